This design comes from an exercise in tuning for small area, a short achievable clock period and few clock cycles per item on the open sky130 flow, not from production work. RTL that was checked went through simulation tests only; none was proved equivalent to the original. Order is by start time. A run may have started before the one above it ended, and the first run may already hold edits. Not every run is shown, and edits may drop behaviour that the tests do not exercise. For runs 1, 2, 10, 12, 13, 18, 33, 35 to 43, 46 and 47, only the layout was checked, not whether the RTL still works. Power and IR drop assume default switching activity.

**flow/constraint.sdc**
```tcl
create_clock -name core_clock -period 15.0 [get_ports {i_clk}]
set_input_delay 3.0000 -clock core_clock [delete_from_list [all_inputs] [get_ports {i_clk}]]
set_output_delay 3.0000 -clock core_clock [all_outputs]
set_load 0.01 [all_outputs]
```
**flow/design.v**
```verilog
module bubbleSort #(
    parameter SIZE_DATA = 16,
    parameter NUM_VALS  = 8
)(
    input  logic                         i_clk,
    input  logic                         i_rst_n,
    input  logic                         i_start,
    input  logic [NUM_VALS-1:0][SIZE_DATA-1:0]    i_data,
    output logic [NUM_VALS-1:0][SIZE_DATA-1:0]    o_data,
    output logic                         o_done
);
    logic [8*SIZE_DATA-1:0] stage[0:7];
    logic [7:0] valid;
    always_ff @(posedge i_clk or negedge i_rst_n) begin
        if (!i_rst_n)
            stage[0] <= '0;
        else if (i_start)
            stage[0] <= i_data;
    end
    always_ff @(posedge i_clk or negedge i_rst_n) begin
        if (!i_rst_n)
            valid[0] <= 1'b0;
        else
            valid[0] <= i_start;
    end
    generate
        genvar i;
        for (i = 0; i < 7; i++) begin : stage_gen
            logic [8*SIZE_DATA-1:0] temp;
            always_comb begin : bubble_logic
                logic [SIZE_DATA-1:0] t;
                t = '0;
                temp = stage[i];
                for (int j = 0; j < 7 - i; j++) begin
                    if (temp[j*SIZE_DATA +: SIZE_DATA] > temp[(j+1)*SIZE_DATA +: SIZE_DATA]) begin
                        t                                = temp[j*SIZE_DATA +: SIZE_DATA];
                        temp[j*SIZE_DATA +: SIZE_DATA]     = temp[(j+1)*SIZE_DATA +: SIZE_DATA];
                        temp[(j+1)*SIZE_DATA +: SIZE_DATA] = t;
                    end
                end
            end
            always_ff @(posedge i_clk or negedge i_rst_n) begin
                if (!i_rst_n)
                    stage[i+1] <= '0;
                else
                    stage[i+1] <= temp;
            end
            always_ff @(posedge i_clk or negedge i_rst_n) begin
                if (!i_rst_n)
                    valid[i+1] <= 1'b0;
                else
                    valid[i+1] <= valid[i];
            end
        end
    endgenerate
    always_ff @(posedge i_clk or negedge i_rst_n) begin
        if (!i_rst_n) begin
            o_data <= '0;
            o_done <= 1'b0;
        end else begin
            o_data <= stage[7];
            o_done <= valid[7];
        end
    end
endmodule
```
**flow/config.mk**
```make
export PLATFORM = sky130hd
export DESIGN_NAME = bubbleSort
export DESIGN_NICKNAME = bubbleSort
export VERILOG_FILES = /design/flow/design.v
export SDC_FILE = /design/flow/constraint.sdc
export NUM_CORES = 8
export LEC_CHECK = 0
export CAP_MARGIN = 20
export CORE_MARGIN = 2
export CORE_UTILIZATION = 40
export SETUP_SLACK_MARGIN = 1.0
export SLEW_MARGIN = 20
```
**flow/run.sh**
```bash
#!/bin/bash
# synth_recipe.tcl (not shown) runs the flow's synth.tcl, then flattens the netlist and writes it again
# the make line also repeats each setting of config.mk as NAME=value (left out here)
make -C /OpenROAD-flow-scripts/flow DESIGN_CONFIG=/design/flow/config.mk WORK_HOME=/design/flow/orfs CLKGATE_MAP_FILE= SYNTH_SCRIPT=/design/flow/synth_recipe.tcl finish
```
==> results of run 1 <==
## cells in the final DEF (no fill, tap or decap), types with 81 or more instances in the layout
master and n:
inv_1 569, buf_4 162, o21ai_0 339, nor2_1 220
ha_1 443, dfrtp_1 1161, mux2i_1 81, mux2_2 312
a21oi_1 296, clkbuf_16 130, nand2_1 426, clkdlybuf4s50_1 257
## registers in the layout (all words and copies together) (netlist names)
name,cells
valid,8
stage,1024
o_done,1
o_data,128
## layout make-up
| class | count | area (sq um) | share of cell area [%] |
|---|---|---|---|
| clock inverters | 73 | 948 | 1.44 |
| repair buffers | 461 | 4660 | 7.09 |
| well taps | 1794 | 2240 | 3.42 |
| multi-input cells | 3049 | 23400 | 35.6 |
| inverters | 582 | 2180 | 3.33 |
| clock buffers | 146 | 3220 | 4.90 |
| flip-flops and latches | 1161 | 29100 | 44.2 |
## routing by layer
layer	track usage (%)	up-vias
met1	28.0	18600
met3	2.60	294
met5	0	-
met4	8.38	0
met2	35.7	990
li1	-	18200
## Yosys cell counts (26+ instances only)
cell type / number
a31oi_1: 69
mux2i_1: 93
a21oi_1: 304
o21ai_1: 32
ha_1: 448
a21o_1: 59
o21a_1: 26
o21ai_0: 341
nor2_1: 224
clkbuf_1: 129
nand2_1: 429
buf_2: 59
inv_1: 570
nor3_1: 49
nand3_1: 66
mux2_2: 312
o31ai_1: 29
nand4_1: 76
o32ai_1: 30
dfrtp_1: 1161
## critical path, delay by kind of cell (launching register included)
family / cells / cell delay [ps]
muxes: 3 / 760
DFF: 1 / 420
AOI/OAI and AO/OA: 23 / 5400
adders and majority gates: 7 / 2100
buffers and inverters: 17 / 2490
and+or+nand+nor: 13 / 2240
## per-stage QoR
step	utilization, %	std cells	worst slack, ps	instance area (sq um)	hold slack (ps)
floorplan	-	5008	1840	55100	331
global placement	43.9	6978	727	60200	331
detailed placement	43.9	6978	618	60200	335
CTS	47.1	7201	1090	64500	282
global route	47.9	7266	950	65700	284
finish	47.9	7266	1470	65700	296
## worst paths after layout
kind / from / endpoint
worst max-delay path: stage[0][15]$_DFFE_PN0P_ / stage[1][102]$_DFF_PN0_
worst min-delay path: stage[4][107]$_DFF_PN0_ / stage[5][107]$_DFF_PN0_
worst max register to register: stage[0][15]$_DFFE_PN0P_ / stage[1][102]$_DFF_PN0_
worst min register to register: stage[4][107]$_DFF_PN0_ / stage[5][107]$_DFF_PN0_
max in group asynchronous: i_rst_n / stage[5][95]$_DFF_PN0_
min in group asynchronous: i_rst_n / stage[7][70]$_DFF_PN0_
## cells by family (layout without fill, tap and decap cells)
group | count (synthesis) | in the layout | share of synthesized area (%)
simple gates | 995 | 996 | 8.42
buf+inv | 799 | 1262 | 5.77
compound gates | 1185 | 1185 | 14.4
flops | 1161 | 1161 | 52.8
fa+ha+maj | 448 | 448 | 10.2
mux | 420 | 420 | 8.46
## timing repair
action	CTS	global route
gates resized for setup	8	68
gates cloned	1	16
pin swaps	2	24
endpoints found under the setup margin	32	32
setup buffers	3	48
==> impl_results.md, run 1 <==
- Post-synth EDFFs: 0
- Die ar.: around 140000 sq um
- First-pass GRT wire length: approximately 230 mm
- Most used DFF post-synth: dfrtp_1
- Hold Crit Class: reg2reg
- Syn Inst Count: 5008
- Vias in the first global route: roughly 38000
- Status: complete, no violations
- Layout cell share with drive strength beyond 1: 17.6%
- Worst slew margin: 26.7%
- Global route overflow: 0
- Mean Syn Cell Area: between 10 and 15 sq um
- Cells on Worst Hold Path: 0
- Netlist cell types: 94
- Final setup violation count: 0
- Final nets: between 5000 and 6000
- Met2 wire len: 73.0 mm
- Worst setup SP type: register
- Final max-slew violation count: 0
- Post-synthesis net count: 5587
- RSZ-0062 raised after global routing: no
- RD Place Congestion: around 0.93
- Type of the worst setup path: reg2reg
- Worst-margin pin slew: 1100 ps
- Longest Clk Path Bufs: 3
- Root Driver: clkbuf_16
- CTS tree: done
- Global-route total usage across every layer: 21.3%
- Worst-path clk slew: 60 ps
- Vias: approximately 38000
- Largest cells by area after synthesis: dfrtp_1 53%, ha_1 10%, mux2_2 6.4%, inv_1 3.9%, o21ai_0 3.1%
- Min cycle time layout: 13530 ps
- First-pass iteration count of the detailed router: 6
- Vias/cell: ~5.2
- Residual DRC: 0
- Cell row count: 136
- Initial Utilization: 40.2%
- Clock latency (worst-skew pair): just under 800 ps
- Final wirelength: 152 mm
- Hold_buf cts: 0
- Mapped Area: around 55000 sq um
- Critical Path AT: 14190 ps
- Largest net degree at the start of global routing: between 150 and 200
- Cell mode on critical path: ha_1
- WL/cell: 20.9 um
- Initial antenna violation count: 0
- Crit-path max cell delay: 570 ps
- Final antenna-violating net count: 0
- Critical path peak fanout: 17
- Largest area contributor in the netlist: dfrtp_1
- H-Tree Level Count: 3
- Max_cap viols: 0
- Yosys top cell area share: between 50% and 60%
- Setup TNS: 0 ps
- Area delta synth->final: 19.3%
- Die H: between 300 and 400 um
- TritonCTS buffer count: roughly 120
- Metal-1 WL: ~67 mm
- Antenna cell count: 0
- Num ports: 260
- Sink Count: 1161
- CP max-delay cell: or4_4
- CP required: 15660 ps
- Synthesis Warnings: 2
- Post-synthesis sequential area ratio: a little over half
- Final period util: 90.2%
- Hold Vio Cnt, Final: 0
- Worst-case reg-to-reg path depth: 63
- DR iter-0 viols: 2933
- FF+latch count, synth: around 1200
- Crit. End Element: register
- Share of flip-flops with an asynchronous set or reset: 100%
- Fmax: roughly 74 MHz
- Die width: 375 um
- Core area: approximately 140000 sq um
- Fillcell total: 12400
- R2r setup slk: 1470 ps
- Top Metal Used: met4
- Clock Skews: 87.4 ps
- Routed wl met3: 6.13 mm
- Dpl hpwl: around 120 mm
- Port Buf Inserts: 259
Power of run 1 is not shown: default switching activity piles up to over one toggle a cycle in this logic, so the estimate is an artifact.
==> run 2: changes to the inputs <==
==> flow/design.v (replaced) <==
module bubbleSort #(
    parameter SIZE_DATA = 16,
    parameter NUM_VALS  = 8
)(
    input  logic                         i_clk,
    input  logic                         i_rst_n,
    input  logic                         i_start,
    input  logic [NUM_VALS-1:0][SIZE_DATA-1:0]    i_data,
    output logic [NUM_VALS-1:0][SIZE_DATA-1:0]    o_data,
    output logic                         o_done
);
    function automatic logic gt(input logic [SIZE_DATA-1:0] a, input logic [SIZE_DATA-1:0] b);
        logic c;
        c = 1'b0;
        for (int i = 0; i < SIZE_DATA; i++)
            c = (a[i] & ~b[i]) | (a[i] & c) | (~b[i] & c);
        gt = c;
    endfunction
    logic [2:0] valid;
    always_ff @(posedge i_clk or negedge i_rst_n) begin
        if (!i_rst_n)
            valid <= '0;
        else
            valid <= {valid[1:0], i_start};
    end
    assign o_done = valid[2];
    logic [SIZE_DATA-1:0] r0_0;
    logic [SIZE_DATA-1:0] r0_1;
    logic [SIZE_DATA-1:0] r0_2;
    logic [SIZE_DATA-1:0] r0_3;
    logic [SIZE_DATA-1:0] r0_4;
    logic [SIZE_DATA-1:0] r0_5;
    logic [SIZE_DATA-1:0] r0_6;
    logic [SIZE_DATA-1:0] r0_7;
    always_ff @(posedge i_clk) begin
        r0_0 <= i_data[0];
        r0_1 <= i_data[1];
        r0_2 <= i_data[2];
        r0_3 <= i_data[3];
        r0_4 <= i_data[4];
        r0_5 <= i_data[5];
        r0_6 <= i_data[6];
        r0_7 <= i_data[7];
    end
    logic s1_02;
    assign s1_02 = gt(r0_0, r0_2);
    logic s1_13;
    assign s1_13 = gt(r0_1, r0_3);
    logic s1_46;
    assign s1_46 = gt(r0_4, r0_6);
    logic s1_57;
    assign s1_57 = gt(r0_5, r0_7);
    logic [SIZE_DATA-1:0] k1_0;
    logic [SIZE_DATA-1:0] k1_2;
    assign k1_0 = s1_02 ? r0_2 : r0_0;
    assign k1_2 = s1_02 ? r0_0 : r0_2;
    logic [SIZE_DATA-1:0] k1_1;
    logic [SIZE_DATA-1:0] k1_3;
    assign k1_1 = s1_13 ? r0_3 : r0_1;
    assign k1_3 = s1_13 ? r0_1 : r0_3;
    logic [SIZE_DATA-1:0] k1_4;
    logic [SIZE_DATA-1:0] k1_6;
    assign k1_4 = s1_46 ? r0_6 : r0_4;
    assign k1_6 = s1_46 ? r0_4 : r0_6;
    logic [SIZE_DATA-1:0] k1_5;
    logic [SIZE_DATA-1:0] k1_7;
    assign k1_5 = s1_57 ? r0_7 : r0_5;
    assign k1_7 = s1_57 ? r0_5 : r0_7;
    logic s2_04;
    assign s2_04 = gt(k1_0, k1_4);
    logic s2_15;
    assign s2_15 = gt(k1_1, k1_5);
    logic s2_26;
    assign s2_26 = gt(k1_2, k1_6);
    logic s2_37;
    assign s2_37 = gt(k1_3, k1_7);
    logic [SIZE_DATA-1:0] k2_0;
    logic [SIZE_DATA-1:0] k2_4;
    assign k2_0 = s2_04 ? k1_4 : k1_0;
    assign k2_4 = s2_04 ? k1_0 : k1_4;
    logic [SIZE_DATA-1:0] k2_1;
    logic [SIZE_DATA-1:0] k2_5;
    assign k2_1 = s2_15 ? k1_5 : k1_1;
    assign k2_5 = s2_15 ? k1_1 : k1_5;
    logic [SIZE_DATA-1:0] k2_2;
    logic [SIZE_DATA-1:0] k2_6;
    assign k2_2 = s2_26 ? k1_6 : k1_2;
    assign k2_6 = s2_26 ? k1_2 : k1_6;
    logic [SIZE_DATA-1:0] k2_3;
    logic [SIZE_DATA-1:0] k2_7;
    assign k2_3 = s2_37 ? k1_7 : k1_3;
    assign k2_7 = s2_37 ? k1_3 : k1_7;
    logic s3_01;
    assign s3_01 = gt(k2_0, k2_1);
    logic s3_23;
    assign s3_23 = gt(k2_2, k2_3);
    logic s3_45;
    assign s3_45 = gt(k2_4, k2_5);
    logic s3_67;
    assign s3_67 = gt(k2_6, k2_7);
    logic [SIZE_DATA-1:0] k3_0;
    logic [SIZE_DATA-1:0] k3_1;
    assign k3_0 = s3_01 ? k2_1 : k2_0;
    assign k3_1 = s3_01 ? k2_0 : k2_1;
    logic [SIZE_DATA-1:0] k3_2;
    logic [SIZE_DATA-1:0] k3_3;
    assign k3_2 = s3_23 ? k2_3 : k2_2;
    assign k3_3 = s3_23 ? k2_2 : k2_3;
    logic [SIZE_DATA-1:0] k3_4;
    logic [SIZE_DATA-1:0] k3_5;
    assign k3_4 = s3_45 ? k2_5 : k2_4;
    assign k3_5 = s3_45 ? k2_4 : k2_5;
    logic [SIZE_DATA-1:0] k3_6;
    logic [SIZE_DATA-1:0] k3_7;
    assign k3_6 = s3_67 ? k2_7 : k2_6;
    assign k3_7 = s3_67 ? k2_6 : k2_7;
    logic [SIZE_DATA-1:0] r1_0;
    logic [SIZE_DATA-1:0] r1_1;
    logic [SIZE_DATA-1:0] r1_2;
    logic [SIZE_DATA-1:0] r1_3;
    logic [SIZE_DATA-1:0] r1_4;
    logic [SIZE_DATA-1:0] r1_5;
    logic [SIZE_DATA-1:0] r1_6;
    logic [SIZE_DATA-1:0] r1_7;
    always_ff @(posedge i_clk) begin
        r1_0 <= k3_0;
        r1_1 <= k3_1;
        r1_2 <= k3_2;
        r1_3 <= k3_3;
        r1_4 <= k3_4;
        r1_5 <= k3_5;
        r1_6 <= k3_6;
        r1_7 <= k3_7;
    end
    logic s4_24;
    assign s4_24 = gt(r1_2, r1_4);
    logic s4_35;
    assign s4_35 = gt(r1_3, r1_5);
    logic [SIZE_DATA-1:0] k4_2;
    logic [SIZE_DATA-1:0] k4_4;
    assign k4_2 = s4_24 ? r1_4 : r1_2;
    assign k4_4 = s4_24 ? r1_2 : r1_4;
    logic [SIZE_DATA-1:0] k4_3;
    logic [SIZE_DATA-1:0] k4_5;
    assign k4_3 = s4_35 ? r1_5 : r1_3;
    assign k4_5 = s4_35 ? r1_3 : r1_5;
    logic s5_14;
    assign s5_14 = gt(r1_1, k4_4);
    logic s5_36;
    assign s5_36 = gt(k4_3, r1_6);
    logic [SIZE_DATA-1:0] k5_1;
    logic [SIZE_DATA-1:0] k5_4;
    assign k5_1 = s5_14 ? k4_4 : r1_1;
    assign k5_4 = s5_14 ? r1_1 : k4_4;
    logic [SIZE_DATA-1:0] k5_3;
    logic [SIZE_DATA-1:0] k5_6;
    assign k5_3 = s5_36 ? r1_6 : k4_3;
    assign k5_6 = s5_36 ? k4_3 : r1_6;
    logic s6_12;
    assign s6_12 = gt(k5_1, k4_2);
    logic s6_34;
    assign s6_34 = gt(k5_3, k5_4);
    logic s6_56;
    assign s6_56 = gt(k4_5, k5_6);
    logic [SIZE_DATA-1:0] k6_1;
    logic [SIZE_DATA-1:0] k6_2;
    assign k6_1 = s6_12 ? k4_2 : k5_1;
    assign k6_2 = s6_12 ? k5_1 : k4_2;
    logic [SIZE_DATA-1:0] k6_3;
    logic [SIZE_DATA-1:0] k6_4;
    assign k6_3 = s6_34 ? k5_4 : k5_3;
    assign k6_4 = s6_34 ? k5_3 : k5_4;
    logic [SIZE_DATA-1:0] k6_5;
    logic [SIZE_DATA-1:0] k6_6;
    assign k6_5 = s6_56 ? k5_6 : k4_5;
    assign k6_6 = s6_56 ? k4_5 : k5_6;
    logic [SIZE_DATA-1:0] r2_0;
    logic [SIZE_DATA-1:0] r2_1;
    logic [SIZE_DATA-1:0] r2_2;
    logic [SIZE_DATA-1:0] r2_3;
    logic [SIZE_DATA-1:0] r2_4;
    logic [SIZE_DATA-1:0] r2_5;
    logic [SIZE_DATA-1:0] r2_6;
    logic [SIZE_DATA-1:0] r2_7;
    always_ff @(posedge i_clk) begin
        r2_0 <= r1_0;
        r2_1 <= k6_1;
        r2_2 <= k6_2;
        r2_3 <= k6_3;
        r2_4 <= k6_4;
        r2_5 <= k6_5;
        r2_6 <= k6_6;
        r2_7 <= r1_7;
    end
    assign o_data[0] = r2_0;
    assign o_data[1] = r2_1;
    assign o_data[2] = r2_2;
    assign o_data[3] = r2_3;
    assign o_data[4] = r2_4;
    assign o_data[5] = r2_5;
    assign o_data[6] = r2_6;
    assign o_data[7] = r2_7;
endmodule
--- a/flow/config.mk
+++ b/flow/config.mk
@@ -5,6 +5,7 @@
 export SDC_FILE = /design/flow/constraint.sdc
 export NUM_CORES = 8
 export LEC_CHECK = 0
+export ABC_AREA = 1
 export CAP_MARGIN = 20
 export CORE_MARGIN = 2
 export CORE_UTILIZATION = 40
==> run 2 against run 1 <==
Compared with the run above: still clean; clock skew down 63 ps; critical path depth up 4; die area down 61%; global-route usage up 2.1 points; highest routed layer unchanged.
==> impl_results.md, run 2 <==
- Status: complete, no violations (unchanged)
- Final instance area: 25100 sq um (was 65700 sq um)
- RD Place Congestion: 0.959 (was 0.928)
- Worst slew margin: 33.3% (was 26.7%)
- Placed Cells: 4286 (was 6978)
- Vias/cell: 4.70 (was 5.24)
- Initial Utilization: 40.7% (was 40.2%)
- Post-synthesis sequential area ratio: 37.1% (was 52.8%)
- Die H: 233 um (was 375 um)
- Clock latency (worst-skew pair): 590 ps (was 780 ps)
- Finished Layout Cells: 4360 (was 7266)
- Cell row count: 83 (was 136)
- Vias: 20500 (was 38100)
- Die ar.: 54200 sq um (was 141000 sq um)
- CTS tree: done (unchanged)
- Final wirelength: 63.9 mm (was 152 mm)
- Hold Crit Class: reg2reg (unchanged)
- TritonCTS buffer count: 42 (was 116)
- Crit. End Element: register (unchanged)
- Min cycle time layout: 7780 ps (was 13530 ps)
- Largest area contributor in the netlist: dfxtp_1 (was dfrtp_1)
- Num ports: 260 (unchanged)
- Commonest cells after routing, fill and taps aside: 1455 x nand2_1, 635 x inv_1, 384 x dfxtp_1, 260 x nand3_1, 259 x clkdlybuf4s50_1 (was 1161 x dfrtp_1, 569 x inv_1, 443 x ha_1, 426 x nand2_1, 339 x o21ai_0)
- Crit-path max cell delay: 890 ps (was 570 ps)
- Share of flip-flops with an asynchronous set or reset: 0.775% (was 100%)
- Port Buf Inserts: 259 (unchanged)
- Setup WS pre-CTS: 7300 ps (was 618 ps)
- Clock Skews: 24.1 ps (was 87.4 ps)
- RSZ-0062 raised after global routing: no (unchanged)
- Syn Inst Count: 3467 (was 5008)
- FF+latch count, synth: 387 (was 1161)
- Fmax: 129 MHz (was 73.9 MHz)
- CP required: 15430 ps (was 15660 ps)
- Initial antenna violation count: 0 (unchanged)
- Synth cell count leaders: 1455 x nand2_1, 635 x inv_1, 384 x dfxtp_1 (was 1161 x dfrtp_1, 570 x inv_1, 448 x ha_1)
- Final setup violation count: 0 (unchanged)
- Worst setup SP type: register (unchanged)
- Most common cell after layout, fill and taps aside: nand2_1 (was dfrtp_1)
- Critical Path AT: 8210 ps (was 14190 ps)
- Final nets: 3781 (was 5950)
- Mean Syn Cell Area: 6.04 sq um (was 11.0 sq um)
- Layout cell share with drive strength beyond 1: 4.35% (was 17.6%)
- Global-route total usage across every layer: 23.4% (was 21.3%)
- H-Tree Level Count: 2 (was 3)
- Setup fix buffers added after clock tree synthesis: 0 (was 3)
- Netlist cell types: 31 (was 94)
- Yosys top cell area share: 36.7% (was 52.8%)
- Core area: 51500 sq um (was 137000 sq um)
- DP Area: 23700 sq um (was 60200 sq um)
- Count leader, synth: nand2_1 (was dfrtp_1)
- Final max-slew violation count: 0 (unchanged)
- Final setup margin: 7220 ps (was 1470 ps)
- CP max-delay cell: o21ai_0 (was or4_4)
- Area delta synth->final: 19.6% (was 19.3%)
- Final period util: 51.9% (was 90.2%)
- WL/cell: 14.7 um (was 20.9 um)
- First-pass iteration count of the detailed router: 6 (unchanged)
- Longest Clk Path Bufs: 3 (unchanged)
- Worst-path clk slew: 60 ps (about the same)
- Post-synth EDFFs: 0 (unchanged)
- Cell mode on critical path: nand2_1 (was ha_1)
- Critical path peak fanout: 58 (was 17)
- Root Driver: clkbuf_16 (unchanged)
- Post-CTS sizing: 0 (was 8)
- Most used DFF post-synth: dfxtp_1 (was dfrtp_1)
- Worst-margin pin slew: 990 ps (was 1100 ps)
- Hold_buf cts: 0 (unchanged)
- Antenna cell count: 0 (unchanged)
- Dpl hpwl: 51.6 mm (was 115 mm)
- Synthesis Warnings: 1 (was 2)
- Mapped Area: 20900 sq um (was 55100 sq um)
- Max_cap viols: 0 (unchanged)
- DR iter-0 viols: 1674 (was 2933)
- Final antenna-violating net count: 0 (unchanged)
- Type of the worst setup path: reg2reg (unchanged)
- Residual DRC: 0 (unchanged)
- Vias in the first global route: 17700 (was 38000)
- Sink Count: 387 (was 1161)
- Post-synthesis net count: 3598 (was 5587)
- First-pass GRT wire length: 97.3 mm (was 228 mm)
- Setup TNS: 0 ps (unchanged)
- Largest cells by area after synthesis: dfxtp_1 37%, nand2_1 26%, inv_1 11%, nand3_1 6.2%, o21ai_0 5.4% (was dfrtp_1 53%, ha_1 10%, mux2_2 6.4%, inv_1 3.9%, o21ai_0 3.1%)
- Global route overflow: 0 (unchanged)
- Hold Vio Cnt, Final: 0 (unchanged)
- Largest net degree at the start of global routing: 60 (was 168)
- Die width: 233 um (was 375 um)
[run 2: cell type report]
type	instances	area, sq um
Inverter	677	2540
Timing Repair Buffer	270	2680
Multi-Input combinational cell	2272	9840
Clock inverter	19	196
Fill cell	5372	26500
Tap cell	680	851
Clock buffer	55	1180
Sequential cell	387	7760
[run 2: worst max-delay path: cells and delay by family (launching register included)]
kind,cells,cell delay [ps]
and+or+nand+nor,59,5100
AOI/OAI and AO/OA,4,1480
buffers and inverters,4,670
DFF,1,370
[run 2: final timing paths]
path                                      start                  to  slack (ps)  cells after the start
worst max register to register  r0_4[1]$_DFF_P_     r1_2[1]$_DFF_P_        7220                     67
min in group asynchronous               i_rst_n  valid[1]$_DFF_PN0_        2610                      1
max in group asynchronous               i_rst_n  valid[0]$_DFF_PN0_       12260                      1
worst max-delay path            r0_4[1]$_DFF_P_     r1_2[1]$_DFF_P_        7220                     67
worst min register to register  r1_7[5]$_DFF_P_     r2_7[5]$_DFF_P_         320                      0
worst min-delay path            r1_7[5]$_DFF_P_     r2_7[5]$_DFF_P_         320                      0
[run 2: kinds of logic after synthesis]
| group | count (synthesis) | share of synthesized area (%) |
|---|---|---|
| buffers and inverters | 808 | 16.0 |
| flip-flops | 387 | 37.1 |
| AO/OA/AOI/OAI | 493 | 12.9 |
| AND/OR/NAND/NOR | 1779 | 34.1 |
[run 2: routing by layer]
layer / vias up / wire (um) / global-route usage (%)
li1: 11000 / - / -
met1: 8785 / 29200 / 31.5
met3: 133 / 4080 / 3.82
met5: - / 0 / 0
met2: 639 / 27100 / 35.7
met4: 0 / 3530 / 12.3
[run 2: per-stage QoR]
step | hold WS (ps) | utilization (%)
finish | 325 | 48.6
global route | 331 | 48.6
CTS | 327 | 48.6
detailed placement | 313 | 46.0
global placement | 311 | 46.0
floorplan | 310 | -
Power of run 2 is not shown: the default activity estimate is doubtful for this run.
==> run 3: changes to the inputs <==
--- a/flow/design.v
+++ b/flow/design.v
@@ -24,6 +24,14 @@
             valid <= {valid[1:0], i_start};
     end
     assign o_done = valid[2];
+    logic s1_02;
+    assign s1_02 = gt(i_data[0], i_data[2]);
+    logic s1_13;
+    assign s1_13 = gt(i_data[1], i_data[3]);
+    logic s1_46;
+    assign s1_46 = gt(i_data[4], i_data[6]);
+    logic s1_57;
+    assign s1_57 = gt(i_data[5], i_data[7]);
     logic [SIZE_DATA-1:0] r0_0;
     logic [SIZE_DATA-1:0] r0_1;
     logic [SIZE_DATA-1:0] r0_2;
@@ -32,6 +40,7 @@
     logic [SIZE_DATA-1:0] r0_5;
     logic [SIZE_DATA-1:0] r0_6;
     logic [SIZE_DATA-1:0] r0_7;
+    logic [3:0] r0_sel;
     always_ff @(posedge i_clk) begin
         r0_0 <= i_data[0];
         r0_1 <= i_data[1];
@@ -41,31 +50,24 @@
         r0_5 <= i_data[5];
         r0_6 <= i_data[6];
         r0_7 <= i_data[7];
-    end
-    logic s1_02;
-    assign s1_02 = gt(r0_0, r0_2);
-    logic s1_13;
-    assign s1_13 = gt(r0_1, r0_3);
-    logic s1_46;
-    assign s1_46 = gt(r0_4, r0_6);
-    logic s1_57;
-    assign s1_57 = gt(r0_5, r0_7);
+        r0_sel <= {s1_57, s1_46, s1_13, s1_02};
+    end
     logic [SIZE_DATA-1:0] k1_0;
     logic [SIZE_DATA-1:0] k1_2;
-    assign k1_0 = s1_02 ? r0_2 : r0_0;
-    assign k1_2 = s1_02 ? r0_0 : r0_2;
+    assign k1_0 = r0_sel[0] ? r0_2 : r0_0;
+    assign k1_2 = r0_sel[0] ? r0_0 : r0_2;
     logic [SIZE_DATA-1:0] k1_1;
     logic [SIZE_DATA-1:0] k1_3;
-    assign k1_1 = s1_13 ? r0_3 : r0_1;
-    assign k1_3 = s1_13 ? r0_1 : r0_3;
+    assign k1_1 = r0_sel[1] ? r0_3 : r0_1;
+    assign k1_3 = r0_sel[1] ? r0_1 : r0_3;
     logic [SIZE_DATA-1:0] k1_4;
     logic [SIZE_DATA-1:0] k1_6;
-    assign k1_4 = s1_46 ? r0_6 : r0_4;
-    assign k1_6 = s1_46 ? r0_4 : r0_6;
+    assign k1_4 = r0_sel[2] ? r0_6 : r0_4;
+    assign k1_6 = r0_sel[2] ? r0_4 : r0_6;
     logic [SIZE_DATA-1:0] k1_5;
     logic [SIZE_DATA-1:0] k1_7;
-    assign k1_5 = s1_57 ? r0_7 : r0_5;
-    assign k1_7 = s1_57 ? r0_5 : r0_7;
+    assign k1_5 = r0_sel[3] ? r0_7 : r0_5;
+    assign k1_7 = r0_sel[3] ? r0_5 : r0_7;
     logic s2_04;
     assign s2_04 = gt(k1_0, k1_4);
     logic s2_15;
@@ -162,18 +164,6 @@
     assign s6_34 = gt(k5_3, k5_4);
     logic s6_56;
     assign s6_56 = gt(k4_5, k5_6);
-    logic [SIZE_DATA-1:0] k6_1;
-    logic [SIZE_DATA-1:0] k6_2;
-    assign k6_1 = s6_12 ? k4_2 : k5_1;
-    assign k6_2 = s6_12 ? k5_1 : k4_2;
-    logic [SIZE_DATA-1:0] k6_3;
-    logic [SIZE_DATA-1:0] k6_4;
-    assign k6_3 = s6_34 ? k5_4 : k5_3;
-    assign k6_4 = s6_34 ? k5_3 : k5_4;
-    logic [SIZE_DATA-1:0] k6_5;
-    logic [SIZE_DATA-1:0] k6_6;
-    assign k6_5 = s6_56 ? k5_6 : k4_5;
-    assign k6_6 = s6_56 ? k4_5 : k5_6;
     logic [SIZE_DATA-1:0] r2_0;
     logic [SIZE_DATA-1:0] r2_1;
     logic [SIZE_DATA-1:0] r2_2;
@@ -182,22 +172,36 @@
     logic [SIZE_DATA-1:0] r2_5;
     logic [SIZE_DATA-1:0] r2_6;
     logic [SIZE_DATA-1:0] r2_7;
+    logic [2:0] r2_sel;
     always_ff @(posedge i_clk) begin
         r2_0 <= r1_0;
-        r2_1 <= k6_1;
-        r2_2 <= k6_2;
-        r2_3 <= k6_3;
-        r2_4 <= k6_4;
-        r2_5 <= k6_5;
-        r2_6 <= k6_6;
+        r2_1 <= k5_1;
+        r2_2 <= k4_2;
+        r2_3 <= k5_3;
+        r2_4 <= k5_4;
+        r2_5 <= k4_5;
+        r2_6 <= k5_6;
         r2_7 <= r1_7;
-    end
+        r2_sel <= {s6_56, s6_34, s6_12};
+    end
+    logic [SIZE_DATA-1:0] k6_1;
+    logic [SIZE_DATA-1:0] k6_2;
+    assign k6_1 = r2_sel[0] ? r2_2 : r2_1;
+    assign k6_2 = r2_sel[0] ? r2_1 : r2_2;
+    logic [SIZE_DATA-1:0] k6_3;
+    logic [SIZE_DATA-1:0] k6_4;
+    assign k6_3 = r2_sel[1] ? r2_4 : r2_3;
+    assign k6_4 = r2_sel[1] ? r2_3 : r2_4;
+    logic [SIZE_DATA-1:0] k6_5;
+    logic [SIZE_DATA-1:0] k6_6;
+    assign k6_5 = r2_sel[2] ? r2_6 : r2_5;
+    assign k6_6 = r2_sel[2] ? r2_5 : r2_6;
     assign o_data[0] = r2_0;
-    assign o_data[1] = r2_1;
-    assign o_data[2] = r2_2;
-    assign o_data[3] = r2_3;
-    assign o_data[4] = r2_4;
-    assign o_data[5] = r2_5;
-    assign o_data[6] = r2_6;
+    assign o_data[1] = k6_1;
+    assign o_data[2] = k6_2;
+    assign o_data[3] = k6_3;
+    assign o_data[4] = k6_4;
+    assign o_data[5] = k6_5;
+    assign o_data[6] = k6_6;
     assign o_data[7] = r2_7;
 endmodule
==> run 3 against run 2 <==
Compared with the run above: still clean on timing, DRC and antenna; sequential share of layout area increased by 0.52 points; wire length rose by 1.9%; non-clock buffer count decreased by 7; clock-buffer cell count did not move; area after synthesis increased by 0.16%; fmax rose by 8.3%; register-to-register slack better by 600 ps; critical path type unchanged; largest cell class unchanged.
==> impl_results.md, run 3 <==
- Crit. End Element: register (unchanged)
- Cell mode on critical path: nand2_1 (unchanged)
- Worst-path clk slew: 60 ps (about the same)
- Leak: 13.6 nW
- Status: complete, no violations (unchanged)
- Most common cell after layout, fill and taps aside: nand2_1 (unchanged)
- Yosys top cell area share: 37.3% (was 36.7%)
- FF+latch count, synth: 394 (was 387)
- Mapped Area: 21000 sq um (was 20900 sq um)
- Initial Utilization: 40.6% (was 40.7%)
- Post-CTS sizing: 0 (unchanged)
- Vias: 20100 (was 20500)
- Syn Inst Count: 3432 (was 3467)
- Critical path peak fanout: 64 (was 58)
- Placed Cells: 4244 (was 4286)
- Fmax: 139 MHz (was 129 MHz)
- Min cycle time layout: 7180 ps (was 7780 ps)
- Final setup violation count: 0 (unchanged)
- CP required: 15450 ps (was 15430 ps)
- P per Cell Area: approximately 250 nW/um^2
- Layout cell share with drive strength beyond 1: 3.49% (was 4.35%)
- Netlist cell types: 31 (unchanged)
- RD Place Congestion: 0.957 (was 0.959)
- Max_cap viols: 0 (unchanged)
- Crit-path max cell delay: 1000 ps (was 890 ps)
- Commonest cells after routing, fill and taps aside: 1196 x nand2_1, 760 x inv_1, 384 x dfxtp_1, 295 x o21ai_0, 259 x clkdlybuf4s50_1 (was 1455 x nand2_1, 635 x inv_1, 384 x dfxtp_1, 260 x nand3_1, 259 x clkdlybuf4s50_1)
- Cell row count: 83 (unchanged)
- Num ports: 260 (unchanged)
- Critical Path AT: 7640 ps (was 8210 ps)
- Final wirelength: 65.1 mm (was 63.9 mm)
- Die width: 233 um (about the same)
- Worst slew margin: 24.2% (was 33.3%)
- Dpl hpwl: 53.6 mm (was 51.6 mm)
- Vias in the first global route: 17900 (was 17700)
- CP max-delay cell: dfxtp_2 (was o21ai_0)
- Die H: 233 um (about the same)
- Largest net degree at the start of global routing: 65 (was 60)
- Post-synthesis sequential area ratio: 37.7% (was 37.1%)
- Global-route total usage across every layer: 24.0% (was 23.4%)
- Hold Crit Class: reg2reg (unchanged)
- Fillcell total: 5359 (was 5372)
- Final max-slew violation count: 0 (unchanged)
- Synth cell count leaders: 1196 x nand2_1, 760 x inv_1, 391 x dfxtp_1 (was 1455 x nand2_1, 635 x inv_1, 384 x dfxtp_1)
- Peak supply drop: 0.0000802 V
- First-pass GRT wire length: 99.9 mm (was 97.3 mm)
- Initial antenna violation count: 0 (unchanged)
- Post-synthesis net count: 3563 (was 3598)
- Vias/cell: 4.65 (was 4.70)
- Post-synth EDFFs: 0 (unchanged)
- WL/cell: 15.1 um (was 14.7 um)
- Core area: 51600 sq um (was 51500 sq um)
- CTS tree: done (unchanged)
- Worst setup SP type: register (unchanged)
- Share of flip-flops with an asynchronous set or reset: 0.761% (was 0.775%)
- Die ar.: 54300 sq um (was 54200 sq um)
- Clock Skews: 21.9 ps (was 24.1 ps)
- DR iter-0 viols: 1819 (was 1674)
- Synthesis Warnings: 1 (unchanged)
- Final nets: 3739 (was 3781)
- Residual DRC: 0 (unchanged)
- Port Buf Inserts: 259 (unchanged)
- Final period util: 47.9% (was 51.9%)
- Mean Syn Cell Area: 6.11 sq um (was 6.04 sq um)
- Antenna cell count: 0 (unchanged)
- Root Driver: clkbuf_16 (unchanged)
- Setup TNS: 0 ps (unchanged)
- Largest cells by area after synthesis: dfxtp_1 37%, nand2_1 21%, inv_1 14%, o21ai_0 7.0%, nand3_1 4.2% (was dfxtp_1 37%, nand2_1 26%, inv_1 11%, nand3_1 6.2%, o21ai_0 5.4%)
- TritonCTS buffer count: 42 (unchanged)
- Clock latency (worst-skew pair): 580 ps (was 590 ps)
- Final antenna-violating net count: 0 (unchanged)
- Type of the worst setup path: reg2reg (unchanged)
- H-Tree Level Count: 2 (unchanged)
- Setup fix buffers added after clock tree synthesis: 0 (unchanged)
- Count leader, synth: nand2_1 (unchanged)
- Longest Clk Path Bufs: 3 (unchanged)
- RSZ-0062 raised after global routing: no (unchanged)
- Hold_buf cts: 0 (unchanged)
- Most used DFF post-synth: dfxtp_1 (unchanged)
- Sink Count: 394 (was 387)
- Finished Layout Cells: 4321 (was 4360)
- Area delta synth->final: 19.7% (was 19.6%)
- First-pass iteration count of the detailed router: 6 (unchanged)
- Global route overflow: 0 (unchanged)
- Worst-margin pin slew: 1130 ps (was 990 ps)
- Hold Vio Cnt, Final: 0 (unchanged)
- Largest area contributor in the netlist: dfxtp_1 (unchanged)
==> run 3: worst max-delay path: cells and delay by family (launching register included) <==
family / cells / cell delay (ps)
compound gates: 2 / 760
buf+inv: 2 / 150
flops: 1 / 1000
simple gates: 53 / 5090
==> run 3: kinds of logic after synthesis <==
family	count (synthesis)	synth area share, %
DFF	394	37.7
buffers and inverters	917	17.6
AOI/OAI and AO/OA	647	17.0
and+or+nand+nor	1474	27.7
==> run 3: final cells by class <==
| type | instances | area [sq um] | share of cell area, % |
|---|---|---|---|
| Clock buffer | 55 | 1130 | 4.51 |
| Sequential cell | 394 | 7910 | 31.5 |
| Multi-Input combinational cell | 2121 | 9380 | 37.4 |
| Inverter | 786 | 2950 | 11.8 |
| Tap cell | 680 | 851 | 3.39 |
| Timing Repair Buffer | 263 | 2620 | 10.4 |
| Clock inverter | 22 | 256 | 1.02 |
==> run 3: path summary, 6_finish.rpt <==
kind	from	endpoint	slack [ps]	cells past startpoint
min reg2reg	r1_0[1]$_DFF_P_	r2_0[1]$_DFF_P_	320	0
max reg2reg	r0_sel[1]$_DFF_P_	r1_2[4]$_DFF_P_	7820	57
max in group asynchronous	i_rst_n	valid[1]$_DFF_PN0_	12250	1
max	r0_sel[1]$_DFF_P_	r1_2[4]$_DFF_P_	7820	57
min in group asynchronous	i_rst_n	valid[0]$_DFF_PN0_	2610	1
min	r1_0[1]$_DFF_P_	r2_0[1]$_DFF_P_	320	0
==> run 3: layer usage <==
metal / up-vias / global-route usage [%] / part of all wire, %
met2: 504 / 38.5 / 44
li1: 10800 / - / -
met4: 0 / 10.7 / 4.5
met1: 8667 / 31.8 / 46
met3: 96 / 3.80 / 5.4
met5: - / 0 / 0
==> run 3: metrics by stage <==
step	power, W	hold slack, ps	instance area, sq um	setup slack [ps]	utilization (%)
after CTS	0.00627	323	25100	7950	48.6
after floorplan	0.00399	310	21000	10450	-
after global routing	0.00684	330	25100	6770	48.6
final	0.00624	324	25100	7820	48.6
after global placement	0.00519	312	23700	8040	46.0
after detailed placement	0.00521	312	23700	7990	46.0
==> run 3: power breakdown <==
part | total [W] | switching, W | internal [W]
registers | 0.00175 | 0.000301 | 0.00145
logic | 0.00344 | 0.00217 | 0.00127
clock network | 0.00105 | 0.000426 | 0.000621
total | 0.00624 | 0.00290 | 0.00335
Testbench counts for the RTL of run 3, summed over its fixed seeds: cycles 2,072, sets 2,048.
==> run 4: changes to the inputs <==
--- a/flow/config.mk
+++ b/flow/config.mk
@@ -6,8 +6,8 @@
 export NUM_CORES = 8
 export LEC_CHECK = 0
 export ABC_AREA = 1
-export CAP_MARGIN = 20
+export CAP_MARGIN = 80
 export CORE_MARGIN = 2
 export CORE_UTILIZATION = 40
 export SETUP_SLACK_MARGIN = 1.0
-export SLEW_MARGIN = 20
+export SLEW_MARGIN = 80
==> run 4 against run 3 <==
Compared with the run above: largest cell class unchanged; still clean on timing, DRC and antenna; final cell count rose by 1.1%; clock skew fell by 5.1 ps; non-clock buffer count rose by 50; utilization rose by 5.6 points; global-route usage rose by 0.52 points; worst hold slack got worse by 5.5 ps; fmax rose by 25%; die area did not move; worst setup slack improved by 1500 ps; wire length rose by 2.0%; sequential share of layout area fell by 3.2 points.
==> impl_results.md, run 4 <==
- Layout cell share with drive strength beyond 1: 12.7% (was 3.49%)
- Yosys top cell area share: 37.3% (unchanged)
- Final period util: 38.2% (was 47.9%)
- Vias in the first global route: 18700 (was 17900)
- Die H: 233 um (unchanged)
- Commonest cells after routing, fill and taps aside: 1159 x nand2_1, 760 x inv_1, 384 x dfxtp_1, 259 x clkdlybuf4s50_1, 176 x nand3_1 (was 1196 x nand2_1, 760 x inv_1, 384 x dfxtp_1, 295 x o21ai_0, 259 x clkdlybuf4s50_1)
- Clk pwr share: 16.5% (was 16.8%)
- First-pass GRT wire length: 103 mm (was 99.9 mm)
- Global-route total usage across every layer: 24.6% (was 24.0%)
- Mean Syn Cell Area: 6.11 sq um (unchanged)
- Final setup margin: 9280 ps (was 7820 ps)
- Final setup violation count: 0 (unchanged)
- WL/cell: 15.2 um (was 15.1 um)
- Largest area contributor in the netlist: dfxtp_1 (unchanged)
- Die width: 233 um (unchanged)
- Cell mode on critical path: nand2_1 (unchanged)
- Area delta synth->final: 33.6% (was 19.7%)
- Hold_buf cts: 0 (unchanged)
- Synth cell count leaders: 1196 x nand2_1, 760 x inv_1, 391 x dfxtp_1 (unchanged)
- Synthesis Warnings: 1 (unchanged)
- Critical path peak fanout: 17 (was 64)
- RSZ-0062 raised after global routing: no (unchanged)
- Dpl hpwl: 55.8 mm (was 53.6 mm)
- Hold Crit Class: reg2reg (unchanged)
- Power, Total: 0.00688 W (was 0.00624 W)
- GRT Max-Usage Layer: met2 (unchanged)
- Syn Inst Count: 3432 (unchanged)
- Residual DRC: 0 (unchanged)
- CTS tree: done (unchanged)
- Post-synth EDFFs: 0 (unchanged)
- Fillcell total: 5016 (was 5359)
- Final antenna-violating net count: 0 (unchanged)
- Vias: 20600 (was 20100)
- Leak: 14.7 nW (was 13.6 nW)
- Hold Vio Cnt, Final: 0 (unchanged)
- Worst slew margin: 79.5% (was 24.2%)
- Crit. End Element: register (unchanged)
- Count leader, synth: nand2_1 (unchanged)
- Met3 usage: 3.39% (was 3.80%)
- Worst hold margin: 318 ps (was 324 ps)
- Met1 Usage GRT: 32.2% (was 31.8%)
- Share of flip-flops with an asynchronous set or reset: 0.761% (unchanged)
- Global route overflow: 0 (unchanged)
- Netlist cell types: 31 (unchanged)
- CP required: 15450 ps (about the same)
- First-pass iteration count of the detailed router: 5 (was 6)
- Switching share of power: 46.0% (was 46.4%)
- Post-synthesis sequential area ratio: 37.7% (unchanged)
- DR iter-0 viols: 1546 (was 1819)
- Critical Path AT: 6180 ps (was 7640 ps)
- FF+latch count, synth: 394 (unchanged)
- CP max-delay cell: dfxtp_4 (was dfxtp_2)
- Cell family with most CP delay: simple AND/OR/NAND/NOR gates (unchanged)
- Final max-slew violation count: 0 (unchanged)
- Sink Count: 394 (unchanged)
- Mapped Area: 21000 sq um (unchanged)
- Initial antenna violation count: 0 (unchanged)
- Root Driver: clkbuf_16 (unchanged)
- Switching power: 0.00316 W (was 0.00290 W)
- Core area: 51600 sq um (unchanged)
- Fmax: 175 MHz (was 139 MHz)
- P per Cell Area: 246 nW/um^2 (was 249 nW/um^2)
- TritonCTS buffer count: 41 (was 42)
- Longest Clk Path Bufs: 3 (unchanged)
- Max_cap viols: 0 (unchanged)
- Final nets: 3788 (was 3739)
- Worst-path clk slew: 60 ps (about the same)
- Post-synthesis net count: 3563 (unchanged)
- Status: complete, no violations (unchanged)
- Min cycle time layout: 5720 ps (was 7180 ps)
- Type of the worst setup path: reg2reg (unchanged)
- Cell row count: 83 (unchanged)
- Worst-margin pin slew: 306 ps (was 1130 ps)
- Clock latency (worst-skew pair): 580 ps (about the same)
- Setup WS pre-CTS: 9400 ps (was 7990 ps)
- Internal Pwr Total: 0.00372 W (was 0.00335 W)
- Num ports: 260 (unchanged)
- Final wirelength: 66.4 mm (was 65.1 mm)
- Port Buf Inserts: 259 (unchanged)
- Peak supply drop: 0.000109 V (was 0.0000802 V)
- Largest cells by area after synthesis: dfxtp_1 37%, nand2_1 21%, inv_1 14%, o21ai_0 7.0%, nand3_1 4.2% (unchanged)
- RD Place Congestion: 0.957 (unchanged)
- Vias/cell: 4.71 (was 4.65)
- Setup fix buffers added after clock tree synthesis: 0 (unchanged)
- Crit-path max cell delay: 440 ps (was 1000 ps)
- Worst setup SP type: register (unchanged)
- H-Tree Level Count: 2 (unchanged)
- Most common cell after layout, fill and taps aside: nand2_1 (unchanged)
- Die ar.: 54300 sq um (unchanged)
- Most used DFF post-synth: dfxtp_1 (unchanged)
- Buf/Inv on CP: 11 (was 2)
- Post-CTS sizing: 0 (unchanged)
- Setup TNS: 0 ps (unchanged)
- Combinational power share: 58.5% (was 55.2%)
- Largest net degree at the start of global routing: 58 (was 65)
- Antenna cell count: 0 (unchanged)
- Seq pwr share: 25.0% (was 28.1%)
- Clock Skews: 16.8 ps (was 21.9 ps)
- Initial Utilization: 40.6% (unchanged)
- Grt met2 use: 41.2% (was 38.5%)
[run 4: cell count changes in the layout (fill, tap and decap cells not counted), sizes merged]
cell and delta:
bufinv +2, buf +49, inv +1, clkdlybuf4s25 +1, clkinv -5, clkbuf +1
[run 4: worst paths after layout]
path	slack, ps	depth (start not counted)	startpoint	endpoint
max	9280	61	r0_sel[2]$_DFF_P_	r1_3[2]$_DFF_P_
min	320	0	r1_0[14]$_DFF_P_	r2_0[14]$_DFF_P_
max reg2reg	9280	61	r0_sel[2]$_DFF_P_	r1_3[2]$_DFF_P_
min reg2reg	320	0	r1_0[14]$_DFF_P_	r2_0[14]$_DFF_P_
max in group asynchronous	12250	1	i_rst_n	valid[0]$_DFF_PN0_
min in group asynchronous	2610	1	i_rst_n	valid[2]$_DFF_PN0_
[run 4: area by class of cell]
class                      count  area (sq um)  area share [%]
clock inverter                20           304            1.09
inverter                     786          2950            10.5
sequential                   394          7930            28.3
clock buffer                  56          1240            4.41
timing repair buffer         313          3380            12.1
tap                          680           851            3.04
multi-input combinational   2121         11400            40.6
[run 4: worst register-to-register path: cells and delay by family, from the launching register on]
family	cells	cell delay, ps
AOI/OAI and AO/OA	3	450
buffers and inverters	11	1760
DFF	1	440
and+or+nand+nor	47	2950
[run 4: per-layer routing]
layer / vias up / wire, um
li1: 11000 / -
met1: 9044 / 30200
met2: 510 / 30400
met3: 93 / 3450
met4: 0 / 2330
met5: - / 0
[run 4: cells by family (layout without fill, tap and decap cells)]
logic type | after synthesis | count (layout) | synth area share [%]
DFF | 394 | 394 | 37.7
AOI/OAI and AO/OA | 647 | 647 | 17.0
buffers and inverters | 917 | 1175 | 17.6
and+or+nand+nor | 1474 | 1474 | 27.7
[run 4: power groups by stage]
stage               logic [W]  registers (W)  clock network [W]
floorplan             0.00237        0.00162                  0
detailed placement    0.00399        0.00175                  0
global placement      0.00341        0.00177                  0
global route          0.00452        0.00177            0.00120
finish                0.00403        0.00172            0.00114
CTS                   0.00400        0.00172            0.00116
[run 4: per-stage QoR]
stage	cells	cell area, sq um	utilization, %
global route	4370	28000	54.3
global placement	4244	23700	46.0
detailed placement	4292	26400	51.1
floorplan	3432	21000	-
finish	4370	28000	54.3
CTS	4368	27900	54.1
==> run 5: changes to the inputs <==
--- a/flow/config.mk
+++ b/flow/config.mk
@@ -6,8 +6,8 @@
 export NUM_CORES = 8
 export LEC_CHECK = 0
 export ABC_AREA = 1
-export CAP_MARGIN = 80
+export CAP_MARGIN = 50
 export CORE_MARGIN = 2
 export CORE_UTILIZATION = 40
 export SETUP_SLACK_MARGIN = 1.0
-export SLEW_MARGIN = 80
+export SLEW_MARGIN = 50
==> run 5 against run 4 <==
Compared with the run above: critical path depth down 12; fmax down 7.5%; synthesized cell count unchanged; non-clock buffer count down 50; area after synthesis unchanged; die area unchanged; sequential share of layout area up 3.2 points; first-iteration DRC count up 11%; total power down 9.0%; worst setup slack worse by 460 ps; clock power down 6%; cell area down 10%; largest power group unchanged.
==> impl_results.md, run 5 <==
- R2r setup slk: 8820 ps (was 9280 ps)
- H-Tree Level Count: 2 (unchanged)
- P per Cell Area: 248 nW/um^2 (was 246 nW/um^2)
- RD Place Congestion: 0.957 (unchanged)
- Dpl hpwl: 53.7 mm (was 55.8 mm)
- Post-CTS sizing: 0 (unchanged)
- Mapped Area: 21000 sq um (unchanged)
- Area delta synth->final: 20.2% (was 33.6%)
- Final antenna-violating net count: 0 (unchanged)
- RSZ-0062 raised after global routing: no (unchanged)
- Initial antenna violation count: 0 (unchanged)
- Synth cell count leaders: 1196 x nand2_1, 760 x inv_1, 391 x dfxtp_1 (unchanged)
- Worst hold margin: 314 ps (was 318 ps)
- Leak: 13.7 nW (was 14.7 nW)
- Netlist cell types: 31 (unchanged)
- Worst slew margin: 50.2% (was 79.5%)
- Longest Clk Path Bufs: 3 (unchanged)
- Min cycle time layout: 6180 ps (was 5720 ps)
- Clock latency (worst-skew pair): 590 ps (was 580 ps)
- Crit. End Element: register (unchanged)
- Core area: 51600 sq um (unchanged)
- First-pass GRT wire length: 100 mm (was 103 mm)
- Die H: 233 um (unchanged)
- Power, Total: 0.00626 W (was 0.00688 W)
- Syn Inst Count: 3432 (unchanged)
- Antenna cell count: 0 (unchanged)
- Num ports: 260 (unchanged)
- Mean Syn Cell Area: 6.11 sq um (unchanged)
- Die ar.: 54300 sq um (unchanged)
- Most common cell after layout, fill and taps aside: nand2_1 (unchanged)
- Worst-path clk slew: 60 ps (about the same)
- Residual DRC: 0 (unchanged)
- Final period util: 41.2% (was 38.2%)
- FF+latch count, synth: 394 (unchanged)
- CP required: 15430 ps (was 15450 ps)
- Peak supply drop: 0.000107 V (was 0.000109 V)
- Largest area contributor in the netlist: dfxtp_1 (unchanged)
- Cell row count: 83 (unchanged)
- CP max-delay cell: dfxtp_4 (unchanged)
- Hold_sp: r1_0[14]$_DFF_P_ (unchanged)
- Post-synthesis net count: 3563 (unchanged)
- Post-synthesis sequential area ratio: 37.7% (unchanged)
- Cell mode on critical path: nand2_1 (unchanged)
- Vias/cell: 4.65 (was 4.71)
- Worst Hold End: r2_0[14]$_DFF_P_ (unchanged)
- First-pass iteration count of the detailed router: 5 (unchanged)
- Share of flip-flops with an asynchronous set or reset: 0.761% (unchanged)
- Root Driver: clkbuf_16 (unchanged)
- Setup TNS: 0 ps (unchanged)
- Sink Count: 394 (unchanged)
- Port Buf Inserts: 259 (unchanged)
- Setup fix buffers added after clock tree synthesis: 0 (unchanged)
- Final wirelength: 65.1 mm (was 66.4 mm)
- Final setup violation count: 0 (unchanged)
- Global-route total usage across every layer: 24.1% (was 24.6%)
- Initial Utilization: 40.6% (unchanged)
- Commonest cells after routing, fill and taps aside: 1191 x nand2_1, 760 x inv_1, 384 x dfxtp_1, 271 x o21ai_0, 259 x clkdlybuf4s50_1 (was 1159 x nand2_1, 760 x inv_1, 384 x dfxtp_1, 259 x clkdlybuf4s50_1, 176 x nand3_1)
- Hold Vio Cnt, Final: 0 (unchanged)
- Global route overflow: 0 (unchanged)
- Final nets: 3738 (was 3788)
- Worst flop-to-flop path startpoint: r0_sel[3]$_DFF_P_ (was r0_sel[2]$_DFF_P_)
- Most used DFF post-synth: dfxtp_1 (unchanged)
- Worst-case reg-to-reg path depth: 49 (was 61)
- CTS tree: done (unchanged)
- Vias: 20100 (was 20600)
- Yosys top cell area share: 37.3% (unchanged)
- Critical Path AT: 6610 ps (was 6180 ps)
- Crit Reg-Reg Endpoint: r1_1[14]$_DFF_P_ (was r1_3[2]$_DFF_P_)
- Placed Cells: 4244 (was 4292)
- Largest cells by area after synthesis: dfxtp_1 37%, nand2_1 21%, inv_1 14%, o21ai_0 7.0%, nand3_1 4.2% (unchanged)
- Hold Crit Class: reg2reg (unchanged)
- Final max-slew violation count: 0 (unchanged)
- Critical path peak fanout: 64 (was 17)
- Max_cap viols: 0 (unchanged)
- Layout cell share with drive strength beyond 1: 3.65% (was 12.7%)
- Finished Layout Cells: 4320 (was 4370)
- Count leader, synth: nand2_1 (unchanged)
- Crit-path max cell delay: 680 ps (was 440 ps)
- Post-synth EDFFs: 0 (unchanged)
- Status: complete, no violations (unchanged)
- DR iter-0 viols: 1722 (was 1546)
- Synthesis Warnings: 1 (unchanged)
- Clock Skews: 36.3 ps (was 16.8 ps)
- WL/cell: 15.1 um (was 15.2 um)
- Worst setup SP type: register (unchanged)
- Cells on Worst Hold Path: 0 (unchanged)
- Worst-margin pin slew: 740 ps (was 306 ps)
- Die width: 233 um (unchanged)
- Fmax: 162 MHz (was 175 MHz)
- TritonCTS buffer count: 41 (unchanged)
- Hold_buf cts: 0 (unchanged)
- Largest net degree at the start of global routing: 65 (was 58)
- Vias in the first global route: 17900 (was 18700)
- Type of the worst setup path: reg2reg (unchanged)
-- run 5: worst max-delay path, delay by kind of cell, from the launching register on --
family	cells	cell delay, ps
simple gates	43	3950
flops	1	680
compound gates	4	780
buf+inv	2	560
-- run 5: cell families after synthesis --
group / share of synthesized area (%)
buf+inv: 17.6
flops: 37.7
simple gates: 27.7
compound gates: 17.0
-- run 5: layout make-up --
cell class / instances / area (sq um)
clock inverter: 17 / 231
multi-input combinational: 2121 / 9420
tap: 680 / 851
inverter: 786 / 2950
clock buffer: 59 / 1210
sequential: 394 / 7930
fill: 5310 / 26400
timing repair buffer: 263 / 2620
-- run 5: routing by layer --
metal / global-route usage, % / part of all wire (%) / vias to the layer above
met5: 0 / 0 / -
met4: 11.1 / 4.8 / 0
met3: 3.91 / 6.0 / 107
met2: 38.5 / 44 / 518
met1: 31.7 / 46 / 8659
li1: - / - / 10800
-- run 5: report_power, final --
part / leakage (nW) / switching (W) / internal (W) / total [W]
clock network: 0.707 / 0.000421 / 0.000649 / 0.00107
logic: 9.66 / 0.00217 / 0.00127 / 0.00344
registers: 3.33 / 0.000301 / 0.00145 / 0.00175
total: 13.7 / 0.00289 / 0.00337 / 0.00626
-- run 5: worst max-delay path by stage --
stage                       from           endpoint  slack [ps]  cells after the start
2_1_floorplan         i_data[33]  r0_sel[0]$_DFF_P_       10450                     17
3_3_place_gp   r0_sel[1]$_DFF_P_    r1_2[0]$_DFF_P_        8040                     57
3_5_place_dp   r0_sel[3]$_DFF_P_   r1_1[14]$_DFF_P_        8930                     49
4_1_cts        r0_sel[3]$_DFF_P_   r1_1[14]$_DFF_P_        8910                     49
5_1_grt        r0_sel[1]$_DFF_P_   r1_1[14]$_DFF_P_        8230                     50
6_report       r0_sel[3]$_DFF_P_   r1_1[14]$_DFF_P_        8820                     49
-- run 5: through the flow --
step | util, % | instance area, sq um | setup slack [ps]
finish | 48.8 | 25200 | 8820
global route | 48.8 | 25200 | 8230
CTS | 48.8 | 25200 | 8910
detailed placement | 46.1 | 23800 | 8930
global placement | 46.0 | 23700 | 8040
floorplan | - | 21000 | 10450
==> run 6: changes to the inputs <==
==> flow/flow/run.sh (new file) <==
#!/bin/bash
# Standard ORFS layout, with repair_timing aiming at a larger setup margin.
set -euo pipefail
sed -e 's/SETUP_SLACK_MARGIN=[^ ]*/SETUP_SLACK_MARGIN=8/' standard.sh > standard_margin.sh
bash standard_margin.sh > standard_margin.log 2>&1
==> flow/standard.sh (new file) <==
#!/bin/bash
# synth_recipe.tcl (not shown) runs the flow's synth.tcl, then flattens the netlist and writes it again
# the make line also repeats each setting of config.mk as NAME=value (left out here)
make -C /OpenROAD-flow-scripts/flow DESIGN_CONFIG=/design/flow/config.mk WORK_HOME=/design/flow/orfs CLKGATE_MAP_FILE= SYNTH_SCRIPT=/design/flow/synth_recipe.tcl "${@:-finish}"
removed: flow/run.sh
==> run 6 against run 5 <==
Compared with the run above: area after synthesis unchanged; critical path depth unchanged; critical endpoint unchanged; register-to-register slack about the same; global-route usage unchanged; cell area unchanged; total power unchanged; worst setup slack unchanged; clock power about the same; final cell count unchanged; wire length unchanged.
==> impl_results.md, run 6 <==
- Critical path peak fanout: 64 (unchanged)
- Core area: 51600 sq um (unchanged)
- Min cycle time layout: 6180 ps (unchanged)
- Worst hold margin: 314 ps (unchanged)
- Post-synth EDFFs: 0 (unchanged)
- Die H: 233 um (unchanged)
- Hold_buf cts: 0 (unchanged)
- Clk pwr share: 17.1% (about the same)
- Max_cap viols: 0 (unchanged)
- CP required: 15430 ps (about the same)
- Share of flip-flops with an asynchronous set or reset: 0.761% (unchanged)
- Worst-path clk slew: 60 ps (about the same)
- Hold Crit Class: reg2reg (unchanged)
- CTS tree: done (unchanged)
- Setup TNS: 0 ps (unchanged)
- RSZ-0062 raised after global routing: no (unchanged)
- Die width: 233 um (unchanged)
- First-pass iteration count of the detailed router: 5 (unchanged)
- Worst Hold End: r2_0[14]$_DFF_P_ (unchanged)
- Num ports: 260 (unchanged)
- Combinational power share: 54.9% (about the same)
- Hold_sp: r1_0[14]$_DFF_P_ (unchanged)
- Largest net degree at the start of global routing: 65 (unchanged)
- Antenna cell count: 0 (unchanged)
- Final antenna-violating net count: 0 (unchanged)
- Power, Total: 0.00626 W (unchanged)
- DR iter-0 viols: 1722 (unchanged)
- Setup fix buffers added after clock tree synthesis: 0 (unchanged)
- Seq pwr share: 28.0% (about the same)
- Synth cell count leaders: 1196 x nand2_1, 760 x inv_1, 391 x dfxtp_1 (unchanged)
- Final period util: 41.2% (unchanged)
- Hold Vio Cnt, Final: 0 (unchanged)
- Final wirelength: 65.1 mm (unchanged)
- RD Place Congestion: 0.957 (unchanged)
- Setup WS pre-CTS: 8930 ps (unchanged)
- Yosys top cell area share: 37.3% (unchanged)
- Type of the worst setup path: reg2reg (unchanged)
- Internal Pwr Total: 0.00337 W (unchanged)
- Crit-path max cell delay: 680 ps (about the same)
- P per Cell Area: 248 nW/um^2 (unchanged)
- Worst-case reg-to-reg path depth: 49 (unchanged)
- Worst setup SP type: register (unchanged)
- Root Driver: clkbuf_16 (unchanged)
- Switching share of power: 46.1% (unchanged)
- TritonCTS buffer count: 41 (unchanged)
- Synthesis Warnings: 1 (unchanged)
- Worst flop-to-flop path startpoint: r0_sel[3]$_DFF_P_ (unchanged)
- Commonest cells after routing, fill and taps aside: 1191 x nand2_1, 760 x inv_1, 384 x dfxtp_1, 271 x o21ai_0, 259 x clkdlybuf4s50_1 (unchanged)
- Mapped Area: 21000 sq um (unchanged)
- CP max-delay cell: dfxtp_4 (unchanged)
- FF+latch count, synth: 394 (unchanged)
- Placed Cells: 4244 (unchanged)
- Leak: 13.7 nW (unchanged)
- Layout cell share with drive strength beyond 1: 3.65% (unchanged)
- Crit Reg-Reg Endpoint: r1_1[14]$_DFF_P_ (unchanged)
- Status: complete, no violations (unchanged)
- Final max-slew violation count: 0 (unchanged)
- H-Tree Level Count: 2 (unchanged)
- Final setup margin: 8820 ps (unchanged)
- Global-route total usage across every layer: 24.1% (unchanged)
- Residual DRC: 0 (unchanged)
- R2r setup slk: 8820 ps (about the same)
- Global route overflow: 0 (unchanged)
- Switching power: 0.00289 W (unchanged)
- Cell row count: 83 (unchanged)
- Vias/cell: 4.65 (unchanged)
- Most used DFF post-synth: dfxtp_1 (unchanged)
- Mean Syn Cell Area: 6.11 sq um (unchanged)
- Post-synthesis net count: 3563 (unchanged)
- Longest Clk Path Bufs: 3 (unchanged)
- Finished Layout Cells: 4320 (unchanged)
- Largest cells by area after synthesis: dfxtp_1 37%, nand2_1 21%, inv_1 14%, o21ai_0 7.0%, nand3_1 4.2% (unchanged)
- Crit. End Element: register (unchanged)
- Die ar.: 54300 sq um (unchanged)
- Clock Skews: 36.3 ps (unchanged)
- Post-CTS sizing: 0 (unchanged)
- Count leader, synth: nand2_1 (unchanged)
- Vias in the first global route: 17900 (unchanged)
- Peak supply drop: 0.000107 V (unchanged)
- Area delta synth->final: 20.2% (unchanged)
- Initial Utilization: 40.6% (unchanged)
- Critical Path AT: 6610 ps (about the same)
- Netlist cell types: 31 (unchanged)
- Final setup violation count: 0 (unchanged)
- Sink Count: 394 (unchanged)
- Most common cell after layout, fill and taps aside: nand2_1 (unchanged)
- Port Buf Inserts: 259 (unchanged)
- Cell mode on critical path: nand2_1 (unchanged)
- Post-synthesis sequential area ratio: 37.7% (unchanged)
- Vias: 20100 (unchanged)
- Cells on Worst Hold Path: 0 (unchanged)
- Largest area contributor in the netlist: dfxtp_1 (unchanged)
- Clock latency (worst-skew pair): 590 ps (about the same)
- Initial antenna violation count: 0 (unchanged)
- Worst slew margin: 50.2% (unchanged)
- Worst-margin pin slew: 740 ps (unchanged)
- Dpl hpwl: 53.7 mm (unchanged)
- WL/cell: 15.1 um (unchanged)
- Syn Inst Count: 3432 (unchanged)
- First-pass GRT wire length: 100 mm (unchanged)
- Final nets: 3738 (unchanged)
- Fmax: 162 MHz (unchanged)
==> run 6: cell families (layout without fill, tap and decap cells) <==
family          count (synthesis)  count (layout)  synth area share (%)
simple gates                 1474            1474                  27.7
buf+inv                       917            1125                  17.6
compound gates                647             647                  17.0
flops                         394             394                  37.7
==> run 6: how the worst max path moves through the flow <==
stage | startpoint | to | slack, ps | cells past startpoint
after floorplan | i_data[33] | r0_sel[0]$_DFF_P_ | 10450 | 17
after global placement | r0_sel[1]$_DFF_P_ | r1_2[0]$_DFF_P_ | 8040 | 57
after detailed placement | r0_sel[3]$_DFF_P_ | r1_1[14]$_DFF_P_ | 8930 | 49
after CTS | r0_sel[3]$_DFF_P_ | r1_1[14]$_DFF_P_ | 8910 | 49
after global routing | r0_sel[1]$_DFF_P_ | r1_1[14]$_DFF_P_ | 8230 | 50
final | r0_sel[3]$_DFF_P_ | r1_1[14]$_DFF_P_ | 8820 | 49
==> run 6: routing by layer <==
| layer | share of wire, % | vias to the layer above | track usage [%] |
|---|---|---|---|
| met2 | 44 | 518 | 38.5 |
| met4 | 4.8 | 0 | 11.1 |
| met5 | 0 | - | 0 |
| met1 | 46 | 8659 | 31.7 |
| li1 | - | 10800 | - |
| met3 | 6.0 | 107 | 3.91 |
==> run 6: per-stage QoR <==
stage | util, % | area (sq um)
2_1_floorplan | - | 21000
6_report | 48.8 | 25200
4_1_cts | 48.8 | 25200
3_5_place_dp | 46.1 | 23800
3_3_place_gp | 46.0 | 23700
5_1_grt | 48.8 | 25200
==> run 6: worst max-delay path: cells and delay by family (launching register included) <==
family                 cells  cell delay [ps]
AND/OR/NAND/NOR           43             3950
AO/OA/AOI/OAI              4              780
buffers and inverters      2              560
flip-flops                 1              680
==> run 6: power by group through the flow <==
stage	logic, W	registers (W)	clock network [W]
floorplan	0.00237	0.00162	0
global placement	0.00341	0.00177	0
detailed placement	0.00344	0.00178	0
CTS	0.00345	0.00176	0.00109
global route	0.00392	0.00181	0.00114
finish	0.00344	0.00175	0.00107
==> run 6: cell type report <==
type | count | area (sq um)
Fill cell | 5310 | 26400
Clock inverter | 17 | 231
Sequential cell | 394 | 7930
Inverter | 786 | 2950
Tap cell | 680 | 851
Clock buffer | 59 | 1210
Multi-Input combinational cell | 2121 | 9420
Timing Repair Buffer | 263 | 2620
==> run 7: changes to the inputs <==
==> flow/flow/run.sh (replaced) <==
#!/bin/bash
# Standard ORFS layout, with repair_timing aiming at a larger setup margin.
set -euo pipefail
sed -e 's/SETUP_SLACK_MARGIN=[^ ]*/SETUP_SLACK_MARGIN=10.5/' standard.sh > standard_margin.sh
bash standard_margin.sh > standard_margin.log 2>&1
==> run 7 against run 6 <==
Compared with the run above: worst setup slack improved by 1500 ps; die area is the same; sequential cell count stayed put.
==> impl_results.md, run 7 <==
- DP Area: 23800 sq um (about the same)
- Fmax: 212 MHz (was 162 MHz)
- Largest net degree at the start of global routing: 45 (was 65)
- Share of flip-flops with an asynchronous set or reset: 0.761% (unchanged)
- Root Driver: clkbuf_16 (unchanged)
- Hold_buf cts: 0 (unchanged)
- Worst slew margin: 46.2% (was 50.2%)
- Layout cell share with drive strength beyond 1: 22.9% (was 3.65%)
- Syn Inst Count: 3432 (unchanged)
- Synthesis Warnings: 1 (unchanged)
- Hold_sp: r1_7[13]$_DFF_P_ (was r1_0[14]$_DFF_P_)
- Residual DRC: 0 (unchanged)
- DR iter-0 viols: 1824 (was 1722)
- Commonest cells after routing, fill and taps aside: 1023 x nand2_1, 740 x inv_1, 373 x dfxtp_1, 188 x o21ai_0, 134 x nand2_2 (was 1191 x nand2_1, 760 x inv_1, 384 x dfxtp_1, 271 x o21ai_0, 259 x clkdlybuf4s50_1)
- Vias in the first global route: 19000 (was 17900)
- Most common cell after layout, fill and taps aside: nand2_1 (unchanged)
- Die width: 233 um (unchanged)
- Clock latency (worst-skew pair): 580 ps (was 590 ps)
- Core area: 51600 sq um (unchanged)
- Worst-margin pin slew: 798 ps (was 740 ps)
- Global route overflow: 0 (unchanged)
- Worst-path clk slew: 60 ps (about the same)
- Initial Utilization: 40.6% (unchanged)
- CP required: 15460 ps (was 15430 ps)
- Critical Path Source: r0_sel[3]$_DFF_P_ (unchanged)
- Num ports: 260 (unchanged)
- Netlist cell types: 31 (unchanged)
- RD Place Congestion: 0.975 (was 0.957)
- Die H: 233 um (unchanged)
- Cell mode on critical path: nand2_1 (unchanged)
- Dpl hpwl: 53.5 mm (was 53.7 mm)
- Largest cells by area after synthesis: dfxtp_1 37%, nand2_1 21%, inv_1 14%, o21ai_0 7.0%, nand3_1 4.2% (unchanged)
- Final wirelength: 76.3 mm (was 65.1 mm)
- H-Tree Level Count: 2 (unchanged)
- CTS tree: done (unchanged)
- Worst setup SP type: register (unchanged)
- Die ar.: 54300 sq um (unchanged)
- Setup TNS: 0 ps (unchanged)
- TritonCTS buffer count: 42 (was 41)
- Vias: 22200 (was 20100)
- Final antenna-violating net count: 0 (unchanged)
- Final instance area: 29600 sq um (was 25200 sq um)
- Initial antenna violation count: 0 (unchanged)
- Buf/Inv on CP: 6 (was 2)
- Most used DFF post-synth: dfxtp_1 (unchanged)
- Sink Count: 394 (unchanged)
- Port Buf Inserts: 259 (unchanged)
- FF+latch count, synth: 394 (unchanged)
- Max_cap viols: 0 (unchanged)
- Hold Vio Cnt, Final: 0 (unchanged)
- Final max-slew violation count: 0 (unchanged)
- Area delta synth->final: 41.3% (was 20.2%)
- Crit. End Element: register (unchanged)
- Critical Path AT: 5180 ps (was 6610 ps)
- Final period util: 31.5% (was 41.2%)
- Worst flop-to-flop path startpoint: r0_sel[3]$_DFF_P_ (unchanged)
- First-pass GRT wire length: 108 mm (was 100 mm)
- Antenna cell count: 0 (unchanged)
- WL/cell: 16.9 um (was 15.1 um)
- Status: complete, no violations (unchanged)
- Synth cell count leaders: 1196 x nand2_1, 760 x inv_1, 391 x dfxtp_1 (unchanged)
- Critical path peak fanout: 34 (was 64)
- Count leader, synth: nand2_1 (unchanged)
- Crit-path max cell delay: 570 ps (was 680 ps)
- Largest area contributor in the netlist: dfxtp_1 (unchanged)
- Longest Clk Path Bufs: 3 (unchanged)
- Post-synthesis net count: 3563 (unchanged)
- Vias/cell: 4.91 (was 4.65)
- Min cycle time layout: 4720 ps (was 6180 ps)
- First-pass iteration count of the detailed router: 6 (was 5)
- RSZ-0062 raised after global routing: yes (was no)
- Post-synthesis sequential area ratio: 37.7% (unchanged)
- Final setup violation count: 0 (unchanged)
- Yosys top cell area share: 37.3% (unchanged)
- Type of the worst setup path: reg2reg (unchanged)
- Mean Syn Cell Area: 6.11 sq um (unchanged)
- Global-route total usage across every layer: 25.9% (was 24.1%)
- Hold Crit Class: reg2reg (unchanged)
- Final nets: 3939 (was 3738)
- CP max-delay cell: o21ai_1 (was dfxtp_4)
- Cell row count: 83 (unchanged)
- Cell family with most CP delay: simple AND/OR/NAND/NOR gates (unchanged)
- Mapped Area: 21000 sq um (unchanged)
- Fillcell total: 4927 (was 5310)
- Clock Skews: 17.0 ps (was 36.3 ps)
- Post-synth EDFFs: 0 (unchanged)
-- run 7: cell counts after synthesis --
Identical to the previous run, type by type.
-- run 7: cell families (layout without fill, tap and decap cells) --
family / Yosys count / count (layout) / synth area share (%)
flops: 394 / 394 / 37.7
compound gates: 647 / 647 / 17.0
buf+inv: 917 / 1287 / 17.6
simple gates: 1474 / 1511 / 27.7
-- run 7: metrics by stage --
stage	std cells	util (%)	hold slack [ps]	setup WS, ps
final	4519	57.4	319	10280
after global routing	4519	57.4	320	9980
after CTS	4417	51.8	318	10430
after detailed placement	4246	46.1	312	9000
after global placement	4246	46.0	311	8120
after floorplan	3432	-	310	10450
-- run 7: cell type report --
class	instances	area, sq um	share of cell area [%]
flip-flops and latches	394	7950	26.8
clock buffers	61	1290	4.34
inverters	786	2970	10.0
multi-input cells	2158	12300	41.4
well taps	680	851	2.87
clock inverters	14	148	0.498
repair buffers	426	4170	14.1
-- run 7: layer usage --
layer | GRT usage, % | vias to the layer above | part of all wire [%]
met2 | 42.5 | 751 | 46
met3 | 3.90 | 183 | 6.1
met5 | 0 | - | 0
li1 | - | 11300 | -
met4 | 10.4 | 0 | 5.1
met1 | 34.0 | 9965 | 43
-- run 7: repair_timing --
action	4_1_cts	5_1_grt
setup buffers	68	75
pin swaps	98	183
gates resized for setup	724	546
cloned	28	27
setup endpoints to repair	224	178
-- run 7: worst paths after layout --
| kind | cells after the start | to | slack, ps |
|---|---|---|---|
| setup / recovery | 41 | r1_1[5]$_DFF_P_ | 10280 |
| hold / removal | 0 | r2_7[13]$_DFF_P_ | 320 |
| setup reg to reg | 41 | r1_1[5]$_DFF_P_ | 10280 |
| hold reg to reg | 0 | r2_7[13]$_DFF_P_ | 320 |
| max in group asynchronous | 1 | valid[0]$_DFF_PN0_ | 12250 |
| min in group asynchronous | 1 | valid[2]$_DFF_PN0_ | 2610 |
Power of run 7 is not shown: the default activity estimate is doubtful for this run.
==> run 8: changes to the inputs <==
==> flow/flow/run.sh (replaced) <==
#!/bin/bash
# Standard ORFS layout, with repair_timing aiming at a larger setup margin.
set -euo pipefail
sed -e 's/SETUP_SLACK_MARGIN=[^ ]*/SETUP_SLACK_MARGIN=11/' standard.sh > standard_margin.sh
bash standard_margin.sh > standard_margin.log 2>&1
==> run 8 against run 7 <==
Compared with the run above: still clean on timing, DRC and antenna; first-iteration DRC count is 3.9% lower; clock-buffer cell count is 5 lower; utilization is 3.4 points higher; clock skew hardly changed; final cell count is 1.7% higher; area after synthesis stayed put; synthesized cell count stayed put; global-route usage is 1.6 points higher; worst setup slack better by 86 ps; fmax is 1.9% higher; critical path depth is 36 lower.
==> impl_results.md, run 8 <==
- Commonest cells after routing, fill and taps aside: 955 x nand2_1, 733 x inv_1, 356 x dfxtp_1, 174 x nand2_2, 150 x o21ai_0 (was 1023 x nand2_1, 740 x inv_1, 373 x dfxtp_1, 188 x o21ai_0, 134 x nand2_2)
- WL/cell: 17.0 um (was 16.9 um)
- Status: complete, no violations (unchanged)
- Netlist cell types: 31 (unchanged)
- Hold Vio Cnt, Final: 0 (unchanged)
- Final antenna-violating net count: 0 (unchanged)
- Clock Skews: 16.9 ps (was 17.0 ps)
- Clock latency (worst-skew pair): 580 ps (about the same)
- Core area: 51600 sq um (unchanged)
- Vias in the first global route: 20800 (was 19000)
- Post-synthesis sequential area ratio: 37.7% (unchanged)
- Worst setup SP type: register (unchanged)
- Final period util: 30.9% (was 31.5%)
- Sink Count: 394 (unchanged)
- Port Buf Inserts: 259 (unchanged)
- Fmax: 216 MHz (was 212 MHz)
- Mean Syn Cell Area: 6.11 sq um (unchanged)
- TritonCTS buffer count: 42 (unchanged)
- Cell row count: 83 (unchanged)
- Share of flip-flops with an asynchronous set or reset: 0.761% (unchanged)
- Synthesis Warnings: 1 (unchanged)
- FF+latch count, synth: 394 (unchanged)
- First-pass iteration count of the detailed router: 5 (was 6)
- Die H: 233 um (unchanged)
- Yosys top cell area share: 37.3% (unchanged)
- Worst slew margin: 44.6% (was 46.2%)
- Initial antenna violation count: 0 (unchanged)
- Mapped Area: 21000 sq um (unchanged)
- H-Tree Level Count: 2 (unchanged)
- Initial Utilization: 40.6% (unchanged)
- Dpl hpwl: 53.3 mm (was 53.5 mm)
- RD Place Congestion: 0.947 (was 0.975)
- Vias/cell: 4.92 (was 4.91)
- Critical path peak fanout: 8 (was 34)
- Setup TNS: 0 ps (unchanged)
- Final max-slew violation count: 0 (unchanged)
- Most used DFF post-synth: dfxtp_1 (unchanged)
- Die ar.: 54300 sq um (unchanged)
- Largest net degree at the start of global routing: 35 (was 45)
- Min cycle time layout: 4640 ps (was 4720 ps)
- Critical Path AT: 1640 ps (was 5180 ps)
- RSZ-0062 raised after global routing: yes (unchanged)
- R2r setup slk: 10430 ps (was 10280 ps)
- Area delta synth->final: 49.6% (was 41.3%)
- Crit. End Element: output pin (was register)
- Largest cells by area after synthesis: dfxtp_1 37%, nand2_1 21%, inv_1 14%, o21ai_0 7.0%, nand3_1 4.2% (unchanged)
- Final nets: 4012 (was 3939)
- Root Driver: clkbuf_16 (unchanged)
- First-pass GRT wire length: 116 mm (was 108 mm)
- Residual DRC: 0 (unchanged)
- Longest Clk Path Bufs: 3 (unchanged)
- Type of the worst setup path: reg2out (was reg2reg)
- CP required: 12000 ps (was 15460 ps)
- Die width: 233 um (unchanged)
- Synth cell count leaders: 1196 x nand2_1, 760 x inv_1, 391 x dfxtp_1 (unchanged)
- Final wirelength: 78.0 mm (was 76.3 mm)
- Syn Inst Count: 3432 (unchanged)
- CTS tree: done (unchanged)
- Worst-path clk slew: 60 ps (about the same)
- Worst-margin pin slew: 829 ps (was 798 ps)
- DR iter-0 viols: 1753 (was 1824)
- Final setup violation count: 0 (unchanged)
- Post-synthesis net count: 3563 (unchanged)
- Count leader, synth: nand2_1 (unchanged)
- Max_cap viols: 0 (unchanged)
- Global-route total usage across every layer: 27.5% (was 25.9%)
- Post-synth EDFFs: 0 (unchanged)
- Hold Crit Class: reg2reg (unchanged)
- Num ports: 260 (unchanged)
- Antenna cell count: 0 (unchanged)
- Global route overflow: 0 (unchanged)
- Largest area contributor in the netlist: dfxtp_1 (unchanged)
- Layout cell share with drive strength beyond 1: 30.0% (was 22.9%)
- Most common cell after layout, fill and taps aside: nand2_1 (unchanged)
- Vias: 22600 (was 22200)
-- run 8: cell type report --
| type | instances | area (sq um) |
|---|---|---|
| Fill cell | 4733 | 20200 |
| Multi-Input combinational cell | 2162 | 13200 |
| Sequential cell | 394 | 7980 |
| Timing Repair Buffer | 495 | 4870 |
| Inverter | 786 | 2970 |
| Clock buffer | 56 | 1240 |
| Tap cell | 680 | 851 |
| Clock inverter | 21 | 260 |
-- run 8: cells by family after synthesis --
family          share of synthesized area [%]
buf+inv                                  17.6
simple gates                             27.7
flops                                    37.7
compound gates                           17.0
-- run 8: through the flow --
stage / hold WS (ps) / std cells / cell area [sq um] / util [%] / setup WS [ps]
finish: 323 / 4594 / 31400 / 60.8 / 10360
global route: 323 / 4594 / 31400 / 60.8 / 10010
detailed placement: 312 / 4244 / 23800 / 46.1 / 9150
floorplan: 310 / 3432 / 21000 / - / 10450
CTS: 320 / 4532 / 29300 / 56.7 / 10410
global placement: 311 / 4244 / 23700 / 46.0 / 8010
-- run 8: per-layer routing --
layer	vias up	wire, um	GRT usage, %	share of wire [%]
li1	11500	-	-	-
met1	10300	33200	34.6	43
met2	703	36400	45.7	47
met3	170	4310	3.98	5.5
met4	0	4140	14.0	5.3
met5	-	0	0	0
-- run 8: final timing paths --
path	cells after the start	start	endpoint
max in group asynchronous	1	i_rst_n	valid[1]$_DFF_PN0_
max reg2reg	48	r0_sel[0]$_DFF_P_	r1_2[2]$_DFF_P_
min reg2reg	0	r1_7[13]$_DFF_P_	r2_7[13]$_DFF_P_
min	0	r1_7[13]$_DFF_P_	r2_7[13]$_DFF_P_
min in group asynchronous	1	i_rst_n	valid[0]$_DFF_PN0_
max	5	r2_sel[0]$_DFF_P_	o_data[19]
-- run 8: what timing repair did --
item / 4_1_cts / 5_1_grt
setup buffers: 163 / 44
pin swaps: 191 / 208
hold buffers: 0 / 0
setup endpoints to repair: 316 / 276
gates cloned: 48 / 16
resized for setup: 1287 / 437
-- run 8: critical path, stage by stage (launching register included) --
cell and delay, ps:
dfxtp_4 510, buf_12 180, buf_4 110, nand2_2 40, o21ai_2 60, buf_2 150
Power of run 8 is not shown: the default activity estimate is doubtful for this run.
==> run 9: changes to the inputs <==
==> flow/flow/run.sh (replaced) <==
#!/bin/bash
# Standard ORFS layout, with repair_timing aiming at a larger setup margin.
set -euo pipefail
sed -e 's/SETUP_SLACK_MARGIN=[^ ]*/SETUP_SLACK_MARGIN=10/' standard.sh > standard_margin.sh
bash standard_margin.sh > standard_margin.log 2>&1
==> run 9 against run 8 <==
Compared with the run above: worst hold slack got worse by 2.4 ps; global-route usage decreased by 2.8 points; sequential share of layout area increased by 3.7 points; clock skew increased by 13 ps; via count decreased by 5.6%; largest cell class unchanged; wire length decreased by 8.6%.
==> impl_results.md, run 9 <==
- Vias/cell: 4.83 (was 4.92)
- Cell family with most CP delay: buffers and inverters (was flip-flops)
- Critical Path AT: 1970 ps (was 1640 ps)
- Largest area contributor in the netlist: dfxtp_1 (unchanged)
- Post-synth EDFFs: 0 (unchanged)
- Post-synthesis sequential area ratio: 37.7% (unchanged)
- Fmax: 201 MHz (was 216 MHz)
- Seq pwr share: 25.1%
- Worst-path clk slew: 60 ps (about the same)
- Global route overflow: 0 (unchanged)
- Sink Count: 394 (unchanged)
- Min cycle time layout: 4970 ps (was 4640 ps)
- Grt met2 use: 39.6% (was 45.7%)
- GRT Max-Usage Layer: met2 (unchanged)
- Switching power: 0.00317 W
- RSZ-0062 raised after global routing: yes (unchanged)
- Final max-slew violation count: 0 (unchanged)
- Mean Syn Cell Area: 6.11 sq um (unchanged)
- Most common cell after layout, fill and taps aside: nand2_1 (unchanged)
- Finished Layout Cells: 4418 (was 4594)
- Worst-margin pin slew: 794 ps (was 829 ps)
- Yosys top cell area share: 37.3% (unchanged)
- Cell row count: 83 (unchanged)
- Longest Clk Path Bufs: 3 (unchanged)
- Hold_sp: r1_0[14]$_DFF_P_ (was r1_7[13]$_DFF_P_)
- CTS tree: done (unchanged)
- Final wirelength: 71.2 mm (was 78.0 mm)
- Met1 Usage GRT: 32.4% (was 34.6%)
- Critical Path Source: r2_sel[0]$_DFF_P_ (unchanged)
- FF+latch count, synth: 394 (unchanged)
- Core area: 51600 sq um (unchanged)
- Hold Crit Class: reg2reg (unchanged)
- Clock Skews: 29.9 ps (was 16.9 ps)
- Hold Vio Cnt, Final: 0 (unchanged)
- Crit-path max cell delay: 600 ps (was 510 ps)
- Most used DFF post-synth: dfxtp_1 (unchanged)
- Critical path peak fanout: 14 (was 8)
- First-pass iteration count of the detailed router: 6 (was 5)
- Final nets: 3836 (was 4012)
- Worst slew margin: 46.8% (was 44.6%)
- Share of flip-flops with an asynchronous set or reset: 0.761% (unchanged)
- Mapped Area: 21000 sq um (unchanged)
- Root Driver: clkbuf_16 (unchanged)
- Final antenna-violating net count: 0 (unchanged)
- Layout Utilization: 52.8% (was 60.8%)
- Die width: 233 um (unchanged)
- Vias: 21300 (was 22600)
- Port Buf Inserts: 259 (unchanged)
- Placed Cells: 4244 (unchanged)
- CP required: 12000 ps (about the same)
- Vias in the first global route: 18300 (was 20800)
- Count leader, synth: nand2_1 (unchanged)
- Worst setup SP type: register (unchanged)
- Residual DRC: 0 (unchanged)
- Critical path cell sequence: buf_12 > o21ai_0 > clkdlybuf4s50_1 (was buf_12 > buf_4 > nand2_2 > o21ai_2 > buf_2)
- Power, Total: 0.00679 W
- Commonest cells after routing, fill and taps aside: 1152 x nand2_1, 757 x inv_1, 377 x dfxtp_1, 243 x clkdlybuf4s50_1, 240 x o21ai_0 (was 955 x nand2_1, 733 x inv_1, 356 x dfxtp_1, 174 x nand2_2, 150 x o21ai_0)
- Final setup violation count: 0 (unchanged)
- Antenna cell count: 0 (unchanged)
- Global-route total usage across every layer: 24.7% (was 27.5%)
- Type of the worst setup path: reg2out (unchanged)
- Synthesis Warnings: 1 (unchanged)
- CP max-delay cell: clkdlybuf4s50_1 (was dfxtp_4)
- Setup WS pre-CTS: 8930 ps (was 9150 ps)
- Dpl hpwl: 53.7 mm (was 53.3 mm)
- DR iter-0 viols: 2002 (was 1753)
- WL/cell: 16.1 um (was 17.0 um)
- Post-synthesis net count: 3563 (unchanged)
- Internal Pwr Total: 0.00362 W
- H-Tree Level Count: 2 (unchanged)
- Setup TNS: 0 ps (unchanged)
- Combinational power share: 59.1%
- Final setup margin: 10030 ps (was 10360 ps)
- Clk pwr share: 15.8%
- Peak supply drop: 0.000112 V
- Num ports: 260 (unchanged)
- TritonCTS buffer count: 41 (was 42)
- Crit. End Element: output pin (unchanged)
- R2r setup slk: 10180 ps (was 10430 ps)
- Buf/Inv on CP: 2 (was 3)
- Clock latency (worst-skew pair): 590 ps (was 580 ps)
- RD Place Congestion: 0.957 (was 0.947)
- Netlist cell types: 31 (unchanged)
- Switching share of power: 46.7%
- Area delta synth->final: 29.9% (was 49.6%)
- Worst flop-to-flop path startpoint: r0_sel[3]$_DFF_P_ (was r0_sel[0]$_DFF_P_)
- Largest cells by area after synthesis: dfxtp_1 37%, nand2_1 21%, inv_1 14%, o21ai_0 7.0%, nand3_1 4.2% (unchanged)
- FF/Latch Area: 7940 sq um (was 7980 sq um)
- Initial Utilization: 40.6% (unchanged)
- Met3 usage: 4.01% (was 3.98%)
- Layout cell share with drive strength beyond 1: 9.18% (was 30.0%)
- Die ar.: 54300 sq um (unchanged)
- First-pass GRT wire length: 103 mm (was 116 mm)
- Leak: 14.6 nW
- Die H: 233 um (unchanged)
- Max_cap viols: 0 (unchanged)
- Final period util: 33.1% (was 30.9%)
- Fillcell total: 5136 (was 4733)
- Syn Inst Count: 3432 (unchanged)
- Synth cell count leaders: 1196 x nand2_1, 760 x inv_1, 391 x dfxtp_1 (unchanged)
- Status: complete, no violations (unchanged)
- Initial antenna violation count: 0 (unchanged)
- P per Cell Area: 249 nW/um^2
- Largest net degree at the start of global routing: 62 (was 35)
- Multi-input gate area in the final layout: 10600 sq um (was 13200 sq um)
==> run 9: cell counts after synthesis <==
No cell type changed its count.
==> run 9: stage by stage <==
| stage | hold WS [ps] | instance area [sq um] |
|---|---|---|
| floorplan | 310 | 21000 |
| global placement | 312 | 23700 |
| detailed placement | 312 | 23800 |
| CTS | 319 | 25600 |
| global route | 330 | 27200 |
| finish | 320 | 27200 |
==> run 9: area by class of cell <==
cell class,instances,share of cell area (%)
Sequential cell,394,29.1
Multi-Input combinational cell,2147,38.7
Timing Repair Buffer,335,12.9
Clock buffer,59,4.43
Inverter,786,10.8
Tap cell,680,3.12
Clock inverter,17,0.849
==> run 9: kinds of logic (layout without fill, tap and decap cells) <==
family,count (synthesis),count (layout),synth area share [%]
simple gates,1474,1500,27.7
buf+inv,917,1197,17.6
compound gates,647,647,17.0
flops,394,394,37.7
==> run 9: power by group through the flow <==
stage	registers, W	logic, W	clock network [W]
5_1_grt	0.00174	0.00449	0.00114
4_1_cts	0.00171	0.00359	0.00109
2_1_floorplan	0.00162	0.00237	0
3_3_place_gp	0.00177	0.00341	0
3_5_place_dp	0.00178	0.00344	0
6_report	0.00170	0.00401	0.00107
==> run 9: final timing paths <==
path	to	cells past startpoint
min in group asynchronous	valid[0]$_DFF_PN0_	1
worst min register to register	r2_0[14]$_DFF_P_	0
worst min-delay path	r2_0[14]$_DFF_P_	0
worst max-delay path	o_data[21]	3
max in group asynchronous	valid[1]$_DFF_PN0_	1
worst max register to register	r1_1[4]$_DFF_P_	42
==> run 9: worst reg2reg max path, delay by kind of cell (launching register included) <==
family                 cells  cell delay (ps)
AO/OA/AOI/OAI              5             1120
buffers and inverters      4              720
AND/OR/NAND/NOR           33             2490
flip-flops                 1              390
==> run 9: timing repair <==
action	CTS	global route
setup buffers	16	52
endpoints found under the setup margin	217	167
hold buffers	0	0
gates resized for setup	49	214
pin swaps	1	68
gates cloned	1	29
==> run 9: routing by layer <==
| layer | share of wire, % | wire length (um) |
|---|---|---|
| met5 | 0 | 0 |
| met4 | 4.7 | 3330 |
| met1 | 44 | 31400 |
| met2 | 45 | 31800 |
| met3 | 6.6 | 4690 |
==> run 10: changes to the inputs <==
--- a/flow/design.v
+++ b/flow/design.v
@@ -10,11 +10,26 @@
     output logic                         o_done
 );
     function automatic logic gt(input logic [SIZE_DATA-1:0] a, input logic [SIZE_DATA-1:0] b);
-        logic c;
-        c = 1'b0;
-        for (int i = 0; i < SIZE_DATA; i++)
-            c = (a[i] & ~b[i]) | (a[i] & c) | (~b[i] & c);
-        gt = c;
+        logic [SIZE_DATA-1:0] g, e;
+        g = a & ~b;
+        e = ~(a ^ b);
+        for (int i = 0; i < 8; i++) begin
+            g[i] = g[2*i+1] | (e[2*i+1] & g[2*i]);
+            e[i] = e[2*i+1] & e[2*i];
+        end
+        for (int i = 0; i < 4; i++) begin
+            g[i] = g[2*i+1] | (e[2*i+1] & g[2*i]);
+            e[i] = e[2*i+1] & e[2*i];
+        end
+        for (int i = 0; i < 2; i++) begin
+            g[i] = g[2*i+1] | (e[2*i+1] & g[2*i]);
+            e[i] = e[2*i+1] & e[2*i];
+        end
+        for (int i = 0; i < 1; i++) begin
+            g[i] = g[2*i+1] | (e[2*i+1] & g[2*i]);
+            e[i] = e[2*i+1] & e[2*i];
+        end
+        gt = g[0];
     endfunction
     logic [2:0] valid;
     always_ff @(posedge i_clk or negedge i_rst_n) begin
==> flow/flow/run.sh (replaced) <==
#!/bin/bash
# Layout flow: the standard ORFS flow (standard.sh) with two changes:
#  - synthesis maps the logic with flow/abc.script (area-oriented mapping)
#    instead of ORFS's abc_area.script; everything else in synth_recipe.tcl,
#    including the register mapping, is unchanged;
#  - repair_timing aims at a larger setup margin (flow/margin.txt), so the
#    placer and CTS steps size and buffer the critical paths.
# Each tool's log stays in orfs/logs/; the make output goes to standard_custom.log.
set -euo pipefail
HERE=$(pwd)
MARGIN=$(cat flow/margin.txt)
cp "$FLOW_HOME/scripts/synth.tcl" synth_abc.tcl
sed -i "s|^source \$::env(SCRIPTS_DIR)/synth_preamble.tcl|&\nset abc_args [lreplace \$abc_args 1 1 $HERE/flow/abc.script]|" synth_abc.tcl
sed "s|\$::env(SCRIPTS_DIR)/synth.tcl|$HERE/synth_abc.tcl|" synth_recipe.tcl > synth_recipe_abc.tcl
sed -e "s/SETUP_SLACK_MARGIN=[^ ]*/SETUP_SLACK_MARGIN=$MARGIN/" \
    -e "s|SYNTH_SCRIPT=[^ ]*|SYNTH_SCRIPT=$HERE/synth_recipe_abc.tcl|" standard.sh > standard_custom.sh
bash standard_custom.sh > standard_custom.log 2>&1
==> flow/flow/abc.script (new file) <==
&get -n
&st
&dch
&nf -R 1000
&put
topo
stime -c
==> flow/flow/margin.txt (new file) <==
10
--- a/flow/config.mk
+++ b/flow/config.mk
@@ -9,5 +9,4 @@
 export CAP_MARGIN = 50
 export CORE_MARGIN = 2
 export CORE_UTILIZATION = 40
-export SETUP_SLACK_MARGIN = 1.0
 export SLEW_MARGIN = 50
==> run 10 against run 9 <==
Compared with the run above: final cell count decreased by 27%; sequential cell count unchanged; non-clock buffer count decreased by 50; critical path depth increased by 24; sequential share of layout area increased by 1.8 points; highest routed layer unchanged.
==> impl_results.md, run 10 <==
- Max_cap viols: 0 (unchanged)
- Initial antenna violation count: 0 (unchanged)
- Longest Clk Path Bufs: 3 (unchanged)
- FF+latch count, synth: 394 (unchanged)
- Met2 wire len: 26.6 mm (was 31.8 mm)
- Global route overflow: 0 (unchanged)
- Largest cells by area after synthesis: dfxtp_1 38%, ha_1 17%, mux2_1 8.9%, mux2i_1 7.1%, a21oi_1 6.0% (was dfxtp_1 37%, nand2_1 21%, inv_1 14%, o21ai_0 7.0%, nand3_1 4.2%)
- Mean Syn Cell Area: 9.27 sq um (was 6.11 sq um)
- Largest area contributor in the netlist: dfxtp_1 (unchanged)
- Post-synth EDFFs: 0 (unchanged)
- Initial Utilization: 40.6% (about the same)
- Post-synthesis sequential area ratio: 38.7% (was 37.7%)
- Most used DFF post-synth: dfxtp_1 (unchanged)
- Routed wl met3: 2.67 mm (was 4.69 mm)
- First-pass GRT wire length: 89.2 mm (was 103 mm)
- Final antenna-violating net count: 0 (unchanged)
- TritonCTS buffer count: 41 (unchanged)
- Top Metal Used: met4 (unchanged)
- Final wirelength: 57.9 mm (was 71.2 mm)
- Dpl hpwl: 48.3 mm (was 53.7 mm)
- Yosys top cell area share: 38.4% (was 37.3%)
- Final max-slew violation count: 0 (unchanged)
- Vias: 16500 (was 21300)
- H-Tree Level Count: 2 (unchanged)
- Setup TNS: 0 ps (unchanged)
- Hold Crit Class: reg2reg (unchanged)
- Fillcell total: 4739 (was 5136)
- DR iter-0 viols: 931 (was 2002)
- Hold Vio Cnt, Final: 0 (unchanged)
- Mapped Area: 20400 sq um (was 21000 sq um)
- Crit. End Element: register (was output pin)
- Min cycle time layout: 6570 ps (was 4970 ps)
- Largest net degree at the start of global routing: 65 (was 62)
- Most common cell after layout, fill and taps aside: dfxtp_1 (was nand2_1)
- Setup fix buffers added after clock tree synthesis: 0 (was 16)
- Fmax: 152 MHz (was 201 MHz)
- Layout cell share with drive strength beyond 1: 4.22% (was 9.18%)
- Type of the worst setup path: reg2reg (was reg2out)
- Share of flip-flops with an asynchronous set or reset: 0.761% (unchanged)
- Worst-path clk slew: 60 ps (about the same)
- Synthesis Warnings: 1 (unchanged)
- Buf/Inv on CP: 6 (was 2)
- CTS tree: done (unchanged)
- Post-synthesis net count: 2617 (was 3563)
- CP max-delay cell: a2111oi_0 (was clkdlybuf4s50_1)
- Root Driver: clkbuf_16 (unchanged)
- Synth cell count leaders: 391 x dfxtp_1, 284 x ha_1, 244 x a21oi_1 (was 1196 x nand2_1, 760 x inv_1, 391 x dfxtp_1)
- Final setup violation count: 0 (unchanged)
- Residual DRC: 0 (unchanged)
- Setup WS pre-CTS: 8280 ps (was 8930 ps)
- Port Buf Inserts: 259 (unchanged)
- CP required: 15450 ps (was 12000 ps)
- RSZ-0062 raised after global routing: no (was yes)
- Commonest cells after routing, fill and taps aside: 389 x dfxtp_1, 284 x ha_1, 259 x clkdlybuf4s50_1, 244 x a21oi_1, 225 x nand2_1 (was 1152 x nand2_1, 757 x inv_1, 377 x dfxtp_1, 243 x clkdlybuf4s50_1, 240 x o21ai_0)
- Critical path peak fanout: 40 (was 14)
- Die ar.: 52800 sq um (was 54300 sq um)
- Cell row count: 82 (was 83)
- Worst hold margin: 324 ps (was 320 ps)
- Critical Path AT: 7020 ps (was 1970 ps)
- Worst slew margin: 49.7% (was 46.8%)
- First-pass iteration count of the detailed router: 5 (was 6)
- Worst setup SP type: register (unchanged)
- Global-route total usage across every layer: 21.7% (was 24.7%)
- Netlist cell types: 29 (was 31)
- Final nets: 2945 (was 3836)
- RD Place Congestion: 0.918 (was 0.957)
- Antenna cell count: 0 (unchanged)
- Clock Skews: 27.0 ps (was 29.9 ps)
- Final period util: 43.8% (was 33.1%)
- Core area: 50300 sq um (was 51600 sq um)
- Metal-1 WL: 27.8 mm (was 31.4 mm)
- Vias/cell: 5.10 (was 4.83)
- Cell family with most CP delay: compound AO/OA/AOI/OAI gates (was buffers and inverters)
- Status: complete, no violations (unchanged)
- Post-CTS sizing: 0 (was 49)
- Worst-margin pin slew: 747 ps (was 794 ps)
- Final setup margin: 8430 ps (was 10030 ps)
- Crit-path max cell delay: 580 ps (was 600 ps)
- Hold_buf cts: 0 (unchanged)
- Die width: 230 um (was 233 um)
- Syn Inst Count: 2202 (was 3432)
- Clock latency (worst-skew pair): 580 ps (was 590 ps)
- Sink Count: 394 (unchanged)
- Num ports: 260 (unchanged)
- Die H: 230 um (was 233 um)
- Count leader, synth: dfxtp_1 (was nand2_1)
- Vias in the first global route: 15800 (was 18300)
- R2r setup slk: 8430 ps (was 10180 ps)
- WL/cell: 17.9 um (was 16.1 um)
- Area delta synth->final: 25.1% (was 29.9%)
[run 10: cell type report]
cell class | instances | area, sq um | share of cell area (%)
Multi-Input combinational cell | 1593 | 11800 | 46.3
Tap cell | 672 | 841 | 3.29
Inverter | 215 | 807 | 3.16
Timing Repair Buffer | 285 | 2790 | 10.9
Clock inverter | 14 | 155 | 0.608
Clock buffer | 59 | 1200 | 4.71
Sequential cell | 394 | 7910 | 31.0
[run 10: metrics by stage]
step,instance area (sq um),std cells,util (%)
2_1_floorplan,20400,2202,-
3_3_place_gp,24100,3157,48.0
3_5_place_dp,24200,3159,48.1
4_1_cts,25500,3232,50.8
5_1_grt,25500,3232,50.8
6_report,25500,3232,50.8
[run 10: routing by layer]
metal  GRT usage (%)  vias up
li1                -     8460
met1            30.0     7629
met2            36.0      346
met3            2.99       62
met4            4.38        0
met5               0        -
[run 10: cell families (layout without fill, tap and decap cells)]
family                   Yosys count  count (layout)  share of synthesized area (%)
AO/OA/AOI/OAI                    528             528                           14.4
adder cells (fa/ha/maj)          284             284                           17.4
buffers and inverters            215             573                           3.95
flip-flops                       394             394                           38.7
multiplexers                     306             306                           16.0
AND/OR/NAND/NOR                  475             475                           9.47
[run 10: final timing paths]
path | from | end | cells after the start
max in group asynchronous | i_rst_n | valid[1]$_DFF_PN0_ | 1
min | r1_0[0]$_DFF_P_ | r2_0[0]$_DFF_P_ | 0
max reg2reg | r1_5[9]$_DFF_P_ | r2_sel[2]$_DFF_P_ | 27
min reg2reg | r1_0[0]$_DFF_P_ | r2_0[0]$_DFF_P_ | 0
min in group asynchronous | i_rst_n | valid[0]$_DFF_PN0_ | 1
max | r1_5[9]$_DFF_P_ | r2_sel[2]$_DFF_P_ | 27
[run 10: worst reg2reg max path: cells and delay by family (launching register included)]
kind                       cells  cell delay, ps
adders and majority gates      3             890
AOI/OAI and AO/OA             14            3430
buffers and inverters          6            1290
and+or+nand+nor                4             510
DFF                            1             320
Power of run 10 is not shown: the default activity estimate is doubtful for this run.
==> run 11: changes to the inputs <==
--- a/flow/design.v
+++ b/flow/design.v
@@ -10,26 +10,11 @@
     output logic                         o_done
 );
     function automatic logic gt(input logic [SIZE_DATA-1:0] a, input logic [SIZE_DATA-1:0] b);
-        logic [SIZE_DATA-1:0] g, e;
-        g = a & ~b;
-        e = ~(a ^ b);
-        for (int i = 0; i < 8; i++) begin
-            g[i] = g[2*i+1] | (e[2*i+1] & g[2*i]);
-            e[i] = e[2*i+1] & e[2*i];
-        end
-        for (int i = 0; i < 4; i++) begin
-            g[i] = g[2*i+1] | (e[2*i+1] & g[2*i]);
-            e[i] = e[2*i+1] & e[2*i];
-        end
-        for (int i = 0; i < 2; i++) begin
-            g[i] = g[2*i+1] | (e[2*i+1] & g[2*i]);
-            e[i] = e[2*i+1] & e[2*i];
-        end
-        for (int i = 0; i < 1; i++) begin
-            g[i] = g[2*i+1] | (e[2*i+1] & g[2*i]);
-            e[i] = e[2*i+1] & e[2*i];
-        end
-        gt = g[0];
+        logic c;
+        c = 1'b0;
+        for (int i = 0; i < SIZE_DATA; i++)
+            c = (a[i] & ~b[i]) | (a[i] & c) | (~b[i] & c);
+        gt = c;
     endfunction
     logic [2:0] valid;
     always_ff @(posedge i_clk or negedge i_rst_n) begin
==> run 11 against run 10 <==
Compared with the run above: final cell count decreased by 14%; via count decreased by 17%; first-iteration DRC count decreased by 1.7%; global-route usage decreased by 1.0 points; wire length decreased by 19%; largest cell class unchanged.
==> impl_results.md, run 11 <==
- Status: complete, no violations (unchanged)
- Area delta synth->final: 28.8% (was 25.1%)
- Hold Vio Cnt, Final: 0 (unchanged)
- Mapped Area: 17400 sq um (was 20400 sq um)
- Antenna cell count: 0 (unchanged)
- Root Driver: clkbuf_16 (unchanged)
- Commonest cells after routing, fill and taps aside: 390 x dfxtp_1, 259 x clkdlybuf4s50_1, 200 x nor2_1, 198 x maj3_1, 191 x a21oi_1 (was 389 x dfxtp_1, 284 x ha_1, 259 x clkdlybuf4s50_1, 244 x a21oi_1, 225 x nand2_1)
- Worst setup SP type: register (unchanged)
- RSZ-0062 raised after global routing: no (unchanged)
- Vias/cell: 4.91 (was 5.10)
- Initial Utilization: 40.4% (was 40.6%)
- Fmax: 69.5 MHz (was 152 MHz)
- Final wirelength: 46.8 mm (was 57.9 mm)
- Clock Skews: 18.6 ps (was 27.0 ps)
- Largest area contributor in the netlist: dfxtp_1 (unchanged)
- First-pass iteration count of the detailed router: 5 (unchanged)
- Multi-input gate area in the final layout: 8910 sq um (was 11800 sq um)
- Post-synthesis net count: 1970 (was 2617)
- Port Buf Inserts: 259 (unchanged)
- CP max-delay cell: maj3_4 (was a2111oi_0)
- Finished Layout Cells: 2788 (was 3232)
- Largest net degree at the start of global routing: 61 (was 65)
- Die H: 212 um (was 230 um)
- FF/Latch Area: 7900 sq um (was 7910 sq um)
- Cell mode on critical path: maj3_1
- Crit. End Element: register (unchanged)
- Count leader, synth: dfxtp_1 (unchanged)
- Layout cell share with drive strength beyond 1: 5.49% (was 4.22%)
- Fillcell total: 4086 (was 4739)
- Core area: 43000 sq um (was 50300 sq um)
- Final instance area: 22400 sq um (was 25500 sq um)
- Die ar.: 45100 sq um (was 52800 sq um)
- Sink Count: 394 (unchanged)
- RD Place Congestion: 0.860 (was 0.918)
- Die width: 212 um (was 230 um)
- Final antenna-violating net count: 0 (unchanged)
- Critical path peak fanout: 8 (was 40)
- Max_cap viols: 0 (unchanged)
- Clock latency (worst-skew pair): 560 ps (was 580 ps)
- Peak supply drop: 0.0000943 V
- Synth cell count leaders: 391 x dfxtp_1, 214 x maj3_1, 201 x nor2_1 (was 391 x dfxtp_1, 284 x ha_1, 244 x a21oi_1)
- Global route overflow: 0 (unchanged)
- FF+latch count, synth: 394 (unchanged)
- Most used DFF post-synth: dfxtp_1 (unchanged)
- First-pass GRT wire length: 71.2 mm (was 89.2 mm)
- Most common cell after layout, fill and taps aside: dfxtp_1 (unchanged)
- Leak: 8.68 nW
- Power, Total: 0.00519 W
- Cell row count: 76 (was 82)
- Worst-margin pin slew: 701 ps (was 747 ps)
- Mean Syn Cell Area: 9.45 sq um (was 9.27 sq um)
- Worst slew margin: 52.7% (was 49.7%)
- Worst-path clk slew: 60 ps (about the same)
- Post-synth EDFFs: 0 (unchanged)
- Syn Inst Count: 1839 (was 2202)
- Global-route total usage across every layer: 20.6% (was 21.7%)
- Synthesis Warnings: 1 (unchanged)
- DR iter-0 viols: 915 (was 931)
- Longest Clk Path Bufs: 3 (unchanged)
- Dpl hpwl: 37.9 mm (was 48.3 mm)
- Cells on Worst Hold Path: 0 (unchanged)
- Final max-slew violation count: 0 (unchanged)
- Netlist cell types: 28 (was 29)
- Initial antenna violation count: 2 (was 0)
- Final period util: 95.9% (was 43.8%)
- Type of the worst setup path: reg2reg (unchanged)
- Yosys top cell area share: 45.0% (was 38.4%)
- H-Tree Level Count: 2 (unchanged)
- Setup TNS: 0 ps (unchanged)
- Placed Cells: 2709 (was 3159)
- DP Area: 21000 sq um (was 24200 sq um)
- CTS tree: done (unchanged)
- WL/cell: 16.8 um (was 17.9 um)
- Vias: 13700 (was 16500)
- Vias in the first global route: 13000 (was 15800)
- Largest cells by area after synthesis: dfxtp_1 45%, maj3_1 12%, mux2_1 11%, mux2i_1 7.3%, a21oi_1 5.6% (was dfxtp_1 38%, ha_1 17%, mux2_1 8.9%, mux2i_1 7.1%, a21oi_1 6.0%)
- Final nets: 2301 (was 2945)
- Residual DRC: 0 (unchanged)
- Hold Crit Class: reg2reg (unchanged)
- Final setup margin: 612 ps (was 8430 ps)
- CP required: 15440 ps (was 15450 ps)
- Crit-path max cell delay: 400 ps (was 580 ps)
- Critical Path AT: 14830 ps (was 7020 ps)
- Setup WS pre-CTS: -46.1 ps (was 8280 ps)
- Share of flip-flops with an asynchronous set or reset: 0.761% (unchanged)
- Min cycle time layout: 14390 ps (was 6570 ps)
- Final setup violation count: 0 (unchanged)
- Num ports: 260 (unchanged)
- TritonCTS buffer count: 41 (unchanged)
- P per Cell Area: 232 nW/um^2
- Post-synthesis sequential area ratio: 45.5% (was 38.7%)
- Worst-case reg-to-reg path depth: 46 (was 27)
-- run 11: cell types whose count changed after synthesis, moves of 18 or more --
| cell | change |
|---|---|
| a2111oi_0 | -18 |
| a21o_1 | -30 |
| a21oi_1 | -51 |
| clkinv_1 | -43 |
| ha_1 | -284 |
| maj3_1 | +214 |
| nand2_1 | -70 |
| nand3_1 | -26 |
| nand4_1 | -32 |
| nor2_1 | +24 |
| o21ai_0 | -33 |
-- run 11: critical path, delay by kind of cell, from the launching register on --
kind            cells  cell delay [ps]
simple gates        2              220
fa+ha+maj          34            12130
buf+inv             1              150
compound gates      9             1420
flops               1              300
-- run 11: what timing repair did --
| action | CTS | global route |
|---|---|---|
| setup buffers | 0 | 3 |
| resized for setup | 1 | 15 |
| setup endpoints to repair | 1 | 1 |
| pin swaps | 0 | 8 |
| hold buffers | 0 | 0 |
-- run 11: power by group --
| part | leakage [nW] | switching [W] | internal (W) |
|---|---|---|---|
| Combinational | 4.66 | 0.00133 | 0.00119 |
| Sequential | 3.33 | 0.000215 | 0.00142 |
| Clock | 0.686 | 0.000416 | 0.000621 |
| Total | 8.68 | 0.00196 | 0.00323 |
-- run 11: area by class of cell --
class                           instances  share of cell area, %
Multi-Input combinational cell       1273                   39.8
Clock buffer                           55                   5.23
Tap cell                              585                   3.27
Sequential cell                       394                   35.3
Clock inverter                         21                  0.983
Inverter                              172                   2.88
Timing Repair Buffer                  288                   12.6
-- run 11: routing by layer --
| metal | GRT usage, % | wire length [um] |
|---|---|---|
| met5 | 0 | 0 |
| met4 | 5.50 | 922 |
| met3 | 3.31 | 2120 |
| met2 | 33.1 | 20900 |
| met1 | 28.8 | 22800 |
-- run 11: per-stage QoR --
stage | util [%] | hold WS [ps]
2_1_floorplan | - | 310
3_3_place_gp | 48.7 | 312
3_5_place_dp | 48.7 | 313
4_1_cts | 52.0 | 324
5_1_grt | 52.1 | 326
6_report | 52.1 | 322
-- run 11: cell families after synthesis --
group | synth area share (%)
mux | 17.9
flops | 45.5
compound gates | 12.0
buf+inv | 3.71
fa+ha+maj | 12.3
simple gates | 8.62
-- run 11: final timing paths --
check | startpoint | to | slack, ps
worst max-delay path | r1_4[0]$_DFF_P_ | r2_sel[1]$_DFF_P_ | 610
worst min-delay path | r1_7[14]$_DFF_P_ | r2_7[14]$_DFF_P_ | 320
worst max register to register | r1_4[0]$_DFF_P_ | r2_sel[1]$_DFF_P_ | 610
worst min register to register | r1_7[14]$_DFF_P_ | r2_7[14]$_DFF_P_ | 320
max in group asynchronous | i_rst_n | valid[2]$_DFF_PN0_ | 12240
min in group asynchronous | i_rst_n | valid[0]$_DFF_PN0_ | 2620
Testbench counts for the RTL of run 11, summed over its fixed seeds: cycles 2,072, sets 2,048.
==> run 12: changes to the inputs <==
--- a/flow/design.v
+++ b/flow/design.v
@@ -10,11 +10,26 @@
     output logic                         o_done
 );
     function automatic logic gt(input logic [SIZE_DATA-1:0] a, input logic [SIZE_DATA-1:0] b);
-        logic c;
-        c = 1'b0;
-        for (int i = 0; i < SIZE_DATA; i++)
-            c = (a[i] & ~b[i]) | (a[i] & c) | (~b[i] & c);
-        gt = c;
+        logic [SIZE_DATA-1:0] g, e;
+        g = a & ~b;
+        e = ~(a ^ b);
+        for (int i = 0; i < 8; i++) begin
+            g[i] = g[2*i+1] | (e[2*i+1] & g[2*i]);
+            e[i] = e[2*i+1] & e[2*i];
+        end
+        for (int i = 0; i < 4; i++) begin
+            g[i] = g[2*i+1] | (e[2*i+1] & g[2*i]);
+            e[i] = e[2*i+1] & e[2*i];
+        end
+        for (int i = 0; i < 2; i++) begin
+            g[i] = g[2*i+1] | (e[2*i+1] & g[2*i]);
+            e[i] = e[2*i+1] & e[2*i];
+        end
+        for (int i = 0; i < 1; i++) begin
+            g[i] = g[2*i+1] | (e[2*i+1] & g[2*i]);
+            e[i] = e[2*i+1] & e[2*i];
+        end
+        gt = g[0];
     endfunction
     logic [2:0] valid;
     always_ff @(posedge i_clk or negedge i_rst_n) begin
==> flow/flow/abc.script (replaced) <==
strash
dch
map -B 0.9
topo
stime -c
buffer -c
upsize -c
dnsize -c
==> run 12 against run 11 <==
Compared with the run above: still clean; register-to-register slack improved by 8500 ps; area after synthesis rose by 26%; first-iteration DRC count rose by 60%; critical path type unchanged.
==> impl_results.md, run 12 <==
- Longest Clk Path Bufs: 3 (unchanged)
- Most used DFF post-synth: dfxtp_1 (unchanged)
- Global-route total usage across every layer: 23.4% (was 20.6%)
- Mapped Area: 21900 sq um (was 17400 sq um)
- GRT Max-Usage Layer: met2 (unchanged)
- Min cycle time layout: 5870 ps (was 14390 ps)
- Xor/xnor cell area share of the yosys netlist: 0% (unchanged)
- Clock latency (worst-skew pair): 590 ps (was 560 ps)
- DR iter-0 viols: 1465 (was 915)
- Final setup violation count: 0 (unchanged)
- Buf/Inv on CP: 2 (was 1)
- Largest net degree at the start of global routing: 65 (was 61)
- Netlist cell types: 37 (was 28)
- Cell family with most CP delay: simple AND/OR/NAND/NOR gates (was adder cells)
- Routed wl met3: 4.17 mm (was 2.12 mm)
- Fillcell total: 5322 (was 4086)
- Share of flip-flops with an asynchronous set or reset: 0.761% (unchanged)
- Final nets: 3668 (was 2301)
- Critical path peak fanout: 35 (was 8)
- CTS tree: done (unchanged)
- Crit-path max cell delay: 650 ps (was 400 ps)
- RD Place Congestion: 0.961 (was 0.860)
- Synth cell count leaders: 813 x nand2_1, 414 x inv_1, 391 x dfxtp_1 (was 391 x dfxtp_1, 214 x maj3_1, 201 x nor2_1)
- FF+latch count, synth: 394 (unchanged)
- TritonCTS buffer count: 43 (was 41)
- Worst setup SP type: register (unchanged)
- Clock Skews: 31.6 ps (was 18.6 ps)
- Cell row count: 85 (was 76)
- Post-CTS sizing: 0 (was 1)
- CP max-delay cell: dfxtp_2 (was maj3_4)
- Synth Area in Compound Gates: 15.9% (was 12.0%)
- Grt met2 use: 39.7% (was 33.1%)
- Global route overflow: 0 (unchanged)
- Root Driver: clkbuf_16 (unchanged)
- Cell mode on critical path: nand2_1 (was maj3_1)
- Worst slew margin: 39.0% (was 52.7%)
- Syn Inst Count: 3074 (was 1839)
- Port Buf Inserts: 259 (unchanged)
- First-pass iteration count of the detailed router: 6 (was 5)
- Largest cells by area after synthesis: dfxtp_1 36%, ha_1 16%, nand2_1 14%, o21ai_0 8.0%, inv_1 7.1% (was dfxtp_1 45%, maj3_1 12%, mux2_1 11%, mux2i_1 7.3%, a21oi_1 5.6%)
- Crit. End Element: register (unchanged)
- Hold_buf cts: 0 (unchanged)
- Fmax: 170 MHz (was 69.5 MHz)
- CP required: 15450 ps (was 15440 ps)
- Vias: 19900 (was 13700)
- Hold Vio Cnt, Final: 0 (unchanged)
- Largest area contributor in the netlist: dfxtp_1 (unchanged)
- Most common cell after layout, fill and taps aside: nand2_1 (was dfxtp_1)
- Num ports: 260 (unchanged)
- Commonest cells after routing, fill and taps aside: 812 x nand2_1, 413 x inv_1, 386 x dfxtp_1, 295 x o21ai_0, 284 x ha_1 (was 390 x dfxtp_1, 259 x clkdlybuf4s50_1, 200 x nor2_1, 198 x maj3_1, 191 x a21oi_1)
- Final wirelength: 67.5 mm (was 46.8 mm)
- Vias in the first global route: 18400 (was 13000)
- Dpl hpwl: 55.6 mm (was 37.9 mm)
- Initial antenna violation count: 0 (was 2)
- Setup fix buffers added after clock tree synthesis: 0 (unchanged)
- Residual DRC: 0 (unchanged)
- Synthesis Warnings: 1 (unchanged)
- RSZ-0062 raised after global routing: no (unchanged)
- Top Metal Used: met4 (unchanged)
- Antenna cell count: 0 (unchanged)
- Status: complete, no violations (unchanged)
- Met3 usage: 4.07% (was 3.31%)
- Mean Syn Cell Area: 7.14 sq um (was 9.45 sq um)
- WL/cell: 16.9 um (was 16.8 um)
- Metal-1 WL: 29.7 mm (was 22.8 mm)
- Post-synthesis sequential area ratio: 36.0% (was 45.5%)
- Core area: 54000 sq um (was 43000 sq um)
- Worst-path clk slew: 60 ps (about the same)
- Largest family of logic cells by synthesized area: simple AND/OR/NAND/NOR gates (was multiplexers)
- Mux share of post-synthesis cell area: 0% (was 17.9%)
- Post-synthesis simple-gate area fraction: 21.9% (was 8.62%)
- Post-synth EDFFs: 0 (unchanged)
- Type of the worst setup path: reg2reg (unchanged)
- Final period util: 39.1% (was 95.9%)
- Critical Path AT: 6320 ps (was 14830 ps)
- Adder and majority gate portion of the synthesized area: 16.2% (was 12.3%)
- First-pass GRT wire length: 102 mm (was 71.2 mm)
- Final antenna-violating net count: 0 (unchanged)
- Layout cell share with drive strength beyond 1: 4.38% (was 5.49%)
- Area delta synth->final: 20.6% (was 28.8%)
- H-Tree Level Count: 2 (unchanged)
- Initial Utilization: 40.6% (was 40.4%)
- Setup TNS: 0 ps (unchanged)
- Final max-slew violation count: 0 (unchanged)
- Hold Crit Class: reg2reg (unchanged)
- Critical path cell sequence: inv_2 > o21ai_0 > ha_1 > nand4_1 > a31oi_1 > a2111oi_1 > nand2_2 > inv_2 > o21ai_0 > ha_1 > nand2_1 > nor2_1 > a211oi_1 > nand2_1 > nand2_2 > nand2_2 > nand2_1 > nand2_1
- Count leader, synth: nand2_1 (was dfxtp_1)
- Die ar.: 56700 sq um (was 45100 sq um)
- Max_cap viols: 0 (unchanged)
- Met1 Usage GRT: 29.5% (was 28.8%)
- Post-synthesis net count: 3489 (was 1970)
- Die H: 238 um (was 212 um)
- Sink Count: 394 (unchanged)
- Met2 wire len: 30.9 mm (was 20.9 mm)
- Vias/cell: 5.01 (was 4.91)
- Yosys top cell area share: 35.7% (was 45.0%)
- Worst-margin pin slew: 906 ps (was 701 ps)
- Die width: 238 um (was 212 um)
## run 12: cell count changes in the layout (fill, tap and decap cells not counted), sizes merged, moves of 21 or more
cell | before | now
maj3 | 214 | 0
nand2 | 155 | 825
nand4 | 0 | 23
o21ai | 136 | 372
nor2 | 201 | 167
mux2 | 163 | 0
mux2i | 127 | 0
a21oi | 193 | 223
inv | 2 | 425
nand3 | 0 | 156
buf | 29 | 8
ha | 0 | 284
clkinv | 184 | 14
## run 12: path summary, 6_finish.rpt
| kind | startpoint | to | slack, ps | cells after the start |
|---|---|---|---|---|
| max | r0_sel[0]$_DFF_P_ | r1_3[15]$_DFF_P_ | 9130 | 18 |
| min | r1_0[6]$_DFF_P_ | r2_0[6]$_DFF_P_ | 320 | 0 |
| max reg2reg | r0_sel[0]$_DFF_P_ | r1_3[15]$_DFF_P_ | 9130 | 18 |
| min reg2reg | r1_0[6]$_DFF_P_ | r2_0[6]$_DFF_P_ | 320 | 0 |
| max in group asynchronous | i_rst_n | valid[0]$_DFF_PN0_ | 12260 | 1 |
| min in group asynchronous | i_rst_n | valid[2]$_DFF_PN0_ | 2600 | 1 |
## run 12: worst register-to-register path, cell delays in order (launching register included)
cell and delay, ps:
dfxtp_2 650, inv_2 310, o21ai_0 580, ha_1 370, nand4_1 120, a31oi_1 60
a2111oi_1 470, nand2_2 460, inv_2 470, o21ai_0 310, ha_1 380, nand2_1 100
nor2_1 50, a211oi_1 150, nand2_1 90, nand2_2 430, nand2_2 500, nand2_1 180
nand2_1 60
## run 12: kinds of logic (layout without fill, tap and decap cells)
| group | count (synthesis) | count (layout) |
|---|---|---|
| AO/OA/AOI/OAI | 654 | 654 |
| adder cells (fa/ha/maj) | 284 | 284 |
| buffers and inverters | 555 | 767 |
| flip-flops | 394 | 394 |
| AND/OR/NAND/NOR | 1187 | 1187 |
## run 12: area by class of cell
class / count / area [sq um] / area share (%)
clock buffers: 53 / 1200 / 4.52
inverters: 422 / 1590 / 5.99
flip-flops and latches: 394 / 7920 / 29.9
repair buffers: 267 / 2650 / 10.0
clock inverters: 25 / 302 / 1.14
multi-input cells: 2125 / 11900 / 45.1
well taps: 696 / 871 / 3.29
## run 12: metrics by stage
step | instances | utilization [%] | setup WS, ps | instance area (sq um) | hold WS (ps)
2_1_floorplan | 3074 | - | 10360 | 21900 | 310
3_3_place_gp | 3904 | 46.1 | 8280 | 24900 | 312
3_5_place_dp | 3904 | 46.1 | 8960 | 24900 | 312
4_1_cts | 3982 | 48.9 | 8960 | 26400 | 325
5_1_grt | 3982 | 49.0 | 8510 | 26500 | 332
6_report | 3982 | 49.0 | 9130 | 26500 | 324
Power of run 12 is not shown: the default activity estimate is doubtful for this run.
==> run 13: changes to the inputs <==
==> flow/flow/run.sh (replaced) <==
#!/bin/bash
# Layout flow: the standard ORFS flow (standard.sh) with these changes:
#  - synthesis maps the logic with flow/abc.script instead of ORFS's
#    abc_area.script; everything else in synth_recipe.tcl, including the
#    register mapping, is unchanged;
#  - the make variables in flow/make_vars.txt (one VAR=value per line) are
#    added to the make command line, e.g. a larger SETUP_SLACK_MARGIN so
#    repair_timing sizes and buffers the critical paths.
# Each tool's log stays in orfs/logs/; the make output goes to standard_custom.log.
set -euo pipefail
HERE=$(pwd)
cp "$FLOW_HOME/scripts/synth.tcl" synth_abc.tcl
sed -i "s|^source \$::env(SCRIPTS_DIR)/synth_preamble.tcl|&\nset abc_args [lreplace \$abc_args 1 1 $HERE/flow/abc.script]|" synth_abc.tcl
sed "s|\$::env(SCRIPTS_DIR)/synth.tcl|$HERE/synth_abc.tcl|" synth_recipe.tcl > synth_recipe_abc.tcl
EXTRA=""
while IFS= read -r line; do
  [[ -z "$line" || "$line" == \#* ]] && continue
  EXTRA="$EXTRA '$line'"
done < flow/make_vars.txt
sed -e "s|SYNTH_SCRIPT=[^ ]*|SYNTH_SCRIPT=$HERE/synth_recipe_abc.tcl|" \
    -e "s|\"\${@:-finish}\"|$EXTRA &|" standard.sh > standard_custom.sh
bash standard_custom.sh > standard_custom.log 2>&1
==> flow/flow/make_vars.txt (new file) <==
SETUP_SLACK_MARGIN=11
BUFFER_PORTS_ARGS=-buffer_cell sky130_fd_sc_hd__buf_2
removed: flow/flow/margin.txt
==> run 13 against run 12 <==
Compared with the run above: first-iteration DRC count rose by 47%; synthesized cell count did not move; fmax rose by 30%; clock-buffer cell count fell by 2; still clean on timing, DRC and antenna; register-to-register slack improved by 1400 ps; area after synthesis did not move; global-route usage rose by 1.2 points; worst setup slack improved by 1400 ps; utilization rose by 13 points.
==> impl_results.md, run 13 <==
- Status: complete, no violations (unchanged)
- Longest Clk Path Bufs: 3 (unchanged)
- R2r setup slk: 10490 ps (was 9130 ps)
- Post-synthesis net count: 3489 (unchanged)
- Hold_sp: r1_0[7]$_DFF_P_ (was r1_0[6]$_DFF_P_)
- Final setup violation count: 0 (unchanged)
- H-Tree Level Count: 2 (unchanged)
- Sink Count: 394 (unchanged)
- Final wirelength: 82.6 mm (was 67.5 mm)
- Global-route total usage across every layer: 24.7% (was 23.4%)
- Area delta synth->final: 52.9% (was 20.6%)
- Worst-path clk slew: 60 ps (about the same)
- Critical path cell sequence: buf_4 > clkbuf_16 > o21ai_1 > nor2_1 > a21oi_2 > o21ai_1 > nor3b_2 > o21ai_2 > buf_6 > buf_6 > nand2_8 > o21ai_1 > ha_4 > buf_4 > a2111oi_4 > buf_4 > buf_12 > buf_12 > nand2_8 > nand2_2 > nand2_1 (was inv_2 > o21ai_0 > ha_1 > nand4_1 > a31oi_1 > a2111oi_1 > nand2_2 > inv_2 > o21ai_0 > ha_1 > nand2_1 > nor2_1 > a211oi_1 > nand2_1 > nand2_2 > nand2_2 > nand2_1 > nand2_1)
- Worst slew margin: 45.0% (was 39.0%)
- Mean Syn Cell Area: 7.14 sq um (unchanged)
- Largest cells by area after synthesis: dfxtp_1 36%, ha_1 16%, nand2_1 14%, o21ai_0 8.0%, inv_1 7.1% (unchanged)
- Cells on Worst Hold Path: 0 (unchanged)
- Worst-case reg-to-reg path depth: 21 (was 18)
- Vias in the first global route: 19800 (was 18400)
- First-pass GRT wire length: 110 mm (was 102 mm)
- Syn Inst Count: 3074 (unchanged)
- Final max-slew violation count: 0 (unchanged)
- Max_cap viols: 0 (unchanged)
- RSZ-0062 raised after global routing: yes (was no)
- Yosys top cell area share: 35.7% (unchanged)
- Residual DRC: 0 (unchanged)
- Final antenna-violating net count: 0 (unchanged)
- Fmax: 222 MHz (was 170 MHz)
- Largest net degree at the start of global routing: 34 (was 65)
- Port Buf Inserts: 259 (unchanged)
- Largest area contributor in the netlist: dfxtp_1 (unchanged)
- Mapped Area: 21900 sq um (unchanged)
- Global route overflow: 0 (unchanged)
- Critical path peak fanout: 16 (was 35)
- Placed Cells: 3903 (was 3904)
- Synthesis Warnings: 1 (unchanged)
- Dpl hpwl: 51.7 mm (was 55.6 mm)
- Post-synth EDFFs: 0 (unchanged)
- Synth cell count leaders: 813 x nand2_1, 414 x inv_1, 391 x dfxtp_1 (unchanged)
- CP required: 15470 ps (was 15450 ps)
- Final period util: 30.1% (was 39.1%)
- Count leader, synth: nand2_1 (unchanged)
- Core area: 54000 sq um (unchanged)
- Commonest cells after routing, fill and taps aside: 689 x nand2_1, 376 x inv_1, 334 x dfxtp_1, 239 x buf_2, 212 x ha_1 (was 812 x nand2_1, 413 x inv_1, 386 x dfxtp_1, 295 x o21ai_0, 284 x ha_1)
- Crit Reg-Reg Endpoint: r1_2[3]$_DFF_P_ (was r1_3[15]$_DFF_P_)
- DR iter-0 viols: 2156 (was 1465)
- CTS tree: done (unchanged)
- Vias: 23300 (was 19900)
- Die ar.: 56700 sq um (unchanged)
- Post-synthesis sequential area ratio: 36.0% (unchanged)
- Finished Layout Cells: 4330 (was 3982)
- Hold Vio Cnt, Final: 0 (unchanged)
- Worst-margin pin slew: 820 ps (was 906 ps)
- Setup TNS: 0 ps (unchanged)
- Initial Utilization: 40.6% (unchanged)
- Critical Path AT: 4980 ps (was 6320 ps)
- Die H: 238 um (unchanged)
- Worst flop-to-flop path startpoint: r0_sel[3]$_DFF_P_ (was r0_sel[0]$_DFF_P_)
- Vias/cell: 5.37 (was 5.01)
- Most common cell after layout, fill and taps aside: nand2_1 (unchanged)
- Share of flip-flops with an asynchronous set or reset: 0.761% (unchanged)
- CP max-delay cell: o21ai_1 (was dfxtp_2)
- Setup crit end: r1_2[3]$_DFF_P_ (was r1_3[15]$_DFF_P_)
- Worst setup SP type: register (unchanged)
- Cell row count: 85 (unchanged)
- FF+latch count, synth: 394 (unchanged)
- Hold Crit Class: reg2reg (unchanged)
- Root Driver: clkbuf_16 (unchanged)
- Crit. End Element: register (unchanged)
- Antenna cell count: 0 (unchanged)
- Most used DFF post-synth: dfxtp_1 (unchanged)
- First-pass iteration count of the detailed router: 6 (unchanged)
- Die width: 238 um (unchanged)
- Final nets: 4015 (was 3668)
- Crit-path max cell delay: 640 ps (was 650 ps)
- Layout cell share with drive strength beyond 1: 39.6% (was 4.38%)
- Num ports: 260 (unchanged)
- Type of the worst setup path: reg2reg (unchanged)
- RD Place Congestion: 0.936 (was 0.961)
- Initial antenna violation count: 0 (unchanged)
- Min cycle time layout: 4510 ps (was 5870 ps)
- TritonCTS buffer count: 43 (unchanged)
- Critical Path Source: r0_sel[3]$_DFF_P_ (was r0_sel[0]$_DFF_P_)
- Clock latency (worst-skew pair): 600 ps (was 590 ps)
- WL/cell: 19.1 um (was 16.9 um)
- Netlist cell types: 37 (unchanged)
- Clock Skews: 28.5 ps (was 31.6 ps)
[run 13: changes by cell type in the layout (fill, tap and decap cells not counted), sizes merged]
cell,previous run,this run
o221a,10,11
clkinvlp,3,7
clkdlybuf4s50,259,0
buf,8,560
bufbuf,0,1
nand2,825,859
bufinv,5,6
inv,425,428
clkbuf,53,60
clkinv,14,18
[run 13: layout make-up]
class | instances | area [sq um]
Timing Repair Buffer | 570 | 4810
Clock inverter | 28 | 324
Multi-Input combinational cell | 2160 | 16600
Fill cell | 4351 | 20500
Inverter | 422 | 1700
Sequential cell | 394 | 8000
Timing Repair inverter | 9 | 104
Tap cell | 696 | 871
Clock buffer | 51 | 1180
[run 13: critical path, delay by kind of cell, from the launching register on]
family          cells  cell delay [ps]
flops               1              370
fa+ha+maj           1              310
buf+inv             8             1250
simple gates        6              590
compound gates      6             1870
[run 13: kinds of logic (layout without fill, tap and decap cells)]
family / count (synthesis) / count (layout) / share of synthesized area, %
buf+inv: 555 / 1080 / 9.97
simple gates: 1187 / 1221 / 21.9
flops: 394 / 394 / 36.0
fa+ha+maj: 284 / 284 / 16.2
compound gates: 654 / 655 / 15.9
[run 13: through the flow]
| stage | setup WS (ps) | instance area [sq um] | hold slack, ps | util [%] |
|---|---|---|---|---|
| floorplan | 10710 | 22000 | 310 | - |
| global placement | 8630 | 23600 | 312 | 43.8 |
| detailed placement | 8920 | 23700 | 312 | 43.8 |
| CTS | 10520 | 28500 | 320 | 52.8 |
| global route | 10430 | 33500 | 321 | 62.1 |
| finish | 10490 | 33500 | 319 | 62.1 |
[run 13: per-layer routing]
layer | vias to the layer above | track usage [%] | wire length [um]
met2 | 1134 | 40.9 | 38100
li1 | 11100 | - | -
met5 | - | 0 | 0
met1 | 10700 | 32.3 | 32900
met4 | 0 | 10.6 | 5530
met3 | 352 | 3.17 | 6110
[run 13: worst min path at each step]
stage	end	slack, ps
4_1_cts	r2_0[7]$_DFF_P_	320
3_3_place_gp	r2_0[14]$_DFF_P_	310
5_1_grt	r2_0[7]$_DFF_P_	320
2_1_floorplan	r2_0[0]$_DFF_P_	310
3_5_place_dp	r2_7[4]$_DFF_P_	310
6_report	r2_0[7]$_DFF_P_	320
[run 13: repair_timing]
action                                 in CTS  in global routing
endpoints found under the hold margin       0                  0
gates resized for setup                   629                697
gates cloned                               26                 33
setup endpoints to repair                 296                262
hold buffers                                0                  0
setup buffers                             128                161
pin swaps                                  60                231
Power of run 13 is left out: the tool's default activity adds up to more than one toggle a clock period on the data nets, which glitch-free logic cannot reach.
==> run 14: changes to the inputs <==
--- a/flow/design.v
+++ b/flow/design.v
@@ -10,26 +10,11 @@
     output logic                         o_done
 );
     function automatic logic gt(input logic [SIZE_DATA-1:0] a, input logic [SIZE_DATA-1:0] b);
-        logic [SIZE_DATA-1:0] g, e;
-        g = a & ~b;
-        e = ~(a ^ b);
-        for (int i = 0; i < 8; i++) begin
-            g[i] = g[2*i+1] | (e[2*i+1] & g[2*i]);
-            e[i] = e[2*i+1] & e[2*i];
-        end
-        for (int i = 0; i < 4; i++) begin
-            g[i] = g[2*i+1] | (e[2*i+1] & g[2*i]);
-            e[i] = e[2*i+1] & e[2*i];
-        end
-        for (int i = 0; i < 2; i++) begin
-            g[i] = g[2*i+1] | (e[2*i+1] & g[2*i]);
-            e[i] = e[2*i+1] & e[2*i];
-        end
-        for (int i = 0; i < 1; i++) begin
-            g[i] = g[2*i+1] | (e[2*i+1] & g[2*i]);
-            e[i] = e[2*i+1] & e[2*i];
-        end
-        gt = g[0];
+        logic c;
+        c = 1'b0;
+        for (int i = 0; i < SIZE_DATA; i++)
+            c = (a[i] & ~b[i]) | (a[i] & c) | (~b[i] & c);
+        gt = c;
     endfunction
     logic [2:0] valid;
     always_ff @(posedge i_clk or negedge i_rst_n) begin
==> flow/flow/make_vars.txt (replaced) <==
SETUP_SLACK_MARGIN=10
BUFFER_PORTS_ARGS=-buffer_cell sky130_fd_sc_hd__buf_2
==> run 14 against run 13 <==
Compared with the run above: wire length shrank 17%; non-clock buffer count shrank 253; via count shrank 9.4%; worst hold slack gained 4.3 ps; cell area shrank 23%; sequential share of layout area grew 6.8 points; utilization shrank 12 points; area after synthesis shrank 4.4%; fmax shrank 5.0%; critical path type unchanged; highest routed layer unchanged.
==> impl_results.md, run 14 <==
- First-pass GRT wire length: 98.4 mm (was 110 mm)
- First-pass iteration count of the detailed router: 6 (unchanged)
- Root Driver: clkbuf_16 (unchanged)
- Largest cells by area after synthesis: dfxtp_1 37%, nand2_1 21%, inv_1 14%, o21ai_0 7.0%, nand3_1 4.2% (was dfxtp_1 36%, ha_1 16%, nand2_1 14%, o21ai_0 8.0%, inv_1 7.1%)
- Type of the worst setup path: reg2reg (unchanged)
- Crit-path max cell delay: 380 ps (was 640 ps)
- Synth cell count leaders: 1196 x nand2_1, 760 x inv_1, 391 x dfxtp_1 (was 813 x nand2_1, 414 x inv_1, 391 x dfxtp_1)
- Fmax: 211 MHz (was 222 MHz)
- Syn Inst Count: 3432 (was 3074)
- Met3 usage: 3.55% (was 3.17%)
- R2r setup slk: 10250 ps (was 10490 ps)
- Worst-margin pin slew: 938 ps (was 820 ps)
- Core area: 51600 sq um (was 54000 sq um)
- Die ar.: 54300 sq um (was 56700 sq um)
- Post-synthesis net count: 3563 (was 3489)
- Longest Clk Path Bufs: 3 (unchanged)
- Vias/cell: 4.79 (was 5.37)
- Finished Layout Cells: 4398 (was 4330)
- Placed Cells: 4245 (was 3903)
- Grt met2 use: 38.9% (was 40.9%)
- Share of flip-flops with an asynchronous set or reset: 0.761% (unchanged)
- Critical path peak fanout: 8 (was 16)
- CP max-delay cell: dfxtp_4 (was o21ai_1)
- Vias in the first global route: 17600 (was 19800)
- Netlist cell types: 31 (was 37)
- Commonest cells after routing, fill and taps aside: 1143 x nand2_1, 758 x inv_1, 377 x dfxtp_1, 259 x buf_2, 244 x o21ai_0 (was 689 x nand2_1, 376 x inv_1, 334 x dfxtp_1, 239 x buf_2, 212 x ha_1)
- Most used DFF post-synth: dfxtp_1 (unchanged)
- Initial antenna violation count: 0 (unchanged)
- Synthesis Warnings: 1 (unchanged)
- Global route overflow: 0 (unchanged)
- Min cycle time layout: 4750 ps (was 4510 ps)
- Largest area contributor in the netlist: dfxtp_1 (unchanged)
- Setup TNS: 0 ps (unchanged)
- Final max-slew violation count: 0 (unchanged)
- Final period util: 31.7% (was 30.1%)
- Final antenna-violating net count: 0 (unchanged)
- Num ports: 260 (unchanged)
- Hold Vio Cnt, Final: 0 (unchanged)
- Cell mode on critical path: nand2_1
- Dpl hpwl: 53.2 mm (was 51.7 mm)
- RSZ-0062 raised after global routing: yes (unchanged)
- Post-synth EDFFs: 0 (unchanged)
- Yosys top cell area share: 37.3% (was 35.7%)
- WL/cell: 15.7 um (was 19.1 um)
- Worst hold margin: 324 ps (was 319 ps)
- Worst-path clk slew: 60 ps (about the same)
- CP required: 15460 ps (was 15470 ps)
- GRT Max-Usage Layer: met2 (unchanged)
- Mean Syn Cell Area: 6.11 sq um (was 7.14 sq um)
- Status: complete, no violations (unchanged)
- Final nets: 3817 (was 4015)
- Sink Count: 394 (unchanged)
- Max_cap viols: 0 (unchanged)
- Die width: 233 um (was 238 um)
- Hold Crit Class: reg2reg (unchanged)
- Most common cell after layout, fill and taps aside: nand2_1 (unchanged)
- Die H: 233 um (was 238 um)
- Global-route total usage across every layer: 23.6% (was 24.7%)
- DR iter-0 viols: 1798 (was 2156)
- Clock latency (worst-skew pair): 570 ps (was 600 ps)
- Port Buf Inserts: 259 (unchanged)
- RD Place Congestion: 0.968 (was 0.936)
- Largest net degree at the start of global routing: 65 (was 34)
- Residual DRC: 0 (unchanged)
- Area delta synth->final: 23.3% (was 52.9%)
- Layout cell share with drive strength beyond 1: 16.5% (was 39.6%)
- Count leader, synth: nand2_1 (unchanged)
- Critical Path AT: 5210 ps (was 4980 ps)
- Antenna cell count: 0 (unchanged)
- Worst setup SP type: register (unchanged)
- Final wirelength: 68.9 mm (was 82.6 mm)
- Cell row count: 83 (was 85)
- Met1 Usage GRT: 31.5% (was 32.3%)
- Clock Skews: 23.9 ps (was 28.5 ps)
- Vias: 21100 (was 23300)
- Final setup violation count: 0 (unchanged)
- TritonCTS buffer count: 44 (was 43)
- Initial Utilization: 40.6% (about the same)
- CTS tree: done (unchanged)
- Crit. End Element: register (unchanged)
- Layout Utilization: 50.1% (was 62.1%)
- Post-synthesis sequential area ratio: 37.7% (was 36.0%)
- FF+latch count, synth: 394 (unchanged)
- Mapped Area: 21000 sq um (was 21900 sq um)
- Worst slew margin: 37.3% (was 45.0%)
- H-Tree Level Count: 2 (unchanged)
==> run 14: cells by family (layout without fill, tap and decap cells) <==
logic type      count (synthesis)  in the layout  synth area share, %
buf+inv                       917           1181                 17.6
flops                         394            394                 37.7
simple gates                 1474           1496                 27.7
compound gates                647            647                 17.0
==> run 14: metrics by stage <==
stage | area [sq um] | worst slack [ps]
5_1_grt | 25900 | 9850
6_report | 25900 | 10250
3_3_place_gp | 22400 | 8150
2_1_floorplan | 21000 | 10450
4_1_cts | 24200 | 9990
3_5_place_dp | 22500 | 8970
==> run 14: path summary, 6_finish.rpt <==
check                                        from            endpoint  depth (start not counted)
worst max-delay path            r0_sel[1]$_DFF_P_    r1_1[14]$_DFF_P_                         46
worst min-delay path              r1_7[7]$_DFF_P_     r2_7[7]$_DFF_P_                          0
worst max register to register  r0_sel[1]$_DFF_P_    r1_1[14]$_DFF_P_                         46
worst min register to register    r1_7[7]$_DFF_P_     r2_7[7]$_DFF_P_                          0
max in group asynchronous                 i_rst_n  valid[1]$_DFF_PN0_                          1
min in group asynchronous                 i_rst_n  valid[2]$_DFF_PN0_                          1
==> run 14: metal layers <==
metal	part of all wire (%)	wire [um]
met1	45	30800
met2	45	31200
met3	6.1	4200
met4	3.9	2710
met5	0	0
==> run 14: area by class of cell <==
| class | instances | area (sq um) |
|---|---|---|
| clock buffer | 60 | 1270 |
| timing repair buffer | 317 | 2000 |
| sequential | 394 | 7940 |
| multi-input combinational | 2143 | 10600 |
| fill | 5364 | 25700 |
| clock inverter | 18 | 224 |
| inverter | 786 | 2950 |
| tap | 680 | 851 |
==> run 14: worst max-delay path: cells and delay by family, from the launching register on <==
| kind | cells | cell delay, ps |
|---|---|---|
| simple gates | 39 | 3120 |
| flops | 1 | 380 |
| buf+inv | 3 | 380 |
| compound gates | 4 | 730 |
==> run 14: timing repair <==
action,4_1_cts,5_1_grt
gates resized for setup,51,217
setup endpoints to repair,123,123
pin swaps,0,35
gates cloned,0,30
hold buffers,0,0
buffers inserted,3,42
Testbench counts for the RTL of run 14, summed over its fixed seeds: cycles 2,072, sets 2,048.
Power of run 14 is not shown: the default activity estimate is doubtful for this run.
==> run 15: changes to the inputs <==
==> flow/flow/make_vars.txt (replaced) <==
SETUP_SLACK_MARGIN=11
BUFFER_PORTS_ARGS=-buffer_cell sky130_fd_sc_hd__buf_2
==> run 15 against run 14 <==
Compared with the run above: critical path depth is 3 lower; clock skew is essentially flat; worst hold slack lost 4.9 ps; highest routed layer unchanged; still clean on timing, DRC and antenna; area after synthesis did not move; final cell count increased by 4.3%; global-route usage increased by 3.9 points; wire length increased by 14%; worst setup slack worse by 110 ps; critical endpoint is now r1_1[1]$_DFF_P_; critical path type unchanged.
==> impl_results.md, run 15 <==
- Worst setup SP type: register (unchanged)
- Post-synthesis net count: 3563 (unchanged)
- Die width: 233 um (unchanged)
- Largest area contributor in the netlist: dfxtp_1 (unchanged)
- Vias in the first global route: 20300 (was 17600)
- Global-route total usage across every layer: 27.5% (was 23.6%)
- Hold Crit Class: reg2reg (unchanged)
- Clock Skews: 24.2 ps (was 23.9 ps)
- Mapped Area: 21000 sq um (unchanged)
- CTS tree: done (unchanged)
- Num ports: 260 (unchanged)
- Core area: 51600 sq um (unchanged)
- Worst Hold End: r2_7[11]$_DFF_P_ (was r2_7[7]$_DFF_P_)
- Antenna cell count: 0 (unchanged)
- Final max-slew violation count: 0 (unchanged)
- Type of the worst setup path: reg2reg (unchanged)
- Yosys top cell area share: 37.3% (unchanged)
- Cells on Worst Hold Path: 0 (unchanged)
- Longest Clk Path Bufs: 3 (unchanged)
- Count leader, synth: nand2_1 (unchanged)
- Min cycle time layout: 4860 ps (was 4750 ps)
- Synthesis Warnings: 1 (unchanged)
- Placed Cells: 4247 (was 4245)
- Post-synthesis sequential area ratio: 37.7% (unchanged)
- Post-synth EDFFs: 0 (unchanged)
- Initial Utilization: 40.6% (unchanged)
- Vias/cell: 4.91 (was 4.79)
- Setup TNS: 0 ps (unchanged)
- Largest cells by area after synthesis: dfxtp_1 37%, nand2_1 21%, inv_1 14%, o21ai_0 7.0%, nand3_1 4.2% (unchanged)
- Worst-path clk slew: 60 ps (about the same)
- Worst slew margin: 43.5% (was 37.3%)
- Area delta synth->final: 43.3% (was 23.3%)
- R2r setup slk: 10140 ps (was 10250 ps)
- Critical Path AT: 5320 ps (was 5210 ps)
- Mean Syn Cell Area: 6.11 sq um (unchanged)
- Hold_sp: r1_7[11]$_DFF_P_ (was r1_7[7]$_DFF_P_)
- Initial antenna violation count: 0 (unchanged)
- Finished Layout Cells: 4586 (was 4398)
- Port Buf Inserts: 259 (unchanged)
- Hold Vio Cnt, Final: 0 (unchanged)
- Cell row count: 83 (unchanged)
- Layout Utilization: 58.2% (was 50.1%)
- Max_cap viols: 0 (unchanged)
- Final antenna-violating net count: 0 (unchanged)
- Worst flop-to-flop path startpoint: r0_sel[1]$_DFF_P_ (unchanged)
- Commonest cells after routing, fill and taps aside: 981 x nand2_1, 747 x inv_1, 360 x dfxtp_1, 238 x buf_2, 173 x nand2_2 (was 1143 x nand2_1, 758 x inv_1, 377 x dfxtp_1, 259 x buf_2, 244 x o21ai_0)
- RD Place Congestion: 0.966 (was 0.968)
- Root Driver: clkbuf_16 (unchanged)
- Share of flip-flops with an asynchronous set or reset: 0.761% (unchanged)
- Final nets: 4003 (was 3817)
- Layout cell share with drive strength beyond 1: 30.0% (was 16.5%)
- H-Tree Level Count: 2 (unchanged)
- Final wirelength: 78.2 mm (was 68.9 mm)
- Crit. End Element: register (unchanged)
- Largest net degree at the start of global routing: 35 (was 65)
- First-pass GRT wire length: 115 mm (was 98.4 mm)
- Die H: 233 um (unchanged)
- Synth cell count leaders: 1196 x nand2_1, 760 x inv_1, 391 x dfxtp_1 (unchanged)
- Crit Reg-Reg Endpoint: r1_1[1]$_DFF_P_ (was r1_1[14]$_DFF_P_)
- Final setup violation count: 0 (unchanged)
- Most used DFF post-synth: dfxtp_1 (unchanged)
- TritonCTS buffer count: 43 (was 44)
- Fmax: 206 MHz (was 211 MHz)
- First-pass iteration count of the detailed router: 6 (unchanged)
- FF+latch count, synth: 394 (unchanged)
- Vias: 22500 (was 21100)
- Dpl hpwl: 53.7 mm (was 53.2 mm)
- WL/cell: 17.1 um (was 15.7 um)
- Final period util: 32.4% (was 31.7%)
- Die ar.: 54300 sq um (unchanged)
- Sink Count: 394 (unchanged)
- Residual DRC: 0 (unchanged)
- Critical path peak fanout: 6 (was 8)
- CP required: 15460 ps (about the same)
- Netlist cell types: 31 (unchanged)
- Worst-margin pin slew: 841 ps (was 938 ps)
- RSZ-0062 raised after global routing: yes (unchanged)
- Clock latency (worst-skew pair): 580 ps (was 570 ps)
- Syn Inst Count: 3432 (unchanged)
- Status: complete, no violations (unchanged)
- Crit-path max cell delay: 380 ps (about the same)
- CP max-delay cell: dfxtp_4 (unchanged)
- Global route overflow: 0 (unchanged)
- Worst-case reg-to-reg path depth: 43 (was 46)
- Hold_buf cts: 0 (unchanged)
- DR iter-0 viols: 1754 (was 1798)
- Most common cell after layout, fill and taps aside: nand2_1 (unchanged)
-- run 15: cell counts after synthesis --
Identical to the previous run, type by type.
-- run 15: how the worst max path moves through the flow --
stage                            startpoint                 to  slack (ps)  cells past startpoint
after floorplan                  i_data[33]  r0_sel[0]$_DFF_P_       10450                     17
after global placement    r0_sel[0]$_DFF_P_    r1_2[0]$_DFF_P_        8070                     52
after detailed placement  r0_sel[3]$_DFF_P_   r1_1[14]$_DFF_P_        8830                     47
after CTS                 r0_sel[3]$_DFF_P_   r1_1[14]$_DFF_P_       10330                     56
after global routing      r0_sel[3]$_DFF_P_    r1_1[1]$_DFF_P_        9900                     54
final                     r0_sel[1]$_DFF_P_    r1_1[1]$_DFF_P_       10140                     43
-- run 15: cells by family (layout without fill, tap and decap cells) --
kind of cell	Yosys count	after routing	synth area share (%)
AND/OR/NAND/NOR	1474	1512	27.7
flip-flops	394	394	37.7
AO/OA/AOI/OAI	647	647	17.0
buffers and inverters	917	1353	17.6
-- run 15: area by class of cell --
type	instances	area, sq um
clock inverters	19	236
multi-input cells	2159	12500
well taps	680	851
flip-flops and latches	394	7970
inverters	786	2960
fillers	4850	21600
clock buffers	60	1230
repair buffers	488	4280
-- run 15: what timing repair did --
action	4_1_cts	5_1_grt
pin swaps	122	169
cloned	62	5
gates resized for setup	636	300
buffers inserted	147	45
endpoints found under the setup margin	316	279
-- run 15: metal layers --
| layer | part of all wire, % | up-vias | track usage [%] |
|---|---|---|---|
| met4 | 4.8 | 0 | 11.1 |
| li1 | - | 11400 | - |
| met3 | 5.9 | 162 | 4.30 |
| met5 | 0 | - | 0 |
| met1 | 42 | 10200 | 34.8 |
| met2 | 47 | 731 | 46.6 |
-- run 15: worst max-delay path, delay by kind of cell (launching register included) --
kind,cells,cell delay (ps)
buf+inv,18,2250
simple gates,22,1700
compound gates,3,410
flops,1,380
-- run 15: stage by stage --
step / setup WS (ps) / hold WS, ps / area [sq um]
after floorplan: 10450 / 310 / 21000
after global placement: 8070 / 311 / 22400
after detailed placement: 8830 / 312 / 22500
after CTS: 10330 / 316 / 28400
after global routing: 9900 / 320 / 30100
final: 10140 / 319 / 30100
Power of run 15 is not shown: the default activity estimate is doubtful for this run.
==> run 16: changes to the inputs <==
==> flow/flow/make_vars.txt (replaced) <==
SETUP_SLACK_MARGIN=10
BUFFER_PORTS_ARGS=-buffer_cell sky130_fd_sc_hd__buf_2
--- a/flow/config.mk
+++ b/flow/config.mk
@@ -8,5 +8,5 @@
 export ABC_AREA = 1
 export CAP_MARGIN = 50
 export CORE_MARGIN = 2
-export CORE_UTILIZATION = 40
+export CORE_UTILIZATION = 65
 export SLEW_MARGIN = 50
==> run 16 against run 15 <==
Compared with the run above: sequential cell count is the same; fmax shrank 6.8%; worst hold slack lost 5.2 ps; global-route usage grew 12 points; die area shrank 38%; non-clock buffer count shrank 163; worst setup slack lost 360 ps; largest cell class unchanged.
==> impl_results.md, run 16 <==
- Crit. End Element: register (unchanged)
- Status: complete, no violations (unchanged)
- Fillcell total: 2143 (was 4850)
- Largest cells by area after synthesis: dfxtp_1 37%, nand2_1 21%, inv_1 14%, o21ai_0 7.0%, nand3_1 4.2% (unchanged)
- Initial Utilization: 66.3% (was 40.6%)
- Synthesis Warnings: 1 (unchanged)
- Most common cell after layout, fill and taps aside: nand2_1 (unchanged)
- Clock Skews: 27.9 ps (was 24.2 ps)
- Vias in the first global route: 19600 (was 20300)
- Die width: 184 um (was 233 um)
- Final period util: 34.8% (was 32.4%)
- Final nets: 3822 (was 4003)
- Largest area contributor in the netlist: dfxtp_1 (unchanged)
- Sink Count: 394 (unchanged)
- Worst-margin pin slew: 1150 ps (was 841 ps)
- Global route overflow: 0 (unchanged)
- Clock latency (worst-skew pair): 560 ps (was 580 ps)
- Netlist cell types: 31 (unchanged)
- CP required: 15420 ps (was 15460 ps)
- Synth cell count leaders: 1196 x nand2_1, 760 x inv_1, 391 x dfxtp_1 (unchanged)
- CP max-delay cell: a21oi_1 (was dfxtp_4)
- Most used DFF post-synth: dfxtp_1 (unchanged)
- Post-synth EDFFs: 0 (unchanged)
- Setup TNS: 0 ps (unchanged)
- Final max-slew violation count: 0 (unchanged)
- Buf/Inv on CP: 4 (was 18)
- Final antenna-violating net count: 0 (unchanged)
- First-pass iteration count of the detailed router: 13 (was 6)
- Global-route total usage across every layer: 39.2% (was 27.5%)
- TritonCTS buffer count: 37 (was 43)
- Syn Inst Count: 3432 (unchanged)
- Hold Vio Cnt, Final: 0 (unchanged)
- Worst-path clk slew: 70 ps (was 60 ps)
- Area delta synth->final: 19.7% (was 43.3%)
- H-Tree Level Count: 2 (unchanged)
- Die ar.: 33700 sq um (was 54300 sq um)
- RD Place Congestion: 1.06 (was 0.966)
- Count leader, synth: nand2_1 (unchanged)
- Post-synthesis net count: 3563 (unchanged)
- CTS tree: done (unchanged)
- Root Driver: clkbuf_16 (unchanged)
- Vias: 23600 (was 22500)
- Worst slew margin: 23.2% (was 43.5%)
- Fmax: 192 MHz (was 206 MHz)
- Core area: 31600 sq um (was 51600 sq um)
- Initial antenna violation count: 3 (was 0)
- Critical Path AT: 5640 ps (was 5320 ps)
- Largest net degree at the start of global routing: 65 (was 35)
- Mapped Area: 21000 sq um (unchanged)
- Cell row count: 65 (was 83)
- Cell family with most CP delay: simple AND/OR/NAND/NOR gates (was buffers and inverters)
- Hold_buf cts: 0 (unchanged)
- Layout cell share with drive strength beyond 1: 15.5% (was 30.0%)
- WL/cell: 18.5 um (was 17.1 um)
- Final wirelength: 76.1 mm (was 78.2 mm)
- Dpl hpwl: 51.9 mm (was 53.7 mm)
- Final setup violation count: 0 (unchanged)
- Max_cap viols: 0 (unchanged)
- FF+latch count, synth: 394 (unchanged)
- Yosys top cell area share: 37.3% (unchanged)
- Post-synthesis sequential area ratio: 37.7% (unchanged)
- Critical path peak fanout: 16 (was 6)
- DR iter-0 viols: 3229 (was 1754)
- Cell mode on critical path: nand2_1
- Worst setup SP type: register (unchanged)
- First-pass GRT wire length: 103 mm (was 115 mm)
- Commonest cells after routing, fill and taps aside: 1158 x nand2_1, 756 x inv_1, 380 x dfxtp_1, 259 x buf_2, 247 x o21ai_0 (was 981 x nand2_1, 747 x inv_1, 360 x dfxtp_1, 238 x buf_2, 173 x nand2_2)
- Crit-path max cell delay: 590 ps (was 380 ps)
- Type of the worst setup path: reg2reg (unchanged)
- Share of flip-flops with an asynchronous set or reset: 0.761% (unchanged)
- Port Buf Inserts: 259 (unchanged)
- Min cycle time layout: 5210 ps (was 4860 ps)
- Vias/cell: 5.72 (was 4.91)
- Residual DRC: 0 (unchanged)
- RSZ-0062 raised after global routing: no (was yes)
- Mean Syn Cell Area: 6.11 sq um (unchanged)
- Longest Clk Path Bufs: 3 (unchanged)
- Die H: 184 um (was 233 um)
- Hold Crit Class: reg2reg (unchanged)
- Num ports: 260 (unchanged)
==> run 16: changes by cell type in the layout (fill, tap and decap cells not counted), sizes merged <==
cell      previous run  this run
buf                478       323
clkbuf              64        51
nand2             1247      1235
bufbuf               6         0
clkinv               9         7
diode                0         2
clkinvlp             3         4
==> run 16: cells by family after synthesis <==
family	share of synthesized area [%]
simple gates	27.7
buf+inv	17.6
compound gates	17.0
flops	37.7
==> run 16: repair_timing <==
action | 4_1_cts | 5_1_grt
pin swaps | 3 | 24
gates cloned | 3 | 24
gates resized for setup | 48 | 175
buffers inserted | 6 | 54
endpoints found under the setup margin | 123 | 123
==> run 16: final timing paths <==
check	to	depth (start not counted)	start	slack, ps
worst max register to register	r1_1[0]$_DFF_P_	45	r0_sel[3]$_DFF_P_	9790
worst min-delay path	r2_7[3]$_DFF_P_	0	r1_7[3]$_DFF_P_	310
worst min register to register	r2_7[3]$_DFF_P_	0	r1_7[3]$_DFF_P_	310
worst max-delay path	r1_1[0]$_DFF_P_	45	r0_sel[3]$_DFF_P_	9790
min in group asynchronous	valid[1]$_DFF_PN0_	1	i_rst_n	2240
max in group asynchronous	valid[2]$_DFF_PN0_	1	i_rst_n	12660
==> run 16: layout make-up <==
class | count | area [sq um] | share of cell area, %
Timing Repair Buffer | 325 | 1960 | 7.80
Clock buffer | 49 | 1070 | 4.28
Antenna cell | 2 | 5.00 | 0.0199
Inverter | 786 | 2950 | 11.8
Multi-Input combinational cell | 2147 | 10400 | 41.6
Clock inverter | 18 | 239 | 0.952
Sequential cell | 394 | 7930 | 31.6
Tap cell | 402 | 503 | 2.00
==> run 16: metal layers <==
layer | GRT usage (%) | wire length [um] | vias up
met1 | 47.8 | 27500 | 10400
met2 | 65.5 | 33400 | 1698
met3 | 5.90 | 8290 | 472
li1 | - | - | 11000
met5 | 0 | 26 | -
met4 | 23.7 | 6890 | 4
==> run 16: through the flow <==
stage | setup slack [ps] | hold WS [ps] | cells | instance area [sq um] | utilization [%]
after global routing | 9470 | 320 | 4121 | 25100 | 79.3
after floorplan | 10450 | 310 | 3432 | 21000 | -
after global placement | 8270 | 311 | 3967 | 22100 | 69.8
after CTS | 9960 | 313 | 4043 | 23700 | 75.0
after detailed placement | 9240 | 312 | 3967 | 22100 | 70.0
final | 9790 | 314 | 4123 | 25100 | 79.4
Power of run 16 is not shown: the default activity estimate is doubtful for this run.
==> run 17: changes to the inputs <==
==> flow/flow/make_vars.txt (replaced) <==
SETUP_SLACK_MARGIN=10
BUFFER_PORTS_ARGS=-buffer_cell sky130_fd_sc_hd__buf_2
CTS_ARGS=-sink_clustering_enable -repair_clock_nets -dont_use_dummy_load -buf_list {sky130_fd_sc_hd__clkbuf_4 sky130_fd_sc_hd__clkbuf_8}
--- a/flow/config.mk
+++ b/flow/config.mk
@@ -8,5 +8,5 @@
 export ABC_AREA = 1
 export CAP_MARGIN = 50
 export CORE_MARGIN = 2
-export CORE_UTILIZATION = 65
+export CORE_UTILIZATION = 40
 export SLEW_MARGIN = 50
==> run 17 against run 16 <==
Compared with the run above: utilization down 31 points; first-iteration DRC count is 49% lower; clock skew grew 32 ps; synthesized cell count did not move; global-route usage shrank 15 points; highest routed layer is now met4; still clean on timing, DRC and antenna; area after synthesis unchanged; clock-buffer cell count grew 20; register-to-register slack improved by 500 ps; critical path depth shrank 42; final cell count is 6.4% higher.
==> impl_results.md, run 17 <==
- Core area: 51600 sq um (was 31600 sq um)
- Worst setup SP type: register (unchanged)
- Largest net degree at the start of global routing: 65 (unchanged)
- Count leader, synth: nand2_1 (unchanged)
- Crit. End Element: output pin (was register)
- Clock Skews: 59.6 ps (was 27.9 ps)
- CP max-delay cell: dfxtp_4 (was a21oi_1)
- Final setup violation count: 0 (unchanged)
- Final antenna-violating net count: 0 (unchanged)
- Layout cell share with drive strength beyond 1: 15.3% (was 15.5%)
- Buf/Inv on CP: 1 (was 4)
- First-pass GRT wire length: 98.8 mm (was 103 mm)
- RSZ-0062 raised after global routing: no (unchanged)
- CTS tree: done (unchanged)
- Dpl hpwl: 53.2 mm (was 51.9 mm)
- Fmax: 207 MHz (was 192 MHz)
- Synthesis Warnings: 1 (unchanged)
- Netlist cell types: 31 (unchanged)
- Worst-path clk slew: 50 ps (was 70 ps)
- Initial Utilization: 40.6% (was 66.3%)
- Most used DFF post-synth: dfxtp_1 (unchanged)
- Crit-path max cell delay: 670 ps (was 590 ps)
- Worst hold margin: 316 ps (was 314 ps)
- Critical path cell sequence: nor2_1 > a21oi_1 > buf_2
- Yosys top cell area share: 37.3% (unchanged)
- R2r setup slk: 10290 ps (was 9790 ps)
- Post-synthesis sequential area ratio: 37.7% (unchanged)
- Share of flip-flops with an asynchronous set or reset: 0.761% (unchanged)
- Final period util: 32.2% (was 34.8%)
- Vias in the first global route: 17700 (was 19600)
- Die ar.: 54300 sq um (was 33700 sq um)
- First-pass iteration count of the detailed router: 6 (was 13)
- Largest cells by area after synthesis: dfxtp_1 37%, nand2_1 21%, inv_1 14%, o21ai_0 7.0%, nand3_1 4.2% (unchanged)
- Max_cap viols: 0 (unchanged)
- FF+latch count, synth: 394 (unchanged)
- Hold_buf cts: 0 (unchanged)
- Most common cell after layout, fill and taps aside: nand2_1 (unchanged)
- Global-route total usage across every layer: 23.8% (was 39.2%)
- Layout Utilization: 48.6% (was 79.4%)
- Clock latency (worst-skew pair): 650 ps (was 560 ps)
- Commonest cells after routing, fill and taps aside: 1159 x nand2_1, 760 x inv_1, 380 x dfxtp_1, 259 x buf_2, 246 x o21ai_0 (was 1158 x nand2_1, 756 x inv_1, 380 x dfxtp_1, 259 x buf_2, 247 x o21ai_0)
- Largest area contributor in the netlist: dfxtp_1 (unchanged)
- Die H: 233 um (was 184 um)
- Root Driver: clkbuf_8 (was clkbuf_16)
- Die width: 233 um (was 184 um)
- Worst slew margin: 45.7% (was 23.2%)
- Vias/cell: 4.78 (was 5.72)
- Area delta synth->final: 19.6% (was 19.7%)
- Status: complete, no violations (unchanged)
- Global route overflow: 0 (unchanged)
- Post-synthesis net count: 3563 (unchanged)
- RD Place Congestion: 0.968 (was 1.06)
- Worst-margin pin slew: 811 ps (was 1150 ps)
- Synth cell count leaders: 1196 x nand2_1, 760 x inv_1, 391 x dfxtp_1 (unchanged)
- Initial antenna violation count: 1 (was 3)
- Cell family with most CP delay: flip-flops (was simple AND/OR/NAND/NOR gates)
- Final max-slew violation count: 0 (unchanged)
- Num ports: 260 (unchanged)
- Post-synth EDFFs: 0 (unchanged)
- Sink Count: 394 (unchanged)
- Vias: 21000 (was 23600)
- Type of the worst setup path: reg2out (was reg2reg)
- H-Tree Level Count: 3 (was 2)
- Port Buf Inserts: 259 (unchanged)
- TritonCTS buffer count: 69 (was 37)
- Syn Inst Count: 3432 (unchanged)
- Final nets: 3840 (was 3822)
- Final wirelength: 68.7 mm (was 76.1 mm)
- Setup TNS: 0 ps (unchanged)
- Longest Clk Path Bufs: 3 (unchanged)
- WL/cell: 15.6 um (was 18.5 um)
- Critical Path AT: 1820 ps (was 5640 ps)
- Mean Syn Cell Area: 6.11 sq um (unchanged)
- Min cycle time layout: 4820 ps (was 5210 ps)
- Cell row count: 83 (was 65)
- Mapped Area: 21000 sq um (unchanged)
- Hold Vio Cnt, Final: 0 (unchanged)
- Residual DRC: 0 (unchanged)
- Hold Crit Class: reg2reg (unchanged)
- Critical path peak fanout: 64 (was 16)
- DR iter-0 viols: 1650 (was 3229)
- CP required: 12000 ps (was 15420 ps)
[run 17: cell counts after synthesis]
Identical to the previous run, type by type.
[run 17: metal layers]
metal | vias up | track usage (%) | part of all wire [%]
li1 | 11000 | - | -
met4 | 0 | 9.24 | 3.7
met3 | 114 | 3.41 | 5.6
met2 | 621 | 38.9 | 45
met5 | - | 0 | 0
met1 | 9247 | 31.7 | 45
[run 17: worst paths after layout]
check / startpoint / endpoint / cells past startpoint
worst max-delay path: r2_sel[0]$_DFF_P_ / o_data[43] / 3
worst min register to register: r1_0[15]$_DFF_P_ / r2_0[15]$_DFF_P_ / 0
worst max register to register: r0_sel[3]$_DFF_P_ / r1_5[12]$_DFF_P_ / 44
max in group asynchronous: i_rst_n / valid[2]$_DFF_PN0_ / 1
min in group asynchronous: i_rst_n / valid[0]$_DFF_PN0_ / 1
worst min-delay path: r1_0[15]$_DFF_P_ / r2_0[15]$_DFF_P_ / 0
[run 17: layout make-up]
class                      instances  area (sq um)
multi-input combinational       2144         10400
antenna                            1          2.50
timing repair buffer             314          2000
tap                              680           851
fill                            5461         26500
sequential                       394          7930
inverter                         786          2950
clock buffer                      69           950
[run 17: logic make-up after synthesis]
| logic type | Yosys count | share of synthesized area [%] |
|---|---|---|
| AO/OA/AOI/OAI | 647 | 17.0 |
| buffers and inverters | 917 | 17.6 |
| flip-flops | 394 | 37.7 |
| AND/OR/NAND/NOR | 1474 | 27.7 |
[run 17: stage by stage]
step	cell area [sq um]	setup WS, ps	cells
floorplan	21000	10450	3432
global route	25100	9910	4388
detailed placement	22500	8970	4245
CTS	23700	9990	4318
finish	25100	10180	4388
global placement	22400	8150	4245
[run 17: repair_timing]
action / CTS / global route
setup buffers: 3 / 39
pin swaps: 1 / 27
gates cloned: 1 / 30
gates resized for setup: 46 / 163
endpoints found under the setup margin: 123 / 123
[run 17: worst reg2reg max path, delay by kind of cell, from the launching register on]
kind            cells  cell delay (ps)
flops               1              380
buf+inv             4              580
compound gates      6             1280
simple gates       34             2420
Power of run 17 is not shown: the default activity estimate is doubtful for this run.
## Run 18: large edit since run 17, in outline
flow/design.v: 207 -> 697 lines; modules unchanged: 0
  bubbleSort: edited, 207 -> 195 lines, shown in part
  bs_cmp_00_10: new, 43 lines, not shown
  bs_swap_0011: new, 13 lines, not shown
  bs_swap_0000: new, 13 lines, not shown
  bs_cmp_11_11: new, 45 lines, not shown
  bs_cmp_01_10: new, 43 lines, not shown
  bs_cmp_01_11: new, 45 lines, not shown
  bs_swap_1100: new, 13 lines, not shown
  bs_swap_0110: new, 12 lines, not shown
  bs_swap_0111: new, 13 lines, not shown
  bs_cmp_00_11: new, 45 lines, not shown
  bs_swap_0100: new, 13 lines, not shown
  bs_cmp_01_01: new, 43 lines, not shown
  bs_swap_0101: new, 12 lines, not shown
  bs_cmp_10_10: new, 43 lines, not shown
  bs_swap_1000: new, 13 lines, not shown
  and 12 more new or edited modules, 0 of them shown
==> module bubbleSort, changes in run 18, first 4 of 270 lines <==
@@ -9,13 +9,6 @@
     output logic [NUM_VALS-1:0][SIZE_DATA-1:0]    o_data,
     output logic                         o_done
 );
new, not shown: flow/flow/cells_map.v
==> flow/flow/run.sh (replaced) <==
#!/bin/bash
# Layout flow: the standard ORFS flow (standard.sh) with these changes:
#  - synthesis: if flow/cells_map.v exists, the design's gate-level leaf
#    modules (bs_*) are mapped onto the sky130hd cells of the same function
#    before the rest of synth_recipe.tcl runs; the remaining logic is mapped
#    with flow/abc.script instead of ORFS's abc_area.script. The register
#    mapping is unchanged.
#  - the make variables in flow/make_vars.txt (one VAR=value per line) are
#    added to the make command line, e.g. a larger SETUP_SLACK_MARGIN so
#    repair_timing sizes and buffers the critical paths.
# Each tool's log stays in orfs/logs/; the make output goes to standard_custom.log.
set -euo pipefail
HERE=$(pwd)
cp "$FLOW_HOME/scripts/synth.tcl" synth_abc.tcl
sed -i "s|^source \$::env(SCRIPTS_DIR)/synth_preamble.tcl|&\nset abc_args [lreplace \$abc_args 1 1 $HERE/flow/abc.script]|" synth_abc.tcl
if [[ -f flow/cells_map.v ]]; then
  sed -i "0,/^hierarchy -check -top \$::env(DESIGN_NAME)/s||&\ntechmap -map $HERE/flow/cells_map.v|" synth_abc.tcl
fi
sed "s|\$::env(SCRIPTS_DIR)/synth.tcl|$HERE/synth_abc.tcl|" synth_recipe.tcl > synth_recipe_abc.tcl
EXTRA=""
while IFS= read -r line; do
  [[ -z "$line" || "$line" == \#* ]] && continue
  EXTRA="$EXTRA '$line'"
done < flow/make_vars.txt
sed -e "s|SYNTH_SCRIPT=[^ ]*|SYNTH_SCRIPT=$HERE/synth_recipe_abc.tcl|" \
    -e "s|\"\${@:-finish}\"|$EXTRA &|" standard.sh > standard_custom.sh
bash standard_custom.sh "$@" > standard_custom.log 2>&1
==> flow/flow/make_vars.txt (replaced) <==
SETUP_SLACK_MARGIN=10
BUFFER_PORTS_ARGS=-buffer_cell sky130_fd_sc_hd__buf_2
==> run 18 against run 17 <==
Compared with the run above: sequential cell count unchanged; clock skew shrank 33 ps; synthesized cell count down 39%; sequential share of layout area is 4.9 points higher; fmax shrank 1.0%; final cell count decreased by 31%; via count shrank 20%.
==> impl_results.md, run 18 <==
- Residual DRC: 0 (unchanged)
- Post-CTS sizing: 1 (was 46)
- Initial Utilization: 40.4% (was 40.6%)
- Worst-margin pin slew: 735 ps (was 811 ps)
- Final nets: 2550 (was 3840)
- Syn Inst Count: 2101 (was 3432)
- Fillcell total: 4319 (was 5461)
- Crit Reg-Reg Endpoint: r1_1[15]$_DFF_P_ (was r1_5[12]$_DFF_P_)
- Clock latency (worst-skew pair): 570 ps (was 650 ps)
- Clock Skews: 26.2 ps (was 59.6 ps)
- Global-route total usage across every layer: 25.3% (was 23.8%)
- Hold Crit Class: reg2reg (unchanged)
- Worst slew margin: 51.0% (was 45.7%)
- Vias in the first global route: 15400 (was 17700)
- Post-synthesis net count: 2232 (was 3563)
- RD Place Congestion: 0.963 (was 0.968)
- Fmax: 205 MHz (was 207 MHz)
- Largest cells by area after synthesis: dfxtp_1 44%, o2bb2ai_1 17%, o22ai_1 7.9%, nand2_1 5.9%, nor2_1 5.7% (was dfxtp_1 37%, nand2_1 21%, inv_1 14%, o21ai_0 7.0%, nand3_1 4.2%)
- Worst-path clk slew: 60 ps (was 50 ps)
- CTS tree: done (unchanged)
- Critical path peak fanout: 33 (was 64)
- Largest area contributor in the netlist: dfxtp_1 (unchanged)
- Num ports: 260 (unchanged)
- Multi-input gate area in the final layout: 10100 sq um (was 10400 sq um)
- Yosys top cell area share: 43.9% (was 37.3%)
- Largest net degree at the start of global routing: 65 (unchanged)
- Final max-slew violation count: 0 (unchanged)
- Port Buf Inserts: 259 (unchanged)
- Mean Syn Cell Area: 8.48 sq um (was 6.11 sq um)
- Die width: 215 um (was 233 um)
- Most common cell after layout, fill and taps aside: dfxtp_1 (was nand2_1)
- Status: complete, no violations (unchanged)
- Die H: 215 um (was 233 um)
- H-Tree Level Count: 2 (was 3)
- Min cycle time layout: 4880 ps (was 4820 ps)
- Share of flip-flops with an asynchronous set or reset: 0.761% (unchanged)
- Max_cap viols: 0 (unchanged)
- First-pass GRT wire length: 91.0 mm (was 98.8 mm)
- Final antenna-violating net count: 0 (unchanged)
- Worst Hold End: r2_0[5]$_DFF_P_ (was r2_0[15]$_DFF_P_)
- DR iter-0 viols: 1268 (was 1650)
- Worst-case reg-to-reg path depth: 15 (was 44)
- Setup fix buffers added after clock tree synthesis: 0 (was 3)
- Worst setup SP type: register (unchanged)
- Hold_buf cts: 0 (unchanged)
- Mapped Area: 17800 sq um (was 21000 sq um)
- R2r setup slk: 10280 ps (was 10290 ps)
- Synth cell count leaders: 391 x dfxtp_1, 352 x o2bb2ai_1, 281 x nand2_1 (was 1196 x nand2_1, 760 x inv_1, 391 x dfxtp_1)
- Synthesis Warnings: 1 (unchanged)
- Vias/cell: 5.54 (was 4.78)
- Netlist cell types: 14 (was 31)
- Sink Count: 394 (unchanged)
- FF+latch count, synth: 394 (unchanged)
- Die ar.: 46200 sq um (was 54300 sq um)
- TritonCTS buffer count: 42 (was 69)
- Cells on Worst Hold Path: 0 (unchanged)
- Most used DFF post-synth: dfxtp_1 (unchanged)
- Final setup violation count: 0 (unchanged)
- Critical Path AT: 1880 ps (was 1820 ps)
- Final wirelength: 60.0 mm (was 68.7 mm)
- Crit. End Element: output pin (unchanged)
- CP required: 12000 ps (about the same)
- Longest Clk Path Bufs: 3 (unchanged)
- Type of the worst setup path: reg2out (unchanged)
- Post-synth EDFFs: 0 (unchanged)
- WL/cell: 19.7 um (was 15.6 um)
- Hold Vio Cnt, Final: 0 (unchanged)
- Layout cell share with drive strength beyond 1: 15.7% (was 15.3%)
- Initial antenna violation count: 0 (was 1)
- RSZ-0062 raised after global routing: yes (was no)
- Post-synthesis sequential area ratio: 44.4% (was 37.7%)
- Vias: 16800 (was 21000)
- Hold_sp: r1_0[5]$_DFF_P_ (was r1_0[15]$_DFF_P_)
- Worst flop-to-flop path startpoint: r0_s1_02$_DFF_P_ (was r0_sel[3]$_DFF_P_)
- Final period util: 32.5% (was 32.2%)
- First-pass iteration count of the detailed router: 6 (unchanged)
- Antenna cell count: 0 (was 1)
- Global route overflow: 0 (unchanged)
- Cell row count: 77 (was 83)
- Commonest cells after routing, fill and taps aside: 387 x dfxtp_1, 348 x o2bb2ai_1, 281 x nand2_1, 269 x nor2_1, 259 x buf_2 (was 1159 x nand2_1, 760 x inv_1, 380 x dfxtp_1, 259 x buf_2, 246 x o21ai_0)
- FF/Latch Area: 7910 sq um (was 7930 sq um)
- Core area: 44100 sq um (was 51600 sq um)
- Setup TNS: 0 ps (unchanged)
- Count leader, synth: dfxtp_1 (was nand2_1)
- Dpl hpwl: 48.3 mm (was 53.2 mm)
- Root Driver: clkbuf_16 (was clkbuf_8)
- Area delta synth->final: 21.7% (was 19.6%)
[run 18: logic make-up after synthesis]
group | count (synthesis) | share of synthesized area [%]
compound gates | 902 | 35.2
simple gates | 798 | 20.3
flops | 394 | 44.4
buf+inv | 7 | 0.148
[run 18: worst max path at each step]
stage,startpoint,endpoint,slack (ps),depth (start not counted)
after detailed placement,r0_s1_02$_DFF_P_,r1_6[1]$_DFF_P_,10280,14
after floorplan,r0_s1_46$_DFF_P_,r1_4[0]$_DFF_P_,10050,14
final,r2_s6_34$_DFF_P_,o_data[72],10120,3
after global placement,r0_s1_02$_DFF_P_,r1_0[4]$_DFF_P_,8780,14
after CTS,r2_s6_56$_DFF_P_,o_data[85],10010,3
after global routing,r0_s1_02$_DFF_P_,r1_3[2]$_DFF_P_,9980,15
[run 18: critical path: stages (launching register included)]
cell       delay, ps
dfxtp_4          550
inv_2            280
o2bb2ai_1        290
buf_2            170
[run 18: area by class of cell]
cell class / instances / share of cell area, %
clock buffers: 52 / 5.49
clock inverters: 24 / 1.39
inverters: 7 / 0.121
multi-input cells: 1700 / 46.4
flip-flops and latches: 394 / 36.5
well taps: 592 / 3.42
repair buffers: 274 / 6.71
[run 18: through the flow]
step                setup slack [ps]  util [%]  hold WS, ps  instance area [sq um]  cells
finish                         10120      49.1          326                  21700   3043
detailed placement             10280      45.5          312                  20100   2961
global placement                8780      45.2          311                  19900   2959
CTS                            10010      48.9          326                  21600   3037
floorplan                      10050         -          310                  17800   2101
global route                    9980      49.1          332                  21700   3043
[run 18: per-layer routing]
layer  vias up  GRT usage (%)  wire length [um]
met1      7625           33.0             26600
met3       105           4.05              3660
li1       8565              -                 -
met4         0           8.37              1880
met2       553           42.8             27900
met5         -              0                 0
Power of run 18 is left out: the tool's default activity adds up to more than one toggle a clock period on the data nets, which glitch-free logic cannot reach.
## Run 19: large edit since run 18, in outline
flow/design.v: 697 -> 641 lines; modules unchanged: 25
  bubbleSort: edited, 195 -> 180 lines, shown in part
  bs_cmp_10_11: new, 45 lines, not shown
  removed: bs_cmp_00_10, bs_cmp_10_10
==> module bubbleSort, changes in run 19, first 42 of 227 lines <==
@@ -18,13 +18,25 @@
     end
     assign o_done = valid[2];
     logic s1_02;
-    bs_cmp_00_10 c1_02 (.a(i_data[0]), .b(i_data[2]), .s(s1_02));
+    logic sn1_02;
+    bs_cmp_00_11 c1_02 (.a(i_data[0]), .b(i_data[2]), .s(s1_02), .sn(sn1_02));
     logic s1_13;
-    bs_cmp_00_10 c1_13 (.a(i_data[1]), .b(i_data[3]), .s(s1_13));
+    logic sn1_13;
+    bs_cmp_00_11 c1_13 (.a(i_data[1]), .b(i_data[3]), .s(s1_13), .sn(sn1_13));
     logic s1_46;
-    bs_cmp_00_10 c1_46 (.a(i_data[4]), .b(i_data[6]), .s(s1_46));
+    logic sn1_46;
+    bs_cmp_00_11 c1_46 (.a(i_data[4]), .b(i_data[6]), .s(s1_46), .sn(sn1_46));
     logic s1_57;
-    bs_cmp_00_10 c1_57 (.a(i_data[5]), .b(i_data[7]), .s(s1_57));
+    logic sn1_57;
+    bs_cmp_00_11 c1_57 (.a(i_data[5]), .b(i_data[7]), .s(s1_57), .sn(sn1_57));
+    logic [SIZE_DATA-1:0] k1_0, k1_2;
+    bs_swap_0011 x1_02 (.a(i_data[0]), .b(i_data[2]), .s(s1_02), .sn(sn1_02), .lo(k1_0), .hi(k1_2));
+    logic [SIZE_DATA-1:0] k1_1, k1_3;
+    bs_swap_0000 x1_13 (.a(i_data[1]), .b(i_data[3]), .s(s1_13), .sn(sn1_13), .lo(k1_1), .hi(k1_3));
+    logic [SIZE_DATA-1:0] k1_4, k1_6;
+    bs_swap_0011 x1_46 (.a(i_data[4]), .b(i_data[6]), .s(s1_46), .sn(sn1_46), .lo(k1_4), .hi(k1_6));
+    logic [SIZE_DATA-1:0] k1_5, k1_7;
+    bs_swap_0011 x1_57 (.a(i_data[5]), .b(i_data[7]), .s(s1_57), .sn(sn1_57), .lo(k1_5), .hi(k1_7));
     logic [SIZE_DATA-1:0] r0_0;
     logic [SIZE_DATA-1:0] r0_1;
     logic [SIZE_DATA-1:0] r0_2;
@@ -33,59 +45,35 @@
     logic [SIZE_DATA-1:0] r0_5;
     logic [SIZE_DATA-1:0] r0_6;
     logic [SIZE_DATA-1:0] r0_7;
-    logic r0_s1_02;
-    logic r0_s1_13;
-    logic r0_s1_46;
-    logic r0_s1_57;
     always_ff @(posedge i_clk) begin
-        r0_0 <= i_data[0];
-        r0_1 <= i_data[1];
-        r0_2 <= i_data[2];
==> flow/flow/make_vars.txt (replaced) <==
SETUP_SLACK_MARGIN=10.6
BUFFER_PORTS_ARGS=-buffer_cell sky130_fd_sc_hd__buf_2
==> run 19 against run 18 <==
Compared with the run above: still clean on timing, DRC and antenna; clock skew down 8.1 ps; non-clock buffer count up 3; die area down 0.31%; register-to-register slack better by 560 ps; critical endpoint is now r0_5[0]$_DFF_P_; synthesized cell count fell by 0.19%; utilization about the same; sequential cell count fell by 4; final cell count down 0.36%; worst hold slack got worse by 0.96 ps; critical path type is now in2reg; sequential share of layout area decreased by 0.28 points; cell area fell by 0.29%.
==> impl_results.md, run 19 <==
- Fillcell total: 4266 (was 4319)
- Mapped Area: 17800 sq um (about the same)
- Status: complete, no violations (unchanged)
- First-pass GRT wire length: 88.3 mm (was 91.0 mm)
- H-Tree Level Count: 2 (unchanged)
- Die ar.: 46100 sq um (was 46200 sq um)
- Final setup violation count: 0 (unchanged)
- Top Metal Used: met4 (unchanged)
- CP required: 15400 ps (was 12000 ps)
- Adder and majority gate portion of the synthesized area: 0% (unchanged)
- Cells on Worst Hold Path: 0 (unchanged)
- Largest cells by area after synthesis: dfxtp_1 44%, o2bb2ai_1 17%, o22ai_1 7.9%, nand2_1 5.9%, nor2_1 5.7% (unchanged)
- Yosys top cell area share: 43.6% (was 43.9%)
- Commonest cells after routing, fill and taps aside: 384 x dfxtp_1, 340 x o2bb2ai_1, 281 x nand2_1, 269 x nor2_1, 259 x buf_2 (was 387 x dfxtp_1, 348 x o2bb2ai_1, 281 x nand2_1, 269 x nor2_1, 259 x buf_2)
- Largest area contributor in the netlist: dfxtp_1 (unchanged)
- CTS tree: done (unchanged)
- Vias/cell: 5.60 (was 5.54)
- Global route overflow: 0 (unchanged)
- Vias in the first global route: 15400 (about the same)
- DP Area: 20000 sq um (was 20100 sq um)
- Global-route total usage across every layer: 24.4% (was 25.3%)
- Mean Syn Cell Area: 8.47 sq um (was 8.48 sq um)
- Worst-margin pin slew: 742 ps (was 735 ps)
- Share of flip-flops with an asynchronous set or reset: 0.769% (was 0.761%)
- Count leader, synth: dfxtp_1 (unchanged)
- Port Buf Inserts: 259 (unchanged)
- R2r setup slk: 10840 ps (was 10280 ps)
- FF/Latch Area: 7830 sq um (was 7910 sq um)
- Final instance area: 21600 sq um (was 21700 sq um)
- Post-synth EDFFs: 0 (unchanged)
- Root Driver: clkbuf_16 (unchanged)
- Worst-case reg-to-reg path depth: 17 (was 15)
- Cell row count: 77 (unchanged)
- Final nets: 2547 (was 2550)
- Critical path peak fanout: 32 (was 33)
- Residual DRC: 0 (unchanged)
- Met2 wire len: 27.2 mm (was 27.9 mm)
- Clock Skews: 18.2 ps (was 26.2 ps)
- Hold Crit Class: reg2reg (unchanged)
- Post-synthesis sequential area ratio: 44.1% (was 44.4%)
- Mux share of post-synthesis cell area: 0% (unchanged)
- Synthesis Warnings: 1 (unchanged)
- Type of the worst setup path: in2reg (was reg2out)
- RSZ-0062 raised after global routing: no (was yes)
- Syn Inst Count: 2097 (was 2101)
- Hold Vio Cnt, Final: 0 (unchanged)
- Largest net degree at the start of global routing: 65 (unchanged)
- Die width: 215 um (about the same)
- Metal-1 WL: 25.9 mm (was 26.6 mm)
- Multi-input gate area in the final layout: 10200 sq um (was 10100 sq um)
- Critical Path AT: 4700 ps (was 1880 ps)
- Synth Area in Compound Gates: 35.6% (was 35.2%)
- Layout cell share with drive strength beyond 1: 15.8% (was 15.7%)
- Most common cell after layout, fill and taps aside: dfxtp_1 (unchanged)
- Initial Utilization: 40.3% (was 40.4%)
- FF+latch count, synth: 390 (was 394)
- Clock latency (worst-skew pair): 570 ps (about the same)
- Core area: 44000 sq um (was 44100 sq um)
- Most used DFF post-synth: dfxtp_1 (unchanged)
- Initial antenna violation count: 0 (unchanged)
- Num ports: 260 (unchanged)
- TritonCTS buffer count: 40 (was 42)
- Final wirelength: 58.5 mm (was 60.0 mm)
- Routed wl met3: 3.69 mm (was 3.66 mm)
- Area delta synth->final: 21.8% (was 21.7%)
- Final period util: 28.6% (was 32.5%)
- Xor/xnor cell area share of the yosys netlist: 0% (unchanged)
- Final antenna-violating net count: 0 (unchanged)
- Longest Clk Path Bufs: 3 (unchanged)
- Min cycle time layout: 4290 ps (was 4880 ps)
- RD Place Congestion: 0.911 (was 0.963)
- Netlist cell types: 13 (was 14)
- Crit. End Element: register (was output pin)
- Worst-path clk slew: 50 ps (was 60 ps)
- Dpl hpwl: 46.4 mm (was 48.3 mm)
- First-pass iteration count of the detailed router: 5 (was 6)
- Worst setup SP type: input port (was register)
- Setup TNS: 0 ps (unchanged)
- Vias: 17000 (was 16800)
- Post-synthesis simple-gate area fraction: 20.4% (was 20.3%)
- Final max-slew violation count: 0 (unchanged)
- Sink Count: 390 (was 394)
- Post-synthesis net count: 2228 (was 2232)
- Synth cell count leaders: 387 x dfxtp_1, 352 x o2bb2ai_1, 281 x nand2_1 (was 391 x dfxtp_1, 352 x o2bb2ai_1, 281 x nand2_1)
- DR iter-0 viols: 1382 (was 1268)
- WL/cell: 19.3 um (was 19.7 um)
- Antenna cell count: 0 (unchanged)
- Fmax: 233 MHz (was 205 MHz)
- Worst slew margin: 50.5% (was 51.0%)
- Largest family of logic cells by synthesized area: compound AO/OA/AOI/OAI gates (unchanged)
- Die H: 215 um (about the same)
- Max_cap viols: 0 (unchanged)
-- run 19: cells by family after synthesis --
logic type / after synthesis
AND/OR/NAND/NOR: 798
AO/OA/AOI/OAI: 909
flip-flops: 390
-- run 19: critical path: stages --
cell and delay (ps):
buf_2 120, nand2b_1 150, a21oi_1 130, o21ai_1 90, a21oi_1 410, o21a_2 600
o22ai_1 170
-- run 19: per-layer routing --
layer / GRT usage [%] / vias to the layer above
met5: 0 / -
met4: 7.96 / 0
met3: 3.97 / 90
met2: 40.8 / 557
met1: 32.2 / 7766
li1: - / 8564
-- run 19: path summary, 6_finish.rpt --
check / startpoint / to
min in group asynchronous: i_rst_n / valid[2]$_DFF_PN0_
min reg2reg: r1_7[3]$_DFF_P_ / r2_7[3]$_DFF_P_
min: r1_7[3]$_DFF_P_ / r2_7[3]$_DFF_P_
max: i_data[83] / r0_5[0]$_DFF_P_
max reg2reg: r0_2[15]$_DFF_P_ / r1_s4_35$_DFF_P_
max in group asynchronous: i_rst_n / valid[0]$_DFF_PN0_
-- run 19: stage by stage --
step	cells	hold slack, ps	utilization, %	setup WS [ps]
floorplan	2097	310	-	10630
global placement	2950	312	45.1	10070
detailed placement	2951	312	45.5	10170
CTS	3017	326	48.4	10660
global route	3032	329	49.1	10610
finish	3032	325	49.1	10710
-- run 19: timing repair --
item | in CTS | in global routing
endpoints found under the setup margin | 1 | 54
buffers inserted | 0 | 1
hold buffers | 0 | 0
gates resized for setup | 1 | 16
hold endpoints to repair | 0 | 0
-- run 19: area by class of cell --
cell class	instances	share of cell area (%)
timing repair buffer	277	7.06
tap	592	3.43
multi-input combinational	1707	47.4
clock buffer	54	5.29
sequential	390	36.2
clock inverter	12	0.619
Testbench counts for the RTL of run 19, summed over its fixed seeds: cycles 2,072, sets 2,048.
Power of run 19 is left out for the same reason.
==> run 20: changes to the inputs <==
==> flow/flow/make_vars.txt (replaced) <==
SETUP_SLACK_MARGIN=10.6
BUFFER_PORTS_ARGS=-buffer_cell sky130_fd_sc_hd__buf_2
CTS_ARGS=-sink_clustering_enable -repair_clock_nets -dont_use_dummy_load -buf_list {sky130_fd_sc_hd__clkbuf_8} -sink_clustering_size 20 -sink_clustering_max_diameter 60
==> run 20 against run 19 <==
Compared with the run above: utilization is 1.9 points lower; clock-buffer cell count is 25 lower; fmax is 2.7% higher; synthesized cell count stayed put; critical path depth is 6 lower; worst setup slack better by 110 ps; still clean on timing, DRC and antenna; via count is 0.99% lower; sequential cell count stayed put; clock skew is 49 ps higher; worst hold slack worse by 37 ps; final cell count is 1.2% lower; sequential share of layout area is 1.5 points higher.
==> impl_results.md, run 20 <==
- Status: complete, no violations (unchanged)
- Hold Vio Cnt, Final: 0 (unchanged)
- Post-synthesis sequential area ratio: 44.1% (unchanged)
- First-pass GRT wire length: 87.1 mm (was 88.3 mm)
- Final instance area: 20800 sq um (was 21600 sq um)
- Residual DRC: 0 (unchanged)
- Critical path cell sequence: buf_2 (was buf_2 > nand2b_1 > a21oi_1 > o21ai_1 > a21oi_1 > o21a_2 > o22ai_1)
- Area delta synth->final: 17.0% (was 21.8%)
- Vias/cell: 5.61 (was 5.60)
- Crit path depth: 1 (was 7)
- Worst-case reg-to-reg path depth: 19 (was 17)
- Critical Path AT: 1180 ps (was 4700 ps)
- Largest cells by area after synthesis: dfxtp_1 44%, o2bb2ai_1 17%, o22ai_1 7.9%, nand2_1 5.9%, nor2_1 5.7% (unchanged)
- H-Tree Level Count: 1 (was 2)
- Yosys top cell area share: 43.6% (unchanged)
- Setup TNS: 0 ps (unchanged)
- Root Driver: clkbuf_8 (was clkbuf_16)
- Multi-input gate area in the final layout: 10300 sq um (was 10200 sq um)
- Share of flip-flops with an asynchronous set or reset: 0.769% (unchanged)
- Global route overflow: 0 (unchanged)
- Core area: 44000 sq um (unchanged)
- Fmax: 239 MHz (was 233 MHz)
- Syn Inst Count: 2097 (unchanged)
- Finished Layout Cells: 2996 (was 3032)
- Setup WS pre-CTS: 10170 ps (unchanged)
- TritonCTS buffer count: 29 (was 40)
- Dpl hpwl: 46.4 mm (unchanged)
- Worst-margin pin slew: 751 ps (was 742 ps)
- Worst slew margin: 49.9% (was 50.5%)
- Die H: 215 um (unchanged)
- Crit-path max cell delay: 390 ps (was 600 ps)
- Post-synth EDFFs: 0 (unchanged)
- CP required: 12000 ps (was 15400 ps)
- Fillcell total: 4337 (was 4266)
- Port Buf Inserts: 259 (unchanged)
- Top Metal Used: met4 (unchanged)
- Die ar.: 46100 sq um (unchanged)
- Commonest cells after routing, fill and taps aside: 384 x dfxtp_1, 336 x o2bb2ai_1, 281 x nand2_1, 269 x nor2_1, 259 x buf_2 (was 384 x dfxtp_1, 340 x o2bb2ai_1, 281 x nand2_1, 269 x nor2_1, 259 x buf_2)
- Initial Utilization: 40.3% (unchanged)
- Mean Syn Cell Area: 8.47 sq um (unchanged)
- Netlist cell types: 13 (unchanged)
- Cell row count: 77 (unchanged)
- Clock Skews: 67.4 ps (was 18.2 ps)
- Num ports: 260 (unchanged)
- Crit. End Element: output pin (was register)
- Final antenna-violating net count: 0 (unchanged)
- Metal-1 WL: 25.5 mm (was 25.9 mm)
- Final max-slew violation count: 0 (unchanged)
- Sink Count: 390 (unchanged)
- Type of the worst setup path: reg2out (was in2reg)
- Synth cell count leaders: 387 x dfxtp_1, 352 x o2bb2ai_1, 281 x nand2_1 (unchanged)
- RSZ-0062 raised after global routing: no (unchanged)
- Post-synthesis net count: 2228 (unchanged)
- Clock latency (worst-skew pair): 660 ps (was 570 ps)
- Placed Cells: 2951 (unchanged)
- Layout cell share with drive strength beyond 1: 14.9% (was 15.8%)
- FF+latch count, synth: 390 (unchanged)
- Buf/Inv on CP: 1 (unchanged)
- Worst setup SP type: register (was input port)
- DR iter-0 viols: 1458 (was 1382)
- Final period util: 27.9% (was 28.6%)
- DP Area: 20000 sq um (unchanged)
- Most common cell after layout, fill and taps aside: dfxtp_1 (unchanged)
- Vias: 16800 (was 17000)
- Min cycle time layout: 4180 ps (was 4290 ps)
- Met2 wire len: 26.8 mm (was 27.2 mm)
- Cells on Worst Hold Path: 0 (unchanged)
- CTS tree: done (unchanged)
- Largest net degree at the start of global routing: 65 (unchanged)
- WL/cell: 19.2 um (was 19.3 um)
- Global-route total usage across every layer: 23.9% (was 24.4%)
- Most used DFF post-synth: dfxtp_1 (unchanged)
- Largest area contributor in the netlist: dfxtp_1 (unchanged)
- Routed wl met3: 3.66 mm (was 3.69 mm)
- Hold Crit Class: reg2reg (unchanged)
- Final wirelength: 57.7 mm (was 58.5 mm)
- Die width: 215 um (unchanged)
- CP max-delay cell: dfxtp_1 (was o21a_2)
- Final setup margin: 10820 ps (was 10710 ps)
- Mapped Area: 17800 sq um (unchanged)
- Final nets: 2536 (was 2547)
- Longest Clk Path Bufs: 3 (unchanged)
- Synthesis Warnings: 1 (unchanged)
- Worst-path clk slew: 100 ps (was 50 ps)
- Max_cap viols: 0 (unchanged)
- Cell family with most CP delay: flip-flops (was compound AO/OA/AOI/OAI gates)
- Final setup violation count: 0 (unchanged)
- Critical path peak fanout: 1 (was 32)
- Hold_buf cts: 0 (unchanged)
- First-pass iteration count of the detailed router: 7 (was 5)
- FF/Latch Area: 7830 sq um (unchanged)
- Initial antenna violation count: 1 (was 0)
- Count leader, synth: dfxtp_1 (unchanged)
- Vias in the first global route: 15300 (was 15400)
- RD Place Congestion: 0.911 (unchanged)
-- run 20: cell count changes in the layout (fill, tap and decap cells not counted), sizes merged --
cell,before,now
diode,0,1
bufinv,2,0
inv,2,0
clkbuf,54,29
clkinvlp,3,0
clkinv,5,0
-- run 20: metal layers --
layer	up-vias	global-route usage [%]
li1	8495	-
met1	7676	31.9
met2	554	40.6
met3	84	2.92
met4	0	7.25
met5	-	0
-- run 20: area by class of cell --
type / instances / area share, %
Antenna cell: 1 / 0.0120
Clock buffer: 29 / 1.92
Sequential cell: 390 / 37.7
Tap cell: 592 / 3.57
Timing Repair Buffer: 277 / 7.37
Multi-Input combinational cell: 1707 / 49.4
-- run 20: stage by stage --
stage | util [%] | hold slack, ps
detailed placement | 45.5 | 312
global route | 47.2 | 282
finish | 47.2 | 287
global placement | 45.1 | 312
floorplan | - | 310
CTS | 46.4 | 285
-- run 20: path summary, 6_finish.rpt --
check,from,to,slack (ps)
setup reg to reg,r0_1[7]$_DFF_P_,r1_sn4_24$_DFF_P_,10920
hold / removal,r1_0[6]$_DFF_P_,r2_0[6]$_DFF_P_,290
setup / recovery,r2_7[12]$_DFF_P_,o_data[124],10820
min in group asynchronous,i_rst_n,valid[1]$_DFF_PN0_,2140
hold reg to reg,r1_0[6]$_DFF_P_,r2_0[6]$_DFF_P_,290
max in group asynchronous,i_rst_n,valid[0]$_DFF_PN0_,12760
-- run 20: cell families (layout without fill, tap and decap cells) --
kind of cell           Yosys count  after routing  share of synthesized area, %
AO/OA/AOI/OAI                  909            909                          35.6
AND/OR/NAND/NOR                798            798                          20.4
flip-flops                     390            390                          44.1
other                            0              1                             0
buffers and inverters            0            306                             0
-- run 20: worst register-to-register path: stages, from the launching register on --
cell       delay, ps
dfxtp_1          480
nor2_1           100
nor2_1           140
nand2_1           60
o21ai_1          280
a21o_1           220
buf_12           300
o2bb2ai_1        360
nor2b_1          100
a21oi_1          170
o21ai_1           80
a21oi_1          320
o21ai_4          170
buf_6            210
o22ai_1          400
nor2_1            70
o21ai_1          160
a21oi_1           90
o21ai_1          170
a21oi_1           90
-- run 20: repair_timing --
item | in CTS | in global routing
buffers inserted | 0 | 1
gates cloned | 0 | 0
gates resized for setup | 1 | 22
endpoints found under the setup margin | 1 | 51
Power of run 20 is left out for the same reason.
## Run 21: large edit since run 20, in outline
flow/design.v: 641 -> 531 lines; modules unchanged: 12
  bubbleSort: edited, 180 -> 166 lines, shown in part
  bs_cmp_00: new, 49 lines, not shown
  bs_swap_00011: new, 13 lines
  bs_swap_00000: new, 13 lines
  bs_cmp_11: new, 49 lines, not shown
  bs_cmp_01: new, 45 lines, not shown
  bs_swap_11100: new, 13 lines, not shown
  bs_swap_01011: new, 15 lines, not shown
  bs_swap_01100: new, 15 lines, not shown
  bs_cmp_10: new, 45 lines, not shown
  bs_swap_10100: new, 15 lines, not shown
  removed: bs_cmp_00_11, bs_swap_0011, bs_swap_0000, bs_cmp_11_11, bs_cmp_01_10, bs_cmp_01_11, bs_swap_1100, bs_swap_0110, bs_swap_0111, bs_swap_0100, bs_cmp_01_01, bs_swap_0101, bs_cmp_10_11, bs_swap_1000
==> module bubbleSort, changes in run 21, first 21 of 183 lines <==
@@ -17,26 +17,22 @@
             valid <= {valid[1:0], i_start};
     end
     assign o_done = valid[2];
-    logic s1_02;
-    logic sn1_02;
-    bs_cmp_00_11 c1_02 (.a(i_data[0]), .b(i_data[2]), .s(s1_02), .sn(sn1_02));
-    logic s1_13;
-    logic sn1_13;
-    bs_cmp_00_11 c1_13 (.a(i_data[1]), .b(i_data[3]), .s(s1_13), .sn(sn1_13));
-    logic s1_46;
-    logic sn1_46;
-    bs_cmp_00_11 c1_46 (.a(i_data[4]), .b(i_data[6]), .s(s1_46), .sn(sn1_46));
-    logic s1_57;
-    logic sn1_57;
-    bs_cmp_00_11 c1_57 (.a(i_data[5]), .b(i_data[7]), .s(s1_57), .sn(sn1_57));
+    logic s1_02, sn1_02;
+    bs_cmp_00 c1_02 (.a(i_data[0]), .b(i_data[2]), .s(s1_02), .sn(sn1_02));
+    logic s1_13, sn1_13;
+    bs_cmp_00 c1_13 (.a(i_data[1]), .b(i_data[3]), .s(s1_13), .sn(sn1_13));
+    logic s1_46, sn1_46;
==> module bs_swap_00011 as of run 21 <==
module bs_swap_00011 (
    input  logic [15:0] a,
    input  logic [15:0] b,
    input  logic        s,
    input  logic        sn,
    output logic [15:0] lo,
    output logic [15:0] hi
);
    for (genvar i = 0; i < 16; i++) begin : bit_
        bs_o22ai ulo (.A1(a[i]), .A2(s), .B1(b[i]), .B2(sn), .Y(lo[i]));
        bs_o22ai uhi (.A1(b[i]), .A2(s), .B1(a[i]), .B2(sn), .Y(hi[i]));
    end
endmodule
==> module bs_swap_00000 as of run 21 <==
module bs_swap_00000 (
    input  logic [15:0] a,
    input  logic [15:0] b,
    input  logic        s,
    input  logic        sn,
    output logic [15:0] lo,
    output logic [15:0] hi
);
    for (genvar i = 0; i < 16; i++) begin : bit_
        bs_a22o ulo (.A1(b[i]), .A2(s), .B1(a[i]), .B2(sn), .X(lo[i]));
        bs_a22o uhi (.A1(a[i]), .A2(s), .B1(b[i]), .B2(sn), .X(hi[i]));
    end
endmodule
==> flow/flow/make_vars.txt (replaced) <==
SETUP_SLACK_MARGIN=10.9
BUFFER_PORTS_ARGS=-buffer_cell sky130_fd_sc_hd__buf_2
==> run 21 against run 20 <==
Compared with the run above: area after synthesis decreased by 1.8%; still clean on timing, DRC and antenna; sequential share of layout area decreased by 2.5 points; critical path depth increased by 7; first-iteration DRC count increased by 11%.
==> impl_results.md, run 21 <==
- Most common cell after layout, fill and taps aside: o22ai_1 (was dfxtp_1)
- Synthesis Warnings: 1 (unchanged)
- Post-synthesis net count: 2536 (was 2228)
- Root Driver: clkbuf_16 (was clkbuf_8)
- Multi-input gate area in the final layout: 9340 sq um (was 10300 sq um)
- Mapped Area: 17400 sq um (was 17800 sq um)
- Fillcell total: 4145 (was 4337)
- Die H: 213 um (was 215 um)
- Worst-margin pin slew: 742 ps (was 751 ps)
- Worst flop-to-flop path startpoint: r0_4[15]$_DFF_P_ (was r0_1[7]$_DFF_P_)
- Mean Syn Cell Area: 7.25 sq um (was 8.47 sq um)
- Post-synth EDFFs: 0 (unchanged)
- Type of the worst setup path: in2reg (was reg2out)
- CP max-delay cell: a21o_2 (was dfxtp_1)
- Max_cap viols: 0 (unchanged)
- Largest cells by area after synthesis: dfxtp_1 45%, o22ai_1 21%, nor2_1 9.2%, nand2_1 8.0%, inv_1 6.5% (was dfxtp_1 44%, o2bb2ai_1 17%, o22ai_1 7.9%, nand2_1 5.9%, nor2_1 5.7%)
- Final antenna-violating net count: 0 (unchanged)
- Largest net degree at the start of global routing: 33 (was 65)
- Cell family with most CP delay: compound AO/OA/AOI/OAI gates (was flip-flops)
- Netlist cell types: 11 (was 13)
- CTS tree: done (unchanged)
- Num ports: 260 (unchanged)
- Residual DRC: 0 (unchanged)
- Clock latency (worst-skew pair): 580 ps (was 660 ps)
- Worst setup SP type: input port (was register)
- RSZ-0062 raised after global routing: yes (was no)
- Fmax: 245 MHz (was 239 MHz)
- Final max-slew violation count: 0 (unchanged)
- Setup crit end: r0_4[1]$_DFF_P_ (was o_data[124])
- Syn Inst Count: 2405 (was 2097)
- FF+latch count, synth: 391 (was 390)
- Die width: 213 um (was 215 um)
- Critical path peak fanout: 16 (was 1)
- Worst-case reg-to-reg path depth: 19 (unchanged)
- Share of flip-flops with an asynchronous set or reset: 0.767% (was 0.769%)
- Final wirelength: 61.9 mm (was 57.7 mm)
- Hold Crit Class: reg2reg (unchanged)
- Critical Path Source: i_data[97] (was r2_7[12]$_DFF_P_)
- Post-synthesis sequential area ratio: 45.0% (was 44.1%)
- Commonest cells after routing, fill and taps aside: 543 x o22ai_1, 392 x nor2_1, 382 x dfxtp_1, 372 x nand2_1, 264 x inv_1 (was 384 x dfxtp_1, 336 x o2bb2ai_1, 281 x nand2_1, 269 x nor2_1, 259 x buf_2)
- Cell row count: 76 (was 77)
- Dpl hpwl: 48.5 mm (was 46.4 mm)
- DR iter-0 viols: 1612 (was 1458)
- Global-route total usage across every layer: 26.3% (was 23.9%)
- Status: complete, no violations (unchanged)
- Vias/cell: 5.54 (was 5.61)
- First-pass iteration count of the detailed router: 6 (was 7)
- Synth cell count leaders: 576 x o22ai_1, 425 x nor2_1, 388 x dfxtp_1 (was 387 x dfxtp_1, 352 x o2bb2ai_1, 281 x nand2_1)
- Clock Skews: 17.4 ps (was 67.4 ps)
- Critical Path AT: 4500 ps (was 1180 ps)
- Crit. End Element: register (was output pin)
- RD Place Congestion: 1.01 (was 0.911)
- TritonCTS buffer count: 43 (was 29)
- Area delta synth->final: 28.0% (was 17.0%)
- Count leader, synth: o22ai_1 (was dfxtp_1)
- Worst slew margin: 50.5% (was 49.9%)
- CP required: 15420 ps (was 12000 ps)
- Crit-path max cell delay: 410 ps (was 390 ps)
- Vias in the first global route: 16200 (was 15300)
- Final period util: 27.2% (was 27.9%)
- Initial antenna violation count: 0 (was 1)
- Worst-path clk slew: 60 ps (was 100 ps)
- Initial Utilization: 40.5% (was 40.3%)
- Layout cell share with drive strength beyond 1: 19.1% (was 14.9%)
- Crit Reg-Reg Endpoint: r1_sn4_24$_DFF_P_ (unchanged)
- Layout Utilization: 51.8% (was 47.2%)
- FF/Latch Area: 7860 sq um (was 7830 sq um)
- Min cycle time layout: 4090 ps (was 4180 ps)
- Global route overflow: 0 (unchanged)
- WL/cell: 18.4 um (was 19.2 um)
- H-Tree Level Count: 2 (was 1)
- R2r setup slk: 10980 ps (was 10920 ps)
- Hold_buf cts: 0 (unchanged)
- Most used DFF post-synth: dfxtp_1 (unchanged)
- First-pass GRT wire length: 91.3 mm (was 87.1 mm)
- Antenna cell count: 0 (was 1)
- Die ar.: 45300 sq um (was 46100 sq um)
- Critical path cell sequence: buf_2 > inv_6 > nor2_1 > o21ai_1 > a21oi_1 > o21ai_2 > a21o_2 > o22ai_1 (was buf_2)
- Buf/Inv on CP: 2 (was 1)
- Longest Clk Path Bufs: 3 (unchanged)
- Final setup violation count: 0 (unchanged)
- Hold Vio Cnt, Final: 0 (unchanged)
- Core area: 43100 sq um (was 44000 sq um)
- Vias: 18600 (was 16800)
- Port Buf Inserts: 259 (unchanged)
- Sink Count: 391 (was 390)
- Largest area contributor in the netlist: dfxtp_1 (unchanged)
- Crit path depth: 8 (was 1)
- Final nets: 2874 (was 2536)
- Yosys top cell area share: 44.6% (was 43.6%)
- Setup TNS: 0 ps (unchanged)
run 21: worst reg2reg max path, stage by stage, from the launching register on:
cell and delay (ps):
dfxtp_1 400, inv_1 70, nand2_1 90, nand2_1 70, nor2_1 310, nand2_2 200
o21a_2 370, o22ai_2 390, nand2_1 110, o21ai_1 140, a21oi_1 70, o21ai_2 310
a21oi_4 170, buf_4 200, o22ai_1 390, nor2_1 120, o21ai_1 180, a21oi_1 90
o21ai_1 180, a21oi_1 60
run 21: metrics by stage:
stage | hold WS, ps | instances | setup slack (ps) | cell area, sq um
after floorplan | 310 | 2405 | 10820 | 17900
after global placement | 312 | 3253 | 10060 | 20000
after detailed placement | 312 | 3254 | 10090 | 20100
after CTS | 325 | 3341 | 10860 | 21700
after global routing | 332 | 3363 | 10870 | 22300
final | 325 | 3363 | 10910 | 22300
run 21: worst min-delay path by stage:
| stage | startpoint | end | slack (ps) | cells after the start |
|---|---|---|---|---|
| floorplan | r1_0[0]$_DFF_P_ | r2_0[0]$_DFF_P_ | 310 | 0 |
| global placement | r1_0[14]$_DFF_P_ | r2_0[14]$_DFF_P_ | 310 | 0 |
| detailed placement | r1_0[10]$_DFF_P_ | r2_0[10]$_DFF_P_ | 310 | 0 |
| CTS | r1_7[0]$_DFF_P_ | r2_7[0]$_DFF_P_ | 330 | 0 |
| global route | r1_7[5]$_DFF_P_ | r2_7[5]$_DFF_P_ | 330 | 0 |
| finish | r1_7[0]$_DFF_P_ | r2_7[0]$_DFF_P_ | 330 | 0 |
run 21: cell families (layout without fill, tap and decap cells):
family	after synthesis	in the layout	synth area share [%]
buffers and inverters	304	665	6.55
flip-flops	391	391	45.0
AND/OR/NAND/NOR	798	798	17.2
AO/OA/AOI/OAI	912	924	31.3
run 21: per-layer routing:
| metal | GRT usage (%) | wire (um) |
|---|---|---|
| met5 | 0 | 0 |
| met1 | 34.2 | 26900 |
| met4 | 9.84 | 2310 |
| met3 | 4.13 | 4090 |
| met2 | 43.9 | 28600 |
run 21: final cells by class:
cell class | instances | area share (%)
multi-input cells | 1722 | 41.8
inverters | 304 | 5.88
flip-flops and latches | 391 | 35.2
clock inverters | 24 | 1.50
clock buffers | 56 | 5.36
repair buffers | 281 | 6.92
well taps | 585 | 3.28
run 21: what timing repair did:
item | CTS | global route
setup endpoints to repair | 32 | 141
gates resized for setup | 15 | 55
setup buffers | 2 | 8
gates cloned | 5 | 7
pin swaps | 6 | 6
Testbench counts for the RTL of run 21, summed over its fixed seeds: cycles 2,072, sets 2,048.
Power of run 21 is left out for the same reason.
==> run 22: changes to the inputs <==
==> flow/flow/make_vars.txt (replaced) <==
SETUP_SLACK_MARGIN=10.6
BUFFER_PORTS_ARGS=-buffer_cell sky130_fd_sc_hd__buf_2
==> run 22 against run 21 <==
Compared with the run above: non-clock buffer count decreased by 3; clock-buffer cell count increased by 3; first-iteration DRC count increased by 9.8%; wire length decreased by 3.8%.
==> impl_results.md, run 22 <==
- Status: complete, no violations (unchanged)
- Clock latency (worst-skew pair): 560 ps (was 580 ps)
- Synthesis Warnings: 1 (unchanged)
- Port Buf Inserts: 259 (unchanged)
- Hold Crit Class: reg2reg (unchanged)
- Post-synthesis simple-gate area fraction: 17.2% (unchanged)
- Commonest cells after routing, fill and taps aside: 576 x o22ai_1, 425 x nor2_1, 384 x dfxtp_1, 373 x nand2_1, 304 x inv_1 (was 543 x o22ai_1, 392 x nor2_1, 382 x dfxtp_1, 372 x nand2_1, 264 x inv_1)
- RD Place Congestion: 0.919 (was 1.01)
- Final wirelength: 59.6 mm (was 61.9 mm)
- Post-synthesis net count: 2536 (unchanged)
- Setup fix buffers added after clock tree synthesis: 0 (was 2)
- Worst-path clk slew: 60 ps (about the same)
- Global route overflow: 0 (unchanged)
- Final antenna-violating net count: 0 (unchanged)
- Largest cells by area after synthesis: dfxtp_1 45%, o22ai_1 21%, nor2_1 9.2%, nand2_1 8.0%, inv_1 6.5% (unchanged)
- Core area: 43100 sq um (unchanged)
- Worst-margin pin slew: 716 ps (was 742 ps)
- RSZ-0062 raised after global routing: yes (unchanged)
- CTS tree: done (unchanged)
- Post-synth EDFFs: 0 (unchanged)
- Count leader, synth: o22ai_1 (unchanged)
- Final nets: 2859 (was 2874)
- Vias/cell: 5.43 (was 5.54)
- Die width: 213 um (unchanged)
- Syn Inst Count: 2405 (unchanged)
- Final max-slew violation count: 0 (unchanged)
- Synth cell count leaders: 576 x o22ai_1, 425 x nor2_1, 388 x dfxtp_1 (unchanged)
- Antenna cell count: 0 (unchanged)
- Layout cell share with drive strength beyond 1: 14.1% (was 19.1%)
- Critical Path AT: 4690 ps (was 4500 ps)
- Fmax: 238 MHz (was 245 MHz)
- Mean Syn Cell Area: 7.25 sq um (unchanged)
- Crit. End Element: register (unchanged)
- Yosys top cell area share: 44.6% (unchanged)
- Type of the worst setup path: in2reg (unchanged)
- Netlist cell types: 11 (unchanged)
- Xor/xnor cell area share of the yosys netlist: 0% (unchanged)
- Largest net degree at the start of global routing: 33 (unchanged)
- Largest family of logic cells by synthesized area: compound AO/OA/AOI/OAI gates (unchanged)
- Final setup violation count: 0 (unchanged)
- Synth Area in Compound Gates: 31.3% (unchanged)
- Post-synthesis sequential area ratio: 45.0% (unchanged)
- Die H: 213 um (unchanged)
- Num ports: 260 (unchanged)
- Global-route total usage across every layer: 25.7% (was 26.3%)
- Clock Skews: 12.2 ps (was 17.4 ps)
- CP max-delay cell: a21o_2 (unchanged)
- Crit-path max cell delay: 560 ps (was 410 ps)
- Critical path peak fanout: 32 (was 16)
- Vias: 18100 (was 18600)
- Cells on Worst Hold Path: 0 (unchanged)
- Most used DFF post-synth: dfxtp_1 (unchanged)
- First-pass GRT wire length: 89.4 mm (was 91.3 mm)
- Placed Cells: 3252 (was 3254)
- Share of flip-flops with an asynchronous set or reset: 0.767% (unchanged)
- Area delta synth->final: 22.8% (was 28.0%)
- Longest Clk Path Bufs: 3 (unchanged)
- Die ar.: 45300 sq um (unchanged)
- Hold Vio Cnt, Final: 0 (unchanged)
- Vias in the first global route: 15900 (was 16200)
- Critical path cell sequence: buf_2 > inv_1 > nor2_1 > nor2_1 > nand2_1 > o21ai_1 > a21o_2 > a22o_1 (was buf_2 > inv_6 > nor2_1 > o21ai_1 > a21oi_1 > o21ai_2 > a21o_2 > o22ai_1)
- Worst-case reg-to-reg path depth: 20 (was 19)
- Sink Count: 391 (unchanged)
- Most common cell after layout, fill and taps aside: o22ai_1 (unchanged)
- Mapped Area: 17400 sq um (unchanged)
- Hold_buf cts: 0 (unchanged)
- Adder and majority gate portion of the synthesized area: 0% (unchanged)
- Worst setup SP type: input port (unchanged)
- Dpl hpwl: 47.5 mm (was 48.5 mm)
- TritonCTS buffer count: 43 (unchanged)
- Min cycle time layout: 4200 ps (was 4090 ps)
- Layout Utilization: 49.7% (was 51.8%)
- CP required: 15490 ps (was 15420 ps)
- Cell mode on critical path: nor2_1
- Residual DRC: 0 (unchanged)
- First-pass iteration count of the detailed router: 6 (unchanged)
- Finished Layout Cells: 3343 (was 3363)
- WL/cell: 17.8 um (was 18.4 um)
- Root Driver: clkbuf_16 (unchanged)
- Cell row count: 76 (unchanged)
- Initial antenna violation count: 0 (unchanged)
- Initial Utilization: 40.5% (unchanged)
- Mux share of post-synthesis cell area: 0% (unchanged)
- H-Tree Level Count: 2 (unchanged)
- Max_cap viols: 0 (unchanged)
- Final period util: 28.0% (was 27.2%)
- DR iter-0 viols: 1770 (was 1612)
- Setup TNS: 0 ps (unchanged)
- FF+latch count, synth: 391 (unchanged)
- Largest area contributor in the netlist: dfxtp_1 (unchanged)
- Worst slew margin: 52.2% (was 50.5%)
## run 22: logic make-up (layout without fill, tap and decap cells)
logic type,after synthesis,count (layout)
AOI/OAI and AO/OA,912,912
and+or+nand+nor,798,798
buffers and inverters,304,657
DFF,391,391
## run 22: worst paths after layout
check	start	end	slack (ps)
setup reg to reg	r0_4[7]$_DFF_P_	r1_sn4_24$_DFF_P_	10870
hold reg to reg	r1_7[13]$_DFF_P_	r2_7[13]$_DFF_P_	320
setup / recovery	i_data[55]	r0_3[12]$_DFF_P_	10800
hold / removal	r1_7[13]$_DFF_P_	r2_7[13]$_DFF_P_	320
min in group asynchronous	i_rst_n	valid[1]$_DFF_PN0_	2220
max in group asynchronous	i_rst_n	valid[0]$_DFF_PN0_	12680
## run 22: layer usage
metal | wire [um] | share of wire (%) | vias up | global-route usage, %
li1 | - | - | 9192 | -
met1 | 26000 | 44 | 8210 | 33.6
met2 | 27900 | 47 | 674 | 43.5
met3 | 4280 | 7.2 | 68 | 4.02
met4 | 1410 | 2.4 | 0 | 7.98
met5 | 0 | 0 | - | 0
## run 22: timing repair
action                                  CTS  global route
endpoints found under the hold margin     0             0
endpoints found under the setup margin    0            36
resized for setup                         0             9
## run 22: critical path, delay by kind of cell
family,cells,cell delay [ps]
AOI/OAI and AO/OA,3,1230
buffers and inverters,2,190
and+or+nand+nor,3,250
## run 22: layout make-up
type                       count  area, sq um
inverter                     304         1140
tap                          585          732
clock buffer                  59         1280
fill                        4300        21700
clock inverter                16          200
sequential                   391         7850
timing repair buffer         278         1510
multi-input combinational   1710         8700
## run 22: stage by stage
step	cell area [sq um]	hold slack [ps]	worst slack, ps
global placement	19600	313	10050
floorplan	17500	310	10600
detailed placement	19700	312	10190
global route	21400	329	10580
CTS	21200	326	10670
finish	21400	325	10800
Power of run 22 is left out for the same reason.
==> run 23: changes to the inputs <==
==> flow/flow/make_vars.txt (replaced) <==
SETUP_SLACK_MARGIN=10.6
BUFFER_PORTS_ARGS=-buffer_cell sky130_fd_sc_hd__buf_2
CTS_ARGS=-sink_clustering_enable -repair_clock_nets -dont_use_dummy_load -buf_list {sky130_fd_sc_hd__clkbuf_8} -sink_clustering_size 20 -sink_clustering_max_diameter 60
==> run 23 against run 22 <==
Compared with the run above: sequential share of layout area is 1.8 points higher; first-iteration DRC count is 8.1% lower; die area stayed put; clock skew is 82 ps higher; worst hold slack worse by 34 ps; utilization is 2.3 points lower; cell area is 4.7% lower; final cell count is 1.2% lower; synthesized cell count stayed put; area after synthesis stayed put; worst setup slack worse by 54 ps; critical endpoint unchanged; largest cell class unchanged.
==> impl_results.md, run 23 <==
- Global-route total usage across every layer: 25.4% (was 25.7%)
- CP required: 15460 ps (was 15490 ps)
- Antenna cell count: 0 (unchanged)
- Hold_sp: r1_0[9]$_DFF_P_ (was r1_7[13]$_DFF_P_)
- Crit. End Element: register (unchanged)
- First-pass iteration count of the detailed router: 6 (unchanged)
- Worst-path clk slew: 110 ps (was 60 ps)
- Vias/cell: 5.45 (was 5.43)
- Post-synth EDFFs: 0 (unchanged)
- DP Area: 19700 sq um (unchanged)
- WL/cell: 17.8 um (about the same)
- Residual DRC: 0 (unchanged)
- Sink Count: 391 (unchanged)
- Initial Utilization: 40.5% (unchanged)
- Worst slew margin: 49.1% (was 52.2%)
- Final max-slew violation count: 0 (unchanged)
- Largest net degree at the start of global routing: 33 (unchanged)
- Cell row count: 76 (unchanged)
- Final instance area: 20400 sq um (was 21400 sq um)
- Post-synthesis sequential area ratio: 45.0% (unchanged)
- First-pass GRT wire length: 88.4 mm (was 89.4 mm)
- Die width: 213 um (unchanged)
- Cells on Worst Hold Path: 0 (unchanged)
- Port Buf Inserts: 259 (unchanged)
- Clock Skews: 94.4 ps (was 12.2 ps)
- Syn Inst Count: 2405 (unchanged)
- Layout cell share with drive strength beyond 1: 13.0% (was 14.1%)
- Worst-case reg-to-reg path depth: 20 (unchanged)
- Synth cell count leaders: 576 x o22ai_1, 425 x nor2_1, 388 x dfxtp_1 (unchanged)
- Mapped Area: 17400 sq um (unchanged)
- Share of flip-flops with an asynchronous set or reset: 0.767% (unchanged)
- Worst Hold End: r2_0[9]$_DFF_P_ (was r2_7[13]$_DFF_P_)
- Min cycle time layout: 4260 ps (was 4200 ps)
- Status: complete, no violations (unchanged)
- Critical path peak fanout: 32 (unchanged)
- Count leader, synth: o22ai_1 (unchanged)
- Largest area contributor in the netlist: dfxtp_1 (unchanged)
- Setup WS pre-CTS: 10190 ps (unchanged)
- Final setup margin: 10740 ps (was 10800 ps)
- R2r setup slk: 10860 ps (was 10870 ps)
- Global route overflow: 0 (unchanged)
- Commonest cells after routing, fill and taps aside: 575 x o22ai_1, 425 x nor2_1, 384 x dfxtp_1, 373 x nand2_1, 304 x inv_1 (was 576 x o22ai_1, 425 x nor2_1, 384 x dfxtp_1, 373 x nand2_1, 304 x inv_1)
- Die H: 213 um (unchanged)
- RD Place Congestion: 0.919 (unchanged)
- Hold Vio Cnt, Final: 0 (unchanged)
- Placed Cells: 3252 (unchanged)
- Synthesis Warnings: 1 (unchanged)
- RSZ-0062 raised after global routing: no (was yes)
- Type of the worst setup path: in2reg (unchanged)
- Yosys top cell area share: 44.6% (unchanged)
- Mean Syn Cell Area: 7.25 sq um (unchanged)
- Area delta synth->final: 17.1% (was 22.8%)
- Vias: 18000 (was 18100)
- Root Driver: clkbuf_8 (was clkbuf_16)
- Final setup violation count: 0 (unchanged)
- Longest Clk Path Bufs: 3 (unchanged)
- FF+latch count, synth: 391 (unchanged)
- Dpl hpwl: 47.5 mm (unchanged)
- Netlist cell types: 11 (unchanged)
- Final antenna-violating net count: 0 (unchanged)
- Initial antenna violation count: 0 (unchanged)
- Worst flop-to-flop path startpoint: r0_4[11]$_DFF_P_ (was r0_4[7]$_DFF_P_)
- Final period util: 28.4% (was 28.0%)
- Largest cells by area after synthesis: dfxtp_1 45%, o22ai_1 21%, nor2_1 9.2%, nand2_1 8.0%, inv_1 6.5% (unchanged)
- Core area: 43100 sq um (unchanged)
- Final nets: 2850 (was 2859)
- TritonCTS buffer count: 34 (was 43)
- Clock latency (worst-skew pair): 630 ps (was 560 ps)
- H-Tree Level Count: 2 (unchanged)
- Die ar.: 45300 sq um (unchanged)
- Worst-margin pin slew: 764 ps (was 716 ps)
- Fmax: 235 MHz (was 238 MHz)
- Setup TNS: 0 ps (unchanged)
- Worst setup SP type: input port (unchanged)
- DR iter-0 viols: 1626 (was 1770)
- Most common cell after layout, fill and taps aside: o22ai_1 (unchanged)
- Crit Reg-Reg Endpoint: r1_sn4_24$_DFF_P_ (unchanged)
- Critical Path AT: 4720 ps (was 4690 ps)
- Vias in the first global route: 15700 (was 15900)
- Final wirelength: 58.9 mm (was 59.6 mm)
- CTS tree: done (unchanged)
- Most used DFF post-synth: dfxtp_1 (unchanged)
- Num ports: 260 (unchanged)
- Finished Layout Cells: 3302 (was 3343)
- Hold Crit Class: reg2reg (unchanged)
- Post-synthesis net count: 2536 (unchanged)
- Max_cap viols: 0 (unchanged)
run 23: changes by cell type in the layout (fill, tap and decap cells not counted), sizes merged:
cell / previous run / this run
clkbuf: 59 / 34
clkinv: 9 / 0
bufinv: 4 / 0
inv: 306 / 304
clkinvlp: 1 / 0
run 23: timing repair:
item                                    4_1_cts  5_1_grt
buffers inserted                              0        0
hold buffers                                  0        0
endpoints found under the setup margin        0       36
gates resized for setup                       0       10
endpoints found under the hold margin         0        0
run 23: logic make-up after synthesis:
group	after synthesis	share of synthesized area [%]
AOI/OAI and AO/OA	912	31.3
and+or+nand+nor	798	17.2
DFF	391	45.0
buffers and inverters	304	6.55
run 23: how the worst max path moves through the flow:
stage               cells after the start  slack (ps)             from               end
floorplan                               7       10600       i_data[39]   r0_0[0]$_DFF_P_
global placement                        8       10050       i_data[97]  r0_4[14]$_DFF_P_
detailed placement                      8       10190       i_data[55]  r0_3[12]$_DFF_P_
CTS                                    17       10640  r0_7[7]$_DFF_P_  r1_s4_24$_DFF_P_
global route                            8       10620       i_data[51]  r0_3[13]$_DFF_P_
finish                                  8       10740       i_data[55]  r0_3[12]$_DFF_P_
run 23: critical path, cell delays in order:
cell,delay [ps]
buf_2,120
inv_1,70
nor2_1,50
nor2_1,130
nand2_1,70
o21ai_1,390
a21o_2,560
a22o_1,320
run 23: cell type report:
type / count / area (sq um)
clock buffers: 34 / 468
flip-flops and latches: 391 / 7850
fillers: 4388 / 22700
inverters: 304 / 1140
well taps: 585 / 732
multi-input cells: 1710 / 8700
repair buffers: 278 / 1510
run 23: stage by stage:
stage	util, %	hold slack (ps)
after floorplan	-	310
after global placement	45.4	313
after detailed placement	45.7	312
after CTS	46.8	290
after global routing	47.4	290
final	47.4	291
run 23: routing by layer:
metal  routed length, um  vias up  GRT usage (%)  part of all wire, %
met5                   0        -              0                    0
met4                1340        0           7.14                  2.3
met3                4520       81           4.71                  7.7
met2               27600      632           43.1                   47
met1               25500     8152           33.1                   43
li1                    -     9146              -                    -
Power of run 23 is left out for the same reason.
==> run 24: changes to the inputs <==
==> flow/flow/make_vars.txt (replaced) <==
SETUP_SLACK_MARGIN=10.45
BUFFER_PORTS_ARGS=-buffer_cell sky130_fd_sc_hd__buf_1
CTS_ARGS=-sink_clustering_enable -repair_clock_nets -dont_use_dummy_load -buf_list {sky130_fd_sc_hd__clkbuf_8} -sink_clustering_size 20 -sink_clustering_max_diameter 60
==> run 24 against run 23 <==
Compared with the run above: final cell count unchanged; global-route usage fell by 0.75 points; non-clock buffer count grew 3; critical path depth increased by 1; clock-buffer cell count is 3 lower; critical path type unchanged; highest routed layer unchanged.
==> impl_results.md, run 24 <==
- Cells on Worst Hold Path: 0 (unchanged)
- Final instance area: 20000 sq um (was 20400 sq um)
- Vias: 18000 (about the same)
- Crit-path max cell delay: 370 ps (was 560 ps)
- Die H: 213 um (unchanged)
- Final nets: 2850 (unchanged)
- Share of flip-flops with an asynchronous set or reset: 0.767% (unchanged)
- Hold_buf cts: 0 (unchanged)
- FF/Latch Area: 7850 sq um (unchanged)
- Dpl hpwl: 47.0 mm (was 47.5 mm)
- Commonest cells after routing, fill and taps aside: 572 x o22ai_1, 425 x nor2_1, 384 x dfxtp_1, 373 x nand2_1, 304 x inv_1 (was 575 x o22ai_1, 425 x nor2_1, 384 x dfxtp_1, 373 x nand2_1, 304 x inv_1)
- Yosys top cell area share: 44.6% (unchanged)
- Worst Hold End: r2_7[0]$_DFF_P_ (was r2_0[9]$_DFF_P_)
- Final period util: 28.2% (was 28.4%)
- CTS tree: done (unchanged)
- Clock latency (worst-skew pair): 680 ps (was 630 ps)
- Crit Reg-Reg Endpoint: r1_sn4_24$_DFF_P_ (unchanged)
- Residual DRC: 0 (unchanged)
- Layout cell share with drive strength beyond 1: 3.50% (was 13.0%)
- Area delta synth->final: 15.0% (was 17.1%)
- DR iter-0 viols: 1631 (was 1626)
- Setup TNS: 0 ps (unchanged)
- Fmax: 236 MHz (was 235 MHz)
- Clock Skews: 101 ps (was 94.4 ps)
- Global route overflow: 0 (unchanged)
- First-pass iteration count of the detailed router: 7 (was 6)
- Final wirelength: 57.8 mm (was 58.9 mm)
- Hold Vio Cnt, Final: 0 (unchanged)
- Largest net degree at the start of global routing: 33 (unchanged)
- CP required: 15440 ps (was 15460 ps)
- R2r setup slk: 10780 ps (was 10860 ps)
- RSZ-0062 raised after global routing: no (unchanged)
- Crit. End Element: register (unchanged)
- Type of the worst setup path: in2reg (unchanged)
- Fillcell total: 4432 (was 4388)
- Worst-margin pin slew: 782 ps (was 764 ps)
- Post-synth EDFFs: 0 (unchanged)
- Die ar.: 45300 sq um (unchanged)
- Vias/cell: 5.45 (about the same)
- Multi-input gate area in the final layout: 8690 sq um (was 8700 sq um)
- Buf/Inv on CP: 3 (was 2)
- First-pass GRT wire length: 86.6 mm (was 88.4 mm)
- Critical path peak fanout: 24 (was 32)
- Synth cell count leaders: 576 x o22ai_1, 425 x nor2_1, 388 x dfxtp_1 (unchanged)
- Mapped Area: 17400 sq um (unchanged)
- CP max-delay cell: a21oi_2 (was a21o_2)
- Syn Inst Count: 2405 (unchanged)
- Min cycle time layout: 4230 ps (was 4260 ps)
- TritonCTS buffer count: 31 (was 34)
- Port Buf Inserts: 259 (unchanged)
- Vias in the first global route: 15500 (was 15700)
- Most used DFF post-synth: dfxtp_1 (unchanged)
- Worst-case reg-to-reg path depth: 19 (was 20)
- Final setup margin: 10770 ps (was 10740 ps)
- Largest cells by area after synthesis: dfxtp_1 45%, o22ai_1 21%, nor2_1 9.2%, nand2_1 8.0%, inv_1 6.5% (unchanged)
- Final antenna-violating net count: 0 (unchanged)
- FF+latch count, synth: 391 (unchanged)
- DP Area: 19400 sq um (was 19700 sq um)
- Hold_sp: r1_7[0]$_DFF_P_ (was r1_0[9]$_DFF_P_)
- Die width: 213 um (unchanged)
- Post-synthesis sequential area ratio: 45.0% (unchanged)
- Longest Clk Path Bufs: 3 (unchanged)
- Worst-path clk slew: 90 ps (was 110 ps)
- Netlist cell types: 11 (unchanged)
- Sink Count: 391 (unchanged)
- Cell family with most CP delay: compound AO/OA/AOI/OAI gates (unchanged)
- Initial Utilization: 40.5% (unchanged)
- WL/cell: 17.5 um (was 17.8 um)
- Status: complete, no violations (unchanged)
- Worst slew margin: 47.9% (was 49.1%)
- Worst setup SP type: input port (unchanged)
- Hold Crit Class: reg2reg (unchanged)
- H-Tree Level Count: 1 (was 2)
- RD Place Congestion: 0.903 (was 0.919)
- Worst flop-to-flop path startpoint: r0_3[7]$_DFF_P_ (was r0_4[11]$_DFF_P_)
- Most common cell after layout, fill and taps aside: o22ai_1 (unchanged)
- Initial antenna violation count: 0 (unchanged)
- Critical Path AT: 4670 ps (was 4720 ps)
- Cell mode on critical path: o21ai_1 (was nor2_1)
- Core area: 43100 sq um (unchanged)
- Cell row count: 76 (unchanged)
- Setup WS pre-CTS: 10230 ps (was 10190 ps)
- Final max-slew violation count: 0 (unchanged)
- Antenna cell count: 0 (unchanged)
- Final setup violation count: 0 (unchanged)
- Mean Syn Cell Area: 7.25 sq um (unchanged)
- Worst hold margin: 302 ps (was 291 ps)
- Max_cap viols: 0 (unchanged)
- Post-synthesis net count: 2536 (unchanged)
- Root Driver: clkbuf_8 (unchanged)
- Global-route total usage across every layer: 24.7% (was 25.4%)
- Synthesis Warnings: 1 (unchanged)
- Count leader, synth: o22ai_1 (unchanged)
- Num ports: 260 (unchanged)
- Critical path cell sequence: buf_1 > inv_1 > nor2_1 > o21ai_1 > a21oi_1 > o21ai_1 > a21oi_2 > buf_4 > o22ai_1 (was buf_2 > inv_1 > nor2_1 > nor2_1 > nand2_1 > o21ai_1 > a21o_2 > a22o_1)
- Largest area contributor in the netlist: dfxtp_1 (unchanged)
-- run 24: cell counts after synthesis --
No cell type changed its count.
-- run 24: logic make-up (layout without fill, tap and decap cells) --
group                  after synthesis  count (layout)  synth area share (%)
AOI/OAI and AO/OA                  912             912                  31.3
and+or+nand+nor                    798             798                  17.2
DFF                                391             391                  45.0
buffers and inverters              304             616                  6.55
-- run 24: layer usage --
metal | share of wire, % | GRT usage, %
met1 | 45 | 33.3
met4 | 3.2 | 8.10
met5 | 0 | 0
met3 | 6.2 | 2.53
met2 | 46 | 41.4
-- run 24: area by class of cell --
cell class | count | area share, %
inverters | 304 | 5.69
multi-input cells | 1710 | 43.4
flip-flops and latches | 391 | 39.1
clock buffers | 31 | 2.13
well taps | 585 | 3.65
repair buffers | 281 | 6.01
-- run 24: how the worst max path moves through the flow --
stage	depth (start not counted)	slack, ps	from	to
after global placement	8	10010	i_data[57]	r0_1[3]$_DFF_P_
final	9	10770	i_data[97]	r0_4[3]$_DFF_P_
after CTS	18	10510	r0_0[3]$_DFF_P_	r1_s4_35$_DFF_P_
after floorplan	7	10570	i_data[53]	r0_1[0]$_DFF_P_
after detailed placement	9	10230	i_data[99]	r0_4[3]$_DFF_P_
after global routing	19	10480	r0_3[7]$_DFF_P_	r1_sn4_24$_DFF_P_
-- run 24: timing repair --
action,in CTS,in global routing
buffers inserted,0,2
resized for setup,0,6
setup endpoints to repair,0,4
-- run 24: metrics by stage --
step	instances	util (%)
3_3_place_gp	3253	44.6
4_1_cts	3288	46.0
3_5_place_dp	3257	45.0
5_1_grt	3302	46.5
2_1_floorplan	2405	-
6_report	3302	46.5
Power of run 24 is left out for the same reason.
==> run 25: changes to the inputs <==
==> flow/flow/make_vars.txt (replaced) <==
SETUP_SLACK_MARGIN=10.75
BUFFER_PORTS_ARGS=-buffer_cell sky130_fd_sc_hd__buf_1
CTS_ARGS=-sink_clustering_enable -repair_clock_nets -dont_use_dummy_load -buf_list {sky130_fd_sc_hd__clkbuf_8} -sink_clustering_size 20 -sink_clustering_max_diameter 60
==> run 25 against run 24 <==
Compared with the run above: synthesized cell count did not move; highest routed layer unchanged; clock-buffer cell count fell by 1; sequential share of layout area is 0.24 points lower; worst hold slack improved by 5.5 ps; register-to-register slack gained 70 ps; cell area rose by 0.62%; still clean on timing, DRC and antenna; via count rose by 1.1%; critical path depth fell by 8; worst setup slack better by 51 ps; area after synthesis did not move; clock skew rose by 10 ps; critical endpoint is now o_data[12].
==> impl_results.md, run 25 <==
- Status: complete, no violations (unchanged)
- Setup fix buffers added after clock tree synthesis: 0 (unchanged)
- Fmax: 239 MHz (was 236 MHz)
- Final max-slew violation count: 0 (unchanged)
- DP Area: 19400 sq um (about the same)
- Netlist cell types: 11 (unchanged)
- Commonest cells after routing, fill and taps aside: 559 x o22ai_1, 424 x nor2_1, 383 x dfxtp_1, 373 x nand2_1, 304 x inv_1 (was 572 x o22ai_1, 425 x nor2_1, 384 x dfxtp_1, 373 x nand2_1, 304 x inv_1)
- Core area: 43100 sq um (unchanged)
- Final period util: 27.9% (was 28.2%)
- RD Place Congestion: 0.910 (was 0.903)
- Mean Syn Cell Area: 7.25 sq um (unchanged)
- FF/Latch Area: 7850 sq um (about the same)
- CP required: 12000 ps (was 15440 ps)
- Antenna cell count: 0 (unchanged)
- CP max-delay cell: dfxtp_1 (was a21oi_2)
- DR iter-0 viols: 1671 (was 1631)
- H-Tree Level Count: 1 (unchanged)
- Multi-input gate area in the final layout: 8850 sq um (was 8690 sq um)
- Count leader, synth: o22ai_1 (unchanged)
- CTS tree: done (unchanged)
- Hold Crit Class: reg2reg (unchanged)
- Fillcell total: 4381 (was 4432)
- Critical path peak fanout: 1 (was 24)
- Post-synthesis sequential area ratio: 45.0% (unchanged)
- Hold_buf cts: 0 (unchanged)
- Mapped Area: 17400 sq um (unchanged)
- Yosys top cell area share: 44.6% (unchanged)
- Critical Path AT: 1180 ps (was 4670 ps)
- Die H: 213 um (unchanged)
- Worst-margin pin slew: 716 ps (was 782 ps)
- Num ports: 260 (unchanged)
- Crit-path max cell delay: 370 ps (about the same)
- Hold Vio Cnt, Final: 0 (unchanged)
- Worst setup SP type: register (was input port)
- Share of flip-flops with an asynchronous set or reset: 0.767% (unchanged)
- Initial antenna violation count: 0 (unchanged)
- Final antenna-violating net count: 0 (unchanged)
- Layout Utilization: 46.8% (was 46.5%)
- WL/cell: 17.9 um (was 17.5 um)
- Largest area contributor in the netlist: dfxtp_1 (unchanged)
- Post-synth EDFFs: 0 (unchanged)
- Residual DRC: 0 (unchanged)
- Layout cell share with drive strength beyond 1: 4.39% (was 3.50%)
- TritonCTS buffer count: 30 (was 31)
- Critical path cell sequence: buf_2 (was buf_1 > inv_1 > nor2_1 > o21ai_1 > a21oi_1 > o21ai_1 > a21oi_2 > buf_4 > o22ai_1)
- Root Driver: clkbuf_8 (unchanged)
- Clock latency (worst-skew pair): 680 ps (about the same)
- Crit. End Element: output pin (was register)
- First-pass iteration count of the detailed router: 8 (was 7)
- Longest Clk Path Bufs: 3 (unchanged)
- Sink Count: 391 (unchanged)
- Global route overflow: 0 (unchanged)
- Max_cap viols: 0 (unchanged)
- Die ar.: 45300 sq um (unchanged)
- Largest net degree at the start of global routing: 33 (unchanged)
- FF+latch count, synth: 391 (unchanged)
- Cell family with most CP delay: flip-flops (was compound AO/OA/AOI/OAI gates)
- Synthesis Warnings: 1 (unchanged)
- Dpl hpwl: 47.6 mm (was 47.0 mm)
- Largest cells by area after synthesis: dfxtp_1 45%, o22ai_1 21%, nor2_1 9.2%, nand2_1 8.0%, inv_1 6.5% (unchanged)
- Setup TNS: 0 ps (unchanged)
- Most used DFF post-synth: dfxtp_1 (unchanged)
- Worst slew margin: 52.3% (was 47.9%)
- Area delta synth->final: 15.7% (was 15.0%)
- Most common cell after layout, fill and taps aside: o22ai_1 (unchanged)
- Vias in the first global route: 15800 (was 15500)
- Cell row count: 76 (unchanged)
- Final instance area: 20200 sq um (was 20000 sq um)
- Post-synthesis net count: 2536 (unchanged)
- Port Buf Inserts: 259 (unchanged)
- Min cycle time layout: 4180 ps (was 4230 ps)
- Buf/Inv on CP: 1 (was 3)
- Vias/cell: 5.52 (was 5.45)
- Final setup violation count: 0 (unchanged)
- Die width: 213 um (unchanged)
- Initial Utilization: 40.5% (unchanged)
- Type of the worst setup path: reg2out (was in2reg)
- Final nets: 2844 (was 2850)
- Vias: 18200 (was 18000)
- Synth cell count leaders: 576 x o22ai_1, 425 x nor2_1, 388 x dfxtp_1 (unchanged)
- Syn Inst Count: 2405 (unchanged)
- First-pass GRT wire length: 87.7 mm (was 86.6 mm)
- Clock Skews: 111 ps (was 101 ps)
- Worst-path clk slew: 100 ps (was 90 ps)
- Final wirelength: 59.1 mm (was 57.8 mm)
- RSZ-0062 raised after global routing: yes (was no)
- Global-route total usage across every layer: 25.1% (was 24.7%)
==> run 25: cell counts after synthesis <==
No cell type changed its count.
==> run 25: what timing repair did <==
action / in CTS / in global routing
cloned: 1 / 0
setup endpoints to repair: 3 / 69
gates resized for setup: 7 / 28
==> run 25: routing by layer <==
| layer | track usage, % | wire (um) | vias to the layer above |
|---|---|---|---|
| li1 | - | - | 9130 |
| met2 | 42.9 | 27500 | 735 |
| met1 | 33.2 | 25500 | 8206 |
| met5 | 0 | 0 | - |
| met3 | 2.72 | 4260 | 107 |
| met4 | 7.74 | 1800 | 0 |
==> run 25: final cells by class <==
type,count,share of cell area [%]
Clock buffer,30,2.05
Inverter,304,5.66
Multi-Input combinational cell,1711,43.9
Timing Repair Buffer,275,5.87
Sequential cell,391,38.9
Tap cell,585,3.63
==> run 25: metrics by stage <==
step / setup slack, ps / instances / hold WS (ps)
6_report: 10820 / 3296 / 307
5_1_grt: 10620 / 3296 / 311
3_5_place_dp: 10140 / 3252 / 312
4_1_cts: 10750 / 3283 / 313
2_1_floorplan: 10790 / 2405 / 310
3_3_place_gp: 10070 / 3250 / 312
==> run 25: path summary, 6_finish.rpt <==
| check | slack (ps) | cells past startpoint | start | endpoint |
|---|---|---|---|---|
| worst max-delay path | 10820 | 1 | r2_0[12]$_DFF_P_ | o_data[12] |
| worst min-delay path | 310 | 0 | r1_0[3]$_DFF_P_ | r2_0[3]$_DFF_P_ |
| worst max register to register | 10850 | 18 | r0_0[4]$_DFF_P_ | r1_s4_24$_DFF_P_ |
| worst min register to register | 310 | 0 | r1_0[3]$_DFF_P_ | r2_0[3]$_DFF_P_ |
| max in group asynchronous | 12680 | 1 | i_rst_n | valid[0]$_DFF_PN0_ |
| min in group asynchronous | 2170 | 1 | i_rst_n | valid[2]$_DFF_PN0_ |
==> run 25: logic make-up (layout without fill, tap and decap cells) <==
kind of cell	Yosys count	in the layout	share of synthesized area, %
compound gates	912	913	31.3
buf+inv	304	609	6.55
flops	391	391	45.0
simple gates	798	798	17.2
Power of run 25 is left out for the same reason.
==> run 26: changes to the inputs <==
==> flow/flow/make_vars.txt (replaced) <==
SETUP_SLACK_MARGIN=10.6
BUFFER_PORTS_ARGS=-buffer_cell sky130_fd_sc_hd__buf_1
CTS_ARGS=-sink_clustering_enable -repair_clock_nets -dont_use_dummy_load -buf_list {sky130_fd_sc_hd__clkbuf_8} -sink_clustering_size 20 -sink_clustering_max_diameter 60
--- a/flow/config.mk
+++ b/flow/config.mk
@@ -8,5 +8,5 @@
 export ABC_AREA = 1
 export CAP_MARGIN = 50
 export CORE_MARGIN = 2
-export CORE_UTILIZATION = 40
+export CORE_UTILIZATION = 50
 export SLEW_MARGIN = 50
==> run 26 against run 25 <==
Compared with the run above: largest cell class unchanged; still clean; clock-buffer cell count is 2 lower; cell area down 1.5%; register-to-register slack worse by 30 ps; first-iteration DRC count grew 0.30%.
==> impl_results.md, run 26 <==
- Setup TNS: 0 ps (unchanged)
- Post-synth EDFFs: 0 (unchanged)
- H-Tree Level Count: 1 (unchanged)
- DR iter-0 viols: 1676 (was 1671)
- R2r setup slk: 10820 ps (was 10850 ps)
- Syn Inst Count: 2405 (unchanged)
- Antenna cell count: 0 (unchanged)
- FF+latch count, synth: 391 (unchanged)
- Worst setup SP type: register (unchanged)
- Vias: 18100 (was 18200)
- RD Place Congestion: 0.976 (was 0.910)
- Clock latency (worst-skew pair): 630 ps (was 680 ps)
- Core area: 34500 sq um (was 43100 sq um)
- Final period util: 27.9% (about the same)
- Layout Utilization: 57.6% (was 46.8%)
- Largest net degree at the start of global routing: 33 (unchanged)
- Die ar.: 36400 sq um (was 45300 sq um)
- Die width: 191 um (was 213 um)
- Worst flop-to-flop path startpoint: r0_7[7]$_DFF_P_ (was r0_0[4]$_DFF_P_)
- Commonest cells after routing, fill and taps aside: 569 x o22ai_1, 425 x nor2_1, 384 x dfxtp_1, 373 x nand2_1, 304 x inv_1 (was 559 x o22ai_1, 424 x nor2_1, 383 x dfxtp_1, 373 x nand2_1, 304 x inv_1)
- Final nets: 2842 (was 2844)
- Most used DFF post-synth: dfxtp_1 (unchanged)
- CTS tree: done (unchanged)
- Mean Syn Cell Area: 7.25 sq um (unchanged)
- Die H: 191 um (was 213 um)
- Netlist cell types: 11 (unchanged)
- Hold_buf cts: 0 (unchanged)
- Global route overflow: 0 (unchanged)
- Critical path peak fanout: 20 (was 1)
- Vias/cell: 5.71 (was 5.52)
- Most common cell after layout, fill and taps aside: o22ai_1 (unchanged)
- Worst slew margin: 53.8% (was 52.3%)
- Cells on Worst Hold Path: 0 (unchanged)
- Worst-margin pin slew: 693 ps (was 716 ps)
- Max_cap viols: 0 (unchanged)
- Num ports: 260 (unchanged)
- Yosys top cell area share: 44.6% (unchanged)
- Fmax: 239 MHz (about the same)
- Port Buf Inserts: 259 (unchanged)
- Clock Skews: 62.7 ps (was 111 ps)
- Final max-slew violation count: 0 (unchanged)
- Critical Path AT: 4710 ps (was 1180 ps)
- Count leader, synth: o22ai_1 (unchanged)
- Post-synthesis sequential area ratio: 45.0% (unchanged)
- Fillcell total: 3270 (was 4381)
- Final setup violation count: 0 (unchanged)
- Multi-input gate area in the final layout: 8730 sq um (was 8850 sq um)
- Post-CTS sizing: 0 (was 7)
- RSZ-0062 raised after global routing: no (was yes)
- Largest cells by area after synthesis: dfxtp_1 45%, o22ai_1 21%, nor2_1 9.2%, nand2_1 8.0%, inv_1 6.5% (unchanged)
- Final antenna-violating net count: 0 (unchanged)
- TritonCTS buffer count: 28 (was 30)
- Sink Count: 391 (unchanged)
- Hold_sp: r1_0[9]$_DFF_P_ (was r1_0[3]$_DFF_P_)
- Initial Utilization: 50.6% (was 40.5%)
- Initial antenna violation count: 0 (unchanged)
- Dpl hpwl: 45.7 mm (was 47.6 mm)
- CP required: 15530 ps (was 12000 ps)
- Residual DRC: 0 (unchanged)
- Setup WS pre-CTS: 10170 ps (was 10140 ps)
- Worst Hold End: r2_0[9]$_DFF_P_ (was r2_0[3]$_DFF_P_)
- First-pass GRT wire length: 84.0 mm (was 87.7 mm)
- Synth cell count leaders: 576 x o22ai_1, 425 x nor2_1, 388 x dfxtp_1 (unchanged)
- Root Driver: clkbuf_8 (unchanged)
- Longest Clk Path Bufs: 3 (unchanged)
- Status: complete, no violations (unchanged)
- Critical path cell sequence: nor2_1 > nor2_1 > nand2_1 > o21ai_1 > a21oi_4 > buf_8 > o22ai_1 > nor2_1 > nor2_1 > nand2_1 > o21ai_1 > a21oi_4 > buf_6 > o22ai_1 > nor2_1 > o21ai_1 > a21oi_1 > o21ai_1 > a21oi_1 (was buf_2)
- CP max-delay cell: dfxtp_1 (unchanged)
- Global-route total usage across every layer: 29.6% (was 25.1%)
- First-pass iteration count of the detailed router: 8 (unchanged)
- Worst-path clk slew: 100 ps (about the same)
- Cell mode on critical path: nor2_1
- Type of the worst setup path: reg2reg (was reg2out)
- Min cycle time layout: 4180 ps (about the same)
- Synthesis Warnings: 1 (unchanged)
- Vias in the first global route: 15100 (was 15800)
- Post-synthesis net count: 2536 (unchanged)
- Final setup margin: 10820 ps (about the same)
- Worst-case reg-to-reg path depth: 19 (was 18)
- Hold Vio Cnt, Final: 0 (unchanged)
- Setup fix buffers added after clock tree synthesis: 0 (unchanged)
- Crit. End Element: register (was output pin)
- Final wirelength: 56.0 mm (was 59.1 mm)
- Largest area contributor in the netlist: dfxtp_1 (unchanged)
- WL/cell: 17.7 um (was 17.9 um)
- Crit Reg-Reg Endpoint: r1_sn4_24$_DFF_P_ (was r1_s4_24$_DFF_P_)
- FF/Latch Area: 7850 sq um (about the same)
- Layout cell share with drive strength beyond 1: 3.32% (was 4.39%)
- Crit-path max cell delay: 470 ps (was 370 ps)
- Cell row count: 68 (was 76)
- Mapped Area: 17400 sq um (unchanged)
- Hold Crit Class: reg2reg (unchanged)
- Area delta synth->final: 13.9% (was 15.7%)
- Share of flip-flops with an asynchronous set or reset: 0.767% (unchanged)
run 26: routing by layer:
layer | track usage [%] | wire length, um
met4 | 14.4 | 2830
met2 | 47.4 | 24200
met3 | 3.50 | 4240
met1 | 39.6 | 24700
met5 | 0 | 0
run 26: cell families after synthesis:
family          Yosys count  share of synthesized area (%)
compound gates          912                           31.3
buf+inv                 304                           6.55
flops                   391                           45.0
simple gates            798                           17.2
run 26: through the flow:
step | std cells | hold slack, ps | instance area, sq um
final | 3164 | 316 | 19900
after global routing | 3164 | 316 | 19900
after CTS | 3151 | 325 | 19600
after detailed placement | 3123 | 312 | 19200
after global placement | 3120 | 311 | 19100
after floorplan | 2405 | 310 | 17500
run 26: layout make-up:
cell class,instances,share of cell area (%)
sequential,391,39.5
tap,455,2.87
clock buffer,28,1.94
multi-input combinational,1710,44.0
inverter,304,5.75
timing repair buffer,276,5.95
run 26: worst max path at each step:
stage | from | endpoint | slack (ps) | cells after the start
after floorplan | i_data[39] | r0_0[0]$_DFF_P_ | 10600 | 7
after global placement | i_data[94] | r0_7[1]$_DFF_P_ | 10050 | 7
after detailed placement | i_data[51] | r0_3[7]$_DFF_P_ | 10170 | 8
after CTS | r0_0[11]$_DFF_P_ | r1_s4_35$_DFF_P_ | 10670 | 17
after global routing | r0_0[8]$_DFF_P_ | r1_sn4_35$_DFF_P_ | 10600 | 19
final | r0_7[7]$_DFF_P_ | r1_sn4_24$_DFF_P_ | 10820 | 19
run 26: worst max-delay path, delay by kind of cell, from the launching register on:
family | cells | cell delay [ps]
buf+inv | 2 | 400
flops | 1 | 470
compound gates | 10 | 2390
simple gates | 7 | 820
Power of run 26 is left out for the same reason.
==> run 27: changes to the inputs <==
--- a/flow/config.mk
+++ b/flow/config.mk
@@ -8,5 +8,5 @@
 export ABC_AREA = 1
 export CAP_MARGIN = 50
 export CORE_MARGIN = 2
-export CORE_UTILIZATION = 50
+export CORE_UTILIZATION = 40
 export SLEW_MARGIN = 50
==> run 27 against run 26 <==
Compared with the run above: worst hold slack lost 19 ps; sequential cell count is the same; fmax shrank 1.0%; still clean; critical path depth shrank 18.
==> impl_results.md, run 27 <==
- Status: complete, no violations (unchanged)
- Final setup violation count: 0 (unchanged)
- Core area: 43100 sq um (was 34500 sq um)
- Longest Clk Path Bufs: 3 (unchanged)
- CTS tree: done (unchanged)
- Most used DFF post-synth: dfxtp_1 (unchanged)
- Worst-margin pin slew: 772 ps (was 693 ps)
- Setup TNS: 0 ps (unchanged)
- First-pass GRT wire length: 86.0 mm (was 84.0 mm)
- Critical path peak fanout: 1 (was 20)
- Worst hold margin: 297 ps (was 316 ps)
- Hold_buf cts: 0 (unchanged)
- Largest net degree at the start of global routing: 33 (unchanged)
- Crit-path max cell delay: 410 ps (was 470 ps)
- Antenna cell count: 0 (unchanged)
- Final setup margin: 10770 ps (was 10820 ps)
- Hold Crit Class: reg2reg (unchanged)
- Initial antenna violation count: 0 (unchanged)
- Final antenna-violating net count: 0 (unchanged)
- Synthesis Warnings: 1 (unchanged)
- Fmax: 237 MHz (was 239 MHz)
- CP max-delay cell: dfxtp_1 (unchanged)
- Largest cells by area after synthesis: dfxtp_1 45%, o22ai_1 21%, nor2_1 9.2%, nand2_1 8.0%, inv_1 6.5% (unchanged)
- Root Driver: clkbuf_8 (unchanged)
- WL/cell: 17.6 um (was 17.7 um)
- Post-synthesis sequential area ratio: 45.0% (unchanged)
- Crit. End Element: output pin (was register)
- Layout cell share with drive strength beyond 1: 3.36% (was 3.32%)
- Final max-slew violation count: 0 (unchanged)
- First-pass iteration count of the detailed router: 6 (was 8)
- Clock latency (worst-skew pair): 650 ps (was 630 ps)
- Post-synthesis net count: 2536 (unchanged)
- Max_cap viols: 0 (unchanged)
- CP required: 12000 ps (was 15530 ps)
- Count leader, synth: o22ai_1 (unchanged)
- Cell family with most CP delay: flip-flops (was compound AO/OA/AOI/OAI gates)
- RD Place Congestion: 0.897 (was 0.976)
- Vias: 18000 (was 18100)
- Setup WS pre-CTS: 10150 ps (was 10170 ps)
- Critical Path AT: 1230 ps (was 4710 ps)
- Dpl hpwl: 46.9 mm (was 45.7 mm)
- Global route overflow: 0 (unchanged)
- Hold Vio Cnt, Final: 0 (unchanged)
- TritonCTS buffer count: 29 (was 28)
- Area delta synth->final: 14.8% (was 13.9%)
- Commonest cells after routing, fill and taps aside: 570 x o22ai_1, 425 x nor2_1, 384 x dfxtp_1, 373 x nand2_1, 304 x inv_1 (was 569 x o22ai_1, 425 x nor2_1, 384 x dfxtp_1, 373 x nand2_1, 304 x inv_1)
- Share of flip-flops with an asynchronous set or reset: 0.767% (unchanged)
- Die ar.: 45300 sq um (was 36400 sq um)
- Final wirelength: 58.2 mm (was 56.0 mm)
- Most common cell after layout, fill and taps aside: o22ai_1 (unchanged)
- Post-synth EDFFs: 0 (unchanged)
- Yosys top cell area share: 44.6% (unchanged)
- Mean Syn Cell Area: 7.25 sq um (unchanged)
- Die H: 213 um (was 191 um)
- Buf/Inv on CP: 1 (was 2)
- Residual DRC: 0 (unchanged)
- Port Buf Inserts: 259 (unchanged)
- Initial Utilization: 40.5% (was 50.6%)
- Setup fix buffers added after clock tree synthesis: 0 (unchanged)
- Worst setup SP type: register (unchanged)
- Fillcell total: 4392 (was 3270)
- Final nets: 2843 (was 2842)
- RSZ-0062 raised after global routing: no (unchanged)
- Critical path cell sequence: buf_1 (was nor2_1 > nor2_1 > nand2_1 > o21ai_1 > a21oi_4 > buf_8 > o22ai_1 > nor2_1 > nor2_1 > nand2_1 > o21ai_1 > a21oi_4 > buf_6 > o22ai_1 > nor2_1 > o21ai_1 > a21oi_1 > o21ai_1 > a21oi_1)
- Mapped Area: 17400 sq um (unchanged)
- Worst-path clk slew: 110 ps (was 100 ps)
- Final period util: 28.2% (was 27.9%)
- Worst slew margin: 48.5% (was 53.8%)
- Cell row count: 76 (was 68)
- FF+latch count, synth: 391 (unchanged)
- Largest area contributor in the netlist: dfxtp_1 (unchanged)
- Die width: 213 um (was 191 um)
- Layout Utilization: 46.5% (was 57.6%)
- DR iter-0 viols: 1410 (was 1676)
- Vias/cell: 5.45 (was 5.71)
- Synth cell count leaders: 576 x o22ai_1, 425 x nor2_1, 388 x dfxtp_1 (unchanged)
- Vias in the first global route: 15800 (was 15100)
- H-Tree Level Count: 1 (unchanged)
- Sink Count: 391 (unchanged)
- Syn Inst Count: 2405 (unchanged)
- Netlist cell types: 11 (unchanged)
- Num ports: 260 (unchanged)
- Type of the worst setup path: reg2out (was reg2reg)
- Global-route total usage across every layer: 24.7% (was 29.6%)
- Clock Skews: 68.9 ps (was 62.7 ps)
- Min cycle time layout: 4230 ps (was 4180 ps)
[run 27: cell counts after synthesis]
No cell type changed its count.
[run 27: timing repair]
action / 4_1_cts / 5_1_grt
hold endpoints to repair: 0 / 0
resized for setup: 0 / 9
setup endpoints to repair: 0 / 4
[run 27: cells by family after synthesis]
group           count (synthesis)  synth area share [%]
compound gates                912                  31.3
buf+inv                       304                  6.55
flops                         391                  45.0
simple gates                  798                  17.2
[run 27: worst register-to-register path, cell delays in order, from the launching register on]
cell and delay, ps:
dfxtp_1 390, inv_1 100, nand2_1 70, a21oi_1 130
o21ai_1 80, a21oi_1 410, o21a_4 410, o22ai_1 260
nor2_1 160, o21ai_1 80, a21oi_1 210, o21ai_1 160
a21oi_4 420, buf_6 240, o22ai_1 160, nor2_1 200
o21ai_1 90, a21oi_1 180, o21ai_1 100, a21o_1 170
[run 27: layout make-up]
| class | count | area, sq um | area share [%] |
|---|---|---|---|
| inverter | 304 | 1140 | 5.70 |
| multi-input combinational | 1711 | 8720 | 43.6 |
| timing repair buffer | 275 | 1170 | 5.85 |
| sequential | 391 | 7850 | 39.2 |
| tap | 585 | 732 | 3.66 |
| clock buffer | 29 | 399 | 1.99 |
[run 27: final timing paths]
| kind | start | end | slack (ps) | depth (start not counted) |
|---|---|---|---|---|
| min | r1_7[7]$_DFF_P_ | r2_7[7]$_DFF_P_ | 300 | 0 |
| max | r2_0[14]$_DFF_P_ | o_data[14] | 10770 | 1 |
| max in group asynchronous | i_rst_n | valid[0]$_DFF_PN0_ | 12710 | 1 |
| min in group asynchronous | i_rst_n | valid[2]$_DFF_PN0_ | 2140 | 1 |
| min reg2reg | r1_7[7]$_DFF_P_ | r2_7[7]$_DFF_P_ | 300 | 0 |
| max reg2reg | r0_4[11]$_DFF_P_ | r1_s4_35$_DFF_P_ | 10910 | 19 |
[run 27: layer usage]
metal / track usage, % / part of all wire (%) / wire (um)
met1: 32.0 / 43 / 25200
met2: 40.6 / 45 / 26300
met3: 3.82 / 7.3 / 4260
met4: 10.9 / 4.1 / 2370
met5: 0 / 0 / 0
[run 27: metrics by stage]
step | cell area, sq um | std cells
2_1_floorplan | 17500 | 2405
6_report | 20000 | 3295
3_5_place_dp | 19400 | 3254
3_3_place_gp | 19300 | 3252
4_1_cts | 19800 | 3283
5_1_grt | 20000 | 3295
Power of run 27 is left out for the same reason.
==> run 28: changes to the inputs <==
--- a/flow/config.mk
+++ b/flow/config.mk
@@ -6,7 +6,7 @@
 export NUM_CORES = 8
 export LEC_CHECK = 0
 export ABC_AREA = 1
-export CAP_MARGIN = 50
+export CAP_MARGIN = 20
 export CORE_MARGIN = 2
 export CORE_UTILIZATION = 40
-export SLEW_MARGIN = 50
+export SLEW_MARGIN = 20
==> run 28 against run 27 <==
Compared with the run above: global-route usage shrank 0.082 points; clock-buffer cell count is the same; non-clock buffer count decreased by 13; sequential share of layout area is 0.27 points higher; sequential cell count unchanged; worst setup slack better by 1.4 ps; critical endpoint is now r0_6[7]$_DFF_P_; largest cell class unchanged; highest routed layer unchanged.
==> impl_results.md, run 28 <==
- Status: complete, no violations (unchanged)
- Cell row count: 76 (unchanged)
- Worst slew margin: 34.6% (was 48.5%)
- Hold Crit Class: reg2reg (unchanged)
- R2r setup slk: 10890 ps (was 10910 ps)
- Max_cap viols: 0 (unchanged)
- Post-synthesis sequential area ratio: 45.0% (unchanged)
- Fmax: 237 MHz (about the same)
- FF+latch count, synth: 391 (unchanged)
- Final period util: 28.2% (about the same)
- Vias: 18100 (was 18000)
- Final wirelength: 58.6 mm (was 58.2 mm)
- RD Place Congestion: 0.897 (unchanged)
- Longest Clk Path Bufs: 3 (unchanged)
- Core area: 43100 sq um (unchanged)
- DR iter-0 viols: 1575 (was 1410)
- Global-route total usage across every layer: 24.6% (was 24.7%)
- CTS tree: done (unchanged)
- Setup TNS: 0 ps (unchanged)
- Num ports: 260 (unchanged)
- Worst Hold End: r2_7[1]$_DFF_P_ (was r2_7[7]$_DFF_P_)
- RSZ-0062 raised after global routing: no (unchanged)
- Share of flip-flops with an asynchronous set or reset: 0.767% (unchanged)
- Mapped Area: 17400 sq um (unchanged)
- Fillcell total: 4388 (was 4392)
- Clock latency (worst-skew pair): 650 ps (about the same)
- FF/Latch Area: 7850 sq um (unchanged)
- Post-synthesis net count: 2536 (unchanged)
- Clock Skews: 67.0 ps (was 68.9 ps)
- Final nets: 2833 (was 2843)
- Yosys top cell area share: 44.6% (unchanged)
- Die ar.: 45300 sq um (unchanged)
- Cells on Worst Hold Path: 0 (unchanged)
- Crit. End Element: register (was output pin)
- Worst setup SP type: input port (was register)
- Hold_buf cts: 0 (unchanged)
- Hold_sp: r1_7[1]$_DFF_P_ (was r1_7[7]$_DFF_P_)
- Final setup violation count: 0 (unchanged)
- Worst-path clk slew: 90 ps (was 110 ps)
- Mean Syn Cell Area: 7.25 sq um (unchanged)
- TritonCTS buffer count: 29 (unchanged)
- Hold Vio Cnt, Final: 0 (unchanged)
- Die H: 213 um (unchanged)
- Syn Inst Count: 2405 (unchanged)
- Synthesis Warnings: 1 (unchanged)
- Commonest cells after routing, fill and taps aside: 570 x o22ai_1, 424 x nor2_1, 384 x dfxtp_1, 373 x nand2_1, 304 x inv_1 (was 570 x o22ai_1, 425 x nor2_1, 384 x dfxtp_1, 373 x nand2_1, 304 x inv_1)
- Most common cell after layout, fill and taps aside: o22ai_1 (unchanged)
- Critical path peak fanout: 32 (was 1)
- Worst-margin pin slew: 982 ps (was 772 ps)
- Worst-case reg-to-reg path depth: 18 (was 19)
- Initial Utilization: 40.5% (unchanged)
- Final antenna-violating net count: 0 (unchanged)
- Netlist cell types: 11 (unchanged)
- Worst hold margin: 295 ps (was 297 ps)
- Synth cell count leaders: 576 x o22ai_1, 425 x nor2_1, 388 x dfxtp_1 (unchanged)
- Residual DRC: 0 (unchanged)
- Dpl hpwl: 46.9 mm (about the same)
- Critical Path AT: 4620 ps (was 1230 ps)
- Setup fix buffers added after clock tree synthesis: 0 (unchanged)
- Count leader, synth: o22ai_1 (unchanged)
- Layout cell share with drive strength beyond 1: 3.04% (was 3.36%)
- Min cycle time layout: 4220 ps (was 4230 ps)
- Port Buf Inserts: 259 (unchanged)
- Type of the worst setup path: in2reg (was reg2out)
- Vias/cell: 5.51 (was 5.45)
- First-pass GRT wire length: 86.4 mm (was 86.0 mm)
- Vias in the first global route: 15700 (was 15800)
- H-Tree Level Count: 1 (unchanged)
- Most used DFF post-synth: dfxtp_1 (unchanged)
- Antenna cell count: 0 (unchanged)
- Die width: 213 um (unchanged)
- Largest area contributor in the netlist: dfxtp_1 (unchanged)
- Root Driver: clkbuf_8 (unchanged)
- Initial antenna violation count: 0 (unchanged)
- Final max-slew violation count: 0 (unchanged)
- Global route overflow: 0 (unchanged)
- Post-synth EDFFs: 0 (unchanged)
- Crit Reg-Reg Endpoint: r1_s4_35$_DFF_P_ (unchanged)
- First-pass iteration count of the detailed router: 5 (was 6)
- Area delta synth->final: 14.0% (was 14.8%)
- Largest net degree at the start of global routing: 33 (unchanged)
- CP required: 15390 ps (was 12000 ps)
- Sink Count: 391 (unchanged)
- Worst flop-to-flop path startpoint: r0_4[3]$_DFF_P_ (was r0_4[11]$_DFF_P_)
- WL/cell: 17.8 um (was 17.6 um)
- Largest cells by area after synthesis: dfxtp_1 45%, o22ai_1 21%, nor2_1 9.2%, nand2_1 8.0%, inv_1 6.5% (unchanged)
- Multi-input gate area in the final layout: 8760 sq um (was 8720 sq um)
run 28: cell counts after synthesis:
Identical to the previous run, type by type.
run 28: critical path, cell delays in order:
cell and delay [ps]:
buf_1 150, inv_1 70, nor2_1 130, o21ai_1 80, a21oi_1 150, o21ai_1 130, a21oi_4 640, o22ai_1 250
run 28: area by class of cell:
type                       count  area share, %
inverter                     304           5.74
clock buffer                  29           2.01
sequential                   391           39.5
tap                          585           3.68
multi-input combinational   1714           44.1
timing repair buffer         262           5.00
run 28: cells by family after synthesis:
kind of cell / after synthesis / share of synthesized area, %
AO/OA/AOI/OAI: 912 / 31.3
AND/OR/NAND/NOR: 798 / 17.2
flip-flops: 391 / 45.0
buffers and inverters: 304 / 6.55
run 28: worst max path at each step:
stage                         start                to  slack, ps  depth (start not counted)
global placement         i_data[65]  r0_4[15]$_DFF_P_      10010                          7
finish                   i_data[99]   r0_6[7]$_DFF_P_      10780                          8
floorplan                i_data[39]   r0_0[0]$_DFF_P_      10600                          7
global route        r0_4[3]$_DFF_P_  r1_s4_35$_DFF_P_      10600                         18
CTS                      i_data[83]  r0_7[12]$_DFF_P_      10610                          7
detailed placement       i_data[83]   r0_7[2]$_DFF_P_       9960                          7
run 28: layer usage:
metal  track usage, %  routed length (um)  vias up
li1                 -                   -     9108
met3             2.81                3870       79
met5                0                   0        -
met1             32.7               25800     8245
met2             41.5               27100      652
met4             8.34                1750        0
run 28: through the flow:
stage / setup WS, ps / cells / instance area, sq um / utilization, %
2_1_floorplan: 10600 / 2405 / 17500 / -
3_3_place_gp: 10010 / 3252 / 19300 / 44.7
3_5_place_dp: 9960 / 3252 / 19300 / 44.8
4_1_cts: 10610 / 3281 / 19700 / 45.8
5_1_grt: 10600 / 3285 / 19900 / 46.1
6_report: 10780 / 3285 / 19900 / 46.1
run 28: repair_timing:
action	in CTS	in global routing
resized for setup	14	24
setup endpoints to repair	104	171
gates cloned	0	4
hold endpoints to repair	0	0
pin swaps	0	5
Power of run 28 is left out for the same reason.
==> run 29: changes to the inputs <==
==> flow/flow/make_vars.txt (replaced) <==
SETUP_SLACK_MARGIN=10.6
BUFFER_PORTS_ARGS=-buffer_cell sky130_fd_sc_hd__buf_1
CTS_ARGS=-sink_clustering_enable -repair_clock_nets -dont_use_dummy_load -buf_list {sky130_fd_sc_hd__clkbuf_8} -sink_clustering_size 16 -sink_clustering_max_diameter 50
--- a/flow/config.mk
+++ b/flow/config.mk
@@ -6,7 +6,7 @@
 export NUM_CORES = 8
 export LEC_CHECK = 0
 export ABC_AREA = 1
-export CAP_MARGIN = 20
+export CAP_MARGIN = 50
 export CORE_MARGIN = 2
 export CORE_UTILIZATION = 40
-export SLEW_MARGIN = 20
+export SLEW_MARGIN = 50
==> run 29 against run 28 <==
Compared with the run above: sequential cell count unchanged; worst hold slack gained 22 ps; critical path type is now reg2out; non-clock buffer count increased by 13; sequential share of layout area down 0.42 points; critical endpoint is now o_data[14]; die area is the same; critical path depth fell by 7; area after synthesis did not move; first-iteration DRC count shrank 10%; highest routed layer unchanged; utilization grew 0.49 points; worst setup slack gained 46 ps; largest cell class unchanged; synthesized cell count did not move.
==> impl_results.md, run 29 <==
- Worst slew margin: 46.1% (was 34.6%)
- Port Buf Inserts: 259 (unchanged)
- Sink Count: 391 (unchanged)
- Synthesis Warnings: 1 (unchanged)
- Initial Utilization: 40.5% (unchanged)
- Longest Clk Path Bufs: 3 (unchanged)
- Mapped Area: 17400 sq um (unchanged)
- Fmax: 239 MHz (was 237 MHz)
- Post-synthesis net count: 2536 (unchanged)
- Layout cell share with drive strength beyond 1: 3.46% (was 3.04%)
- Final max-slew violation count: 0 (unchanged)
- Worst flop-to-flop path startpoint: r0_4[7]$_DFF_P_ (was r0_4[3]$_DFF_P_)
- Syn Inst Count: 2405 (unchanged)
- CP required: 12000 ps (was 15390 ps)
- Clock latency (worst-skew pair): 620 ps (was 650 ps)
- Yosys top cell area share: 44.6% (unchanged)
- Global-route total usage across every layer: 25.0% (was 24.6%)
- Final antenna-violating net count: 0 (unchanged)
- Final nets: 2849 (was 2833)
- Largest family of logic cells by synthesized area: compound AO/OA/AOI/OAI gates (unchanged)
- Netlist cell types: 11 (unchanged)
- Cell family with most CP delay: flip-flops (was compound AO/OA/AOI/OAI gates)
- Adder and majority gate portion of the synthesized area: 0% (unchanged)
- Type of the worst setup path: reg2out (was in2reg)
- Largest net degree at the start of global routing: 33 (unchanged)
- Setup TNS: 0 ps (unchanged)
- DR iter-0 viols: 1418 (was 1575)
- Hold Vio Cnt, Final: 0 (unchanged)
- Placed Cells: 3254 (was 3252)
- Crit. End Element: output pin (was register)
- Die H: 213 um (unchanged)
- First-pass GRT wire length: 86.5 mm (was 86.4 mm)
- Xor/xnor cell area share of the yosys netlist: 0% (unchanged)
- R2r setup slk: 10830 ps (was 10890 ps)
- Worst-case reg-to-reg path depth: 19 (was 18)
- Antenna cell count: 0 (unchanged)
- Synth cell count leaders: 576 x o22ai_1, 425 x nor2_1, 388 x dfxtp_1 (unchanged)
- Final setup violation count: 0 (unchanged)
- Hold_buf cts: 0 (unchanged)
- Worst setup SP type: register (was input port)
- Hold Crit Class: reg2reg (unchanged)
- H-Tree Level Count: 2 (was 1)
- Clock Skews: 96.8 ps (was 67.0 ps)
- Post-CTS sizing: 0 (was 14)
- Vias: 18000 (was 18100)
- Vias/cell: 5.45 (was 5.51)
- Commonest cells after routing, fill and taps aside: 572 x o22ai_1, 425 x nor2_1, 384 x dfxtp_1, 373 x nand2_1, 304 x inv_1 (was 570 x o22ai_1, 424 x nor2_1, 384 x dfxtp_1, 373 x nand2_1, 304 x inv_1)
- CTS tree: done (unchanged)
- Critical path cell sequence: buf_1 (was buf_1 > inv_1 > nor2_1 > o21ai_1 > a21oi_1 > o21ai_1 > a21oi_4 > o22ai_1)
- Share of flip-flops with an asynchronous set or reset: 0.767% (unchanged)
- Worst-path clk slew: 90 ps (about the same)
- Die ar.: 45300 sq um (unchanged)
- Most common cell after layout, fill and taps aside: o22ai_1 (unchanged)
- Largest cells by area after synthesis: dfxtp_1 45%, o22ai_1 21%, nor2_1 9.2%, nand2_1 8.0%, inv_1 6.5% (unchanged)
- Most used DFF post-synth: dfxtp_1 (unchanged)
- Core area: 43100 sq um (unchanged)
- Vias in the first global route: 15800 (was 15700)
- Final period util: 27.9% (was 28.2%)
- RD Place Congestion: 0.897 (unchanged)
- Setup fix buffers added after clock tree synthesis: 0 (unchanged)
- Mux share of post-synthesis cell area: 0% (unchanged)
- Status: complete, no violations (unchanged)
- Crit Reg-Reg Endpoint: r1_s4_35$_DFF_P_ (unchanged)
- Mean Syn Cell Area: 7.25 sq um (unchanged)
- Worst-margin pin slew: 808 ps (was 982 ps)
- Post-synthesis sequential area ratio: 45.0% (unchanged)
- Post-synth EDFFs: 0 (unchanged)
- Cell row count: 76 (unchanged)
- Post-synthesis simple-gate area fraction: 17.2% (unchanged)
- FF+latch count, synth: 391 (unchanged)
- Crit-path max cell delay: 400 ps (was 640 ps)
- Final wirelength: 58.4 mm (was 58.6 mm)
- Synth Area in Compound Gates: 31.3% (unchanged)
- Critical path peak fanout: 1 (was 32)
- Largest area contributor in the netlist: dfxtp_1 (unchanged)
- TritonCTS buffer count: 36 (was 29)
- Buf/Inv on CP: 1 (was 2)
- Area delta synth->final: 15.2% (was 14.0%)
- RSZ-0062 raised after global routing: no (unchanged)
- Residual DRC: 0 (unchanged)
- Hold_sp: r1_7[7]$_DFF_P_ (was r1_7[1]$_DFF_P_)
- First-pass iteration count of the detailed router: 6 (was 5)
- WL/cell: 17.7 um (was 17.8 um)
- Finished Layout Cells: 3301 (was 3285)
- Num ports: 260 (unchanged)
- Critical Path AT: 1180 ps (was 4620 ps)
- CP max-delay cell: dfxtp_1 (was a21oi_4)
- Global route overflow: 0 (unchanged)
- Initial antenna violation count: 0 (unchanged)
- Final instance area: 20100 sq um (was 19900 sq um)
- Count leader, synth: o22ai_1 (unchanged)
- Die width: 213 um (unchanged)
- Root Driver: clkbuf_8 (unchanged)
- Dpl hpwl: 46.9 mm (about the same)
- Worst Hold End: r2_7[7]$_DFF_P_ (was r2_7[1]$_DFF_P_)
- Cells on Worst Hold Path: 0 (unchanged)
- Min cycle time layout: 4180 ps (was 4220 ps)
- Max_cap viols: 0 (unchanged)
- DP Area: 19400 sq um (was 19300 sq um)
==> run 29: cell types whose count changed in the layout (fill, tap and decap cells not counted), moves of 3 or more <==
cell / delta
o21ai_1: +3
a21oi_2: -3
buf_6: +5
buf_8: +8
o21ai_2: -3
clkbuf_8: +7
==> run 29: worst max-delay path by stage <==
| stage | start | end | depth (start not counted) |
|---|---|---|---|
| 2_1_floorplan | i_data[39] | r0_0[0]$_DFF_P_ | 7 |
| 3_3_place_gp | i_data[65] | r0_4[15]$_DFF_P_ | 7 |
| 3_5_place_dp | i_data[97] | r0_4[15]$_DFF_P_ | 8 |
| 4_1_cts | r0_1[3]$_DFF_P_ | r1_s4_35$_DFF_P_ | 17 |
| 5_1_grt | r0_4[0]$_DFF_P_ | r1_s4_24$_DFF_P_ | 19 |
| 6_report | r2_0[14]$_DFF_P_ | o_data[14] | 1 |
==> run 29: cell type report <==
cell class / instances / area (sq um)
inverter: 304 / 1140
multi-input combinational: 1710 / 8700
timing repair buffer: 275 / 1170
clock buffer: 36 / 495
tap: 585 / 732
fill: 4392 / 23000
sequential: 391 / 7850
==> run 29: cells by family (layout without fill, tap and decap cells) <==
kind of cell | Yosys count | count (layout)
flip-flops | 391 | 391
buffers and inverters | 304 | 615
AO/OA/AOI/OAI | 912 | 912
AND/OR/NAND/NOR | 798 | 798
==> run 29: layer usage <==
metal / GRT usage [%] / wire [um]
met5: 0 / 0
met4: 12.2 / 2460
met3: 4.27 / 4420
met2: 40.7 / 26400
met1: 32.2 / 25200
==> run 29: per-stage QoR <==
step	util [%]	setup WS (ps)	hold WS, ps
2_1_floorplan	-	10600	310
3_3_place_gp	44.7	10010	313
3_5_place_dp	45.0	10150	312
4_1_cts	46.1	10740	320
5_1_grt	46.6	10600	328
6_report	46.6	10820	317
Power of run 29 is left out for the same reason.
==> run 30: changes to the inputs <==
==> flow/flow/make_vars.txt (replaced) <==
SETUP_SLACK_MARGIN=10.6
BUFFER_PORTS_ARGS=-buffer_cell sky130_fd_sc_hd__buf_1
CTS_ARGS=-sink_clustering_enable -repair_clock_nets -dont_use_dummy_load -buf_list {sky130_fd_sc_hd__clkbuf_8} -sink_clustering_size 18 -sink_clustering_max_diameter 60
==> run 30 against run 29 <==
Compared with the run above: clock skew down 33 ps; via count rose by 0.43%; sequential share of layout area grew 0.14 points.
==> impl_results.md, run 30 <==
- Buf/Inv on CP: 1 (unchanged)
- Worst-path clk slew: 100 ps (was 90 ps)
- Yosys top cell area share: 44.6% (unchanged)
- Mean Syn Cell Area: 7.25 sq um (unchanged)
- Worst-margin pin slew: 739 ps (was 808 ps)
- Num ports: 260 (unchanged)
- Vias in the first global route: 15800 (about the same)
- Die H: 213 um (unchanged)
- Final period util: 28.3% (was 27.9%)
- Max_cap viols: 0 (unchanged)
- Dpl hpwl: 46.9 mm (unchanged)
- Core area: 43100 sq um (unchanged)
- Final antenna-violating net count: 0 (unchanged)
- Netlist cell types: 11 (unchanged)
- Worst slew margin: 50.8% (was 46.1%)
- Fillcell total: 4401 (was 4392)
- Largest cells by area after synthesis: dfxtp_1 45%, o22ai_1 21%, nor2_1 9.2%, nand2_1 8.0%, inv_1 6.5% (unchanged)
- Root Driver: clkbuf_8 (unchanged)
- Most used DFF post-synth: dfxtp_1 (unchanged)
- Fmax: 235 MHz (was 239 MHz)
- Type of the worst setup path: reg2out (unchanged)
- CP max-delay cell: dfxtp_1 (unchanged)
- Largest area contributor in the netlist: dfxtp_1 (unchanged)
- RD Place Congestion: 0.897 (unchanged)
- Critical path cell sequence: buf_1 (unchanged)
- Crit. End Element: output pin (unchanged)
- Worst setup SP type: register (unchanged)
- Synth cell count leaders: 576 x o22ai_1, 425 x nor2_1, 388 x dfxtp_1 (unchanged)
- Setup fix buffers added after clock tree synthesis: 0 (unchanged)
- Antenna cell count: 0 (unchanged)
- Hold Crit Class: reg2reg (unchanged)
- CP required: 12000 ps (about the same)
- Area delta synth->final: 14.8% (was 15.2%)
- Critical Path AT: 1250 ps (was 1180 ps)
- Initial antenna violation count: 0 (unchanged)
- Most common cell after layout, fill and taps aside: o22ai_1 (unchanged)
- Final wirelength: 58.4 mm (about the same)
- CTS tree: done (unchanged)
- Cell row count: 76 (unchanged)
- Die width: 213 um (unchanged)
- Port Buf Inserts: 259 (unchanged)
- Min cycle time layout: 4250 ps (was 4180 ps)
- Count leader, synth: o22ai_1 (unchanged)
- Global-route total usage across every layer: 24.8% (was 25.0%)
- Die ar.: 45300 sq um (unchanged)
- Critical path peak fanout: 1 (unchanged)
- H-Tree Level Count: 1 (was 2)
- Vias/cell: 5.48 (was 5.45)
- Post-synthesis sequential area ratio: 45.0% (unchanged)
- Cell family with most CP delay: flip-flops (unchanged)
- Vias: 18100 (was 18000)
- Clock latency (worst-skew pair): 650 ps (was 620 ps)
- Longest Clk Path Bufs: 3 (unchanged)
- FF/Latch Area: 7850 sq um (unchanged)
- Share of flip-flops with an asynchronous set or reset: 0.767% (unchanged)
- Sink Count: 391 (unchanged)
- Final setup violation count: 0 (unchanged)
- RSZ-0062 raised after global routing: no (unchanged)
- Hold Vio Cnt, Final: 0 (unchanged)
- FF+latch count, synth: 391 (unchanged)
- Post-synthesis net count: 2536 (unchanged)
- Setup TNS: 0 ps (unchanged)
- Layout cell share with drive strength beyond 1: 3.32% (was 3.46%)
- Final max-slew violation count: 0 (unchanged)
- Clock Skews: 63.5 ps (was 96.8 ps)
- First-pass GRT wire length: 86.3 mm (was 86.5 mm)
- DR iter-0 viols: 1432 (was 1418)
- First-pass iteration count of the detailed router: 6 (unchanged)
- Synthesis Warnings: 1 (unchanged)
- Multi-input gate area in the final layout: 8700 sq um (about the same)
- Syn Inst Count: 2405 (unchanged)
- Residual DRC: 0 (unchanged)
- Post-synth EDFFs: 0 (unchanged)
- WL/cell: 17.7 um (about the same)
- Final nets: 2845 (was 2849)
- Initial Utilization: 40.5% (unchanged)
- Status: complete, no violations (unchanged)
- Crit-path max cell delay: 420 ps (was 400 ps)
- Mapped Area: 17400 sq um (unchanged)
- TritonCTS buffer count: 31 (was 36)
- Largest net degree at the start of global routing: 33 (unchanged)
- Global route overflow: 0 (unchanged)
- Commonest cells after routing, fill and taps aside: 572 x o22ai_1, 425 x nor2_1, 384 x dfxtp_1, 373 x nand2_1, 304 x inv_1 (unchanged)
run 30: cell families after synthesis:
| family | after synthesis | synth area share [%] |
|---|---|---|
| simple gates | 798 | 17.2 |
| flops | 391 | 45.0 |
| buf+inv | 304 | 6.55 |
| compound gates | 912 | 31.3 |
run 30: what timing repair did:
item,in CTS,in global routing
hold buffers,0,0
resized for setup,0,6
setup endpoints to repair,0,4
run 30: final timing paths:
kind	start	slack, ps	cells after the start	endpoint
max	r2_0[14]$_DFF_P_	10750	1	o_data[14]
min	r1_7[7]$_DFF_P_	320	0	r2_7[7]$_DFF_P_
max reg2reg	r0_4[5]$_DFF_P_	10810	19	r1_s4_35$_DFF_P_
min reg2reg	r1_7[7]$_DFF_P_	320	0	r2_7[7]$_DFF_P_
max in group asynchronous	i_rst_n	12710	1	valid[0]$_DFF_PN0_
min in group asynchronous	i_rst_n	2140	1	valid[2]$_DFF_PN0_
run 30: area by class of cell:
class / count / share of cell area (%)
timing repair buffer: 275 / 5.83
multi-input combinational: 1711 / 43.5
clock buffer: 31 / 2.13
tap: 585 / 3.66
sequential: 391 / 39.2
inverter: 304 / 5.70
run 30: metal layers:
layer / vias up / GRT usage (%) / routed length, um
met5: - / 0 / 0
met4: 0 / 10.9 / 2420
li1: 9131 / - / -
met3: 116 / 3.71 / 4360
met2: 643 / 40.8 / 26400
met1: 8172 / 32.2 / 25200
run 30: stage by stage:
step / instances / worst slack, ps / util, % / hold WS (ps) / area (sq um)
floorplan: 2405 / 10600 / - / 310 / 17500
global placement: 3252 / 10010 / 44.7 / 313 / 19300
detailed placement: 3254 / 10150 / 45.0 / 312 / 19400
CTS: 3285 / 10710 / 46.0 / 318 / 19800
global route: 3297 / 10600 / 46.5 / 322 / 20000
finish: 3297 / 10750 / 46.5 / 316 / 20000
Power of run 30 is left out for the same reason.
==> run 31: changes to the inputs <==
==> flow/flow/make_vars.txt (replaced) <==
SETUP_SLACK_MARGIN=10.6
BUFFER_PORTS_ARGS=-buffer_cell sky130_fd_sc_hd__buf_1
CTS_ARGS=-sink_clustering_enable -repair_clock_nets -dont_use_dummy_load -buf_list {sky130_fd_sc_hd__clkbuf_8} -sink_clustering_size 20 -sink_clustering_max_diameter 50
==> run 31 against run 30 <==
Compared with the run above: area after synthesis is the same; critical path depth rose by 18; cell area is 0.39% higher; critical endpoint is now r1_s4_35$_DFF_P_; sequential cell count unchanged; worst setup slack improved by 56 ps; register-to-register slack is essentially flat; still clean on timing, DRC and antenna.
==> impl_results.md, run 31 <==
- Status: complete, no violations (unchanged)
- Sink Count: 391 (unchanged)
- Commonest cells after routing, fill and taps aside: 572 x o22ai_1, 425 x nor2_1, 384 x dfxtp_1, 373 x nand2_1, 304 x inv_1 (unchanged)
- CP required: 15530 ps (was 12000 ps)
- Global-route total usage across every layer: 25.0% (was 24.8%)
- Mapped Area: 17400 sq um (unchanged)
- Type of the worst setup path: reg2reg (was reg2out)
- Die H: 213 um (unchanged)
- Hold Vio Cnt, Final: 0 (unchanged)
- Most common cell after layout, fill and taps aside: o22ai_1 (unchanged)
- Vias in the first global route: 15800 (about the same)
- Die width: 213 um (unchanged)
- Synthesis Warnings: 1 (unchanged)
- Largest area contributor in the netlist: dfxtp_1 (unchanged)
- Clock latency (worst-skew pair): 630 ps (was 650 ps)
- Crit. End Element: register (was output pin)
- WL/cell: 17.7 um (about the same)
- Antenna cell count: 0 (unchanged)
- Initial antenna violation count: 0 (unchanged)
- Dpl hpwl: 46.9 mm (unchanged)
- Min cycle time layout: 4190 ps (was 4250 ps)
- RSZ-0062 raised after global routing: no (unchanged)
- Worst slew margin: 50.9% (was 50.8%)
- Cells on Worst Hold Path: 0 (unchanged)
- Root Driver: clkbuf_8 (unchanged)
- Cell row count: 76 (unchanged)
- Layout cell share with drive strength beyond 1: 3.50% (was 3.32%)
- FF/Latch Area: 7850 sq um (unchanged)
- Vias: 18000 (was 18100)
- Final max-slew violation count: 0 (unchanged)
- Post-synthesis net count: 2536 (unchanged)
- Syn Inst Count: 2405 (unchanged)
- Worst Hold End: r2_7[7]$_DFF_P_ (unchanged)
- Residual DRC: 0 (unchanged)
- Worst-path clk slew: 110 ps (was 100 ps)
- Final period util: 28.0% (was 28.3%)
- Hold_buf cts: 0 (unchanged)
- Largest cells by area after synthesis: dfxtp_1 45%, o22ai_1 21%, nor2_1 9.2%, nand2_1 8.0%, inv_1 6.5% (unchanged)
- CTS tree: done (unchanged)
- Post-synthesis sequential area ratio: 45.0% (unchanged)
- Critical path peak fanout: 32 (was 1)
- Core area: 43100 sq um (unchanged)
- Hold Crit Class: reg2reg (unchanged)
- Final setup violation count: 0 (unchanged)
- Worst setup SP type: register (unchanged)
- Critical Path AT: 4720 ps (was 1250 ps)
- Max_cap viols: 0 (unchanged)
- Netlist cell types: 11 (unchanged)
- DR iter-0 viols: 1421 (was 1432)
- Setup fix buffers added after clock tree synthesis: 0 (unchanged)
- Final nets: 2850 (was 2845)
- Final antenna-violating net count: 0 (unchanged)
- Vias/cell: 5.45 (was 5.48)
- H-Tree Level Count: 2 (was 1)
- Fillcell total: 4379 (was 4401)
- TritonCTS buffer count: 36 (was 31)
- First-pass GRT wire length: 86.3 mm (about the same)
- Port Buf Inserts: 259 (unchanged)
- Mean Syn Cell Area: 7.25 sq um (unchanged)
- RD Place Congestion: 0.897 (unchanged)
- Final wirelength: 58.4 mm (about the same)
- FF+latch count, synth: 391 (unchanged)
- Worst-margin pin slew: 737 ps (was 739 ps)
- Count leader, synth: o22ai_1 (unchanged)
- Most used DFF post-synth: dfxtp_1 (unchanged)
- Crit Reg-Reg Endpoint: r1_s4_35$_DFF_P_ (unchanged)
- Longest Clk Path Bufs: 3 (unchanged)
- Initial Utilization: 40.5% (unchanged)
- Num ports: 260 (unchanged)
- Area delta synth->final: 15.3% (was 14.8%)
- Yosys top cell area share: 44.6% (unchanged)
- Share of flip-flops with an asynchronous set or reset: 0.767% (unchanged)
- Multi-input gate area in the final layout: 8710 sq um (was 8700 sq um)
- Hold_sp: r1_7[7]$_DFF_P_ (unchanged)
- Fmax: 238 MHz (was 235 MHz)
- Die ar.: 45300 sq um (unchanged)
- Worst flop-to-flop path startpoint: r0_4[5]$_DFF_P_ (unchanged)
- Synth cell count leaders: 576 x o22ai_1, 425 x nor2_1, 388 x dfxtp_1 (unchanged)
- Worst-case reg-to-reg path depth: 19 (unchanged)
- Clock Skews: 98.6 ps (was 63.5 ps)
- Setup TNS: 0 ps (unchanged)
- R2r setup slk: 10810 ps (about the same)
- Global route overflow: 0 (unchanged)
- Post-synth EDFFs: 0 (unchanged)
- First-pass iteration count of the detailed router: 6 (unchanged)
- Largest net degree at the start of global routing: 33 (unchanged)
[run 31: cell counts after synthesis]
Identical to the previous run, type by type.
[run 31: final cells by class]
class	count	share of cell area, %
multi-input combinational	1711	43.3
tap	585	3.64
inverter	304	5.68
clock buffer	36	2.47
timing repair buffer	275	5.83
sequential	391	39.0
[run 31: timing repair]
action                     CTS  global route
setup endpoints to repair    0             6
hold endpoints to repair     0             0
resized for setup            0             7
[run 31: cell families after synthesis]
family / Yosys count / share of synthesized area [%]
AOI/OAI and AO/OA: 912 / 31.3
and+or+nand+nor: 798 / 17.2
DFF: 391 / 45.0
buffers and inverters: 304 / 6.55
[run 31: routing by layer]
layer | track usage (%) | vias to the layer above | part of all wire [%]
met2 | 40.7 | 664 | 45
met4 | 12.0 | 0 | 4.3
met3 | 4.35 | 119 | 7.5
met5 | 0 | - | 0
li1 | - | 9145 | -
met1 | 32.0 | 8069 | 43
[run 31: worst max-delay path by stage]
stage / start / to / slack [ps]
finish: r0_4[5]$_DFF_P_ / r1_s4_35$_DFF_P_ / 10810
global route: r0_4[3]$_DFF_P_ / r1_s4_24$_DFF_P_ / 10590
CTS: r0_4[5]$_DFF_P_ / r1_s4_35$_DFF_P_ / 10730
detailed placement: i_data[97] / r0_4[15]$_DFF_P_ / 10150
global placement: i_data[65] / r0_4[15]$_DFF_P_ / 10010
floorplan: i_data[39] / r0_0[0]$_DFF_P_ / 10600
[run 31: through the flow]
stage	utilization, %	cell area [sq um]	instances	setup slack, ps	hold WS, ps
final	46.7	20100	3302	10810	318
after floorplan	-	17500	2405	10600	310
after CTS	46.1	19900	3290	10730	320
after global placement	44.7	19300	3252	10010	313
after detailed placement	45.0	19400	3254	10150	312
after global routing	46.7	20100	3302	10590	328
[run 31: critical path, stage by stage, from the launching register on]
cell and delay [ps]:
dfxtp_1 390, inv_1 100, nand2_1 80, a21oi_1 170, o21ai_1 70, a21oi_1 440, o21a_4 400, o22ai_1 270
nor2_1 170, o21ai_1 80, a21oi_1 210, o21ai_1 160, a21oi_4 420, buf_6 230, o22ai_1 160, nor2_1 210
o21ai_1 90, a21oi_1 180, o21ai_1 100, a21o_1 170
Power of run 31 is left out for the same reason.
==> run 32: changes to the inputs <==
==> flow/flow/make_vars.txt (replaced) <==
SETUP_SLACK_MARGIN=10.6
BUFFER_PORTS_ARGS=-buffer_cell sky130_fd_sc_hd__buf_1
CTS_ARGS=-sink_clustering_enable -repair_clock_nets -dont_use_dummy_load -buf_list {sky130_fd_sc_hd__clkbuf_8} -sink_clustering_size 24 -sink_clustering_max_diameter 60
==> run 32 against run 31 <==
Compared with the run above: still clean; utilization decreased by 0.19 points; register-to-register slack improved by 90 ps; sequential cell count unchanged; clock skew about the same; cell area decreased by 0.40%; global-route usage decreased by 0.25 points; sequential share of layout area increased by 0.16 points; fmax decreased by 1.1%; final cell count decreased by 0.21%; die area unchanged; via count increased by 0.23%; non-clock buffer count unchanged; critical endpoint is now o_data[14].
==> impl_results.md, run 32 <==
- Worst flop-to-flop path startpoint: r0_7[7]$_DFF_P_ (was r0_4[5]$_DFF_P_)
- Syn Inst Count: 2405 (unchanged)
- Cell row count: 76 (unchanged)
- Critical path peak fanout: 1 (was 32)
- Post-synthesis simple-gate area fraction: 17.2% (unchanged)
- FF+latch count, synth: 391 (unchanged)
- Share of flip-flops with an asynchronous set or reset: 0.767% (unchanged)
- Critical Path AT: 1240 ps (was 4720 ps)
- CP max-delay cell: dfxtp_1 (was a21oi_1)
- Num ports: 260 (unchanged)
- Largest family of logic cells by synthesized area: compound AO/OA/AOI/OAI gates (unchanged)
- Critical path cell sequence: buf_1 (was inv_1 > nand2_1 > a21oi_1 > o21ai_1 > a21oi_1 > o21a_4 > o22ai_1 > nor2_1 > o21ai_1 > a21oi_1 > o21ai_1 > a21oi_4 > buf_6 > o22ai_1 > nor2_1 > o21ai_1 > a21oi_1 > o21ai_1 > a21o_1)
- Count leader, synth: o22ai_1 (unchanged)
- Clock Skews: 99.0 ps (was 98.6 ps)
- Status: complete, no violations (unchanged)
- Residual DRC: 0 (unchanged)
- RSZ-0062 raised after global routing: no (unchanged)
- Clock latency (worst-skew pair): 660 ps (was 630 ps)
- Largest area contributor in the netlist: dfxtp_1 (unchanged)
- Layout cell share with drive strength beyond 1: 3.39% (was 3.50%)
- Commonest cells after routing, fill and taps aside: 569 x o22ai_1, 425 x nor2_1, 384 x dfxtp_1, 373 x nand2_1, 304 x inv_1 (was 572 x o22ai_1, 425 x nor2_1, 384 x dfxtp_1, 373 x nand2_1, 304 x inv_1)
- Worst slew margin: 47.8% (was 50.9%)
- CP required: 12000 ps (was 15530 ps)
- Vias in the first global route: 15800 (about the same)
- Crit. End Element: output pin (was register)
- Setup fix buffers added after clock tree synthesis: 0 (unchanged)
- Post-synthesis sequential area ratio: 45.0% (unchanged)
- Mapped Area: 17400 sq um (unchanged)
- Final setup margin: 10760 ps (was 10810 ps)
- Xor/xnor cell area share of the yosys netlist: 0% (unchanged)
- R2r setup slk: 10900 ps (was 10810 ps)
- Final period util: 28.3% (was 28.0%)
- CTS tree: done (unchanged)
- Die ar.: 45300 sq um (unchanged)
- Worst setup SP type: register (unchanged)
- Hold_buf cts: 0 (unchanged)
- Metal-1 WL: 25.1 mm (was 25.2 mm)
- Min cycle time layout: 4240 ps (was 4190 ps)
- Critical Path Source: r2_0[14]$_DFF_P_ (was r0_4[5]$_DFF_P_)
- Port Buf Inserts: 259 (unchanged)
- Area delta synth->final: 14.8% (was 15.3%)
- Hold_sp: r1_7[7]$_DFF_P_ (unchanged)
- Fillcell total: 4392 (was 4379)
- Initial Utilization: 40.5% (unchanged)
- Sink Count: 391 (unchanged)
- Fmax: 236 MHz (was 238 MHz)
- Crit-path max cell delay: 410 ps (was 440 ps)
- Worst-path clk slew: 120 ps (was 110 ps)
- Worst-margin pin slew: 783 ps (was 737 ps)
- Setup crit end: o_data[14] (was r1_s4_35$_DFF_P_)
- Buf/Inv on CP: 1 (was 2)
- H-Tree Level Count: 1 (was 2)
- Core area: 43100 sq um (unchanged)
- Post-synth EDFFs: 0 (unchanged)
- Post-synthesis net count: 2536 (unchanged)
- Final max-slew violation count: 0 (unchanged)
- WL/cell: 17.7 um (about the same)
- Global route overflow: 0 (unchanged)
- Crit Reg-Reg Endpoint: r1_s4_24$_DFF_P_ (was r1_s4_35$_DFF_P_)
- Synth cell count leaders: 576 x o22ai_1, 425 x nor2_1, 388 x dfxtp_1 (unchanged)
- Most used DFF post-synth: dfxtp_1 (unchanged)
- Root Driver: clkbuf_8 (unchanged)
- Most common cell after layout, fill and taps aside: o22ai_1 (unchanged)
- Hold Vio Cnt, Final: 0 (unchanged)
- Dpl hpwl: 46.9 mm (unchanged)
- Largest cells by area after synthesis: dfxtp_1 45%, o22ai_1 21%, nor2_1 9.2%, nand2_1 8.0%, inv_1 6.5% (unchanged)
- Worst-case reg-to-reg path depth: 18 (was 19)
- Routed wl met3: 4.31 mm (was 4.37 mm)
- Mux share of post-synthesis cell area: 0% (unchanged)
- Synth Area in Compound Gates: 31.3% (unchanged)
- Yosys top cell area share: 44.6% (unchanged)
- Netlist cell types: 11 (unchanged)
- Final antenna-violating net count: 0 (unchanged)
- Longest Clk Path Bufs: 3 (unchanged)
- Antenna cell count: 0 (unchanged)
- Global-route total usage across every layer: 24.7% (was 25.0%)
- Vias/cell: 5.47 (was 5.45)
- Cell family with most CP delay: flip-flops (was compound AO/OA/AOI/OAI gates)
- Adder and majority gate portion of the synthesized area: 0% (unchanged)
- Die width: 213 um (unchanged)
- DR iter-0 viols: 1374 (was 1421)
- First-pass GRT wire length: 86.1 mm (was 86.3 mm)
- Type of the worst setup path: reg2out (was reg2reg)
- Max_cap viols: 0 (unchanged)
- First-pass iteration count of the detailed router: 9 (was 6)
- Setup WS pre-CTS: 10150 ps (unchanged)
- TritonCTS buffer count: 29 (was 36)
- Die H: 213 um (unchanged)
- Mean Syn Cell Area: 7.25 sq um (unchanged)
- Met2 wire len: 26.2 mm (was 26.4 mm)
- Initial antenna violation count: 0 (unchanged)
- RD Place Congestion: 0.897 (unchanged)
- Final setup violation count: 0 (unchanged)
- Hold Crit Class: reg2reg (unchanged)
- Final nets: 2843 (was 2850)
- Synthesis Warnings: 1 (unchanged)
- Largest net degree at the start of global routing: 33 (unchanged)
- Top Metal Used: met4 (unchanged)
- Crit path depth: 1 (was 19)
- Setup TNS: 0 ps (unchanged)
- Final wirelength: 58.2 mm (was 58.4 mm)
- Vias: 18000 (about the same)
[run 32: worst min-delay path by stage]
stage	end	depth (start not counted)
global route	r2_7[7]$_DFF_P_	0
floorplan	r2_0[0]$_DFF_P_	0
global placement	r2_0[9]$_DFF_P_	0
detailed placement	r2_0[10]$_DFF_P_	0
finish	r2_7[7]$_DFF_P_	0
CTS	r2_7[7]$_DFF_P_	0
[run 32: repair_timing]
action | CTS | global route
setup endpoints to repair | 0 | 4
resized for setup | 0 | 9
hold endpoints to repair | 0 | 0
[run 32: logic make-up after synthesis]
family                 after synthesis
DFF                                391
and+or+nand+nor                    798
AOI/OAI and AO/OA                  912
buffers and inverters              304
[run 32: metal layers]
layer,track usage [%],vias up
li1,-,9119
met1,32.0,8136
met2,40.3,653
met3,4.04,130
met4,11.6,0
met5,0,-
[run 32: cell type report]
cell class              instances  area, sq um  share of cell area, %
flip-flops and latches        391         7850                   39.2
multi-input cells            1711         8730                   43.6
clock buffers                  29          399                   1.99
repair buffers                275         1170                   5.85
well taps                     585          732                   3.66
inverters                     304         1140                   5.70
[run 32: metrics by stage]
stage | cell area, sq um | hold slack [ps] | util [%] | cells
finish | 20000 | 262 | 46.5 | 3295
floorplan | 17500 | 310 | - | 2405
global placement | 19300 | 313 | 44.7 | 3252
CTS | 19800 | 262 | 45.9 | 3283
global route | 20000 | 258 | 46.5 | 3295
detailed placement | 19400 | 312 | 45.0 | 3254
Power of run 32 is left out for the same reason.
==> run 33: changes to the inputs <==
--- a/flow/design.v
+++ b/flow/design.v
@@ -26,11 +26,11 @@
     logic s1_57, sn1_57;
     bs_cmp_00 c1_57 (.a(i_data[5]), .b(i_data[7]), .s(s1_57), .sn(sn1_57));
     logic [SIZE_DATA-1:0] k1_0, k1_2;
-    bs_swap_00011 x1_02 (.a(i_data[0]), .b(i_data[2]), .s(s1_02), .sn(sn1_02), .lo(k1_0), .hi(k1_2));
+    bs_swap_00010 x1_02 (.a(i_data[0]), .b(i_data[2]), .s(s1_02), .sn(sn1_02), .lo(k1_0), .hi(k1_2));
     logic [SIZE_DATA-1:0] k1_1, k1_3;
     bs_swap_00000 x1_13 (.a(i_data[1]), .b(i_data[3]), .s(s1_13), .sn(sn1_13), .lo(k1_1), .hi(k1_3));
     logic [SIZE_DATA-1:0] k1_4, k1_6;
-    bs_swap_00011 x1_46 (.a(i_data[4]), .b(i_data[6]), .s(s1_46), .sn(sn1_46), .lo(k1_4), .hi(k1_6));
+    bs_swap_00001 x1_46 (.a(i_data[4]), .b(i_data[6]), .s(s1_46), .sn(sn1_46), .lo(k1_4), .hi(k1_6));
     logic [SIZE_DATA-1:0] k1_5, k1_7;
     bs_swap_00011 x1_57 (.a(i_data[5]), .b(i_data[7]), .s(s1_57), .sn(sn1_57), .lo(k1_5), .hi(k1_7));
     logic [SIZE_DATA-1:0] r0_0;
@@ -52,19 +52,19 @@
         r0_7 <= k1_7;
     end
     logic s2_04, sn2_04;
-    bs_cmp_11 c2_04 (.a(r0_0), .b(r0_4), .s(s2_04), .sn(sn2_04));
+    bs_cmp_10 c2_04 (.a(r0_0), .b(r0_4), .s(s2_04), .sn(sn2_04));
     logic s2_15, sn2_15;
     bs_cmp_01 c2_15 (.a(r0_1), .b(r0_5), .s(s2_15), .sn(sn2_15));
     logic s2_26, sn2_26;
-    bs_cmp_11 c2_26 (.a(r0_2), .b(r0_6), .s(s2_26), .sn(sn2_26));
+    bs_cmp_01 c2_26 (.a(r0_2), .b(r0_6), .s(s2_26), .sn(sn2_26));
     logic s2_37, sn2_37;
     bs_cmp_01 c2_37 (.a(r0_3), .b(r0_7), .s(s2_37), .sn(sn2_37));
     logic [SIZE_DATA-1:0] k2_0, k2_4;
-    bs_swap_11100 x2_04 (.a(r0_0), .b(r0_4), .s(s2_04), .sn(sn2_04), .lo(k2_0), .hi(k2_4));
+    bs_swap_10100 x2_04 (.a(r0_0), .b(r0_4), .s(s2_04), .sn(sn2_04), .lo(k2_0), .hi(k2_4));
     logic [SIZE_DATA-1:0] k2_1, k2_5;
     bs_swap_01011 x2_15 (.a(r0_1), .b(r0_5), .s(s2_15), .sn(sn2_15), .lo(k2_1), .hi(k2_5));
     logic [SIZE_DATA-1:0] k2_2, k2_6;
-    bs_swap_11100 x2_26 (.a(r0_2), .b(r0_6), .s(s2_26), .sn(sn2_26), .lo(k2_2), .hi(k2_6));
+    bs_swap_01100 x2_26 (.a(r0_2), .b(r0_6), .s(s2_26), .sn(sn2_26), .lo(k2_2), .hi(k2_6));
     logic [SIZE_DATA-1:0] k2_3, k2_7;
     bs_swap_01011 x2_37 (.a(r0_3), .b(r0_7), .s(s2_37), .sn(sn2_37), .lo(k2_3), .hi(k2_7));
     logic s3_01, sn3_01;
@@ -116,27 +116,31 @@
     logic [SIZE_DATA-1:0] k4_2, k4_4;
     bs_swap_01011 x4_24 (.a(r1_2), .b(r1_4), .s(r1_s4_24), .sn(r1_sn4_24), .lo(k4_2), .hi(k4_4));
     logic [SIZE_DATA-1:0] k4_3, k4_5;
-    bs_swap_01100 x4_35 (.a(r1_3), .b(r1_5), .s(r1_s4_35), .sn(r1_sn4_35), .lo(k4_3), .hi(k4_5));
+    bs_swap_01011 x4_35 (.a(r1_3), .b(r1_5), .s(r1_s4_35), .sn(r1_sn4_35), .lo(k4_3), .hi(k4_5));
+    logic [SIZE_DATA-1:0] f4_5;
+    for (genvar i = 0; i < SIZE_DATA; i++) begin : fl4_5
+        bs_inv u (.A(k4_5[i]), .Y(f4_5[i]));
+    end
     logic s5_14, sn5_14;
     bs_cmp_01 c5_14 (.a(r1_1), .b(k4_4), .s(s5_14), .sn(sn5_14));
     logic s5_36, sn5_36;
-    bs_cmp_00 c5_36 (.a(k4_3), .b(r1_6), .s(s5_36), .sn(sn5_36));
+    bs_cmp_10 c5_36 (.a(k4_3), .b(r1_6), .s(s5_36), .sn(sn5_36));
     logic [SIZE_DATA-1:0] k5_1, k5_4;
     bs_swap_01100 x5_14 (.a(r1_1), .b(k4_4), .s(s5_14), .sn(sn5_14), .lo(k5_1), .hi(k5_4));
     logic [SIZE_DATA-1:0] k5_3, k5_6;
-    bs_swap_00011 x5_36 (.a(k4_3), .b(r1_6), .s(s5_36), .sn(sn5_36), .lo(k5_3), .hi(k5_6));
+    bs_swap_10011 x5_36 (.a(k4_3), .b(r1_6), .s(s5_36), .sn(sn5_36), .lo(k5_3), .hi(k5_6));
     logic s6_12, sn6_12;
     bs_cmp_01 c6_12 (.a(k5_1), .b(k4_2), .s(s6_12), .sn(sn6_12));
     logic s6_34, sn6_34;
     bs_cmp_10 c6_34 (.a(k5_3), .b(k5_4), .s(s6_34), .sn(sn6_34));
     logic s6_56, sn6_56;
-    bs_cmp_01 c6_56 (.a(k4_5), .b(k5_6), .s(s6_56), .sn(sn6_56));
+    bs_cmp_01 c6_56 (.a(f4_5), .b(k5_6), .s(s6_56), .sn(sn6_56));
     logic [SIZE_DATA-1:0] k6_1, k6_2;
     bs_swap_01100 x6_12 (.a(k5_1), .b(k4_2), .s(s6_12), .sn(sn6_12), .lo(k6_1), .hi(k6_2));
     logic [SIZE_DATA-1:0] k6_3, k6_4;
     bs_swap_10100 x6_34 (.a(k5_3), .b(k5_4), .s(s6_34), .sn(sn6_34), .lo(k6_3), .hi(k6_4));
     logic [SIZE_DATA-1:0] k6_5, k6_6;
-    bs_swap_01100 x6_56 (.a(k4_5), .b(k5_6), .s(s6_56), .sn(sn6_56), .lo(k6_5), .hi(k6_6));
+    bs_swap_01100 x6_56 (.a(f4_5), .b(k5_6), .s(s6_56), .sn(sn6_56), .lo(k6_5), .hi(k6_6));
     logic [SIZE_DATA-1:0] r2_0;
     logic [SIZE_DATA-1:0] r2_1;
     logic [SIZE_DATA-1:0] r2_2;
@@ -213,7 +217,7 @@
     bs_a21o urp (.A1(p3[1]), .A2(g3[0]), .B1(g3[1]), .X(s));
     bs_a21oi urn (.A1(p3[1]), .A2(g3[0]), .B1(g3[1]), .Y(sn));
 endmodule
-module bs_swap_00011 (
+module bs_swap_00010 (
     input  logic [15:0] a,
     input  logic [15:0] b,
     input  logic        s,
@@ -223,7 +227,7 @@
 );
     for (genvar i = 0; i < 16; i++) begin : bit_
         bs_o22ai ulo (.A1(a[i]), .A2(s), .B1(b[i]), .B2(sn), .Y(lo[i]));
-        bs_o22ai uhi (.A1(b[i]), .A2(s), .B1(a[i]), .B2(sn), .Y(hi[i]));
+        bs_a22o uhi (.A1(a[i]), .A2(s), .B1(b[i]), .B2(sn), .X(hi[i]));
     end
 endmodule
 module bs_swap_00000 (
@@ -239,21 +243,43 @@
         bs_a22o uhi (.A1(a[i]), .A2(s), .B1(b[i]), .B2(sn), .X(hi[i]));
     end
 endmodule
-module bs_cmp_11 (
+module bs_swap_00001 (
+    input  logic [15:0] a,
+    input  logic [15:0] b,
+    input  logic        s,
+    input  logic        sn,
+    output logic [15:0] lo,
+    output logic [15:0] hi
+);
+    for (genvar i = 0; i < 16; i++) begin : bit_
+        bs_a22o ulo (.A1(b[i]), .A2(s), .B1(a[i]), .B2(sn), .X(lo[i]));
+        bs_o22ai uhi (.A1(b[i]), .A2(s), .B1(a[i]), .B2(sn), .Y(hi[i]));
+    end
+endmodule
+module bs_swap_00011 (
+    input  logic [15:0] a,
+    input  logic [15:0] b,
+    input  logic        s,
+    input  logic        sn,
+    output logic [15:0] lo,
+    output logic [15:0] hi
+);
+    for (genvar i = 0; i < 16; i++) begin : bit_
+        bs_o22ai ulo (.A1(a[i]), .A2(s), .B1(b[i]), .B2(sn), .Y(lo[i]));
+        bs_o22ai uhi (.A1(b[i]), .A2(s), .B1(a[i]), .B2(sn), .Y(hi[i]));
+    end
+endmodule
+module bs_cmp_10 (
     input  logic [15:0] a,
     input  logic [15:0] b,
     output logic        s,
     output logic        sn
 );
-    logic [15:0] bi;
-    for (genvar i = 0; i < 16; i++) begin : ib
-        bs_inv u (.A(b[i]), .Y(bi[i]));
-    end
     logic [15:0] g0, p0;
     for (genvar i = 0; i < 16; i++) begin : lf
-        bs_nor2 ug (.A(a[i]), .B(bi[i]), .Y(g0[i]));
+        bs_nor2 ug (.A(a[i]), .B(b[i]), .Y(g0[i]));
         if (i > 0) begin : pp
-            bs_nand2 up (.A(a[i]), .B(bi[i]), .Y(p0[i]));
+            bs_nand2 up (.A(a[i]), .B(b[i]), .Y(p0[i]));
         end else begin : np
             assign p0[i] = 1'b0;
         end
@@ -333,7 +359,7 @@
     bs_a21o urp (.A1(p3[1]), .A2(g3[0]), .B1(g3[1]), .X(s));
     bs_a21oi urn (.A1(p3[1]), .A2(g3[0]), .B1(g3[1]), .Y(sn));
 endmodule
-module bs_swap_11100 (
+module bs_swap_10100 (
     input  logic [15:0] a,
     input  logic [15:0] b,
     input  logic        s,
@@ -342,8 +368,10 @@
     output logic [15:0] hi
 );
     for (genvar i = 0; i < 16; i++) begin : bit_
-        bs_o22ai ulo (.A1(a[i]), .A2(s), .B1(b[i]), .B2(sn), .Y(lo[i]));
-        bs_o22ai uhi (.A1(b[i]), .A2(s), .B1(a[i]), .B2(sn), .Y(hi[i]));
+        logic bi;
+        bs_inv ub (.A(b[i]), .Y(bi));
+        bs_o22ai ulo (.A1(a[i]), .A2(s), .B1(bi), .B2(sn), .Y(lo[i]));
+        bs_o22ai uhi (.A1(bi), .A2(s), .B1(a[i]), .B2(sn), .Y(hi[i]));
     end
 endmodule
 module bs_swap_01011 (
@@ -376,52 +404,7 @@
         bs_o22ai uhi (.A1(b[i]), .A2(s), .B1(ai), .B2(sn), .Y(hi[i]));
     end
 endmodule
-module bs_cmp_10 (
-    input  logic [15:0] a,
-    input  logic [15:0] b,
-    output logic        s,
-    output logic        sn
-);
-    logic [15:0] g0, p0;
-    for (genvar i = 0; i < 16; i++) begin : lf
-        bs_nor2 ug (.A(a[i]), .B(b[i]), .Y(g0[i]));
-        if (i > 0) begin : pp
-            bs_nand2 up (.A(a[i]), .B(b[i]), .Y(p0[i]));
-        end else begin : np
-            assign p0[i] = 1'b0;
-        end
-    end
-    logic [7:0] g1, p1;
-    for (genvar i = 0; i < 8; i++) begin : t1
-        bs_a21oi ug (.A1(p0[2*i+1]), .A2(g0[2*i]), .B1(g0[2*i+1]), .Y(g1[i]));
-        if (i > 0) begin : pp
-            bs_nand2 up (.A(p0[2*i+1]), .B(p0[2*i]), .Y(p1[i]));
-        end else begin : np
-            assign p1[i] = 1'b0;
-        end
-    end
-    logic [3:0] g2, p2;
-    for (genvar i = 0; i < 4; i++) begin : t2
-        bs_o21ai ug (.A1(p1[2*i+1]), .A2(g1[2*i]), .B1(g1[2*i+1]), .Y(g2[i]));
-        if (i > 0) begin : pp
-            bs_nor2 up (.A(p1[2*i+1]), .B(p1[2*i]), .Y(p2[i]));
-        end else begin : np
-            assign p2[i] = 1'b0;
-        end
-    end
-    logic [1:0] g3, p3;
-    for (genvar i = 0; i < 2; i++) begin : t3
-        bs_a21oi ug (.A1(p2[2*i+1]), .A2(g2[2*i]), .B1(g2[2*i+1]), .Y(g3[i]));
-        if (i > 0) begin : pp
-            bs_nand2 up (.A(p2[2*i+1]), .B(p2[2*i]), .Y(p3[i]));
-        end else begin : np
-            assign p3[i] = 1'b0;
-        end
-    end
-    bs_o21ai urp (.A1(p3[1]), .A2(g3[0]), .B1(g3[1]), .Y(s));
-    bs_o21a urn (.A1(p3[1]), .A2(g3[0]), .B1(g3[1]), .X(sn));
-endmodule
-module bs_swap_10100 (
+module bs_swap_10011 (
     input  logic [15:0] a,
     input  logic [15:0] b,
     input  logic        s,
@@ -430,10 +413,10 @@
     output logic [15:0] hi
 );
     for (genvar i = 0; i < 16; i++) begin : bit_
-        logic bi;
-        bs_inv ub (.A(b[i]), .Y(bi));
-        bs_o22ai ulo (.A1(a[i]), .A2(s), .B1(bi), .B2(sn), .Y(lo[i]));
-        bs_o22ai uhi (.A1(bi), .A2(s), .B1(a[i]), .B2(sn), .Y(hi[i]));
+        logic ai;
+        bs_inv ua (.A(a[i]), .Y(ai));
+        bs_o22ai ulo (.A1(ai), .A2(s), .B1(b[i]), .B2(sn), .Y(lo[i]));
+        bs_o22ai uhi (.A1(b[i]), .A2(s), .B1(ai), .B2(sn), .Y(hi[i]));
     end
 endmodule
 module bs_inv (
==> flow/flow/make_vars.txt (replaced) <==
SETUP_SLACK_MARGIN=10.6
BUFFER_PORTS_ARGS=-buffer_cell sky130_fd_sc_hd__buf_1
CTS_ARGS=-sink_clustering_enable -repair_clock_nets -dont_use_dummy_load -buf_list {sky130_fd_sc_hd__clkbuf_8} -sink_clustering_size 20 -sink_clustering_max_diameter 60
==> run 33 against run 32 <==
Compared with the run above: still clean on timing, DRC and antenna; highest routed layer unchanged; sequential cell count stayed put; clock-buffer cell count is 1 lower; non-clock buffer count is 3 higher; sequential share of layout area is 0.24 points lower; global-route usage is 0.35 points lower.
==> impl_results.md, run 33 <==
- Status: complete, no violations (unchanged)
- Critical Path Source: r2_0[15]$_DFF_P_ (was r2_0[14]$_DFF_P_)
- Post-synthesis sequential area ratio: 44.6% (was 45.0%)
- Min cycle time layout: 4210 ps (was 4240 ps)
- Post-CTS sizing: 0 (unchanged)
- Hold Vio Cnt, Final: 0 (unchanged)
- Crit Reg-Reg Endpoint: r2_4[10]$_DFF_P_ (was r1_s4_24$_DFF_P_)
- RD Place Congestion: 0.928 (was 0.897)
- Synthesis Warnings: 1 (unchanged)
- Hold_buf cts: 0 (unchanged)
- Count leader, synth: o22ai_1 (unchanged)
- Crit path depth: 1 (unchanged)
- Root Driver: clkbuf_8 (unchanged)
- Final period util: 28.0% (was 28.3%)
- Die H: 214 um (was 213 um)
- FF+latch count, synth: 391 (unchanged)
- Die width: 214 um (was 213 um)
- CTS tree: done (unchanged)
- Dpl hpwl: 46.7 mm (was 46.9 mm)
- Core area: 43200 sq um (was 43100 sq um)
- Cell family with most CP delay: flip-flops (unchanged)
- Worst flop-to-flop path startpoint: r1_s4_24$_DFF_P_ (was r0_7[7]$_DFF_P_)
- Mean Syn Cell Area: 7.26 sq um (was 7.25 sq um)
- Buf/Inv on CP: 1 (unchanged)
- RSZ-0062 raised after global routing: yes (was no)
- Critical path cell sequence: buf_1 (unchanged)
- Largest cells by area after synthesis: dfxtp_1 44%, o22ai_1 19%, nor2_1 9.1%, nand2_1 8.0%, inv_1 6.8% (was dfxtp_1 45%, o22ai_1 21%, nor2_1 9.2%, nand2_1 8.0%, inv_1 6.5%)
- Fillcell total: 4387 (was 4392)
- Setup fix buffers added after clock tree synthesis: 0 (unchanged)
- Cell row count: 76 (unchanged)
- Syn Inst Count: 2421 (was 2405)
- Post-synthesis net count: 2552 (was 2536)
- Worst setup SP type: register (unchanged)
- Worst-case reg-to-reg path depth: 13 (was 18)
- Num ports: 260 (unchanged)
- CP required: 12000 ps (about the same)
- Fmax: 238 MHz (was 236 MHz)
- Layout cell share with drive strength beyond 1: 3.19% (was 3.39%)
- Final nets: 2860 (was 2843)
- Vias: 18000 (about the same)
- Yosys top cell area share: 44.2% (was 44.6%)
- Netlist cell types: 11 (unchanged)
- Share of flip-flops with an asynchronous set or reset: 0.767% (unchanged)
- Post-synth EDFFs: 0 (unchanged)
- R2r setup slk: 10900 ps (about the same)
- Final max-slew violation count: 0 (unchanged)
- Longest Clk Path Bufs: 3 (unchanged)
- Crit-path max cell delay: 400 ps (was 410 ps)
- Hold Crit Class: reg2reg (unchanged)
- Synth cell count leaders: 544 x o22ai_1, 425 x nor2_1, 388 x dfxtp_1 (was 576 x o22ai_1, 425 x nor2_1, 388 x dfxtp_1)
- CP max-delay cell: dfxtp_1 (unchanged)
- Commonest cells after routing, fill and taps aside: 543 x o22ai_1, 425 x nor2_1, 384 x dfxtp_1, 373 x nand2_1, 320 x inv_1 (was 569 x o22ai_1, 425 x nor2_1, 384 x dfxtp_1, 373 x nand2_1, 304 x inv_1)
- First-pass GRT wire length: 86.2 mm (was 86.1 mm)
- Global route overflow: 0 (unchanged)
- Port Buf Inserts: 259 (unchanged)
- First-pass iteration count of the detailed router: 6 (was 9)
- Global-route total usage across every layer: 24.4% (was 24.7%)
- Final setup violation count: 0 (unchanged)
- DR iter-0 viols: 1804 (was 1374)
- Initial Utilization: 40.7% (was 40.5%)
- TritonCTS buffer count: 28 (was 29)
- Largest net degree at the start of global routing: 33 (unchanged)
- Critical path peak fanout: 1 (unchanged)
- Most used DFF post-synth: dfxtp_1 (unchanged)
- Worst-margin pin slew: 751 ps (was 783 ps)
- Most common cell after layout, fill and taps aside: o22ai_1 (unchanged)
- Mapped Area: 17600 sq um (was 17400 sq um)
- FF/Latch Area: 7850 sq um (unchanged)
- Area delta synth->final: 14.6% (was 14.8%)
- Largest area contributor in the netlist: dfxtp_1 (unchanged)
- Antenna cell count: 0 (unchanged)
- Worst slew margin: 50.0% (was 47.8%)
- Setup crit end: o_data[15] (was o_data[14])
- Worst-path clk slew: 110 ps (was 120 ps)
- Type of the worst setup path: reg2out (unchanged)
- Final antenna-violating net count: 0 (unchanged)
- H-Tree Level Count: 1 (unchanged)
- Multi-input gate area in the final layout: 8780 sq um (was 8730 sq um)
- Sink Count: 391 (unchanged)
- Crit. End Element: output pin (unchanged)
- Clock Skews: 109 ps (was 99.0 ps)
- Initial antenna violation count: 0 (unchanged)
- WL/cell: 17.4 um (was 17.7 um)
- Die ar.: 45600 sq um (was 45300 sq um)
- Residual DRC: 0 (unchanged)
- Final wirelength: 57.6 mm (was 58.2 mm)
- Setup TNS: 0 ps (unchanged)
- Max_cap viols: 0 (unchanged)
- Vias/cell: 5.43 (was 5.47)
- Vias in the first global route: 15500 (was 15800)
- Clock latency (worst-skew pair): 660 ps (about the same)
- Critical Path AT: 1210 ps (was 1240 ps)
-- run 33: cell types whose count changed in the layout (fill, tap and decap cells not counted), moves of 3 or more --
| cell | before | now |
|---|---|---|
| o22ai_1 | 569 | 543 |
| a22o_1 | 32 | 64 |
| inv_1 | 304 | 320 |
| buf_6 | 5 | 12 |
| buf_4 | 3 | 0 |
| o22ai_2 | 7 | 1 |
| a21oi_2 | 3 | 0 |
| buf_8 | 8 | 5 |
-- run 33: metrics by stage --
stage	hold slack [ps]	utilization [%]	setup slack (ps)	std cells	area, sq um
3_5_place_dp	314	45.2	10240	3267	19500
3_3_place_gp	312	44.9	10030	3265	19400
2_1_floorplan	310	-	10600	2421	17600
5_1_grt	302	46.7	10580	3312	20100
4_1_cts	304	46.1	10740	3295	19900
6_report	302	46.7	10790	3312	20100
-- run 33: area by class of cell --
class                      count  share of cell area [%]
inverter                     320                    5.96
clock buffer                  28                    1.91
timing repair buffer         278                    5.92
tap                          585                    3.63
sequential                   391                    39.0
multi-input combinational   1710                    43.6
-- run 33: worst min-delay path by stage --
stage,startpoint,endpoint,slack [ps],cells past startpoint
after detailed placement,r1_0[8]$_DFF_P_,r2_0[8]$_DFF_P_,310,0
after global placement,r1_0[9]$_DFF_P_,r2_0[9]$_DFF_P_,310,0
after global routing,r1_0[12]$_DFF_P_,r2_0[12]$_DFF_P_,300,0
final,r1_0[12]$_DFF_P_,r2_0[12]$_DFF_P_,300,0
after floorplan,r1_0[0]$_DFF_P_,r2_0[0]$_DFF_P_,310,0
after CTS,r1_0[12]$_DFF_P_,r2_0[12]$_DFF_P_,300,0
-- run 33: cells by family (layout without fill, tap and decap cells) --
kind of cell | count (synthesis) | in the layout | share of synthesized area [%]
buffers and inverters | 320 | 626 | 6.84
AOI/OAI and AO/OA | 912 | 912 | 31.5
DFF | 391 | 391 | 44.6
and+or+nand+nor | 798 | 798 | 17.0
-- run 33: metal layers --
| metal | wire [um] | global-route usage, % | vias to the layer above |
|---|---|---|---|
| li1 | - | - | 9150 |
| met1 | 25800 | 32.4 | 8148 |
| met3 | 3620 | 2.87 | 82 |
| met5 | 0 | 0 | - |
| met2 | 26400 | 41.1 | 605 |
| met4 | 1780 | 8.14 | 0 |
Power of run 33 is left out for the same reason.
==> run 34: changes to the inputs <==
==> flow/design.v: back to that of run 21 <==
--- a/flow/config.mk
+++ b/flow/config.mk
@@ -8,5 +8,6 @@
 export ABC_AREA = 1
 export CAP_MARGIN = 50
 export CORE_MARGIN = 2
-export CORE_UTILIZATION = 40
+export CORE_UTILIZATION = 55
+export PLACE_DENSITY = 0.7
 export SLEW_MARGIN = 50
==> run 34 against run 33 <==
Compared with the run above: clock skew is 39 ps lower; clock-buffer cell count stayed put; final cell count is 6.1% lower; synthesized cell count is 0.66% lower; utilization is 16 points higher; first-iteration DRC count is 4.0% higher; worst setup slack worse by 31 ps; critical path depth is 18 higher; register-to-register slack worse by 140 ps; wire length is 4.5% lower; critical path type is now reg2reg; largest cell class unchanged.
==> impl_results.md, run 34 <==
- Status: complete, no violations (unchanged)
- FF+latch count, synth: 391 (unchanged)
- Sink Count: 391 (unchanged)
- Post-synthesis net count: 2536 (was 2552)
- Netlist cell types: 11 (unchanged)
- Area delta synth->final: 13.7% (was 14.6%)
- Die ar.: 33100 sq um (was 45600 sq um)
- First-pass GRT wire length: 83.1 mm (was 86.2 mm)
- Most common cell after layout, fill and taps aside: o22ai_1 (unchanged)
- Hold Vio Cnt, Final: 0 (unchanged)
- Dpl hpwl: 44.5 mm (was 46.7 mm)
- Vias/cell: 5.91 (was 5.43)
- Antenna cell count: 0 (unchanged)
- Syn Inst Count: 2405 (was 2421)
- RD Place Congestion: 1.05 (was 0.928)
- Critical Path AT: 4750 ps (was 1210 ps)
- Max_cap viols: 0 (unchanged)
- Mean Syn Cell Area: 7.25 sq um (was 7.26 sq um)
- Worst setup SP type: register (unchanged)
- Crit. End Element: register (was output pin)
- Largest area contributor in the netlist: dfxtp_1 (unchanged)
- Synth cell count leaders: 576 x o22ai_1, 425 x nor2_1, 388 x dfxtp_1 (was 544 x o22ai_1, 425 x nor2_1, 388 x dfxtp_1)
- DR iter-0 viols: 1876 (was 1804)
- CP required: 15510 ps (was 12000 ps)
- Final period util: 28.2% (was 28.0%)
- Fillcell total: 2872 (was 4387)
- Clock latency (worst-skew pair): 620 ps (was 660 ps)
- Die width: 182 um (was 214 um)
- Cell row count: 65 (was 76)
- First-pass iteration count of the detailed router: 10 (was 6)
- Critical path peak fanout: 24 (was 1)
- Yosys top cell area share: 44.6% (was 44.2%)
- Root Driver: clkbuf_8 (unchanged)
- Longest Clk Path Bufs: 3 (unchanged)
- Worst-path clk slew: 110 ps (about the same)
- Setup TNS: 0 ps (unchanged)
- Post-CTS sizing: 0 (unchanged)
- Initial antenna violation count: 0 (unchanged)
- Mapped Area: 17400 sq um (was 17600 sq um)
- Die H: 182 um (was 214 um)
- Num ports: 260 (unchanged)
- TritonCTS buffer count: 28 (unchanged)
- CTS tree: done (unchanged)
- Commonest cells after routing, fill and taps aside: 565 x o22ai_1, 425 x nor2_1, 384 x dfxtp_1, 373 x nand2_1, 304 x inv_1 (was 543 x o22ai_1, 425 x nor2_1, 384 x dfxtp_1, 373 x nand2_1, 320 x inv_1)
- Largest cells by area after synthesis: dfxtp_1 45%, o22ai_1 21%, nor2_1 9.2%, nand2_1 8.0%, inv_1 6.5% (was dfxtp_1 44%, o22ai_1 19%, nor2_1 9.1%, nand2_1 8.0%, inv_1 6.8%)
- Clock Skews: 69.9 ps (was 109 ps)
- Final wirelength: 55.0 mm (was 57.6 mm)
- Count leader, synth: o22ai_1 (unchanged)
- RSZ-0062 raised after global routing: no (was yes)
- Hold_buf cts: 0 (unchanged)
- Global route overflow: 0 (unchanged)
- Layout cell share with drive strength beyond 1: 3.47% (was 3.19%)
- Setup fix buffers added after clock tree synthesis: 0 (unchanged)
- H-Tree Level Count: 1 (unchanged)
- Share of flip-flops with an asynchronous set or reset: 0.767% (unchanged)
- Min cycle time layout: 4240 ps (was 4210 ps)
- Fmax: 236 MHz (was 238 MHz)
- Initial Utilization: 55.5% (was 40.7%)
- Final max-slew violation count: 0 (unchanged)
- Synthesis Warnings: 1 (unchanged)
- Most used DFF post-synth: dfxtp_1 (unchanged)
- Vias in the first global route: 15600 (was 15500)
- Worst-margin pin slew: 729 ps (was 751 ps)
- Vias: 18400 (was 18000)
- Post-synthesis sequential area ratio: 45.0% (was 44.6%)
- Port Buf Inserts: 259 (unchanged)
- Type of the worst setup path: reg2reg (was reg2out)
- Hold Crit Class: reg2reg (unchanged)
- Layout Utilization: 63.1% (was 46.7%)
- Residual DRC: 0 (unchanged)
- WL/cell: 17.7 um (was 17.4 um)
- Core area: 31400 sq um (was 43200 sq um)
- Post-synth EDFFs: 0 (unchanged)
- Final antenna-violating net count: 0 (unchanged)
- Final nets: 2842 (was 2860)
- Final setup violation count: 0 (unchanged)
- Global-route total usage across every layer: 31.7% (was 24.4%)
- Largest net degree at the start of global routing: 33 (unchanged)
- Worst slew margin: 51.4% (was 50.0%)
[run 34: cell types whose count changed in the layout (fill, tap and decap cells not counted), sizes merged]
cell   before  now
a22o       64   32
inv       320  304
buf       278  276
o22ai     544  576
[run 34: per-stage QoR]
stage | hold WS [ps] | instance area (sq um) | setup WS, ps | cells
6_report | 318 | 19800 | 10760 | 3111
5_1_grt | 323 | 19800 | 10600 | 3111
4_1_cts | 318 | 19500 | 10670 | 3097
3_5_place_dp | 312 | 19200 | 10150 | 3069
3_3_place_gp | 311 | 19000 | 10110 | 3067
2_1_floorplan | 310 | 17500 | 10600 | 2405
[run 34: area by class of cell]
cell class / count / area [sq um] / area share [%]
Sequential cell: 391 / 7850 / 39.6
Inverter: 304 / 1140 / 5.76
Timing Repair Buffer: 276 / 1190 / 5.98
Tap cell: 402 / 503 / 2.54
Multi-Input combinational cell: 1710 / 8760 / 44.2
Clock buffer: 28 / 385 / 1.94
[run 34: cell families after synthesis]
family	Yosys count	share of synthesized area (%)
buf+inv	304	6.55
compound gates	912	31.3
simple gates	798	17.2
flops	391	45.0
[run 34: metal layers]
metal / global-route usage, % / up-vias / part of all wire (%)
met5: 0 / - / 0
met4: 16.3 / 0 / 6.0
met3: 3.99 / 151 / 7.3
met2: 50.4 / 821 / 43
met1: 42.3 / 8287 / 44
li1: - / 9124 / -
[run 34: worst max-delay path, stage by stage (launching register included)]
cell     delay, ps
dfxtp_1        460
nand2_1        120
a21oi_1        170
o21ai_1         70
a21oi_1        320
o21ai_4        170
buf_6          210
o22ai_1        480
nor2_1         150
o21ai_1        170
a21oi_1         50
o21ai_1        310
a21oi_4        200
buf_6          190
o22ai_1        450
nor2_1         110
nor2_1         150
nand2_1        100
o21ai_1        180
a21oi_1         50
[run 34: path summary, 6_finish.rpt]
check | startpoint | to | slack [ps] | cells past startpoint
worst max-delay path | r0_0[9]$_DFF_P_ | r1_sn4_35$_DFF_P_ | 10760 | 19
worst min-delay path | r1_7[11]$_DFF_P_ | r2_7[11]$_DFF_P_ | 320 | 0
worst max register to register | r0_0[9]$_DFF_P_ | r1_sn4_35$_DFF_P_ | 10760 | 19
worst min register to register | r1_7[11]$_DFF_P_ | r2_7[11]$_DFF_P_ | 320 | 0
max in group asynchronous | i_rst_n | valid[2]$_DFF_PN0_ | 12680 | 1
min in group asynchronous | i_rst_n | valid[0]$_DFF_PN0_ | 2170 | 1
Testbench counts for the RTL of run 34, summed over its fixed seeds: cycles 2,072, sets 2,048.
Power of run 34 is left out for the same reason.
==> run 35: too many edits to list; what changed since run 34 <==
flow/design.v: 531 -> 497 lines; modules unchanged: 9
  bubbleSort: edited, 166 -> 57 lines, not shown
  bs_cmp_0_s: new, 43 lines, not shown
  bs_cmp_0_both: new, 45 lines, not shown
  bs_cmp_1_s: new, 43 lines, not shown
  bs_cmp_1_both: new, 45 lines, not shown
  bs_invrow: new, 8 lines
  bs_mux2i: new, 11 lines, not shown
  bs_mux2: new, 11 lines, not shown
  bs_oh3i: new, 11 lines, not shown
  bs_oh4: new, 15 lines, not shown
  bs_oh4i: new, 15 lines, not shown
  bs_sort4: new, 36 lines, not shown
  bs_merge8: new, 69 lines, shown in part
  bs_or2: new, 7 lines
  bs_a222oi: new, 11 lines, not shown
  removed: bs_cmp_00, bs_swap_00011, bs_swap_00000, bs_cmp_11, bs_cmp_01, bs_swap_11100, bs_swap_01011, bs_swap_01100, bs_cmp_10, bs_swap_10100, bs_nand2b, bs_nor2b, bs_o2bb2ai
==> module bs_invrow as of run 35 <==
module bs_invrow (
    input  logic [15:0] a,
    output logic [15:0] y
);
    for (genvar i = 0; i < 16; i++) begin : bit_
        bs_inv u (.A(a[i]), .Y(y[i]));
    end
endmodule
==> module bs_merge8 as of run 35, first 18 of 69 lines <==
module bs_merge8 (
    input  logic [15:0] a0,
    input  logic [15:0] a1,
    input  logic [15:0] a2,
    input  logic [15:0] a3,
    input  logic [15:0] b0,
    input  logic [15:0] b1,
    input  logic [15:0] b2,
    input  logic [15:0] b3,
    output logic [15:0] o0,
    output logic [15:0] o1,
    output logic [15:0] o2,
    output logic [15:0] o3,
    output logic [15:0] o4,
    output logic [15:0] o5,
    output logic [15:0] o6,
    output logic [15:0] o7
);
==> module bs_or2 as of run 35 <==
module bs_or2 (
    input  logic A,
    input  logic B,
    output logic X
);
    assign X = A | B;
endmodule
--- a/flow/flow/cells_map.v
+++ b/flow/flow/cells_map.v
@@ -72,3 +72,14 @@
     output Y;
     sky130_fd_sc_hd__o2bb2ai_1 _TECHMAP_REPLACE_ (.A1_N(A1_N), .A2_N(A2_N), .B1(B1), .B2(B2), .Y(Y));
 endmodule
+module bs_or2 (A, B, X);
+    input A, B;
+    output X;
+    sky130_fd_sc_hd__or2_1 _TECHMAP_REPLACE_ (.A(A), .B(B), .X(X));
+endmodule
+
+module bs_a222oi (A1, A2, B1, B2, C1, C2, Y);
+    input A1, A2, B1, B2, C1, C2;
+    output Y;
+    sky130_fd_sc_hd__a222oi_1 _TECHMAP_REPLACE_ (.A1(A1), .A2(A2), .B1(B1), .B2(B2), .C1(C1), .C2(C2), .Y(Y));
+endmodule
--- a/flow/config.mk
+++ b/flow/config.mk
@@ -8,6 +8,5 @@
 export ABC_AREA = 1
 export CAP_MARGIN = 50
 export CORE_MARGIN = 2
-export CORE_UTILIZATION = 55
-export PLACE_DENSITY = 0.7
+export CORE_UTILIZATION = 40
 export SLEW_MARGIN = 50
==> run 35 against run 34 <==
Compared with the run above: worst hold slack improved by 37 ps; register-to-register slack got worse by 90 ps; fmax fell by 12%; sequential cell count decreased by 133; critical endpoint is now r0_5[3]$_DFF_P_.
==> impl_results.md, run 35 <==
- Xor/xnor cell area share of the yosys netlist: 0% (unchanged)
- Worst-path clk slew: 80 ps (was 110 ps)
- Longest Clk Path Bufs: 3 (unchanged)
- Critical Path Source: i_data[87] (was r0_0[9]$_DFF_P_)
- Residual DRC: 0 (unchanged)
- Dpl hpwl: 52.2 mm (was 44.5 mm)
- Clock latency (worst-skew pair): 580 ps (was 620 ps)
- Largest register FFs: 128
- Worst-margin pin slew: 796 ps (was 729 ps)
- Worst slew margin: 46.9% (was 51.4%)
- Count leader, synth: nor2_1 (was o22ai_1)
- Largest net degree at the start of global routing: 36 (was 33)
- DR iter-0 viols: 3381 (was 1876)
- Hold_buf cts: 0 (unchanged)
- Grt met2 use: 56.3% (was 50.4%)
- Met3 usage: 5.66% (was 3.99%)
- Final wirelength: 83.8 mm (was 55.0 mm)
- Num ports: 260 (unchanged)
- Worst-case reg-to-reg path depth: 15 (was 19)
- WL/cell: 24.5 um (was 17.7 um)
- R2r setup slk: 10670 ps (was 10760 ps)
- Global-route total usage across every layer: 35.7% (was 31.7%)
- Met1 Usage GRT: 46.0% (was 42.3%)
- Synth cell count leaders: 617 x nor2_1, 475 x nand2_1, 448 x o22ai_1 (was 576 x o22ai_1, 425 x nor2_1, 388 x dfxtp_1)
- Worst flop-to-flop path startpoint: r0_7[3]$_DFF_P_ (was r0_0[9]$_DFF_P_)
- Adder and majority gate portion of the synthesized area: 1.27% (was 0%)
- Die H: 202 um (was 182 um)
- Crit. End Element: register (unchanged)
- Die width: 202 um (was 182 um)
- Root Driver: clkbuf_8 (unchanged)
- Synth Area in Compound Gates: 32.6% (was 31.3%)
- GRT Max-Usage Layer: met2 (unchanged)
- Layout Utilization: 65.1% (was 63.1%)
- Setup crit end: r0_5[3]$_DFF_P_ (was r1_sn4_35$_DFF_P_)
- Largest area contributor in the netlist: dfxtp_1 (unchanged)
- Type of the worst setup path: in2reg (was reg2reg)
- Initial Utilization: 40.6% (was 55.5%)
- Core area: 38700 sq um (was 31400 sq um)
- Most common cell after layout, fill and taps aside: nor2_1 (was o22ai_1)
- Largest cells by area after synthesis: dfxtp_1 33%, o22ai_1 18%, nor2_1 15%, nand2_1 11%, o21ai_1 6.2% (was dfxtp_1 45%, o22ai_1 21%, nor2_1 9.2%, nand2_1 8.0%, inv_1 6.5%)
- Min cycle time layout: 4840 ps (was 4240 ps)
- Port Buf Inserts: 259 (unchanged)
- Mux share of post-synthesis cell area: 0% (unchanged)
- Setup TNS: 0 ps (unchanged)
- Mapped Area: 15700 sq um (was 17400 sq um)
- Fillcell total: 3129 (was 2872)
- First-pass iteration count of the detailed router: 9 (was 10)
- Post-synthesis sequential area ratio: 32.9% (was 45.0%)
- CP required: 15470 ps (was 15510 ps)
- Syn Inst Count: 2483 (was 2405)
- Layout cell share with drive strength beyond 1: 34.9% (was 3.47%)
- Vias in the first global route: 19400 (was 15600)
- Initial antenna violation count: 1 (was 0)
- Hold Vio Cnt, Final: 0 (unchanged)
- H-Tree Level Count: 1 (unchanged)
- Crit Reg-Reg Endpoint: o_data[97]$_DFF_P_ (was r1_sn4_35$_DFF_P_)
- Cell row count: 72 (was 65)
- FF/Latch Area: 5170 sq um (was 7850 sq um)
- Final antenna-violating net count: 0 (unchanged)
- Synthesis Warnings: 1 (unchanged)
- RD Place Congestion: 0.968 (was 1.05)
- Worst setup SP type: input port (was register)
- Max_cap viols: 0 (unchanged)
- CTS tree: done (unchanged)
- Post-synthesis simple-gate area fraction: 27.5% (was 17.2%)
- Final max-slew violation count: 0 (unchanged)
- Clock Skews: 30.4 ps (was 69.9 ps)
- Critical Path AT: 5300 ps (was 4750 ps)
- Vias/cell: 6.54 (was 5.91)
- Vias: 22400 (was 18400)
- Mean Syn Cell Area: 6.33 sq um (was 7.25 sq um)
- TritonCTS buffer count: 18 (was 28)
- Most used DFF post-synth: dfxtp_1 (unchanged)
- Final nets: 3048 (was 2842)
- FF+latch count, synth: 258 (was 391)
- Antenna cell count: 0 (unchanged)
- Status: complete, no violations (unchanged)
- Post-synth EDFFs: 0 (unchanged)
- Yosys top cell area share: 32.6% (was 44.6%)
- Post-synthesis net count: 2624 (was 2536)
- Sink Count: 258 (was 391)
- First-pass GRT wire length: 114 mm (was 83.1 mm)
- Share of flip-flops with an asynchronous set or reset: 0.775% (was 0.767%)
- Final setup violation count: 0 (unchanged)
- Largest family of logic cells by synthesized area: compound AO/OA/AOI/OAI gates (unchanged)
- Multi-input gate area in the final layout: 14100 sq um (was 8760 sq um)
- Final period util: 32.2% (was 28.2%)
- Most flops, register: o_data
- Fmax: 207 MHz (was 236 MHz)
- Hold Crit Class: reg2reg (unchanged)
- RSZ-0062 raised after global routing: yes (was no)
- Global route overflow: 0 (unchanged)
- Critical path peak fanout: 9 (was 24)
- Die ar.: 40900 sq um (was 33100 sq um)
- Commonest cells after routing, fill and taps aside: 425 x nor2_1, 412 x nand2_1, 256 x dfxtp_1, 225 x o22ai_1, 158 x o22ai_2 (was 565 x o22ai_1, 425 x nor2_1, 384 x dfxtp_1, 373 x nand2_1, 304 x inv_1)
- Area delta synth->final: 60.4% (was 13.7%)
- Netlist cell types: 17 (was 11)
==> run 35: stage by stage <==
step	setup WS [ps]	std cells	instance area [sq um]	hold WS, ps
after floorplan	10330	2483	16300	331
after global placement	9210	3277	18100	341
after detailed placement	9190	3277	18100	338
after CTS	10450	3385	22600	357
after global routing	10140	3423	25200	377
final	10160	3423	25200	355
==> run 35: repair_timing <==
action                                  CTS  global route
pin swaps                               231           176
resized for setup                       894           523
endpoints found under the setup margin  224           224
cloned                                   28             2
endpoints found under the hold margin     0             0
setup buffers                            62            36
==> run 35: cell type report <==
cell class | instances | share of cell area, %
Clock buffer | 18 | 0.983
Inverter | 240 | 5.99
Multi-Input combinational cell | 2015 | 55.9
Sequential cell | 258 | 20.5
Tap cell | 518 | 2.57
Timing Repair Buffer | 374 | 14.0
==> run 35: cells by family after synthesis <==
family | Yosys count
AO/OA/AOI/OAI | 848
adder cells (fa/ha/maj) | 10
buffers and inverters | 240
flip-flops | 258
AND/OR/NAND/NOR | 1127
==> run 35: worst min-delay path by stage <==
| stage | cells after the start | end | startpoint |
|---|---|---|---|
| after floorplan | 0 | valid[1]$_DFF_PN0_ | valid[0]$_DFF_PN0_ |
| after global placement | 0 | valid[1]$_DFF_PN0_ | valid[0]$_DFF_PN0_ |
| after detailed placement | 0 | valid[1]$_DFF_PN0_ | valid[0]$_DFF_PN0_ |
| after CTS | 0 | valid[1]$_DFF_PN0_ | valid[0]$_DFF_PN0_ |
| after global routing | 0 | valid[1]$_DFF_PN0_ | valid[0]$_DFF_PN0_ |
| final | 0 | valid[1]$_DFF_PN0_ | valid[0]$_DFF_PN0_ |
==> run 35: routing by layer <==
| layer | wire length (um) | up-vias |
|---|---|---|
| met3 | 10000 | 539 |
| met1 | 30400 | 10300 |
| met5 | 16 | - |
| met4 | 6830 | 2 |
| met2 | 36500 | 1840 |
| li1 | - | 9655 |
==> run 35: critical path, cell delays in order <==
cell	delay, ps
buf_6	140
inv_2	100
nor2_4	40
nor2_2	160
nand2_1	110
o21ai_2	170
a21o_1	210
inv_2	60
fa_2	590
buf_12	190
clkinv_16	100
nand2_8	160
o22ai_2	90
nor2_1	150
Power of run 35 is left out for the same reason.
==> run 36: changes to the inputs <==
==> flow/flow/make_vars.txt (replaced) <==
SETUP_SLACK_MARGIN=10.8
BUFFER_PORTS_ARGS=-buffer_cell sky130_fd_sc_hd__buf_1
CTS_ARGS=-sink_clustering_enable -repair_clock_nets -dont_use_dummy_load -buf_list {sky130_fd_sc_hd__clkbuf_8} -sink_clustering_size 20 -sink_clustering_max_diameter 60
==> run 36 against run 35 <==
Compared with the run above: critical endpoint is now r0_2[8]$_DFF_P_; die area unchanged; cell area down 2.6%; final cell count down 0.20%.
==> impl_results.md, run 36 <==
- Status: complete, no violations (unchanged)
- Worst-margin pin slew: 595 ps (was 796 ps)
- Root Driver: clkbuf_8 (unchanged)
- Finished Layout Cells: 3416 (was 3423)
- Grt met2 use: 54.5% (was 56.3%)
- Critical path cell sequence: buf_4 > inv_2 > nor2_1 > nor2_1 > nand2_2 > o21ai_4 > a21o_1 > inv_2 > fa_2 > buf_12 > nand2_8 > o22ai_4 > nor2_2 (was buf_6 > inv_2 > nor2_4 > nor2_2 > nand2_1 > o21ai_2 > a21o_1 > inv_2 > fa_2 > buf_12 > clkinv_16 > nand2_8 > o22ai_2 > nor2_1)
- Synth cell count leaders: 617 x nor2_1, 475 x nand2_1, 448 x o22ai_1 (unchanged)
- Netlist cell types: 17 (unchanged)
- Initial Utilization: 40.6% (unchanged)
- Worst slew margin: 60.3% (was 46.9%)
- RSZ-0062 raised after global routing: yes (unchanged)
- Core area: 38700 sq um (unchanged)
- Placed Cells: 3274 (was 3277)
- Mapped Area: 15700 sq um (unchanged)
- Post-synth EDFFs: 0 (unchanged)
- Sink Count: 258 (unchanged)
- CP required: 15470 ps (about the same)
- Final setup violation count: 0 (unchanged)
- Global route overflow: 0 (unchanged)
- Syn Inst Count: 2483 (unchanged)
- Layout cell share with drive strength beyond 1: 34.4% (was 34.9%)
- Residual DRC: 0 (unchanged)
- Hold_buf cts: 0 (unchanged)
- Max_cap viols: 0 (unchanged)
- Crit-path max cell delay: 580 ps (was 590 ps)
- Num ports: 260 (unchanged)
- Port Buf Inserts: 259 (unchanged)
- Hold Vio Cnt, Final: 0 (unchanged)
- Initial antenna violation count: 2 (was 1)
- CTS tree: done (unchanged)
- Global-route total usage across every layer: 33.8% (was 35.7%)
- FF+latch count, synth: 258 (unchanged)
- Final wirelength: 78.9 mm (was 83.8 mm)
- Worst setup SP type: input port (unchanged)
- Final max-slew violation count: 0 (unchanged)
- Cell row count: 72 (unchanged)
- Dpl hpwl: 51.5 mm (was 52.2 mm)
- Largest area contributor in the netlist: dfxtp_1 (unchanged)
- Die ar.: 40900 sq um (unchanged)
- Met3 usage: 4.72% (was 5.66%)
- Largest cells by area after synthesis: dfxtp_1 33%, o22ai_1 18%, nor2_1 15%, nand2_1 11%, o21ai_1 6.2% (unchanged)
- Area delta synth->final: 56.2% (was 60.4%)
- Min cycle time layout: 4880 ps (was 4840 ps)
- Final setup margin: 10120 ps (was 10160 ps)
- Die width: 202 um (unchanged)
- Critical path peak fanout: 9 (unchanged)
- RD Place Congestion: 1.01 (was 0.968)
- Fillcell total: 3220 (was 3129)
- Clock latency (worst-skew pair): 600 ps (was 580 ps)
- Antenna cell count: 0 (unchanged)
- Type of the worst setup path: in2reg (unchanged)
- Vias in the first global route: 18900 (was 19400)
- Most common cell after layout, fill and taps aside: nor2_1 (unchanged)
- Worst-path clk slew: 80 ps (about the same)
- Setup TNS: 0 ps (unchanged)
- Share of flip-flops with an asynchronous set or reset: 0.775% (unchanged)
- Worst hold margin: 356 ps (was 355 ps)
- Final nets: 3041 (was 3048)
- Met1 Usage GRT: 44.2% (was 46.0%)
- Count leader, synth: nor2_1 (unchanged)
- First-pass iteration count of the detailed router: 9 (unchanged)
- Yosys top cell area share: 32.6% (unchanged)
- Commonest cells after routing, fill and taps aside: 448 x nor2_1, 423 x nand2_1, 252 x dfxtp_1, 203 x o22ai_2, 193 x o22ai_1 (was 425 x nor2_1, 412 x nand2_1, 256 x dfxtp_1, 225 x o22ai_1, 158 x o22ai_2)
- Clock Skews: 49.9 ps (was 30.4 ps)
- Fmax: 205 MHz (was 207 MHz)
- Die H: 202 um (unchanged)
- TritonCTS buffer count: 20 (was 18)
- Most flops, register: o_data (unchanged)
- Vias: 21700 (was 22400)
- Post-synthesis sequential area ratio: 32.9% (unchanged)
- First-pass GRT wire length: 108 mm (was 114 mm)
- H-Tree Level Count: 1 (unchanged)
- WL/cell: 23.1 um (was 24.5 um)
- Final period util: 32.5% (was 32.2%)
- Critical Path AT: 5350 ps (was 5300 ps)
- Mean Syn Cell Area: 6.33 sq um (unchanged)
- Largest register FFs: 128 (unchanged)
- Post-synthesis net count: 2624 (unchanged)
- Final antenna-violating net count: 0 (unchanged)
- GRT Max-Usage Layer: met2 (unchanged)
- Longest Clk Path Bufs: 3 (unchanged)
- Vias/cell: 6.36 (was 6.54)
- Largest net degree at the start of global routing: 36 (unchanged)
- CP max-delay cell: fa_2 (unchanged)
- DR iter-0 viols: 3076 (was 3381)
- Setup WS pre-CTS: 9040 ps (was 9190 ps)
- Crit. End Element: register (unchanged)
- Synthesis Warnings: 1 (unchanged)
- Most used DFF post-synth: dfxtp_1 (unchanged)
- Hold Crit Class: reg2reg (unchanged)
run 36: cell counts after synthesis:
Identical to the previous run, type by type.
run 36: worst paths after layout:
path | start | end | slack, ps | cells past startpoint
setup / recovery | i_data[20] | r0_2[8]$_DFF_P_ | 10120 | 13
hold / removal | valid[0]$_DFF_PN0_ | valid[1]$_DFF_PN0_ | 360 | 0
setup reg to reg | r0_6[3]$_DFF_P_ | o_data[69]$_DFF_P_ | 10920 | 16
hold reg to reg | valid[0]$_DFF_PN0_ | valid[1]$_DFF_PN0_ | 360 | 0
max in group asynchronous | i_rst_n | valid[0]$_DFF_PN0_ | 12680 | 1
min in group asynchronous | i_rst_n | valid[1]$_DFF_PN0_ | 2200 | 1
run 36: critical path: cells and delay by family:
kind / cells / cell delay [ps]
and+or+nand+nor: 5 / 480
AOI/OAI and AO/OA: 3 / 800
adders and majority gates: 1 / 580
buffers and inverters: 4 / 470
run 36: cell type report:
class | instances | area (sq um) | area share [%]
flip-flops and latches | 258 | 5180 | 21.1
well taps | 518 | 648 | 2.64
inverters | 240 | 1320 | 5.36
clock buffers | 20 | 275 | 1.12
repair buffers | 370 | 3200 | 13.0
multi-input cells | 2010 | 13900 | 56.8
run 36: logic make-up after synthesis:
family          after synthesis  share of synthesized area, %
fa+ha+maj                    10                          1.27
compound gates              848                          32.6
simple gates               1127                          27.5
buf+inv                     240                          5.73
flops                       258                          32.9
run 36: what timing repair did:
action,4_1_cts,5_1_grt
buffers inserted,61,34
gates cloned,20,5
gates resized for setup,830,405
pin swaps,179,128
setup endpoints to repair,224,225
run 36: per-layer routing:
layer  part of all wire [%]  wire [um]  vias to the layer above
met1                     37      29600                    10000
met4                    6.9       5410                        4
met3                     11       8610                      439
li1                       -          -                     9621
met2                     45      35300                     1651
met5                  0.032         25                        -
run 36: metrics by stage:
step                area (sq um)  util [%]
floorplan                  16300         -
global placement           18000      46.6
detailed placement         18100      46.7
CTS                        22300      57.6
global route               24600      63.4
finish                     24600      63.4
Power of run 36 is left out for the same reason.
==> run 37: changes to the inputs <==
--- a/flow/design.v
+++ b/flow/design.v
@@ -17,11 +17,11 @@
             valid <= {valid[0], i_start};
     end
     assign o_done = valid[1];
-    logic [SIZE_DATA-1:0] q0, q1, q2, q3, q4, q5, q6, q7;
-    bs_sort4 sa (.k0(i_data[0]), .k1(i_data[1]), .k2(i_data[2]), .k3(i_data[3]),
-                 .o0(q0), .o1(q1), .o2(q2), .o3(q3));
-    bs_sort4 sb (.k0(i_data[4]), .k1(i_data[5]), .k2(i_data[6]), .k3(i_data[7]),
-                 .o0(q4), .o1(q5), .o2(q6), .o3(q7));
+    logic [3:0] pa0, pa1, pa2, pa3, pb0, pb1, pb2, pb3;
+    bs_rank4 ra (.k0(i_data[0]), .k1(i_data[1]), .k2(i_data[2]), .k3(i_data[3]),
+                 .sn0(pa0), .sn1(pa1), .sn2(pa2), .sn3(pa3));
+    bs_rank4 rb (.k0(i_data[4]), .k1(i_data[5]), .k2(i_data[6]), .k3(i_data[7]),
+                 .sn0(pb0), .sn1(pb1), .sn2(pb2), .sn3(pb3));
     logic [SIZE_DATA-1:0] r0_0;
     logic [SIZE_DATA-1:0] r0_1;
     logic [SIZE_DATA-1:0] r0_2;
@@ -30,19 +30,35 @@
     logic [SIZE_DATA-1:0] r0_5;
     logic [SIZE_DATA-1:0] r0_6;
     logic [SIZE_DATA-1:0] r0_7;
+    logic [3:0] r0_pa0, r0_pa1, r0_pa2, r0_pa3, r0_pb0, r0_pb1, r0_pb2, r0_pb3;
     always_ff @(posedge i_clk) begin
-        r0_0 <= q0;
-        r0_1 <= q1;
-        r0_2 <= q2;
-        r0_3 <= q3;
-        r0_4 <= q4;
-        r0_5 <= q5;
-        r0_6 <= q6;
-        r0_7 <= q7;
+        r0_0 <= i_data[0];
+        r0_1 <= i_data[1];
+        r0_2 <= i_data[2];
+        r0_3 <= i_data[3];
+        r0_4 <= i_data[4];
+        r0_5 <= i_data[5];
+        r0_6 <= i_data[6];
+        r0_7 <= i_data[7];
+        r0_pa0 <= pa0;
+        r0_pa1 <= pa1;
+        r0_pa2 <= pa2;
+        r0_pa3 <= pa3;
+        r0_pb0 <= pb0;
+        r0_pb1 <= pb1;
+        r0_pb2 <= pb2;
+        r0_pb3 <= pb3;
     end
+    logic [SIZE_DATA-1:0] q0, q1, q2, q3, q4, q5, q6, q7;
+    bs_pick4 sa (.k0(r0_0), .k1(r0_1), .k2(r0_2), .k3(r0_3),
+                 .sn0(r0_pa0), .sn1(r0_pa1), .sn2(r0_pa2), .sn3(r0_pa3),
+                 .o0(q0), .o1(q1), .o2(q2), .o3(q3));
+    bs_pick4 sb (.k0(r0_4), .k1(r0_5), .k2(r0_6), .k3(r0_7),
+                 .sn0(r0_pb0), .sn1(r0_pb1), .sn2(r0_pb2), .sn3(r0_pb3),
+                 .o0(q4), .o1(q5), .o2(q6), .o3(q7));
     logic [SIZE_DATA-1:0] m0, m1, m2, m3, m4, m5, m6, m7;
-    bs_merge8 mg (.a0(r0_0), .a1(r0_1), .a2(r0_2), .a3(r0_3),
-                  .b0(r0_4), .b1(r0_5), .b2(r0_6), .b3(r0_7),
+    bs_merge8 mg (.a0(q0), .a1(q1), .a2(q2), .a3(q3),
+                  .b0(q4), .b1(q5), .b2(q6), .b3(q7),
                   .o0(m0), .o1(m1), .o2(m2), .o3(m3), .o4(m4), .o5(m5), .o6(m6), .o7(m7));
     always_ff @(posedge i_clk) begin
         o_data[0] <= m0;
@@ -302,15 +318,15 @@
         bs_or2 uy (.A(h0), .B(h1), .X(y[i]));
     end
 endmodule
-module bs_sort4 (
+module bs_rank4 (
     input  logic [15:0] k0,
     input  logic [15:0] k1,
     input  logic [15:0] k2,
     input  logic [15:0] k3,
-    output logic [15:0] o0,
-    output logic [15:0] o1,
-    output logic [15:0] o2,
-    output logic [15:0] o3
+    output logic [3:0]  sn0,
+    output logic [3:0]  sn1,
+    output logic [3:0]  sn2,
+    output logic [3:0]  sn3
 );
     logic [15:0] n1, n2, n3;
     bs_invrow i1 (.a(k1), .y(n1));
@@ -323,16 +339,42 @@
     bs_cmp_0_s u12 (.a(k1), .b(n2), .s(c12));
     bs_cmp_0_s u13 (.a(k1), .b(n3), .s(c13));
     bs_cmp_0_s u23 (.a(k2), .b(n3), .s(c23));
-    logic [1:0] r0, r1, r2, r3;
-    assign r0 = 2'(c01) + 2'(c02) + 2'(c03);
-    assign r1 = 2'(!c01) + 2'(c12) + 2'(c13);
-    assign r2 = 2'(!c02) + 2'(!c12) + 2'(c23);
-    assign r3 = 2'(!c03) + 2'(!c13) + 2'(!c23);
-    logic [3:0] sn0, sn1, sn2, sn3;
-    assign sn0 = {r3 != 2'd0, r2 != 2'd0, r1 != 2'd0, r0 != 2'd0};
-    assign sn1 = {r3 != 2'd1, r2 != 2'd1, r1 != 2'd1, r0 != 2'd1};
-    assign sn2 = {r3 != 2'd2, r2 != 2'd2, r1 != 2'd2, r0 != 2'd2};
-    assign sn3 = {r3 != 2'd3, r2 != 2'd3, r1 != 2'd3, r0 != 2'd3};
+    logic [2:0] b0, b1, b2, b3;
+    assign b0 = {c03, c02, c01};
+    assign b1 = {c13, c12, !c01};
+    assign b2 = {c23, !c12, !c02};
+    assign b3 = {!c23, !c13, !c03};
+    assign sn0[0] = b0[0] | b0[1] | b0[2];
+    assign sn1[0] = ~((b0[0] & !b0[1] & !b0[2]) | (!b0[0] & b0[1] & !b0[2]) | (!b0[0] & !b0[1] & b0[2]));
+    assign sn2[0] = ~((b0[0] & b0[1] & !b0[2]) | (b0[0] & !b0[1] & b0[2]) | (!b0[0] & b0[1] & b0[2]));
+    assign sn3[0] = ~(b0[0] & b0[1] & b0[2]);
+    assign sn0[1] = b1[0] | b1[1] | b1[2];
+    assign sn1[1] = ~((b1[0] & !b1[1] & !b1[2]) | (!b1[0] & b1[1] & !b1[2]) | (!b1[0] & !b1[1] & b1[2]));
+    assign sn2[1] = ~((b1[0] & b1[1] & !b1[2]) | (b1[0] & !b1[1] & b1[2]) | (!b1[0] & b1[1] & b1[2]));
+    assign sn3[1] = ~(b1[0] & b1[1] & b1[2]);
+    assign sn0[2] = b2[0] | b2[1] | b2[2];
+    assign sn1[2] = ~((b2[0] & !b2[1] & !b2[2]) | (!b2[0] & b2[1] & !b2[2]) | (!b2[0] & !b2[1] & b2[2]));
+    assign sn2[2] = ~((b2[0] & b2[1] & !b2[2]) | (b2[0] & !b2[1] & b2[2]) | (!b2[0] & b2[1] & b2[2]));
+    assign sn3[2] = ~(b2[0] & b2[1] & b2[2]);
+    assign sn0[3] = b3[0] | b3[1] | b3[2];
+    assign sn1[3] = ~((b3[0] & !b3[1] & !b3[2]) | (!b3[0] & b3[1] & !b3[2]) | (!b3[0] & !b3[1] & b3[2]));
+    assign sn2[3] = ~((b3[0] & b3[1] & !b3[2]) | (b3[0] & !b3[1] & b3[2]) | (!b3[0] & b3[1] & b3[2]));
+    assign sn3[3] = ~(b3[0] & b3[1] & b3[2]);
+endmodule
+module bs_pick4 (
+    input  logic [15:0] k0,
+    input  logic [15:0] k1,
+    input  logic [15:0] k2,
+    input  logic [15:0] k3,
+    input  logic [3:0]  sn0,
+    input  logic [3:0]  sn1,
+    input  logic [3:0]  sn2,
+    input  logic [3:0]  sn3,
+    output logic [15:0] o0,
+    output logic [15:0] o1,
+    output logic [15:0] o2,
+    output logic [15:0] o3
+);
     bs_oh4 m0 (.x0(k0), .x1(k1), .x2(k2), .x3(k3), .sn(sn0), .y(o0));
     bs_oh4 m1 (.x0(k0), .x1(k1), .x2(k2), .x3(k3), .sn(sn1), .y(o1));
     bs_oh4 m2 (.x0(k0), .x1(k1), .x2(k2), .x3(k3), .sn(sn2), .y(o2));
==> flow/flow/make_vars.txt (replaced) <==
SETUP_SLACK_MARGIN=10.6
BUFFER_PORTS_ARGS=-buffer_cell sky130_fd_sc_hd__buf_1
CTS_ARGS=-sink_clustering_enable -repair_clock_nets -dont_use_dummy_load -buf_list {sky130_fd_sc_hd__clkbuf_8} -sink_clustering_size 20 -sink_clustering_max_diameter 60
==> run 37 against run 36 <==
Compared with the run above: clock-buffer cell count grew 4; via count decreased by 5.5%; sequential share of layout area increased by 8.6 points; utilization shrank 13 points; area after synthesis rose by 3.5%; final cell count decreased by 0.94%; sequential cell count is 32 higher; register-to-register slack got worse by 330 ps; highest routed layer is now met4.
==> impl_results.md, run 37 <==
- Global route overflow: 0 (unchanged)
- P per Cell Area: 253 nW/um^2
- Most used DFF post-synth: dfxtp_1 (unchanged)
- Synthesis Warnings: 1 (unchanged)
- Synth cell count leaders: 620 x nor2_1, 488 x nand2_1, 448 x o22ai_1 (was 617 x nor2_1, 475 x nand2_1, 448 x o22ai_1)
- Mean Syn Cell Area: 6.44 sq um (was 6.33 sq um)
- Largest cells by area after synthesis: dfxtp_1 35%, o22ai_1 17%, nor2_1 14%, nand2_1 11%, o21ai_1 6.0% (was dfxtp_1 33%, o22ai_1 18%, nor2_1 15%, nand2_1 11%, o21ai_1 6.2%)
- Longest Clk Path Bufs: 3 (unchanged)
- Cell mode on critical path: nand2_1
- Crit-path max cell delay: 580 ps (about the same)
- Post-synthesis simple-gate area fraction: 27.5% (about the same)
- Layout cell share with drive strength beyond 1: 10.9% (was 34.4%)
- Residual DRC: 0 (unchanged)
- Largest family of logic cells by synthesized area: compound AO/OA/AOI/OAI gates (unchanged)
- Core area: 39900 sq um (was 38700 sq um)
- Initial Utilization: 40.8% (was 40.6%)
- Initial antenna violation count: 0 (was 2)
- Crit. End Element: register (unchanged)
- Die ar.: 42300 sq um (was 40900 sq um)
- Count leader, synth: nor2_1 (unchanged)
- Hold Crit Class: reg2reg (unchanged)
- Setup TNS: 0 ps (unchanged)
- Critical path cell sequence: o22ai_1 > nor2_2 > nor2_1 > nor2_1 > nand2_1 > o21ai_1 > a21o_4 > o22ai_2 > clkdlybuf4s18_2 > nand2_1 > nand2_1 > nor2_2 > nand2_1 > o21ai_4 > inv_1 > o21ai_0 > buf_4 > o22ai_1 > or2_1 (was buf_4 > inv_2 > nor2_1 > nor2_1 > nand2_2 > o21ai_4 > a21o_1 > inv_2 > fa_2 > buf_12 > nand2_8 > o22ai_4 > nor2_2)
- Max_cap viols: 0 (unchanged)
- Die H: 206 um (was 202 um)
- DR iter-0 viols: 2682 (was 3076)
- Port Buf Inserts: 259 (unchanged)
- Share of flip-flops with an asynchronous set or reset: 0.690% (was 0.775%)
- Mapped Area: 16300 sq um (was 15700 sq um)
- Largest area contributor in the netlist: dfxtp_1 (unchanged)
- Worst setup SP type: register (was input port)
- Post-synthesis sequential area ratio: 35.7% (was 32.9%)
- TritonCTS buffer count: 24 (was 20)
- Area delta synth->final: 22.7% (was 56.2%)
- CTS tree: done (unchanged)
- Post-synth EDFFs: 0 (unchanged)
- Xor/xnor cell area share of the yosys netlist: 0% (unchanged)
- Sink Count: 290 (was 258)
- Min cycle time layout: 4410 ps (was 4880 ps)
- RD Place Congestion: 0.987 (was 1.01)
- First-pass iteration count of the detailed router: 8 (was 9)
- Clock Skews: 87.9 ps (was 49.9 ps)
- Layout Utilization: 50.0% (was 63.4%)
- Placed Cells: 3324 (was 3274)
- Hold Vio Cnt, Final: 0 (unchanged)
- WL/cell: 21.7 um (was 23.1 um)
- CP max-delay cell: dfxtp_2 (was fa_2)
- Most flops, register: o_data (unchanged)
- Post-synthesis net count: 2659 (was 2624)
- Global-route total usage across every layer: 32.3% (was 33.8%)
- Yosys top cell area share: 35.4% (was 32.6%)
- Worst slew margin: 62.7% (was 60.3%)
- Vias/cell: 6.07 (was 6.36)
- CP required: 15490 ps (was 15470 ps)
- Most common cell after layout, fill and taps aside: nor2_1 (unchanged)
- Commonest cells after routing, fill and taps aside: 517 x nor2_1, 487 x nand2_1, 380 x o22ai_1, 259 x buf_1, 256 x dfxtp_1 (was 448 x nor2_1, 423 x nand2_1, 252 x dfxtp_1, 203 x o22ai_2, 193 x o22ai_1)
- Adder and majority gate portion of the synthesized area: 0% (was 1.27%)
- Final antenna-violating net count: 0 (unchanged)
- Antenna cell count: 0 (unchanged)
- Root Driver: clkbuf_8 (unchanged)
- H-Tree Level Count: 1 (unchanged)
- Worst-path clk slew: 110 ps (was 80 ps)
- First-pass GRT wire length: 105 mm (was 108 mm)
- Mux share of post-synthesis cell area: 0% (unchanged)
- Type of the worst setup path: reg2reg (was in2reg)
- FF+latch count, synth: 290 (was 258)
- Peak supply drop: about 0.00017 V
- Critical path peak fanout: 16 (was 9)
- Final max-slew violation count: 0 (unchanged)
- Status: complete, no violations (unchanged)
- Final period util: 29.4% (was 32.5%)
- Largest net degree at the start of global routing: 36 (unchanged)
- Final wirelength: 73.4 mm (was 78.9 mm)
- Dpl hpwl: 55.1 mm (was 51.5 mm)
- Vias: 20500 (was 21700)
- Cell row count: 73 (was 72)
- Die width: 206 um (was 202 um)
- Clock latency (worst-skew pair): 630 ps (was 600 ps)
- Critical Path AT: 4910 ps (was 5350 ps)
- Synth Area in Compound Gates: 31.6% (was 32.6%)
- Worst-margin pin slew: 555 ps (was 595 ps)
- Fillcell total: 4045 (was 3220)
- Netlist cell types: 17 (unchanged)
- Finished Layout Cells: 3384 (was 3416)
- Largest register FFs: 128 (unchanged)
- Num ports: 260 (unchanged)
- Final setup violation count: 0 (unchanged)
- Vias in the first global route: 17700 (was 18900)
- Fmax: 227 MHz (was 205 MHz)
- Final nets: 2992 (was 3041)
- Leak: approximately 8.5 nW
- Power, Total: roughly 0.0051 W
- RSZ-0062 raised after global routing: yes (unchanged)
- Syn Inst Count: 2528 (was 2483)
run 37: report_power, final:
| part | internal [W] | total (W) | switching (W) |
|---|---|---|---|
| clock network | 0.000143 | 0.000390 | 0.000248 |
| logic | 0.00118 | 0.00346 | 0.00228 |
| registers | 0.00103 | 0.00120 | 0.000176 |
| total | 0.00235 | 0.00505 | 0.00271 |
run 37: per-layer routing:
layer  wire length [um]  global-route usage (%)  vias to the layer above
met2              31200                    49.1                     1244
met3               7660                    5.16                      194
met1              30500                    44.5                     9534
met4               4010                    15.2                        0
li1                   -                       -                     9560
met5                  0                       0                        -
run 37: timing repair:
action                                  CTS  global route
cloned                                    1             8
buffers inserted                          6            21
endpoints found under the setup margin   96           100
pin swaps                                 4            20
gates resized for setup                 147           141
hold buffers                              0             0
run 37: layout make-up:
cell class	instances	area, sq um	area share, %
clock buffers	24	330	1.65
inverters	225	855	4.28
multi-input cells	2021	10800	54.3
flip-flops and latches	290	5920	29.7
well taps	525	657	3.29
repair buffers	299	1360	6.82
run 37: final timing paths:
check | from | slack [ps] | depth (start not counted) | end
worst min-delay path | valid[0]$_DFF_PN0_ | 370 | 0 | valid[1]$_DFF_PN0_
min in group asynchronous | i_rst_n | 2150 | 1 | valid[1]$_DFF_PN0_
worst max register to register | r0_pa2[1]$_DFF_P_ | 10590 | 19 | o_data[57]$_DFF_P_
worst max-delay path | r0_pa2[1]$_DFF_P_ | 10590 | 19 | o_data[57]$_DFF_P_
worst min register to register | valid[0]$_DFF_PN0_ | 370 | 0 | valid[1]$_DFF_PN0_
max in group asynchronous | i_rst_n | 12730 | 1 | valid[0]$_DFF_PN0_
run 37: cell families after synthesis:
| group | count (synthesis) |
|---|---|
| AOI/OAI and AO/OA | 851 |
| buffers and inverters | 225 |
| DFF | 290 |
| and+or+nand+nor | 1162 |
run 37: through the flow:
step / worst slack (ps) / instance area (sq um) / hold WS [ps]
floorplan: 10650 / 16300 / 331
global placement: 8500 / 18000 / 343
detailed placement: 9180 / 18200 / 343
CTS: 10600 / 19100 / 376
global route: 10430 / 20000 / 380
finish: 10590 / 20000 / 373
run 37: worst max-delay path, delay by kind of cell (launching register included):
kind,cells,cell delay [ps]
AND/OR/NAND/NOR,9,1500
buffers and inverters,3,750
flip-flops,1,580
AO/OA/AOI/OAI,7,1480
==> run 38: changes to the inputs <==
==> flow/flow/make_vars.txt (replaced) <==
SETUP_SLACK_MARGIN=10.8
BUFFER_PORTS_ARGS=-buffer_cell sky130_fd_sc_hd__buf_1
CTS_ARGS=-sink_clustering_enable -repair_clock_nets -dont_use_dummy_load -buf_list {sky130_fd_sc_hd__clkbuf_8} -sink_clustering_size 20 -sink_clustering_max_diameter 60
==> run 38 against run 37 <==
Compared with the run above: critical endpoint is now o_data[72]$_DFF_P_; highest routed layer unchanged; non-clock buffer count increased by 99; largest power group unchanged; clock power increased by 5.6%; critical path type unchanged; worst hold slack better by 0.92 ps; area after synthesis stayed put; largest cell class unchanged; combinational power rose by 16%; total power grew 12%.
==> impl_results.md, run 38 <==
- Status: complete, no violations (unchanged)
- Synth Area in Compound Gates: 31.6% (unchanged)
- Power, Total: 0.00564 W (was 0.00505 W)
- Worst-case reg-to-reg path depth: 22 (was 19)
- Longest Clk Path Bufs: 3 (unchanged)
- P per Cell Area: 259 nW/um^2 (was 253 nW/um^2)
- Core area: 39900 sq um (unchanged)
- Most common cell after layout, fill and taps aside: nand2_1 (was nor2_1)
- Cell family with most CP delay: compound AO/OA/AOI/OAI gates (was simple AND/OR/NAND/NOR gates)
- Post-synth EDFFs: 0 (unchanged)
- First-pass iteration count of the detailed router: 9 (was 8)
- Seq pwr share: 21.2% (was 23.8%)
- WL/cell: 22.6 um (was 21.7 um)
- Commonest cells after routing, fill and taps aside: 485 x nand2_1, 483 x nor2_1, 364 x o22ai_1, 257 x buf_1, 255 x dfxtp_1 (was 517 x nor2_1, 487 x nand2_1, 380 x o22ai_1, 259 x buf_1, 256 x dfxtp_1)
- Vias/cell: 6.11 (was 6.07)
- Netlist cell types: 17 (unchanged)
- Area delta synth->final: 33.8% (was 22.7%)
- Switching share of power: 53.0% (was 53.5%)
- Clk pwr share: 7.3% (was 7.7%)
- Setup TNS: 0 ps (unchanged)
- Initial antenna violation count: 0 (unchanged)
- Global-route total usage across every layer: 34.5% (was 32.3%)
- Sink Count: 290 (unchanged)
- TritonCTS buffer count: 27 (was 24)
- Min cycle time layout: 4370 ps (was 4410 ps)
- Antenna cell count: 0 (unchanged)
- RSZ-0062 raised after global routing: yes (unchanged)
- Hold_buf cts: 0 (unchanged)
- Port Buf Inserts: 259 (unchanged)
- Clock latency (worst-skew pair): 640 ps (was 630 ps)
- Vias in the first global route: 18400 (was 17700)
- Most used DFF post-synth: dfxtp_1 (unchanged)
- Internal Pwr Total: 0.00265 W (was 0.00235 W)
- Final wirelength: 78.8 mm (was 73.4 mm)
- Root Driver: clkbuf_8 (unchanged)
- Cell mode on critical path: o21ai_4 (was nand2_1)
- Cell row count: 73 (unchanged)
- Buf/Inv on CP: 6 (was 3)
- Crit. End Element: register (unchanged)
- Switching power: 0.00299 W (was 0.00271 W)
- Worst-margin pin slew: 532 ps (was 555 ps)
- Crit-path max cell delay: 440 ps (was 580 ps)
- DP Area: 18200 sq um (about the same)
- Mean Syn Cell Area: 6.44 sq um (unchanged)
- DR iter-0 viols: 3089 (was 2682)
- CP required: 15480 ps (was 15490 ps)
- Hold Crit Class: reg2reg (unchanged)
- Largest net degree at the start of global routing: 34 (was 36)
- CP max-delay cell: dfxtp_4 (was dfxtp_2)
- Final antenna-violating net count: 0 (unchanged)
- Combinational power share: 71.5% (was 68.5%)
- RD Place Congestion: 1.00 (was 0.987)
- Syn Inst Count: 2528 (unchanged)
- Initial Utilization: 40.8% (unchanged)
- Mux share of post-synthesis cell area: 0% (unchanged)
- Final nets: 3097 (was 2992)
- Synthesis Warnings: 1 (unchanged)
- Die ar.: 42300 sq um (unchanged)
- Die width: 206 um (unchanged)
- FF+latch count, synth: 290 (unchanged)
- Worst setup SP type: register (unchanged)
- Leak: 9.16 nW (was 8.45 nW)
- Crit path depth: 22 (was 19)
- Vias: 21300 (was 20500)
- Critical path peak fanout: 8 (was 16)
- Hold Vio Cnt, Final: 0 (unchanged)
- Critical Path Source: r0_pb1[3]$_DFF_P_ (was r0_pa2[1]$_DFF_P_)
- Crit Reg-Reg Endpoint: o_data[72]$_DFF_P_ (was o_data[57]$_DFF_P_)
- Clock Skews: 70.0 ps (was 87.9 ps)
- H-Tree Level Count: 1 (unchanged)
- Residual DRC: 0 (unchanged)
[run 38: final cells by class]
class	count	area (sq um)	share of cell area [%]
inverter	225	856	3.93
multi-input combinational	2024	11600	53.3
timing repair buffer	398	2350	10.8
sequential	290	5940	27.3
clock buffer	27	372	1.71
tap	525	657	3.02
[run 38: kinds of logic (layout without fill, tap and decap cells)]
logic type | after synthesis | in the layout
AND/OR/NAND/NOR | 1162 | 1164
AO/OA/AOI/OAI | 851 | 860
flip-flops | 290 | 290
buffers and inverters | 225 | 650
[run 38: timing repair]
action,CTS,global route
gates resized for setup,229,255
gates cloned,8,10
setup buffers,20,100
pin swaps,15,45
endpoints found under the setup margin,98,105
[run 38: metrics by stage]
| step | hold slack [ps] | cells | setup slack, ps |
|---|---|---|---|
| global route | 387 | 3489 | 10600 |
| global placement | 338 | 3321 | 8530 |
| detailed placement | 345 | 3324 | 9180 |
| finish | 374 | 3489 | 10630 |
| CTS | 383 | 3379 | 10780 |
| floorplan | 331 | 2528 | 10820 |
[run 38: metal layers]
metal  part of all wire (%)  up-vias  GRT usage (%)
li1                       -     9775              -
met1                     41     9775           48.7
met2                     41     1492           51.0
met3                     12      270           6.26
met4                    6.6        0           15.4
met5                      0        -              0
[run 38: worst min-delay path by stage]
stage / endpoint / depth (start not counted) / slack (ps) / from
floorplan: valid[1]$_DFF_PN0_ / 0 / 330 / valid[0]$_DFF_PN0_
global placement: valid[1]$_DFF_PN0_ / 0 / 340 / valid[0]$_DFF_PN0_
detailed placement: valid[1]$_DFF_PN0_ / 0 / 340 / valid[0]$_DFF_PN0_
CTS: valid[1]$_DFF_PN0_ / 0 / 380 / valid[0]$_DFF_PN0_
global route: valid[1]$_DFF_PN0_ / 0 / 390 / valid[0]$_DFF_PN0_
finish: valid[1]$_DFF_PN0_ / 0 / 370 / valid[0]$_DFF_PN0_
[run 38: power by group through the flow]
stage	combinational (W)	clock (W)	sequential [W]
after detailed placement	0.00287	0	0.00121
after CTS	0.00321	0.000420	0.00120
after global placement	0.00278	0	0.00121
final	0.00403	0.000412	0.00119
after global routing	0.00425	0.000449	0.00121
after floorplan	0.00179	0	0.00123
[run 38: worst register-to-register path: stages (launching register included)]
cell        delay [ps]
dfxtp_4            440
clkbuf_4           220
o22ai_1            100
nor2_2             280
inv_1              100
nor2_1             120
nor2_1              70
a21oi_2            310
o21ai_4            170
a21o_4             310
o22ai_2            270
inv_1              130
nand2_1             90
a21oi_1             90
o21ai_2            200
a21oi_2            110
o21ai_4            230
clkinvlp_4         240
buf_4              190
o21ai_4             80
buf_6              190
o22ai_1             80
or2_1              230
==> run 39: changes to the inputs <==
--- a/flow/design.v
+++ b/flow/design.v
@@ -22,6 +22,13 @@
                  .sn0(pa0), .sn1(pa1), .sn2(pa2), .sn3(pa3));
     bs_rank4 rb (.k0(i_data[4]), .k1(i_data[5]), .k2(i_data[6]), .k3(i_data[7]),
                  .sn0(pb0), .sn1(pb1), .sn2(pb2), .sn3(pb3));
+    logic [SIZE_DATA-1:0] q0, q1, q2, q3, q4, q5, q6, q7;
+    bs_pick4 sa (.k0(i_data[0]), .k1(i_data[1]), .k2(i_data[2]), .k3(i_data[3]),
+                 .sn0(pa0), .sn1(pa1), .sn2(pa2), .sn3(pa3),
+                 .o0(q0), .o1(q1), .o2(q2), .o3(q3));
+    bs_pick4 sb (.k0(i_data[4]), .k1(i_data[5]), .k2(i_data[6]), .k3(i_data[7]),
+                 .sn0(pb0), .sn1(pb1), .sn2(pb2), .sn3(pb3),
+                 .o0(q4), .o1(q5), .o2(q6), .o3(q7));
     logic [SIZE_DATA-1:0] r0_0;
     logic [SIZE_DATA-1:0] r0_1;
     logic [SIZE_DATA-1:0] r0_2;
@@ -30,35 +37,19 @@
     logic [SIZE_DATA-1:0] r0_5;
     logic [SIZE_DATA-1:0] r0_6;
     logic [SIZE_DATA-1:0] r0_7;
-    logic [3:0] r0_pa0, r0_pa1, r0_pa2, r0_pa3, r0_pb0, r0_pb1, r0_pb2, r0_pb3;
     always_ff @(posedge i_clk) begin
-        r0_0 <= i_data[0];
-        r0_1 <= i_data[1];
-        r0_2 <= i_data[2];
-        r0_3 <= i_data[3];
-        r0_4 <= i_data[4];
-        r0_5 <= i_data[5];
-        r0_6 <= i_data[6];
-        r0_7 <= i_data[7];
-        r0_pa0 <= pa0;
-        r0_pa1 <= pa1;
-        r0_pa2 <= pa2;
-        r0_pa3 <= pa3;
-        r0_pb0 <= pb0;
-        r0_pb1 <= pb1;
-        r0_pb2 <= pb2;
-        r0_pb3 <= pb3;
+        r0_0 <= q0;
+        r0_1 <= q1;
+        r0_2 <= q2;
+        r0_3 <= q3;
+        r0_4 <= q4;
+        r0_5 <= q5;
+        r0_6 <= q6;
+        r0_7 <= q7;
     end
-    logic [SIZE_DATA-1:0] q0, q1, q2, q3, q4, q5, q6, q7;
-    bs_pick4 sa (.k0(r0_0), .k1(r0_1), .k2(r0_2), .k3(r0_3),
-                 .sn0(r0_pa0), .sn1(r0_pa1), .sn2(r0_pa2), .sn3(r0_pa3),
-                 .o0(q0), .o1(q1), .o2(q2), .o3(q3));
-    bs_pick4 sb (.k0(r0_4), .k1(r0_5), .k2(r0_6), .k3(r0_7),
-                 .sn0(r0_pb0), .sn1(r0_pb1), .sn2(r0_pb2), .sn3(r0_pb3),
-                 .o0(q4), .o1(q5), .o2(q6), .o3(q7));
     logic [SIZE_DATA-1:0] m0, m1, m2, m3, m4, m5, m6, m7;
-    bs_merge8 mg (.a0(q0), .a1(q1), .a2(q2), .a3(q3),
-                  .b0(q4), .b1(q5), .b2(q6), .b3(q7),
+    bs_merge8 mg (.a0(r0_0), .a1(r0_1), .a2(r0_2), .a3(r0_3),
+                  .b0(r0_4), .b1(r0_5), .b2(r0_6), .b3(r0_7),
                   .o0(m0), .o1(m1), .o2(m2), .o3(m3), .o4(m4), .o5(m5), .o6(m6), .o7(m7));
     always_ff @(posedge i_clk) begin
         o_data[0] <= m0;
==> flow/flow/make_vars.txt (replaced) <==
SETUP_SLACK_MARGIN=10.4
BUFFER_PORTS_ARGS=-buffer_cell sky130_fd_sc_hd__buf_1
CTS_ARGS=-sink_clustering_enable -repair_clock_nets -dont_use_dummy_load -buf_list {sky130_fd_sc_hd__clkbuf_8} -sink_clustering_size 20 -sink_clustering_max_diameter 60
==> run 39 against run 38 <==
Compared with the run above: critical endpoint is now r0_2[9]$_DFF_P_; largest cell class unchanged; clock-buffer cell count shrank 6; fmax shrank 4.7%; register-to-register slack lost 100 ps; global-route usage shrank 2.4 points; worst hold slack lost 7.3 ps; wire length shrank 11%; non-clock buffer count shrank 92; highest routed layer is now met5; final cell count shrank 4.0%; clock power shrank 17%; synthesized cell count shrank 1.3%; worst setup slack lost 220 ps.
==> impl_results.md, run 39 <==
- Layout cell share with drive strength beyond 1: 13.1% (was 17.3%)
- Min cycle time layout: 4580 ps (was 4370 ps)
- First-pass iteration count of the detailed router: 9 (unchanged)
- Met1 Usage GRT: 43.5% (was 48.7%)
- Critical path peak fanout: 16 (was 8)
- First-pass GRT wire length: 102 mm (was 111 mm)
- Grt met2 use: 51.0% (about the same)
- Global-route total usage across every layer: 32.1% (was 34.5%)
- Setup TNS: 0 ps (unchanged)
- Port Buf Inserts: 259 (unchanged)
- Largest area contributor in the netlist: dfxtp_1 (unchanged)
- TritonCTS buffer count: 21 (was 27)
- Core area: 38600 sq um (was 39900 sq um)
- Share of flip-flops with an asynchronous set or reset: 0.775% (was 0.690%)
- Count leader, synth: nor2_1 (unchanged)
- Worst Hold End: valid[1]$_DFF_PN0_ (unchanged)
- Netlist cell types: 17 (unchanged)
- Synth cell count leaders: 620 x nor2_1, 488 x nand2_1, 448 x o22ai_1 (unchanged)
- Vias in the first global route: 17400 (was 18400)
- FF/Latch Area: 5170 sq um (was 5940 sq um)
- Largest net degree at the start of global routing: 36 (was 34)
- CP max-delay cell: o21ai_1 (was dfxtp_4)
- Mapped Area: 15600 sq um (was 16300 sq um)
- Num ports: 260 (unchanged)
- Cell mode on critical path: nand2_1 (was o21ai_4)
- Switching share of power: 53.5% (was 53.0%)
- Global route overflow: 0 (unchanged)
- Yosys top cell area share: 32.8% (was 35.4%)
- Synthesis Warnings: 1 (unchanged)
- Final wirelength: 70.0 mm (was 78.8 mm)
- Post-synthesis net count: 2627 (was 2659)
- Fmax: 218 MHz (was 229 MHz)
- Most used DFF post-synth: dfxtp_1 (unchanged)
- Crit Reg-Reg Endpoint: o_data[89]$_DFF_P_ (was o_data[72]$_DFF_P_)
- Clock Skews: 63.0 ps (was 70.0 ps)
- Hold_sp: valid[0]$_DFF_PN0_ (unchanged)
- Mean Syn Cell Area: 6.26 sq um (was 6.44 sq um)
- Commonest cells after routing, fill and taps aside: 596 x nor2_1, 463 x nand2_1, 402 x o22ai_1, 256 x dfxtp_1, 207 x inv_1 (was 485 x nand2_1, 483 x nor2_1, 364 x o22ai_1, 257 x buf_1, 255 x dfxtp_1)
- Final setup violation count: 0 (unchanged)
- Die H: 202 um (was 206 um)
- Post-synth EDFFs: 0 (unchanged)
- Antenna cell count: 0 (unchanged)
- Worst-path clk slew: 100 ps (was 110 ps)
- Initial antenna violation count: 5 (was 0)
- Final max-slew violation count: 0 (unchanged)
- Critical Path AT: 5100 ps (was 4850 ps)
- DR iter-0 viols: 3189 (was 3089)
- Status: complete, no violations (unchanged)
- Internal Pwr Total: 0.00215 W (was 0.00265 W)
- CTS tree: done (unchanged)
- Power, Total: 0.00463 W (was 0.00564 W)
- WL/cell: 20.9 um (was 22.6 um)
- Crit. End Element: register (unchanged)
- Type of the worst setup path: in2reg (was reg2reg)
- Syn Inst Count: 2496 (was 2528)
- RD Place Congestion: 0.992 (was 1.00)
- FF+latch count, synth: 258 (was 290)
- Most common cell after layout, fill and taps aside: nor2_1 (was nand2_1)
- Multi-input gate area in the final layout: 10700 sq um (was 11600 sq um)
- Largest register FFs: 128 (unchanged)
- Hold Vio Cnt, Final: 0 (unchanged)
- Max_cap viols: 0 (unchanged)
- Leak: 8.46 nW (was 9.16 nW)
- Die width: 202 um (was 206 um)
- Layout Utilization: 49.6% (was 54.6%)
- Die ar.: 40700 sq um (was 42300 sq um)
- CP required: 15520 ps (was 15480 ps)
- Vias: 20300 (was 21300)
- Worst slew margin: 50.0% (was 64.5%)
- Worst setup SP type: input port (was register)
- Buf/Inv on CP: 3 (was 6)
## run 39: cell type report
cell class	instances	share of cell area, %
Tap cell	518	3.38
Timing Repair Buffer	306	8.04
Sequential cell	258	27.0
Multi-Input combinational cell	2020	55.6
Clock buffer	21	1.51
Inverter	225	4.46
## run 39: through the flow
| stage | worst slack [ps] | hold WS, ps | instances | area, sq um |
|---|---|---|---|---|
| floorplan | 10260 | 331 | 2496 | 15700 |
| global placement | 8920 | 344 | 3285 | 17400 |
| detailed placement | 8980 | 340 | 3285 | 17600 |
| CTS | 10350 | 364 | 3326 | 18400 |
| global route | 10360 | 390 | 3348 | 19200 |
| finish | 10420 | 366 | 3348 | 19200 |
## run 39: worst max-delay path by stage
stage	from	to	cells past startpoint
after global placement	i_data[36]	r0_2[11]$_DFF_P_	11
after CTS	i_data[51]	r0_0[1]$_DFF_P_	11
after detailed placement	i_data[36]	r0_2[11]$_DFF_P_	11
final	i_data[48]	r0_2[9]$_DFF_P_	14
after global routing	i_data[38]	r0_1[7]$_DFF_P_	14
after floorplan	i_data[37]	r0_2[0]$_DFF_P_	10
## run 39: cell families (layout without fill, tap and decap cells)
kind of cell    after synthesis  count (layout)  synth area share [%]
simple gates               1162            1169                  28.6
compound gates              851             851                  32.9
buf+inv                     225             552                  5.40
flops                       258             258                  33.1
## run 39: metal layers
layer	routed length [um]	share of wire (%)
met1	28900	41
met2	30400	43
met3	7440	11
met4	3200	4.6
met5	40	0.057
## run 39: timing repair
action	CTS	global route
gates cloned	2	5
pin swaps	5	19
buffers inserted	18	13
setup endpoints to repair	155	182
gates resized for setup	145	157
## run 39: worst reg2reg max path, stage by stage, from the launching register on
cell	delay (ps)
dfxtp_1	550
nor2_1	130
nor2_1	170
nand2_1	80
o21ai_1	410
a21oi_4	210
buf_8	210
o22ai_1	330
nand2_1	100
o21ai_1	180
a21oi_1	100
o21ai_1	310
a21o_1	170
buf_4	370
nor2_1	270
buf_4	250
a222oi_1	440
## run 39: power by group through the flow
| stage | registers (W) | logic, W | clock network (W) |
|---|---|---|---|
| 3_5_place_dp | 0.00116 | 0.00283 | 0 |
| 6_report | 0.00115 | 0.00314 | 0.000344 |
| 4_1_cts | 0.00114 | 0.00290 | 0.000350 |
| 3_3_place_gp | 0.00115 | 0.00276 | 0 |
| 2_1_floorplan | 0.00119 | 0.00178 | 0 |
| 5_1_grt | 0.00117 | 0.00339 | 0.000373 |
==> run 40: changes to the inputs <==
==> flow/flow/make_vars.txt (replaced) <==
SETUP_SLACK_MARGIN=10.2
BUFFER_PORTS_ARGS=-buffer_cell sky130_fd_sc_hd__buf_1
CTS_ARGS=-sink_clustering_enable -repair_clock_nets -dont_use_dummy_load -buf_list {sky130_fd_sc_hd__clkbuf_8} -sink_clustering_size 20 -sink_clustering_max_diameter 60
==> run 40 against run 39 <==
Compared with the run above: register-to-register slack got worse by 80 ps; worst setup slack got worse by 310 ps; fmax shrank 6.4%; sequential cell count stayed put; critical path type unchanged; highest routed layer unchanged.
==> impl_results.md, run 40 <==
- Status: complete, no violations (unchanged)
- Worst-path clk slew: 120 ps (was 100 ps)
- Most used DFF post-synth: dfxtp_1 (unchanged)
- Worst flop-to-flop path startpoint: r0_4[5]$_DFF_P_ (was r0_2[7]$_DFF_P_)
- RSZ-0062 raised after global routing: yes (unchanged)
- Hold Crit Class: reg2reg (unchanged)
- Worst-margin pin slew: 776 ps (was 750 ps)
- Leak: 8.26 nW (was 8.46 nW)
- Final instance area: 18700 sq um (was 19200 sq um)
- Syn Inst Count: 2496 (unchanged)
- Cell row count: 72 (unchanged)
- Final nets: 2951 (was 2963)
- Die width: 202 um (unchanged)
- Setup WS pre-CTS: 8860 ps (was 8980 ps)
- DP Area: 17600 sq um (about the same)
- Die H: 202 um (unchanged)
- Root Driver: clkbuf_8 (unchanged)
- Final period util: 32.6% (was 30.5%)
- Synthesis Warnings: 1 (unchanged)
- Most common cell after layout, fill and taps aside: nor2_1 (unchanged)
- Share of flip-flops with an asynchronous set or reset: 0.775% (unchanged)
- WL/cell: 20.7 um (was 20.9 um)
- Hold_buf cts: 0 (unchanged)
- Crit. End Element: register (unchanged)
- DR iter-0 viols: 2664 (was 3189)
- Fmax: 204 MHz (was 218 MHz)
- Global-route total usage across every layer: 32.0% (was 32.1%)
- Largest cells by area after synthesis: dfxtp_1 33%, o22ai_1 18%, nor2_1 15%, nand2_1 12%, o21ai_1 6.2% (unchanged)
- Layout cell share with drive strength beyond 1: 9.79% (was 13.1%)
- Most flops, register: o_data (unchanged)
- Finished Layout Cells: 3343 (was 3348)
- Final wirelength: 69.1 mm (was 70.0 mm)
- Port Buf Inserts: 259 (unchanged)
- Initial antenna violation count: 8 (was 5)
- Hold_sp: valid[0]$_DFF_PN0_ (unchanged)
- CTS tree: done (unchanged)
- Post-synthesis net count: 2627 (unchanged)
- Critical Path Source: i_data[49] (was i_data[48])
- Mean Syn Cell Area: 6.26 sq um (unchanged)
- Clock latency (worst-skew pair): 590 ps (was 600 ps)
- Vias in the first global route: 17100 (was 17400)
- First-pass GRT wire length: 102 mm (about the same)
- Initial Utilization: 40.5% (unchanged)
- Yosys top cell area share: 32.8% (unchanged)
- Setup TNS: 0 ps (unchanged)
- Type of the worst setup path: in2reg (unchanged)
- Commonest cells after routing, fill and taps aside: 607 x nor2_1, 473 x nand2_1, 414 x o22ai_1, 256 x dfxtp_1, 213 x inv_1 (was 596 x nor2_1, 463 x nand2_1, 402 x o22ai_1, 256 x dfxtp_1, 207 x inv_1)
- Residual DRC: 0 (unchanged)
- H-Tree Level Count: 1 (unchanged)
- Worst hold margin: 368 ps (was 366 ps)
- Max_cap viols: 0 (unchanged)
- Worst slew margin: 48.3% (was 50.0%)
- Dpl hpwl: 53.8 mm (was 53.1 mm)
- Vias/cell: 5.98 (was 6.05)
- Post-synth EDFFs: 0 (unchanged)
- Core area: 38600 sq um (unchanged)
- Final antenna-violating net count: 0 (unchanged)
- Min cycle time layout: 4890 ps (was 4580 ps)
- FF+latch count, synth: 258 (unchanged)
- Die ar.: 40700 sq um (unchanged)
- TritonCTS buffer count: 19 (was 21)
- Final max-slew violation count: 0 (unchanged)
- CP required: 15470 ps (was 15520 ps)
- Area delta synth->final: 19.6% (was 22.6%)
- Clock Skews: 66.0 ps (was 63.0 ps)
- Num ports: 260 (unchanged)
- Vias: 20000 (was 20300)
- Sink Count: 258 (unchanged)
- Critical path peak fanout: 16 (unchanged)
- Post-synthesis sequential area ratio: 33.1% (unchanged)
- Final setup violation count: 0 (unchanged)
- Hold Vio Cnt, Final: 0 (unchanged)
- RD Place Congestion: 0.984 (was 0.992)
- Synth cell count leaders: 620 x nor2_1, 488 x nand2_1, 448 x o22ai_1 (unchanged)
- Count leader, synth: nor2_1 (unchanged)
- Worst setup SP type: input port (unchanged)
- First-pass iteration count of the detailed router: 10 (was 9)
- Global route overflow: 0 (unchanged)
- Largest net degree at the start of global routing: 36 (unchanged)
- Final setup margin: 10110 ps (was 10420 ps)
- Critical Path AT: 5370 ps (was 5100 ps)
- Largest area contributor in the netlist: dfxtp_1 (unchanged)
- P per Cell Area: 242 nW/um^2 (was 241 nW/um^2)
- Placed Cells: 3287 (was 3285)
- Netlist cell types: 17 (unchanged)
- Largest register FFs: 128 (unchanged)
- Longest Clk Path Bufs: 3 (unchanged)
- Mapped Area: 15600 sq um (unchanged)
- Peak supply drop: 0.000155 V (was 0.000109 V)
[run 40: cell types whose count changed in the layout (fill, tap and decap cells not counted), sizes merged]
cell / delta
nand2: -3
diode: +7
nand3: -3
clkbuf: +18
buf: -24
[run 40: logic make-up after synthesis]
group	Yosys count	synth area share, %
compound gates	851	32.9
simple gates	1162	28.6
buf+inv	225	5.40
flops	258	33.1
[run 40: worst paths after layout]
path | depth (start not counted) | slack, ps | end
max | 11 | 10110 | r0_0[3]$_DFF_P_
min | 0 | 370 | valid[1]$_DFF_PN0_
max reg2reg | 17 | 10450 | o_data[62]$_DFF_P_
min reg2reg | 0 | 370 | valid[1]$_DFF_PN0_
max in group asynchronous | 1 | 12690 | valid[1]$_DFF_PN0_
min in group asynchronous | 1 | 2190 | valid[0]$_DFF_PN0_
[run 40: final cells by class]
| cell class | count | area (sq um) |
|---|---|---|
| Tap cell | 518 | 648 |
| Inverter | 225 | 848 |
| Antenna cell | 7 | 17.5 |
| Fill cell | 4079 | 19900 |
| Timing Repair Buffer | 302 | 1440 |
| Clock buffer | 19 | 262 |
| Sequential cell | 258 | 5170 |
| Multi-Input combinational cell | 2014 | 10300 |
[run 40: repair_timing]
item	CTS	global route
cloned	0	1
pin swaps	3	8
setup endpoints to repair	80	161
buffers inserted	4	23
resized for setup	68	125
[run 40: layer usage]
metal  global-route usage, %  vias up  share of wire [%]
li1                        -     9432                  -
met1                    44.5     9174                 42
met2                    51.4     1217                 44
met3                    3.85      150                 10
met4                    11.0        2                4.0
met5                       0        -              0.017
[run 40: through the flow]
stage                     total power (W)  utilization, %
after global placement            0.00395            45.0
after floorplan                   0.00297               -
after detailed placement          0.00403            45.5
final                             0.00453            48.4
after global routing              0.00484            48.4
after CTS                         0.00438            47.0
[run 40: worst max-delay path, stage by stage]
cell and delay (ps):
buf_1 190, inv_1 160, nor2_1 130, o21ai_1 90, a21oi_1 230, o21ai_1 130, a21o_1 300, inv_1 200
nand3_2 380, o22ai_1 420, nor2_1 130
[run 40: power by group]
group	switching (W)	total, W	internal [W]	leakage [nW]
registers	0.000169	0.00115	0.000984	2.17
logic	0.00205	0.00306	0.00101	5.95
clock network	0.000206	0.000320	0.000114	0.137
total	0.00242	0.00453	0.00211	8.26
==> run 41: changes to the inputs <==
==> flow/flow/make_vars.txt (replaced) <==
SETUP_SLACK_MARGIN=10.6
BUFFER_PORTS_ARGS=-buffer_cell sky130_fd_sc_hd__buf_1
CTS_ARGS=-sink_clustering_enable -repair_clock_nets -dont_use_dummy_load -buf_list {sky130_fd_sc_hd__clkbuf_8} -sink_clustering_size 20 -sink_clustering_max_diameter 60
==> run 41 against run 40 <==
Compared with the run above: worst hold slack about the same; clock skew up 19 ps; critical endpoint is now r0_1[7]$_DFF_P_; fmax rose by 9.0%; critical path depth grew 3; cell area grew 10%; final cell count grew 2.1%; worst setup slack improved by 400 ps; register-to-register slack better by 150 ps; utilization up 4.9 points.
==> impl_results.md, run 41 <==
- Seq pwr share: 24.5% (was 25.5%)
- Post-synthesis net count: 2627 (unchanged)
- Vias/cell: 6.11 (was 5.98)
- Final period util: 29.9% (was 32.6%)
- Synthesis Warnings: 1 (unchanged)
- Mux share of post-synthesis cell area: 0% (unchanged)
- Vias in the first global route: 17900 (was 17100)
- Global route overflow: 0 (unchanged)
- Worst slew margin: 53.5% (was 48.3%)
- Internal Pwr Total: 0.00220 W (was 0.00211 W)
- Synth Area in Compound Gates: 32.9% (unchanged)
- TritonCTS buffer count: 19 (unchanged)
- Mean Syn Cell Area: 6.26 sq um (unchanged)
- Worst flop-to-flop path startpoint: r0_2[7]$_DFF_P_ (was r0_4[5]$_DFF_P_)
- Placed Cells: 3289 (was 3287)
- Worst-case reg-to-reg path depth: 16 (was 17)
- CP max-delay cell: nor2_2 (was o22ai_1)
- Sink Count: 258 (unchanged)
- Mapped Area: 15600 sq um (unchanged)
- Critical path cell sequence: buf_4 > inv_1 > nor2_2 > o21ai_1 > a21oi_1 > o21ai_1 > a21o_2 > inv_4 > nand2_1 > nand2_4 > nand2_8 > nand2_8 > o22ai_1 > nor2_2 (was buf_1 > inv_1 > nor2_1 > o21ai_1 > a21oi_1 > o21ai_1 > a21o_1 > inv_1 > nand3_2 > o22ai_1 > nor2_1)
- Crit-path max cell delay: 280 ps (was 420 ps)
- Commonest cells after routing, fill and taps aside: 524 x nor2_1, 445 x nand2_1, 393 x o22ai_1, 256 x dfxtp_1, 181 x o21ai_1 (was 607 x nor2_1, 473 x nand2_1, 414 x o22ai_1, 256 x dfxtp_1, 213 x inv_1)
- Clock Skews: 84.9 ps (was 66.0 ps)
- RD Place Congestion: 0.933 (was 0.984)
- Critical Path Source: i_data[29] (was i_data[49])
- Met3 usage: 5.05% (was 3.85%)
- Longest Clk Path Bufs: 3 (unchanged)
- Synth cell count leaders: 620 x nor2_1, 488 x nand2_1, 448 x o22ai_1 (unchanged)
- CP required: 15500 ps (was 15470 ps)
- H-Tree Level Count: 1 (unchanged)
- Worst-path clk slew: 110 ps (was 120 ps)
- WL/cell: 21.7 um (was 20.7 um)
- Final nets: 3022 (was 2951)
- Combinational power share: 68.6% (was 67.5%)
- Initial Utilization: 40.5% (unchanged)
- Crit Reg-Reg Endpoint: o_data[82]$_DFF_P_ (was o_data[62]$_DFF_P_)
- GRT Max-Usage Layer: met2 (unchanged)
- Dpl hpwl: 54.4 mm (was 53.8 mm)
- Final antenna-violating net count: 0 (unchanged)
- Peak supply drop: 0.000158 V (was 0.000155 V)
- Hold_sp: valid[0]$_DFF_PN0_ (unchanged)
- Type of the worst setup path: in2reg (unchanged)
- Num ports: 260 (unchanged)
- Setup crit end: r0_1[7]$_DFF_P_ (was r0_0[3]$_DFF_P_)
- Clock latency (worst-skew pair): 600 ps (was 590 ps)
- Switching share of power: 53.2% (was 53.5%)
- Hold Crit Class: reg2reg (unchanged)
- Core area: 38600 sq um (unchanged)
- Crit path depth: 14 (was 11)
- Die H: 202 um (unchanged)
- Switching power: 0.00251 W (was 0.00242 W)
- Global-route total usage across every layer: 33.5% (was 32.0%)
- Most used DFF post-synth: dfxtp_1 (unchanged)
- Initial antenna violation count: 4 (was 8)
- First-pass GRT wire length: 106 mm (was 102 mm)
- Port Buf Inserts: 259 (unchanged)
- DP Area: 17800 sq um (was 17600 sq um)
- Largest register FFs: 128 (unchanged)
- R2r setup slk: 10600 ps (was 10450 ps)
- Syn Inst Count: 2496 (unchanged)
- First-pass iteration count of the detailed router: 8 (was 10)
- RSZ-0062 raised after global routing: yes (unchanged)
- Largest family of logic cells by synthesized area: compound AO/OA/AOI/OAI gates (unchanged)
- Critical path peak fanout: 9 (was 16)
- Status: complete, no violations (unchanged)
- Netlist cell types: 17 (unchanged)
- Most common cell after layout, fill and taps aside: nor2_1 (unchanged)
- Worst setup SP type: input port (unchanged)
- Area delta synth->final: 31.6% (was 19.6%)
- Finished Layout Cells: 3412 (was 3343)
- Crit. End Element: register (unchanged)
- Xor/xnor cell area share of the yosys netlist: 0% (unchanged)
- Final wirelength: 73.9 mm (was 69.1 mm)
- Yosys top cell area share: 32.8% (unchanged)
- Cell row count: 72 (unchanged)
- Adder and majority gate portion of the synthesized area: 0% (unchanged)
- Clk pwr share: 6.9% (was 7.1%)
- Final setup violation count: 0 (unchanged)
- Fmax: 223 MHz (was 204 MHz)
- Post-synthesis sequential area ratio: 33.1% (unchanged)
- Hold_buf cts: 0 (unchanged)
- Final max-slew violation count: 0 (unchanged)
- Layout cell share with drive strength beyond 1: 20.8% (was 9.79%)
- Root Driver: clkbuf_8 (unchanged)
- Die width: 202 um (unchanged)
- Largest area contributor in the netlist: dfxtp_1 (unchanged)
- Most flops, register: o_data (unchanged)
- Max_cap viols: 0 (unchanged)
- FF+latch count, synth: 258 (unchanged)
- Critical Path AT: 4990 ps (was 5370 ps)
- Die ar.: 40700 sq um (unchanged)
- Leak: 8.86 nW (was 8.26 nW)
- Vias: 20900 (was 20000)
- Met1 Usage GRT: 45.4% (was 44.5%)
- DR iter-0 viols: 3017 (was 2664)
- Residual DRC: 0 (unchanged)
- Post-synth EDFFs: 0 (unchanged)
- Share of flip-flops with an asynchronous set or reset: 0.775% (unchanged)
- Min cycle time layout: 4490 ps (was 4890 ps)
- Post-synthesis simple-gate area fraction: 28.6% (unchanged)
- Grt met2 use: 52.8% (was 51.4%)
- Setup TNS: 0 ps (unchanged)
-- run 41: cell counts after synthesis --
No cell type changed its count.
-- run 41: worst min path at each step --
stage | end | slack (ps) | cells after the start
2_1_floorplan | valid[1]$_DFF_PN0_ | 330 | 0
3_3_place_gp | valid[1]$_DFF_PN0_ | 340 | 0
3_5_place_dp | valid[1]$_DFF_PN0_ | 350 | 0
4_1_cts | valid[1]$_DFF_PN0_ | 370 | 0
5_1_grt | valid[1]$_DFF_PN0_ | 380 | 0
6_report | valid[1]$_DFF_PN0_ | 370 | 0
-- run 41: cells by family after synthesis --
family / Yosys count
AND/OR/NAND/NOR: 1162
AO/OA/AOI/OAI: 851
flip-flops: 258
buffers and inverters: 225
-- run 41: layout make-up --
class,instances,area [sq um]
Timing Repair Buffer,361,2200
Multi-Input combinational cell,2026,11300
Tap cell,518,648
Antenna cell,5,12.5
Sequential cell,258,5170
Inverter,225,987
Fill cell,3848,18100
Clock buffer,19,262
-- run 41: stage by stage --
stage	worst slack, ps	hold slack [ps]	util (%)	total power, W
3_3_place_gp	9210	344	45.8	0.00396
2_1_floorplan	10450	331	-	0.00299
6_report	10510	368	53.2	0.00471
4_1_cts	10570	369	49.2	0.00443
5_1_grt	10540	381	53.2	0.00502
3_5_place_dp	9180	346	46.1	0.00402
-- run 41: metal layers --
layer	share of wire (%)	vias to the layer above
li1	-	9621
met1	41	9637
met2	44	1346
met3	10	255
met4	5.0	2
met5	0.016	-
-- run 41: repair_timing --
item / CTS / global route
gates resized for setup: 235 / 322
pin swaps: 27 / 68
endpoints found under the setup margin: 194 / 207
gates cloned: 7 / 6
setup buffers: 45 / 40
-- run 41: power groups by stage --
stage	registers, W	clock network (W)	logic, W
2_1_floorplan	0.00119	0	0.00180
3_3_place_gp	0.00115	0	0.00281
3_5_place_dp	0.00116	0	0.00286
4_1_cts	0.00114	0.000335	0.00296
5_1_grt	0.00118	0.000360	0.00348
6_report	0.00115	0.000327	0.00323
==> run 42: changes to the inputs <==
--- a/flow/design.v
+++ b/flow/design.v
@@ -22,13 +22,6 @@
                  .sn0(pa0), .sn1(pa1), .sn2(pa2), .sn3(pa3));
     bs_rank4 rb (.k0(i_data[4]), .k1(i_data[5]), .k2(i_data[6]), .k3(i_data[7]),
                  .sn0(pb0), .sn1(pb1), .sn2(pb2), .sn3(pb3));
-    logic [SIZE_DATA-1:0] q0, q1, q2, q3, q4, q5, q6, q7;
-    bs_pick4 sa (.k0(i_data[0]), .k1(i_data[1]), .k2(i_data[2]), .k3(i_data[3]),
-                 .sn0(pa0), .sn1(pa1), .sn2(pa2), .sn3(pa3),
-                 .o0(q0), .o1(q1), .o2(q2), .o3(q3));
-    bs_pick4 sb (.k0(i_data[4]), .k1(i_data[5]), .k2(i_data[6]), .k3(i_data[7]),
-                 .sn0(pb0), .sn1(pb1), .sn2(pb2), .sn3(pb3),
-                 .o0(q4), .o1(q5), .o2(q6), .o3(q7));
     logic [SIZE_DATA-1:0] r0_0;
     logic [SIZE_DATA-1:0] r0_1;
     logic [SIZE_DATA-1:0] r0_2;
@@ -37,19 +30,35 @@
     logic [SIZE_DATA-1:0] r0_5;
     logic [SIZE_DATA-1:0] r0_6;
     logic [SIZE_DATA-1:0] r0_7;
+    logic [3:0] r0_pa0, r0_pa1, r0_pa2, r0_pa3, r0_pb0, r0_pb1, r0_pb2, r0_pb3;
     always_ff @(posedge i_clk) begin
-        r0_0 <= q0;
-        r0_1 <= q1;
-        r0_2 <= q2;
-        r0_3 <= q3;
-        r0_4 <= q4;
-        r0_5 <= q5;
-        r0_6 <= q6;
-        r0_7 <= q7;
+        r0_0 <= i_data[0];
+        r0_1 <= i_data[1];
+        r0_2 <= i_data[2];
+        r0_3 <= i_data[3];
+        r0_4 <= i_data[4];
+        r0_5 <= i_data[5];
+        r0_6 <= i_data[6];
+        r0_7 <= i_data[7];
+        r0_pa0 <= pa0;
+        r0_pa1 <= pa1;
+        r0_pa2 <= pa2;
+        r0_pa3 <= pa3;
+        r0_pb0 <= pb0;
+        r0_pb1 <= pb1;
+        r0_pb2 <= pb2;
+        r0_pb3 <= pb3;
     end
+    logic [SIZE_DATA-1:0] q0, q1, q2, q3, q4, q5, q6, q7;
+    bs_pick4 sa (.k0(r0_0), .k1(r0_1), .k2(r0_2), .k3(r0_3),
+                 .sn0(r0_pa0), .sn1(r0_pa1), .sn2(r0_pa2), .sn3(r0_pa3),
+                 .o0(q0), .o1(q1), .o2(q2), .o3(q3));
+    bs_pick4 sb (.k0(r0_4), .k1(r0_5), .k2(r0_6), .k3(r0_7),
+                 .sn0(r0_pb0), .sn1(r0_pb1), .sn2(r0_pb2), .sn3(r0_pb3),
+                 .o0(q4), .o1(q5), .o2(q6), .o3(q7));
     logic [SIZE_DATA-1:0] m0, m1, m2, m3, m4, m5, m6, m7;
-    bs_merge8 mg (.a0(r0_0), .a1(r0_1), .a2(r0_2), .a3(r0_3),
-                  .b0(r0_4), .b1(r0_5), .b2(r0_6), .b3(r0_7),
+    bs_merge8 mg (.a0(q0), .a1(q1), .a2(q2), .a3(q3),
+                  .b0(q4), .b1(q5), .b2(q6), .b3(q7),
                   .o0(m0), .o1(m1), .o2(m2), .o3(m3), .o4(m4), .o5(m5), .o6(m6), .o7(m7));
     always_ff @(posedge i_clk) begin
         o_data[0] <= m0;
@@ -268,45 +277,58 @@
         bs_a22o u (.A1(x1[i]), .A2(s), .B1(x0[i]), .B2(sn), .X(y[i]));
     end
 endmodule
-module bs_oh3i (
+module bs_oh4 (
     input  logic [15:0] x0,
     input  logic [15:0] x1,
     input  logic [15:0] x2,
-    input  logic [2:0]  s,
+    input  logic [15:0] x3,
+    input  logic [3:0]  sn,
     output logic [15:0] y
 );
     for (genvar i = 0; i < 16; i++) begin : bit_
-        bs_a222oi u (.A1(x0[i]), .A2(s[0]), .B1(x1[i]), .B2(s[1]), .C1(x2[i]), .C2(s[2]), .Y(y[i]));
+        logic [1:0] h;
+        bs_o22ai u0 (.A1(x0[i]), .A2(sn[0]), .B1(x1[i]), .B2(sn[1]), .Y(h[0]));
+        bs_o22ai u1 (.A1(x2[i]), .A2(sn[2]), .B1(x3[i]), .B2(sn[3]), .Y(h[1]));
+        bs_nor2 uy (.A(h[0]), .B(h[1]), .Y(y[i]));
     end
 endmodule
-module bs_oh4 (
+module bs_oh6 (
     input  logic [15:0] x0,
     input  logic [15:0] x1,
     input  logic [15:0] x2,
     input  logic [15:0] x3,
-    input  logic [3:0]  sn,
+    input  logic [15:0] x4,
+    input  logic [15:0] x5,
+    input  logic [5:0]  sn,
     output logic [15:0] y
 );
     for (genvar i = 0; i < 16; i++) begin : bit_
-        logic h0, h1;
-        bs_o22ai u0 (.A1(x0[i]), .A2(sn[0]), .B1(x1[i]), .B2(sn[1]), .Y(h0));
-        bs_o22ai u1 (.A1(x2[i]), .A2(sn[2]), .B1(x3[i]), .B2(sn[3]), .Y(h1));
-        bs_nor2 uy (.A(h0), .B(h1), .Y(y[i]));
+        logic [2:0] h;
+        bs_o22ai u0 (.A1(x0[i]), .A2(sn[0]), .B1(x1[i]), .B2(sn[1]), .Y(h[0]));
+        bs_o22ai u1 (.A1(x2[i]), .A2(sn[2]), .B1(x3[i]), .B2(sn[3]), .Y(h[1]));
+        bs_o22ai u2 (.A1(x4[i]), .A2(sn[4]), .B1(x5[i]), .B2(sn[5]), .Y(h[2]));
+        bs_nor3 uy (.A(h[0]), .B(h[1]), .C(h[2]), .Y(y[i]));
     end
 endmodule
-module bs_oh4i (
+module bs_oh8 (
     input  logic [15:0] x0,
     input  logic [15:0] x1,
     input  logic [15:0] x2,
     input  logic [15:0] x3,
-    input  logic [3:0]  sn,
+    input  logic [15:0] x4,
+    input  logic [15:0] x5,
+    input  logic [15:0] x6,
+    input  logic [15:0] x7,
+    input  logic [7:0]  sn,
     output logic [15:0] y
 );
     for (genvar i = 0; i < 16; i++) begin : bit_
-        logic h0, h1;
-        bs_o22ai u0 (.A1(x0[i]), .A2(sn[0]), .B1(x1[i]), .B2(sn[1]), .Y(h0));
-        bs_o22ai u1 (.A1(x2[i]), .A2(sn[2]), .B1(x3[i]), .B2(sn[3]), .Y(h1));
-        bs_or2 uy (.A(h0), .B(h1), .X(y[i]));
+        logic [3:0] h;
+        bs_o22ai u0 (.A1(x0[i]), .A2(sn[0]), .B1(x1[i]), .B2(sn[1]), .Y(h[0]));
+        bs_o22ai u1 (.A1(x2[i]), .A2(sn[2]), .B1(x3[i]), .B2(sn[3]), .Y(h[1]));
+        bs_o22ai u2 (.A1(x4[i]), .A2(sn[4]), .B1(x5[i]), .B2(sn[5]), .Y(h[2]));
+        bs_o22ai u3 (.A1(x6[i]), .A2(sn[6]), .B1(x7[i]), .B2(sn[7]), .Y(h[3]));
+        bs_nor4 uy (.A(h[0]), .B(h[1]), .C(h[2]), .D(h[3]), .Y(y[i]));
     end
 endmodule
 module bs_rank4 (
@@ -390,55 +412,47 @@
     output logic [15:0] o7
 );
     logic [15:0] nb0, nb1, nb2, nb3;
-    logic [15:0] u0, u1, u2, u3, u4, u5, u6, u7;
-    logic s0, z0;
     bs_invrow ib0 (.a(b0), .y(nb0));
-    bs_cmp_0_both c0 (.a(a0), .b(nb0), .s(s0), .sn(z0));
-    bs_mux2 l0 (.x0(a0), .x1(b0), .s(s0), .sn(z0), .y(u0));
-    bs_mux2i h0 (.x0(b0), .x1(a0), .s(s0), .sn(z0), .y(u4));
-    logic s1, z1;
     bs_invrow ib1 (.a(b1), .y(nb1));
-    bs_cmp_0_both c1 (.a(a1), .b(nb1), .s(s1), .sn(z1));
-    bs_mux2i l1 (.x0(a1), .x1(b1), .s(s1), .sn(z1), .y(u1));
-    bs_mux2i h1 (.x0(b1), .x1(a1), .s(s1), .sn(z1), .y(u5));
-    logic s2, z2;
     bs_invrow ib2 (.a(b2), .y(nb2));
-    bs_cmp_0_both c2 (.a(a2), .b(nb2), .s(s2), .sn(z2));
-    bs_mux2i l2 (.x0(a2), .x1(b2), .s(s2), .sn(z2), .y(u2));
-    bs_mux2i h2 (.x0(b2), .x1(a2), .s(s2), .sn(z2), .y(u6));
-    logic s3, z3;
     bs_invrow ib3 (.a(b3), .y(nb3));
-    bs_cmp_0_both c3 (.a(a3), .b(nb3), .s(s3), .sn(z3));
-    bs_mux2i l3 (.x0(a3), .x1(b3), .s(s3), .sn(z3), .y(u3));
-    bs_mux2 h3 (.x0(b3), .x1(a3), .s(s3), .sn(z3), .y(u7));
-    logic [15:0] t3, t4, t5;
-    bs_invrow i3 (.a(u3), .y(t3));
-    bs_invrow i4 (.a(u4), .y(t4));
-    bs_invrow i5 (.a(u5), .y(t5));
-    logic c14, c24, c25, c34, c35, c36;    
-    bs_cmp_1_s d14 (.a(u1), .b(t4), .s(c14));
-    bs_cmp_1_s d24 (.a(u2), .b(t4), .s(c24));
-    bs_cmp_1_s d25 (.a(u2), .b(t5), .s(c25));
-    bs_cmp_1_s d34 (.a(u3), .b(t4), .s(c34));
-    bs_cmp_1_s d35 (.a(u3), .b(t5), .s(c35));
-    bs_cmp_0_s d36 (.a(t3), .b(u6), .s(c36));
-    assign o0 = u0;
-    assign o7 = u7;
-    bs_mux2i m1 (.x0(u1), .x1(u4), .s(c14), .sn(!c14), .y(o1));
-    bs_mux2i m6 (.x0(u6), .x1(u3), .s(c36), .sn(!c36), .y(o6));
-    bs_oh3i m2 (.x0(u1), .x1(u4), .x2(u2), .s({!c14 && !c24, !c14 && c24, c14}), .y(o2));
-    bs_oh3i m5 (.x0(u6), .x1(u3), .x2(u5), .s({!c36 && !c35, !c36 && c35, c36}), .y(o5));
-    logic [3:0] sn3, sn4;    
-    assign sn3 = ~{c35 && c24 && c25,
-                   (!c35 && !c24 && c34) || (c35 && !c24),
-                   !c35 && !c24 && !c34,
-                   (!c35 && c24) || (c35 && c24 && !c25)};
-    assign sn4 = ~{c35 && (!c24 || !c25),
-                   !c35 && !c24 && !c34,
-                   !c35 && (c24 || c34),
-                   c35 && c24 && c25};
-    bs_oh4i m3 (.x0(u2), .x1(u3), .x2(u4), .x3(u5), .sn(sn3), .y(o3));
-    bs_oh4i m4 (.x0(u2), .x1(u3), .x2(u4), .x3(u5), .sn(sn4), .y(o4));
+    logic [3:0] c0, c1, c2, c3;    
+    bs_cmp_0_s u00 (.a(a0), .b(nb0), .s(c0[0]));
+    bs_cmp_0_s u01 (.a(a0), .b(nb1), .s(c0[1]));
+    bs_cmp_0_s u02 (.a(a0), .b(nb2), .s(c0[2]));
+    bs_cmp_0_s u03 (.a(a0), .b(nb3), .s(c0[3]));
+    bs_cmp_0_s u10 (.a(a1), .b(nb0), .s(c1[0]));
+    bs_cmp_0_s u11 (.a(a1), .b(nb1), .s(c1[1]));
+    bs_cmp_0_s u12 (.a(a1), .b(nb2), .s(c1[2]));
+    bs_cmp_0_s u13 (.a(a1), .b(nb3), .s(c1[3]));
+    bs_cmp_0_s u20 (.a(a2), .b(nb0), .s(c2[0]));
+    bs_cmp_0_s u21 (.a(a2), .b(nb1), .s(c2[1]));
+    bs_cmp_0_s u22 (.a(a2), .b(nb2), .s(c2[2]));
+    bs_cmp_0_s u23 (.a(a2), .b(nb3), .s(c2[3]));
+    bs_cmp_0_s u30 (.a(a3), .b(nb0), .s(c3[0]));
+    bs_cmp_0_s u31 (.a(a3), .b(nb1), .s(c3[1]));
+    bs_cmp_0_s u32 (.a(a3), .b(nb2), .s(c3[2]));
+    bs_cmp_0_s u33 (.a(a3), .b(nb3), .s(c3[3]));
+    bs_mux2 m0 (.x0(a0), .x1(b0), .s(c0[0]), .sn(!c0[0]), .y(o0));
+    bs_mux2 m7 (.x0(b3), .x1(a3), .s(c3[3]), .sn(!c3[3]), .y(o7));
+    logic [3:0] sn1;
+    assign sn1 = ~{c0[1], (!c0[0] && c1[0]), !c1[0], (c0[0] && !c0[1])};
+    bs_oh4 m1 (.x0(a0), .x1(a1), .x2(b0), .x3(b1), .sn(sn1), .y(o1));
+    logic [5:0] sn2;
+    assign sn2 = ~{c0[2], (!c0[1] && c1[1]), (!c1[0] && c2[0]), !c2[0], (c1[0] && !c1[1]), (c0[1] && !c0[2])};
+    bs_oh6 m2 (.x0(a0), .x1(a1), .x2(a2), .x3(b0), .x4(b1), .x5(b2), .sn(sn2), .y(o2));
+    logic [7:0] sn3;
+    assign sn3 = ~{c0[3], (!c0[2] && c1[2]), (!c1[1] && c2[1]), (!c2[0] && c3[0]), !c3[0], (c2[0] && !c2[1]), (c1[1] && !c1[2]), (c0[2] && !c0[3])};
+    bs_oh8 m3 (.x0(a0), .x1(a1), .x2(a2), .x3(a3), .x4(b0), .x5(b1), .x6(b2), .x7(b3), .sn(sn3), .y(o3));
+    logic [7:0] sn4;
+    assign sn4 = ~{(!c0[3] && c1[3]), (!c1[2] && c2[2]), (!c2[1] && c3[1]), !c3[0], (c3[0] && !c3[1]), (c2[1] && !c2[2]), (c1[2] && !c1[3]), c0[3]};
+    bs_oh8 m4 (.x0(a0), .x1(a1), .x2(a2), .x3(a3), .x4(b0), .x5(b1), .x6(b2), .x7(b3), .sn(sn4), .y(o4));
+    logic [5:0] sn5;
+    assign sn5 = ~{(!c1[3] && c2[3]), (!c2[2] && c3[2]), !c3[1], (c3[1] && !c3[2]), (c2[2] && !c2[3]), c1[3]};
+    bs_oh6 m5 (.x0(a1), .x1(a2), .x2(a3), .x3(b1), .x4(b2), .x5(b3), .sn(sn5), .y(o5));
+    logic [3:0] sn6;
+    assign sn6 = ~{(!c2[3] && c3[3]), !c3[2], (c3[2] && !c3[3]), c2[3]};
+    bs_oh4 m6 (.x0(a2), .x1(a3), .x2(b2), .x3(b3), .sn(sn6), .y(o6));
 endmodule
 module bs_inv (
     input  logic A,
@@ -460,12 +474,22 @@
 );
     assign Y = ~(A | B);
 endmodule
-module bs_or2 (
+module bs_nor3 (
     input  logic A,
     input  logic B,
-    output logic X
+    input  logic C,
+    output logic Y
 );
-    assign X = A | B;
+    assign Y = ~(A | B | C);
+endmodule
+module bs_nor4 (
+    input  logic A,
+    input  logic B,
+    input  logic C,
+    input  logic D,
+    output logic Y
+);
+    assign Y = ~(A | B | C | D);
 endmodule
 module bs_a21oi (
     input  logic A1,
@@ -517,14 +541,3 @@
 );
     assign X = (A1 & A2) | (B1 & B2);
 endmodule
-module bs_a222oi (
-    input  logic A1,
-    input  logic A2,
-    input  logic B1,
-    input  logic B2,
-    input  logic C1,
-    input  logic C2,
-    output logic Y
-);
-    assign Y = ~((A1 & A2) | (B1 & B2) | (C1 & C2));
-endmodule
--- a/flow/flow/cells_map.v
+++ b/flow/flow/cells_map.v
@@ -83,3 +83,15 @@
     output Y;
     sky130_fd_sc_hd__a222oi_1 _TECHMAP_REPLACE_ (.A1(A1), .A2(A2), .B1(B1), .B2(B2), .C1(C1), .C2(C2), .Y(Y));
 endmodule
+
+module bs_nor3 (A, B, C, Y);
+    input A, B, C;
+    output Y;
+    sky130_fd_sc_hd__nor3_1 _TECHMAP_REPLACE_ (.A(A), .B(B), .C(C), .Y(Y));
+endmodule
+
+module bs_nor4 (A, B, C, D, Y);
+    input A, B, C, D;
+    output Y;
+    sky130_fd_sc_hd__nor4_1 _TECHMAP_REPLACE_ (.A(A), .B(B), .C(C), .D(D), .Y(Y));
+endmodule
==> flow/flow/make_vars.txt (replaced) <==
SETUP_SLACK_MARGIN=10.8
BUFFER_PORTS_ARGS=-buffer_cell sky130_fd_sc_hd__buf_1
CTS_ARGS=-sink_clustering_enable -repair_clock_nets -dont_use_dummy_load -buf_list {sky130_fd_sc_hd__clkbuf_8} -sink_clustering_size 20 -sink_clustering_max_diameter 60
==> run 42 against run 41 <==
Compared with the run above: total power fell by 12%; critical path depth fell by 2; largest power group unchanged; critical path type is now reg2reg; non-clock buffer count fell by 35; cell area rose by 2.2%.
==> impl_results.md, run 42 <==
- Status: complete, no violations (unchanged)
- Largest register FFs: 128 (unchanged)
- RSZ-0062 raised after global routing: no (was yes)
- Final wirelength: 93.9 mm (was 73.9 mm)
- First-pass iteration count of the detailed router: 7 (was 8)
- Mapped Area: 18100 sq um (was 15600 sq um)
- Post-synth EDFFs: 0 (unchanged)
- Critical path cell sequence: o22ai_1 > nor2_1 > inv_1 > nor2_1 > o21ai_1 > a21oi_1 > o21ai_1 > a21o_1 > inv_2 > nand2_2 > o22ai_1 > nor4_1 (was buf_4 > inv_1 > nor2_2 > o21ai_1 > a21oi_1 > o21ai_1 > a21o_2 > inv_4 > nand2_1 > nand2_4 > nand2_8 > nand2_8 > o22ai_1 > nor2_2)
- Worst hold margin: 350 ps (was 368 ps)
- Clk pwr share: 10.5% (was 6.9%)
- Final instance area: 21000 sq um (was 20600 sq um)
- Worst-margin pin slew: 756 ps (was 693 ps)
- Final period util: 28.5% (was 29.9%)
- Hold Crit Class: reg2reg (unchanged)
- Area delta synth->final: 16.0% (was 31.6%)
- Sink Count: 290 (was 258)
- Fillcell total: 4869 (was 3848)
- Vias in the first global route: 21600 (was 17900)
- Layout cell share with drive strength beyond 1: 7.05% (was 20.8%)
- RD Place Congestion: 1.02 (was 0.933)
- FF/Latch Area: 5870 sq um (was 5170 sq um)
- Worst-path clk slew: 110 ps (about the same)
- Final nets: 3453 (was 3022)
- Most used DFF post-synth: dfxtp_1 (unchanged)
- Type of the worst setup path: reg2reg (was in2reg)
- Combinational power share: 60.8% (was 68.6%)
- TritonCTS buffer count: 29 (was 19)
- Min cycle time layout: 4280 ps (was 4490 ps)
- H-Tree Level Count: 1 (unchanged)
- CP max-delay cell: dfxtp_2 (was nor2_2)
- WL/cell: 23.9 um (was 21.7 um)
- Max_cap viols: 0 (unchanged)
- CTS tree: done (unchanged)
- First-pass GRT wire length: 136 mm (was 106 mm)
- Layout Utilization: 46.6% (was 53.2%)
- Initial antenna violation count: 3 (was 4)
- Vias: 24800 (was 20900)
- Buf/Inv on CP: 2 (was 3)
- Syn Inst Count: 2965 (was 2496)
- P per Cell Area: 196 nW/um^2 (was 229 nW/um^2)
- Synthesis Warnings: 1 (unchanged)
- Core area: 45100 sq um (was 38600 sq um)
- Port Buf Inserts: 259 (unchanged)
- Num ports: 260 (unchanged)
- DR iter-0 viols: 4169 (was 3017)
- Yosys top cell area share: 31.8% (was 32.8%)
- Switching power: 0.00223 W (was 0.00251 W)
- Seq pwr share: 28.7% (was 24.5%)
- Crit. End Element: register (unchanged)
- Setup TNS: 0 ps (unchanged)
- Critical path peak fanout: 18 (was 9)
- Peak supply drop: 0.000117 V (was 0.000158 V)
- Global route overflow: 0 (unchanged)
- Die width: 217 um (was 202 um)
- Clock latency (worst-skew pair): 680 ps (was 600 ps)
- Clock Skews: 107 ps (was 84.9 ps)
- DP Area: 20500 sq um (was 17800 sq um)
- Leak: 8.89 nW (was 8.86 nW)
- Post-synthesis net count: 3096 (was 2627)
- Die ar.: 47000 sq um (was 40700 sq um)
- Fmax: 234 MHz (was 223 MHz)
- FF+latch count, synth: 290 (was 258)
- Vias/cell: 6.31 (was 6.11)
- Global-route total usage across every layer: 38.1% (was 33.5%)
- Share of flip-flops with an asynchronous set or reset: 0.690% (was 0.775%)
- Residual DRC: 0 (unchanged)
- Most flops, register: o_data (unchanged)
- Switching share of power: 54.0% (was 53.2%)
- Netlist cell types: 17 (unchanged)
- Critical Path AT: 4760 ps (was 4990 ps)
- Dpl hpwl: 70.0 mm (was 54.4 mm)
- Final setup violation count: 0 (unchanged)
- Longest Clk Path Bufs: 3 (unchanged)
- Initial Utilization: 40.2% (was 40.5%)
- Largest area contributor in the netlist: dfxtp_1 (unchanged)
- Most common cell after layout, fill and taps aside: nor2_1 (unchanged)
- Post-synthesis sequential area ratio: 32.1% (was 33.1%)
- Hold Vio Cnt, Final: 0 (unchanged)
- Final antenna-violating net count: 0 (unchanged)
- Commonest cells after routing, fill and taps aside: 773 x nor2_1, 579 x nand2_1, 544 x o22ai_1, 279 x o21ai_1, 245 x dfxtp_1 (was 524 x nor2_1, 445 x nand2_1, 393 x o22ai_1, 256 x dfxtp_1, 181 x o21ai_1)
- CP required: 15480 ps (was 15500 ps)
- Hold_buf cts: 0 (unchanged)
- Count leader, synth: nor2_1 (unchanged)
- Mean Syn Cell Area: 6.11 sq um (was 6.26 sq um)
- Largest cells by area after synthesis: dfxtp_1 32%, o22ai_1 19%, nor2_1 17%, nand2_1 12%, o21ai_1 7.7% (was dfxtp_1 33%, o22ai_1 18%, nor2_1 15%, nand2_1 12%, o21ai_1 6.2%)
- Root Driver: clkbuf_8 (unchanged)
- Die H: 217 um (was 202 um)
- Multi-input gate area in the final layout: 11800 sq um (was 11300 sq um)
- Final max-slew violation count: 0 (unchanged)
- Internal Pwr Total: 0.00190 W (was 0.00220 W)
- Cell row count: 78 (was 72)
- Cell family with most CP delay: compound AO/OA/AOI/OAI gates (was simple AND/OR/NAND/NOR gates)
- Crit-path max cell delay: 640 ps (was 280 ps)
- Worst setup SP type: register (was input port)
- Worst slew margin: 49.5% (was 53.5%)
- Largest net degree at the start of global routing: 35 (was 33)
- Synth cell count leaders: 806 x nor2_1, 601 x nand2_1, 544 x o22ai_1 (was 620 x nor2_1, 488 x nand2_1, 448 x o22ai_1)
==> run 42: cell types whose count changed after synthesis, sizes merged, moves of 32 or more <==
cell    change
nor2      +186
nor3       +32
a222oi     -32
inv        -40
o21ai      +82
dfxtp      +32
o22ai      +96
nor4       +32
nand2     +111
==> run 42: logic make-up after synthesis <==
family,synth area share [%]
AOI/OAI and AO/OA,32.4
buffers and inverters,3.83
DFF,32.1
and+or+nand+nor,31.7
==> run 42: cell type report <==
cell class / count / area share [%]
sequential: 290 / 27.9
timing repair buffer: 326 / 7.16
antenna: 3 / 0.0357
inverter: 185 / 3.32
multi-input combinational: 2490 / 56.1
clock buffer: 29 / 1.90
tap: 600 / 3.57
==> run 42: per-layer routing <==
layer / routed length [um] / part of all wire (%) / track usage (%) / vias to the layer above
met5: 0 / 0 / 0 / -
met4: 4620 / 4.9 / 16.0 / 0
met3: 12600 / 13 / 9.81 / 308
met2: 38800 / 41 / 56.5 / 1899
met1: 37900 / 40 / 52.3 / 11400
li1: - / - / - / 11200
==> run 42: power groups by stage <==
stage,logic (W),registers (W),clock network [W]
after global routing,0.00262,0.00120,0.000468
after detailed placement,0.00234,0.00118,0
final,0.00251,0.00118,0.000433
after CTS,0.00235,0.00117,0.000441
after floorplan,0.00132,0.00118,0
after global placement,0.00230,0.00118,0
==> run 42: worst paths after layout <==
kind	from	end	slack [ps]	depth (start not counted)
worst max-delay path	r0_pb2[2]$_DFF_P_	o_data[61]$_DFF_P_	10720	12
worst min-delay path	valid[0]$_DFF_PN0_	valid[1]$_DFF_PN0_	350	0
worst max register to register	r0_pb2[2]$_DFF_P_	o_data[61]$_DFF_P_	10720	12
worst min register to register	valid[0]$_DFF_PN0_	valid[1]$_DFF_PN0_	350	0
max in group asynchronous	i_rst_n	valid[1]$_DFF_PN0_	12700	1
min in group asynchronous	i_rst_n	valid[0]$_DFF_PN0_	2180	1
==> run 42: what timing repair did <==
action                     CTS  global route
setup buffers                0             0
gates resized for setup     33            29
setup endpoints to repair   45            75
==> run 42: per-stage QoR <==
| step | total power (W) | setup slack, ps | instances |
|---|---|---|---|
| after floorplan | 0.00250 | 10960 | 2965 |
| after global placement | 0.00348 | 10270 | 3891 |
| after detailed placement | 0.00352 | 10270 | 3891 |
| after CTS | 0.00397 | 10800 | 3920 |
| after global routing | 0.00428 | 10800 | 3921 |
| final | 0.00412 | 10720 | 3923 |
==> run 43: changes to the inputs <==
==> flow/flow/make_vars.txt (replaced) <==
SETUP_SLACK_MARGIN=10.6
BUFFER_PORTS_ARGS=-buffer_cell sky130_fd_sc_hd__buf_1
CTS_ARGS=-sink_clustering_enable -repair_clock_nets -dont_use_dummy_load -buf_list {sky130_fd_sc_hd__clkbuf_8} -sink_clustering_size 20 -sink_clustering_max_diameter 60
==> run 43 against run 42 <==
Compared with the run above: still clean; synthesized cell count unchanged; register-to-register slack got worse by 20 ps; non-clock buffer count unchanged; final cell count unchanged; wire length about the same; global-route usage about the same; combinational power about the same; sequential cell count unchanged; clock-buffer cell count unchanged; utilization decreased by 0.21 points; cell area decreased by 0.46%; first-iteration DRC count increased by 1.9%; highest routed layer unchanged.
==> impl_results.md, run 43 <==
- Synthesis Warnings: 1 (unchanged)
- Critical Path AT: 4780 ps (was 4760 ps)
- Die ar.: 47000 sq um (unchanged)
- Final wirelength: 94.0 mm (was 93.9 mm)
- RSZ-0062 raised after global routing: no (unchanged)
- Final nets: 3453 (unchanged)
- Final antenna-violating net count: 0 (unchanged)
- Critical path cell sequence: o22ai_1 > nor2_1 > inv_1 > nor2_1 > o21ai_1 > a21oi_1 > o21ai_1 > a21o_1 > inv_2 > nand2_2 > o22ai_1 > nor4_1 (unchanged)
- First-pass GRT wire length: 136 mm (about the same)
- Largest cells by area after synthesis: dfxtp_1 32%, o22ai_1 19%, nor2_1 17%, nand2_1 12%, o21ai_1 7.7% (unchanged)
- Share of flip-flops with an asynchronous set or reset: 0.690% (unchanged)
- Critical Path Source: r0_pb2[2]$_DFF_P_ (unchanged)
- Crit. End Element: register (unchanged)
- R2r setup slk: 10700 ps (was 10720 ps)
- Longest Clk Path Bufs: 3 (unchanged)
- Root Driver: clkbuf_8 (unchanged)
- Cell family with most CP delay: compound AO/OA/AOI/OAI gates (unchanged)
- CP max-delay cell: dfxtp_2 (unchanged)
- Initial Utilization: 40.2% (unchanged)
- Die width: 217 um (unchanged)
- CTS tree: done (unchanged)
- Hold Crit Class: reg2reg (unchanged)
- Hold Vio Cnt, Final: 0 (unchanged)
- Worst-margin pin slew: 780 ps (was 756 ps)
- Port Buf Inserts: 259 (unchanged)
- Layout cell share with drive strength beyond 1: 5.48% (was 7.05%)
- Largest area contributor in the netlist: dfxtp_1 (unchanged)
- Largest net degree at the start of global routing: 35 (unchanged)
- Count leader, synth: nor2_1 (unchanged)
- Final max-slew violation count: 0 (unchanged)
- Worst slew margin: 47.9% (was 49.5%)
- Sink Count: 290 (unchanged)
- DR iter-0 viols: 4249 (was 4169)
- Worst-path clk slew: 110 ps (about the same)
- Leak: 8.82 nW (was 8.89 nW)
- H-Tree Level Count: 1 (unchanged)
- Hold_sp: valid[0]$_DFF_PN0_ (unchanged)
- Setup TNS: 0 ps (unchanged)
- TritonCTS buffer count: 29 (unchanged)
- Syn Inst Count: 2965 (unchanged)
- Most flops, register: o_data (unchanged)
- FF+latch count, synth: 290 (unchanged)
- Yosys top cell area share: 31.8% (unchanged)
- Most used DFF post-synth: dfxtp_1 (unchanged)
- Mapped Area: 18100 sq um (unchanged)
- Global-route total usage across every layer: 38.1% (about the same)
- Setup fix buffers added after clock tree synthesis: 0 (unchanged)
- Worst setup SP type: register (unchanged)
- Layout Utilization: 46.4% (was 46.6%)
- Post-synthesis net count: 3096 (unchanged)
- Dpl hpwl: 70.0 mm (unchanged)
- Area delta synth->final: 15.4% (was 16.0%)
- Die H: 217 um (unchanged)
- P per Cell Area: 196 nW/um^2 (about the same)
- Crit-path max cell delay: 640 ps (about the same)
- Post-synthesis sequential area ratio: 32.1% (unchanged)
- Final setup violation count: 0 (unchanged)
- Clock Skews: 113 ps (was 107 ps)
- Cell row count: 78 (unchanged)
- Largest register FFs: 128 (unchanged)
- Vias in the first global route: 21600 (about the same)
- Mean Syn Cell Area: 6.11 sq um (unchanged)
- Residual DRC: 0 (unchanged)
- Peak supply drop: 0.000116 V (was 0.000117 V)
- Vias/cell: 6.29 (was 6.31)
- Most common cell after layout, fill and taps aside: nor2_1 (unchanged)
- Critical path peak fanout: 18 (unchanged)
- Core area: 45100 sq um (unchanged)
- Worst flop-to-flop path startpoint: r0_pb2[2]$_DFF_P_ (unchanged)
- Global route overflow: 0 (unchanged)
- Netlist cell types: 17 (unchanged)
- Min cycle time layout: 4300 ps (was 4280 ps)
- Vias: 24700 (was 24800)
- Fmax: 232 MHz (was 234 MHz)
- Max_cap viols: 0 (unchanged)
- First-pass iteration count of the detailed router: 10 (was 7)
- WL/cell: 23.9 um (about the same)
- Num ports: 260 (unchanged)
- Post-synth EDFFs: 0 (unchanged)
- Synth cell count leaders: 806 x nor2_1, 601 x nand2_1, 544 x o22ai_1 (unchanged)
- RD Place Congestion: 1.02 (unchanged)
- Clock latency (worst-skew pair): 690 ps (was 680 ps)
- Buf/Inv on CP: 2 (unchanged)
- Status: complete, no violations (unchanged)
- Final period util: 28.7% (was 28.5%)
- Type of the worst setup path: reg2reg (unchanged)
- Initial antenna violation count: 4 (was 3)
- CP required: 15480 ps (about the same)
- Commonest cells after routing, fill and taps aside: 776 x nor2_1, 579 x nand2_1, 544 x o22ai_1, 280 x o21ai_1, 263 x dfxtp_1 (was 773 x nor2_1, 579 x nand2_1, 544 x o22ai_1, 279 x o21ai_1, 245 x dfxtp_1)
run 43: report_power, final:
group	switching, W	total (W)	leakage [nW]	internal, W
clock	0.000263	0.000433	0.209	0.000170
combinational	0.00176	0.00249	6.17	0.000729
sequential	0.000199	0.00118	2.44	0.000983
total	0.00222	0.00410	8.82	0.00188
run 43: final timing paths:
path,end,cells after the start
setup reg to reg,o_data[61]$_DFF_P_,12
hold reg to reg,valid[1]$_DFF_PN0_,0
setup / recovery,o_data[61]$_DFF_P_,12
hold / removal,valid[1]$_DFF_PN0_,0
max in group asynchronous,valid[1]$_DFF_PN0_,1
min in group asynchronous,valid[0]$_DFF_PN0_,1
run 43: repair_timing:
action / CTS / global route
endpoints found under the setup margin: 16 / 55
hold buffers: 0 / 0
gates resized for setup: 1 / 8
run 43: cell families (layout without fill, tap and decap cells):
| kind of cell | after synthesis | in the layout | synth area share (%) |
|---|---|---|---|
| AOI/OAI and AO/OA | 998 | 998 | 32.4 |
| buffers and inverters | 185 | 540 | 3.83 |
| and+or+nand+nor | 1492 | 1492 | 31.7 |
| DFF | 290 | 290 | 32.1 |
| other | 0 | 3 | 0 |
run 43: layout make-up:
cell class	count	area, sq um
Antenna cell	3	7.51
Tap cell	600	751
Multi-Input combinational cell	2490	11800
Inverter	185	694
Fill cell	4871	24200
Sequential cell	290	5850
Clock buffer	29	399
Timing Repair Buffer	326	1480
run 43: metrics by stage:
step / setup slack, ps / instances / hold WS [ps] / power (W) / area (sq um)
floorplan: 10960 / 2965 / 331 / 0.00250 / 18100
finish: 10700 / 3923 / 350 / 0.00410 / 20900
global route: 10680 / 3921 / 354 / 0.00427 / 20900
global placement: 10270 / 3891 / 333 / 0.00348 / 20400
detailed placement: 10270 / 3891 / 344 / 0.00352 / 20500
CTS: 10710 / 3920 / 353 / 0.00396 / 20900
run 43: routing by layer:
metal	global-route usage [%]	vias to the layer above	share of wire, %
met4	15.7	0	5.0
met5	0	-	0
met3	9.88	311	14
met2	56.6	1859	41
li1	-	11200	-
met1	52.3	11300	40
==> run 44: changes to the inputs <==
==> flow/design.v: back to that of run 21 <==
--- a/flow/config.mk
+++ b/flow/config.mk
@@ -9,4 +9,5 @@
 export CAP_MARGIN = 50
 export CORE_MARGIN = 2
 export CORE_UTILIZATION = 40
+export GPL_ROUTABILITY_DRIVEN = 0
 export SLEW_MARGIN = 50
==> run 44 against run 43 <==
Compared with the run above: critical path depth is 11 lower; register-to-register slack improved by 150 ps; utilization increased by 0.15 points; cell area fell by 4.2%; via count fell by 27%; first-iteration DRC count fell by 65%.
==> impl_results.md, run 44 <==
- CTS tree: done (unchanged)
- Final setup margin: 10760 ps (was 10700 ps)
- Max_cap viols: 0 (unchanged)
- Post-synthesis sequential area ratio: 45.0% (was 32.1%)
- Fillcell total: 4343 (was 4871)
- Worst-path clk slew: 110 ps (about the same)
- Port Buf Inserts: 259 (unchanged)
- Final antenna-violating net count: 0 (unchanged)
- Hold Crit Class: reg2reg (unchanged)
- Yosys top cell area share: 44.6% (was 31.8%)
- Worst hold margin: 306 ps (was 350 ps)
- Final max-slew violation count: 0 (unchanged)
- Clock Skews: 94.8 ps (was 113 ps)
- Sink Count: 391 (was 290)
- Crit. End Element: output pin (was register)
- Layout cell share with drive strength beyond 1: 3.47% (was 5.48%)
- Critical path cell sequence: buf_1 (was o22ai_1 > nor2_1 > inv_1 > nor2_1 > o21ai_1 > a21oi_1 > o21ai_1 > a21o_1 > inv_2 > nand2_2 > o22ai_1 > nor4_1)
- TritonCTS buffer count: 30 (was 29)
- RSZ-0062 raised after global routing: no (unchanged)
- Die H: 213 um (was 217 um)
- Cell row count: 76 (was 78)
- Final nets: 2845 (was 3453)
- Syn Inst Count: 2405 (was 2965)
- First-pass iteration count of the detailed router: 6 (was 10)
- Most common cell after layout, fill and taps aside: o22ai_1 (was nor2_1)
- Commonest cells after routing, fill and taps aside: 569 x o22ai_1, 425 x nor2_1, 384 x dfxtp_1, 373 x nand2_1, 304 x inv_1 (was 776 x nor2_1, 579 x nand2_1, 544 x o22ai_1, 280 x o21ai_1, 263 x dfxtp_1)
- Share of flip-flops with an asynchronous set or reset: 0.767% (was 0.690%)
- WL/cell: 17.5 um (was 23.9 um)
- Worst-case reg-to-reg path depth: 19 (was 12)
- Worst flop-to-flop path startpoint: r0_2[7]$_DFF_P_ (was r0_pb2[2]$_DFF_P_)
- Residual DRC: 0 (unchanged)
- Crit-path max cell delay: 400 ps (was 640 ps)
- Hold_sp: r1_0[3]$_DFF_P_ (was valid[0]$_DFF_PN0_)
- Final setup violation count: 0 (unchanged)
- Longest Clk Path Bufs: 3 (unchanged)
- Mapped Area: 17400 sq um (was 18100 sq um)
- Multi-input gate area in the final layout: 8740 sq um (was 11800 sq um)
- Global-route total usage across every layer: 24.6% (was 38.1%)
- Vias/cell: 5.48 (was 6.29)
- FF+latch count, synth: 391 (was 290)
- Dpl hpwl: 46.7 mm (was 70.0 mm)
- Worst Hold End: r2_0[3]$_DFF_P_ (was valid[1]$_DFF_PN0_)
- Die width: 213 um (was 217 um)
- Worst slew margin: 51.2% (was 47.9%)
- CP required: 12000 ps (was 15480 ps)
- Post-synthesis net count: 2536 (was 3096)
- Worst-margin pin slew: 732 ps (was 780 ps)
- Netlist cell types: 11 (was 17)
- Root Driver: clkbuf_8 (unchanged)
- R2r setup slk: 10850 ps (was 10700 ps)
- Mean Syn Cell Area: 7.25 sq um (was 6.11 sq um)
- Status: complete, no violations (unchanged)
- Vias in the first global route: 15800 (was 21600)
- Largest area contributor in the netlist: dfxtp_1 (unchanged)
- CP max-delay cell: dfxtp_1 (was dfxtp_2)
- Worst setup SP type: register (unchanged)
- Core area: 43100 sq um (was 45100 sq um)
- Largest net degree at the start of global routing: 33 (was 35)
- DP Area: 19400 sq um (was 20500 sq um)
- Initial Utilization: 40.5% (was 40.2%)
- Setup TNS: 0 ps (unchanged)
- Largest cells by area after synthesis: dfxtp_1 45%, o22ai_1 21%, nor2_1 9.2%, nand2_1 8.0%, inv_1 6.5% (was dfxtp_1 32%, o22ai_1 19%, nor2_1 17%, nand2_1 12%, o21ai_1 7.7%)
- Vias: 18100 (was 24700)
- Cells on Worst Hold Path: 0 (unchanged)
- Final wirelength: 57.8 mm (was 94.0 mm)
- Cell family with most CP delay: flip-flops (was compound AO/OA/AOI/OAI gates)
- Critical Path AT: 1240 ps (was 4780 ps)
- Post-synth EDFFs: 0 (unchanged)
- Critical path peak fanout: 1 (was 18)
- Initial antenna violation count: 0 (was 4)
- First-pass GRT wire length: 87.1 mm (was 136 mm)
- DR iter-0 viols: 1481 (was 4249)
- Count leader, synth: o22ai_1 (was nor2_1)
- Crit Reg-Reg Endpoint: r1_s4_24$_DFF_P_ (was o_data[61]$_DFF_P_)
- FF/Latch Area: 7850 sq um (was 5850 sq um)
- Area delta synth->final: 15.1% (was 15.4%)
- Buf/Inv on CP: 1 (was 2)
- Fmax: 236 MHz (was 232 MHz)
- Clock latency (worst-skew pair): 670 ps (was 690 ps)
- Type of the worst setup path: reg2out (was reg2reg)
- Final instance area: 20100 sq um (was 20900 sq um)
- Num ports: 260 (unchanged)
- Die ar.: 45300 sq um (was 47000 sq um)
- Antenna cell count: 0 (was 3)
- H-Tree Level Count: 1 (unchanged)
- Most used DFF post-synth: dfxtp_1 (unchanged)
- Setup WS pre-CTS: 10220 ps (was 10270 ps)
- Synthesis Warnings: 1 (unchanged)
- Final period util: 28.3% (was 28.7%)
- Min cycle time layout: 4240 ps (was 4300 ps)
- Synth cell count leaders: 576 x o22ai_1, 425 x nor2_1, 388 x dfxtp_1 (was 806 x nor2_1, 601 x nand2_1, 544 x o22ai_1)
- Global route overflow: 0 (unchanged)
- Hold Vio Cnt, Final: 0 (unchanged)
==> run 44: logic make-up after synthesis <==
| kind of cell | after synthesis | share of synthesized area (%) |
|---|---|---|
| flip-flops | 391 | 45.0 |
| AND/OR/NAND/NOR | 798 | 17.2 |
| buffers and inverters | 304 | 6.55 |
| AO/OA/AOI/OAI | 912 | 31.3 |
==> run 44: timing repair <==
action,in CTS,in global routing
endpoints found under the setup margin,0,17
setup buffers,0,0
gates resized for setup,0,14
hold buffers,0,0
==> run 44: per-stage QoR <==
| step | utilization [%] | cells |
|---|---|---|
| 6_report | 46.6 | 3297 |
| 2_1_floorplan | - | 2405 |
| 3_5_place_dp | 45.0 | 3251 |
| 5_1_grt | 46.6 | 3297 |
| 3_3_place_gp | 44.7 | 3250 |
| 4_1_cts | 45.9 | 3281 |
==> run 44: cell type report <==
class	count	area share (%)
Inverter	304	5.69
Clock buffer	30	2.06
Tap cell	585	3.65
Sequential cell	391	39.1
Timing Repair Buffer	277	5.90
Multi-Input combinational cell	1710	43.6
==> run 44: per-layer routing <==
| layer | global-route usage (%) | share of wire (%) | up-vias |
|---|---|---|---|
| li1 | - | - | 9126 |
| met5 | 0 | 0 | - |
| met2 | 41.5 | 46 | 689 |
| met1 | 32.3 | 43 | 8131 |
| met3 | 3.46 | 7.7 | 112 |
| met4 | 8.58 | 3.3 | 0 |
==> run 44: worst max path at each step <==
stage	depth (start not counted)	from	end	slack (ps)
finish	1	r2_0[8]$_DFF_P_	o_data[8]	10760
global route	18	r0_3[7]$_DFF_P_	r1_s4_24$_DFF_P_	10600
CTS	17	r0_0[1]$_DFF_P_	r1_s4_24$_DFF_P_	10680
detailed placement	8	i_data[109]	r0_6[7]$_DFF_P_	10220
global placement	7	i_data[83]	r0_7[11]$_DFF_P_	10040
floorplan	7	i_data[39]	r0_0[0]$_DFF_P_	10600
Testbench counts for the RTL of run 44, summed over its fixed seeds: cycles 2,072, sets 2,048.
Power of run 44 is left out: the tool's default activity adds up to more than one toggle a clock period on the data nets, which glitch-free logic cannot reach.
==> run 45: changes to the inputs <==
--- a/flow/config.mk
+++ b/flow/config.mk
@@ -9,5 +9,5 @@
 export CAP_MARGIN = 50
 export CORE_MARGIN = 2
 export CORE_UTILIZATION = 40
-export GPL_ROUTABILITY_DRIVEN = 0
+export PLACE_DENSITY = 0.72
 export SLEW_MARGIN = 50
==> run 45 against run 44 <==
Compared with the run above: still clean; highest routed layer unchanged; final cell count is the same; register-to-register slack is essentially flat; non-clock buffer count is the same; die area is the same; sequential cell count is the same.
==> impl_results.md, run 45 <==
- Status: complete, no violations (unchanged)
- First-pass GRT wire length: 87.5 mm (was 87.1 mm)
- Area delta synth->final: 14.8% (was 15.1%)
- Worst-margin pin slew: 832 ps (was 732 ps)
- Worst setup SP type: register (unchanged)
- Initial antenna violation count: 1 (was 0)
- Buf/Inv on CP: 1 (unchanged)
- Hold Crit Class: reg2reg (unchanged)
- Yosys top cell area share: 44.6% (unchanged)
- Crit Reg-Reg Endpoint: r1_s4_35$_DFF_P_ (was r1_s4_24$_DFF_P_)
- Crit path depth: 1 (unchanged)
- Sink Count: 391 (unchanged)
- Global route overflow: 0 (unchanged)
- Post-synthesis sequential area ratio: 45.0% (unchanged)
- Cell family with most CP delay: flip-flops (unchanged)
- Die width: 213 um (unchanged)
- Hold_buf cts: 0 (unchanged)
- RD Place Congestion: 0.970
- DR iter-0 viols: 1784 (was 1481)
- Mux share of post-synthesis cell area: 0% (unchanged)
- Netlist cell types: 11 (unchanged)
- Largest net degree at the start of global routing: 33 (unchanged)
- Largest family of logic cells by synthesized area: compound AO/OA/AOI/OAI gates (unchanged)
- Mean Syn Cell Area: 7.25 sq um (unchanged)
- Layout cell share with drive strength beyond 1: 3.32% (was 3.47%)
- Dpl hpwl: 47.0 mm (was 46.7 mm)
- Adder and majority gate portion of the synthesized area: 0% (unchanged)
- Hold Vio Cnt, Final: 0 (unchanged)
- Critical Path Source: r2_0[8]$_DFF_P_ (unchanged)
- CTS tree: done (unchanged)
- Crit. End Element: output pin (unchanged)
- Residual DRC: 0 (unchanged)
- Most used DFF post-synth: dfxtp_1 (unchanged)
- Root Driver: clkbuf_8 (unchanged)
- Critical path cell sequence: buf_1 (unchanged)
- Worst flop-to-flop path startpoint: r0_3[7]$_DFF_P_ (was r0_2[7]$_DFF_P_)
- Max_cap viols: 0 (unchanged)
- Most common cell after layout, fill and taps aside: o22ai_1 (unchanged)
- Die H: 213 um (unchanged)
- Final nets: 2844 (was 2845)
- CP required: 12000 ps (about the same)
- WL/cell: 17.9 um (was 17.5 um)
- Largest area contributor in the netlist: dfxtp_1 (unchanged)
- Post-synthesis simple-gate area fraction: 17.2% (unchanged)
- FF+latch count, synth: 391 (unchanged)
- Post-synthesis net count: 2536 (unchanged)
- Die ar.: 45300 sq um (unchanged)
- Count leader, synth: o22ai_1 (unchanged)
- Mapped Area: 17400 sq um (unchanged)
- Crit-path max cell delay: 410 ps (was 400 ps)
- First-pass iteration count of the detailed router: 8 (was 6)
- Fmax: 237 MHz (was 236 MHz)
- Num ports: 260 (unchanged)
- Worst slew margin: 44.5% (was 51.2%)
- Share of flip-flops with an asynchronous set or reset: 0.767% (unchanged)
- Vias: 18500 (was 18100)
- R2r setup slk: 10860 ps (was 10850 ps)
- Final max-slew violation count: 0 (unchanged)
- Final period util: 28.1% (was 28.3%)
- Syn Inst Count: 2405 (unchanged)
- Clock latency (worst-skew pair): 650 ps (was 670 ps)
- Synthesis Warnings: 1 (unchanged)
- Multi-input gate area in the final layout: 8710 sq um (was 8740 sq um)
- Critical Path AT: 1220 ps (was 1240 ps)
- TritonCTS buffer count: 29 (was 30)
- Synth cell count leaders: 576 x o22ai_1, 425 x nor2_1, 388 x dfxtp_1 (unchanged)
- Worst-case reg-to-reg path depth: 18 (was 19)
- Initial Utilization: 40.5% (unchanged)
- Fillcell total: 4327 (was 4343)
- Setup crit end: o_data[8] (unchanged)
- CP max-delay cell: dfxtp_1 (unchanged)
- Critical path peak fanout: 1 (unchanged)
- Final wirelength: 58.9 mm (was 57.8 mm)
- H-Tree Level Count: 1 (unchanged)
- Setup TNS: 0 ps (unchanged)
- Type of the worst setup path: reg2out (unchanged)
- Synth Area in Compound Gates: 31.3% (unchanged)
- Xor/xnor cell area share of the yosys netlist: 0% (unchanged)
- Clock Skews: 84.8 ps (was 94.8 ps)
- FF/Latch Area: 7850 sq um (unchanged)
- Vias/cell: 5.61 (was 5.48)
- Global-route total usage across every layer: 24.8% (was 24.6%)
- Worst-path clk slew: 110 ps (about the same)
- Port Buf Inserts: 259 (unchanged)
- Min cycle time layout: 4220 ps (was 4240 ps)
- Longest Clk Path Bufs: 3 (unchanged)
- Final setup violation count: 0 (unchanged)
- Commonest cells after routing, fill and taps aside: 571 x o22ai_1, 425 x nor2_1, 384 x dfxtp_1, 373 x nand2_1, 304 x inv_1 (was 569 x o22ai_1, 425 x nor2_1, 384 x dfxtp_1, 373 x nand2_1, 304 x inv_1)
- Post-synth EDFFs: 0 (unchanged)
- Cell row count: 76 (unchanged)
- Core area: 43100 sq um (unchanged)
- RSZ-0062 raised after global routing: yes (was no)
- Largest cells by area after synthesis: dfxtp_1 45%, o22ai_1 21%, nor2_1 9.2%, nand2_1 8.0%, inv_1 6.5% (unchanged)
- Final antenna-violating net count: 0 (unchanged)
- Vias in the first global route: 15900 (was 15800)
-- run 45: cell counts after synthesis --
No cell type changed its count.
-- run 45: logic make-up after synthesis --
kind of cell | count (synthesis)
simple gates | 798
compound gates | 912
buf+inv | 304
flops | 391
-- run 45: what timing repair did --
item                       in CTS  in global routing
gates resized for setup         0                  8
setup buffers                   0                  0
setup endpoints to repair       0                  9
-- run 45: final cells by class --
cell class	count	share of cell area (%)
inverters	304	5.70
well taps	585	3.66
multi-input cells	1710	43.5
clock buffers	29	1.99
repair buffers	277	5.89
flip-flops and latches	391	39.2
diodes	1	0.0125
-- run 45: layer usage --
metal  vias to the layer above  track usage (%)  wire length [um]
li1                       9134                -                 -
met1                      8360             33.1             24900
met2                       856             41.4             26600
met3                       130             2.84              5130
met4                         0             9.24              2230
met5                         -                0                 0
-- run 45: worst min-delay path by stage --
stage / slack, ps / from / cells past startpoint / end
floorplan: 310 / r1_0[0]$_DFF_P_ / 0 / r2_0[0]$_DFF_P_
global placement: 310 / r1_0[15]$_DFF_P_ / 0 / r2_0[15]$_DFF_P_
detailed placement: 310 / r1_0[0]$_DFF_P_ / 0 / r2_0[0]$_DFF_P_
CTS: 280 / r1_7[0]$_DFF_P_ / 0 / r2_7[0]$_DFF_P_
global route: 280 / r1_7[0]$_DFF_P_ / 0 / r2_7[0]$_DFF_P_
finish: 280 / r1_7[0]$_DFF_P_ / 0 / r2_7[0]$_DFF_P_
-- run 45: stage by stage --
| stage | util, % | setup slack [ps] | cells | hold WS (ps) | cell area, sq um |
|---|---|---|---|---|---|
| final | 46.5 | 10780 | 3297 | 280 | 20000 |
| after global routing | 46.5 | 10600 | 3297 | 278 | 20000 |
| after CTS | 45.9 | 10630 | 3283 | 279 | 19800 |
| after detailed placement | 45.0 | 10190 | 3254 | 312 | 19400 |
| after global placement | 44.7 | 10020 | 3252 | 313 | 19300 |
| after floorplan | - | 10600 | 2405 | 310 | 17500 |
Power of run 45 is left out for the same reason.
--- run 46: outline of the changes from run 45 ---
flow/design.v: 531 -> 614 lines; modules unchanged: 12
  bubbleSort: edited, 166 -> 166 lines, not shown
  bs_cmp_00_x2: new, 51 lines, not shown
  bs_swap_00011_x2: new, 13 lines, not shown
  bs_swap_00000_x2: new, 13 lines
  bs_cmp_11_x2: new, 51 lines, not shown
  bs_cmp_01_x2: new, 47 lines, not shown
  bs_swap_11100_x2: new, 13 lines, not shown
  bs_swap_01011_x2: new, 15 lines, not shown
  bs_swap_01100_x2: new, 15 lines, not shown
  bs_cmp_01: edited, 45 -> 45 lines, not shown
  bs_swap_01011: edited, 15 -> 15 lines, not shown
  bs_swap_01100: edited, 15 -> 15 lines, not shown
  bs_cmp_10_x2: new, 47 lines, not shown
  bs_swap_10100_x2: new, 15 lines, not shown
  removed: bs_cmp_00, bs_swap_00011, bs_swap_00000, bs_cmp_11, bs_swap_11100, bs_cmp_10, bs_swap_10100
==> module bs_swap_00000_x2 as of run 46 <==
module bs_swap_00000_x2 (
    input  logic [15:0] a,
    input  logic [15:0] b,
    input  logic [1:0]  s,
    input  logic [1:0]  sn,
    output logic [15:0] lo,
    output logic [15:0] hi
);
    for (genvar i = 0; i < 16; i++) begin : bit_
        bs_a22o ulo (.A1(b[i]), .A2(s[i/8]), .B1(a[i]), .B2(sn[i/8]), .X(lo[i]));
        bs_a22o uhi (.A1(a[i]), .A2(s[i/8]), .B1(b[i]), .B2(sn[i/8]), .X(hi[i]));
    end
endmodule
--- a/flow/config.mk
+++ b/flow/config.mk
@@ -9,5 +9,4 @@
 export CAP_MARGIN = 50
 export CORE_MARGIN = 2
 export CORE_UTILIZATION = 40
-export PLACE_DENSITY = 0.72
 export SLEW_MARGIN = 50
==> run 46 against run 45 <==
Compared with the run above: die area rose by 1.2%; final cell count rose by 0.67%; clock-buffer cell count rose by 5; still clean on timing, DRC and antenna; global-route usage fell by 1.2 points; wire length fell by 3.7%; critical endpoint is now r0_6[10]$_DFF_P_.
==> impl_results.md, run 46 <==
- CTS tree: done (unchanged)
- Setup fix buffers added after clock tree synthesis: 0 (unchanged)
- Global-route total usage across every layer: 23.6% (was 24.8%)
- Cells on Worst Hold Path: 0 (unchanged)
- Min cycle time layout: 4240 ps (was 4220 ps)
- Largest cells by area after synthesis: dfxtp_1 44%, o22ai_1 20%, nor2_1 9.0%, nand2_1 7.9%, inv_1 6.5% (was dfxtp_1 45%, o22ai_1 21%, nor2_1 9.2%, nand2_1 8.0%, inv_1 6.5%)
- Synthesis Warnings: 1 (unchanged)
- Die width: 214 um (was 213 um)
- First-pass iteration count of the detailed router: 6 (was 8)
- Most used DFF post-synth: dfxtp_1 (unchanged)
- Crit Reg-Reg Endpoint: r1_sn4_35$_DFF_P_ (was r1_s4_35$_DFF_P_)
- Crit. End Element: register (was output pin)
- Share of flip-flops with an asynchronous set or reset: 0.767% (unchanged)
- Hold Crit Class: reg2reg (unchanged)
- Netlist cell types: 11 (unchanged)
- Critical Path Source: i_data[99] (was r2_0[8]$_DFF_P_)
- Mean Syn Cell Area: 7.23 sq um (was 7.25 sq um)
- Largest area contributor in the netlist: dfxtp_1 (unchanged)
- Initial Utilization: 40.8% (was 40.5%)
- Final wirelength: 56.7 mm (was 58.9 mm)
- Worst hold margin: 287 ps (was 280 ps)
- Longest Clk Path Bufs: 3 (unchanged)
- Finished Layout Cells: 3319 (was 3297)
- R2r setup slk: 10820 ps (was 10860 ps)
- Worst-path clk slew: 110 ps (about the same)
- Post-synthesis sequential area ratio: 44.4% (was 45.0%)
- Core area: 43300 sq um (was 43100 sq um)
- Count leader, synth: o22ai_1 (unchanged)
- Final period util: 28.3% (was 28.1%)
- Sink Count: 391 (unchanged)
- Critical Path AT: 4680 ps (was 1220 ps)
- Global route overflow: 0 (unchanged)
- Root Driver: clkbuf_8 (unchanged)
- WL/cell: 17.1 um (was 17.9 um)
- Hold Vio Cnt, Final: 0 (unchanged)
- Vias/cell: 5.49 (was 5.61)
- Type of the worst setup path: in2reg (was reg2out)
- Layout cell share with drive strength beyond 1: 3.66% (was 3.32%)
- Worst-case reg-to-reg path depth: 17 (was 18)
- RSZ-0062 raised after global routing: yes (unchanged)
- Die ar.: 45800 sq um (was 45300 sq um)
- Final antenna-violating net count: 0 (unchanged)
- Post-synthesis net count: 2570 (was 2536)
- Die H: 214 um (was 213 um)
- Largest net degree at the start of global routing: 33 (unchanged)
- Port Buf Inserts: 259 (unchanged)
- Clock latency (worst-skew pair): 630 ps (was 650 ps)
- Most common cell after layout, fill and taps aside: o22ai_1 (unchanged)
- Initial antenna violation count: 0 (was 1)
- Status: complete, no violations (unchanged)
- CP required: 15440 ps (was 12000 ps)
- Layout Utilization: 46.5% (about the same)
- Commonest cells after routing, fill and taps aside: 573 x o22ai_1, 422 x nor2_1, 384 x dfxtp_1, 373 x nand2_1, 304 x inv_1 (was 571 x o22ai_1, 425 x nor2_1, 384 x dfxtp_1, 373 x nand2_1, 304 x inv_1)
- RD Place Congestion: 0.923 (was 0.970)
- Setup TNS: 0 ps (unchanged)
- Clock Skews: 98.8 ps (was 84.8 ps)
- Worst flop-to-flop path startpoint: r0_1[1]$_DFF_P_ (was r0_3[7]$_DFF_P_)
- H-Tree Level Count: 2 (was 1)
- Worst-margin pin slew: 708 ps (was 832 ps)
- Syn Inst Count: 2439 (was 2405)
- Residual DRC: 0 (unchanged)
- Final max-slew violation count: 0 (unchanged)
- Vias in the first global route: 15700 (was 15900)
- Area delta synth->final: 14.1% (was 14.8%)
- Cell row count: 76 (unchanged)
- Antenna cell count: 0 (was 1)
- Dpl hpwl: 46.5 mm (was 47.0 mm)
- Yosys top cell area share: 44.0% (was 44.6%)
- Critical path peak fanout: 16 (was 1)
- First-pass GRT wire length: 86.9 mm (was 87.5 mm)
- Final nets: 2867 (was 2844)
- Worst setup SP type: input port (was register)
- Mapped Area: 17600 sq um (was 17400 sq um)
- Synth cell count leaders: 576 x o22ai_1, 425 x nor2_1, 388 x dfxtp_1 (unchanged)
- TritonCTS buffer count: 34 (was 29)
- Placed Cells: 3285 (was 3254)
- FF+latch count, synth: 391 (unchanged)
- Fillcell total: 4379 (was 4327)
- Max_cap viols: 0 (unchanged)
- Post-synth EDFFs: 0 (unchanged)
- Vias: 18200 (was 18500)
- Setup crit end: r0_6[10]$_DFF_P_ (was o_data[8])
- Worst slew margin: 52.5% (was 44.5%)
- Final setup violation count: 0 (unchanged)
- Num ports: 260 (unchanged)
- Fmax: 236 MHz (was 237 MHz)
- DR iter-0 viols: 1446 (was 1784)
run 46: changes by cell type in the layout (fill, tap and decap cells not counted), moves of 5 or more:
cell and change:
a21o_2 -5, buf_6 -11, o21ai_2 +12, clkbuf_8 +5, a21o_1 +23, o21ai_1 -9, a21oi_2 +19
run 46: area by class of cell:
class,instances,area [sq um],area share [%]
multi-input combinational,1744,8950,44.4
inverter,304,1140,5.67
tap,585,732,3.64
clock buffer,34,468,2.32
sequential,391,7860,39.0
timing repair buffer,261,987,4.90
run 46: how the worst min path moves through the flow:
stage | slack, ps | to | startpoint
finish | 290 | r2_0[14]$_DFF_P_ | r1_0[14]$_DFF_P_
global route | 280 | r2_0[14]$_DFF_P_ | r1_0[14]$_DFF_P_
CTS | 300 | r2_0[14]$_DFF_P_ | r1_0[14]$_DFF_P_
detailed placement | 310 | r2_0[0]$_DFF_P_ | r1_0[0]$_DFF_P_
global placement | 310 | r2_0[3]$_DFF_P_ | r1_0[3]$_DFF_P_
floorplan | 310 | r2_0[0]$_DFF_P_ | r1_0[0]$_DFF_P_
run 46: layer usage:
layer  up-vias  global-route usage [%]  wire length, um
li1       9249                       -                -
met1      8288                    33.3            26600
met2       606                    37.9            25300
met3        62                    3.08             3640
met4         0                    6.46             1230
met5         -                       0                0
run 46: stage by stage:
stage                     area, sq um  worst slack [ps]
final                           20100             10760
after global routing            20100             10590
after CTS                       20000             10600
after detailed placement        19500             10120
after global placement          19400              9790
after floorplan                 17600             10620
run 46: timing repair:
item	in CTS	in global routing
resized for setup	0	39
hold buffers	0	0
endpoints found under the setup margin	0	132
endpoints found under the hold margin	0	0
run 46: cell families (layout without fill, tap and decap cells):
group | after synthesis | count (layout) | share of synthesized area [%]
AOI/OAI and AO/OA | 946 | 946 | 32.1
buffers and inverters | 304 | 599 | 6.47
DFF | 391 | 391 | 44.4
and+or+nand+nor | 798 | 798 | 17.0
run 46: critical path: stages:
cell and delay, ps:
buf_1 130, inv_1 70, nor2_1 140, o21ai_1 90
a21oi_1 230, o21ai_1 250, a21oi_2 600, o22ai_1 160
Power of run 46 is left out for the same reason.
==> run 47: changes to the inputs <==
==> flow/flow/make_vars.txt (replaced) <==
SETUP_SLACK_MARGIN=10.8
BUFFER_PORTS_ARGS=-buffer_cell sky130_fd_sc_hd__buf_1
CTS_ARGS=-sink_clustering_enable -repair_clock_nets -dont_use_dummy_load -buf_list {sky130_fd_sc_hd__clkbuf_8} -sink_clustering_size 20 -sink_clustering_max_diameter 60
==> run 47 against run 46 <==
Compared with the run above: via count grew 0.44%; wire length grew 1.2%; critical path type is now reg2out; non-clock buffer count grew 5; sequential cell count is the same; utilization grew 0.91 points; still clean on timing, DRC and antenna; sequential share of layout area shrank 0.75 points; cell area grew 2.0%; critical path depth shrank 7.
==> impl_results.md, run 47 <==
- Vias/cell: 5.50 (was 5.49)
- Residual DRC: 0 (unchanged)
- Crit. End Element: output pin (was register)
- CP required: 12000 ps (was 15440 ps)
- Num ports: 260 (unchanged)
- Share of flip-flops with an asynchronous set or reset: 0.767% (unchanged)
- Setup TNS: 0 ps (unchanged)
- Metal-1 WL: 26.8 mm (was 26.6 mm)
- Most common cell after layout, fill and taps aside: o22ai_1 (unchanged)
- Area delta synth->final: 16.4% (was 14.1%)
- Routed wl met3: 3.68 mm (was 3.64 mm)
- H-Tree Level Count: 2 (unchanged)
- WL/cell: 17.2 um (was 17.1 um)
- Final setup margin: 10820 ps (was 10760 ps)
- Cell row count: 76 (unchanged)
- Top Metal Used: met4 (unchanged)
- Final max-slew violation count: 0 (unchanged)
- Worst setup SP type: register (was input port)
- Die H: 214 um (unchanged)
- Critical path cell sequence: buf_1 (was buf_1 > inv_1 > nor2_1 > o21ai_1 > a21oi_1 > o21ai_1 > a21oi_2 > o22ai_1)
- Mean Syn Cell Area: 7.23 sq um (unchanged)
- Worst-path clk slew: 110 ps (about the same)
- Setup WS pre-CTS: 10120 ps (unchanged)
- Clock latency (worst-skew pair): 630 ps (about the same)
- Layout cell share with drive strength beyond 1: 5.51% (was 3.66%)
- Hold Vio Cnt, Final: 0 (unchanged)
- Hold_buf cts: 0 (unchanged)
- Cells on Worst Hold Path: 0 (unchanged)
- Global route overflow: 0 (unchanged)
- Worst slew margin: 55.1% (was 52.5%)
- Port Buf Inserts: 259 (unchanged)
- Synthesis Warnings: 1 (unchanged)
- Final nets: 2875 (was 2867)
- Worst flop-to-flop path startpoint: r0_3[3]$_DFF_P_ (was r0_1[1]$_DFF_P_)
- Antenna cell count: 0 (unchanged)
- First-pass GRT wire length: 87.1 mm (was 86.9 mm)
- Synth cell count leaders: 576 x o22ai_1, 425 x nor2_1, 388 x dfxtp_1 (unchanged)
- Yosys top cell area share: 44.0% (unchanged)
- Final period util: 27.8% (was 28.3%)
- RD Place Congestion: 0.923 (unchanged)
- Die ar.: 45800 sq um (unchanged)
- Worst-case reg-to-reg path depth: 17 (unchanged)
- Min cycle time layout: 4180 ps (was 4240 ps)
- Netlist cell types: 11 (unchanged)
- Dpl hpwl: 46.5 mm (unchanged)
- Worst Hold End: r2_0[14]$_DFF_P_ (unchanged)
- Worst-margin pin slew: 674 ps (was 708 ps)
- Layout Utilization: 47.5% (was 46.5%)
- Core area: 43300 sq um (unchanged)
- DR iter-0 viols: 1245 (was 1446)
- TritonCTS buffer count: 34 (unchanged)
- CP max-delay cell: dfxtp_1 (was a21oi_2)
- RSZ-0062 raised after global routing: yes (unchanged)
- Final antenna-violating net count: 0 (unchanged)
- Post-synth EDFFs: 0 (unchanged)
- Syn Inst Count: 2439 (unchanged)
- Fmax: 240 MHz (was 236 MHz)
- First-pass iteration count of the detailed router: 8 (was 6)
- R2r setup slk: 11060 ps (was 10820 ps)
- Fillcell total: 4349 (was 4379)
- Largest area contributor in the netlist: dfxtp_1 (unchanged)
- Sink Count: 391 (unchanged)
- Largest cells by area after synthesis: dfxtp_1 44%, o22ai_1 20%, nor2_1 9.0%, nand2_1 7.9%, inv_1 6.5% (unchanged)
- Count leader, synth: o22ai_1 (unchanged)
- Critical path peak fanout: 1 (was 16)
- Die width: 214 um (unchanged)
- Critical Path AT: 1180 ps (was 4680 ps)
- Met2 wire len: 25.6 mm (was 25.3 mm)
- Cell family with most CP delay: flip-flops (was compound AO/OA/AOI/OAI gates)
- Vias: 18300 (was 18200)
- Crit Reg-Reg Endpoint: r1_s4_24$_DFF_P_ (was r1_sn4_35$_DFF_P_)
- Largest net degree at the start of global routing: 33 (unchanged)
- Post-synthesis net count: 2570 (unchanged)
- Hold_sp: r1_0[14]$_DFF_P_ (unchanged)
- Final wirelength: 57.4 mm (was 56.7 mm)
- Global-route total usage across every layer: 23.7% (was 23.6%)
- Commonest cells after routing, fill and taps aside: 558 x o22ai_1, 417 x nor2_1, 384 x dfxtp_1, 372 x nand2_1, 304 x inv_1 (was 573 x o22ai_1, 422 x nor2_1, 384 x dfxtp_1, 373 x nand2_1, 304 x inv_1)
- Buf/Inv on CP: 1 (was 2)
- Root Driver: clkbuf_8 (unchanged)
- Type of the worst setup path: reg2out (was in2reg)
- FF+latch count, synth: 391 (unchanged)
- Most used DFF post-synth: dfxtp_1 (unchanged)
- Vias in the first global route: 15700 (about the same)
- Worst hold margin: 289 ps (was 287 ps)
- Initial Utilization: 40.8% (unchanged)
- Max_cap viols: 0 (unchanged)
- Final setup violation count: 0 (unchanged)
- Longest Clk Path Bufs: 3 (unchanged)
- Initial antenna violation count: 0 (unchanged)
- Post-synthesis sequential area ratio: 44.4% (unchanged)
- Clock Skews: 98.3 ps (was 98.8 ps)
- Status: complete, no violations (unchanged)
- Mapped Area: 17600 sq um (unchanged)
- Hold Crit Class: reg2reg (unchanged)
- CTS tree: done (unchanged)
- Crit-path max cell delay: 420 ps (was 600 ps)
-- run 47: what timing repair did --
action                                  4_1_cts  5_1_grt
gates cloned                                  0        3
endpoints found under the hold margin         0        0
resized for setup                            16       92
endpoints found under the setup margin        9      175
buffers inserted                              0        5
pin swaps                                     0        3
-- run 47: worst max path at each step --
stage               depth (start not counted)                to             start
finish                                      1         o_data[8]   r2_0[8]$_DFF_P_
global route                               13   r2_4[4]$_DFF_P_  r1_s4_35$_DFF_P_
CTS                                         7  r0_0[10]$_DFF_P_         i_data[7]
detailed placement                          7   r0_2[1]$_DFF_P_         i_data[7]
global placement                            8   r0_6[7]$_DFF_P_        i_data[99]
floorplan                                   7   r0_1[0]$_DFF_P_        i_data[53]
-- run 47: metrics by stage --
step                      std cells  cell area [sq um]
final                          3327              20500
after global routing           3327              20500
after CTS                      3319              20000
after detailed placement       3285              19500
after global placement         3285              19400
after floorplan                2439              17600
-- run 47: kinds of logic after synthesis --
family | after synthesis | share of synthesized area [%]
AOI/OAI and AO/OA | 946 | 32.1
and+or+nand+nor | 798 | 17.0
DFF | 391 | 44.4
buffers and inverters | 304 | 6.47
-- run 47: cell type report --
cell class	instances	area [sq um]	area share (%)
repair buffers	266	1030	5.00
flip-flops and latches	391	7860	38.3
well taps	585	732	3.57
multi-input cells	1747	9310	45.3
inverters	304	1140	5.56
clock buffers	34	468	2.28
-- run 47: layer usage --
metal	global-route usage, %	vias up
met2	38.0	629
met1	33.4	8308
li1	-	9274
met3	3.12	75
met4	6.43	0
met5	0	-
Power of run 47 is left out for the same reason.
==> run 48: changes to the inputs <==
==> flow/design.v: back to that of run 21 <==
==> flow/flow/make_vars.txt (replaced) <==
SETUP_SLACK_MARGIN=10.6
BUFFER_PORTS_ARGS=-buffer_cell sky130_fd_sc_hd__buf_1
CTS_ARGS=-sink_clustering_enable -repair_clock_nets -dont_use_dummy_load -buf_list {sky130_fd_sc_hd__clkbuf_8} -sink_clustering_size 20 -sink_clustering_max_diameter 60
SKIP_CTS_REPAIR_TIMING=1
==> run 48 against run 47 <==
Compared with the run above: via count down 1.7%; highest routed layer unchanged; utilization down 1.0 points; still clean on timing, DRC and antenna; fmax down 1.2%; clock-buffer cell count down 5; final cell count down 0.96%; worst hold slack better by 7.8 ps; cell area down 2.5%; critical path type unchanged; worst setup slack worse by 51 ps.
==> impl_results.md, run 48 <==
- Status: complete, no violations (unchanged)
- Worst Hold End: r2_7[7]$_DFF_P_ (was r2_0[14]$_DFF_P_)
- Layout cell share with drive strength beyond 1: 3.36% (was 5.51%)
- RSZ-0062 raised after global routing: no (was yes)
- Vias/cell: 5.45 (was 5.50)
- Setup TNS: 0 ps (unchanged)
- Min cycle time layout: 4230 ps (was 4180 ps)
- Fillcell total: 4392 (was 4349)
- Die H: 213 um (was 214 um)
- Synth cell count leaders: 576 x o22ai_1, 425 x nor2_1, 388 x dfxtp_1 (unchanged)
- Final setup violation count: 0 (unchanged)
- TritonCTS buffer count: 29 (was 34)
- Yosys top cell area share: 44.6% (was 44.0%)
- Port Buf Inserts: 259 (unchanged)
- Worst slew margin: 48.5% (was 55.1%)
- Final wirelength: 58.2 mm (was 57.4 mm)
- Most used DFF post-synth: dfxtp_1 (unchanged)
- Clock Skews: 68.9 ps (was 98.3 ps)
- Syn Inst Count: 2405 (was 2439)
- Clock latency (worst-skew pair): 650 ps (was 630 ps)
- Core area: 43100 sq um (was 43300 sq um)
- WL/cell: 17.6 um (was 17.2 um)
- CTS tree: done (unchanged)
- Largest area contributor in the netlist: dfxtp_1 (unchanged)
- Die ar.: 45300 sq um (was 45800 sq um)
- First-pass iteration count of the detailed router: 6 (was 8)
- Vias: 18000 (was 18300)
- Worst setup SP type: register (unchanged)
- Initial Utilization: 40.5% (was 40.8%)
- Hold Vio Cnt, Final: 0 (unchanged)
- Mean Syn Cell Area: 7.25 sq um (was 7.23 sq um)
- Type of the worst setup path: reg2out (unchanged)
- H-Tree Level Count: 1 (was 2)
- Synthesis Warnings: 1 (unchanged)
- Crit Reg-Reg Endpoint: r1_s4_35$_DFF_P_ (was r1_s4_24$_DFF_P_)
- Global route overflow: 0 (unchanged)
- Count leader, synth: o22ai_1 (unchanged)
- Post-synth EDFFs: 0 (unchanged)
- Cells on Worst Hold Path: 0 (unchanged)
- DR iter-0 viols: 1410 (was 1245)
- Commonest cells after routing, fill and taps aside: 570 x o22ai_1, 425 x nor2_1, 384 x dfxtp_1, 373 x nand2_1, 304 x inv_1 (was 558 x o22ai_1, 417 x nor2_1, 384 x dfxtp_1, 372 x nand2_1, 304 x inv_1)
- Netlist cell types: 11 (unchanged)
- Vias in the first global route: 15800 (was 15700)
- Mapped Area: 17400 sq um (was 17600 sq um)
- Initial antenna violation count: 0 (unchanged)
- Critical path cell sequence: buf_1 (unchanged)
- Num ports: 260 (unchanged)
- Worst-case reg-to-reg path depth: 19 (was 17)
- Antenna cell count: 0 (unchanged)
- Longest Clk Path Bufs: 3 (unchanged)
- CP max-delay cell: dfxtp_1 (unchanged)
- RD Place Congestion: 0.897 (was 0.923)
- CP required: 12000 ps (about the same)
- Die width: 213 um (was 214 um)
- Hold Crit Class: reg2reg (unchanged)
- Critical Path AT: 1230 ps (was 1180 ps)
- Crit-path max cell delay: 410 ps (was 420 ps)
- Share of flip-flops with an asynchronous set or reset: 0.767% (unchanged)
- Largest cells by area after synthesis: dfxtp_1 45%, o22ai_1 21%, nor2_1 9.2%, nand2_1 8.0%, inv_1 6.5% (was dfxtp_1 44%, o22ai_1 20%, nor2_1 9.0%, nand2_1 7.9%, inv_1 6.5%)
- Critical path peak fanout: 1 (unchanged)
- Residual DRC: 0 (unchanged)
- Area delta synth->final: 14.8% (was 16.4%)
- Buf/Inv on CP: 1 (unchanged)
- R2r setup slk: 10910 ps (was 11060 ps)
- First-pass GRT wire length: 86.0 mm (was 87.1 mm)
- Global-route total usage across every layer: 24.7% (was 23.7%)
- Sink Count: 391 (unchanged)
- Final antenna-violating net count: 0 (unchanged)
- Largest net degree at the start of global routing: 33 (unchanged)
- Root Driver: clkbuf_8 (unchanged)
- Hold_sp: r1_7[7]$_DFF_P_ (was r1_0[14]$_DFF_P_)
- Worst-path clk slew: 110 ps (about the same)
- Worst-margin pin slew: 772 ps (was 674 ps)
- Fmax: 237 MHz (was 240 MHz)
- Max_cap viols: 0 (unchanged)
- Post-synthesis net count: 2536 (was 2570)
- Cell row count: 76 (unchanged)
- Worst flop-to-flop path startpoint: r0_4[11]$_DFF_P_ (was r0_3[3]$_DFF_P_)
- Most common cell after layout, fill and taps aside: o22ai_1 (unchanged)
- Cell family with most CP delay: flip-flops (unchanged)
- Dpl hpwl: 46.9 mm (was 46.5 mm)
- FF+latch count, synth: 391 (unchanged)
- Final nets: 2843 (was 2875)
- Crit. End Element: output pin (unchanged)
- Post-synthesis sequential area ratio: 45.0% (was 44.4%)
- Final max-slew violation count: 0 (unchanged)
- Final period util: 28.2% (was 27.8%)
-- run 48: changes by cell type after synthesis --
cell and change:
a21o_1 -14, a21oi_1 -14, o21a_1 -3, o21ai_1 -3
-- run 48: through the flow --
stage | std cells | hold WS (ps) | util [%] | setup slack (ps) | cell area (sq um)
2_1_floorplan | 2405 | 310 | - | 10600 | 17500
3_3_place_gp | 3252 | 313 | 44.7 | 10010 | 19300
3_5_place_dp | 3254 | 312 | 45.0 | 10150 | 19400
4_1_cts | 3283 | 301 | 45.9 | 10720 | 19800
5_1_grt | 3295 | 305 | 46.5 | 10600 | 20000
6_report | 3295 | 297 | 46.5 | 10770 | 20000
-- run 48: how the worst max path moves through the flow --
stage | depth (start not counted) | from | slack (ps) | end
floorplan | 7 | i_data[39] | 10600 | r0_0[0]$_DFF_P_
finish | 1 | r2_0[14]$_DFF_P_ | 10770 | o_data[14]
global route | 18 | r0_2[7]$_DFF_P_ | 10600 | r1_s4_24$_DFF_P_
detailed placement | 8 | i_data[97] | 10150 | r0_4[15]$_DFF_P_
CTS | 1 | r2_0[14]$_DFF_P_ | 10720 | o_data[14]
global placement | 7 | i_data[65] | 10010 | r0_4[15]$_DFF_P_
-- run 48: kinds of logic after synthesis --
logic type | after synthesis | share of synthesized area (%)
compound gates | 912 | 31.3
flops | 391 | 45.0
buf+inv | 304 | 6.55
simple gates | 798 | 17.2
-- run 48: area by class of cell --
class	instances	area [sq um]	area share, %
repair buffers	275	1170	5.85
inverters	304	1140	5.70
clock buffers	29	399	1.99
multi-input cells	1711	8720	43.6
flip-flops and latches	391	7850	39.2
well taps	585	732	3.66
-- run 48: metal layers --
layer / global-route usage (%) / share of wire [%]
met1: 32.0 / 43
met2: 40.6 / 45
met3: 3.82 / 7.3
met4: 10.9 / 4.1
met5: 0 / 0
-- run 48: worst register-to-register path, delay by kind of cell, from the launching register on --
family	cells	cell delay (ps)
flip-flops	1	390
buffers and inverters	2	340
AND/OR/NAND/NOR	3	430
AO/OA/AOI/OAI	14	2860
Testbench counts for the RTL of run 48, summed over its fixed seeds: cycles 2,072, sets 2,048.
Power of run 48 is left out for the same reason.
==> run 49: changes to the inputs <==
==> flow/flow/make_vars.txt (replaced) <==
SETUP_SLACK_MARGIN=10.6
BUFFER_PORTS_ARGS=-buffer_cell sky130_fd_sc_hd__buf_1
CTS_ARGS=-sink_clustering_enable -repair_clock_nets -dont_use_dummy_load -buf_list {sky130_fd_sc_hd__clkbuf_8} -sink_clustering_size 20 -sink_clustering_max_diameter 60
--- a/flow/config.mk
+++ b/flow/config.mk
@@ -9,4 +9,5 @@
 export CAP_MARGIN = 50
 export CORE_MARGIN = 2
 export CORE_UTILIZATION = 40
+export GPL_TIMING_DRIVEN = 0
 export SLEW_MARGIN = 50
==> run 49 against run 48 <==
Compared with the run above: final cell count stayed put; still clean on timing, DRC and antenna; via count barely moved; critical path depth increased by 6; largest cell class unchanged; register-to-register slack worse by 110 ps.
==> impl_results.md, run 49 <==
- Status: complete, no violations (unchanged)
- Residual DRC: 0 (unchanged)
- DR iter-0 viols: 1683 (was 1410)
- Area delta synth->final: 15.3% (was 14.8%)
- Crit-path max cell delay: 560 ps (was 410 ps)
- Die H: 213 um (unchanged)
- Netlist cell types: 11 (unchanged)
- Most common cell after layout, fill and taps aside: o22ai_1 (unchanged)
- RD Place Congestion: 0.942 (was 0.897)
- WL/cell: 17.4 um (was 17.6 um)
- Yosys top cell area share: 44.6% (unchanged)
- FF+latch count, synth: 391 (unchanged)
- First-pass GRT wire length: 86.3 mm (was 86.0 mm)
- First-pass iteration count of the detailed router: 9 (was 6)
- Vias in the first global route: 15600 (was 15800)
- Port Buf Inserts: 259 (unchanged)
- RSZ-0062 raised after global routing: no (unchanged)
- Critical Path AT: 4640 ps (was 1230 ps)
- Synthesis Warnings: 1 (unchanged)
- Post-synth EDFFs: 0 (unchanged)
- Syn Inst Count: 2405 (unchanged)
- Final wirelength: 57.4 mm (was 58.2 mm)
- Root Driver: clkbuf_8 (unchanged)
- Synth cell count leaders: 576 x o22ai_1, 425 x nor2_1, 388 x dfxtp_1 (unchanged)
- Critical path peak fanout: 32 (was 1)
- Critical Path Source: i_data[81] (was r2_0[14]$_DFF_P_)
- Fmax: 237 MHz (about the same)
- Die ar.: 45300 sq um (unchanged)
- Mapped Area: 17400 sq um (unchanged)
- Placed Cells: 3256 (was 3254)
- Crit. End Element: register (was output pin)
- Final antenna-violating net count: 0 (unchanged)
- Max_cap viols: 0 (unchanged)
- Largest area contributor in the netlist: dfxtp_1 (unchanged)
- Worst setup SP type: input port (was register)
- Clock latency (worst-skew pair): 630 ps (was 650 ps)
- TritonCTS buffer count: 29 (unchanged)
- Clock Skews: 54.8 ps (was 68.9 ps)
- Setup TNS: 0 ps (unchanged)
- Core area: 43100 sq um (unchanged)
- Post-synthesis net count: 2536 (unchanged)
- Count leader, synth: o22ai_1 (unchanged)
- Antenna cell count: 0 (unchanged)
- Vias: 18000 (about the same)
- Min cycle time layout: 4220 ps (was 4230 ps)
- CTS tree: done (unchanged)
- Largest cells by area after synthesis: dfxtp_1 45%, o22ai_1 21%, nor2_1 9.2%, nand2_1 8.0%, inv_1 6.5% (unchanged)
- Final setup violation count: 0 (unchanged)
- Die width: 213 um (unchanged)
- Dpl hpwl: 46.6 mm (was 46.9 mm)
- Worst slew margin: 55.1% (was 48.5%)
- Vias/cell: 5.46 (was 5.45)
- Worst-path clk slew: 90 ps (was 110 ps)
- Share of flip-flops with an asynchronous set or reset: 0.767% (unchanged)
- Critical path cell sequence: buf_1 > nor2_1 > o21ai_1 > a21oi_1 > o21ai_1 > a21o_2 > o22ai_1 (was buf_1)
- Cell row count: 76 (unchanged)
- Cell family with most CP delay: compound AO/OA/AOI/OAI gates (was flip-flops)
- Hold_sp: r1_7[0]$_DFF_P_ (was r1_7[7]$_DFF_P_)
- Worst flop-to-flop path startpoint: r0_0[10]$_DFF_P_ (was r0_4[11]$_DFF_P_)
- Largest net degree at the start of global routing: 33 (unchanged)
- Num ports: 260 (unchanged)
- Final period util: 28.1% (was 28.2%)
- Global route overflow: 0 (unchanged)
- Mean Syn Cell Area: 7.25 sq um (unchanged)
- Hold Crit Class: reg2reg (unchanged)
- Initial antenna violation count: 0 (unchanged)
- Post-synthesis sequential area ratio: 45.0% (unchanged)
- Layout cell share with drive strength beyond 1: 3.65% (was 3.36%)
- Type of the worst setup path: in2reg (was reg2out)
- CP required: 15430 ps (was 12000 ps)
- Cell mode on critical path: o21ai_1
- Finished Layout Cells: 3295 (unchanged)
- Sink Count: 391 (unchanged)
- Hold Vio Cnt, Final: 0 (unchanged)
- H-Tree Level Count: 1 (unchanged)
- Final max-slew violation count: 0 (unchanged)
- Buf/Inv on CP: 1 (unchanged)
- Global-route total usage across every layer: 24.5% (was 24.7%)
- Longest Clk Path Bufs: 3 (unchanged)
- Most used DFF post-synth: dfxtp_1 (unchanged)
- Commonest cells after routing, fill and taps aside: 563 x o22ai_1, 425 x nor2_1, 384 x dfxtp_1, 373 x nand2_1, 304 x inv_1 (was 570 x o22ai_1, 425 x nor2_1, 384 x dfxtp_1, 373 x nand2_1, 304 x inv_1)
- Worst-margin pin slew: 674 ps (was 772 ps)
- Layout Utilization: 46.7% (was 46.5%)
- CP max-delay cell: a21o_2 (was dfxtp_1)
- Initial Utilization: 40.5% (unchanged)
- Final nets: 2843 (unchanged)
run 49: cell counts after synthesis:
Identical to the previous run, type by type.
run 49: worst paths after layout:
path,depth (start not counted),end,slack (ps)
max in group asynchronous,1,valid[0]$_DFF_PN0_,12700
min reg2reg,0,r2_7[0]$_DFF_P_,290
min in group asynchronous,1,valid[2]$_DFF_PN0_,2150
max,7,r0_7[13]$_DFF_P_,10780
min,0,r2_7[0]$_DFF_P_,290
max reg2reg,18,r1_s4_35$_DFF_P_,10800
run 49: stage by stage:
stage	setup WS, ps	cell area (sq um)	hold slack [ps]
4_1_cts	10610	19900	298
3_5_place_dp	10150	19500	312
3_3_place_gp	8990	19200	313
5_1_grt	10600	20100	299
6_report	10780	20100	294
2_1_floorplan	10600	17500	310
run 49: kinds of logic after synthesis:
group | count (synthesis) | synth area share, %
compound gates | 912 | 31.3
buf+inv | 304 | 6.55
flops | 391 | 45.0
simple gates | 798 | 17.2
run 49: layout make-up:
| cell class | count | area, sq um |
|---|---|---|
| clock buffer | 29 | 399 |
| fill | 4370 | 23000 |
| inverter | 304 | 1140 |
| multi-input combinational | 1710 | 8790 |
| sequential | 391 | 7850 |
| tap | 585 | 732 |
| timing repair buffer | 276 | 1190 |
run 49: metal layers:
metal | part of all wire [%] | global-route usage (%)
met3 | 6.9 | 2.94
met2 | 46 | 40.8
met1 | 44 | 32.7
met4 | 3.7 | 9.33
met5 | 0 | 0
run 49: timing repair:
item | 4_1_cts | 5_1_grt
gates resized for setup | 1 | 11
hold buffers | 0 | 0
setup buffers | 0 | 0
pin swaps | 1 | 0
cloned | 0 | 0
endpoints found under the setup margin | 2 | 11
Power of run 49 is left out for the same reason.

## port drivers added, routing unchanged
How much do the figures lean on ideal ports? The routed layouts below were timed once more, with nothing changed but the port constraints.
Step 1 (the two cells are an assumption about what drives the block):
set clk [get_ports {i_clk}]
set_driving_cell -lib_cell sky130_fd_sc_hd__clkbuf_16 $clk
set_driving_cell -lib_cell sky130_fd_sc_hd__buf_2 [delete_from_list [all_inputs] $clk]
Step 2 times the ports against the registers' clock, not the clock port: input delays grow and output delays shrink by t, the midpoint of the rising clock arrivals with the driver on.
Three values: no drivers, after step 1, after step 2; two values: the first two.
run | t (ns) | setup slack, ns | hold slack, ns | slew at the worst register clock pin (ns) | cell pins on the clock port's net
run 1 | 0.818 | 1.469 / 1.469 / 1.469 | 0.296 / 0.296 / 0.296 | 0.07 / 0.07 | 1
run 2 | 0.629 | 7.220 / 7.220 / 7.220 | 0.325 / 0.325 / 0.325 | 0.07 / 0.07 | 1
run 3 | 0.627 | 7.818 / 7.818 / 7.818 | 0.324 / 0.324 / 0.324 | 0.07 / 0.07 | 1
run 4 | 0.625 | 9.276 / 9.276 / 9.276 | 0.318 / 0.318 / 0.318 | 0.07 / 0.07 | 1
run 5 | 0.628 | 8.815 / 8.815 / 8.815 | 0.314 / 0.314 / 0.314 | 0.07 / 0.07 | 1
run 6 | 0.628 | 8.815 / 8.815 / 8.815 | 0.314 / 0.314 / 0.314 | 0.07 / 0.07 | 1
run 7 | 0.634 | 10.278 / 10.278 / 9.932 | 0.319 / 0.319 / 0.319 | 0.07 / 0.07 | 1
run 8 | 0.631 | 10.364 / 10.303 / 9.978 | 0.323 / 0.323 / 0.323 | 0.07 / 0.07 | 1
run 9 | 0.634 | 10.035 / 9.977 / 9.657 | 0.320 / 0.320 / 0.320 | 0.07 / 0.07 | 1
run 10 | 0.627 | 8.427 / 8.427 / 8.427 | 0.324 / 0.324 / 0.324 | 0.07 / 0.07 | 1
run 11 | 0.611 | 0.612 / 0.612 / 0.612 | 0.322 / 0.322 / 0.322 | 0.07 / 0.07 | 1
run 12 | 0.629 | 9.133 / 9.133 / 9.133 | 0.324 / 0.324 / 0.324 | 0.07 / 0.07 | 1
run 13 | 0.642 | 10.488 / 10.438 / 10.455 | 0.319 / 0.319 / 0.319 | 0.07 / 0.07 | 1
run 14 | 0.619 | 10.250 / 10.204 / 9.989 | 0.324 / 0.324 / 0.324 | 0.06 / 0.06 | 1
run 15 | 0.631 | 10.140 / 10.140 / 9.966 | 0.319 / 0.319 / 0.319 | 0.07 / 0.07 | 1
run 16 | 0.598 | 9.785 / 9.785 / 9.743 | 0.314 / 0.314 / 0.314 | 0.08 / 0.08 | 1
run 17 | 0.681 | 10.176 / 10.118 / 9.955 | 0.316 / 0.316 / 0.316 | 0.06 / 0.06 | 1
run 18 | 0.618 | 10.124 / 10.068 / 10.285 | 0.326 / 0.326 / 0.326 | 0.07 / 0.07 | 1
run 19 | 0.611 | 10.707 / 10.739 / 10.128 | 0.325 / 0.325 / 0.325 | 0.07 / 0.07 | 1
run 20 | 0.679 | 10.821 / 10.765 / 10.207 | 0.287 / 0.287 / 0.287 | 0.11 / 0.11 | 1
run 21 | 0.629 | 10.914 / 10.869 / 10.327 | 0.325 / 0.325 / 0.325 | 0.07 / 0.07 | 1
run 22 | 0.615 | 10.797 / 10.832 / 10.218 | 0.325 / 0.325 / 0.325 | 0.06 / 0.06 | 1
run 23 | 0.642 | 10.743 / 10.766 / 10.135 | 0.291 / 0.291 / 0.291 | 0.11 / 0.11 | 1
run 24 | 0.679 | 10.766 / 10.747 / 10.117 | 0.302 / 0.302 / 0.302 | 0.11 / 0.11 | 1
run 25 | 0.677 | 10.817 / 10.764 / 10.222 | 0.307 / 0.307 / 0.307 | 0.12 / 0.12 | 1
run 26 | 0.660 | 10.816 / 10.803 / 10.221 | 0.316 / 0.316 / 0.316 | 0.12 / 0.12 | 1
run 27 | 0.670 | 10.774 / 10.721 / 10.151 | 0.297 / 0.297 / 0.297 | 0.11 / 0.11 | 1
run 28 | 0.667 | 10.775 / 10.722 / 10.139 | 0.295 / 0.295 / 0.295 | 0.12 / 0.12 | 1
run 29 | 0.632 | 10.821 / 10.768 / 10.249 | 0.317 / 0.317 / 0.317 | 0.10 / 0.10 | 1
run 30 | 0.676 | 10.751 / 10.694 / 10.164 | 0.316 / 0.316 / 0.316 | 0.11 / 0.11 | 1
run 31 | 0.633 | 10.807 / 10.755 / 10.249 | 0.318 / 0.318 / 0.318 | 0.11 / 0.11 | 1
run 32 | 0.670 | 10.760 / 10.705 / 10.168 | 0.262 / 0.262 / 0.262 | 0.12 / 0.12 | 1
run 33 | 0.651 | 10.794 / 10.745 / 10.216 | 0.302 / 0.302 / 0.302 | 0.12 / 0.12 | 1
run 34 | 0.639 | 10.764 / 10.764 / 10.182 | 0.318 / 0.318 / 0.318 | 0.11 / 0.11 | 1
run 35 | 0.607 | 10.164 / 10.178 / 9.571 | 0.355 / 0.355 / 0.355 | 0.12 / 0.12 | 1
run 36 | 0.626 | 10.119 / 10.124 / 9.498 | 0.356 / 0.356 / 0.356 | 0.12 / 0.12 | 1
run 37 | 0.637 | 10.587 / 10.587 / 10.074 | 0.373 / 0.373 / 0.373 | 0.12 / 0.12 | 1
run 38 | 0.649 | 10.635 / 10.635 / 10.296 | 0.374 / 0.374 / 0.374 | 0.12 / 0.12 | 1
run 39 | 0.615 | 10.418 / 10.407 / 9.792 | 0.366 / 0.366 / 0.366 | 0.11 / 0.11 | 1
run 40 | 0.609 | 10.106 / 10.058 / 9.448 | 0.368 / 0.368 / 0.368 | 0.12 / 0.12 | 1
run 41 | 0.617 | 10.510 / 10.535 / 9.918 | 0.368 / 0.368 / 0.368 | 0.12 / 0.12 | 1
run 42 | 0.681 | 10.719 / 10.719 / 10.279 | 0.350 / 0.350 / 0.350 | 0.12 / 0.12 | 1
run 43 | 0.685 | 10.699 / 10.694 / 10.238 | 0.350 / 0.350 / 0.350 | 0.12 / 0.12 | 1
run 44 | 0.677 | 10.758 / 10.704 / 10.187 | 0.306 / 0.306 / 0.306 | 0.12 / 0.12 | 1
run 45 | 0.665 | 10.781 / 10.723 / 10.260 | 0.280 / 0.280 / 0.280 | 0.12 / 0.12 | 1
run 46 | 0.631 | 10.758 / 10.788 / 10.157 | 0.287 / 0.287 / 0.287 | 0.11 / 0.11 | 1
run 47 | 0.631 | 10.825 / 10.773 / 10.267 | 0.289 / 0.289 / 0.289 | 0.11 / 0.11 | 1
run 48 | 0.670 | 10.774 / 10.721 / 10.151 | 0.297 / 0.297 / 0.297 | 0.11 / 0.11 | 1
run 49 | 0.661 | 10.785 / 10.776 / 10.152 | 0.294 / 0.294 / 0.294 | 0.11 / 0.11 | 1
After both steps setup and hold are still met in every run listed. The setup slack of run 40, which loses most, moves by -0.048 ns with the drivers and by -0.658 ns with both steps.
